Source: an optimization exercise on an open RTL-to-GDS flow (aim: small area, a short achievable clock period and few clock cycles per item). Production flows keep margins and buffers that such runs may drop.
The RTL was checked by simulation tests, not by an equivalence proof against the original design.
Order is by start time. A run may have started before the one above it ended, and the first run may already hold edits.
The series may have gaps, and a smaller design here may also do less where the tests do not look.
Power and IR drop assume default switching activity.

==> flow/design.v <==
module SNN(
	clk,
	rst_n,
	in_valid,
	img,
	ker,
	weight,
	out_valid,
	out_data
);
input clk;
input rst_n;
input in_valid;
input [7:0] img;
input [7:0] ker;
input [7:0] weight;
output reg out_valid;
output reg [9:0] out_data;
genvar x, y;
reg [6:0] count_in;
wire [2:0] count_in_x;
wire [1:0] count_in_y;
wire [2:0] count_row;
reg [7:0] image[2:0][5:0];
reg [7:0] kernel[8:0];
reg [7:0] fc_weight[3:0];
reg conv_in_valid;
wire conv_out_valid;
reg [63:0] next_conv_in;
reg [71:0] conv_in;
wire [19:0] conv_out;
wire [7:0] conv_quantize_out;
wire conv_quantize_out_valid;
wire [7:0] max_pool_out;
wire max_pool_out_valid;
wire [16:0] fc_out_1;
wire [16:0] fc_out_2;
wire fc_out_valid;
wire [7:0] fc_quantization_out_1;
wire [7:0] fc_quantization_out_2;
wire fc_quantization_out_valid;
wire [9:0] l1_out;
wire l1_out_valid;
assign count_in_x = count_in % 'd6;
assign count_in_y = (count_in / 'd6) % 'd3;
assign count_row = (count_in / 'd6) % 'd6;
always@(posedge clk or negedge rst_n) begin
	if(!rst_n)
		count_in <= 0;
	else if(in_valid)
		count_in <= count_in + 1;
	else
		count_in <= 0;
end
generate
for(x=0;x<6;x=x+1) begin
	for(y=0;y<3;y=y+1) begin
		always@(posedge clk) begin
			if(x == count_in_x && count_in_y == y)
				image[y][x] <= img;
			else
				image[y][x] <= image[y][x];
		end
	end
end
for(x=0;x<9;x=x+1) begin
	always@(posedge clk) begin
		if(x == count_in)
			kernel[x] <= ker;
		else
			kernel[x] <= kernel[x];
	end
end
for(x=0;x<4;x=x+1) begin
	always@(posedge clk) begin
		if(in_valid && x == count_in)
			fc_weight[x] <= weight;
		else
			fc_weight[x] <= fc_weight[x];
	end
end
endgenerate
wire [23:0] row1;
wire [23:0] row2;
wire [23:0] row3;
assign row1 = {image[0][count_in_x],image[0][count_in_x-1],image[0][count_in_x-2]};
assign row2 = {image[1][count_in_x],image[1][count_in_x-1],image[1][count_in_x-2]};
assign row3 = {image[2][count_in_x],image[2][count_in_x-1],image[2][count_in_x-2]};
always@(*) begin
	case(count_in_y)
	'd2: next_conv_in = {row3[15:0],row2,row1};
	'd0: next_conv_in = {row1[15:0],row3,row2};
	'd1: next_conv_in = {row2[15:0],row1,row3};
	default: next_conv_in = 0;
	endcase
end
always@(*) begin
	if(count_row > 1 && count_in_x > 1)
		conv_in = {img,next_conv_in};
	else
		conv_in = 0;
end
always@(*) begin
	conv_in_valid = count_row > 1 && count_in_x > 1;
end
conv c1(
	.rst_n(rst_n),
	.clk(clk),
	.clk_valid(clk),
	.in_valid(conv_in_valid),
	.kernel({kernel[8],kernel[7],kernel[6],kernel[5],kernel[4],kernel[3],kernel[2],kernel[1],kernel[0]}),
	.image(conv_in),
	.out_valid(conv_out_valid),
	.out(conv_out)
);
quatization_1 q1(
	.rst_n(rst_n),
	.clk(clk),
	.in_valid(conv_out_valid),
	.in(conv_out),
	.out(conv_quantize_out),
	.out_valid(conv_quantize_out_valid)
);
max_pool m1(
	.rst_n(rst_n),
	.clk(clk),
	.in_valid(conv_quantize_out_valid),
	.in(conv_quantize_out),
	.out(max_pool_out),
	.out_valid(max_pool_out_valid)
);
fully_connect fc1(
	.rst_n(rst_n),
	.clk(clk),
	.in_valid(max_pool_out_valid),
	.in(max_pool_out),
	.weight({fc_weight[3],fc_weight[2],fc_weight[1],fc_weight[0]}),
	.out_1(fc_out_1),
	.out_2(fc_out_2),
	.out_valid(fc_out_valid)
);
quatization_2 q2(
	.rst_n(rst_n),
	.clk(clk),
	.in_valid(fc_out_valid),
	.in_1(fc_out_1),
	.in_2(fc_out_2),
	.out_1(fc_quantization_out_1),
	.out_2(fc_quantization_out_2),
	.out_valid(fc_quantization_out_valid)
);
L1_distance l1(
	.rst_n(rst_n),
	.clk(clk),
	.in_valid(fc_quantization_out_valid),
	.in_1(fc_quantization_out_1),
	.in_2(fc_quantization_out_2),
	.out(l1_out),
	.out_valid(l1_out_valid)
);
always@(posedge clk or negedge rst_n) begin
	if(!rst_n) begin
		out_data <= 0;
	end
	else if(l1_out_valid)
		out_data <= l1_out;
	else
		out_data <= 0;
end
always@(posedge clk or negedge rst_n) begin
	if(!rst_n) begin
		out_valid <= 0;
	end
	else
		out_valid <= l1_out_valid;
end
endmodule
module conv(
	input rst_n,
	input clk,
	input clk_valid,
	input in_valid,
	input [71:0] kernel,
	input [71:0] image,
	output reg out_valid,
	output reg [19:0] out
);
wire [15:0] mult_out[8:0];
genvar gen_conv;
generate
for(gen_conv=0;gen_conv<9;gen_conv=gen_conv+1)
	assign mult_out[gen_conv] = kernel[(gen_conv*8)+7:(gen_conv*8)] * image[(gen_conv*8)+7:(gen_conv*8)];
endgenerate
wire [19:0] next_out;
assign next_out = ( (mult_out[0] + mult_out[1]) + (mult_out[2] + mult_out[3]) ) + ( (mult_out[4] + mult_out[5]) + (mult_out[6] + mult_out[7]) + mult_out[8]);
always@(posedge clk) begin
	if(in_valid)
		out <= next_out;
	else
		out <= out;
end
always@(posedge clk_valid or negedge rst_n) begin
	if(!rst_n)
		out_valid <= 0;
	else
		out_valid <= in_valid;
end
endmodule
module quatization_1(
	input rst_n,
	input clk,
	input in_valid,
	input [19:0] in,
	output reg [7:0] out,
	output reg out_valid
);
wire [7:0] next_out;
assign next_out = in / 'd2295;
always@(*) begin
	out = next_out;
end
always@(*) begin
	out_valid = in_valid;
end
endmodule
module max_pool(
	input rst_n,
	input clk,
	input in_valid,
	input [7:0] in,
	output reg [7:0] out,
	output reg out_valid
);
reg [2:0] count_in;
reg [7:0] temp1;
reg [7:0] temp2;
wire [7:0] next_temp;
reg [7:0] cmp_in;
always@(posedge clk or negedge rst_n) begin
	if(!rst_n)
		count_in <= 0;
	else if(in_valid)
		count_in <= count_in + 1;
	else
		count_in <= count_in;
end
always@(posedge clk) begin
	if(in_valid && count_in == 0)
		temp1 <= in;
	else if(in_valid && (count_in == 'd1 || count_in == 'd4))
		temp1 <= next_temp;
	else
		temp1 <= temp1;
end
always@(posedge clk) begin
	if(in_valid && count_in == 'd2)
		temp2 <= in;
	else if(in_valid && (count_in == 'd3 || count_in == 'd6))
		temp2 <= next_temp;
	else
		temp2 <= temp2;
end
always@(*) begin
	case(count_in)
	'd1,'d4,'d5: cmp_in = temp1;
	'd3,'d6,'d7: cmp_in = temp2;
	default: cmp_in = temp1;
	endcase
end
assign next_temp = (cmp_in > in) ? cmp_in : in;
always@(posedge clk) begin
	if(count_in == 'd5 || count_in == 'd7)
		out <= next_temp;
	else
		out <= out;
end
always@(posedge clk or negedge rst_n) begin
	if(!rst_n)
		out_valid <= 0;
	else
		out_valid <= (count_in == 'd5 || count_in == 'd7) && in_valid;
end
endmodule
module fully_connect(
	input rst_n,
	input clk,
	input in_valid,
	input [7:0] in,
	input [31:0] weight,
	output reg [16:0] out_1,
	output reg [16:0] out_2,
	output reg out_valid
);
reg count_in;
wire [15:0] mul_out_1;
wire [15:0] mul_out_2;
reg [7:0] mul_in_1;
reg [7:0] mul_in_2;
reg [15:0] temp1;
reg [15:0] temp2;
always@(posedge clk or negedge rst_n) begin
	if(!rst_n)
		count_in <= 0;
	else if(in_valid)
		count_in <= ~count_in;
	else
		count_in <= count_in;
end
always@(*) begin
	case(count_in)
	'd0: mul_in_1 = weight[7:0];
	'd1: mul_in_1 = weight[23:16];
	endcase
end
always@(*) begin
	case(count_in)
	'd0: mul_in_2 = weight[15:8];
	'd1: mul_in_2 = weight[31:24];
	endcase
end
assign mul_out_1 = mul_in_1 * in;
assign mul_out_2 = mul_in_2 * in;
always@(posedge clk) begin
	if(in_valid)
		temp1 <= mul_out_1;
	else
		temp1 <= temp1;
end
always@(posedge clk) begin
	if(in_valid)
		temp2 <= mul_out_2;
	else
		temp2 <= temp2;
end
always@(*) begin
	if(in_valid && count_in)
		out_1 = mul_out_1 + temp1;
	else
		out_1 = 0;
end
always@(*) begin
	if(in_valid && count_in)
		out_2 = mul_out_2 + temp2;
	else
		out_2 = 0;
end
always@(*) begin
	out_valid = in_valid && count_in;
end
endmodule
module quatization_2(
	input rst_n,
	input clk,
	input in_valid,
	input [16:0] in_1,
	input [16:0] in_2,
	output reg [7:0] out_1,
	output reg [7:0] out_2,
	output reg out_valid
);
always@(*) begin
	out_1 = in_1 / 'd510;
end
always@(*) begin
	out_2 = in_2 / 'd510;
end
always@(*) begin
	out_valid = in_valid;
end
endmodule
module L1_distance(
	input rst_n,
	input clk,
	input in_valid,
	input [7:0] in_1,
	input [7:0] in_2,
	output reg [9:0] out,
	output reg out_valid
);
reg [1:0] count_in;
reg [7:0] temp [3:0];
wire [7:0] next_temp[3:0];
always@(posedge clk or negedge rst_n) begin
	if(!rst_n)
		count_in <= 0;
	else if(in_valid)
		count_in <= count_in + 1;
	else
		count_in <= count_in;
end
always@(posedge clk) begin
	if(in_valid && count_in == 0) begin
		temp[0] <= in_1;
		temp[1] <= in_2;
	end
	else if(in_valid && count_in == 'd1) begin
		temp[2] <= in_1;
		temp[3] <= in_2;
	end
	else begin
		temp[0] <= temp[0];
		temp[1] <= temp[1];
		temp[2] <= temp[2];
		temp[3] <= temp[3];
	end
end
reg [7:0] adder_in_1;
reg [7:0] adder_in_2;
reg [7:0] adder_in_3;
reg [7:0] adder_in_4;
always@(*) begin
	if(count_in == 'd2) begin
		adder_in_1 = (temp[0] > in_1) ? temp[0] - in_1 : in_1 - temp[0];
		adder_in_2 = (temp[1] > in_2) ? temp[1] - in_2 : in_2 - temp[1];
	end
	else begin
		adder_in_1 = 0;
		adder_in_2 = 0;
	end
end
always@(*) begin
	if(count_in == 'd3) begin
		adder_in_3 = (temp[2] > in_1) ? temp[2] - in_1 : in_1 - temp[2];
		adder_in_4 = (temp[3] > in_2) ? temp[3] - in_2 : in_2 - temp[3];
	end
	else begin
		adder_in_3 = 0;
		adder_in_4 = 0;
	end
end
wire [7:0] real_adder_in_1;
wire [7:0] real_adder_in_2;
assign real_adder_in_1 = (count_in == 'd3) ? adder_in_3 : adder_in_1;
assign real_adder_in_2 = (count_in == 'd3) ? adder_in_4 : adder_in_2;
wire [8:0] adder_out;
assign adder_out = real_adder_in_1 + real_adder_in_2;
reg [8:0] temp_out;
always@(posedge clk) begin
	if(count_in == 'd2)
		temp_out <= adder_out;
	else
		temp_out <= temp_out;
end
wire [9:0] sum;
wire [9:0] next_out;
assign sum = adder_out + temp_out;
assign next_out = (sum > 'd15) ? sum : 0;
always@(*) begin
	out = next_out;
end
always@(*) begin
	out_valid = count_in == 'd3 && in_valid;
end
endmodule
==> flow/run.sh <==
#!/bin/bash
# synth_recipe.tcl (not shown) runs the flow's synth.tcl, then flattens the netlist and writes it again
# the make line also repeats each setting of config.mk as NAME=value (left out here)
make -C /OpenROAD-flow-scripts/flow DESIGN_CONFIG=/design/flow/config.mk WORK_HOME=/design/flow/orfs CLKGATE_MAP_FILE= SYNTH_SCRIPT=/design/flow/synth_recipe.tcl finish
==> flow/config.mk <==
export PLATFORM = sky130hd
export DESIGN_NAME = SNN
export DESIGN_NICKNAME = SNN
export VERILOG_FILES = /design/flow/design.v
export SDC_FILE = /design/flow/constraint.sdc
export NUM_CORES = 4
export LEC_CHECK = 0
export CAP_MARGIN = 20
export CORE_MARGIN = 2
export CORE_UTILIZATION = 40
export SLEW_MARGIN = 20
==> flow/constraint.sdc <==
create_clock -name core_clock -period 17.0 [get_ports {clk}]
set_input_delay 3.4000 -clock core_clock [delete_from_list [all_inputs] [get_ports {clk}]]
set_output_delay 3.4000 -clock core_clock [all_outputs]
set_load 0.01 [all_outputs]
==> results.tsv, run 1 <==
stage	metric	value	unit
outcome	status	finished clean	
min_path	min-delay worst type	flop to flop	
layout	fillers	13900	
clock_network	Worst-path clk slew	0.06	ns
placed_design	Final GP Congestion	1.10	
worst_setup_path	WP data arrival	16.73	ns
worst_setup_path	CP Max Fanout	20	
worst_setup_path	reg2reg path depth	60	
worst_setup_path	kind of critical path	flop to flop	
sta	Hold Vio Cnt, Final	0	
clock_network	CTS tree	built	
synth	Post-synth EDFFs	365	
synth	top_reg_cell synth	edfxtp_1	
worst_setup_path	CP endpoint kind	flop	
clock_network	Longest Clk Path Bufs	3	
clock_network	CTS buffer count	51	
routing	initial DRC count	5763	
min_path	Worst Hold Endpoint	m1.count_in[0]	
layout	# nets final	7667	
worst_setup_path	flop-to-flop setup slack	0.73	ns
routing	Vias/cell	5.98	
placed_design	number of port buffers	37	
routing	Routed Antenna Nets	0	
sta	setup_tns	0	ns
clock_network	clk sinks	391	
floorplan	CORE AREA	0.143	mm^2
sta	Slew Limit Fails	0	
floorplan	row cnt	139	
global_routing	vias in the first global route	50600	
worst_setup_path	reg-to-reg critical path startpoint	count_in[6]	
placed_design	pre-CTS WS	-0.248	ns
sta	worst-margin pin slew	1.20	ns
clock_network	clock latency (worst-skew pair)	0.71	ns
sta	clk_skew	0.0816	ns
floorplan	Die Ht	384	um
sta	post-route setup slack	0.727	ns
floorplan	IO Count	38	
layout	fraction of layout cells with a size suffix above 1	9.76	%
worst_setup_path	CP most frequent cell	fa_1	
clock_network	cts hold-fix bufs	0	
floorplan	Initial Util	40.2	%
sta	period utilisation layout	95.7	%
placed_design	HPWL after detailed placement	158000	um
routing	First-pass DRT Iterations	13	
routing	drt total wl	203000	um
layout	commonest non-fill, non-tap cell in the layout	inv_1	
run	max-cap violations	0	
power_and_ir_drop	leakage	29.1	nW
clock_network	H-Tree Depth	2	
min_path	hold path depth	1	
worst_setup_path	WP data required	17.46	ns
routing	DR vias	50800	
worst_setup_path	reg-to-reg endpoint	c1.out[18]	
synth	sequential share of the synthesized area	20.1	%
synth	YS warnings	11	
sta	worst hold margin	0.562	ns
power_and_ir_drop	power per cell area	67.0	mW/mm^2
floorplan	Die X	384	um
worst_setup_path	CP max stage delay	0.91	ns
layout	area delta synth->final	11.6	%
synth	flops & latches, synth	391	
synth	Cell Area, Synth	0.0577	mm^2
global_routing	first-pass GRT wire length	308000	um
global_routing	global-route usage over all layers	27.1	%
global_routing	GR Overflow Total	0	
routing	WL/cell	23.9	um
layout	area of the multi-input gates	0.0427	mm^2
global_routing	initial antenna violation count	3	
layout	Register Area	0.0116	mm^2
layout	most frequent cells in the layout	inv_1 (882), nand2_1 (638), fa_1 (568)	
sta	Final Critical Period	16.27	ns
sta	Max Clock Freq	61.5	MHz
sta	# setup viols final	0	
worst_setup_path	Setup crit start kind	flop	
synth	post-synthesis cell type count	124	
synth	synthesized instance count	6395	
power_and_ir_drop	Worst VDD drop	0.0000804	V
clock_network	Clock Root Buffer	clkbuf_16	
floorplan	die area	0.147	mm^2
sta	slew margin rel.	20.0	%
synth	asr flop ratio synth	6.65	%
global_routing	pin count of the biggest net entering global routing	72	
routing	Residual DRC	0	
min_path	worst hold start	m1.count_in[0]	
worst_setup_path	slowest cell on the critical path	nor2_1	
synth	Syn Area/Cell	9.02	um^2
[worst max path at each step]
stage | start | endpoint | slack [ns] | cells past startpoint
5_1_grt | fc1.count_in | out_data[0] | -0.24 | 76
3_5_place_dp | fc1.count_in | out_data[3] | -0.25 | 72
2_1_floorplan | fc1.count_in | out_data[2] | 0.04 | 74
3_3_place_gp | fc1.count_in | out_data[3] | 0.15 | 76
4_1_cts | count_in[6] | c1.out[18] | 0.03 | 61
6_report | count_in[6] | c1.out[18] | 0.73 | 60
[cells by family after synthesis]
logic type	Yosys count	share of synthesized area, %
xor+xnor	215	3.31
simple gates	1951	17.1
flops	391	20.1
mux	109	1.96
compound gates	1511	18.8
buf+inv	1113	7.34
fa+ha+maj	1105	31.4
[sequential cells by signal, summed over array words and instances, names as in the netlist]
signal,flops
c1.out,20
count_in,7
image,144
out_valid,1
m1.out,8
l1.count_in,2
m1.temp2,8
m1.temp1,8
fc1.temp2,16
fc1.temp1,16
out_data,10
kernel,72
fc1.count_in,1
m1.out_valid,1
l1.temp,32
l1.temp_out,9
fc_weight,32
m1.count_in,3
c1.out_valid,1
[Yosys cell counts (19+ instances only)]
library cell / count / area share (%)
inv_1: 884 / 5.8
nand2_1: 640 / 4.2
fa_1: 570 / 20
ha_1: 527 / 11
edfxtp_1: 365 / 19
and2_1: 313 / 3.4
a21oi_1: 305 / 2.6
nor2_1: 285 / 1.9
o21ai_0: 196 / 1.7
a22oi_1: 193 / 2.5
clkbuf_1: 178 / 1.2
nor2b_1: 159 / 1.7
xnor2_1: 153 / 2.3
nand3_1: 105 / 0.91
and3_1: 103 / 1.1
nor3_1: 88 / 0.76
o21bai_1: 81 / 1.1
mux2i_1: 80 / 1.4
nand4_1: 72 / 0.78
a222oi_1: 70 / 1.2
a211oi_1: 69 / 0.90
a21o_1: 60 / 0.78
xor2_1: 60 / 0.91
a221oi_1: 58 / 0.88
a22o_1: 54 / 0.82
nand2b_1: 53 / 0.58
a31oi_1: 48 / 0.52
o211ai_1: 44 / 0.57
o21a_1: 31 / 0.40
or3_1: 29 / 0.31
mux2_2: 27 / 0.53
dfrtp_1: 26 / 1.1
buf_1: 25 / 0.16
a2111oi_0: 21 / 0.32
o22a_1: 21 / 0.32
nor4_1: 20 / 0.22
o31ai_1: 19 / 0.25
[what timing repair did]
action / in CTS / in global routing
gates resized for setup: 11 / 165
pin swaps: 3 / 64
endpoints found under the hold margin: 0 / 0
setup buffers: 1 / 45
setup endpoints to repair: 6 / 23
[critical path, delay by kind of cell (launching register included)]
kind                     cells  cell delay [ns]
flip-flops                   1             0.53
buffers and inverters        8             0.87
XOR/XNOR                     4             1.14
AND/OR/NAND/NOR             10             2.50
adder cells (fa/ha/maj)     16             6.88
AO/OA/AOI/OAI               22             4.10
[area by class of cell]
cell class	count	area share, %
antenna	3	0.0117
clock inverter	37	0.733
inverter	891	5.20
tap	1903	3.70
clock buffer	58	2.07
timing repair buffer	317	3.87
sequential	391	18.0
multi-input combinational	4891	66.4
[metal layers]
layer | up-vias | part of all wire (%) | global-route usage, %
li1 | 22800 | - | -
met1 | 25100 | 40 | 35.0
met2 | 2414 | 46 | 44.6
met3 | 529 | 8.3 | 4.93
met4 | 4 | 5.0 | 11.4
met5 | - | 0.015 | 0
[where the power goes]
part           internal, W  switching, W  leakage, nW
combinational     0.000712       0.00127         24.6
clock             0.000670      0.000508        0.864
sequential         0.00110     0.0000497         3.64
[stage by stage]
step | area, um^2 | std cells | total power [W] | utilization, %
after floorplan | 57700 | 6395 | 0.00240 | -
after global placement | 61300 | 8345 | 0.00299 | 42.8
after detailed placement | 61300 | 8345 | 0.00300 | 42.8
after CTS | 63200 | 8441 | 0.00420 | 44.1
after global routing | 64300 | 8488 | 0.00454 | 44.9
final | 64400 | 8491 | 0.00431 | 44.9
Testbench counts, summed over its fixed seeds: cycles 14,208, items 192.
==> run 2: too many edits to list; what changed since run 1 <==
flow/design.v: 454 -> 1869 lines; modules unchanged: 0
  SNN: edited, 177 -> 1850 lines, shown in part
  snn_fa: new, 10 lines
  snn_ha: new, 9 lines
  removed: conv, quatization_1, max_pool, fully_connect, quatization_2, L1_distance
==> module SNN, changes in run 2, first 75 of 1986 lines <==
@@ -16,162 +16,1835 @@
 input [7:0] weight;
 output reg out_valid;
 output reg [9:0] out_data;
-genvar x, y;
-reg [6:0] count_in;
-wire [2:0] count_in_x;
-wire [1:0] count_in_y;
-wire [2:0] count_row;
-reg [7:0] image[2:0][5:0];
-reg [7:0] kernel[8:0];
-reg [7:0] fc_weight[3:0];
-reg conv_in_valid;
-wire conv_out_valid;
-reg [63:0] next_conv_in;
-reg [71:0] conv_in;
-wire [19:0] conv_out;
-wire [7:0] conv_quantize_out;
-wire conv_quantize_out_valid;
-wire [7:0] max_pool_out;
-wire max_pool_out_valid;
-wire [16:0] fc_out_1;
-wire [16:0] fc_out_2;
-wire fc_out_valid;
-wire [7:0] fc_quantization_out_1;
-wire [7:0] fc_quantization_out_2;
-wire fc_quantization_out_valid;
-wire [9:0] l1_out;
-wire l1_out_valid;
-assign count_in_x = count_in % 'd6;
-assign count_in_y = (count_in / 'd6) % 'd3;
-assign count_row = (count_in / 'd6) % 'd6;
-always@(posedge clk or negedge rst_n) begin
-	if(!rst_n)
-		count_in <= 0;
-	else if(in_valid)
-		count_in <= count_in + 1;
-	else
-		count_in <= 0;
-end
-generate
-for(x=0;x<6;x=x+1) begin
-	for(y=0;y<3;y=y+1) begin
-		always@(posedge clk) begin
-			if(x == count_in_x && count_in_y == y)
-				image[y][x] <= img;
-			else
-				image[y][x] <= image[y][x];
-		end
-	end
+reg       cnt_img;
+reg [2:0] cnt_row;
+reg [2:0] cnt_col;
+always @(posedge clk or negedge rst_n) begin
+	if (!rst_n) begin
+		cnt_img <= 1'b0;
+		cnt_row <= 3'd0;
+		cnt_col <= 3'd0;
+	end else if (!in_valid) begin
+		cnt_img <= 1'b0;
+		cnt_row <= 3'd0;
+		cnt_col <= 3'd0;
+	end else if (cnt_col == 3'd5) begin
+		cnt_col <= 3'd0;
+		if (cnt_row == 3'd5) begin
+			cnt_row <= 3'd0;
+			cnt_img <= ~cnt_img;
+		end else
+			cnt_row <= cnt_row + 3'd1;
+	end else
+		cnt_col <= cnt_col + 3'd1;
 end
-for(x=0;x<9;x=x+1) begin
-	always@(posedge clk) begin
-		if(x == count_in)
==> module snn_fa as of run 2 <==
module snn_fa(
	input a,
	input b,
	input c,
	output s,
	output co
);
assign s = a ^ b ^ c;
assign co = (a & b) | (a & c) | (b & c);
endmodule
==> module snn_ha as of run 2 <==
module snn_ha(
	input a,
	input b,
	output s,
	output co
);
assign s = a ^ b;
assign co = a & b;
endmodule
--- a/flow/config.mk
+++ b/flow/config.mk
@@ -9,3 +9,4 @@
 export CORE_MARGIN = 2
 export CORE_UTILIZATION = 40
 export SLEW_MARGIN = 20
+export SYNTH_HIERARCHICAL = 1
==> run 2 against run 1 <==
Against the previous run:
- clock skew shrank 0.048 ns
- die area is 31% lower
- setup slack gained 11 ns
- worst hold slack lost 0.24 ns
- clock-buffer cell count is 8 higher
- sequential share of layout area grew 11 points
==> results.tsv, run 2 <==
stage	metric	value	unit
synth	most frequent cell after synthesis	fa_1	
global_routing	initial antenna violation count	7	
clock_network	clk sinks	534	
min_path	min-delay worst type	flop to flop	
global_routing	GR Overflow Total	0	
clock_network	Longest Clk Path Bufs	3	
synth	Cell Area, Synth	0.0394	mm^2
synth	synth top area cells	fa_1 (37%), dfxtp_1 (16%), edfxtp_1 (15%)	
layout	fraction of layout cells with a size suffix above 1	5.51	%
routing	initial DRC count	1012	
layout	area delta synth->final	10.4	%
synth	Post-synth EDFFs	193	
worst_setup_path	reg-to-reg critical path startpoint	fbot	
outcome	status	finished clean	
synth	flops & latches, synth	534	
clock_network	postcts setup bufs	0	
worst_setup_path	CP Max Fanout	20	
worst_setup_path	WP data arrival	6.09	ns
sta	Max Clock Freq	179	MHz
sta	setup_tns	0	ns
synth	top_reg_cell synth	dfxtp_1	
synth	asr flop ratio synth	4.49	%
routing	drt total wl	86000	um
routing	WL/cell	19.4	um
floorplan	Initial Util	40.2	%
placed_design	HPWL after detailed placement	67800	um
sta	worst-margin pin slew	0.957	ns
clock_network	post-cts resize count	0	
routing	First-pass DRT Iterations	7	
global_routing	vias in the first global route	24800	
clock_network	CTS tree	built	
synth	Post-synth top cells	fa_1 (722), and2_1 (615), dfxtp_1 (317)	
clock_network	Clock Root Buffer	clkbuf_16	
worst_setup_path	CP endpoint kind	flop	
layout	post-layout util	44.4	%
synth	sequential share of the synthesized area	32.3	%
layout	ANT cells	0	
floorplan	Die X	318	um
min_path	worst hold start	mbot	
floorplan	IO Count	38	
synth	Syn Area/Cell	13.2	um^2
layout	# nets final	4067	
sta	slew margin rel.	34.4	%
synth	post-synth top area cell	fa_1	
placed_design	number of port buffers	37	
run	max-cap violations	0	
floorplan	die area	0.101	mm^2
placed_design	Final GP Congestion	0.836	
sta	Hold Vio Cnt, Final	0	
synth	Synth top area share	36.7	%
clock_network	H-Tree Depth	2	
floorplan	Die Ht	318	um
clock_network	cts hold-fix bufs	0	
sta	RSZ-0062 raised after global routing	no	
clock_network	CTS buffer count	59	
global_routing	first-pass GRT wire length	140000	um
routing	Routed Antenna Nets	0	
sta	Slew Limit Fails	0	
routing	DR vias	22100	
synth	post-synthesis cell type count	69	
sta	# setup viols final	0	
floorplan	row cnt	115	
worst_setup_path	Setup crit start kind	flop	
global_routing	pin count of the biggest net entering global routing	51	
sta	worst hold margin	0.319	ns
clock_network	clock latency (worst-skew pair)	0.64	ns
worst_setup_path	WP data required	17.51	ns
floorplan	CORE AREA	0.0980	mm^2
sta	clk_skew	0.0340	ns
synth	YS warnings	7	
worst_setup_path	kind of critical path	flop to flop	
sta	Final Critical Period	5.58	ns
synth	synthesized instance count	2991	
routing	Vias/cell	5.00	
worst_setup_path	Crit. Startpoint	fbot	
global_routing	global-route usage over all layers	17.7	%
sta	period utilisation layout	32.8	%
layout	most frequent cells in the layout	fa_1 (722), and2_1 (615), dfxtp_1 (315)	
routing	Residual DRC	0	
layout	commonest non-fill, non-tap cell in the layout	fa_1	
clock_network	Worst-path clk slew	0.06	ns
run 2: changes by cell type after synthesis, sizes merged, moves of 172 or more:
cell    delta
a22oi    -194
edfxtp   -172
nor2     -218
nand2    -598
inv      -782
ha       -296
a21oi    -239
dfxtp    +317
and2     +300
run 2: layout make-up:
| class | instances | area (um^2) |
|---|---|---|
| clock inverter | 46 | 483 |
| tap | 1287 | 1610 |
| inverter | 108 | 405 |
| multi-input combinational | 2338 | 26300 |
| clock buffer | 66 | 1600 |
| fill | 8918 | 54400 |
| timing repair buffer | 46 | 438 |
| sequential | 534 | 12700 |
run 2: layer usage:
| layer | track usage [%] | routed length, um | vias to the layer above |
|---|---|---|---|
| met4 | 5.01 | 2280 | 6 |
| met1 | 23.8 | 37600 | 11500 |
| met2 | 30.0 | 42600 | 413 |
| li1 | - | - | 10100 |
| met5 | 0 | 33 | - |
| met3 | 2.50 | 3430 | 128 |
run 2: worst paths after layout:
check | endpoint | slack [ns] | cells past startpoint
setup / recovery | out_data[2] | 11.42 | 21
hold / removal | xbot | 0.32 | 0
setup reg to reg | out_data[2] | 11.42 | 21
hold reg to reg | xbot | 0.32 | 0
max in group asynchronous | qv | 13.58 | 2
min in group asynchronous | cnt_row[0] | 3.14 | 2
run 2: per-module statistics from Yosys, one instance, submodules excluded:
module | copies in the design | cell area, um^2 | cells inside | flip-flops and latches
snn_ha | 88 | 12.5 | 1 | 0
snn_fa | 713 | 20.0 | 1 | 0
SNN | 1 | 24100 | 2190 | 534
run 2: through the flow:
step / setup WS [ns] / instance area [um^2] / cells
floorplan: 11.12 / 39500 / 3012
global placement: 11.14 / 41500 / 4313
detailed placement: 10.99 / 41500 / 4313
CTS: 10.99 / 43600 / 4425
global route: 11.02 / 43600 / 4425
finish: 11.42 / 43600 / 4425
run 2: critical path: stages (launching register included):
cell and delay (ns):
dfxtp_2 0.72, mux2i_1 0.42, inv_1 0.15, fa_1 0.45, nand3_1 0.15, a21oi_1 0.11
o22ai_4 0.34, mux2_2 0.42, ha_1 0.30, a21o_1 0.16, a21oi_1 0.22, o21bai_1 0.09
a21oi_1 0.21, xnor2_1 0.20, ha_1 0.32, a21o_1 0.22, a31oi_1 0.20, a21o_1 0.16
a21oi_1 0.08, xnor2_1 0.14, and4_1 0.19, nor4_1 0.23
run 2: cell families after synthesis:
family	after synthesis	synth area share [%]
AO/OA/AOI/OAI	239	4.10
XOR/XNOR	81	1.80
adder cells (fa/ha/maj)	953	44.0
buffers and inverters	140	1.35
flip-flops	534	32.3
multiplexers	63	1.66
other	2	0.0190
AND/OR/NAND/NOR	979	14.8
Testbench counts for the RTL of run 2, summed over its fixed seeds: cycles 14,976, items 192.
Power of run 2 is not shown: default switching activity piles up to over one toggle a cycle in this logic, so the estimate is an artifact.
==> run 3: changes to the inputs <==
--- a/flow/design.v
+++ b/flow/design.v
@@ -59,6 +59,7 @@
 end
 reg       v1;
 reg [7:0] px;
+reg [7:0] pxl;    
 reg       img1;
 reg [2:0] row1;
 reg [2:0] col1;
@@ -70,6 +71,8 @@
 end
 always @(posedge clk) begin
 	px   <= img;
+	if (in_valid)
+		pxl <= img;
 	img1 <= cnt_img;
 	row1 <= cnt_row;
 	col1 <= cnt_col;
@@ -91,12 +94,11 @@
 reg  [19:0] a1_s, a1_c, a2_s, a2_c, a3_s, a3_c;
 reg  [19:0] conv;
 reg  [7:0]  m;
-wire        mright;
-wire [7:0]  wsel0 = mright ? w2 : w0;
-wire [7:0]  wsel1 = mright ? w3 : w1;
-reg  [15:0] p0, p1;
-wire [15:0] pin0 = mright ? p0 : 16'd0;
-wire [15:0] pin1 = mright ? p1 : 16'd0;
+reg         mright;
+reg         mv, mv_d;
+reg  [16:0] xs;
+reg  [15:0] pin;
+reg  [7:0]  wsel;
 wire s1_0, s1_1;
 snn_fa s1_0_u (.a((k0[0] & sr11[6])), .b((k0[1] & sr11[5])), .c((k0[2] & sr11[4])), .s(s1_0), .co(s1_1));
 wire s1_2, s1_3;
@@ -853,8 +855,6 @@
 snn_fa s2_412_u (.a(a1_s[17]), .b(a1_c[17]), .c(s2_377), .s(s2_412), .co(s2_413));
 wire s2_414, s2_415;
 snn_ha s2_414_u (.a(a1_s[18]), .b(a1_c[18]), .s(s2_414), .co(s2_415));
-wire s2_416, s2_417;
-snn_ha s2_416_u (.a(a1_s[19]), .b(a1_c[19]), .s(s2_416), .co(s2_417));
 wire s3_0, s3_1;
 snn_ha s3_0_u (.a(a2_s[5]), .b(a2_c[5]), .s(s3_0), .co(s3_1));
 wire s3_2, s3_3;
@@ -1133,8 +1133,6 @@
 snn_ha s3_274_u (.a(a2_s[17]), .b(a2_c[17]), .s(s3_274), .co(s3_275));
 wire s3_276, s3_277;
 snn_ha s3_276_u (.a(a2_s[18]), .b(a2_c[18]), .s(s3_276), .co(s3_277));
-wire s3_278, s3_279;
-snn_ha s3_278_u (.a(a2_s[19]), .b(a2_c[19]), .s(s3_278), .co(s3_279));
 wire s4_0, s4_1;
 snn_ha s4_0_u (.a(a3_s[7]), .b(a3_c[7]), .s(s4_0), .co(s4_1));
 wire s4_2, s4_3;
@@ -1142,55 +1140,55 @@
 wire s4_4, s4_5;
 snn_ha s4_4_u (.a(a3_s[4]), .b(a3_c[4]), .s(s4_4), .co(s4_5));
 wire s4_6, s4_7;
-snn_fa s4_6_u (.a(a3_s[5]), .b(a3_c[5]), .c((k8[0] & px[5])), .s(s4_6), .co(s4_7));
+snn_fa s4_6_u (.a(a3_s[5]), .b(a3_c[5]), .c((k8[0] & pxl[5])), .s(s4_6), .co(s4_7));
 wire s4_8, s4_9;
-snn_ha s4_8_u (.a((k8[1] & px[4])), .b((k8[2] & px[3])), .s(s4_8), .co(s4_9));
+snn_ha s4_8_u (.a((k8[1] & pxl[4])), .b((k8[2] & pxl[3])), .s(s4_8), .co(s4_9));
 wire s4_10, s4_11;
-snn_fa s4_10_u (.a(a3_s[6]), .b(a3_c[6]), .c((k8[0] & px[6])), .s(s4_10), .co(s4_11));
+snn_fa s4_10_u (.a(a3_s[6]), .b(a3_c[6]), .c((k8[0] & pxl[6])), .s(s4_10), .co(s4_11));
 wire s4_12, s4_13;
-snn_fa s4_12_u (.a((k8[1] & px[5])), .b((k8[2] & px[4])), .c((k8[3] & px[3])), .s(s4_12), .co(s4_13));
+snn_fa s4_12_u (.a((k8[1] & pxl[5])), .b((k8[2] & pxl[4])), .c((k8[3] & pxl[3])), .s(s4_12), .co(s4_13));
 wire s4_14, s4_15;
-snn_ha s4_14_u (.a((k8[4] & px[2])), .b((k8[5] & px[1])), .s(s4_14), .co(s4_15));
+snn_ha s4_14_u (.a((k8[4] & pxl[2])), .b((k8[5] & pxl[1])), .s(s4_14), .co(s4_15));
 wire s4_16, s4_17;
-snn_fa s4_16_u (.a(s4_0), .b((k8[0] & px[7])), .c((k8[1] & px[6])), .s(s4_16), .co(s4_17));
+snn_fa s4_16_u (.a(s4_0), .b((k8[0] & pxl[7])), .c((k8[1] & pxl[6])), .s(s4_16), .co(s4_17));
 wire s4_18, s4_19;
-snn_fa s4_18_u (.a((k8[2] & px[5])), .b((k8[3] & px[4])), .c((k8[4] & px[3])), .s(s4_18), .co(s4_19));
+snn_fa s4_18_u (.a((k8[2] & pxl[5])), .b((k8[3] & pxl[4])), .c((k8[4] & pxl[3])), .s(s4_18), .co(s4_19));
 wire s4_20, s4_21;
-snn_fa s4_20_u (.a((k8[5] & px[2])), .b((k8[6] & px[1])), .c((k8[7] & px[0])), .s(s4_20), .co(s4_21));
+snn_fa s4_20_u (.a((k8[5] & pxl[2])), .b((k8[6] & pxl[1])), .c((k8[7] & pxl[0])), .s(s4_20), .co(s4_21));
 wire s4_22, s4_23;
-snn_fa s4_22_u (.a(s4_1), .b(s4_2), .c((k8[1] & px[7])), .s(s4_22), .co(s4_23));
+snn_fa s4_22_u (.a(s4_1), .b(s4_2), .c((k8[1] & pxl[7])), .s(s4_22), .co(s4_23));
 wire s4_24, s4_25;
-snn_fa s4_24_u (.a((k8[2] & px[6])), .b((k8[3] & px[5])), .c((k8[4] & px[4])), .s(s4_24), .co(s4_25));
+snn_fa s4_24_u (.a((k8[2] & pxl[6])), .b((k8[3] & pxl[5])), .c((k8[4] & pxl[4])), .s(s4_24), .co(s4_25));
 wire s4_26, s4_27;
-snn_fa s4_26_u (.a((k8[5] & px[3])), .b((k8[6] & px[2])), .c((k8[7] & px[1])), .s(s4_26), .co(s4_27));
+snn_fa s4_26_u (.a((k8[5] & pxl[3])), .b((k8[6] & pxl[2])), .c((k8[7] & pxl[1])), .s(s4_26), .co(s4_27));
 wire s4_28, s4_29;
 snn_fa s4_28_u (.a(a3_s[9]), .b(a3_c[9]), .c(s4_3), .s(s4_28), .co(s4_29));
 wire s4_30, s4_31;
-snn_fa s4_30_u (.a((k8[2] & px[7])), .b((k8[3] & px[6])), .c((k8[4] & px[5])), .s(s4_30), .co(s4_31));
+snn_fa s4_30_u (.a((k8[2] & pxl[7])), .b((k8[3] & pxl[6])), .c((k8[4] & pxl[5])), .s(s4_30), .co(s4_31));
 wire s4_32, s4_33;
-snn_fa s4_32_u (.a((k8[5] & px[4])), .b((k8[6] & px[3])), .c((k8[7] & px[2])), .s(s4_32), .co(s4_33));
+snn_fa s4_32_u (.a((k8[5] & pxl[4])), .b((k8[6] & pxl[3])), .c((k8[7] & pxl[2])), .s(s4_32), .co(s4_33));
 wire s4_34, s4_35;
-snn_fa s4_34_u (.a(a3_s[10]), .b(a3_c[10]), .c((k8[3] & px[7])), .s(s4_34), .co(s4_35));
+snn_fa s4_34_u (.a(a3_s[10]), .b(a3_c[10]), .c((k8[3] & pxl[7])), .s(s4_34), .co(s4_35));
 wire s4_36, s4_37;
-snn_fa s4_36_u (.a((k8[4] & px[6])), .b((k8[5] & px[5])), .c((k8[6] & px[4])), .s(s4_36), .co(s4_37));
+snn_fa s4_36_u (.a((k8[4] & pxl[6])), .b((k8[5] & pxl[5])), .c((k8[6] & pxl[4])), .s(s4_36), .co(s4_37));
 wire s4_38, s4_39;
-snn_fa s4_38_u (.a(a3_s[11]), .b(a3_c[11]), .c((k8[4] & px[7])), .s(s4_38), .co(s4_39));
+snn_fa s4_38_u (.a(a3_s[11]), .b(a3_c[11]), .c((k8[4] & pxl[7])), .s(s4_38), .co(s4_39));
 wire s4_40, s4_41;
 snn_ha s4_40_u (.a(a3_s[2]), .b(a3_c[2]), .s(s4_40), .co(s4_41));
 wire s4_42, s4_43;
-snn_fa s4_42_u (.a(a3_s[3]), .b(a3_c[3]), .c((k8[0] & px[3])), .s(s4_42), .co(s4_43));
+snn_fa s4_42_u (.a(a3_s[3]), .b(a3_c[3]), .c((k8[0] & pxl[3])), .s(s4_42), .co(s4_43));
 wire s4_44, s4_45;
-snn_ha s4_44_u (.a((k8[1] & px[2])), .b((k8[2] & px[1])), .s(s4_44), .co(s4_45));
+snn_ha s4_44_u (.a((k8[1] & pxl[2])), .b((k8[2] & pxl[1])), .s(s4_44), .co(s4_45));
 wire s4_46, s4_47;
-snn_fa s4_46_u (.a(s4_4), .b((k8[0] & px[4])), .c((k8[1] & px[3])), .s(s4_46), .co(s4_47));
+snn_fa s4_46_u (.a(s4_4), .b((k8[0] & pxl[4])), .c((k8[1] & pxl[3])), .s(s4_46), .co(s4_47));
 wire s4_48, s4_49;
-snn_fa s4_48_u (.a((k8[2] & px[2])), .b((k8[3] & px[1])), .c((k8[4] & px[0])), .s(s4_48), .co(s4_49));
+snn_fa s4_48_u (.a((k8[2] & pxl[2])), .b((k8[3] & pxl[1])), .c((k8[4] & pxl[0])), .s(s4_48), .co(s4_49));
 wire s4_50, s4_51;
-snn_fa s4_50_u (.a(s4_5), .b((k8[3] & px[2])), .c((k8[4] & px[1])), .s(s4_50), .co(s4_51));
+snn_fa s4_50_u (.a(s4_5), .b((k8[3] & pxl[2])), .c((k8[4] & pxl[1])), .s(s4_50), .co(s4_51));
 wire s4_52, s4_53;
-snn_fa s4_52_u (.a((k8[5] & px[0])), .b(s4_8), .c(s4_6), .s(s4_52), .co(s4_53));
+snn_fa s4_52_u (.a((k8[5] & pxl[0])), .b(s4_8), .c(s4_6), .s(s4_52), .co(s4_53));
 wire s4_54, s4_55;
-snn_fa s4_54_u (.a((k8[6] & px[0])), .b(s4_9), .c(s4_14), .s(s4_54), .co(s4_55));
+snn_fa s4_54_u (.a((k8[6] & pxl[0])), .b(s4_9), .c(s4_14), .s(s4_54), .co(s4_55));
 wire s4_56, s4_57;
 snn_fa s4_56_u (.a(s4_7), .b(s4_10), .c(s4_12), .s(s4_56), .co(s4_57));
 wire s4_58, s4_59;
@@ -1206,25 +1204,25 @@
 wire s4_68, s4_69;
 snn_fa s4_68_u (.a(s4_27), .b(s4_30), .c(s4_32), .s(s4_68), .co(s4_69));
 wire s4_70, s4_71;
-snn_fa s4_70_u (.a((k8[7] & px[3])), .b(s4_29), .c(s4_31), .s(s4_70), .co(s4_71));
+snn_fa s4_70_u (.a((k8[7] & pxl[3])), .b(s4_29), .c(s4_31), .s(s4_70), .co(s4_71));
 wire s4_72, s4_73;
 snn_fa s4_72_u (.a(s4_33), .b(s4_34), .c(s4_36), .s(s4_72), .co(s4_73));
 wire s4_74, s4_75;
-snn_fa s4_74_u (.a((k8[5] & px[6])), .b((k8[6] & px[5])), .c((k8[7] & px[4])), .s(s4_74), .co(s4_75));
+snn_fa s4_74_u (.a((k8[5] & pxl[6])), .b((k8[6] & pxl[5])), .c((k8[7] & pxl[4])), .s(s4_74), .co(s4_75));
 wire s4_76, s4_77;
 snn_fa s4_76_u (.a(s4_35), .b(s4_37), .c(s4_38), .s(s4_76), .co(s4_77));
 wire s4_78, s4_79;
-snn_fa s4_78_u (.a(a3_s[12]), .b(a3_c[12]), .c((k8[5] & px[7])), .s(s4_78), .co(s4_79));
+snn_fa s4_78_u (.a(a3_s[12]), .b(a3_c[12]), .c((k8[5] & pxl[7])), .s(s4_78), .co(s4_79));
 wire s4_80, s4_81;
-snn_fa s4_80_u (.a((k8[6] & px[6])), .b((k8[7] & px[5])), .c(s4_39), .s(s4_80), .co(s4_81));
+snn_fa s4_80_u (.a((k8[6] & pxl[6])), .b((k8[7] & pxl[5])), .c(s4_39), .s(s4_80), .co(s4_81));
 wire s4_82, s4_83;
-snn_fa s4_82_u (.a(a3_s[13]), .b(a3_c[13]), .c((k8[6] & px[7])), .s(s4_82), .co(s4_83));
+snn_fa s4_82_u (.a(a3_s[13]), .b(a3_c[13]), .c((k8[6] & pxl[7])), .s(s4_82), .co(s4_83));
 wire s4_84, s4_85;
 snn_ha s4_84_u (.a(a3_s[1]), .b(a3_c[1]), .s(s4_84), .co(s4_85));
 wire s4_86, s4_87;
-snn_fa s4_86_u (.a(s4_40), .b((k8[0] & px[2])), .c((k8[1] & px[1])), .s(s4_86), .co(s4_87));
+snn_fa s4_86_u (.a(s4_40), .b((k8[0] & pxl[2])), .c((k8[1] & pxl[1])), .s(s4_86), .co(s4_87));
 wire s4_88, s4_89;
-snn_fa s4_88_u (.a(s4_41), .b((k8[3] & px[0])), .c(s4_44), .s(s4_88), .co(s4_89));
+snn_fa s4_88_u (.a(s4_41), .b((k8[3] & pxl[0])), .c(s4_44), .s(s4_88), .co(s4_89));
 wire s4_90, s4_91;
 snn_fa s4_90_u (.a(s4_45), .b(s4_43), .c(s4_46), .s(s4_90), .co(s4_91));
 wire s4_92, s4_93;
@@ -1244,15 +1242,15 @@
 wire s4_106, s4_107;
 snn_fa s4_106_u (.a(s4_75), .b(s4_78), .c(s4_77), .s(s4_106), .co(s4_107));
 wire s4_108, s4_109;
-snn_fa s4_108_u (.a((k8[7] & px[6])), .b(s4_79), .c(s4_82), .s(s4_108), .co(s4_109));
+snn_fa s4_108_u (.a((k8[7] & pxl[6])), .b(s4_79), .c(s4_82), .s(s4_108), .co(s4_109));
 wire s4_110, s4_111;
-snn_fa s4_110_u (.a(a3_s[14]), .b(a3_c[14]), .c((k8[7] & px[7])), .s(s4_110), .co(s4_111));
+snn_fa s4_110_u (.a(a3_s[14]), .b(a3_c[14]), .c((k8[7] & pxl[7])), .s(s4_110), .co(s4_111));
 wire s4_112, s4_113;
 snn_ha s4_112_u (.a(a3_s[0]), .b(a3_c[0]), .s(s4_112), .co(s4_113));
 wire s4_114, s4_115;
-snn_fa s4_114_u (.a(s4_84), .b((k8[0] & px[1])), .c((k8[1] & px[0])), .s(s4_114), .co(s4_115));
+snn_fa s4_114_u (.a(s4_84), .b((k8[0] & pxl[1])), .c((k8[1] & pxl[0])), .s(s4_114), .co(s4_115));
 wire s4_116, s4_117;
-snn_fa s4_116_u (.a(s4_85), .b((k8[2] & px[0])), .c(s4_86), .s(s4_116), .co(s4_117));
+snn_fa s4_116_u (.a(s4_85), .b((k8[2] & pxl[0])), .c(s4_86), .s(s4_116), .co(s4_117));
 wire s4_118, s4_119;
 snn_fa s4_118_u (.a(s4_87), .b(s4_42), .c(s4_88), .s(s4_118), .co(s4_119));
 wire s4_120, s4_121;
@@ -1289,11 +1287,11 @@
 snn_ha s4_150_u (.a(a3_s[19]), .b(a3_c[19]), .s(s4_150), .co(s4_151));
 wire [19:0] s1_s = {1'b0, 1'b0, 1'b0, s1_339, s1_337, s1_335, s1_333, s1_331, s1_329, s1_327, s1_325, s1_323, s1_321, s1_319, s1_317, s1_315, s1_313, s1_311, s1_309, s1_308};
 wire [19:0] s1_c = {1'b0, 1'b0, 1'b0, 1'b0, s1_338, s1_336, s1_334, s1_332, s1_330, s1_328, s1_326, s1_324, s1_322, s1_320, s1_318, s1_316, s1_314, s1_312, s1_310, (k2[0] & sr9[0])};
-wire [19:0] s2_s = {s2_415, s2_413, s2_411, s2_409, s2_407, s2_405, s2_403, s2_401, s2_399, s2_397, s2_395, s2_393, s2_391, s2_389, s2_387, s2_385, s2_383, s2_381, s2_379, s2_378};
-wire [19:0] s2_c = {s2_416, s2_414, s2_412, s2_410, s2_408, s2_406, s2_404, s2_402, s2_400, s2_398, s2_396, s2_394, s2_392, s2_390, s2_388, s2_386, s2_384, s2_382, s2_380, s2_344};
-wire [19:0] s3_s = {s3_277, s3_275, s3_273, s3_271, s3_269, s3_267, s3_265, s3_263, s3_261, s3_259, s3_257, s3_255, s3_253, s3_251, s3_249, s3_247, s3_245, s3_243, s3_241, s3_240};
-wire [19:0] s3_c = {s3_278, s3_276, s3_274, s3_272, s3_270, s3_268, s3_266, s3_264, s3_262, s3_260, s3_258, s3_256, s3_254, s3_252, s3_250, s3_248, s3_246, s3_244, s3_242, (k7[0] & px[0])};
-wire [19:0] conv_nx = {s4_149, s4_147, s4_145, s4_143, s4_141, s4_139, s4_137, s4_135, s4_133, s4_131, s4_129, s4_127, s4_125, s4_123, s4_121, s4_119, s4_117, s4_115, s4_113, s4_112} + {s4_150, s4_148, s4_146, s4_144, s4_142, s4_140, s4_138, s4_136, s4_134, s4_132, s4_130, s4_128, s4_126, s4_124, s4_122, s4_120, s4_118, s4_116, s4_114, (k8[0] & px[0])};
+wire [19:0] s2_s = {1'b0, s2_413, s2_411, s2_409, s2_407, s2_405, s2_403, s2_401, s2_399, s2_397, s2_395, s2_393, s2_391, s2_389, s2_387, s2_385, s2_383, s2_381, s2_379, s2_378};
+wire [19:0] s2_c = {1'b0, s2_414, s2_412, s2_410, s2_408, s2_406, s2_404, s2_402, s2_400, s2_398, s2_396, s2_394, s2_392, s2_390, s2_388, s2_386, s2_384, s2_382, s2_380, s2_344};
+wire [19:0] s3_s = {1'b0, s3_275, s3_273, s3_271, s3_269, s3_267, s3_265, s3_263, s3_261, s3_259, s3_257, s3_255, s3_253, s3_251, s3_249, s3_247, s3_245, s3_243, s3_241, s3_240};
+wire [19:0] s3_c = {1'b0, s3_276, s3_274, s3_272, s3_270, s3_268, s3_266, s3_264, s3_262, s3_260, s3_258, s3_256, s3_254, s3_252, s3_250, s3_248, s3_246, s3_244, s3_242, (k7[0] & px[0])};
+wire [19:0] conv_nx = {s4_149, s4_147, s4_145, s4_143, s4_141, s4_139, s4_137, s4_135, s4_133, s4_131, s4_129, s4_127, s4_125, s4_123, s4_121, s4_119, s4_117, s4_115, s4_113, s4_112} + {s4_150, s4_148, s4_146, s4_144, s4_142, s4_140, s4_138, s4_136, s4_134, s4_132, s4_130, s4_128, s4_126, s4_124, s4_122, s4_120, s4_118, s4_116, s4_114, (k8[0] & pxl[0])};
 wire dq_0, dq_1;
 snn_ha dq_0_u (.a(~conv[14]), .b(~conv[12]), .s(dq_0), .co(dq_1));
 wire dq_2, dq_3;
@@ -1484,232 +1482,119 @@
 snn_ha dq_186_u (.a(conv[18]), .b(1'b1), .s(dq_186), .co(dq_187));
 wire [22:0] qsum = {dq_185, dq_183, dq_181, dq_179, dq_177, dq_175, dq_173, dq_171, dq_169, dq_167, dq_165, dq_163, dq_161, dq_159, dq_157, dq_155, dq_153, dq_151, dq_149, dq_147, dq_145, dq_143, dq_142} + {dq_186, dq_184, dq_182, dq_180, dq_178, dq_176, dq_174, dq_172, dq_170, dq_168, dq_166, dq_164, dq_162, dq_160, dq_158, dq_156, dq_154, dq_152, dq_150, dq_148, dq_146, dq_144, dq_36};
 wire [7:0] q_nx = qsum[22:15];
-wire fc0_0, fc0_1;
-snn_ha fc0_0_u (.a(pin0[5]), .b((wsel0[0] & m[5])), .s(fc0_0), .co(fc0_1));
-wire fc0_2, fc0_3;
-snn_fa fc0_2_u (.a(pin0[6]), .b((wsel0[0] & m[6])), .c((wsel0[1] & m[5])), .s(fc0_2), .co(fc0_3));
-wire fc0_4, fc0_5;
-snn_ha fc0_4_u (.a((wsel0[2] & m[4])), .b((wsel0[3] & m[3])), .s(fc0_4), .co(fc0_5));
-wire fc0_6, fc0_7;
-snn_fa fc0_6_u (.a(pin0[7]), .b((wsel0[0] & m[7])), .c((wsel0[1] & m[6])), .s(fc0_6), .co(fc0_7));
-wire fc0_8, fc0_9;
-snn_fa fc0_8_u (.a((wsel0[2] & m[5])), .b((wsel0[3] & m[4])), .c((wsel0[4] & m[3])), .s(fc0_8), .co(fc0_9));
-wire fc0_10, fc0_11;
-snn_ha fc0_10_u (.a((wsel0[5] & m[2])), .b((wsel0[6] & m[1])), .s(fc0_10), .co(fc0_11));
-wire fc0_12, fc0_13;
-snn_fa fc0_12_u (.a(pin0[8]), .b((wsel0[1] & m[7])), .c((wsel0[2] & m[6])), .s(fc0_12), .co(fc0_13));
-wire fc0_14, fc0_15;
-snn_fa fc0_14_u (.a((wsel0[3] & m[5])), .b((wsel0[4] & m[4])), .c((wsel0[5] & m[3])), .s(fc0_14), .co(fc0_15));
-wire fc0_16, fc0_17;
-snn_ha fc0_16_u (.a((wsel0[6] & m[2])), .b((wsel0[7] & m[1])), .s(fc0_16), .co(fc0_17));
-wire fc0_18, fc0_19;
-snn_fa fc0_18_u (.a(pin0[9]), .b((wsel0[2] & m[7])), .c((wsel0[3] & m[6])), .s(fc0_18), .co(fc0_19));
-wire fc0_20, fc0_21;
-snn_fa fc0_20_u (.a((wsel0[4] & m[5])), .b((wsel0[5] & m[4])), .c((wsel0[6] & m[3])), .s(fc0_20), .co(fc0_21));
-wire fc0_22, fc0_23;
-snn_fa fc0_22_u (.a(pin0[10]), .b((wsel0[3] & m[7])), .c((wsel0[4] & m[6])), .s(fc0_22), .co(fc0_23));
-wire fc0_24, fc0_25;
-snn_ha fc0_24_u (.a(pin0[3]), .b((wsel0[0] & m[3])), .s(fc0_24), .co(fc0_25));
-wire fc0_26, fc0_27;
-snn_fa fc0_26_u (.a(pin0[4]), .b((wsel0[0] & m[4])), .c((wsel0[1] & m[3])), .s(fc0_26), .co(fc0_27));
-wire fc0_28, fc0_29;
-snn_ha fc0_28_u (.a((wsel0[2] & m[2])), .b((wsel0[3] & m[1])), .s(fc0_28), .co(fc0_29));
-wire fc0_30, fc0_31;
-snn_fa fc0_30_u (.a((wsel0[1] & m[4])), .b((wsel0[2] & m[3])), .c((wsel0[3] & m[2])), .s(fc0_30), .co(fc0_31));
-wire fc0_32, fc0_33;
-snn_fa fc0_32_u (.a((wsel0[4] & m[1])), .b((wsel0[5] & m[0])), .c(fc0_0), .s(fc0_32), .co(fc0_33));
-wire fc0_34, fc0_35;
-snn_fa fc0_34_u (.a((wsel0[4] & m[2])), .b((wsel0[5] & m[1])), .c((wsel0[6] & m[0])), .s(fc0_34), .co(fc0_35));
-wire fc0_36, fc0_37;
-snn_fa fc0_36_u (.a(fc0_1), .b(fc0_4), .c(fc0_2), .s(fc0_36), .co(fc0_37));
-wire fc0_38, fc0_39;
-snn_fa fc0_38_u (.a((wsel0[7] & m[0])), .b(fc0_5), .c(fc0_10), .s(fc0_38), .co(fc0_39));
-wire fc0_40, fc0_41;
-snn_fa fc0_40_u (.a(fc0_3), .b(fc0_6), .c(fc0_8), .s(fc0_40), .co(fc0_41));
-wire fc0_42, fc0_43;
-snn_fa fc0_42_u (.a(fc0_11), .b(fc0_16), .c(fc0_7), .s(fc0_42), .co(fc0_43));
-wire fc0_44, fc0_45;
-snn_fa fc0_44_u (.a(fc0_9), .b(fc0_12), .c(fc0_14), .s(fc0_44), .co(fc0_45));
-wire fc0_46, fc0_47;
-snn_fa fc0_46_u (.a((wsel0[7] & m[2])), .b(fc0_17), .c(fc0_13), .s(fc0_46), .co(fc0_47));
-wire fc0_48, fc0_49;
-snn_fa fc0_48_u (.a(fc0_15), .b(fc0_18), .c(fc0_20), .s(fc0_48), .co(fc0_49));
-wire fc0_50, fc0_51;
-snn_fa fc0_50_u (.a((wsel0[5] & m[5])), .b((wsel0[6] & m[4])), .c((wsel0[7] & m[3])), .s(fc0_50), .co(fc0_51));
-wire fc0_52, fc0_53;
-snn_fa fc0_52_u (.a(fc0_19), .b(fc0_21), .c(fc0_22), .s(fc0_52), .co(fc0_53));
-wire fc0_54, fc0_55;
-snn_fa fc0_54_u (.a(pin0[11]), .b((wsel0[4] & m[7])), .c((wsel0[5] & m[6])), .s(fc0_54), .co(fc0_55));
-wire fc0_56, fc0_57;
-snn_fa fc0_56_u (.a((wsel0[6] & m[5])), .b((wsel0[7] & m[4])), .c(fc0_23), .s(fc0_56), .co(fc0_57));
-wire fc0_58, fc0_59;
-snn_fa fc0_58_u (.a(pin0[12]), .b((wsel0[5] & m[7])), .c((wsel0[6] & m[6])), .s(fc0_58), .co(fc0_59));
-wire fc0_60, fc0_61;
-snn_ha fc0_60_u (.a(pin0[2]), .b((wsel0[0] & m[2])), .s(fc0_60), .co(fc0_61));
-wire fc0_62, fc0_63;
-snn_fa fc0_62_u (.a((wsel0[1] & m[2])), .b((wsel0[2] & m[1])), .c((wsel0[3] & m[0])), .s(fc0_62), .co(fc0_63));
-wire fc0_64, fc0_65;
-snn_fa fc0_64_u (.a((wsel0[4] & m[0])), .b(fc0_25), .c(fc0_28), .s(fc0_64), .co(fc0_65));
-wire fc0_66, fc0_67;
-snn_fa fc0_66_u (.a(fc0_29), .b(fc0_27), .c(fc0_30), .s(fc0_66), .co(fc0_67));
-wire fc0_68, fc0_69;
-snn_fa fc0_68_u (.a(fc0_31), .b(fc0_34), .c(fc0_33), .s(fc0_68), .co(fc0_69));
-wire fc0_70, fc0_71;
-snn_fa fc0_70_u (.a(fc0_35), .b(fc0_38), .c(fc0_37), .s(fc0_70), .co(fc0_71));
-wire fc0_72, fc0_73;
-snn_fa fc0_72_u (.a(fc0_39), .b(fc0_41), .c(fc0_42), .s(fc0_72), .co(fc0_73));
-wire fc0_74, fc0_75;
-snn_fa fc0_74_u (.a(fc0_43), .b(fc0_45), .c(fc0_46), .s(fc0_74), .co(fc0_75));
-wire fc0_76, fc0_77;
-snn_fa fc0_76_u (.a(fc0_50), .b(fc0_47), .c(fc0_49), .s(fc0_76), .co(fc0_77));
-wire fc0_78, fc0_79;
-snn_fa fc0_78_u (.a(fc0_51), .b(fc0_54), .c(fc0_53), .s(fc0_78), .co(fc0_79));
-wire fc0_80, fc0_81;
-snn_fa fc0_80_u (.a((wsel0[7] & m[5])), .b(fc0_55), .c(fc0_58), .s(fc0_80), .co(fc0_81));
-wire fc0_82, fc0_83;
-snn_fa fc0_82_u (.a(pin0[13]), .b((wsel0[6] & m[7])), .c((wsel0[7] & m[6])), .s(fc0_82), .co(fc0_83));
-wire fc0_84, fc0_85;
-snn_ha fc0_84_u (.a(pin0[1]), .b((wsel0[0] & m[1])), .s(fc0_84), .co(fc0_85));
-wire fc0_86, fc0_87;
-snn_fa fc0_86_u (.a((wsel0[1] & m[1])), .b((wsel0[2] & m[0])), .c(fc0_60), .s(fc0_86), .co(fc0_87));
-wire fc0_88, fc0_89;
-snn_fa fc0_88_u (.a(fc0_61), .b(fc0_24), .c(fc0_62), .s(fc0_88), .co(fc0_89));
-wire fc0_90, fc0_91;
-snn_fa fc0_90_u (.a(fc0_63), .b(fc0_26), .c(fc0_64), .s(fc0_90), .co(fc0_91));
-wire fc0_92, fc0_93;
-snn_fa fc0_92_u (.a(fc0_65), .b(fc0_32), .c(fc0_66), .s(fc0_92), .co(fc0_93));
-wire fc0_94, fc0_95;
-snn_fa fc0_94_u (.a(fc0_67), .b(fc0_36), .c(fc0_68), .s(fc0_94), .co(fc0_95));
-wire fc0_96, fc0_97;
-snn_fa fc0_96_u (.a(fc0_40), .b(fc0_69), .c(fc0_70), .s(fc0_96), .co(fc0_97));
-wire fc0_98, fc0_99;
-snn_fa fc0_98_u (.a(fc0_44), .b(fc0_71), .c(fc0_72), .s(fc0_98), .co(fc0_99));
-wire fc0_100, fc0_101;
-snn_fa fc0_100_u (.a(fc0_48), .b(fc0_73), .c(fc0_74), .s(fc0_100), .co(fc0_101));
-wire fc0_102, fc0_103;
-snn_fa fc0_102_u (.a(fc0_52), .b(fc0_75), .c(fc0_76), .s(fc0_102), .co(fc0_103));
-wire fc0_104, fc0_105;
-snn_fa fc0_104_u (.a(fc0_56), .b(fc0_77), .c(fc0_78), .s(fc0_104), .co(fc0_105));
-wire fc0_106, fc0_107;
-snn_fa fc0_106_u (.a(fc0_80), .b(fc0_57), .c(fc0_79), .s(fc0_106), .co(fc0_107));
-wire fc0_108, fc0_109;
-snn_fa fc0_108_u (.a(fc0_82), .b(fc0_59), .c(fc0_81), .s(fc0_108), .co(fc0_109));
-wire fc0_110, fc0_111;
-snn_fa fc0_110_u (.a(pin0[14]), .b((wsel0[7] & m[7])), .c(fc0_83), .s(fc0_110), .co(fc0_111));
-wire [16:0] x0_nx = {1'b0, fc0_111, fc0_109, fc0_107, fc0_105, fc0_103, fc0_101, fc0_99, fc0_97, fc0_95, fc0_93, fc0_91, fc0_89, fc0_87, fc0_85, fc0_84, pin0[0]} + {1'b0, pin0[15], fc0_110, fc0_108, fc0_106, fc0_104, fc0_102, fc0_100, fc0_98, fc0_96, fc0_94, fc0_92, fc0_90, fc0_88, fc0_86, (wsel0[1] & m[0]), (wsel0[0] & m[0])};
-wire fc1_0, fc1_1;
-snn_ha fc1_0_u (.a(pin1[5]), .b((wsel1[0] & m[5])), .s(fc1_0), .co(fc1_1));
-wire fc1_2, fc1_3;
-snn_fa fc1_2_u (.a(pin1[6]), .b((wsel1[0] & m[6])), .c((wsel1[1] & m[5])), .s(fc1_2), .co(fc1_3));
-wire fc1_4, fc1_5;
-snn_ha fc1_4_u (.a((wsel1[2] & m[4])), .b((wsel1[3] & m[3])), .s(fc1_4), .co(fc1_5));
-wire fc1_6, fc1_7;
-snn_fa fc1_6_u (.a(pin1[7]), .b((wsel1[0] & m[7])), .c((wsel1[1] & m[6])), .s(fc1_6), .co(fc1_7));
-wire fc1_8, fc1_9;
-snn_fa fc1_8_u (.a((wsel1[2] & m[5])), .b((wsel1[3] & m[4])), .c((wsel1[4] & m[3])), .s(fc1_8), .co(fc1_9));
-wire fc1_10, fc1_11;
-snn_ha fc1_10_u (.a((wsel1[5] & m[2])), .b((wsel1[6] & m[1])), .s(fc1_10), .co(fc1_11));
-wire fc1_12, fc1_13;
-snn_fa fc1_12_u (.a(pin1[8]), .b((wsel1[1] & m[7])), .c((wsel1[2] & m[6])), .s(fc1_12), .co(fc1_13));
-wire fc1_14, fc1_15;
-snn_fa fc1_14_u (.a((wsel1[3] & m[5])), .b((wsel1[4] & m[4])), .c((wsel1[5] & m[3])), .s(fc1_14), .co(fc1_15));
-wire fc1_16, fc1_17;
-snn_ha fc1_16_u (.a((wsel1[6] & m[2])), .b((wsel1[7] & m[1])), .s(fc1_16), .co(fc1_17));
-wire fc1_18, fc1_19;
-snn_fa fc1_18_u (.a(pin1[9]), .b((wsel1[2] & m[7])), .c((wsel1[3] & m[6])), .s(fc1_18), .co(fc1_19));
-wire fc1_20, fc1_21;
-snn_fa fc1_20_u (.a((wsel1[4] & m[5])), .b((wsel1[5] & m[4])), .c((wsel1[6] & m[3])), .s(fc1_20), .co(fc1_21));
-wire fc1_22, fc1_23;
-snn_fa fc1_22_u (.a(pin1[10]), .b((wsel1[3] & m[7])), .c((wsel1[4] & m[6])), .s(fc1_22), .co(fc1_23));
-wire fc1_24, fc1_25;
-snn_ha fc1_24_u (.a(pin1[3]), .b((wsel1[0] & m[3])), .s(fc1_24), .co(fc1_25));
-wire fc1_26, fc1_27;
-snn_fa fc1_26_u (.a(pin1[4]), .b((wsel1[0] & m[4])), .c((wsel1[1] & m[3])), .s(fc1_26), .co(fc1_27));
-wire fc1_28, fc1_29;
-snn_ha fc1_28_u (.a((wsel1[2] & m[2])), .b((wsel1[3] & m[1])), .s(fc1_28), .co(fc1_29));
-wire fc1_30, fc1_31;
-snn_fa fc1_30_u (.a((wsel1[1] & m[4])), .b((wsel1[2] & m[3])), .c((wsel1[3] & m[2])), .s(fc1_30), .co(fc1_31));
-wire fc1_32, fc1_33;
-snn_fa fc1_32_u (.a((wsel1[4] & m[1])), .b((wsel1[5] & m[0])), .c(fc1_0), .s(fc1_32), .co(fc1_33));
-wire fc1_34, fc1_35;
-snn_fa fc1_34_u (.a((wsel1[4] & m[2])), .b((wsel1[5] & m[1])), .c((wsel1[6] & m[0])), .s(fc1_34), .co(fc1_35));
-wire fc1_36, fc1_37;
-snn_fa fc1_36_u (.a(fc1_1), .b(fc1_4), .c(fc1_2), .s(fc1_36), .co(fc1_37));
-wire fc1_38, fc1_39;
-snn_fa fc1_38_u (.a((wsel1[7] & m[0])), .b(fc1_5), .c(fc1_10), .s(fc1_38), .co(fc1_39));
-wire fc1_40, fc1_41;
-snn_fa fc1_40_u (.a(fc1_3), .b(fc1_6), .c(fc1_8), .s(fc1_40), .co(fc1_41));
-wire fc1_42, fc1_43;
-snn_fa fc1_42_u (.a(fc1_11), .b(fc1_16), .c(fc1_7), .s(fc1_42), .co(fc1_43));
-wire fc1_44, fc1_45;
-snn_fa fc1_44_u (.a(fc1_9), .b(fc1_12), .c(fc1_14), .s(fc1_44), .co(fc1_45));
-wire fc1_46, fc1_47;
-snn_fa fc1_46_u (.a((wsel1[7] & m[2])), .b(fc1_17), .c(fc1_13), .s(fc1_46), .co(fc1_47));
-wire fc1_48, fc1_49;
-snn_fa fc1_48_u (.a(fc1_15), .b(fc1_18), .c(fc1_20), .s(fc1_48), .co(fc1_49));
-wire fc1_50, fc1_51;
-snn_fa fc1_50_u (.a((wsel1[5] & m[5])), .b((wsel1[6] & m[4])), .c((wsel1[7] & m[3])), .s(fc1_50), .co(fc1_51));
-wire fc1_52, fc1_53;
-snn_fa fc1_52_u (.a(fc1_19), .b(fc1_21), .c(fc1_22), .s(fc1_52), .co(fc1_53));
-wire fc1_54, fc1_55;
-snn_fa fc1_54_u (.a(pin1[11]), .b((wsel1[4] & m[7])), .c((wsel1[5] & m[6])), .s(fc1_54), .co(fc1_55));
-wire fc1_56, fc1_57;
-snn_fa fc1_56_u (.a((wsel1[6] & m[5])), .b((wsel1[7] & m[4])), .c(fc1_23), .s(fc1_56), .co(fc1_57));
-wire fc1_58, fc1_59;
-snn_fa fc1_58_u (.a(pin1[12]), .b((wsel1[5] & m[7])), .c((wsel1[6] & m[6])), .s(fc1_58), .co(fc1_59));
-wire fc1_60, fc1_61;
-snn_ha fc1_60_u (.a(pin1[2]), .b((wsel1[0] & m[2])), .s(fc1_60), .co(fc1_61));
-wire fc1_62, fc1_63;
-snn_fa fc1_62_u (.a((wsel1[1] & m[2])), .b((wsel1[2] & m[1])), .c((wsel1[3] & m[0])), .s(fc1_62), .co(fc1_63));
-wire fc1_64, fc1_65;
-snn_fa fc1_64_u (.a((wsel1[4] & m[0])), .b(fc1_25), .c(fc1_28), .s(fc1_64), .co(fc1_65));
-wire fc1_66, fc1_67;
-snn_fa fc1_66_u (.a(fc1_29), .b(fc1_27), .c(fc1_30), .s(fc1_66), .co(fc1_67));
-wire fc1_68, fc1_69;
-snn_fa fc1_68_u (.a(fc1_31), .b(fc1_34), .c(fc1_33), .s(fc1_68), .co(fc1_69));
-wire fc1_70, fc1_71;
-snn_fa fc1_70_u (.a(fc1_35), .b(fc1_38), .c(fc1_37), .s(fc1_70), .co(fc1_71));
-wire fc1_72, fc1_73;
-snn_fa fc1_72_u (.a(fc1_39), .b(fc1_41), .c(fc1_42), .s(fc1_72), .co(fc1_73));
-wire fc1_74, fc1_75;
-snn_fa fc1_74_u (.a(fc1_43), .b(fc1_45), .c(fc1_46), .s(fc1_74), .co(fc1_75));
-wire fc1_76, fc1_77;
-snn_fa fc1_76_u (.a(fc1_50), .b(fc1_47), .c(fc1_49), .s(fc1_76), .co(fc1_77));
-wire fc1_78, fc1_79;
-snn_fa fc1_78_u (.a(fc1_51), .b(fc1_54), .c(fc1_53), .s(fc1_78), .co(fc1_79));
-wire fc1_80, fc1_81;
-snn_fa fc1_80_u (.a((wsel1[7] & m[5])), .b(fc1_55), .c(fc1_58), .s(fc1_80), .co(fc1_81));
-wire fc1_82, fc1_83;
-snn_fa fc1_82_u (.a(pin1[13]), .b((wsel1[6] & m[7])), .c((wsel1[7] & m[6])), .s(fc1_82), .co(fc1_83));
-wire fc1_84, fc1_85;
-snn_ha fc1_84_u (.a(pin1[1]), .b((wsel1[0] & m[1])), .s(fc1_84), .co(fc1_85));
-wire fc1_86, fc1_87;
-snn_fa fc1_86_u (.a((wsel1[1] & m[1])), .b((wsel1[2] & m[0])), .c(fc1_60), .s(fc1_86), .co(fc1_87));
-wire fc1_88, fc1_89;
-snn_fa fc1_88_u (.a(fc1_61), .b(fc1_24), .c(fc1_62), .s(fc1_88), .co(fc1_89));
-wire fc1_90, fc1_91;
-snn_fa fc1_90_u (.a(fc1_63), .b(fc1_26), .c(fc1_64), .s(fc1_90), .co(fc1_91));
-wire fc1_92, fc1_93;
-snn_fa fc1_92_u (.a(fc1_65), .b(fc1_32), .c(fc1_66), .s(fc1_92), .co(fc1_93));
-wire fc1_94, fc1_95;
-snn_fa fc1_94_u (.a(fc1_67), .b(fc1_36), .c(fc1_68), .s(fc1_94), .co(fc1_95));
-wire fc1_96, fc1_97;
-snn_fa fc1_96_u (.a(fc1_40), .b(fc1_69), .c(fc1_70), .s(fc1_96), .co(fc1_97));
-wire fc1_98, fc1_99;
-snn_fa fc1_98_u (.a(fc1_44), .b(fc1_71), .c(fc1_72), .s(fc1_98), .co(fc1_99));
-wire fc1_100, fc1_101;
-snn_fa fc1_100_u (.a(fc1_48), .b(fc1_73), .c(fc1_74), .s(fc1_100), .co(fc1_101));
-wire fc1_102, fc1_103;
-snn_fa fc1_102_u (.a(fc1_52), .b(fc1_75), .c(fc1_76), .s(fc1_102), .co(fc1_103));
-wire fc1_104, fc1_105;
-snn_fa fc1_104_u (.a(fc1_56), .b(fc1_77), .c(fc1_78), .s(fc1_104), .co(fc1_105));
-wire fc1_106, fc1_107;
-snn_fa fc1_106_u (.a(fc1_80), .b(fc1_57), .c(fc1_79), .s(fc1_106), .co(fc1_107));
-wire fc1_108, fc1_109;
-snn_fa fc1_108_u (.a(fc1_82), .b(fc1_59), .c(fc1_81), .s(fc1_108), .co(fc1_109));
-wire fc1_110, fc1_111;
-snn_fa fc1_110_u (.a(pin1[14]), .b((wsel1[7] & m[7])), .c(fc1_83), .s(fc1_110), .co(fc1_111));
-wire [16:0] x1_nx = {1'b0, fc1_111, fc1_109, fc1_107, fc1_105, fc1_103, fc1_101, fc1_99, fc1_97, fc1_95, fc1_93, fc1_91, fc1_89, fc1_87, fc1_85, fc1_84, pin1[0]} + {1'b0, pin1[15], fc1_110, fc1_108, fc1_106, fc1_104, fc1_102, fc1_100, fc1_98, fc1_96, fc1_94, fc1_92, fc1_90, fc1_88, fc1_86, (wsel1[1] & m[0]), (wsel1[0] & m[0])};
+wire fc_0, fc_1;
+snn_ha fc_0_u (.a(pin[5]), .b((wsel[0] & m[5])), .s(fc_0), .co(fc_1));
+wire fc_2, fc_3;
+snn_fa fc_2_u (.a(pin[6]), .b((wsel[0] & m[6])), .c((wsel[1] & m[5])), .s(fc_2), .co(fc_3));
+wire fc_4, fc_5;
+snn_ha fc_4_u (.a((wsel[2] & m[4])), .b((wsel[3] & m[3])), .s(fc_4), .co(fc_5));
+wire fc_6, fc_7;
+snn_fa fc_6_u (.a(pin[7]), .b((wsel[0] & m[7])), .c((wsel[1] & m[6])), .s(fc_6), .co(fc_7));
+wire fc_8, fc_9;
+snn_fa fc_8_u (.a((wsel[2] & m[5])), .b((wsel[3] & m[4])), .c((wsel[4] & m[3])), .s(fc_8), .co(fc_9));
+wire fc_10, fc_11;
+snn_ha fc_10_u (.a((wsel[5] & m[2])), .b((wsel[6] & m[1])), .s(fc_10), .co(fc_11));
+wire fc_12, fc_13;
+snn_fa fc_12_u (.a(pin[8]), .b((wsel[1] & m[7])), .c((wsel[2] & m[6])), .s(fc_12), .co(fc_13));
+wire fc_14, fc_15;
+snn_fa fc_14_u (.a((wsel[3] & m[5])), .b((wsel[4] & m[4])), .c((wsel[5] & m[3])), .s(fc_14), .co(fc_15));
+wire fc_16, fc_17;
+snn_ha fc_16_u (.a((wsel[6] & m[2])), .b((wsel[7] & m[1])), .s(fc_16), .co(fc_17));
+wire fc_18, fc_19;
+snn_fa fc_18_u (.a(pin[9]), .b((wsel[2] & m[7])), .c((wsel[3] & m[6])), .s(fc_18), .co(fc_19));
+wire fc_20, fc_21;
+snn_fa fc_20_u (.a((wsel[4] & m[5])), .b((wsel[5] & m[4])), .c((wsel[6] & m[3])), .s(fc_20), .co(fc_21));
+wire fc_22, fc_23;
+snn_fa fc_22_u (.a(pin[10]), .b((wsel[3] & m[7])), .c((wsel[4] & m[6])), .s(fc_22), .co(fc_23));
+wire fc_24, fc_25;
+snn_ha fc_24_u (.a(pin[3]), .b((wsel[0] & m[3])), .s(fc_24), .co(fc_25));
+wire fc_26, fc_27;
+snn_fa fc_26_u (.a(pin[4]), .b((wsel[0] & m[4])), .c((wsel[1] & m[3])), .s(fc_26), .co(fc_27));
+wire fc_28, fc_29;
+snn_ha fc_28_u (.a((wsel[2] & m[2])), .b((wsel[3] & m[1])), .s(fc_28), .co(fc_29));
+wire fc_30, fc_31;
+snn_fa fc_30_u (.a((wsel[1] & m[4])), .b((wsel[2] & m[3])), .c((wsel[3] & m[2])), .s(fc_30), .co(fc_31));
+wire fc_32, fc_33;
+snn_fa fc_32_u (.a((wsel[4] & m[1])), .b((wsel[5] & m[0])), .c(fc_0), .s(fc_32), .co(fc_33));
+wire fc_34, fc_35;
+snn_fa fc_34_u (.a((wsel[4] & m[2])), .b((wsel[5] & m[1])), .c((wsel[6] & m[0])), .s(fc_34), .co(fc_35));
+wire fc_36, fc_37;
+snn_fa fc_36_u (.a(fc_1), .b(fc_4), .c(fc_2), .s(fc_36), .co(fc_37));
+wire fc_38, fc_39;
+snn_fa fc_38_u (.a((wsel[7] & m[0])), .b(fc_5), .c(fc_10), .s(fc_38), .co(fc_39));
+wire fc_40, fc_41;
+snn_fa fc_40_u (.a(fc_3), .b(fc_6), .c(fc_8), .s(fc_40), .co(fc_41));
+wire fc_42, fc_43;
+snn_fa fc_42_u (.a(fc_11), .b(fc_16), .c(fc_7), .s(fc_42), .co(fc_43));
+wire fc_44, fc_45;
+snn_fa fc_44_u (.a(fc_9), .b(fc_12), .c(fc_14), .s(fc_44), .co(fc_45));
+wire fc_46, fc_47;
+snn_fa fc_46_u (.a((wsel[7] & m[2])), .b(fc_17), .c(fc_13), .s(fc_46), .co(fc_47));
+wire fc_48, fc_49;
+snn_fa fc_48_u (.a(fc_15), .b(fc_18), .c(fc_20), .s(fc_48), .co(fc_49));
+wire fc_50, fc_51;
+snn_fa fc_50_u (.a((wsel[5] & m[5])), .b((wsel[6] & m[4])), .c((wsel[7] & m[3])), .s(fc_50), .co(fc_51));
+wire fc_52, fc_53;
+snn_fa fc_52_u (.a(fc_19), .b(fc_21), .c(fc_22), .s(fc_52), .co(fc_53));
+wire fc_54, fc_55;
+snn_fa fc_54_u (.a(pin[11]), .b((wsel[4] & m[7])), .c((wsel[5] & m[6])), .s(fc_54), .co(fc_55));
+wire fc_56, fc_57;
+snn_fa fc_56_u (.a((wsel[6] & m[5])), .b((wsel[7] & m[4])), .c(fc_23), .s(fc_56), .co(fc_57));
+wire fc_58, fc_59;
+snn_fa fc_58_u (.a(pin[12]), .b((wsel[5] & m[7])), .c((wsel[6] & m[6])), .s(fc_58), .co(fc_59));
+wire fc_60, fc_61;
+snn_ha fc_60_u (.a(pin[2]), .b((wsel[0] & m[2])), .s(fc_60), .co(fc_61));
+wire fc_62, fc_63;
+snn_fa fc_62_u (.a((wsel[1] & m[2])), .b((wsel[2] & m[1])), .c((wsel[3] & m[0])), .s(fc_62), .co(fc_63));
+wire fc_64, fc_65;
+snn_fa fc_64_u (.a((wsel[4] & m[0])), .b(fc_25), .c(fc_28), .s(fc_64), .co(fc_65));
+wire fc_66, fc_67;
+snn_fa fc_66_u (.a(fc_29), .b(fc_27), .c(fc_30), .s(fc_66), .co(fc_67));
+wire fc_68, fc_69;
+snn_fa fc_68_u (.a(fc_31), .b(fc_34), .c(fc_33), .s(fc_68), .co(fc_69));
+wire fc_70, fc_71;
+snn_fa fc_70_u (.a(fc_35), .b(fc_38), .c(fc_37), .s(fc_70), .co(fc_71));
+wire fc_72, fc_73;
+snn_fa fc_72_u (.a(fc_39), .b(fc_41), .c(fc_42), .s(fc_72), .co(fc_73));
+wire fc_74, fc_75;
+snn_fa fc_74_u (.a(fc_43), .b(fc_45), .c(fc_46), .s(fc_74), .co(fc_75));
+wire fc_76, fc_77;
+snn_fa fc_76_u (.a(fc_50), .b(fc_47), .c(fc_49), .s(fc_76), .co(fc_77));
+wire fc_78, fc_79;
+snn_fa fc_78_u (.a(fc_51), .b(fc_54), .c(fc_53), .s(fc_78), .co(fc_79));
+wire fc_80, fc_81;
+snn_fa fc_80_u (.a((wsel[7] & m[5])), .b(fc_55), .c(fc_58), .s(fc_80), .co(fc_81));
+wire fc_82, fc_83;
+snn_fa fc_82_u (.a(pin[13]), .b((wsel[6] & m[7])), .c((wsel[7] & m[6])), .s(fc_82), .co(fc_83));
+wire fc_84, fc_85;
+snn_ha fc_84_u (.a(pin[1]), .b((wsel[0] & m[1])), .s(fc_84), .co(fc_85));
+wire fc_86, fc_87;
+snn_fa fc_86_u (.a((wsel[1] & m[1])), .b((wsel[2] & m[0])), .c(fc_60), .s(fc_86), .co(fc_87));
+wire fc_88, fc_89;
+snn_fa fc_88_u (.a(fc_61), .b(fc_24), .c(fc_62), .s(fc_88), .co(fc_89));
+wire fc_90, fc_91;
+snn_fa fc_90_u (.a(fc_63), .b(fc_26), .c(fc_64), .s(fc_90), .co(fc_91));
+wire fc_92, fc_93;
+snn_fa fc_92_u (.a(fc_65), .b(fc_32), .c(fc_66), .s(fc_92), .co(fc_93));
+wire fc_94, fc_95;
+snn_fa fc_94_u (.a(fc_67), .b(fc_36), .c(fc_68), .s(fc_94), .co(fc_95));
+wire fc_96, fc_97;
+snn_fa fc_96_u (.a(fc_40), .b(fc_69), .c(fc_70), .s(fc_96), .co(fc_97));
+wire fc_98, fc_99;
+snn_fa fc_98_u (.a(fc_44), .b(fc_71), .c(fc_72), .s(fc_98), .co(fc_99));
+wire fc_100, fc_101;
+snn_fa fc_100_u (.a(fc_48), .b(fc_73), .c(fc_74), .s(fc_100), .co(fc_101));
+wire fc_102, fc_103;
+snn_fa fc_102_u (.a(fc_52), .b(fc_75), .c(fc_76), .s(fc_102), .co(fc_103));
+wire fc_104, fc_105;
+snn_fa fc_104_u (.a(fc_56), .b(fc_77), .c(fc_78), .s(fc_104), .co(fc_105));
+wire fc_106, fc_107;
+snn_fa fc_106_u (.a(fc_80), .b(fc_57), .c(fc_79), .s(fc_106), .co(fc_107));
+wire fc_108, fc_109;
+snn_fa fc_108_u (.a(fc_82), .b(fc_59), .c(fc_81), .s(fc_108), .co(fc_109));
+wire fc_110, fc_111;
+snn_fa fc_110_u (.a(pin[14]), .b((wsel[7] & m[7])), .c(fc_83), .s(fc_110), .co(fc_111));
+wire [16:0] x_nx = {1'b0, fc_111, fc_109, fc_107, fc_105, fc_103, fc_101, fc_99, fc_97, fc_95, fc_93, fc_91, fc_89, fc_87, fc_85, fc_84, pin[0]} + {1'b0, pin[15], fc_110, fc_108, fc_106, fc_104, fc_102, fc_100, fc_98, fc_96, fc_94, fc_92, fc_90, fc_88, fc_86, (wsel[1] & m[0]), (wsel[0] & m[0])};
 always @(posedge clk) begin
 	a1_s <= s1_s;
 	a1_c <= s1_c;
@@ -1754,38 +1639,38 @@
 reg  [7:0] mp_l, mp_r;
 wire [7:0] mcur = qc[1] ? mp_r : mp_l;
 wire [7:0] mnew = (qr[0] || qc[0]) ? ((mcur > q) ? mcur : q) : q;
-reg mv;
+wire       mdone = qv && qr[0] && qc[0];
 reg mimg;
-reg mright_r;
 reg mbot;
-assign mright = mright_r;
 always @(posedge clk) begin
 	if (qv && !qc[1])
 		mp_l <= mnew;
 	if (qv && qc[1])
 		mp_r <= mnew;
-	m        <= mnew;
-	mimg     <= qimg;
-	mright_r <= qc[1];
-	mbot     <= qr[1];
+	if (mdone) begin
+		m      <= mnew;
+		mimg   <= qimg;
+		mright <= qc[1];
+		mbot   <= qr[1];
+	end
 end
 always @(posedge clk or negedge rst_n) begin
-	if (!rst_n)
-		mv <= 1'b0;
-	else
-		mv <= qv && qr[0] && qc[0];
+	if (!rst_n) begin
+		mv   <= 1'b0;
+		mv_d <= 1'b0;
+	end else begin
+		mv   <= mdone;
+		mv_d <= mv;
+	end
 end
-reg  [16:0] x0s, x1s;
-reg         xv;
-reg         ximg;
-reg         xbot;
+reg xv;
+reg ximg;
+reg xbot;
+wire nxt_right = mdone ? qc[1] : mright;
 always @(posedge clk) begin
-	if (mv && !mright) begin
-		p0 <= x0_nx[15:0];
-		p1 <= x1_nx[15:0];
-	end
-	x0s  <= x0_nx;
-	x1s  <= x1_nx;
+	xs   <= x_nx;
+	pin  <= nxt_right ? xs[15:0] : 16'd0;
+	wsel <= mdone ? (qc[1] ? w2 : w0) : (mright ? w3 : w1);
 	ximg <= mimg;
 	xbot <= mbot;
 end
@@ -1793,53 +1678,40 @@
 	if (!rst_n)
 		xv <= 1'b0;
 	else
-		xv <= mv && mright;
+		xv <= (mv || mv_d) && mright;
 end
-wire [15:0] y0 = x0s[16:1];
-wire [15:0] y1 = x1s[16:1];
-wire [16:0] f0p = y0 + y0[15:8] + 17'd1;
-wire [16:0] f1p = y1 + y1[15:8] + 17'd1;
-reg  [7:0]  f0, f1;
-reg         fv;
-reg         fimg;
-reg         fbot;
+wire [15:0] y = xs[16:1];
+wire [7:0]  yh = y[15:8];
+wire [8:0]  fl = y[7:0] + yh + 9'd1;
+wire        fc = fl[8];
+wire [7:0]  f = yh + fc;
+reg  [7:0] fa0, fa1, fa2, fa3;
+reg  [9:0] acc;
+reg  [1:0] fcnt;
+wire [9:0] base = (fcnt == 2'd0) ? 10'd0 : acc;
+wire [9:0] sp = base + fa0 - yh - fc;
+wire [9:0] sn = base + yh + fc - fa0;
+wire [9:0] dtot = (fa0 > yh) ? sp : sn;
 always @(posedge clk) begin
-	f0   <= f0p[15:8];
-	f1   <= f1p[15:8];
-	fimg <= ximg;
-	fbot <= xbot;
+	if (xv) begin
+		fa0 <= fa1;
+		fa1 <= fa2;
+		fa2 <= fa3;
+		fa3 <= f;
+		acc <= dtot;
+	end
 end
 always @(posedge clk or negedge rst_n) begin
 	if (!rst_n)
-		fv <= 1'b0;
-	else
-		fv <= xv;
-end
-reg  [7:0] fa0, fa1, fa2, fa3;
-reg  [8:0] s01;
-wire [7:0] ra0 = fbot ? fa2 : fa0;
-wire [7:0] ra1 = fbot ? fa3 : fa1;
-wire [7:0] d0 = (ra0 > f0) ? ra0 - f0 : f0 - ra0;
-wire [7:0] d1 = (ra1 > f1) ? ra1 - f1 : f1 - ra1;
-wire [8:0] dsum = d0 + d1;
-wire [9:0] dtot = dsum + s01;
-always @(posedge clk) begin
-	if (fv && !fimg && !fbot) begin
-		fa0 <= f0;
-		fa1 <= f1;
-	end
-	if (fv && !fimg && fbot) begin
-		fa2 <= f0;
-		fa3 <= f1;
-	end
-	if (fv && fimg && !fbot)
-		s01 <= dsum;
+		fcnt <= 2'd0;
+	else if (xv)
+		fcnt <= fcnt + 2'd1;
 end
 always @(posedge clk or negedge rst_n) begin
 	if (!rst_n) begin
 		out_valid <= 1'b0;
 		out_data  <= 10'd0;
-	end else if (fv && fimg && fbot) begin
+	end else if (xv && ximg && fcnt == 2'd3) begin
 		out_valid <= 1'b1;
 		out_data  <= (dtot > 10'd15) ? dtot : 10'd0;
 	end else begin
==> run 3 against run 2 <==
Against the previous run:
- critical path depth is 16 lower
- register-to-register slack better by 0.78 ns
- design area fell by 9.8%
- critical path type is now input pin to flop
- largest cell class unchanged
- highest routed layer unchanged
==> results.tsv, run 3 <==
stage	metric	value	unit
sta	worst-margin pin slew	1.03	ns
placed_design	number of port buffers	37	
synth	top_reg_cell synth	dfxtp_1	
worst_setup_path	WP data required	17.27	ns
synth	post-synthesis cell type count	68	
placed_design	Final GP Congestion	0.879	
synth	post-synth top area cell	fa_1	
floorplan	die area	0.0909	mm^2
clock_network	clk sinks	496	
worst_setup_path	critical path cell sequence	clkdlybuf4s50_1, buf_4, nor4b_1, nand2b_1, nor2_2	
global_routing	first-pass GRT wire length	128000	um
floorplan	IO Count	38	
synth	Synth top area share	38.7	%
floorplan	CORE AREA	0.0881	mm^2
layout	commonest non-fill, non-tap cell in the layout	fa_1	
sta	Slew Limit Fails	0	
sta	# setup viols final	0	
sta	slew margin rel.	31.2	%
synth	Post-synth EDFFs	179	
worst_setup_path	CP top delay family	simple AND/OR/NAND/NOR gates	
placed_design	pre-CTS WS	10.99	ns
routing	drt total wl	78900	um
worst_setup_path	kind of critical path	input pin to flop	
synth	YS warnings	7	
layout	most frequent cells in the layout	fa_1 (685), and2_1 (650), dfxtp_1 (291)	
sta	Hold Vio Cnt, Final	0	
global_routing	pin count of the biggest net entering global routing	47	
clock_network	post-cts resize count	0	
floorplan	Die Ht	302	um
worst_setup_path	CP max stage delay	0.76	ns
floorplan	Initial Util	40.2	%
synth	Cell Area, Synth	0.0354	mm^2
worst_setup_path	slowest cell on the critical path	nor2_2	
clock_network	CTS tree	built	
routing	DR vias	19600	
worst_setup_path	CP endpoint kind	flop	
layout	max FFs per register	20	
floorplan	Die X	302	um
worst_setup_path	WP data arrival	5.60	ns
clock_network	H-Tree Depth	2	
layout	Reg with most FFs	conv	
global_routing	global-route usage over all layers	18.3	%
routing	Routed Antenna Nets	0	
placed_design	HPWL after detailed placement	63700	um
sta	Max Clock Freq	187	MHz
sta	RSZ-0062 raised after global routing	no	
sta	clk_skew	0.0232	ns
clock_network	Worst-path clk slew	0.06	ns
synth	Syn Area/Cell	13.6	um^2
global_routing	GR Overflow Total	0	
synth	Post-synth top cells	fa_1 (685), and2_1 (650), dfxtp_1 (291)	
routing	WL/cell	20.1	um
clock_network	cts hold-fix bufs	0	
synth	synth top area cells	fa_1 (39%), dfxtp_1 (16%), edfxtp_1 (15%)	
sta	setup_tns	0	ns
clock_network	postcts setup bufs	0	
global_routing	initial antenna violation count	4	
layout	# nets final	3614	
synth	most frequent cell after synthesis	fa_1	
layout	fraction of layout cells with a size suffix above 1	4.39	%
sta	Final Critical Period	5.34	ns
clock_network	CTS buffer count	54	
routing	Vias/cell	4.99	
routing	initial DRC count	1035	
worst_setup_path	Setup crit start kind	input pin	
routing	First-pass DRT Iterations	4	
outcome	status	finished clean	
worst_setup_path	CP Max Fanout	17	
layout	fillers	8012	
floorplan	row cnt	109	
synth	synthesized instance count	2604	
synth	flops & latches, synth	496	
run	max-cap violations	0	
worst_setup_path	WP buf/inv	2	
min_path	min-delay worst type	flop to flop	
sta	post-route setup slack	11.66	ns
synth	asr flop ratio synth	5.24	%
routing	Residual DRC	0	
clock_network	Longest Clk Path Bufs	3	
layout	area delta synth->final	10.9	%
clock_network	clock latency (worst-skew pair)	0.64	ns
sta	period utilisation layout	31.4	%
synth	sequential share of the synthesized area	33.5	%
clock_network	Clock Root Buffer	clkbuf_16	
global_routing	vias in the first global route	22800	
## run 3: cell families (layout without fill, tap and decap cells)
| logic type | Yosys count | in the layout | synth area share [%] |
|---|---|---|---|
| simple gates | 840 | 840 | 14.2 |
| mux | 23 | 23 | 0.689 |
| fa+ha+maj | 874 | 874 | 45.4 |
| buf+inv | 122 | 255 | 1.30 |
| flops | 496 | 496 | 33.5 |
| xor+xnor | 61 | 61 | 1.51 |
| compound gates | 186 | 186 | 3.43 |
| other cells | 2 | 25 | 0.0212 |
## run 3: per-module statistics from Yosys (local to each module, per instance)
module  cells inside  area, um^2  flops+latches
SNN             1861       21100            496
snn_ha             1        12.5              0
snn_fa             1        20.0              0
## run 3: path summary, 6_finish.rpt
check                           startpoint     endpoint  slack (ns)  cells past startpoint
worst min-delay path                sr8[0]       sr9[0]        0.31                      0
min in group asynchronous            rst_n  out_data[1]        3.14                      2
worst min register to register      sr8[0]       sr9[0]        0.31                      0
worst max-delay path              in_valid        k2[5]       11.66                      5
max in group asynchronous            rst_n           xv       13.56                      2
worst max register to register       k8[3]     conv[16]       12.20                     13
## run 3: worst register-to-register path: stages (launching register included)
cell and delay, ns:
edfxtp_1 0.57, and2_1 0.26, fa_1 0.48, fa_1 0.42
fa_1 0.55, fa_1 0.43, ha_1 0.36, a21o_1 0.20
a221o_1 0.39, or3_1 0.33, o21ba_1 0.25, a21o_1 0.21
a21oi_2 0.14, xnor2_1 0.13
## run 3: area by class of cell
type	count	area [um^2]	share of cell area, %
timing repair buffer	42	408	1.04
clock inverter	35	483	1.23
multi-input combinational	2007	23200	59.1
sequential	496	11900	30.2
tap	1165	1460	3.71
antenna	2	5.00	0.0127
clock buffer	66	1450	3.69
inverter	112	420	1.07
## run 3: per-layer routing
metal,up-vias,global-route usage [%],part of all wire (%)
met5,-,0,0.052
met4,6,5.07,2.4
met3,121,3.12,4.7
met2,391,31.3,50
met1,10400,23.9,43
li1,8675,-,-
## run 3: metrics by stage
step	cells	util (%)	area (um^2)	hold WS, ns
final	3925	44.6	39300	0.314
after global routing	3923	44.6	39300	0.307
after CTS	3923	44.6	39300	0.301
after detailed placement	3822	42.4	37400	0.312
after global placement	3822	42.4	37400	0.312
after floorplan	2625	-	35500	0.310
Testbench counts for the RTL of run 3, summed over its fixed seeds: cycles 14,976, items 192.
Power of run 3 is not shown: the default activity estimate is doubtful for this run.
==> run 4: changes to the inputs <==
--- a/flow/config.mk
+++ b/flow/config.mk
@@ -7,6 +7,7 @@
 export LEC_CHECK = 0
 export CAP_MARGIN = 20
 export CORE_MARGIN = 2
-export CORE_UTILIZATION = 40
+export CORE_UTILIZATION = 55
+export CTS_BUF_LIST = sky130_fd_sc_hd__clkbuf_8 sky130_fd_sc_hd__clkbuf_4
 export SLEW_MARGIN = 20
 export SYNTH_HIERARCHICAL = 1
==> run 4 against run 3 <==
Against the previous run:
- still clean on timing, DRC and antenna
- critical path depth stayed put
- via count rose by 1.3%
- flip-flop and latch count is the same
- wire length grew 0.32%
- global-route usage rose by 7.2 points
- design area fell by 0.91%
- sequential share of layout area up 0.28 points
- register-to-register slack worse by 0.02 ns
- non-clock buffer count rose by 4
- clock skew increased by 0.027 ns
- largest cell class unchanged
==> results.tsv, run 4 <==
stage	metric	value	unit
global_routing	GR Overflow Total	0	
sta	# setup viols final	0	
routing	Routed Antenna Nets	0	
min_path	min-delay worst type	flop to flop	
synth	most frequent cell after synthesis	fa_1	
clock_network	Worst-path clk slew	0.06	ns
sta	Hold Vio Cnt, Final	0	
global_routing	met3 Resource Use GR	6.22	%
run	max-cap violations	0	
global_routing	pin count of the biggest net entering global routing	47	
worst_setup_path	flop-to-flop setup slack	12.18	ns
floorplan	Die Ht	258	um
clock_network	cts hold-fix bufs	0	
global_routing	vias in the first global route	23100	
synth	Syn Area/Cell	13.6	um^2
worst_setup_path	CP Depth	5	
synth	synthesized instance count	2604	
worst_setup_path	WP data arrival	5.44	ns
clock_network	H-Tree Depth	3	
sta	period utilisation layout	30.4	%
sta	slew margin rel.	35.1	%
placed_design	Cells after DPL	3516	
clock_network	clock latency (worst-skew pair)	0.69	ns
layout	commonest non-fill, non-tap cell in the layout	fa_1	
global_routing	layer with the highest usage	met2	
worst_setup_path	Crit. Startpoint	in_valid	
worst_setup_path	slowest cell on the critical path	nor4_2	
clock_network	CTS tree	built	
worst_setup_path	CP endpoint kind	flop	
worst_setup_path	CP Max Fanout	17	
global_routing	GRT met2 Usage	43.0	%
placed_design	pre-CTS WS	11.18	ns
sta	post-route setup slack	11.84	ns
routing	Residual DRC	0	
floorplan	IO Count	38	
floorplan	CORE AREA	0.0641	mm^2
synth	Post-synth top cells	fa_1 (685), and2_1 (650), dfxtp_1 (291)	
floorplan	row cnt	93	
global_routing	initial antenna violation count	4	
placed_design	number of port buffers	37	
worst_setup_path	reg-to-reg critical path startpoint	conv[16]	
worst_setup_path	WP buf/inv	2	
synth	post-synth top area cell	fa_1	
placed_design	Final GP Congestion	0.882	
worst_setup_path	reg-to-reg endpoint	q[5]	
layout	final instance area	0.0389	mm^2
routing	DR vias	19800	
outcome	status	finished clean	
clock_network	clk sinks	496	
floorplan	die area	0.0664	mm^2
synth	sequential share of the synthesized area	33.5	%
routing	WL/cell	21.5	um
placed_design	HPWL after detailed placement	63000	um
synth	YS warnings	7	
worst_setup_path	kind of critical path	input pin to flop	
clock_network	post-cts resize count	0	
global_routing	met1 GRT Util	32.8	%
floorplan	Die X	258	um
routing	drt total wl	79100	um
worst_setup_path	WP data required	17.28	ns
synth	synth top area cells	fa_1 (39%), dfxtp_1 (16%), edfxtp_1 (15%)	
synth	Post-synth EDFFs	179	
synth	Cell Area, Synth	0.0354	mm^2
synth	post-synthesis cell type count	68	
global_routing	global-route usage over all layers	25.5	%
sta	Max Clock Freq	194	MHz
global_routing	first-pass GRT wire length	129000	um
worst_setup_path	CP top delay family	simple AND/OR/NAND/NOR gates	
clock_network	Clock Root Buffer	clkbuf_8	
layout	# nets final	3651	
layout	fraction of layout cells with a size suffix above 1	6.80	%
synth	asr flop ratio synth	5.24	%
synth	flops & latches, synth	496	
layout	most frequent cells in the layout	fa_1 (685), and2_1 (650), dfxtp_1 (290)	
synth	top_reg_cell synth	dfxtp_1	
routing	First-pass DRT Iterations	5	
sta	worst-margin pin slew	0.965	ns
worst_setup_path	Setup crit start kind	input pin	
worst_setup_path	CP max stage delay	0.71	ns
sta	clk_skew	0.0500	ns
floorplan	Initial Util	55.2	%
sta	Slew Limit Fails	0	
clock_network	postcts setup bufs	0	
layout	Reg with most FFs	conv	
worst_setup_path	crit path to	k4[2]	
routing	Vias/cell	5.39	
worst_setup_path	critical path cell sequence	clkdlybuf4s50_1, buf_4, nor4b_1, nand2b_1, nor4_2	
clock_network	Longest Clk Path Bufs	3	
layout	final std cells w/o fill	3679	
clock_network	CTS buffer count	87	
worst_setup_path	reg2reg path depth	14	
placed_design	DP Area	0.0370	mm^2
layout	max FFs per register	20	
sta	RSZ-0062 raised after global routing	no	
layout	area delta synth->final	9.91	%
synth	Synth top area share	38.7	%
routing	initial DRC count	1097	
sta	setup_tns	0	ns
layout	fillers	5114	
sta	Final Critical Period	5.16	ns
[run 4: through the flow]
| step | utilization [%] | hold WS, ns |
|---|---|---|
| final | 60.7 | 0.310 |
| after global routing | 60.7 | 0.305 |
| after CTS | 60.7 | 0.302 |
| after detailed placement | 57.7 | 0.312 |
| after global placement | 57.7 | 0.311 |
| after floorplan | - | 0.310 |
[run 4: metal layers]
layer  wire, um  share of wire (%)  vias up
met5         28              0.035        -
met4       2260                2.9        4
met3       4600                5.8      138
met2      40100                 51      457
met1      32100                 41    10400
li1           -                  -     8771
[run 4: per-module statistics from Yosys (local to each module, per instance)]
module | cells | times used | cell area [um^2]
snn_fa | 1 | 665 | 20.0
snn_ha | 1 | 78 | 12.5
SNN | 1861 | 1 | 21100
[run 4: cells by family after synthesis]
kind of cell	Yosys count	synth area share [%]
AOI/OAI and AO/OA	186	3.43
xor gates and xnor gates	61	1.51
adders and majority gates	874	45.4
buffers and inverters	122	1.30
DFF	496	33.5
muxes	23	0.689
other	2	0.0212
and+or+nand+nor	840	14.2
[run 4: layout make-up]
cell class	count	area (um^2)	area share [%]
multi-input cells	2007	23200	59.6
flip-flops and latches	496	11900	30.4
clock buffers	122	1550	3.99
well taps	855	1070	2.75
repair buffers	46	438	1.12
inverters	112	420	1.08
clock inverters	40	385	0.990
diodes	1	2.50	0.00643
[run 4: worst min-delay path by stage]
| stage | from | endpoint | slack (ns) | cells past startpoint |
|---|---|---|---|---|
| global placement | row1[0] | cr | 0.31 | 0 |
| floorplan | col1[0] | cc[0] | 0.31 | 0 |
| global route | sr7[1] | sr8[1] | 0.31 | 0 |
| finish | sr8[0] | sr9[0] | 0.31 | 0 |
| CTS | sr7[1] | sr8[1] | 0.30 | 0 |
| detailed placement | cc[1] | qc[1] | 0.31 | 0 |
Power of run 4 is not shown: the default activity estimate is doubtful for this run.
==> run 5: too many edits to list; what changed since run 4 <==
flow/design.v: 1741 -> 3029 lines; modules unchanged: 2
  SNN: edited, 1722 -> 3003 lines, shown in part
  snn_pp: new, 7 lines
==> module SNN, changes in run 5, first 57 of 3690 lines <==
@@ -38,28 +38,11 @@
 	end else
 		cnt_col <= cnt_col + 3'd1;
 end
-wire first_row = in_valid && !cnt_img && cnt_row == 3'd0;
-wire second_row = in_valid && !cnt_img && cnt_row == 3'd1;
-reg [7:0] k0, k1, k2, k3, k4, k5, k6, k7, k8;
+reg [7:0] k0_n, k1_n, k2_n, k3_n, k4_n, k5_n, k6_n, k7_n, k8_n;
 reg [7:0] w0, w1, w2, w3;
-always @(posedge clk) begin
-	if (first_row && cnt_col == 3'd0) k0 <= ker;
-	if (first_row && cnt_col == 3'd1) k1 <= ker;
-	if (first_row && cnt_col == 3'd2) k2 <= ker;
-	if (first_row && cnt_col == 3'd3) k3 <= ker;
-	if (first_row && cnt_col == 3'd4) k4 <= ker;
-	if (first_row && cnt_col == 3'd5) k5 <= ker;
-	if (second_row && cnt_col == 3'd0) k6 <= ker;
-	if (second_row && cnt_col == 3'd1) k7 <= ker;
-	if (second_row && cnt_col == 3'd2) k8 <= ker;
-	if (first_row && cnt_col == 3'd0) w0 <= weight;
-	if (first_row && cnt_col == 3'd1) w1 <= weight;
-	if (first_row && cnt_col == 3'd2) w2 <= weight;
-	if (first_row && cnt_col == 3'd3) w3 <= weight;
-end
 reg       v1;
-reg [7:0] px;
-reg [7:0] pxl;    
+reg [7:0] px_n;
+reg [7:0] pxl_n;    
 reg       img1;
 reg [2:0] row1;
 reg [2:0] col1;
@@ -70,1228 +53,2398 @@
 		v1 <= in_valid;
 end
 always @(posedge clk) begin
-	px   <= img;
+	px_n <= ~img;
 	if (in_valid)
-		pxl <= img;
+		pxl_n <= ~img;
 	img1 <= cnt_img;
 	row1 <= cnt_row;
 	col1 <= cnt_col;
 end
-reg [7:0] sr1, sr2, sr3, sr4, sr5, sr6, sr7, sr8, sr9, sr10, sr11;
+reg [7:0] ker1_n, wgt1;
+always @(posedge clk) begin
+	ker1_n <= ~ker;
+	wgt1 <= weight;
+end
+wire first_row1 = v1 && !img1 && row1 == 3'd0;
+wire second_row1 = v1 && !img1 && row1 == 3'd1;
+always @(posedge clk) begin
+	if (first_row1 && col1 == 3'd0) k0_n <= ker1_n;
+	if (first_row1 && col1 == 3'd1) k1_n <= ker1_n;
+	if (first_row1 && col1 == 3'd2) k2_n <= ker1_n;
==> module snn_pp as of run 5 <==
module snn_pp(
	input a,
	input b,
	output y
);
assign y = ~(a | b);
endmodule
==> run 5 against run 4 <==
Against the previous run:
- worst hold slack gained 0.0044 ns
- global-route usage rose by 0.34 points
- final cell count is 0.14% lower
- highest routed layer is now met4
==> results.tsv, run 5 <==
stage	metric	value	unit
routing	initial DRC count	1085	
worst_setup_path	Setup crit start kind	flop	
clock_network	postcts setup bufs	0	
placed_design	DP Area	0.0358	mm^2
sta	RSZ-0062 raised after global routing	no	
layout	area of the multi-input gates	0.0216	mm^2
sta	Max Clock Freq	202	MHz
worst_setup_path	flop-to-flop setup slack	12.33	ns
global_routing	vias in the first global route	22700	
placed_design	HPWL after detailed placement	61500	um
worst_setup_path	kind of critical path	flop to output pin	
run	max-cap violations	0	
synth	YS warnings	7	
placed_design	number of port buffers	37	
layout	max FFs per register	20	
worst_setup_path	reg-to-reg critical path startpoint	xs[10]	
outcome	status	finished clean	
routing	drt total wl	77600	um
clock_network	Longest Clk Path Bufs	3	
sta	period utilisation layout	29.1	%
layout	commonest non-fill, non-tap cell in the layout	fa_1	
routing	First-pass DRT Iterations	7	
sta	Slew Limit Fails	0	
synth	Post-synth EDFFs	179	
routing	Vias/cell	5.41	
clock_network	clk sinks	511	
min_path	min-delay worst type	flop to flop	
synth	sequential share of the synthesized area	35.5	%
synth	flops & latches, synth	511	
layout	fillers	4961	
worst_setup_path	WP data arrival	1.55	ns
global_routing	GR Overflow Total	0	
worst_setup_path	CP Max Fanout	1	
layout	Register Area	0.0122	mm^2
sta	clk_skew	0.0451	ns
clock_network	post-cts resize count	0	
layout	# nets final	3661	
synth	Post-synth top cells	fa_1 (685), nor2_1 (682), dfxtp_1 (306)	
floorplan	CORE AREA	0.0616	mm^2
worst_setup_path	reg-to-reg endpoint	out_data[3]	
clock_network	H-Tree Depth	3	
worst_setup_path	reg2reg path depth	23	
floorplan	IO Count	38	
global_routing	first-pass GRT wire length	125000	um
sta	setup_tns	0	ns
routing	Routed Antenna Nets	0	
sta	# setup viols final	0	
layout	most frequent cells in the layout	fa_1 (685), nor2_1 (682), dfxtp_1 (306)	
layout	fraction of layout cells with a size suffix above 1	7.37	%
min_path	worst hold start	sr2_n[0]	
worst_setup_path	WP data required	13.60	ns
min_path	hold path depth	0	
floorplan	Initial Util	55.5	%
synth	post-synth top area cell	fa_1	
layout	area delta synth->final	10.2	%
placed_design	Final GP Congestion	0.864	
synth	Synth top area share	40.1	%
worst_setup_path	CP max stage delay	0.53	ns
clock_network	cts hold-fix bufs	0	
layout	post-layout util	61.2	%
clock_network	clock latency (worst-skew pair)	0.68	ns
sta	slew margin rel.	36.7	%
synth	synth top area cells	fa_1 (40%), dfxtp_1 (18%), edfxtp_1 (16%)	
routing	DR vias	19900	
clock_network	CTS tree	built	
synth	Syn Area/Cell	13.1	um^2
global_routing	pin count of the biggest net entering global routing	47	
routing	Residual DRC	0	
worst_setup_path	slowest cell on the critical path	clkdlybuf4s50_1	
synth	synthesized instance count	2620	
min_path	Worst Hold Endpoint	sr3_n[0]	
floorplan	row cnt	91	
clock_network	CTS buffer count	84	
worst_setup_path	critical path cell sequence	clkdlybuf4s50_1	
sta	Hold Vio Cnt, Final	0	
worst_setup_path	WP buf/inv	1	
floorplan	Die X	253	um
synth	post-synthesis cell type count	64	
synth	most frequent cell after synthesis	fa_1	
floorplan	die area	0.0642	mm^2
sta	Final Critical Period	4.95	ns
clock_network	Clock Root Buffer	clkbuf_8	
synth	asr flop ratio synth	5.09	%
global_routing	initial antenna violation count	1	
sta	worst-margin pin slew	0.945	ns
floorplan	Die Ht	253	um
synth	top_reg_cell synth	dfxtp_1	
clock_network	Worst-path clk slew	0.06	ns
global_routing	global-route usage over all layers	25.8	%
synth	Cell Area, Synth	0.0342	mm^2
worst_setup_path	CP top delay family	buffers and inverters	
worst_setup_path	CP endpoint kind	output pin	
layout	Reg with most FFs	conv	
routing	WL/cell	21.1	um
layout	final instance area	0.0377	mm^2
worst_setup_path	Crit. Startpoint	out_data[9]	
run 5: changes by cell type in the layout (fill, tap and decap cells not counted), moves of 8 or more:
| cell | delta |
|---|---|
| nor2_1 | +621 |
| inv_1 | +23 |
| and2_1 | -639 |
| a21oi_1 | -10 |
| clkbuf_4 | +11 |
| mux2i_1 | +11 |
| o21ai_1 | -8 |
| a211oi_1 | -10 |
| nor2b_1 | -9 |
| nand2_1 | +16 |
| dfxtp_1 | +16 |
| a21o_1 | -10 |
run 5: worst max path at each step:
stage	end	slack (ns)	depth (start not counted)
finish	out_data[9]	12.05	1
floorplan	out_data[0]	12.75	23
global placement	pxl_n[0]	12.29	1
CTS	out_data[7]	11.97	1
global route	out_data[3]	11.93	23
detailed placement	pxl_n[0]	12.29	1
run 5: final cells by class:
type | count | share of cell area (%)
antenna | 3 | 0.0199
clock buffer | 131 | 4.27
clock inverter | 26 | 0.827
inverter | 134 | 1.33
multi-input combinational | 1984 | 57.3
sequential | 511 | 32.2
tap | 837 | 2.78
timing repair buffer | 48 | 1.20
run 5: kinds of logic (layout without fill, tap and decap cells):
logic type / Yosys count / in the layout / share of synthesized area, %
muxes: 42 / 42 / 1.31
other: 2 / 23 / 0.0220
adders and majority gates: 871 / 871 / 46.9
xor gates and xnor gates: 65 / 65 / 1.66
DFF: 511 / 511 / 35.5
AOI/OAI and AO/OA: 143 / 143 / 2.85
buffers and inverters: 143 / 339 / 1.59
and+or+nand+nor: 843 / 843 / 10.1
run 5: per-module statistics from Yosys, one instance, submodules excluded:
module  flops+latches  cell area (um^2)  times used  cells
snn_ha              0              12.5          76      1
snn_fa              0              20.0         665      1
snn_pp              0              3.75         640      1
SNN               511             17500           1   1239
run 5: through the flow:
step | setup slack, ns | hold slack, ns | instances
floorplan | 12.75 | 0.310 | 2638
global placement | 12.29 | 0.311 | 3514
detailed placement | 12.29 | 0.312 | 3514
CTS | 11.97 | 0.318 | 3671
global route | 11.93 | 0.315 | 3672
finish | 12.05 | 0.315 | 3674
run 5: metal layers:
metal / vias to the layer above / track usage (%) / wire [um]
met5: - / 0 / 0
met4: 0 / 8.83 / 2320
met3: 137 / 5.30 / 4340
met2: 518 / 43.1 / 39300
met1: 10500 / 33.8 / 31700
li1: 8746 / - / -
Testbench counts for the RTL of run 5, summed over its fixed seeds: cycles 14,976, items 192.
Power of run 5 is not shown: the default activity estimate is doubtful for this run.
==> run 6: changes to the inputs <==
==> flow/flow/run.sh (new file) <==
#!/bin/bash
# The standard layout, with the port buffers made of buf_4 cells instead of
# the cell buffer_ports picks by default (a slow delay buffer).
set -o pipefail
export BUFFER_PORTS_ARGS="-buffer_cell sky130_fd_sc_hd__buf_4"
bash standard.sh 2>&1 | tee standard.log
==> flow/standard.sh (new file) <==
#!/bin/bash
# synth_recipe.tcl (not shown) runs the flow's synth.tcl, then flattens the netlist and writes it again
# the make line also repeats each setting of config.mk as NAME=value (left out here)
make -C /OpenROAD-flow-scripts/flow DESIGN_CONFIG=/design/flow/config.mk WORK_HOME=/design/flow/orfs CLKGATE_MAP_FILE= SYNTH_SCRIPT=/design/flow/synth_recipe.tcl "${@:-finish}"
removed: flow/run.sh
==> run 6 against run 5 <==
Against the previous run:
- final cell count did not move
- flip-flop and latch count did not move
- register-to-register slack got worse by 0.04 ns
- die area did not move
- worst hold slack improved by 0.011 ns
- highest routed layer unchanged
==> results.tsv, run 6 <==
stage	metric	value	unit
routing	First-pass DRT Iterations	5	
min_path	min-delay worst type	flop to flop	
clock_network	CTS tree	built	
global_routing	layer with the highest usage	met2	
layout	most frequent cells in the layout	fa_1 (685), nor2_1 (682), dfxtp_1 (306)	
sta	clk_skew	0.0353	ns
clock_network	post-cts resize count	0	
placed_design	number of port buffers	37	
synth	YS warnings	7	
synth	Post-synth top cells	fa_1 (685), nor2_1 (682), dfxtp_1 (306)	
floorplan	CORE AREA	0.0616	mm^2
global_routing	global-route usage over all layers	26.4	%
global_routing	GRT met2 Usage	44.0	%
layout	area of the multi-input gates	0.0216	mm^2
routing	Vias/cell	5.44	
routing	initial DRC count	1215	
layout	area delta synth->final	10.3	%
sta	Slew Limit Fails	0	
worst_setup_path	WP data arrival	5.27	ns
layout	fillers	4858	
worst_setup_path	reg-to-reg critical path startpoint	xs[10]	
sta	slew margin rel.	35.7	%
synth	Cell Area, Synth	0.0342	mm^2
synth	synthesized instance count	2620	
clock_network	CTS buffer count	85	
layout	fraction of layout cells with a size suffix above 1	8.68	%
run	max-cap violations	0	
worst_setup_path	crit path to	out_data[2]	
sta	# setup viols final	0	
sta	Max Clock Freq	212	MHz
clock_network	postcts setup bufs	0	
placed_design	Final GP Congestion	0.904	
clock_network	H-Tree Depth	3	
synth	Synth top area share	40.1	%
floorplan	row cnt	91	
routing	drt total wl	78700	um
global_routing	vias in the first global route	23100	
clock_network	Clock Root Buffer	clkbuf_8	
floorplan	IO Count	38	
worst_setup_path	reg-to-reg endpoint	out_data[2]	
layout	Register Area	0.0122	mm^2
floorplan	die area	0.0642	mm^2
worst_setup_path	reg2reg path depth	23	
routing	WL/cell	21.4	um
clock_network	clock latency (worst-skew pair)	0.69	ns
sta	worst-margin pin slew	0.963	ns
floorplan	Initial Util	55.5	%
placed_design	HPWL after detailed placement	62300	um
layout	max FFs per register	20	
sta	Hold Vio Cnt, Final	0	
synth	post-synthesis cell type count	64	
global_routing	met3 Resource Use GR	5.03	%
routing	Residual DRC	0	
synth	synth top area cells	fa_1 (40%), dfxtp_1 (18%), edfxtp_1 (16%)	
worst_setup_path	Crit. Startpoint	xs[10]	
layout	Reg with most FFs	conv	
global_routing	GR Overflow Total	0	
synth	most frequent cell after synthesis	fa_1	
clock_network	clk sinks	511	
global_routing	met1 GRT Util	34.8	%
min_path	worst hold start	sr3_n[3]	
floorplan	Die Ht	253	um
sta	setup_tns	0	ns
worst_setup_path	flop-to-flop setup slack	12.29	ns
worst_setup_path	WP data required	17.56	ns
clock_network	Worst-path clk slew	0.06	ns
worst_setup_path	Setup crit start kind	flop	
routing	DR vias	20000	
sta	RSZ-0062 raised after global routing	no	
synth	post-synth top area cell	fa_1	
sta	period utilisation layout	27.7	%
synth	sequential share of the synthesized area	35.5	%
routing	Routed Antenna Nets	0	
global_routing	initial antenna violation count	2	
floorplan	Die X	253	um
sta	Final Critical Period	4.71	ns
worst_setup_path	kind of critical path	flop to flop	
clock_network	cts hold-fix bufs	0	
synth	Post-synth EDFFs	179	
synth	asr flop ratio synth	5.09	%
layout	# nets final	3661	
synth	top_reg_cell synth	dfxtp_1	
global_routing	pin count of the biggest net entering global routing	47	
worst_setup_path	CP Max Fanout	5	
synth	flops & latches, synth	511	
layout	commonest non-fill, non-tap cell in the layout	fa_1	
synth	Syn Area/Cell	13.1	um^2
outcome	status	finished clean	
global_routing	first-pass GRT wire length	128000	um
clock_network	Longest Clk Path Bufs	3	
worst_setup_path	CP endpoint kind	flop	
-- run 6: cell counts after synthesis --
Identical to the previous run, type by type.
-- run 6: Yosys stat by module (local to each module, per instance) --
module / cells inside / area (um^2) / copies in the design
SNN: 1239 / 17500 / 1
snn_pp: 1 / 3.75 / 640
snn_fa: 1 / 20.0 / 665
snn_ha: 1 / 12.5 / 76
-- run 6: routing by layer --
layer / vias to the layer above / routed length (um)
met5: - / 0
met4: 0 / 2430
met3: 141 / 4560
met2: 593 / 39900
met1: 10500 / 31700
li1: 8753 / -
-- run 6: cell families after synthesis --
family / Yosys count / synth area share (%)
AO/OA/AOI/OAI: 143 / 2.85
flip-flops: 511 / 35.5
XOR/XNOR: 65 / 1.66
buffers and inverters: 143 / 1.59
AND/OR/NAND/NOR: 843 / 10.1
adder cells (fa/ha/maj): 871 / 46.9
multiplexers: 42 / 1.31
other: 2 / 0.0220
-- run 6: layout make-up --
| type | instances | share of cell area (%) |
|---|---|---|
| inverters | 134 | 1.33 |
| clock buffers | 124 | 4.22 |
| repair buffers | 47 | 0.935 |
| flip-flops and latches | 511 | 32.2 |
| well taps | 837 | 2.78 |
| clock inverters | 35 | 1.28 |
| diodes | 2 | 0.0133 |
| multi-input cells | 1984 | 57.2 |
-- run 6: through the flow --
stage	worst slack, ns	util, %	cells	hold slack (ns)	area [um^2]
3_5_place_dp	12.26	57.9	3513	0.312	35700
6_report	12.29	61.3	3674	0.325	37700
3_3_place_gp	12.40	57.9	3513	0.311	35700
5_1_grt	11.95	61.3	3673	0.329	37700
4_1_cts	12.29	61.3	3672	0.326	37700
2_1_floorplan	12.75	-	2638	0.310	34300
-- run 6: worst min-delay path by stage --
stage          depth (start not counted)        to
2_1_floorplan                          0     qc[0]
3_3_place_gp                           0      qimg
3_5_place_dp                           0     qc[0]
4_1_cts                                0  sr4_n[3]
5_1_grt                                0      qimg
6_report                               0  sr4_n[3]
-- run 6: critical path, stage by stage (launching register included) --
cell and delay, ns:
dfxtp_1 0.41, ha_1 0.26, o21a_1 0.10, o21a_1 0.17
o21ai_0 0.18, nand2b_1 0.08, a21oi_1 0.14, nor2b_1 0.05
o21ai_0 0.14, a21oi_1 0.14, fa_1 0.49, fa_1 0.52
inv_1 0.04, ha_1 0.18, inv_1 0.07, fa_1 0.19
inv_1 0.05, a21o_1 0.21, a311oi_1 0.34, xnor2_1 0.10
mux2i_1 0.23, nand3_1 0.17, nor4_4 0.24, nor2_1 0.09
Power of run 6 is not shown: the default activity estimate is doubtful for this run.
==> run 7: changes to the inputs <==
--- a/flow/design.v
+++ b/flow/design.v
@@ -40,6 +40,24 @@
 end
 reg [7:0] k0_n, k1_n, k2_n, k3_n, k4_n, k5_n, k6_n, k7_n, k8_n;
 reg [7:0] w0, w1, w2, w3;
+wire cap_row0 = !cnt_img && cnt_row == 3'd0;
+wire cap_row1 = !cnt_img && cnt_row == 3'd1;
+wire [7:0] ker_n = ~ker;
+always @(posedge clk) begin
+	if (cap_row0 && cnt_col == 3'd0) k0_n <= ker_n;
+	if (cap_row0 && cnt_col == 3'd1) k1_n <= ker_n;
+	if (cap_row0 && cnt_col == 3'd2) k2_n <= ker_n;
+	if (cap_row0 && cnt_col == 3'd3) k3_n <= ker_n;
+	if (cap_row0 && cnt_col == 3'd4) k4_n <= ker_n;
+	if (cap_row0 && cnt_col == 3'd5) k5_n <= ker_n;
+	if (cap_row1 && cnt_col == 3'd0) k6_n <= ker_n;
+	if (cap_row1 && cnt_col == 3'd1) k7_n <= ker_n;
+	if (cap_row1 && cnt_col == 3'd2) k8_n <= ker_n;
+	if (in_valid && cap_row0 && cnt_col == 3'd0) w0 <= weight;
+	if (cap_row0 && cnt_col == 3'd1) w1 <= weight;
+	if (cap_row0 && cnt_col == 3'd2) w2 <= weight;
+	if (cap_row0 && cnt_col == 3'd3) w3 <= weight;
+end
 reg       v1;
 reg [7:0] px_n;
 reg [7:0] pxl_n;    
@@ -60,28 +78,6 @@
 	row1 <= cnt_row;
 	col1 <= cnt_col;
 end
-reg [7:0] ker1_n, wgt1;
-always @(posedge clk) begin
-	ker1_n <= ~ker;
-	wgt1 <= weight;
-end
-wire first_row1 = v1 && !img1 && row1 == 3'd0;
-wire second_row1 = v1 && !img1 && row1 == 3'd1;
-always @(posedge clk) begin
-	if (first_row1 && col1 == 3'd0) k0_n <= ker1_n;
-	if (first_row1 && col1 == 3'd1) k1_n <= ker1_n;
-	if (first_row1 && col1 == 3'd2) k2_n <= ker1_n;
-	if (first_row1 && col1 == 3'd3) k3_n <= ker1_n;
-	if (first_row1 && col1 == 3'd4) k4_n <= ker1_n;
-	if (first_row1 && col1 == 3'd5) k5_n <= ker1_n;
-	if (second_row1 && col1 == 3'd0) k6_n <= ker1_n;
-	if (second_row1 && col1 == 3'd1) k7_n <= ker1_n;
-	if (second_row1 && col1 == 3'd2) k8_n <= ker1_n;
-	if (first_row1 && col1 == 3'd0) w0 <= wgt1;
-	if (first_row1 && col1 == 3'd1) w1 <= wgt1;
-	if (first_row1 && col1 == 3'd2) w2 <= wgt1;
-	if (first_row1 && col1 == 3'd3) w3 <= wgt1;
-end
 reg [7:0] sr1_n, sr2_n, sr3_n, sr4_n, sr5_n, sr6_n, sr7_n, sr8_n, sr9_n, sr10_n, sr11_n;
 always @(posedge clk) begin
 	sr1_n  <= px_n;
@@ -2375,63 +2371,147 @@
 wire s4_148, s4_149;
 snn_ha s4_148_u (.a(a3_s[1]), .b(a3_c[1]), .s(s4_148), .co(s4_149));
 wire s4_150, s4_151;
-snn_fa s4_150_u (.a(s4_104), .b(s4_pp2_0), .c(s4_pp9_0), .s(s4_150), .co(s4_151));
+wire s4_150_x;
+snn_x2 s4_150_u0 (.a(s4_104), .b(s4_pp2_0), .y(s4_150_x));
+snn_x2 s4_150_u1 (.a(s4_150_x), .b(s4_pp9_0), .y(s4_150));
+snn_mj s4_150_u2 (.a(s4_104), .b(s4_pp2_0), .c(s4_pp9_0), .y(s4_151));
 wire s4_152, s4_153;
-snn_fa s4_152_u (.a(s4_105), .b(s4_pp24_0), .c(s4_108), .s(s4_152), .co(s4_153));
+wire s4_152_x;
+snn_x2 s4_152_u0 (.a(s4_105), .b(s4_pp24_0), .y(s4_152_x));
+snn_x2 s4_152_u1 (.a(s4_152_x), .b(s4_108), .y(s4_152));
+snn_mj s4_152_u2 (.a(s4_105), .b(s4_pp24_0), .c(s4_108), .y(s4_153));
 wire s4_154, s4_155;
-snn_fa s4_154_u (.a(s4_109), .b(s4_107), .c(s4_110), .s(s4_154), .co(s4_155));
+wire s4_154_x;
+snn_x2 s4_154_u0 (.a(s4_109), .b(s4_107), .y(s4_154_x));
+snn_x2 s4_154_u1 (.a(s4_154_x), .b(s4_110), .y(s4_154));
+snn_mj s4_154_u2 (.a(s4_109), .b(s4_107), .c(s4_110), .y(s4_155));
 wire s4_156, s4_157;
-snn_fa s4_156_u (.a(s4_111), .b(s4_113), .c(s4_114), .s(s4_156), .co(s4_157));
+wire s4_156_x;
+snn_x2 s4_156_u0 (.a(s4_111), .b(s4_113), .y(s4_156_x));
+snn_x2 s4_156_u1 (.a(s4_156_x), .b(s4_114), .y(s4_156));
+snn_mj s4_156_u2 (.a(s4_111), .b(s4_113), .c(s4_114), .y(s4_157));
 wire s4_158, s4_159;
-snn_fa s4_158_u (.a(s4_115), .b(s4_118), .c(s4_117), .s(s4_158), .co(s4_159));
+wire s4_158_x;
+snn_x2 s4_158_u0 (.a(s4_115), .b(s4_118), .y(s4_158_x));
+snn_x2 s4_158_u1 (.a(s4_158_x), .b(s4_117), .y(s4_158));
+snn_mj s4_158_u2 (.a(s4_115), .b(s4_118), .c(s4_117), .y(s4_159));
 wire s4_160, s4_161;
-snn_fa s4_160_u (.a(s4_119), .b(s4_121), .c(s4_122), .s(s4_160), .co(s4_161));
+wire s4_160_x;
+snn_x2 s4_160_u0 (.a(s4_119), .b(s4_121), .y(s4_160_x));
+snn_x2 s4_160_u1 (.a(s4_160_x), .b(s4_122), .y(s4_160));
+snn_mj s4_160_u2 (.a(s4_119), .b(s4_121), .c(s4_122), .y(s4_161));
 wire s4_162, s4_163;
-snn_fa s4_162_u (.a(s4_123), .b(s4_125), .c(s4_126), .s(s4_162), .co(s4_163));
+wire s4_162_x;
+snn_x2 s4_162_u0 (.a(s4_123), .b(s4_125), .y(s4_162_x));
+snn_x2 s4_162_u1 (.a(s4_162_x), .b(s4_126), .y(s4_162));
+snn_mj s4_162_u2 (.a(s4_123), .b(s4_125), .c(s4_126), .y(s4_163));
 wire s4_164, s4_165;
-snn_fa s4_164_u (.a(s4_127), .b(s4_129), .c(s4_130), .s(s4_164), .co(s4_165));
+wire s4_164_x;
+snn_x2 s4_164_u0 (.a(s4_127), .b(s4_129), .y(s4_164_x));
+snn_x2 s4_164_u1 (.a(s4_164_x), .b(s4_130), .y(s4_164));
+snn_mj s4_164_u2 (.a(s4_127), .b(s4_129), .c(s4_130), .y(s4_165));
 wire s4_166, s4_167;
-snn_fa s4_166_u (.a(s4_131), .b(s4_133), .c(s4_134), .s(s4_166), .co(s4_167));
+wire s4_166_x;
+snn_x2 s4_166_u0 (.a(s4_131), .b(s4_133), .y(s4_166_x));
+snn_x2 s4_166_u1 (.a(s4_166_x), .b(s4_134), .y(s4_166));
+snn_mj s4_166_u2 (.a(s4_131), .b(s4_133), .c(s4_134), .y(s4_167));
 wire s4_168, s4_169;
-snn_fa s4_168_u (.a(s4_138), .b(s4_135), .c(s4_137), .s(s4_168), .co(s4_169));
+wire s4_168_x;
+snn_x2 s4_168_u0 (.a(s4_138), .b(s4_135), .y(s4_168_x));
+snn_x2 s4_168_u1 (.a(s4_168_x), .b(s4_137), .y(s4_168));
+snn_mj s4_168_u2 (.a(s4_138), .b(s4_135), .c(s4_137), .y(s4_169));
 wire s4_170, s4_171;
-snn_fa s4_170_u (.a(s4_139), .b(s4_142), .c(s4_141), .s(s4_170), .co(s4_171));
+wire s4_170_x;
+snn_x2 s4_170_u0 (.a(s4_139), .b(s4_142), .y(s4_170_x));
+snn_x2 s4_170_u1 (.a(s4_170_x), .b(s4_141), .y(s4_170));
+snn_mj s4_170_u2 (.a(s4_139), .b(s4_142), .c(s4_141), .y(s4_171));
 wire s4_172, s4_173;
-snn_fa s4_172_u (.a(s4_pp62_0), .b(s4_143), .c(s4_146), .s(s4_172), .co(s4_173));
+wire s4_172_x;
+snn_x2 s4_172_u0 (.a(s4_pp62_0), .b(s4_143), .y(s4_172_x));
+snn_x2 s4_172_u1 (.a(s4_172_x), .b(s4_146), .y(s4_172));
+snn_mj s4_172_u2 (.a(s4_pp62_0), .b(s4_143), .c(s4_146), .y(s4_173));
 wire s4_174, s4_175;
-snn_fa s4_174_u (.a(a3_s[14]), .b(a3_c[14]), .c(s4_pp63_0), .s(s4_174), .co(s4_175));
+wire s4_174_x;
+snn_x2 s4_174_u0 (.a(a3_s[14]), .b(a3_c[14]), .y(s4_174_x));
+snn_x2 s4_174_u1 (.a(s4_174_x), .b(s4_pp63_0), .y(s4_174));
+snn_mj s4_174_u2 (.a(a3_s[14]), .b(a3_c[14]), .c(s4_pp63_0), .y(s4_175));
 wire s4_176, s4_177;
 snn_ha s4_176_u (.a(a3_s[0]), .b(a3_c[0]), .s(s4_176), .co(s4_177));
 wire s4_178, s4_179;
-snn_fa s4_178_u (.a(s4_148), .b(s4_pp1_0), .c(s4_pp8_0), .s(s4_178), .co(s4_179));
+wire s4_178_x;
+snn_x2 s4_178_u0 (.a(s4_148), .b(s4_pp1_0), .y(s4_178_x));
+snn_x2 s4_178_u1 (.a(s4_178_x), .b(s4_pp8_0), .y(s4_178));
+snn_mj s4_178_u2 (.a(s4_148), .b(s4_pp1_0), .c(s4_pp8_0), .y(s4_179));
 wire s4_180, s4_181;
-snn_fa s4_180_u (.a(s4_149), .b(s4_pp16_0), .c(s4_150), .s(s4_180), .co(s4_181));
+wire s4_180_x;
+snn_x2 s4_180_u0 (.a(s4_149), .b(s4_pp16_0), .y(s4_180_x));
+snn_x2 s4_180_u1 (.a(s4_180_x), .b(s4_150), .y(s4_180));
+snn_mj s4_180_u2 (.a(s4_149), .b(s4_pp16_0), .c(s4_150), .y(s4_181));
 wire s4_182, s4_183;
-snn_fa s4_182_u (.a(s4_151), .b(s4_106), .c(s4_152), .s(s4_182), .co(s4_183));
+wire s4_182_x;
+snn_x2 s4_182_u0 (.a(s4_151), .b(s4_106), .y(s4_182_x));
+snn_x2 s4_182_u1 (.a(s4_182_x), .b(s4_152), .y(s4_182));
+snn_mj s4_182_u2 (.a(s4_151), .b(s4_106), .c(s4_152), .y(s4_183));
 wire s4_184, s4_185;
-snn_fa s4_184_u (.a(s4_112), .b(s4_153), .c(s4_154), .s(s4_184), .co(s4_185));
+wire s4_184_x;
+snn_x2 s4_184_u0 (.a(s4_112), .b(s4_153), .y(s4_184_x));
+snn_x2 s4_184_u1 (.a(s4_184_x), .b(s4_154), .y(s4_184));
+snn_mj s4_184_u2 (.a(s4_112), .b(s4_153), .c(s4_154), .y(s4_185));
 wire s4_186, s4_187;
-snn_fa s4_186_u (.a(s4_155), .b(s4_156), .c(s4_116), .s(s4_186), .co(s4_187));
+wire s4_186_x;
+snn_x2 s4_186_u0 (.a(s4_155), .b(s4_156), .y(s4_186_x));
+snn_x2 s4_186_u1 (.a(s4_186_x), .b(s4_116), .y(s4_186));
+snn_mj s4_186_u2 (.a(s4_155), .b(s4_156), .c(s4_116), .y(s4_187));
 wire s4_188, s4_189;
-snn_fa s4_188_u (.a(s4_157), .b(s4_120), .c(s4_158), .s(s4_188), .co(s4_189));
+wire s4_188_x;
+snn_x2 s4_188_u0 (.a(s4_157), .b(s4_120), .y(s4_188_x));
+snn_x2 s4_188_u1 (.a(s4_188_x), .b(s4_158), .y(s4_188));
+snn_mj s4_188_u2 (.a(s4_157), .b(s4_120), .c(s4_158), .y(s4_189));
 wire s4_190, s4_191;
-snn_fa s4_190_u (.a(s4_124), .b(s4_159), .c(s4_160), .s(s4_190), .co(s4_191));
+wire s4_190_x;
+snn_x2 s4_190_u0 (.a(s4_124), .b(s4_159), .y(s4_190_x));
+snn_x2 s4_190_u1 (.a(s4_190_x), .b(s4_160), .y(s4_190));
+snn_mj s4_190_u2 (.a(s4_124), .b(s4_159), .c(s4_160), .y(s4_191));
 wire s4_192, s4_193;
-snn_fa s4_192_u (.a(s4_128), .b(s4_161), .c(s4_162), .s(s4_192), .co(s4_193));
+wire s4_192_x;
+snn_x2 s4_192_u0 (.a(s4_128), .b(s4_161), .y(s4_192_x));
+snn_x2 s4_192_u1 (.a(s4_192_x), .b(s4_162), .y(s4_192));
+snn_mj s4_192_u2 (.a(s4_128), .b(s4_161), .c(s4_162), .y(s4_193));
 wire s4_194, s4_195;
-snn_fa s4_194_u (.a(s4_132), .b(s4_163), .c(s4_164), .s(s4_194), .co(s4_195));
+wire s4_194_x;
+snn_x2 s4_194_u0 (.a(s4_132), .b(s4_163), .y(s4_194_x));
+snn_x2 s4_194_u1 (.a(s4_194_x), .b(s4_164), .y(s4_194));
+snn_mj s4_194_u2 (.a(s4_132), .b(s4_163), .c(s4_164), .y(s4_195));
 wire s4_196, s4_197;
-snn_fa s4_196_u (.a(s4_136), .b(s4_165), .c(s4_166), .s(s4_196), .co(s4_197));
+wire s4_196_x;
+snn_x2 s4_196_u0 (.a(s4_136), .b(s4_165), .y(s4_196_x));
+snn_x2 s4_196_u1 (.a(s4_196_x), .b(s4_166), .y(s4_196));
+snn_mj s4_196_u2 (.a(s4_136), .b(s4_165), .c(s4_166), .y(s4_197));
 wire s4_198, s4_199;
-snn_fa s4_198_u (.a(s4_140), .b(s4_167), .c(s4_168), .s(s4_198), .co(s4_199));
+wire s4_198_x;
+snn_x2 s4_198_u0 (.a(s4_140), .b(s4_167), .y(s4_198_x));
+snn_x2 s4_198_u1 (.a(s4_198_x), .b(s4_168), .y(s4_198));
+snn_mj s4_198_u2 (.a(s4_140), .b(s4_167), .c(s4_168), .y(s4_199));
 wire s4_200, s4_201;
-snn_fa s4_200_u (.a(s4_144), .b(s4_169), .c(s4_170), .s(s4_200), .co(s4_201));
+wire s4_200_x;
+snn_x2 s4_200_u0 (.a(s4_144), .b(s4_169), .y(s4_200_x));
+snn_x2 s4_200_u1 (.a(s4_200_x), .b(s4_170), .y(s4_200));
+snn_mj s4_200_u2 (.a(s4_144), .b(s4_169), .c(s4_170), .y(s4_201));
 wire s4_202, s4_203;
-snn_fa s4_202_u (.a(s4_172), .b(s4_145), .c(s4_171), .s(s4_202), .co(s4_203));
+wire s4_202_x;
+snn_x2 s4_202_u0 (.a(s4_172), .b(s4_145), .y(s4_202_x));
+snn_x2 s4_202_u1 (.a(s4_202_x), .b(s4_171), .y(s4_202));
+snn_mj s4_202_u2 (.a(s4_172), .b(s4_145), .c(s4_171), .y(s4_203));
 wire s4_204, s4_205;
-snn_fa s4_204_u (.a(s4_174), .b(s4_147), .c(s4_173), .s(s4_204), .co(s4_205));
+wire s4_204_x;
+snn_x2 s4_204_u0 (.a(s4_174), .b(s4_147), .y(s4_204_x));
+snn_x2 s4_204_u1 (.a(s4_204_x), .b(s4_173), .y(s4_204));
+snn_mj s4_204_u2 (.a(s4_174), .b(s4_147), .c(s4_173), .y(s4_205));
 wire s4_206, s4_207;
-snn_fa s4_206_u (.a(a3_s[15]), .b(a3_c[15]), .c(s4_175), .s(s4_206), .co(s4_207));
+wire s4_206_x;
+snn_x2 s4_206_u0 (.a(a3_s[15]), .b(a3_c[15]), .y(s4_206_x));
+snn_x2 s4_206_u1 (.a(s4_206_x), .b(s4_175), .y(s4_206));
+snn_mj s4_206_u2 (.a(a3_s[15]), .b(a3_c[15]), .c(s4_175), .y(s4_207));
 wire s4_208, s4_209;
 snn_ha s4_208_u (.a(a3_s[16]), .b(a3_c[16]), .s(s4_208), .co(s4_209));
 wire s4_210, s4_211;
@@ -2548,41 +2628,95 @@
 wire dq_100, dq_101;
 snn_ha dq_100_u (.a(conv[2]), .b(1'b1), .s(dq_100), .co(dq_101));
 wire dq_102, dq_103;
-snn_fa dq_102_u (.a(dq_37), .b(dq_38), .c(dq_2), .s(dq_102), .co(dq_103));
+wire dq_102_x;
+snn_x2 dq_102_u0 (.a(dq_37), .b(dq_38), .y(dq_102_x));
+snn_x2 dq_102_u1 (.a(dq_102_x), .b(dq_2), .y(dq_102));
+snn_mj dq_102_u2 (.a(dq_37), .b(dq_38), .c(dq_2), .y(dq_103));
 wire dq_104, dq_105;
-snn_fa dq_104_u (.a(dq_39), .b(dq_42), .c(dq_41), .s(dq_104), .co(dq_105));
+wire dq_104_x;
+snn_x2 dq_104_u0 (.a(dq_39), .b(dq_42), .y(dq_104_x));
+snn_x2 dq_104_u1 (.a(dq_104_x), .b(dq_41), .y(dq_104));
+snn_mj dq_104_u2 (.a(dq_39), .b(dq_42), .c(dq_41), .y(dq_105));
 wire dq_106, dq_107;
-snn_fa dq_106_u (.a(dq_43), .b(dq_46), .c(dq_45), .s(dq_106), .co(dq_107));
+wire dq_106_x;
+snn_x2 dq_106_u0 (.a(dq_43), .b(dq_46), .y(dq_106_x));
+snn_x2 dq_106_u1 (.a(dq_106_x), .b(dq_45), .y(dq_106));
+snn_mj dq_106_u2 (.a(dq_43), .b(dq_46), .c(dq_45), .y(dq_107));
 wire dq_108, dq_109;
-snn_fa dq_108_u (.a(dq_47), .b(dq_50), .c(dq_49), .s(dq_108), .co(dq_109));
+wire dq_108_x;
+snn_x2 dq_108_u0 (.a(dq_47), .b(dq_50), .y(dq_108_x));
+snn_x2 dq_108_u1 (.a(dq_108_x), .b(dq_49), .y(dq_108));
+snn_mj dq_108_u2 (.a(dq_47), .b(dq_50), .c(dq_49), .y(dq_109));
 wire dq_110, dq_111;
-snn_fa dq_110_u (.a(dq_51), .b(dq_53), .c(dq_54), .s(dq_110), .co(dq_111));
+wire dq_110_x;
+snn_x2 dq_110_u0 (.a(dq_51), .b(dq_53), .y(dq_110_x));
+snn_x2 dq_110_u1 (.a(dq_110_x), .b(dq_54), .y(dq_110));
+snn_mj dq_110_u2 (.a(dq_51), .b(dq_53), .c(dq_54), .y(dq_111));
 wire dq_112, dq_113;
-snn_fa dq_112_u (.a(dq_55), .b(dq_57), .c(dq_58), .s(dq_112), .co(dq_113));
+wire dq_112_x;
+snn_x2 dq_112_u0 (.a(dq_55), .b(dq_57), .y(dq_112_x));
+snn_x2 dq_112_u1 (.a(dq_112_x), .b(dq_58), .y(dq_112));
+snn_mj dq_112_u2 (.a(dq_55), .b(dq_57), .c(dq_58), .y(dq_113));
 wire dq_114, dq_115;
-snn_fa dq_114_u (.a(dq_59), .b(dq_61), .c(dq_62), .s(dq_114), .co(dq_115));
+wire dq_114_x;
+snn_x2 dq_114_u0 (.a(dq_59), .b(dq_61), .y(dq_114_x));
+snn_x2 dq_114_u1 (.a(dq_114_x), .b(dq_62), .y(dq_114));
+snn_mj dq_114_u2 (.a(dq_59), .b(dq_61), .c(dq_62), .y(dq_115));
 wire dq_116, dq_117;
-snn_fa dq_116_u (.a(dq_66), .b(dq_63), .c(dq_65), .s(dq_116), .co(dq_117));
+wire dq_116_x;
+snn_x2 dq_116_u0 (.a(dq_66), .b(dq_63), .y(dq_116_x));
+snn_x2 dq_116_u1 (.a(dq_116_x), .b(dq_65), .y(dq_116));
+snn_mj dq_116_u2 (.a(dq_66), .b(dq_63), .c(dq_65), .y(dq_117));
 wire dq_118, dq_119;
-snn_fa dq_118_u (.a(dq_67), .b(dq_70), .c(dq_69), .s(dq_118), .co(dq_119));
+wire dq_118_x;
+snn_x2 dq_118_u0 (.a(dq_67), .b(dq_70), .y(dq_118_x));
+snn_x2 dq_118_u1 (.a(dq_118_x), .b(dq_69), .y(dq_118));
+snn_mj dq_118_u2 (.a(dq_67), .b(dq_70), .c(dq_69), .y(dq_119));
 wire dq_120, dq_121;
-snn_fa dq_120_u (.a(dq_71), .b(dq_74), .c(dq_73), .s(dq_120), .co(dq_121));
+wire dq_120_x;
+snn_x2 dq_120_u0 (.a(dq_71), .b(dq_74), .y(dq_120_x));
+snn_x2 dq_120_u1 (.a(dq_120_x), .b(dq_73), .y(dq_120));
+snn_mj dq_120_u2 (.a(dq_71), .b(dq_74), .c(dq_73), .y(dq_121));
 wire dq_122, dq_123;
-snn_fa dq_122_u (.a(dq_75), .b(dq_78), .c(dq_80), .s(dq_122), .co(dq_123));
+wire dq_122_x;
+snn_x2 dq_122_u0 (.a(dq_75), .b(dq_78), .y(dq_122_x));
+snn_x2 dq_122_u1 (.a(dq_122_x), .b(dq_80), .y(dq_122));
+snn_mj dq_122_u2 (.a(dq_75), .b(dq_78), .c(dq_80), .y(dq_123));
 wire dq_124, dq_125;
-snn_fa dq_124_u (.a(dq_79), .b(dq_82), .c(dq_84), .s(dq_124), .co(dq_125));
+wire dq_124_x;
+snn_x2 dq_124_u0 (.a(dq_79), .b(dq_82), .y(dq_124_x));
+snn_x2 dq_124_u1 (.a(dq_124_x), .b(dq_84), .y(dq_124));
+snn_mj dq_124_u2 (.a(dq_79), .b(dq_82), .c(dq_84), .y(dq_125));
 wire dq_126, dq_127;
-snn_fa dq_126_u (.a(dq_88), .b(dq_83), .c(dq_86), .s(dq_126), .co(dq_127));
+wire dq_126_x;
+snn_x2 dq_126_u0 (.a(dq_88), .b(dq_83), .y(dq_126_x));
+snn_x2 dq_126_u1 (.a(dq_126_x), .b(dq_86), .y(dq_126));
+snn_mj dq_126_u2 (.a(dq_88), .b(dq_83), .c(dq_86), .y(dq_127));
 wire dq_128, dq_129;
-snn_fa dq_128_u (.a(dq_89), .b(dq_92), .c(dq_87), .s(dq_128), .co(dq_129));
+wire dq_128_x;
+snn_x2 dq_128_u0 (.a(dq_89), .b(dq_92), .y(dq_128_x));
+snn_x2 dq_128_u1 (.a(dq_128_x), .b(dq_87), .y(dq_128));
+snn_mj dq_128_u2 (.a(dq_89), .b(dq_92), .c(dq_87), .y(dq_129));
 wire dq_130, dq_131;
-snn_fa dq_130_u (.a(1'b1), .b(dq_93), .c(dq_91), .s(dq_130), .co(dq_131));
+wire dq_130_x;
+snn_x2 dq_130_u0 (.a(1'b1), .b(dq_93), .y(dq_130_x));
+snn_x2 dq_130_u1 (.a(dq_130_x), .b(dq_91), .y(dq_130));
+snn_mj dq_130_u2 (.a(1'b1), .b(dq_93), .c(dq_91), .y(dq_131));
 wire dq_132, dq_133;
-snn_fa dq_132_u (.a(conv[12]), .b(1'b1), .c(dq_96), .s(dq_132), .co(dq_133));
+wire dq_132_x;
+snn_x2 dq_132_u0 (.a(conv[12]), .b(1'b1), .y(dq_132_x));
+snn_x2 dq_132_u1 (.a(dq_132_x), .b(dq_96), .y(dq_132));
+snn_mj dq_132_u2 (.a(conv[12]), .b(1'b1), .c(dq_96), .y(dq_133));
 wire dq_134, dq_135;
-snn_fa dq_134_u (.a(conv[13]), .b(1'b1), .c(dq_97), .s(dq_134), .co(dq_135));
+wire dq_134_x;
+snn_x2 dq_134_u0 (.a(conv[13]), .b(1'b1), .y(dq_134_x));
+snn_x2 dq_134_u1 (.a(dq_134_x), .b(dq_97), .y(dq_134));
+snn_mj dq_134_u2 (.a(conv[13]), .b(1'b1), .c(dq_97), .y(dq_135));
 wire dq_136, dq_137;
-snn_fa dq_136_u (.a(~conv[17]), .b(conv[14]), .c(1'b1), .s(dq_136), .co(dq_137));
+wire dq_136_x;
+snn_x2 dq_136_u0 (.a(~conv[17]), .b(conv[14]), .y(dq_136_x));
+snn_x2 dq_136_u1 (.a(dq_136_x), .b(1'b1), .y(dq_136));
+snn_mj dq_136_u2 (.a(~conv[17]), .b(conv[14]), .c(1'b1), .y(dq_137));
 wire dq_138, dq_139;
 snn_ha dq_138_u (.a(~conv[18]), .b(conv[15]), .s(dq_138), .co(dq_139));
 wire dq_140, dq_141;
@@ -2590,45 +2724,105 @@
 wire dq_142, dq_143;
 snn_ha dq_142_u (.a(dq_100), .b(dq_0), .s(dq_142), .co(dq_143));
 wire dq_144, dq_145;
-snn_fa dq_144_u (.a(dq_101), .b(dq_40), .c(dq_102), .s(dq_144), .co(dq_145));
+wire dq_144_x;
+snn_x2 dq_144_u0 (.a(dq_101), .b(dq_40), .y(dq_144_x));
+snn_x2 dq_144_u1 (.a(dq_144_x), .b(dq_102), .y(dq_144));
+snn_mj dq_144_u2 (.a(dq_101), .b(dq_40), .c(dq_102), .y(dq_145));
 wire dq_146, dq_147;
-snn_fa dq_146_u (.a(dq_103), .b(dq_44), .c(dq_104), .s(dq_146), .co(dq_147));
+wire dq_146_x;
+snn_x2 dq_146_u0 (.a(dq_103), .b(dq_44), .y(dq_146_x));
+snn_x2 dq_146_u1 (.a(dq_146_x), .b(dq_104), .y(dq_146));
+snn_mj dq_146_u2 (.a(dq_103), .b(dq_44), .c(dq_104), .y(dq_147));
 wire dq_148, dq_149;
-snn_fa dq_148_u (.a(dq_48), .b(dq_105), .c(dq_106), .s(dq_148), .co(dq_149));
+wire dq_148_x;
+snn_x2 dq_148_u0 (.a(dq_48), .b(dq_105), .y(dq_148_x));
+snn_x2 dq_148_u1 (.a(dq_148_x), .b(dq_106), .y(dq_148));
+snn_mj dq_148_u2 (.a(dq_48), .b(dq_105), .c(dq_106), .y(dq_149));
 wire dq_150, dq_151;
-snn_fa dq_150_u (.a(dq_52), .b(dq_107), .c(dq_108), .s(dq_150), .co(dq_151));
+wire dq_150_x;
+snn_x2 dq_150_u0 (.a(dq_52), .b(dq_107), .y(dq_150_x));
+snn_x2 dq_150_u1 (.a(dq_150_x), .b(dq_108), .y(dq_150));
+snn_mj dq_150_u2 (.a(dq_52), .b(dq_107), .c(dq_108), .y(dq_151));
 wire dq_152, dq_153;
-snn_fa dq_152_u (.a(dq_56), .b(dq_109), .c(dq_110), .s(dq_152), .co(dq_153));
+wire dq_152_x;
+snn_x2 dq_152_u0 (.a(dq_56), .b(dq_109), .y(dq_152_x));
+snn_x2 dq_152_u1 (.a(dq_152_x), .b(dq_110), .y(dq_152));
+snn_mj dq_152_u2 (.a(dq_56), .b(dq_109), .c(dq_110), .y(dq_153));
 wire dq_154, dq_155;
-snn_fa dq_154_u (.a(dq_60), .b(dq_111), .c(dq_112), .s(dq_154), .co(dq_155));
+wire dq_154_x;
+snn_x2 dq_154_u0 (.a(dq_60), .b(dq_111), .y(dq_154_x));
+snn_x2 dq_154_u1 (.a(dq_154_x), .b(dq_112), .y(dq_154));
+snn_mj dq_154_u2 (.a(dq_60), .b(dq_111), .c(dq_112), .y(dq_155));
 wire dq_156, dq_157;
-snn_fa dq_156_u (.a(dq_64), .b(dq_113), .c(dq_114), .s(dq_156), .co(dq_157));
+wire dq_156_x;
+snn_x2 dq_156_u0 (.a(dq_64), .b(dq_113), .y(dq_156_x));
+snn_x2 dq_156_u1 (.a(dq_156_x), .b(dq_114), .y(dq_156));
+snn_mj dq_156_u2 (.a(dq_64), .b(dq_113), .c(dq_114), .y(dq_157));
 wire dq_158, dq_159;
-snn_fa dq_158_u (.a(dq_68), .b(dq_115), .c(dq_116), .s(dq_158), .co(dq_159));
+wire dq_158_x;
+snn_x2 dq_158_u0 (.a(dq_68), .b(dq_115), .y(dq_158_x));
+snn_x2 dq_158_u1 (.a(dq_158_x), .b(dq_116), .y(dq_158));
+snn_mj dq_158_u2 (.a(dq_68), .b(dq_115), .c(dq_116), .y(dq_159));
 wire dq_160, dq_161;
-snn_fa dq_160_u (.a(dq_72), .b(dq_117), .c(dq_118), .s(dq_160), .co(dq_161));
+wire dq_160_x;
+snn_x2 dq_160_u0 (.a(dq_72), .b(dq_117), .y(dq_160_x));
+snn_x2 dq_160_u1 (.a(dq_160_x), .b(dq_118), .y(dq_160));
+snn_mj dq_160_u2 (.a(dq_72), .b(dq_117), .c(dq_118), .y(dq_161));
 wire dq_162, dq_163;
-snn_fa dq_162_u (.a(dq_76), .b(dq_119), .c(dq_120), .s(dq_162), .co(dq_163));
+wire dq_162_x;
+snn_x2 dq_162_u0 (.a(dq_76), .b(dq_119), .y(dq_162_x));
+snn_x2 dq_162_u1 (.a(dq_162_x), .b(dq_120), .y(dq_162));
+snn_mj dq_162_u2 (.a(dq_76), .b(dq_119), .c(dq_120), .y(dq_163));
 wire dq_164, dq_165;
-snn_fa dq_164_u (.a(dq_77), .b(dq_122), .c(dq_121), .s(dq_164), .co(dq_165));
+wire dq_164_x;
+snn_x2 dq_164_u0 (.a(dq_77), .b(dq_122), .y(dq_164_x));
+snn_x2 dq_164_u1 (.a(dq_164_x), .b(dq_121), .y(dq_164));
+snn_mj dq_164_u2 (.a(dq_77), .b(dq_122), .c(dq_121), .y(dq_165));
 wire dq_166, dq_167;
-snn_fa dq_166_u (.a(dq_81), .b(dq_124), .c(dq_123), .s(dq_166), .co(dq_167));
+wire dq_166_x;
+snn_x2 dq_166_u0 (.a(dq_81), .b(dq_124), .y(dq_166_x));
+snn_x2 dq_166_u1 (.a(dq_166_x), .b(dq_123), .y(dq_166));
+snn_mj dq_166_u2 (.a(dq_81), .b(dq_124), .c(dq_123), .y(dq_167));
 wire dq_168, dq_169;
-snn_fa dq_168_u (.a(dq_85), .b(dq_126), .c(dq_125), .s(dq_168), .co(dq_169));
+wire dq_168_x;
+snn_x2 dq_168_u0 (.a(dq_85), .b(dq_126), .y(dq_168_x));
+snn_x2 dq_168_u1 (.a(dq_168_x), .b(dq_125), .y(dq_168));
+snn_mj dq_168_u2 (.a(dq_85), .b(dq_126), .c(dq_125), .y(dq_169));
 wire dq_170, dq_171;
-snn_fa dq_170_u (.a(dq_90), .b(dq_127), .c(dq_128), .s(dq_170), .co(dq_171));
+wire dq_170_x;
+snn_x2 dq_170_u0 (.a(dq_90), .b(dq_127), .y(dq_170_x));
+snn_x2 dq_170_u1 (.a(dq_170_x), .b(dq_128), .y(dq_170));
+snn_mj dq_170_u2 (.a(dq_90), .b(dq_127), .c(dq_128), .y(dq_171));
 wire dq_172, dq_173;
-snn_fa dq_172_u (.a(dq_94), .b(dq_129), .c(dq_130), .s(dq_172), .co(dq_173));
+wire dq_172_x;
+snn_x2 dq_172_u0 (.a(dq_94), .b(dq_129), .y(dq_172_x));
+snn_x2 dq_172_u1 (.a(dq_172_x), .b(dq_130), .y(dq_172));
+snn_mj dq_172_u2 (.a(dq_94), .b(dq_129), .c(dq_130), .y(dq_173));
 wire dq_174, dq_175;
-snn_fa dq_174_u (.a(dq_95), .b(dq_132), .c(dq_131), .s(dq_174), .co(dq_175));
+wire dq_174_x;
+snn_x2 dq_174_u0 (.a(dq_95), .b(dq_132), .y(dq_174_x));
+snn_x2 dq_174_u1 (.a(dq_174_x), .b(dq_131), .y(dq_174));
+snn_mj dq_174_u2 (.a(dq_95), .b(dq_132), .c(dq_131), .y(dq_175));
 wire dq_176, dq_177;
-snn_fa dq_176_u (.a(dq_98), .b(dq_133), .c(dq_134), .s(dq_176), .co(dq_177));
+wire dq_176_x;
+snn_x2 dq_176_u0 (.a(dq_98), .b(dq_133), .y(dq_176_x));
+snn_x2 dq_176_u1 (.a(dq_176_x), .b(dq_134), .y(dq_176));
+snn_mj dq_176_u2 (.a(dq_98), .b(dq_133), .c(dq_134), .y(dq_177));
 wire dq_178, dq_179;
-snn_fa dq_178_u (.a(dq_99), .b(dq_136), .c(dq_135), .s(dq_178), .co(dq_179));
+wire dq_178_x;
+snn_x2 dq_178_u0 (.a(dq_99), .b(dq_136), .y(dq_178_x));
+snn_x2 dq_178_u1 (.a(dq_178_x), .b(dq_135), .y(dq_178));
+snn_mj dq_178_u2 (.a(dq_99), .b(dq_136), .c(dq_135), .y(dq_179));
 wire dq_180, dq_181;
-snn_fa dq_180_u (.a(1'b1), .b(dq_138), .c(dq_137), .s(dq_180), .co(dq_181));
+wire dq_180_x;
+snn_x2 dq_180_u0 (.a(1'b1), .b(dq_138), .y(dq_180_x));
+snn_x2 dq_180_u1 (.a(dq_180_x), .b(dq_137), .y(dq_180));
+snn_mj dq_180_u2 (.a(1'b1), .b(dq_138), .c(dq_137), .y(dq_181));
 wire dq_182, dq_183;
-snn_fa dq_182_u (.a(1'b1), .b(dq_139), .c(dq_140), .s(dq_182), .co(dq_183));
+wire dq_182_x;
+snn_x2 dq_182_u0 (.a(1'b1), .b(dq_139), .y(dq_182_x));
+snn_x2 dq_182_u1 (.a(dq_182_x), .b(dq_140), .y(dq_182));
+snn_mj dq_182_u2 (.a(1'b1), .b(dq_139), .c(dq_140), .y(dq_183));
 wire dq_184, dq_185;
 snn_ha dq_184_u (.a(conv[17]), .b(dq_141), .s(dq_184), .co(dq_185));
 wire dq_186, dq_187;
@@ -2963,16 +3157,18 @@
 end
 wire [15:0] y = xs[16:1];
 wire [7:0]  yh = y[15:8];
-wire [8:0]  fl = y[7:0] + yh + 9'd1;
-wire        fc = fl[8];
+wire        fc = y[7:0] >= ~yh;
 wire [7:0]  f = yh + fc;
 reg  [7:0] fa0, fa1, fa2, fa3;
 reg  [9:0] acc;
 reg  [1:0] fcnt;
 wire [9:0] base = (fcnt == 2'd0) ? 10'd0 : acc;
-wire [9:0] sp = base + fa0 - yh - fc;
-wire [9:0] sn = base + yh + fc - fa0;
-wire [9:0] dtot = (fa0 > yh) ? sp : sn;
+wire [9:0] sp1 = base + fa0 + ~{2'b11, yh};            
+wire [9:0] sp0 = base + fa0 + ~{2'b11, yh} + 10'd1;    
+wire [9:0] sn0 = base + yh + ~{2'b11, fa0} + 10'd1;    
+wire [9:0] sn1 = base + yh + ~{2'b11, fa0} + 10'd2;    
+wire       gt = fa0 > yh;
+wire [9:0] dtot = gt ? (fc ? sp1 : sp0) : (fc ? sn1 : sn0);
 always @(posedge clk) begin
 	if (xv) begin
 		fa0 <= fa1;
@@ -3008,6 +3204,21 @@
 );
 assign y = ~(a | b);
 endmodule
+module snn_x2(
+	input a,
+	input b,
+	output y
+);
+assign y = a ^ b;
+endmodule
+module snn_mj(
+	input a,
+	input b,
+	input c,
+	output y
+);
+assign y = (a & b) | (a & c) | (b & c);
+endmodule
 module snn_fa(
 	input a,
 	input b,
==> run 7 against run 6 <==
Against the previous run:
- register-to-register slack improved by 0.22 ns
- area after synthesis rose by 1.4%
- clock-buffer cell count rose by 4
- design area rose by 0.79%
- critical endpoint is now out_data[3]
==> results.tsv, run 7 <==
stage	metric	value	unit
outcome	status	finished clean	
clock_network	CTS tree	built	
clock_network	Longest Clk Path Bufs	3	
synth	Synth top area share	35.6	%
sta	Final Critical Period	4.59	ns
sta	# setup viols final	0	
clock_network	CTS buffer count	83	
synth	Post-synth EDFFs	179	
routing	WL/cell	21.3	um
floorplan	CORE AREA	0.0627	mm^2
placed_design	number of port buffers	37	
synth	top_reg_cell synth	dfxtp_1	
synth	synth top area cells	fa_1 (36%), dfxtp_1 (17%), edfxtp_1 (15%)	
synth	Cell Area, Synth	0.0347	mm^2
routing	Vias/cell	5.51	
global_routing	pin count of the biggest net entering global routing	47	
sta	Slew Limit Fails	0	
sta	worst-margin pin slew	1.14	ns
clock_network	postcts setup bufs	0	
global_routing	global-route usage over all layers	26.8	%
global_routing	first-pass GRT wire length	130000	um
placed_design	Final GP Congestion	0.891	
worst_setup_path	WP data required	13.60	ns
layout	fillers	5073	
worst_setup_path	WP buf/inv	1	
global_routing	initial antenna violation count	6	
clock_network	Worst-path clk slew	0.06	ns
placed_design	DP Area	0.0361	mm^2
worst_setup_path	CP max stage delay	0.37	ns
layout	fraction of layout cells with a size suffix above 1	10.3	%
run	max-cap violations	0	
clock_network	clk sinks	495	
synth	Syn Area/Cell	12.5	um^2
synth	YS warnings	7	
layout	Reg with most FFs	conv	
routing	initial DRC count	1230	
layout	most frequent cells in the layout	nor2_1 (694), fa_1 (617), dfxtp_1 (290)	
synth	sequential share of the synthesized area	34.1	%
worst_setup_path	CP endpoint kind	output pin	
floorplan	row cnt	92	
sta	Max Clock Freq	218	MHz
routing	Residual DRC	0	
sta	clk_skew	0.0340	ns
floorplan	Die Ht	255	um
synth	asr flop ratio synth	5.25	%
layout	commonest non-fill, non-tap cell in the layout	nor2_1	
global_routing	GR Overflow Total	0	
sta	setup_tns	0	ns
layout	post-layout util	60.6	%
clock_network	clock latency (worst-skew pair)	0.69	ns
global_routing	vias in the first global route	23300	
sta	slew margin rel.	23.4	%
clock_network	post-cts resize count	0	
routing	drt total wl	81800	um
worst_setup_path	Setup crit start kind	flop	
floorplan	Die X	255	um
routing	DR vias	21200	
worst_setup_path	CP Max Fanout	1	
clock_network	H-Tree Depth	3	
routing	First-pass DRT Iterations	5	
layout	area delta synth->final	9.61	%
sta	Hold Vio Cnt, Final	0	
worst_setup_path	critical path cell sequence	buf_4	
floorplan	IO Count	38	
worst_setup_path	kind of critical path	flop to output pin	
synth	flops & latches, synth	495	
placed_design	HPWL after detailed placement	65000	um
worst_setup_path	WP data arrival	1.19	ns
layout	# nets final	3740	
worst_setup_path	CP top delay family	flip-flops	
min_path	min-delay worst type	flop to flop	
floorplan	Initial Util	55.3	%
placed_design	pre-CTS WS	12.50	ns
clock_network	cts hold-fix bufs	0	
sta	post-route setup slack	12.41	ns
synth	post-synth top area cell	fa_1	
layout	max FFs per register	20	
sta	period utilisation layout	27.0	%
synth	Post-synth top cells	nor2_1 (694), fa_1 (617), dfxtp_1 (290)	
sta	RSZ-0062 raised after global routing	no	
worst_setup_path	slowest cell on the critical path	dfrtp_1	
synth	post-synthesis cell type count	79	
synth	synthesized instance count	2776	
layout	final instance area	0.0380	mm^2
clock_network	Clock Root Buffer	clkbuf_8	
synth	most frequent cell after synthesis	nor2_1	
routing	Routed Antenna Nets	0	
floorplan	die area	0.0651	mm^2
## run 7: final timing paths
| kind | to | cells past startpoint | slack, ns | from |
|---|---|---|---|---|
| setup / recovery | out_data[3] | 1 | 12.41 | out_data[3] |
| hold / removal | cc[0] | 0 | 0.31 | col1[0] |
| setup reg to reg | conv[18] | 16 | 12.51 | k8_n[0] |
| hold reg to reg | cc[0] | 0 | 0.31 | col1[0] |
| max in group asynchronous | xv | 1 | 14.07 | rst_n |
| min in group asynchronous | out_data[5] | 1 | 2.63 | rst_n |
## run 7: cell type report
| type | instances | area, um^2 | area share [%] |
|---|---|---|---|
| antenna | 5 | 12.5 | 0.0329 |
| clock buffer | 128 | 1580 | 4.15 |
| clock inverter | 28 | 299 | 0.786 |
| inverter | 115 | 432 | 1.13 |
| multi-input combinational | 2179 | 22500 | 59.2 |
| sequential | 495 | 11800 | 31.1 |
| tap | 846 | 1060 | 2.78 |
| timing repair buffer | 43 | 323 | 0.849 |
## run 7: through the flow
step / std cells / hold WS (ns)
floorplan: 2800 / 0.310
finish: 3839 / 0.311
global route: 3838 / 0.311
CTS: 3834 / 0.304
detailed placement: 3678 / 0.313
global placement: 3678 / 0.310
## run 7: per-module statistics from Yosys (local to each module, per instance)
module	flops+latches	cells	times used	cell area, um^2
snn_pp	0	1	640	3.75
snn_mj	0	1	66	11.3
snn_fa	0	1	599	20.0
snn_x2	0	1	132	8.76
snn_ha	0	1	76	12.5
SNN	495	1263	1	17500
## run 7: cells by family after synthesis
group,after synthesis,synth area share (%)
and+or+nand+nor,870,10.4
adders and majority gates,862,44.2
DFF,495,34.1
xor gates and xnor gates,202,5.16
AOI/OAI and AO/OA,179,3.52
buffers and inverters,126,1.39
muxes,40,1.24
other,2,0.0216
## run 7: metal layers
layer  GRT usage, %  vias to the layer above  share of wire, %
li1               -                     9409                 -
met1           36.4                    10900                42
met2           43.3                      628                49
met3           4.42                      185               5.1
met4           10.6                        0               3.7
met5              0                        -                 0
## run 7: worst register-to-register path, delay by kind of cell (launching register included)
kind | cells | cell delay, ns
DFF | 1 | 0.54
and+or+nand+nor | 3 | 0.51
adders and majority gates | 4 | 1.60
AOI/OAI and AO/OA | 6 | 1.28
xor gates and xnor gates | 3 | 0.48
Testbench counts for the RTL of run 7, summed over its fixed seeds: cycles 14,976, items 192.
Power of run 7 is not shown: the default activity estimate is doubtful for this run.
==> run 8: changes to the inputs <==
--- a/flow/config.mk
+++ b/flow/config.mk
@@ -7,7 +7,9 @@
 export LEC_CHECK = 0
 export CAP_MARGIN = 20
 export CORE_MARGIN = 2
-export CORE_UTILIZATION = 55
-export CTS_BUF_LIST = sky130_fd_sc_hd__clkbuf_8 sky130_fd_sc_hd__clkbuf_4
+export CORE_UTILIZATION = 60
+export CTS_BUF_LIST = sky130_fd_sc_hd__clkbuf_16 sky130_fd_sc_hd__clkbuf_8
+export CTS_CLUSTER_DIAMETER = 60
+export CTS_CLUSTER_SIZE = 30
 export SLEW_MARGIN = 20
 export SYNTH_HIERARCHICAL = 1
==> run 8 against run 7 <==
Against the previous run:
- still clean on timing, DRC and antenna
- first-iteration DRC count is 6.6% higher
- clock skew up 0.012 ns
- area after synthesis unchanged
- non-clock buffer count grew 1
- clock-buffer cell count shrank 83
- synthesized cell count unchanged
- final cell count decreased by 4.2%
- design area is 0.29% lower
- critical path type is now flop to flop
==> results.tsv, run 8 <==
stage	metric	value	unit
outcome	status	finished clean	
global_routing	vias in the first global route	23500	
global_routing	met1 GRT Util	39.8	%
worst_setup_path	CP top delay family	compound AO/OA/AOI/OAI gates	
clock_network	clk sinks	495	
placed_design	Cells after DPL	3598	
sta	RSZ-0062 raised after global routing	no	
synth	Cell Area, Synth	0.0347	mm^2
global_routing	met3 Resource Use GR	4.19	%
synth	Post-synth EDFFs	179	
worst_setup_path	WP buf/inv	0	
worst_setup_path	critical path cell sequence	nor2_1, fa_1, fa_1, xor2_1, xor2_1, xor2_1, ha_1, a2111oi_0, a21oi_1, o211ai_1, a21oi_1, nor4_1, nor3_1, a211oi_1, a21oi_1, xor2_1	
synth	Post-synth top cells	nor2_1 (694), fa_1 (617), dfxtp_1 (290)	
floorplan	Die X	244	um
sta	setup_tns	0	ns
worst_setup_path	WP data arrival	5.05	ns
worst_setup_path	CP Max Fanout	8	
routing	Routed Antenna Nets	0	
global_routing	layer with the highest usage	met2	
routing	First-pass DRT Iterations	5	
sta	Final Critical Period	4.58	ns
synth	top_reg_cell synth	dfxtp_1	
worst_setup_path	Crit. Startpoint	pxl_n[4]	
worst_setup_path	slowest cell on the critical path	edfxtp_1	
clock_network	Clock Root Buffer	clkbuf_16	
layout	area delta synth->final	9.29	%
clock_network	post-cts resize count	0	
sta	clk_skew	0.0461	ns
worst_setup_path	WP data required	17.47	ns
routing	Residual DRC	0	
routing	drt total wl	80800	um
clock_network	clock latency (worst-skew pair)	0.62	ns
worst_setup_path	CP Depth	16	
worst_setup_path	reg-to-reg endpoint	conv[18]	
sta	Hold Vio Cnt, Final	0	
layout	commonest non-fill, non-tap cell in the layout	nor2_1	
routing	WL/cell	22.0	um
floorplan	IO Count	38	
worst_setup_path	reg-to-reg critical path startpoint	pxl_n[4]	
global_routing	first-pass GRT wire length	131000	um
placed_design	number of port buffers	37	
worst_setup_path	CP endpoint kind	flop	
worst_setup_path	reg2reg path depth	16	
synth	synthesized instance count	2776	
layout	Register Area	0.0118	mm^2
layout	Reg with most FFs	conv	
sta	period utilisation layout	26.9	%
layout	final std cells w/o fill	3678	
routing	Vias/cell	5.73	
sta	Max Clock Freq	218	MHz
clock_network	postcts setup bufs	0	
global_routing	pin count of the biggest net entering global routing	47	
placed_design	Final GP Congestion	0.921	
global_routing	initial antenna violation count	5	
layout	max FFs per register	20	
worst_setup_path	flop-to-flop setup slack	12.42	ns
floorplan	row cnt	88	
global_routing	GRT met2 Usage	46.8	%
synth	sequential share of the synthesized area	34.1	%
clock_network	H-Tree Depth	2	
floorplan	die area	0.0598	mm^2
synth	YS warnings	7	
sta	Slew Limit Fails	0	
sta	worst-margin pin slew	1.05	ns
run	max-cap violations	0	
synth	post-synth top area cell	fa_1	
layout	most frequent cells in the layout	nor2_1 (694), fa_1 (617), dfxtp_1 (290)	
layout	fraction of layout cells with a size suffix above 1	7.93	%
worst_setup_path	kind of critical path	flop to flop	
sta	slew margin rel.	30.0	%
worst_setup_path	Setup crit start kind	flop	
clock_network	CTS tree	built	
synth	post-synthesis cell type count	79	
routing	initial DRC count	1311	
worst_setup_path	CP most frequent cell	xor2_1	
synth	Synth top area share	35.6	%
floorplan	Die Ht	244	um
sta	# setup viols final	0	
synth	most frequent cell after synthesis	nor2_1	
worst_setup_path	crit path to	conv[18]	
floorplan	Initial Util	60.4	%
layout	fillers	4363	
global_routing	global-route usage over all layers	28.8	%
layout	area of the multi-input gates	0.0225	mm^2
clock_network	Longest Clk Path Bufs	3	
placed_design	HPWL after detailed placement	64000	um
layout	# nets final	3701	
synth	Syn Area/Cell	12.5	um^2
clock_network	cts hold-fix bufs	0	
synth	flops & latches, synth	495	
min_path	min-delay worst type	flop to flop	
synth	synth top area cells	fa_1 (36%), dfxtp_1 (17%), edfxtp_1 (15%)	
min_path	worst hold start	sr2_n[7]	
global_routing	GR Overflow Total	0	
worst_setup_path	CP max stage delay	0.55	ns
synth	asr flop ratio synth	5.25	%
floorplan	CORE AREA	0.0575	mm^2
clock_network	Worst-path clk slew	0.11	ns
clock_network	CTS buffer count	43	
routing	DR vias	21100	
## run 8: cell counts after synthesis
Identical to the previous run, type by type.
## run 8: cell families after synthesis
family | count (synthesis) | share of synthesized area (%)
mux | 40 | 1.24
fa+ha+maj | 862 | 44.2
other cells | 2 | 0.0216
simple gates | 870 | 10.4
xor+xnor | 202 | 5.16
buf+inv | 126 | 1.39
compound gates | 179 | 3.52
flops | 495 | 34.1
## run 8: worst min path at each step
stage,to,slack (ns),cells past startpoint
floorplan,cc[0],0.31,0
global placement,qc[1],0.31,0
detailed placement,sr4_n[2],0.31,0
CTS,sr3_n[5],0.32,0
global route,sr3_n[5],0.32,0
finish,sr3_n[7],0.32,0
## run 8: worst reg2reg max path: cells and delay by family (launching register included)
family                   cells  cell delay [ns]
AND/OR/NAND/NOR              3             0.55
flip-flops                   1             0.55
AO/OA/AOI/OAI                6             1.30
XOR/XNOR                     4             0.88
adder cells (fa/ha/maj)      3             1.19
## run 8: per-layer routing
metal / vias up / routed length [um] / share of wire [%]
met5: - / 8 / 0.0099
met4: 2 / 3310 / 4.1
met3: 192 / 4380 / 5.4
met2: 667 / 39300 / 49
met1: 10900 / 33700 / 42
li1: 9269 / - / -
## run 8: stage by stage
step | hold slack (ns) | setup WS [ns] | utilization [%] | cell area, um^2
after global placement | 0.311 | 12.53 | 62.7 | 36000
final | 0.321 | 12.42 | 66.0 | 37900
after detailed placement | 0.312 | 12.46 | 62.7 | 36000
after floorplan | 0.310 | 12.90 | - | 34800
after CTS | 0.322 | 12.45 | 66.0 | 37900
after global routing | 0.324 | 12.17 | 66.0 | 37900
## run 8: final cells by class
| class | instances | area share [%] |
|---|---|---|
| Tap cell | 765 | 2.52 |
| Clock inverter | 34 | 2.01 |
| Timing Repair Buffer | 44 | 0.871 |
| Antenna cell | 1 | 0.00660 |
| Inverter | 115 | 1.14 |
| Clock buffer | 45 | 2.97 |
| Multi-Input combinational cell | 2179 | 59.3 |
| Sequential cell | 495 | 31.2 |
## run 8: modules after synthesis (local to each module, per instance)
module  cell area (um^2)  flip-flops and latches  times used
snn_fa              20.0                       0         599
snn_ha              12.5                       0          76
snn_pp              3.75                       0         640
SNN                17500                     495           1
snn_mj              11.3                       0          66
snn_x2              8.76                       0         132
Power of run 8 is not shown: the default activity estimate is doubtful for this run.
==> run 9: changes to the inputs <==
--- a/flow/design.v
+++ b/flow/design.v
@@ -60,7 +60,6 @@
 end
 reg       v1;
 reg [7:0] px_n;
-reg [7:0] pxl_n;    
 reg       img1;
 reg [2:0] row1;
 reg [2:0] col1;
@@ -72,8 +71,6 @@
 end
 always @(posedge clk) begin
 	px_n <= ~img;
-	if (in_valid)
-		pxl_n <= ~img;
 	img1 <= cnt_img;
 	row1 <= cnt_row;
 	col1 <= cnt_col;
@@ -2157,133 +2154,133 @@
 wire s3_404, s3_405;
 snn_ha s3_404_u (.a(a2_s[18]), .b(a2_c[18]), .s(s3_404), .co(s3_405));
 wire s4_pp0_0;
-snn_pp s4_pp0_0_u (.a(k8_n[0]), .b(pxl_n[0]), .y(s4_pp0_0));
+snn_pp s4_pp0_0_u (.a(k8_n[0]), .b(px_n[0]), .y(s4_pp0_0));
 wire s4_pp1_0;
-snn_pp s4_pp1_0_u (.a(k8_n[0]), .b(pxl_n[1]), .y(s4_pp1_0));
+snn_pp s4_pp1_0_u (.a(k8_n[0]), .b(px_n[1]), .y(s4_pp1_0));
 wire s4_pp2_0;
-snn_pp s4_pp2_0_u (.a(k8_n[0]), .b(pxl_n[2]), .y(s4_pp2_0));
+snn_pp s4_pp2_0_u (.a(k8_n[0]), .b(px_n[2]), .y(s4_pp2_0));
 wire s4_pp3_0;
-snn_pp s4_pp3_0_u (.a(k8_n[0]), .b(pxl_n[3]), .y(s4_pp3_0));
+snn_pp s4_pp3_0_u (.a(k8_n[0]), .b(px_n[3]), .y(s4_pp3_0));
 wire s4_pp4_0;
-snn_pp s4_pp4_0_u (.a(k8_n[0]), .b(pxl_n[4]), .y(s4_pp4_0));
+snn_pp s4_pp4_0_u (.a(k8_n[0]), .b(px_n[4]), .y(s4_pp4_0));
 wire s4_pp5_0;
-snn_pp s4_pp5_0_u (.a(k8_n[0]), .b(pxl_n[5]), .y(s4_pp5_0));
+snn_pp s4_pp5_0_u (.a(k8_n[0]), .b(px_n[5]), .y(s4_pp5_0));
 wire s4_pp6_0;
-snn_pp s4_pp6_0_u (.a(k8_n[0]), .b(pxl_n[6]), .y(s4_pp6_0));
+snn_pp s4_pp6_0_u (.a(k8_n[0]), .b(px_n[6]), .y(s4_pp6_0));
 wire s4_pp7_0;
-snn_pp s4_pp7_0_u (.a(k8_n[0]), .b(pxl_n[7]), .y(s4_pp7_0));
+snn_pp s4_pp7_0_u (.a(k8_n[0]), .b(px_n[7]), .y(s4_pp7_0));
 wire s4_pp8_0;
-snn_pp s4_pp8_0_u (.a(k8_n[1]), .b(pxl_n[0]), .y(s4_pp8_0));
+snn_pp s4_pp8_0_u (.a(k8_n[1]), .b(px_n[0]), .y(s4_pp8_0));
 wire s4_pp9_0;
-snn_pp s4_pp9_0_u (.a(k8_n[1]), .b(pxl_n[1]), .y(s4_pp9_0));
+snn_pp s4_pp9_0_u (.a(k8_n[1]), .b(px_n[1]), .y(s4_pp9_0));
 wire s4_pp10_0;
-snn_pp s4_pp10_0_u (.a(k8_n[1]), .b(pxl_n[2]), .y(s4_pp10_0));
+snn_pp s4_pp10_0_u (.a(k8_n[1]), .b(px_n[2]), .y(s4_pp10_0));
 wire s4_pp11_0;
-snn_pp s4_pp11_0_u (.a(k8_n[1]), .b(pxl_n[3]), .y(s4_pp11_0));
+snn_pp s4_pp11_0_u (.a(k8_n[1]), .b(px_n[3]), .y(s4_pp11_0));
 wire s4_pp12_0;
-snn_pp s4_pp12_0_u (.a(k8_n[1]), .b(pxl_n[4]), .y(s4_pp12_0));
+snn_pp s4_pp12_0_u (.a(k8_n[1]), .b(px_n[4]), .y(s4_pp12_0));
 wire s4_pp13_0;
-snn_pp s4_pp13_0_u (.a(k8_n[1]), .b(pxl_n[5]), .y(s4_pp13_0));
+snn_pp s4_pp13_0_u (.a(k8_n[1]), .b(px_n[5]), .y(s4_pp13_0));
 wire s4_pp14_0;
-snn_pp s4_pp14_0_u (.a(k8_n[1]), .b(pxl_n[6]), .y(s4_pp14_0));
+snn_pp s4_pp14_0_u (.a(k8_n[1]), .b(px_n[6]), .y(s4_pp14_0));
 wire s4_pp15_0;
-snn_pp s4_pp15_0_u (.a(k8_n[1]), .b(pxl_n[7]), .y(s4_pp15_0));
+snn_pp s4_pp15_0_u (.a(k8_n[1]), .b(px_n[7]), .y(s4_pp15_0));
 wire s4_pp16_0;
-snn_pp s4_pp16_0_u (.a(k8_n[2]), .b(pxl_n[0]), .y(s4_pp16_0));
+snn_pp s4_pp16_0_u (.a(k8_n[2]), .b(px_n[0]), .y(s4_pp16_0));
 wire s4_pp17_0;
-snn_pp s4_pp17_0_u (.a(k8_n[2]), .b(pxl_n[1]), .y(s4_pp17_0));
+snn_pp s4_pp17_0_u (.a(k8_n[2]), .b(px_n[1]), .y(s4_pp17_0));
 wire s4_pp18_0;
-snn_pp s4_pp18_0_u (.a(k8_n[2]), .b(pxl_n[2]), .y(s4_pp18_0));
+snn_pp s4_pp18_0_u (.a(k8_n[2]), .b(px_n[2]), .y(s4_pp18_0));
 wire s4_pp19_0;
-snn_pp s4_pp19_0_u (.a(k8_n[2]), .b(pxl_n[3]), .y(s4_pp19_0));
+snn_pp s4_pp19_0_u (.a(k8_n[2]), .b(px_n[3]), .y(s4_pp19_0));
 wire s4_pp20_0;
-snn_pp s4_pp20_0_u (.a(k8_n[2]), .b(pxl_n[4]), .y(s4_pp20_0));
+snn_pp s4_pp20_0_u (.a(k8_n[2]), .b(px_n[4]), .y(s4_pp20_0));
 wire s4_pp21_0;
-snn_pp s4_pp21_0_u (.a(k8_n[2]), .b(pxl_n[5]), .y(s4_pp21_0));
+snn_pp s4_pp21_0_u (.a(k8_n[2]), .b(px_n[5]), .y(s4_pp21_0));
 wire s4_pp22_0;
-snn_pp s4_pp22_0_u (.a(k8_n[2]), .b(pxl_n[6]), .y(s4_pp22_0));
+snn_pp s4_pp22_0_u (.a(k8_n[2]), .b(px_n[6]), .y(s4_pp22_0));
 wire s4_pp23_0;
-snn_pp s4_pp23_0_u (.a(k8_n[2]), .b(pxl_n[7]), .y(s4_pp23_0));
+snn_pp s4_pp23_0_u (.a(k8_n[2]), .b(px_n[7]), .y(s4_pp23_0));
 wire s4_pp24_0;
-snn_pp s4_pp24_0_u (.a(k8_n[3]), .b(pxl_n[0]), .y(s4_pp24_0));
+snn_pp s4_pp24_0_u (.a(k8_n[3]), .b(px_n[0]), .y(s4_pp24_0));
 wire s4_pp25_0;
-snn_pp s4_pp25_0_u (.a(k8_n[3]), .b(pxl_n[1]), .y(s4_pp25_0));
+snn_pp s4_pp25_0_u (.a(k8_n[3]), .b(px_n[1]), .y(s4_pp25_0));
 wire s4_pp26_0;
-snn_pp s4_pp26_0_u (.a(k8_n[3]), .b(pxl_n[2]), .y(s4_pp26_0));
+snn_pp s4_pp26_0_u (.a(k8_n[3]), .b(px_n[2]), .y(s4_pp26_0));
 wire s4_pp27_0;
-snn_pp s4_pp27_0_u (.a(k8_n[3]), .b(pxl_n[3]), .y(s4_pp27_0));
+snn_pp s4_pp27_0_u (.a(k8_n[3]), .b(px_n[3]), .y(s4_pp27_0));
 wire s4_pp28_0;
-snn_pp s4_pp28_0_u (.a(k8_n[3]), .b(pxl_n[4]), .y(s4_pp28_0));
+snn_pp s4_pp28_0_u (.a(k8_n[3]), .b(px_n[4]), .y(s4_pp28_0));
 wire s4_pp29_0;
-snn_pp s4_pp29_0_u (.a(k8_n[3]), .b(pxl_n[5]), .y(s4_pp29_0));
+snn_pp s4_pp29_0_u (.a(k8_n[3]), .b(px_n[5]), .y(s4_pp29_0));
 wire s4_pp30_0;
-snn_pp s4_pp30_0_u (.a(k8_n[3]), .b(pxl_n[6]), .y(s4_pp30_0));
+snn_pp s4_pp30_0_u (.a(k8_n[3]), .b(px_n[6]), .y(s4_pp30_0));
 wire s4_pp31_0;
-snn_pp s4_pp31_0_u (.a(k8_n[3]), .b(pxl_n[7]), .y(s4_pp31_0));
+snn_pp s4_pp31_0_u (.a(k8_n[3]), .b(px_n[7]), .y(s4_pp31_0));
 wire s4_pp32_0;
-snn_pp s4_pp32_0_u (.a(k8_n[4]), .b(pxl_n[0]), .y(s4_pp32_0));
+snn_pp s4_pp32_0_u (.a(k8_n[4]), .b(px_n[0]), .y(s4_pp32_0));
 wire s4_pp33_0;
-snn_pp s4_pp33_0_u (.a(k8_n[4]), .b(pxl_n[1]), .y(s4_pp33_0));
+snn_pp s4_pp33_0_u (.a(k8_n[4]), .b(px_n[1]), .y(s4_pp33_0));
 wire s4_pp34_0;
-snn_pp s4_pp34_0_u (.a(k8_n[4]), .b(pxl_n[2]), .y(s4_pp34_0));
+snn_pp s4_pp34_0_u (.a(k8_n[4]), .b(px_n[2]), .y(s4_pp34_0));
 wire s4_pp35_0;
-snn_pp s4_pp35_0_u (.a(k8_n[4]), .b(pxl_n[3]), .y(s4_pp35_0));
+snn_pp s4_pp35_0_u (.a(k8_n[4]), .b(px_n[3]), .y(s4_pp35_0));
 wire s4_pp36_0;
-snn_pp s4_pp36_0_u (.a(k8_n[4]), .b(pxl_n[4]), .y(s4_pp36_0));
+snn_pp s4_pp36_0_u (.a(k8_n[4]), .b(px_n[4]), .y(s4_pp36_0));
 wire s4_pp37_0;
-snn_pp s4_pp37_0_u (.a(k8_n[4]), .b(pxl_n[5]), .y(s4_pp37_0));
+snn_pp s4_pp37_0_u (.a(k8_n[4]), .b(px_n[5]), .y(s4_pp37_0));
 wire s4_pp38_0;
-snn_pp s4_pp38_0_u (.a(k8_n[4]), .b(pxl_n[6]), .y(s4_pp38_0));
+snn_pp s4_pp38_0_u (.a(k8_n[4]), .b(px_n[6]), .y(s4_pp38_0));
 wire s4_pp39_0;
-snn_pp s4_pp39_0_u (.a(k8_n[4]), .b(pxl_n[7]), .y(s4_pp39_0));
+snn_pp s4_pp39_0_u (.a(k8_n[4]), .b(px_n[7]), .y(s4_pp39_0));
 wire s4_pp40_0;
-snn_pp s4_pp40_0_u (.a(k8_n[5]), .b(pxl_n[0]), .y(s4_pp40_0));
+snn_pp s4_pp40_0_u (.a(k8_n[5]), .b(px_n[0]), .y(s4_pp40_0));
 wire s4_pp41_0;
-snn_pp s4_pp41_0_u (.a(k8_n[5]), .b(pxl_n[1]), .y(s4_pp41_0));
+snn_pp s4_pp41_0_u (.a(k8_n[5]), .b(px_n[1]), .y(s4_pp41_0));
 wire s4_pp42_0;
-snn_pp s4_pp42_0_u (.a(k8_n[5]), .b(pxl_n[2]), .y(s4_pp42_0));
+snn_pp s4_pp42_0_u (.a(k8_n[5]), .b(px_n[2]), .y(s4_pp42_0));
 wire s4_pp43_0;
-snn_pp s4_pp43_0_u (.a(k8_n[5]), .b(pxl_n[3]), .y(s4_pp43_0));
+snn_pp s4_pp43_0_u (.a(k8_n[5]), .b(px_n[3]), .y(s4_pp43_0));
 wire s4_pp44_0;
-snn_pp s4_pp44_0_u (.a(k8_n[5]), .b(pxl_n[4]), .y(s4_pp44_0));
+snn_pp s4_pp44_0_u (.a(k8_n[5]), .b(px_n[4]), .y(s4_pp44_0));
 wire s4_pp45_0;
-snn_pp s4_pp45_0_u (.a(k8_n[5]), .b(pxl_n[5]), .y(s4_pp45_0));
+snn_pp s4_pp45_0_u (.a(k8_n[5]), .b(px_n[5]), .y(s4_pp45_0));
 wire s4_pp46_0;
-snn_pp s4_pp46_0_u (.a(k8_n[5]), .b(pxl_n[6]), .y(s4_pp46_0));
+snn_pp s4_pp46_0_u (.a(k8_n[5]), .b(px_n[6]), .y(s4_pp46_0));
 wire s4_pp47_0;
-snn_pp s4_pp47_0_u (.a(k8_n[5]), .b(pxl_n[7]), .y(s4_pp47_0));
+snn_pp s4_pp47_0_u (.a(k8_n[5]), .b(px_n[7]), .y(s4_pp47_0));
 wire s4_pp48_0;
-snn_pp s4_pp48_0_u (.a(k8_n[6]), .b(pxl_n[0]), .y(s4_pp48_0));
+snn_pp s4_pp48_0_u (.a(k8_n[6]), .b(px_n[0]), .y(s4_pp48_0));
 wire s4_pp49_0;
-snn_pp s4_pp49_0_u (.a(k8_n[6]), .b(pxl_n[1]), .y(s4_pp49_0));
+snn_pp s4_pp49_0_u (.a(k8_n[6]), .b(px_n[1]), .y(s4_pp49_0));
 wire s4_pp50_0;
-snn_pp s4_pp50_0_u (.a(k8_n[6]), .b(pxl_n[2]), .y(s4_pp50_0));
+snn_pp s4_pp50_0_u (.a(k8_n[6]), .b(px_n[2]), .y(s4_pp50_0));
 wire s4_pp51_0;
-snn_pp s4_pp51_0_u (.a(k8_n[6]), .b(pxl_n[3]), .y(s4_pp51_0));
+snn_pp s4_pp51_0_u (.a(k8_n[6]), .b(px_n[3]), .y(s4_pp51_0));
 wire s4_pp52_0;
-snn_pp s4_pp52_0_u (.a(k8_n[6]), .b(pxl_n[4]), .y(s4_pp52_0));
+snn_pp s4_pp52_0_u (.a(k8_n[6]), .b(px_n[4]), .y(s4_pp52_0));
 wire s4_pp53_0;
-snn_pp s4_pp53_0_u (.a(k8_n[6]), .b(pxl_n[5]), .y(s4_pp53_0));
+snn_pp s4_pp53_0_u (.a(k8_n[6]), .b(px_n[5]), .y(s4_pp53_0));
 wire s4_pp54_0;
-snn_pp s4_pp54_0_u (.a(k8_n[6]), .b(pxl_n[6]), .y(s4_pp54_0));
+snn_pp s4_pp54_0_u (.a(k8_n[6]), .b(px_n[6]), .y(s4_pp54_0));
 wire s4_pp55_0;
-snn_pp s4_pp55_0_u (.a(k8_n[6]), .b(pxl_n[7]), .y(s4_pp55_0));
+snn_pp s4_pp55_0_u (.a(k8_n[6]), .b(px_n[7]), .y(s4_pp55_0));
 wire s4_pp56_0;
-snn_pp s4_pp56_0_u (.a(k8_n[7]), .b(pxl_n[0]), .y(s4_pp56_0));
+snn_pp s4_pp56_0_u (.a(k8_n[7]), .b(px_n[0]), .y(s4_pp56_0));
 wire s4_pp57_0;
-snn_pp s4_pp57_0_u (.a(k8_n[7]), .b(pxl_n[1]), .y(s4_pp57_0));
+snn_pp s4_pp57_0_u (.a(k8_n[7]), .b(px_n[1]), .y(s4_pp57_0));
 wire s4_pp58_0;
-snn_pp s4_pp58_0_u (.a(k8_n[7]), .b(pxl_n[2]), .y(s4_pp58_0));
+snn_pp s4_pp58_0_u (.a(k8_n[7]), .b(px_n[2]), .y(s4_pp58_0));
 wire s4_pp59_0;
-snn_pp s4_pp59_0_u (.a(k8_n[7]), .b(pxl_n[3]), .y(s4_pp59_0));
+snn_pp s4_pp59_0_u (.a(k8_n[7]), .b(px_n[3]), .y(s4_pp59_0));
 wire s4_pp60_0;
-snn_pp s4_pp60_0_u (.a(k8_n[7]), .b(pxl_n[4]), .y(s4_pp60_0));
+snn_pp s4_pp60_0_u (.a(k8_n[7]), .b(px_n[4]), .y(s4_pp60_0));
 wire s4_pp61_0;
-snn_pp s4_pp61_0_u (.a(k8_n[7]), .b(pxl_n[5]), .y(s4_pp61_0));
+snn_pp s4_pp61_0_u (.a(k8_n[7]), .b(px_n[5]), .y(s4_pp61_0));
 wire s4_pp62_0;
-snn_pp s4_pp62_0_u (.a(k8_n[7]), .b(pxl_n[6]), .y(s4_pp62_0));
+snn_pp s4_pp62_0_u (.a(k8_n[7]), .b(px_n[6]), .y(s4_pp62_0));
 wire s4_pp63_0;
-snn_pp s4_pp63_0_u (.a(k8_n[7]), .b(pxl_n[7]), .y(s4_pp63_0));
+snn_pp s4_pp63_0_u (.a(k8_n[7]), .b(px_n[7]), .y(s4_pp63_0));
 wire s4_64, s4_65;
 snn_ha s4_64_u (.a(a3_s[7]), .b(a3_c[7]), .s(s4_64), .co(s4_65));
 wire s4_66, s4_67;
@@ -2291,83 +2288,188 @@
 wire s4_68, s4_69;
 snn_ha s4_68_u (.a(a3_s[4]), .b(a3_c[4]), .s(s4_68), .co(s4_69));
 wire s4_70, s4_71;
-snn_fa s4_70_u (.a(a3_s[5]), .b(a3_c[5]), .c(s4_pp5_0), .s(s4_70), .co(s4_71));
+wire s4_70_x;
+snn_x2 s4_70_u0 (.a(a3_s[5]), .b(a3_c[5]), .y(s4_70_x));
+snn_x2 s4_70_u1 (.a(s4_70_x), .b(s4_pp5_0), .y(s4_70));
+snn_mj s4_70_u2 (.a(a3_s[5]), .b(a3_c[5]), .c(s4_pp5_0), .y(s4_71));
 wire s4_72, s4_73;
 snn_ha s4_72_u (.a(s4_pp12_0), .b(s4_pp19_0), .s(s4_72), .co(s4_73));
 wire s4_74, s4_75;
-snn_fa s4_74_u (.a(a3_s[6]), .b(a3_c[6]), .c(s4_pp6_0), .s(s4_74), .co(s4_75));
+wire s4_74_x;
+snn_x2 s4_74_u0 (.a(a3_s[6]), .b(a3_c[6]), .y(s4_74_x));
+snn_x2 s4_74_u1 (.a(s4_74_x), .b(s4_pp6_0), .y(s4_74));
+snn_mj s4_74_u2 (.a(a3_s[6]), .b(a3_c[6]), .c(s4_pp6_0), .y(s4_75));
 wire s4_76, s4_77;
-snn_fa s4_76_u (.a(s4_pp13_0), .b(s4_pp20_0), .c(s4_pp27_0), .s(s4_76), .co(s4_77));
+wire s4_76_x;
+snn_x2 s4_76_u0 (.a(s4_pp13_0), .b(s4_pp20_0), .y(s4_76_x));
+snn_x2 s4_76_u1 (.a(s4_76_x), .b(s4_pp27_0), .y(s4_76));
+snn_mj s4_76_u2 (.a(s4_pp13_0), .b(s4_pp20_0), .c(s4_pp27_0), .y(s4_77));
 wire s4_78, s4_79;
 snn_ha s4_78_u (.a(s4_pp34_0), .b(s4_pp41_0), .s(s4_78), .co(s4_79));
 wire s4_80, s4_81;
-snn_fa s4_80_u (.a(s4_64), .b(s4_pp7_0), .c(s4_pp14_0), .s(s4_80), .co(s4_81));
+wire s4_80_x;
+snn_x2 s4_80_u0 (.a(s4_64), .b(s4_pp7_0), .y(s4_80_x));
+snn_x2 s4_80_u1 (.a(s4_80_x), .b(s4_pp14_0), .y(s4_80));
+snn_mj s4_80_u2 (.a(s4_64), .b(s4_pp7_0), .c(s4_pp14_0), .y(s4_81));
 wire s4_82, s4_83;
-snn_fa s4_82_u (.a(s4_pp21_0), .b(s4_pp28_0), .c(s4_pp35_0), .s(s4_82), .co(s4_83));
+wire s4_82_x;
+snn_x2 s4_82_u0 (.a(s4_pp21_0), .b(s4_pp28_0), .y(s4_82_x));
+snn_x2 s4_82_u1 (.a(s4_82_x), .b(s4_pp35_0), .y(s4_82));
+snn_mj s4_82_u2 (.a(s4_pp21_0), .b(s4_pp28_0), .c(s4_pp35_0), .y(s4_83));
 wire s4_84, s4_85;
-snn_fa s4_84_u (.a(s4_pp42_0), .b(s4_pp49_0), .c(s4_pp56_0), .s(s4_84), .co(s4_85));
+wire s4_84_x;
+snn_x2 s4_84_u0 (.a(s4_pp42_0), .b(s4_pp49_0), .y(s4_84_x));
+snn_x2 s4_84_u1 (.a(s4_84_x), .b(s4_pp56_0), .y(s4_84));
+snn_mj s4_84_u2 (.a(s4_pp42_0), .b(s4_pp49_0), .c(s4_pp56_0), .y(s4_85));
 wire s4_86, s4_87;
-snn_fa s4_86_u (.a(s4_65), .b(s4_66), .c(s4_pp15_0), .s(s4_86), .co(s4_87));
+wire s4_86_x;
+snn_x2 s4_86_u0 (.a(s4_65), .b(s4_66), .y(s4_86_x));
+snn_x2 s4_86_u1 (.a(s4_86_x), .b(s4_pp15_0), .y(s4_86));
+snn_mj s4_86_u2 (.a(s4_65), .b(s4_66), .c(s4_pp15_0), .y(s4_87));
 wire s4_88, s4_89;
-snn_fa s4_88_u (.a(s4_pp22_0), .b(s4_pp29_0), .c(s4_pp36_0), .s(s4_88), .co(s4_89));
+wire s4_88_x;
+snn_x2 s4_88_u0 (.a(s4_pp22_0), .b(s4_pp29_0), .y(s4_88_x));
+snn_x2 s4_88_u1 (.a(s4_88_x), .b(s4_pp36_0), .y(s4_88));
+snn_mj s4_88_u2 (.a(s4_pp22_0), .b(s4_pp29_0), .c(s4_pp36_0), .y(s4_89));
 wire s4_90, s4_91;
-snn_fa s4_90_u (.a(s4_pp43_0), .b(s4_pp50_0), .c(s4_pp57_0), .s(s4_90), .co(s4_91));
+wire s4_90_x;
+snn_x2 s4_90_u0 (.a(s4_pp43_0), .b(s4_pp50_0), .y(s4_90_x));
+snn_x2 s4_90_u1 (.a(s4_90_x), .b(s4_pp57_0), .y(s4_90));
+snn_mj s4_90_u2 (.a(s4_pp43_0), .b(s4_pp50_0), .c(s4_pp57_0), .y(s4_91));
 wire s4_92, s4_93;
-snn_fa s4_92_u (.a(a3_s[9]), .b(a3_c[9]), .c(s4_67), .s(s4_92), .co(s4_93));
+wire s4_92_x;
+snn_x2 s4_92_u0 (.a(a3_s[9]), .b(a3_c[9]), .y(s4_92_x));
+snn_x2 s4_92_u1 (.a(s4_92_x), .b(s4_67), .y(s4_92));
+snn_mj s4_92_u2 (.a(a3_s[9]), .b(a3_c[9]), .c(s4_67), .y(s4_93));
 wire s4_94, s4_95;
-snn_fa s4_94_u (.a(s4_pp23_0), .b(s4_pp30_0), .c(s4_pp37_0), .s(s4_94), .co(s4_95));
+wire s4_94_x;
+snn_x2 s4_94_u0 (.a(s4_pp23_0), .b(s4_pp30_0), .y(s4_94_x));
+snn_x2 s4_94_u1 (.a(s4_94_x), .b(s4_pp37_0), .y(s4_94));
+snn_mj s4_94_u2 (.a(s4_pp23_0), .b(s4_pp30_0), .c(s4_pp37_0), .y(s4_95));
 wire s4_96, s4_97;
-snn_fa s4_96_u (.a(s4_pp44_0), .b(s4_pp51_0), .c(s4_pp58_0), .s(s4_96), .co(s4_97));
+wire s4_96_x;
+snn_x2 s4_96_u0 (.a(s4_pp44_0), .b(s4_pp51_0), .y(s4_96_x));
+snn_x2 s4_96_u1 (.a(s4_96_x), .b(s4_pp58_0), .y(s4_96));
+snn_mj s4_96_u2 (.a(s4_pp44_0), .b(s4_pp51_0), .c(s4_pp58_0), .y(s4_97));
 wire s4_98, s4_99;
-snn_fa s4_98_u (.a(a3_s[10]), .b(a3_c[10]), .c(s4_pp31_0), .s(s4_98), .co(s4_99));
+wire s4_98_x;
+snn_x2 s4_98_u0 (.a(a3_s[10]), .b(a3_c[10]), .y(s4_98_x));
+snn_x2 s4_98_u1 (.a(s4_98_x), .b(s4_pp31_0), .y(s4_98));
+snn_mj s4_98_u2 (.a(a3_s[10]), .b(a3_c[10]), .c(s4_pp31_0), .y(s4_99));
 wire s4_100, s4_101;
-snn_fa s4_100_u (.a(s4_pp38_0), .b(s4_pp45_0), .c(s4_pp52_0), .s(s4_100), .co(s4_101));
+wire s4_100_x;
+snn_x2 s4_100_u0 (.a(s4_pp38_0), .b(s4_pp45_0), .y(s4_100_x));
+snn_x2 s4_100_u1 (.a(s4_100_x), .b(s4_pp52_0), .y(s4_100));
+snn_mj s4_100_u2 (.a(s4_pp38_0), .b(s4_pp45_0), .c(s4_pp52_0), .y(s4_101));
 wire s4_102, s4_103;
-snn_fa s4_102_u (.a(a3_s[11]), .b(a3_c[11]), .c(s4_pp39_0), .s(s4_102), .co(s4_103));
+wire s4_102_x;
+snn_x2 s4_102_u0 (.a(a3_s[11]), .b(a3_c[11]), .y(s4_102_x));
+snn_x2 s4_102_u1 (.a(s4_102_x), .b(s4_pp39_0), .y(s4_102));
+snn_mj s4_102_u2 (.a(a3_s[11]), .b(a3_c[11]), .c(s4_pp39_0), .y(s4_103));
 wire s4_104, s4_105;
 snn_ha s4_104_u (.a(a3_s[2]), .b(a3_c[2]), .s(s4_104), .co(s4_105));
 wire s4_106, s4_107;
-snn_fa s4_106_u (.a(a3_s[3]), .b(a3_c[3]), .c(s4_pp3_0), .s(s4_106), .co(s4_107));
+wire s4_106_x;
+snn_x2 s4_106_u0 (.a(a3_s[3]), .b(a3_c[3]), .y(s4_106_x));
+snn_x2 s4_106_u1 (.a(s4_106_x), .b(s4_pp3_0), .y(s4_106));
+snn_mj s4_106_u2 (.a(a3_s[3]), .b(a3_c[3]), .c(s4_pp3_0), .y(s4_107));
 wire s4_108, s4_109;
 snn_ha s4_108_u (.a(s4_pp10_0), .b(s4_pp17_0), .s(s4_108), .co(s4_109));
 wire s4_110, s4_111;
-snn_fa s4_110_u (.a(s4_68), .b(s4_pp4_0), .c(s4_pp11_0), .s(s4_110), .co(s4_111));
+wire s4_110_x;
+snn_x2 s4_110_u0 (.a(s4_68), .b(s4_pp4_0), .y(s4_110_x));
+snn_x2 s4_110_u1 (.a(s4_110_x), .b(s4_pp11_0), .y(s4_110));
+snn_mj s4_110_u2 (.a(s4_68), .b(s4_pp4_0), .c(s4_pp11_0), .y(s4_111));
 wire s4_112, s4_113;
-snn_fa s4_112_u (.a(s4_pp18_0), .b(s4_pp25_0), .c(s4_pp32_0), .s(s4_112), .co(s4_113));
+wire s4_112_x;
+snn_x2 s4_112_u0 (.a(s4_pp18_0), .b(s4_pp25_0), .y(s4_112_x));
+snn_x2 s4_112_u1 (.a(s4_112_x), .b(s4_pp32_0), .y(s4_112));
+snn_mj s4_112_u2 (.a(s4_pp18_0), .b(s4_pp25_0), .c(s4_pp32_0), .y(s4_113));
 wire s4_114, s4_115;
-snn_fa s4_114_u (.a(s4_69), .b(s4_pp26_0), .c(s4_pp33_0), .s(s4_114), .co(s4_115));
+wire s4_114_x;
+snn_x2 s4_114_u0 (.a(s4_69), .b(s4_pp26_0), .y(s4_114_x));
+snn_x2 s4_114_u1 (.a(s4_114_x), .b(s4_pp33_0), .y(s4_114));
+snn_mj s4_114_u2 (.a(s4_69), .b(s4_pp26_0), .c(s4_pp33_0), .y(s4_115));
 wire s4_116, s4_117;
-snn_fa s4_116_u (.a(s4_pp40_0), .b(s4_72), .c(s4_70), .s(s4_116), .co(s4_117));
+wire s4_116_x;
+snn_x2 s4_116_u0 (.a(s4_pp40_0), .b(s4_72), .y(s4_116_x));
+snn_x2 s4_116_u1 (.a(s4_116_x), .b(s4_70), .y(s4_116));
+snn_mj s4_116_u2 (.a(s4_pp40_0), .b(s4_72), .c(s4_70), .y(s4_117));
 wire s4_118, s4_119;
-snn_fa s4_118_u (.a(s4_pp48_0), .b(s4_73), .c(s4_78), .s(s4_118), .co(s4_119));
+wire s4_118_x;
+snn_x2 s4_118_u0 (.a(s4_pp48_0), .b(s4_73), .y(s4_118_x));
+snn_x2 s4_118_u1 (.a(s4_118_x), .b(s4_78), .y(s4_118));
+snn_mj s4_118_u2 (.a(s4_pp48_0), .b(s4_73), .c(s4_78), .y(s4_119));
 wire s4_120, s4_121;
-snn_fa s4_120_u (.a(s4_71), .b(s4_74), .c(s4_76), .s(s4_120), .co(s4_121));
+wire s4_120_x;
+snn_x2 s4_120_u0 (.a(s4_71), .b(s4_74), .y(s4_120_x));
+snn_x2 s4_120_u1 (.a(s4_120_x), .b(s4_76), .y(s4_120));
+snn_mj s4_120_u2 (.a(s4_71), .b(s4_74), .c(s4_76), .y(s4_121));
 wire s4_122, s4_123;
-snn_fa s4_122_u (.a(s4_79), .b(s4_75), .c(s4_77), .s(s4_122), .co(s4_123));
+wire s4_122_x;
+snn_x2 s4_122_u0 (.a(s4_79), .b(s4_75), .y(s4_122_x));
+snn_x2 s4_122_u1 (.a(s4_122_x), .b(s4_77), .y(s4_122));
+snn_mj s4_122_u2 (.a(s4_79), .b(s4_75), .c(s4_77), .y(s4_123));
 wire s4_124, s4_125;
-snn_fa s4_124_u (.a(s4_80), .b(s4_82), .c(s4_84), .s(s4_124), .co(s4_125));
+wire s4_124_x;
+snn_x2 s4_124_u0 (.a(s4_80), .b(s4_82), .y(s4_124_x));
+snn_x2 s4_124_u1 (.a(s4_124_x), .b(s4_84), .y(s4_124));
+snn_mj s4_124_u2 (.a(s4_80), .b(s4_82), .c(s4_84), .y(s4_125));
 wire s4_126, s4_127;
-snn_fa s4_126_u (.a(s4_81), .b(s4_83), .c(s4_85), .s(s4_126), .co(s4_127));
+wire s4_126_x;
+snn_x2 s4_126_u0 (.a(s4_81), .b(s4_83), .y(s4_126_x));
+snn_x2 s4_126_u1 (.a(s4_126_x), .b(s4_85), .y(s4_126));
+snn_mj s4_126_u2 (.a(s4_81), .b(s4_83), .c(s4_85), .y(s4_127));
 wire s4_128, s4_129;
-snn_fa s4_128_u (.a(s4_86), .b(s4_88), .c(s4_90), .s(s4_128), .co(s4_129));
+wire s4_128_x;
+snn_x2 s4_128_u0 (.a(s4_86), .b(s4_88), .y(s4_128_x));
+snn_x2 s4_128_u1 (.a(s4_128_x), .b(s4_90), .y(s4_128));
+snn_mj s4_128_u2 (.a(s4_86), .b(s4_88), .c(s4_90), .y(s4_129));
 wire s4_130, s4_131;
-snn_fa s4_130_u (.a(s4_92), .b(s4_87), .c(s4_89), .s(s4_130), .co(s4_131));
+wire s4_130_x;
+snn_x2 s4_130_u0 (.a(s4_92), .b(s4_87), .y(s4_130_x));
+snn_x2 s4_130_u1 (.a(s4_130_x), .b(s4_89), .y(s4_130));
+snn_mj s4_130_u2 (.a(s4_92), .b(s4_87), .c(s4_89), .y(s4_131));
 wire s4_132, s4_133;
-snn_fa s4_132_u (.a(s4_91), .b(s4_94), .c(s4_96), .s(s4_132), .co(s4_133));
+wire s4_132_x;
+snn_x2 s4_132_u0 (.a(s4_91), .b(s4_94), .y(s4_132_x));
+snn_x2 s4_132_u1 (.a(s4_132_x), .b(s4_96), .y(s4_132));
+snn_mj s4_132_u2 (.a(s4_91), .b(s4_94), .c(s4_96), .y(s4_133));
 wire s4_134, s4_135;
-snn_fa s4_134_u (.a(s4_pp59_0), .b(s4_93), .c(s4_95), .s(s4_134), .co(s4_135));
+wire s4_134_x;
+snn_x2 s4_134_u0 (.a(s4_pp59_0), .b(s4_93), .y(s4_134_x));
+snn_x2 s4_134_u1 (.a(s4_134_x), .b(s4_95), .y(s4_134));
+snn_mj s4_134_u2 (.a(s4_pp59_0), .b(s4_93), .c(s4_95), .y(s4_135));
 wire s4_136, s4_137;
-snn_fa s4_136_u (.a(s4_97), .b(s4_98), .c(s4_100), .s(s4_136), .co(s4_137));
+wire s4_136_x;
+snn_x2 s4_136_u0 (.a(s4_97), .b(s4_98), .y(s4_136_x));
+snn_x2 s4_136_u1 (.a(s4_136_x), .b(s4_100), .y(s4_136));
+snn_mj s4_136_u2 (.a(s4_97), .b(s4_98), .c(s4_100), .y(s4_137));
 wire s4_138, s4_139;
-snn_fa s4_138_u (.a(s4_pp46_0), .b(s4_pp53_0), .c(s4_pp60_0), .s(s4_138), .co(s4_139));
+wire s4_138_x;
+snn_x2 s4_138_u0 (.a(s4_pp46_0), .b(s4_pp53_0), .y(s4_138_x));
+snn_x2 s4_138_u1 (.a(s4_138_x), .b(s4_pp60_0), .y(s4_138));
+snn_mj s4_138_u2 (.a(s4_pp46_0), .b(s4_pp53_0), .c(s4_pp60_0), .y(s4_139));
 wire s4_140, s4_141;
-snn_fa s4_140_u (.a(s4_99), .b(s4_101), .c(s4_102), .s(s4_140), .co(s4_141));
+wire s4_140_x;
+snn_x2 s4_140_u0 (.a(s4_99), .b(s4_101), .y(s4_140_x));
+snn_x2 s4_140_u1 (.a(s4_140_x), .b(s4_102), .y(s4_140));
+snn_mj s4_140_u2 (.a(s4_99), .b(s4_101), .c(s4_102), .y(s4_141));
 wire s4_142, s4_143;
-snn_fa s4_142_u (.a(a3_s[12]), .b(a3_c[12]), .c(s4_pp47_0), .s(s4_142), .co(s4_143));
+wire s4_142_x;
+snn_x2 s4_142_u0 (.a(a3_s[12]), .b(a3_c[12]), .y(s4_142_x));
+snn_x2 s4_142_u1 (.a(s4_142_x), .b(s4_pp47_0), .y(s4_142));
+snn_mj s4_142_u2 (.a(a3_s[12]), .b(a3_c[12]), .c(s4_pp47_0), .y(s4_143));
 wire s4_144, s4_145;
-snn_fa s4_144_u (.a(s4_pp54_0), .b(s4_pp61_0), .c(s4_103), .s(s4_144), .co(s4_145));
+wire s4_144_x;
+snn_x2 s4_144_u0 (.a(s4_pp54_0), .b(s4_pp61_0), .y(s4_144_x));
+snn_x2 s4_144_u1 (.a(s4_144_x), .b(s4_103), .y(s4_144));
+snn_mj s4_144_u2 (.a(s4_pp54_0), .b(s4_pp61_0), .c(s4_103), .y(s4_145));
 wire s4_146, s4_147;
-snn_fa s4_146_u (.a(a3_s[13]), .b(a3_c[13]), .c(s4_pp55_0), .s(s4_146), .co(s4_147));
+wire s4_146_x;
+snn_x2 s4_146_u0 (.a(a3_s[13]), .b(a3_c[13]), .y(s4_146_x));
+snn_x2 s4_146_u1 (.a(s4_146_x), .b(s4_pp55_0), .y(s4_146));
+snn_mj s4_146_u2 (.a(a3_s[13]), .b(a3_c[13]), .c(s4_pp55_0), .y(s4_147));
 wire s4_148, s4_149;
 snn_ha s4_148_u (.a(a3_s[1]), .b(a3_c[1]), .s(s4_148), .co(s4_149));
 wire s4_150, s4_151;
@@ -2528,99 +2630,216 @@
 wire dq_0, dq_1;
 snn_ha dq_0_u (.a(~conv[14]), .b(~conv[12]), .s(dq_0), .co(dq_1));
 wire dq_2, dq_3;
-snn_fa dq_2_u (.a(~conv[15]), .b(~conv[13]), .c(conv[11]), .s(dq_2), .co(dq_3));
+wire dq_2_x;
+snn_x2 dq_2_u0 (.a(~conv[15]), .b(~conv[13]), .y(dq_2_x));
+snn_x2 dq_2_u1 (.a(dq_2_x), .b(conv[11]), .y(dq_2));
+snn_mj dq_2_u2 (.a(~conv[15]), .b(~conv[13]), .c(conv[11]), .y(dq_3));
 wire dq_4, dq_5;
-snn_fa dq_4_u (.a(~conv[16]), .b(~conv[14]), .c(conv[12]), .s(dq_4), .co(dq_5));
+wire dq_4_x;
+snn_x2 dq_4_u0 (.a(~conv[16]), .b(~conv[14]), .y(dq_4_x));
+snn_x2 dq_4_u1 (.a(dq_4_x), .b(conv[12]), .y(dq_4));
+snn_mj dq_4_u2 (.a(~conv[16]), .b(~conv[14]), .c(conv[12]), .y(dq_5));
 wire dq_6, dq_7;
 snn_ha dq_6_u (.a(~conv[10]), .b(conv[7]), .s(dq_6), .co(dq_7));
 wire dq_8, dq_9;
-snn_fa dq_8_u (.a(~conv[17]), .b(~conv[15]), .c(conv[13]), .s(dq_8), .co(dq_9));
+wire dq_8_x;
+snn_x2 dq_8_u0 (.a(~conv[17]), .b(~conv[15]), .y(dq_8_x));
+snn_x2 dq_8_u1 (.a(dq_8_x), .b(conv[13]), .y(dq_8));
+snn_mj dq_8_u2 (.a(~conv[17]), .b(~conv[15]), .c(conv[13]), .y(dq_9));
 wire dq_10, dq_11;
 snn_ha dq_10_u (.a(~conv[11]), .b(conv[8]), .s(dq_10), .co(dq_11));
 wire dq_12, dq_13;
-snn_fa dq_12_u (.a(~conv[18]), .b(~conv[16]), .c(conv[14]), .s(dq_12), .co(dq_13));
+wire dq_12_x;
+snn_x2 dq_12_u0 (.a(~conv[18]), .b(~conv[16]), .y(dq_12_x));
+snn_x2 dq_12_u1 (.a(dq_12_x), .b(conv[14]), .y(dq_12));
+snn_mj dq_12_u2 (.a(~conv[18]), .b(~conv[16]), .c(conv[14]), .y(dq_13));
 wire dq_14, dq_15;
-snn_fa dq_14_u (.a(~conv[12]), .b(conv[9]), .c(conv[6]), .s(dq_14), .co(dq_15));
+wire dq_14_x;
+snn_x2 dq_14_u0 (.a(~conv[12]), .b(conv[9]), .y(dq_14_x));
+snn_x2 dq_14_u1 (.a(dq_14_x), .b(conv[6]), .y(dq_14));
+snn_mj dq_14_u2 (.a(~conv[12]), .b(conv[9]), .c(conv[6]), .y(dq_15));
 wire dq_16, dq_17;
-snn_fa dq_16_u (.a(~conv[19]), .b(~conv[17]), .c(conv[15]), .s(dq_16), .co(dq_17));
+wire dq_16_x;
+snn_x2 dq_16_u0 (.a(~conv[19]), .b(~conv[17]), .y(dq_16_x));
+snn_x2 dq_16_u1 (.a(dq_16_x), .b(conv[15]), .y(dq_16));
+snn_mj dq_16_u2 (.a(~conv[19]), .b(~conv[17]), .c(conv[15]), .y(dq_17));
 wire dq_18, dq_19;
-snn_fa dq_18_u (.a(~conv[13]), .b(conv[10]), .c(conv[7]), .s(dq_18), .co(dq_19));
+wire dq_18_x;
+snn_x2 dq_18_u0 (.a(~conv[13]), .b(conv[10]), .y(dq_18_x));
+snn_x2 dq_18_u1 (.a(dq_18_x), .b(conv[7]), .y(dq_18));
+snn_mj dq_18_u2 (.a(~conv[13]), .b(conv[10]), .c(conv[7]), .y(dq_19));
 wire dq_20, dq_21;
-snn_fa dq_20_u (.a(~conv[18]), .b(conv[16]), .c(~conv[14]), .s(dq_20), .co(dq_21));
+wire dq_20_x;
+snn_x2 dq_20_u0 (.a(~conv[18]), .b(conv[16]), .y(dq_20_x));
+snn_x2 dq_20_u1 (.a(dq_20_x), .b(~conv[14]), .y(dq_20));
+snn_mj dq_20_u2 (.a(~conv[18]), .b(conv[16]), .c(~conv[14]), .y(dq_21));
 wire dq_22, dq_23;
-snn_fa dq_22_u (.a(conv[11]), .b(conv[8]), .c(~conv[5]), .s(dq_22), .co(dq_23));
+wire dq_22_x;
+snn_x2 dq_22_u0 (.a(conv[11]), .b(conv[8]), .y(dq_22_x));
+snn_x2 dq_22_u1 (.a(dq_22_x), .b(~conv[5]), .y(dq_22));
+snn_mj dq_22_u2 (.a(conv[11]), .b(conv[8]), .c(~conv[5]), .y(dq_23));
 wire dq_24, dq_25;
-snn_fa dq_24_u (.a(~conv[19]), .b(conv[17]), .c(~conv[15]), .s(dq_24), .co(dq_25));
+wire dq_24_x;
+snn_x2 dq_24_u0 (.a(~conv[19]), .b(conv[17]), .y(dq_24_x));
+snn_x2 dq_24_u1 (.a(dq_24_x), .b(~conv[15]), .y(dq_24));
+snn_mj dq_24_u2 (.a(~conv[19]), .b(conv[17]), .c(~conv[15]), .y(dq_25));
 wire dq_26, dq_27;
-snn_fa dq_26_u (.a(conv[12]), .b(conv[9]), .c(~conv[6]), .s(dq_26), .co(dq_27));
+wire dq_26_x;
+snn_x2 dq_26_u0 (.a(conv[12]), .b(conv[9]), .y(dq_26_x));
+snn_x2 dq_26_u1 (.a(dq_26_x), .b(~conv[6]), .y(dq_26));
+snn_mj dq_26_u2 (.a(conv[12]), .b(conv[9]), .c(~conv[6]), .y(dq_27));
 wire dq_28, dq_29;
-snn_fa dq_28_u (.a(conv[18]), .b(~conv[16]), .c(conv[13]), .s(dq_28), .co(dq_29));
+wire dq_28_x;
+snn_x2 dq_28_u0 (.a(conv[18]), .b(~conv[16]), .y(dq_28_x));
+snn_x2 dq_28_u1 (.a(dq_28_x), .b(conv[13]), .y(dq_28));
+snn_mj dq_28_u2 (.a(conv[18]), .b(~conv[16]), .c(conv[13]), .y(dq_29));
 wire dq_30, dq_31;
-snn_fa dq_30_u (.a(conv[19]), .b(~conv[17]), .c(conv[14]), .s(dq_30), .co(dq_31));
+wire dq_30_x;
+snn_x2 dq_30_u0 (.a(conv[19]), .b(~conv[17]), .y(dq_30_x));
+snn_x2 dq_30_u1 (.a(dq_30_x), .b(conv[14]), .y(dq_30));
+snn_mj dq_30_u2 (.a(conv[19]), .b(~conv[17]), .c(conv[14]), .y(dq_31));
 wire dq_32, dq_33;
 snn_ha dq_32_u (.a(~conv[18]), .b(conv[15]), .s(dq_32), .co(dq_33));
 wire dq_34, dq_35;
 snn_ha dq_34_u (.a(~conv[19]), .b(conv[16]), .s(dq_34), .co(dq_35));
 wire dq_36, dq_37;
-snn_fa dq_36_u (.a(conv[10]), .b(~conv[8]), .c(conv[5]), .s(dq_36), .co(dq_37));
+wire dq_36_x;
+snn_x2 dq_36_u0 (.a(conv[10]), .b(~conv[8]), .y(dq_36_x));
+snn_x2 dq_36_u1 (.a(dq_36_x), .b(conv[5]), .y(dq_36));
+snn_mj dq_36_u2 (.a(conv[10]), .b(~conv[8]), .c(conv[5]), .y(dq_37));
 wire dq_38, dq_39;
-snn_fa dq_38_u (.a(~conv[9]), .b(conv[6]), .c(conv[3]), .s(dq_38), .co(dq_39));
+wire dq_38_x;
+snn_x2 dq_38_u0 (.a(~conv[9]), .b(conv[6]), .y(dq_38_x));
+snn_x2 dq_38_u1 (.a(dq_38_x), .b(conv[3]), .y(dq_38));
+snn_mj dq_38_u2 (.a(~conv[9]), .b(conv[6]), .c(conv[3]), .y(dq_39));
 wire dq_40, dq_41;
 snn_ha dq_40_u (.a(~conv[0]), .b(dq_1), .s(dq_40), .co(dq_41));
 wire dq_42, dq_43;
-snn_fa dq_42_u (.a(conv[4]), .b(~conv[1]), .c(1'b1), .s(dq_42), .co(dq_43));
+wire dq_42_x;
+snn_x2 dq_42_u0 (.a(conv[4]), .b(~conv[1]), .y(dq_42_x));
+snn_x2 dq_42_u1 (.a(dq_42_x), .b(1'b1), .y(dq_42));
+snn_mj dq_42_u2 (.a(conv[4]), .b(~conv[1]), .c(1'b1), .y(dq_43));
 wire dq_44, dq_45;
-snn_fa dq_44_u (.a(dq_6), .b(dq_3), .c(dq_4), .s(dq_44), .co(dq_45));
+wire dq_44_x;
+snn_x2 dq_44_u0 (.a(dq_6), .b(dq_3), .y(dq_44_x));
+snn_x2 dq_44_u1 (.a(dq_44_x), .b(dq_4), .y(dq_44));
+snn_mj dq_44_u2 (.a(dq_6), .b(dq_3), .c(dq_4), .y(dq_45));
 wire dq_46, dq_47;
-snn_fa dq_46_u (.a(conv[5]), .b(~conv[2]), .c(dq_7), .s(dq_46), .co(dq_47));
+wire dq_46_x;
+snn_x2 dq_46_u0 (.a(conv[5]), .b(~conv[2]), .y(dq_46_x));
+snn_x2 dq_46_u1 (.a(dq_46_x), .b(dq_7), .y(dq_46));
+snn_mj dq_46_u2 (.a(conv[5]), .b(~conv[2]), .c(dq_7), .y(dq_47));
 wire dq_48, dq_49;
-snn_fa dq_48_u (.a(dq_10), .b(dq_5), .c(dq_8), .s(dq_48), .co(dq_49));
+wire dq_48_x;
+snn_x2 dq_48_u0 (.a(dq_10), .b(dq_5), .y(dq_48_x));
+snn_x2 dq_48_u1 (.a(dq_48_x), .b(dq_8), .y(dq_48));
+snn_mj dq_48_u2 (.a(dq_10), .b(dq_5), .c(dq_8), .y(dq_49));
 wire dq_50, dq_51;
-snn_fa dq_50_u (.a(~conv[3]), .b(conv[0]), .c(dq_11), .s(dq_50), .co(dq_51));
+wire dq_50_x;
+snn_x2 dq_50_u0 (.a(~conv[3]), .b(conv[0]), .y(dq_50_x));
+snn_x2 dq_50_u1 (.a(dq_50_x), .b(dq_11), .y(dq_50));
+snn_mj dq_50_u2 (.a(~conv[3]), .b(conv[0]), .c(dq_11), .y(dq_51));
 wire dq_52, dq_53;
-snn_fa dq_52_u (.a(dq_9), .b(dq_12), .c(dq_14), .s(dq_52), .co(dq_53));
+wire dq_52_x;
+snn_x2 dq_52_u0 (.a(dq_9), .b(dq_12), .y(dq_52_x));
+snn_x2 dq_52_u1 (.a(dq_52_x), .b(dq_14), .y(dq_52));
+snn_mj dq_52_u2 (.a(dq_9), .b(dq_12), .c(dq_14), .y(dq_53));
 wire dq_54, dq_55;
-snn_fa dq_54_u (.a(~conv[4]), .b(conv[1]), .c(dq_13), .s(dq_54), .co(dq_55));
+wire dq_54_x;
+snn_x2 dq_54_u0 (.a(~conv[4]), .b(conv[1]), .y(dq_54_x));
+snn_x2 dq_54_u1 (.a(dq_54_x), .b(dq_13), .y(dq_54));
+snn_mj dq_54_u2 (.a(~conv[4]), .b(conv[1]), .c(dq_13), .y(dq_55));
 wire dq_56, dq_57;
-snn_fa dq_56_u (.a(dq_15), .b(dq_16), .c(dq_18), .s(dq_56), .co(dq_57));
+wire dq_56_x;
+snn_x2 dq_56_u0 (.a(dq_15), .b(dq_16), .y(dq_56_x));
+snn_x2 dq_56_u1 (.a(dq_56_x), .b(dq_18), .y(dq_56));
+snn_mj dq_56_u2 (.a(dq_15), .b(dq_16), .c(dq_18), .y(dq_57));
 wire dq_58, dq_59;
-snn_fa dq_58_u (.a(conv[2]), .b(1'b1), .c(dq_17), .s(dq_58), .co(dq_59));
+wire dq_58_x;
+snn_x2 dq_58_u0 (.a(conv[2]), .b(1'b1), .y(dq_58_x));
+snn_x2 dq_58_u1 (.a(dq_58_x), .b(dq_17), .y(dq_58));
+snn_mj dq_58_u2 (.a(conv[2]), .b(1'b1), .c(dq_17), .y(dq_59));
 wire dq_60, dq_61;
-snn_fa dq_60_u (.a(dq_19), .b(dq_20), .c(dq_22), .s(dq_60), .co(dq_61));
+wire dq_60_x;
+snn_x2 dq_60_u0 (.a(dq_19), .b(dq_20), .y(dq_60_x));
+snn_x2 dq_60_u1 (.a(dq_60_x), .b(dq_22), .y(dq_60));
+snn_mj dq_60_u2 (.a(dq_19), .b(dq_20), .c(dq_22), .y(dq_61));
 wire dq_62, dq_63;
-snn_fa dq_62_u (.a(conv[3]), .b(1'b1), .c(dq_21), .s(dq_62), .co(dq_63));
+wire dq_62_x;
+snn_x2 dq_62_u0 (.a(conv[3]), .b(1'b1), .y(dq_62_x));
+snn_x2 dq_62_u1 (.a(dq_62_x), .b(dq_21), .y(dq_62));
+snn_mj dq_62_u2 (.a(conv[3]), .b(1'b1), .c(dq_21), .y(dq_63));
 wire dq_64, dq_65;
-snn_fa dq_64_u (.a(dq_23), .b(dq_24), .c(dq_26), .s(dq_64), .co(dq_65));
+wire dq_64_x;
+snn_x2 dq_64_u0 (.a(dq_23), .b(dq_24), .y(dq_64_x));
+snn_x2 dq_64_u1 (.a(dq_64_x), .b(dq_26), .y(dq_64));
+snn_mj dq_64_u2 (.a(dq_23), .b(dq_24), .c(dq_26), .y(dq_65));
 wire dq_66, dq_67;
-snn_fa dq_66_u (.a(conv[10]), .b(~conv[7]), .c(conv[4]), .s(dq_66), .co(dq_67));
+wire dq_66_x;
+snn_x2 dq_66_u0 (.a(conv[10]), .b(~conv[7]), .y(dq_66_x));
+snn_x2 dq_66_u1 (.a(dq_66_x), .b(conv[4]), .y(dq_66));
+snn_mj dq_66_u2 (.a(conv[10]), .b(~conv[7]), .c(conv[4]), .y(dq_67));
 wire dq_68, dq_69;
-snn_fa dq_68_u (.a(dq_25), .b(dq_27), .c(dq_28), .s(dq_68), .co(dq_69));
+wire dq_68_x;
+snn_x2 dq_68_u0 (.a(dq_25), .b(dq_27), .y(dq_68_x));
+snn_x2 dq_68_u1 (.a(dq_68_x), .b(dq_28), .y(dq_68));
+snn_mj dq_68_u2 (.a(dq_25), .b(dq_27), .c(dq_28), .y(dq_69));
 wire dq_70, dq_71;
-snn_fa dq_70_u (.a(conv[11]), .b(~conv[8]), .c(conv[5]), .s(dq_70), .co(dq_71));
+wire dq_70_x;
+snn_x2 dq_70_u0 (.a(conv[11]), .b(~conv[8]), .y(dq_70_x));
+snn_x2 dq_70_u1 (.a(dq_70_x), .b(conv[5]), .y(dq_70));
+snn_mj dq_70_u2 (.a(conv[11]), .b(~conv[8]), .c(conv[5]), .y(dq_71));
 wire dq_72, dq_73;
-snn_fa dq_72_u (.a(1'b1), .b(dq_29), .c(dq_30), .s(dq_72), .co(dq_73));
+wire dq_72_x;
+snn_x2 dq_72_u0 (.a(1'b1), .b(dq_29), .y(dq_72_x));
+snn_x2 dq_72_u1 (.a(dq_72_x), .b(dq_30), .y(dq_72));
+snn_mj dq_72_u2 (.a(1'b1), .b(dq_29), .c(dq_30), .y(dq_73));
 wire dq_74, dq_75;
-snn_fa dq_74_u (.a(conv[12]), .b(~conv[9]), .c(conv[6]), .s(dq_74), .co(dq_75));
+wire dq_74_x;
+snn_x2 dq_74_u0 (.a(conv[12]), .b(~conv[9]), .y(dq_74_x));
+snn_x2 dq_74_u1 (.a(dq_74_x), .b(conv[6]), .y(dq_74));
+snn_mj dq_74_u2 (.a(conv[12]), .b(~conv[9]), .c(conv[6]), .y(dq_75));
 wire dq_76, dq_77;
-snn_fa dq_76_u (.a(1'b1), .b(dq_32), .c(dq_31), .s(dq_76), .co(dq_77));
+wire dq_76_x;
+snn_x2 dq_76_u0 (.a(1'b1), .b(dq_32), .y(dq_76_x));
+snn_x2 dq_76_u1 (.a(dq_76_x), .b(dq_31), .y(dq_76));
+snn_mj dq_76_u2 (.a(1'b1), .b(dq_32), .c(dq_31), .y(dq_77));
 wire dq_78, dq_79;
-snn_fa dq_78_u (.a(conv[13]), .b(~conv[10]), .c(conv[7]), .s(dq_78), .co(dq_79));
+wire dq_78_x;
+snn_x2 dq_78_u0 (.a(conv[13]), .b(~conv[10]), .y(dq_78_x));
+snn_x2 dq_78_u1 (.a(dq_78_x), .b(conv[7]), .y(dq_78));
+snn_mj dq_78_u2 (.a(conv[13]), .b(~conv[10]), .c(conv[7]), .y(dq_79));
 wire dq_80, dq_81;
-snn_fa dq_80_u (.a(1'b1), .b(dq_33), .c(dq_34), .s(dq_80), .co(dq_81));
+wire dq_80_x;
+snn_x2 dq_80_u0 (.a(1'b1), .b(dq_33), .y(dq_80_x));
+snn_x2 dq_80_u1 (.a(dq_80_x), .b(dq_34), .y(dq_80));
+snn_mj dq_80_u2 (.a(1'b1), .b(dq_33), .c(dq_34), .y(dq_81));
 wire dq_82, dq_83;
-snn_fa dq_82_u (.a(conv[17]), .b(conv[14]), .c(~conv[11]), .s(dq_82), .co(dq_83));
+wire dq_82_x;
+snn_x2 dq_82_u0 (.a(conv[17]), .b(conv[14]), .y(dq_82_x));
+snn_x2 dq_82_u1 (.a(dq_82_x), .b(~conv[11]), .y(dq_82));
+snn_mj dq_82_u2 (.a(conv[17]), .b(conv[14]), .c(~conv[11]), .y(dq_83));
 wire dq_84, dq_85;
 snn_ha dq_84_u (.a(conv[8]), .b(dq_35), .s(dq_84), .co(dq_85));
 wire dq_86, dq_87;
-snn_fa dq_86_u (.a(conv[18]), .b(conv[15]), .c(~conv[12]), .s(dq_86), .co(dq_87));
+wire dq_86_x;
+snn_x2 dq_86_u0 (.a(conv[18]), .b(conv[15]), .y(dq_86_x));
+snn_x2 dq_86_u1 (.a(dq_86_x), .b(~conv[12]), .y(dq_86));
+snn_mj dq_86_u2 (.a(conv[18]), .b(conv[15]), .c(~conv[12]), .y(dq_87));
 wire dq_88, dq_89;
 snn_ha dq_88_u (.a(conv[9]), .b(1'b1), .s(dq_88), .co(dq_89));
 wire dq_90, dq_91;
-snn_fa dq_90_u (.a(conv[19]), .b(conv[16]), .c(~conv[13]), .s(dq_90), .co(dq_91));
+wire dq_90_x;
+snn_x2 dq_90_u0 (.a(conv[19]), .b(conv[16]), .y(dq_90_x));
+snn_x2 dq_90_u1 (.a(dq_90_x), .b(~conv[13]), .y(dq_90));
+snn_mj dq_90_u2 (.a(conv[19]), .b(conv[16]), .c(~conv[13]), .y(dq_91));
 wire dq_92, dq_93;
 snn_ha dq_92_u (.a(conv[10]), .b(1'b1), .s(dq_92), .co(dq_93));
 wire dq_94, dq_95;
-snn_fa dq_94_u (.a(conv[17]), .b(~conv[14]), .c(conv[11]), .s(dq_94), .co(dq_95));
+wire dq_94_x;
+snn_x2 dq_94_u0 (.a(conv[17]), .b(~conv[14]), .y(dq_94_x));
+snn_x2 dq_94_u1 (.a(dq_94_x), .b(conv[11]), .y(dq_94));
+snn_mj dq_94_u2 (.a(conv[17]), .b(~conv[14]), .c(conv[11]), .y(dq_95));
 wire dq_96, dq_97;
 snn_ha dq_96_u (.a(conv[18]), .b(~conv[15]), .s(dq_96), .co(dq_97));
 wire dq_98, dq_99;
@@ -2827,8 +3046,8 @@
 snn_ha dq_184_u (.a(conv[17]), .b(dq_141), .s(dq_184), .co(dq_185));
 wire dq_186, dq_187;
 snn_ha dq_186_u (.a(conv[18]), .b(1'b1), .s(dq_186), .co(dq_187));
-wire [22:0] qsum = {dq_185, dq_183, dq_181, dq_179, dq_177, dq_175, dq_173, dq_171, dq_169, dq_167, dq_165, dq_163, dq_161, dq_159, dq_157, dq_155, dq_153, dq_151, dq_149, dq_147, dq_145, dq_143, dq_142} + {dq_186, dq_184, dq_182, dq_180, dq_178, dq_176, dq_174, dq_172, dq_170, dq_168, dq_166, dq_164, dq_162, dq_160, dq_158, dq_156, dq_154, dq_152, dq_150, dq_148, dq_146, dq_144, dq_36};
-wire [7:0] q_nx = qsum[22:15];
+wire [7:0] q_nx;
+snn_qadd u_qadd (.a({dq_185, dq_183, dq_181, dq_179, dq_177, dq_175, dq_173, dq_171, dq_169, dq_167, dq_165, dq_163, dq_161, dq_159, dq_157, dq_155, dq_153, dq_151, dq_149, dq_147, dq_145, dq_143, dq_142}), .b({dq_186, dq_184, dq_182, dq_180, dq_178, dq_176, dq_174, dq_172, dq_170, dq_168, dq_166, dq_164, dq_162, dq_160, dq_158, dq_156, dq_154, dq_152, dq_150, dq_148, dq_146, dq_144, dq_36}), .y(q_nx));
 wire fc_pp0_0;
 snn_pp fc_pp0_0_u (.a(wsel_n[0]), .b(m_n[0]), .y(fc_pp0_0));
 wire fc_pp1_0;
@@ -3020,55 +3239,127 @@
 wire fc_124, fc_125;
 snn_ha fc_124_u (.a(pin[2]), .b(fc_pp2_0), .s(fc_124), .co(fc_125));
 wire fc_126, fc_127;
-snn_fa fc_126_u (.a(fc_pp10_0), .b(fc_pp17_0), .c(fc_pp24_0), .s(fc_126), .co(fc_127));
+wire fc_126_x;
+snn_x2 fc_126_u0 (.a(fc_pp10_0), .b(fc_pp17_0), .y(fc_126_x));
+snn_x2 fc_126_u1 (.a(fc_126_x), .b(fc_pp24_0), .y(fc_126));
+snn_mj fc_126_u2 (.a(fc_pp10_0), .b(fc_pp17_0), .c(fc_pp24_0), .y(fc_127));
 wire fc_128, fc_129;
-snn_fa fc_128_u (.a(fc_pp32_0), .b(fc_89), .c(fc_92), .s(fc_128), .co(fc_129));
+wire fc_128_x;
+snn_x2 fc_128_u0 (.a(fc_pp32_0), .b(fc_89), .y(fc_128_x));
+snn_x2 fc_128_u1 (.a(fc_128_x), .b(fc_92), .y(fc_128));
+snn_mj fc_128_u2 (.a(fc_pp32_0), .b(fc_89), .c(fc_92), .y(fc_129));
 wire fc_130, fc_131;
-snn_fa fc_130_u (.a(fc_93), .b(fc_91), .c(fc_94), .s(fc_130), .co(fc_131));
+wire fc_130_x;
+snn_x2 fc_130_u0 (.a(fc_93), .b(fc_91), .y(fc_130_x));
+snn_x2 fc_130_u1 (.a(fc_130_x), .b(fc_94), .y(fc_130));
+snn_mj fc_130_u2 (.a(fc_93), .b(fc_91), .c(fc_94), .y(fc_131));
 wire fc_132, fc_133;
-snn_fa fc_132_u (.a(fc_95), .b(fc_98), .c(fc_97), .s(fc_132), .co(fc_133));
+wire fc_132_x;
+snn_x2 fc_132_u0 (.a(fc_95), .b(fc_98), .y(fc_132_x));
+snn_x2 fc_132_u1 (.a(fc_132_x), .b(fc_97), .y(fc_132));
+snn_mj fc_132_u2 (.a(fc_95), .b(fc_98), .c(fc_97), .y(fc_133));
 wire fc_134, fc_135;
-snn_fa fc_134_u (.a(fc_99), .b(fc_102), .c(fc_101), .s(fc_134), .co(fc_135));
+wire fc_134_x;
+snn_x2 fc_134_u0 (.a(fc_99), .b(fc_102), .y(fc_134_x));
+snn_x2 fc_134_u1 (.a(fc_134_x), .b(fc_101), .y(fc_134));
+snn_mj fc_134_u2 (.a(fc_99), .b(fc_102), .c(fc_101), .y(fc_135));
 wire fc_136, fc_137;
-snn_fa fc_136_u (.a(fc_103), .b(fc_105), .c(fc_106), .s(fc_136), .co(fc_137));
+wire fc_136_x;
+snn_x2 fc_136_u0 (.a(fc_103), .b(fc_105), .y(fc_136_x));
+snn_x2 fc_136_u1 (.a(fc_136_x), .b(fc_106), .y(fc_136));
+snn_mj fc_136_u2 (.a(fc_103), .b(fc_105), .c(fc_106), .y(fc_137));
 wire fc_138, fc_139;
-snn_fa fc_138_u (.a(fc_107), .b(fc_109), .c(fc_110), .s(fc_138), .co(fc_139));
+wire fc_138_x;
+snn_x2 fc_138_u0 (.a(fc_107), .b(fc_109), .y(fc_138_x));
+snn_x2 fc_138_u1 (.a(fc_138_x), .b(fc_110), .y(fc_138));
+snn_mj fc_138_u2 (.a(fc_107), .b(fc_109), .c(fc_110), .y(fc_139));
 wire fc_140, fc_141;
-snn_fa fc_140_u (.a(fc_114), .b(fc_111), .c(fc_113), .s(fc_140), .co(fc_141));
+wire fc_140_x;
+snn_x2 fc_140_u0 (.a(fc_114), .b(fc_111), .y(fc_140_x));
+snn_x2 fc_140_u1 (.a(fc_140_x), .b(fc_113), .y(fc_140));
+snn_mj fc_140_u2 (.a(fc_114), .b(fc_111), .c(fc_113), .y(fc_141));
 wire fc_142, fc_143;
-snn_fa fc_142_u (.a(fc_115), .b(fc_118), .c(fc_117), .s(fc_142), .co(fc_143));
+wire fc_142_x;
+snn_x2 fc_142_u0 (.a(fc_115), .b(fc_118), .y(fc_142_x));
+snn_x2 fc_142_u1 (.a(fc_142_x), .b(fc_117), .y(fc_142));
+snn_mj fc_142_u2 (.a(fc_115), .b(fc_118), .c(fc_117), .y(fc_143));
 wire fc_144, fc_145;
-snn_fa fc_144_u (.a(fc_pp61_0), .b(fc_119), .c(fc_122), .s(fc_144), .co(fc_145));
+wire fc_144_x;
+snn_x2 fc_144_u0 (.a(fc_pp61_0), .b(fc_119), .y(fc_144_x));
+snn_x2 fc_144_u1 (.a(fc_144_x), .b(fc_122), .y(fc_144));
+snn_mj fc_144_u2 (.a(fc_pp61_0), .b(fc_119), .c(fc_122), .y(fc_145));
 wire fc_146, fc_147;
-snn_fa fc_146_u (.a(pin[13]), .b(fc_pp55_0), .c(fc_pp62_0), .s(fc_146), .co(fc_147));
+wire fc_146_x;
+snn_x2 fc_146_u0 (.a(pin[13]), .b(fc_pp55_0), .y(fc_146_x));
+snn_x2 fc_146_u1 (.a(fc_146_x), .b(fc_pp62_0), .y(fc_146));
+snn_mj fc_146_u2 (.a(pin[13]), .b(fc_pp55_0), .c(fc_pp62_0), .y(fc_147));
 wire fc_148, fc_149;
 snn_ha fc_148_u (.a(pin[1]), .b(fc_pp1_0), .s(fc_148), .co(fc_149));
 wire fc_150, fc_151;
-snn_fa fc_150_u (.a(fc_pp9_0), .b(fc_pp16_0), .c(fc_124), .s(fc_150), .co(fc_151));
+wire fc_150_x;
+snn_x2 fc_150_u0 (.a(fc_pp9_0), .b(fc_pp16_0), .y(fc_150_x));
+snn_x2 fc_150_u1 (.a(fc_150_x), .b(fc_124), .y(fc_150));
+snn_mj fc_150_u2 (.a(fc_pp9_0), .b(fc_pp16_0), .c(fc_124), .y(fc_151));
 wire fc_152, fc_153;
-snn_fa fc_152_u (.a(fc_125), .b(fc_88), .c(fc_126), .s(fc_152), .co(fc_153));
+wire fc_152_x;
+snn_x2 fc_152_u0 (.a(fc_125), .b(fc_88), .y(fc_152_x));
+snn_x2 fc_152_u1 (.a(fc_152_x), .b(fc_126), .y(fc_152));
+snn_mj fc_152_u2 (.a(fc_125), .b(fc_88), .c(fc_126), .y(fc_153));
 wire fc_154, fc_155;
-snn_fa fc_154_u (.a(fc_127), .b(fc_90), .c(fc_128), .s(fc_154), .co(fc_155));
+wire fc_154_x;
+snn_x2 fc_154_u0 (.a(fc_127), .b(fc_90), .y(fc_154_x));
+snn_x2 fc_154_u1 (.a(fc_154_x), .b(fc_128), .y(fc_154));
+snn_mj fc_154_u2 (.a(fc_127), .b(fc_90), .c(fc_128), .y(fc_155));
 wire fc_156, fc_157;
-snn_fa fc_156_u (.a(fc_129), .b(fc_96), .c(fc_130), .s(fc_156), .co(fc_157));
+wire fc_156_x;
+snn_x2 fc_156_u0 (.a(fc_129), .b(fc_96), .y(fc_156_x));
+snn_x2 fc_156_u1 (.a(fc_156_x), .b(fc_130), .y(fc_156));
+snn_mj fc_156_u2 (.a(fc_129), .b(fc_96), .c(fc_130), .y(fc_157));
 wire fc_158, fc_159;
-snn_fa fc_158_u (.a(fc_131), .b(fc_100), .c(fc_132), .s(fc_158), .co(fc_159));
+wire fc_158_x;
+snn_x2 fc_158_u0 (.a(fc_131), .b(fc_100), .y(fc_158_x));
+snn_x2 fc_158_u1 (.a(fc_158_x), .b(fc_132), .y(fc_158));
+snn_mj fc_158_u2 (.a(fc_131), .b(fc_100), .c(fc_132), .y(fc_159));
 wire fc_160, fc_161;
-snn_fa fc_160_u (.a(fc_104), .b(fc_133), .c(fc_134), .s(fc_160), .co(fc_161));
+wire fc_160_x;
+snn_x2 fc_160_u0 (.a(fc_104), .b(fc_133), .y(fc_160_x));
+snn_x2 fc_160_u1 (.a(fc_160_x), .b(fc_134), .y(fc_160));
+snn_mj fc_160_u2 (.a(fc_104), .b(fc_133), .c(fc_134), .y(fc_161));
 wire fc_162, fc_163;
-snn_fa fc_162_u (.a(fc_108), .b(fc_135), .c(fc_136), .s(fc_162), .co(fc_163));
+wire fc_162_x;
+snn_x2 fc_162_u0 (.a(fc_108), .b(fc_135), .y(fc_162_x));
+snn_x2 fc_162_u1 (.a(fc_162_x), .b(fc_136), .y(fc_162));
+snn_mj fc_162_u2 (.a(fc_108), .b(fc_135), .c(fc_136), .y(fc_163));
 wire fc_164, fc_165;
-snn_fa fc_164_u (.a(fc_112), .b(fc_137), .c(fc_138), .s(fc_164), .co(fc_165));
+wire fc_164_x;
+snn_x2 fc_164_u0 (.a(fc_112), .b(fc_137), .y(fc_164_x));
+snn_x2 fc_164_u1 (.a(fc_164_x), .b(fc_138), .y(fc_164));
+snn_mj fc_164_u2 (.a(fc_112), .b(fc_137), .c(fc_138), .y(fc_165));
 wire fc_166, fc_167;
-snn_fa fc_166_u (.a(fc_116), .b(fc_139), .c(fc_140), .s(fc_166), .co(fc_167));
+wire fc_166_x;
+snn_x2 fc_166_u0 (.a(fc_116), .b(fc_139), .y(fc_166_x));
+snn_x2 fc_166_u1 (.a(fc_166_x), .b(fc_140), .y(fc_166));
+snn_mj fc_166_u2 (.a(fc_116), .b(fc_139), .c(fc_140), .y(fc_167));
 wire fc_168, fc_169;
-snn_fa fc_168_u (.a(fc_120), .b(fc_141), .c(fc_142), .s(fc_168), .co(fc_169));
+wire fc_168_x;
+snn_x2 fc_168_u0 (.a(fc_120), .b(fc_141), .y(fc_168_x));
+snn_x2 fc_168_u1 (.a(fc_168_x), .b(fc_142), .y(fc_168));
+snn_mj fc_168_u2 (.a(fc_120), .b(fc_141), .c(fc_142), .y(fc_169));
 wire fc_170, fc_171;
-snn_fa fc_170_u (.a(fc_144), .b(fc_121), .c(fc_143), .s(fc_170), .co(fc_171));
+wire fc_170_x;
+snn_x2 fc_170_u0 (.a(fc_144), .b(fc_121), .y(fc_170_x));
+snn_x2 fc_170_u1 (.a(fc_170_x), .b(fc_143), .y(fc_170));
+snn_mj fc_170_u2 (.a(fc_144), .b(fc_121), .c(fc_143), .y(fc_171));
 wire fc_172, fc_173;
-snn_fa fc_172_u (.a(fc_146), .b(fc_123), .c(fc_145), .s(fc_172), .co(fc_173));
+wire fc_172_x;
+snn_x2 fc_172_u0 (.a(fc_146), .b(fc_123), .y(fc_172_x));
+snn_x2 fc_172_u1 (.a(fc_172_x), .b(fc_145), .y(fc_172));
+snn_mj fc_172_u2 (.a(fc_146), .b(fc_123), .c(fc_145), .y(fc_173));
 wire fc_174, fc_175;
-snn_fa fc_174_u (.a(pin[14]), .b(fc_pp63_0), .c(fc_147), .s(fc_174), .co(fc_175));
+wire fc_174_x;
+snn_x2 fc_174_u0 (.a(pin[14]), .b(fc_pp63_0), .y(fc_174_x));
+snn_x2 fc_174_u1 (.a(fc_174_x), .b(fc_147), .y(fc_174));
+snn_mj fc_174_u2 (.a(pin[14]), .b(fc_pp63_0), .c(fc_147), .y(fc_175));
 wire [16:0] x_nx = {1'b0, fc_175, fc_173, fc_171, fc_169, fc_167, fc_165, fc_163, fc_161, fc_159, fc_157, fc_155, fc_153, fc_151, fc_149, fc_148, pin[0]} + {1'b0, pin[15], fc_174, fc_172, fc_170, fc_168, fc_166, fc_164, fc_162, fc_160, fc_158, fc_156, fc_154, fc_152, fc_150, fc_pp8_0, fc_pp0_0};
 always @(posedge clk) begin
 	a1_s <= s1_s;
@@ -3238,3 +3529,247 @@
 assign s = a ^ b;
 assign co = a & b;
 endmodule
+module snn_qadd(
+	input [22:0] a,
+	input [22:0] b,
+	output [7:0] y
+);
+wire [22:0] p = a ^ b;
+wire [22:0] c0 = a & b;
+wire [22:0] c1, t1;
+assign c1[0] = c0[0];
+assign t1[0] = p[0];
+assign c1[1] = c0[1] | (p[1] & c0[0]);
+assign t1[1] = p[1] & p[0];
+assign c1[2] = c0[2];
+assign t1[2] = p[2];
+assign c1[3] = c0[3] | (p[3] & c0[2]);
+assign t1[3] = p[3] & p[2];
+assign c1[4] = c0[4];
+assign t1[4] = p[4];
+assign c1[5] = c0[5] | (p[5] & c0[4]);
+assign t1[5] = p[5] & p[4];
+assign c1[6] = c0[6];
+assign t1[6] = p[6];
+assign c1[7] = c0[7] | (p[7] & c0[6]);
+assign t1[7] = p[7] & p[6];
+assign c1[8] = c0[8];
+assign t1[8] = p[8];
+assign c1[9] = c0[9] | (p[9] & c0[8]);
+assign t1[9] = p[9] & p[8];
+assign c1[10] = c0[10];
+assign t1[10] = p[10];
+assign c1[11] = c0[11] | (p[11] & c0[10]);
+assign t1[11] = p[11] & p[10];
+assign c1[12] = c0[12];
+assign t1[12] = p[12];
+assign c1[13] = c0[13] | (p[13] & c0[12]);
+assign t1[13] = p[13] & p[12];
+assign c1[14] = c0[14];
+assign t1[14] = p[14];
+assign c1[15] = c0[15] | (p[15] & c0[14]);
+assign t1[15] = p[15] & p[14];
+assign c1[16] = c0[16];
+assign t1[16] = p[16];
+assign c1[17] = c0[17] | (p[17] & c0[16]);
+assign t1[17] = p[17] & p[16];
+assign c1[18] = c0[18];
+assign t1[18] = p[18];
+assign c1[19] = c0[19] | (p[19] & c0[18]);
+assign t1[19] = p[19] & p[18];
+assign c1[20] = c0[20];
+assign t1[20] = p[20];
+assign c1[21] = c0[21] | (p[21] & c0[20]);
+assign t1[21] = p[21] & p[20];
+assign c1[22] = c0[22];
+assign t1[22] = p[22];
+wire [22:0] c2, t2;
+assign c2[0] = c1[0];
+assign t2[0] = t1[0];
+assign c2[1] = c1[1];
+assign t2[1] = t1[1];
+assign c2[2] = c1[2] | (t1[2] & c1[1]);
+assign t2[2] = t1[2] & t1[1];
+assign c2[3] = c1[3] | (t1[3] & c1[1]);
+assign t2[3] = t1[3] & t1[1];
+assign c2[4] = c1[4];
+assign t2[4] = t1[4];
+assign c2[5] = c1[5];
+assign t2[5] = t1[5];
+assign c2[6] = c1[6] | (t1[6] & c1[5]);
+assign t2[6] = t1[6] & t1[5];
+assign c2[7] = c1[7] | (t1[7] & c1[5]);
+assign t2[7] = t1[7] & t1[5];
+assign c2[8] = c1[8];
+assign t2[8] = t1[8];
+assign c2[9] = c1[9];
+assign t2[9] = t1[9];
+assign c2[10] = c1[10] | (t1[10] & c1[9]);
+assign t2[10] = t1[10] & t1[9];
+assign c2[11] = c1[11] | (t1[11] & c1[9]);
+assign t2[11] = t1[11] & t1[9];
+assign c2[12] = c1[12];
+assign t2[12] = t1[12];
+assign c2[13] = c1[13];
+assign t2[13] = t1[13];
+assign c2[14] = c1[14] | (t1[14] & c1[13]);
+assign t2[14] = t1[14] & t1[13];
+assign c2[15] = c1[15] | (t1[15] & c1[13]);
+assign t2[15] = t1[15] & t1[13];
+assign c2[16] = c1[16];
+assign t2[16] = t1[16];
+assign c2[17] = c1[17];
+assign t2[17] = t1[17];
+assign c2[18] = c1[18] | (t1[18] & c1[17]);
+assign t2[18] = t1[18] & t1[17];
+assign c2[19] = c1[19] | (t1[19] & c1[17]);
+assign t2[19] = t1[19] & t1[17];
+assign c2[20] = c1[20];
+assign t2[20] = t1[20];
+assign c2[21] = c1[21];
+assign t2[21] = t1[21];
+assign c2[22] = c1[22] | (t1[22] & c1[21]);
+assign t2[22] = t1[22] & t1[21];
+wire [22:0] c3, t3;
+assign c3[0] = c2[0];
+assign t3[0] = t2[0];
+assign c3[1] = c2[1];
+assign t3[1] = t2[1];
+assign c3[2] = c2[2];
+assign t3[2] = t2[2];
+assign c3[3] = c2[3];
+assign t3[3] = t2[3];
+assign c3[4] = c2[4] | (t2[4] & c2[3]);
+assign t3[4] = t2[4] & t2[3];
+assign c3[5] = c2[5] | (t2[5] & c2[3]);
+assign t3[5] = t2[5] & t2[3];
+assign c3[6] = c2[6] | (t2[6] & c2[3]);
+assign t3[6] = t2[6] & t2[3];
+assign c3[7] = c2[7] | (t2[7] & c2[3]);
+assign t3[7] = t2[7] & t2[3];
+assign c3[8] = c2[8];
+assign t3[8] = t2[8];
+assign c3[9] = c2[9];
+assign t3[9] = t2[9];
+assign c3[10] = c2[10];
+assign t3[10] = t2[10];
+assign c3[11] = c2[11];
+assign t3[11] = t2[11];
+assign c3[12] = c2[12] | (t2[12] & c2[11]);
+assign t3[12] = t2[12] & t2[11];
+assign c3[13] = c2[13] | (t2[13] & c2[11]);
+assign t3[13] = t2[13] & t2[11];
+assign c3[14] = c2[14] | (t2[14] & c2[11]);
+assign t3[14] = t2[14] & t2[11];
+assign c3[15] = c2[15] | (t2[15] & c2[11]);
+assign t3[15] = t2[15] & t2[11];
+assign c3[16] = c2[16];
+assign t3[16] = t2[16];
+assign c3[17] = c2[17];
+assign t3[17] = t2[17];
+assign c3[18] = c2[18];
+assign t3[18] = t2[18];
+assign c3[19] = c2[19];
+assign t3[19] = t2[19];
+assign c3[20] = c2[20] | (t2[20] & c2[19]);
+assign t3[20] = t2[20] & t2[19];
+assign c3[21] = c2[21] | (t2[21] & c2[19]);
+assign t3[21] = t2[21] & t2[19];
+assign c3[22] = c2[22] | (t2[22] & c2[19]);
+assign t3[22] = t2[22] & t2[19];
+wire [22:0] c4, t4;
+assign c4[0] = c3[0];
+assign t4[0] = t3[0];
+assign c4[1] = c3[1];
+assign t4[1] = t3[1];
+assign c4[2] = c3[2];
+assign t4[2] = t3[2];
+assign c4[3] = c3[3];
+assign t4[3] = t3[3];
+assign c4[4] = c3[4];
+assign t4[4] = t3[4];
+assign c4[5] = c3[5];
+assign t4[5] = t3[5];
+assign c4[6] = c3[6];
+assign t4[6] = t3[6];
+assign c4[7] = c3[7];
+assign t4[7] = t3[7];
+assign c4[8] = c3[8] | (t3[8] & c3[7]);
+assign t4[8] = t3[8] & t3[7];
+assign c4[9] = c3[9] | (t3[9] & c3[7]);
+assign t4[9] = t3[9] & t3[7];
+assign c4[10] = c3[10] | (t3[10] & c3[7]);
+assign t4[10] = t3[10] & t3[7];
+assign c4[11] = c3[11] | (t3[11] & c3[7]);
+assign t4[11] = t3[11] & t3[7];
+assign c4[12] = c3[12] | (t3[12] & c3[7]);
+assign t4[12] = t3[12] & t3[7];
+assign c4[13] = c3[13] | (t3[13] & c3[7]);
+assign t4[13] = t3[13] & t3[7];
+assign c4[14] = c3[14] | (t3[14] & c3[7]);
+assign t4[14] = t3[14] & t3[7];
+assign c4[15] = c3[15] | (t3[15] & c3[7]);
+assign t4[15] = t3[15] & t3[7];
+assign c4[16] = c3[16];
+assign t4[16] = t3[16];
+assign c4[17] = c3[17];
+assign t4[17] = t3[17];
+assign c4[18] = c3[18];
+assign t4[18] = t3[18];
+assign c4[19] = c3[19];
+assign t4[19] = t3[19];
+assign c4[20] = c3[20];
+assign t4[20] = t3[20];
+assign c4[21] = c3[21];
+assign t4[21] = t3[21];
+assign c4[22] = c3[22];
+assign t4[22] = t3[22];
+wire [22:0] c5, t5;
+assign c5[0] = c4[0];
+assign t5[0] = t4[0];
+assign c5[1] = c4[1];
+assign t5[1] = t4[1];
+assign c5[2] = c4[2];
+assign t5[2] = t4[2];
+assign c5[3] = c4[3];
+assign t5[3] = t4[3];
+assign c5[4] = c4[4];
+assign t5[4] = t4[4];
+assign c5[5] = c4[5];
+assign t5[5] = t4[5];
+assign c5[6] = c4[6];
+assign t5[6] = t4[6];
+assign c5[7] = c4[7];
+assign t5[7] = t4[7];
+assign c5[8] = c4[8];
+assign t5[8] = t4[8];
+assign c5[9] = c4[9];
+assign t5[9] = t4[9];
+assign c5[10] = c4[10];
+assign t5[10] = t4[10];
+assign c5[11] = c4[11];
+assign t5[11] = t4[11];
+assign c5[12] = c4[12];
+assign t5[12] = t4[12];
+assign c5[13] = c4[13];
+assign t5[13] = t4[13];
+assign c5[14] = c4[14];
+assign t5[14] = t4[14];
+assign c5[15] = c4[15];
+assign t5[15] = t4[15];
+assign c5[16] = c4[16] | (t4[16] & c4[15]);
+assign t5[16] = t4[16] & t4[15];
+assign c5[17] = c4[17] | (t4[17] & c4[15]);
+assign t5[17] = t4[17] & t4[15];
+assign c5[18] = c4[18] | (t4[18] & c4[15]);
+assign t5[18] = t4[18] & t4[15];
+assign c5[19] = c4[19] | (t4[19] & c4[15]);
+assign t5[19] = t4[19] & t4[15];
+assign c5[20] = c4[20] | (t4[20] & c4[15]);
+assign t5[20] = t4[20] & t4[15];
+assign c5[21] = c4[21] | (t4[21] & c4[15]);
+assign t5[21] = t4[21] & t4[15];
+assign c5[22] = c4[22] | (t4[22] & c4[15]);
+assign t5[22] = t4[22] & t4[15];
+assign y = {p[22] ^ c5[21], p[21] ^ c5[20], p[20] ^ c5[19], p[19] ^ c5[18], p[18] ^ c5[17], p[17] ^ c5[16], p[16] ^ c5[15], p[15] ^ c5[14]};
+endmodule
==> flow/config.mk (replaced) <==
export PLATFORM = sky130hd
export DESIGN_NAME = SNN
export DESIGN_NICKNAME = SNN
export VERILOG_FILES = /design/flow/design.v
export SDC_FILE = /design/flow/constraint.sdc
export NUM_CORES = 4
export LEC_CHECK = 0
export CAP_MARGIN = 20
export CORE_MARGIN = 2
export CORE_UTILIZATION = 55
export CTS_BUF_LIST = sky130_fd_sc_hd__clkbuf_8 sky130_fd_sc_hd__clkbuf_4
export SLEW_MARGIN = 20
export SYNTH_HIERARCHICAL = 1
==> run 9 against run 8 <==
Against the previous run:
- fmax shrank 2.3%
- core utilization shrank 5.3 points
- register-to-register slack lost 0.11 ns
- still clean on timing, DRC and antenna
- synthesized cell count grew 7.4%
==> results.tsv, run 9 <==
stage	metric	value	unit
synth	largest family of logic cells by synthesized area	adder cells	
run	max-cap violations	0	
synth	Post-synth EDFFs	171	
worst_setup_path	WP data required	17.54	ns
floorplan	Die X	258	um
sta	Final Critical Period	4.69	ns
clock_network	clock latency (worst-skew pair)	0.69	ns
floorplan	CORE AREA	0.0641	mm^2
synth	Cell Area, Synth	0.0354	mm^2
floorplan	row cnt	93	
clock_network	CTS buffer count	85	
clock_network	clk sinks	487	
min_path	hold path depth	0	
synth	Post-synth top cells	nor2_1 (692), fa_1 (520), xor2_1 (348)	
min_path	worst hold start	sr2_n[1]	
sta	Max Clock Freq	213	MHz
routing	initial DRC count	1572	
sta	Slew Limit Fails	0	
clock_network	post-cts resize count	0	
layout	# nets final	3853	
routing	drt total wl	82300	um
clock_network	Clock Root Buffer	clkbuf_8	
synth	XOR/XNOR share of the synthesized area	10.0	%
clock_network	cts hold-fix bufs	0	
synth	flops & latches, synth	487	
layout	commonest non-fill, non-tap cell in the layout	nor2_1	
synth	top_reg_cell synth	dfxtp_1	
layout	most frequent cells in the layout	nor2_1 (692), fa_1 (520), xor2_1 (348)	
layout	Reg with most FFs	conv	
routing	First-pass DRT Iterations	6	
layout	max FFs per register	20	
worst_setup_path	CP max stage delay	0.59	ns
synth	Synth top area share	29.4	%
global_routing	vias in the first global route	24700	
synth	asr flop ratio synth	5.34	%
worst_setup_path	WP data arrival	5.23	ns
floorplan	Initial Util	55.3	%
routing	WL/cell	20.3	um
global_routing	global-route usage over all layers	26.2	%
worst_setup_path	flop-to-flop setup slack	12.31	ns
synth	Syn Area/Cell	11.9	um^2
floorplan	die area	0.0665	mm^2
clock_network	H-Tree Depth	3	
clock_network	Worst-path clk slew	0.07	ns
worst_setup_path	reg-to-reg endpoint	out_data[1]	
synth	Synth Area in Adders	41.0	%
sta	period utilisation layout	27.6	%
outcome	status	finished clean	
placed_design	Final GP Congestion	0.877	
sta	Hold Vio Cnt, Final	0	
min_path	min-delay worst type	flop to flop	
layout	area delta synth->final	9.76	%
worst_setup_path	kind of critical path	flop to flop	
synth	synth top area cells	fa_1 (29%), dfxtp_1 (16%), edfxtp_1 (14%)	
global_routing	pin count of the biggest net entering global routing	47	
global_routing	first-pass GRT wire length	135000	um
clock_network	Longest Clk Path Bufs	3	
global_routing	initial antenna violation count	1	
routing	Vias/cell	5.48	
min_path	Worst Hold Endpoint	sr3_n[1]	
routing	DR vias	22200	
worst_setup_path	reg2reg path depth	15	
clock_network	postcts setup bufs	0	
sta	RSZ-0062 raised after global routing	no	
floorplan	IO Count	38	
floorplan	Die Ht	258	um
global_routing	GR Overflow Total	0	
placed_design	number of port buffers	37	
layout	fraction of layout cells with a size suffix above 1	12.8	%
worst_setup_path	reg-to-reg critical path startpoint	fcnt[0]	
synth	YS warnings	7	
sta	clk_skew	0.0334	ns
synth	post-synth top area cell	fa_1	
sta	# setup viols final	0	
worst_setup_path	CP endpoint kind	flop	
synth	synthesized instance count	2982	
layout	ANT cells	0	
sta	setup_tns	0	ns
routing	Routed Antenna Nets	0	
synth	post-synthesis compound-gate area fraction	3.33	%
synth	Simple-Gate Fraction of Synth Area	10.3	%
synth	most frequent cell after synthesis	nor2_1	
synth	post-synthesis cell type count	79	
sta	worst-margin pin slew	1.06	ns
worst_setup_path	CP Max Fanout	10	
worst_setup_path	Setup crit start kind	flop	
synth	sequential share of the synthesized area	32.7	%
worst_setup_path	critical path cell sequence	inv_1, ha_1, nand2b_1, fa_1, xor2_1, ha_1, o21bai_1, o221a_1, o41ai_1, nand2b_1, xnor2_1, or4_1, o211ai_2, nor4_2, a21oi_1	
worst_setup_path	slowest cell on the critical path	fa_1	
routing	Residual DRC	0	
placed_design	HPWL after detailed placement	65500	um
synth	multiplexer share of the synthesized area	1.21	%
sta	slew margin rel.	29.0	%
clock_network	CTS tree	built	
[run 9: through the flow]
step / util [%] / hold WS, ns / cells / instance area [um^2] / worst slack [ns]
2_1_floorplan: - / 0.310 / 3012 / 35600 / 13.00
3_3_place_gp: 57.6 / 0.311 / 3897 / 36900 / 12.54
3_5_place_dp: 57.6 / 0.312 / 3897 / 36900 / 12.40
4_1_cts: 60.7 / 0.309 / 4055 / 38900 / 12.31
5_1_grt: 60.7 / 0.325 / 4055 / 38900 / 11.98
6_report: 60.7 / 0.319 / 4055 / 38900 / 12.31
[run 9: worst max path at each step]
stage / startpoint / endpoint / slack (ns) / cells past startpoint
global placement: fcnt[0] / acc[9] / 12.54 / 15
floorplan: m_n[6] / xs[15] / 13.00 / 14
global route: fcnt[0] / out_data[1] / 11.98 / 15
detailed placement: fcnt[0] / out_data[1] / 12.40 / 15
finish: fcnt[0] / out_data[1] / 12.31 / 15
CTS: out_data[5] / out_data[5] / 12.31 / 1
[run 9: critical path: cells and delay by family, from the launching register on]
| family | cells | cell delay [ns] |
|---|---|---|
| AOI/OAI and AO/OA | 5 | 1.10 |
| xor gates and xnor gates | 2 | 0.69 |
| adders and majority gates | 3 | 1.18 |
| buffers and inverters | 1 | 0.07 |
| DFF | 1 | 0.41 |
| and+or+nand+nor | 4 | 1.08 |
[run 9: layout make-up]
class / instances / area, um^2
clock inverter: 48 / 574
multi-input combinational: 2392 / 23500
clock buffer: 110 / 1410
inverter: 120 / 450
fill: 5170 / 25200
sequential: 487 / 11600
tap: 855 / 1070
timing repair buffer: 43 / 323
[run 9: Yosys stat by module (local to each module, per instance)]
module,copies in the design,cells inside,area [um^2]
snn_fa,501,1,20.0
snn_qadd,1,81,663
snn_mj,164,1,11.3
snn_ha,76,1,12.5
snn_x2,328,1,8.76
snn_pp,640,1,3.75
SNN,1,1192,16700
[run 9: kinds of logic (layout without fill, tap and decap cells)]
group | Yosys count | in the layout
other | 2 | 32
and+or+nand+nor | 876 | 876
muxes | 39 | 39
adders and majority gates | 866 | 866
DFF | 487 | 487
xor gates and xnor gates | 404 | 404
AOI/OAI and AO/OA | 175 | 175
buffers and inverters | 133 | 321
[run 9: metal layers]
layer  up-vias  track usage, %  share of wire [%]
met5         -               0              0.016
met2       663            42.4                 48
met3       146            4.20                5.6
met4         2            8.01                2.7
li1      10100               -                  -
met1     11300            36.5                 43
Testbench counts for the RTL of run 9, summed over its fixed seeds: cycles 14,976, items 192.
Power of run 9 is not shown: the default activity estimate is doubtful for this run.
==> run 10: changes to the inputs <==
--- a/flow/config.mk
+++ b/flow/config.mk
@@ -7,7 +7,7 @@
 export LEC_CHECK = 0
 export CAP_MARGIN = 20
 export CORE_MARGIN = 2
-export CORE_UTILIZATION = 55
+export CORE_UTILIZATION = 65
 export CTS_BUF_LIST = sky130_fd_sc_hd__clkbuf_8 sky130_fd_sc_hd__clkbuf_4
 export SLEW_MARGIN = 20
 export SYNTH_HIERARCHICAL = 1
==> run 10 against run 9 <==
Against the previous run:
- clock skew rose by 0.00051 ns
- setup slack improved by 0.098 ns
- via count rose by 2.1%
- design area decreased by 0.89%
- critical path type is now flop to output pin
- highest routed layer unchanged
==> results.tsv, run 10 <==
stage	metric	value	unit
outcome	status	finished clean	
worst_setup_path	CP top delay family	flip-flops	
sta	Max Clock Freq	218	MHz
synth	Post-synth EDFFs	171	
worst_setup_path	kind of critical path	flop to output pin	
floorplan	CORE AREA	0.0538	mm^2
layout	Reg with most FFs	conv	
min_path	min-delay worst type	flop to flop	
worst_setup_path	flop-to-flop setup slack	12.45	ns
layout	final std cells w/o fill	3894	
synth	sequential share of the synthesized area	32.7	%
synth	Post-synth top cells	nor2_1 (692), fa_1 (520), xor2_1 (348)	
synth	top_reg_cell synth	dfxtp_1	
clock_network	cts hold-fix bufs	0	
clock_network	CTS buffer count	81	
min_path	Worst Hold Endpoint	sr9_n[0]	
sta	RSZ-0062 raised after global routing	no	
clock_network	H-Tree Depth	3	
sta	setup_tns	0	ns
layout	most frequent cells in the layout	nor2_1 (692), fa_1 (520), xor2_1 (348)	
layout	fraction of layout cells with a size suffix above 1	12.6	%
sta	worst-margin pin slew	1.18	ns
floorplan	Initial Util	65.9	%
sta	period utilisation layout	27.0	%
placed_design	number of port buffers	37	
synth	YS warnings	7	
layout	commonest non-fill, non-tap cell in the layout	nor2_1	
synth	most frequent cell after synthesis	nor2_1	
worst_setup_path	reg-to-reg critical path startpoint	px_n[2]	
sta	Final Critical Period	4.59	ns
global_routing	GR Overflow Total	0	
global_routing	vias in the first global route	24900	
global_routing	global-route usage over all layers	30.2	%
routing	initial DRC count	1507	
synth	post-synth top area cell	fa_1	
run	max-cap violations	0	
layout	Register Area	0.0116	mm^2
placed_design	Cells after DPL	3739	
floorplan	Die X	238	um
sta	slew margin rel.	20.7	%
synth	asr flop ratio synth	5.34	%
sta	Hold Vio Cnt, Final	0	
routing	DR vias	22700	
layout	post-layout util	71.6	%
sta	# setup viols final	0	
routing	drt total wl	80500	um
routing	WL/cell	20.7	um
clock_network	Longest Clk Path Bufs	3	
routing	First-pass DRT Iterations	5	
layout	max FFs per register	20	
global_routing	first-pass GRT wire length	132000	um
placed_design	HPWL after detailed placement	63900	um
worst_setup_path	CP endpoint kind	output pin	
synth	Cell Area, Synth	0.0354	mm^2
clock_network	Worst-path clk slew	0.06	ns
worst_setup_path	CP max stage delay	0.38	ns
clock_network	postcts setup bufs	0	
sta	worst hold margin	0.303	ns
routing	Residual DRC	0	
layout	area of the multi-input gates	0.0235	mm^2
worst_setup_path	WP data arrival	1.19	ns
clock_network	Clock Root Buffer	clkbuf_8	
layout	area delta synth->final	8.78	%
worst_setup_path	WP data required	13.60	ns
worst_setup_path	critical path cell sequence	buf_4	
worst_setup_path	Setup crit start kind	flop	
floorplan	row cnt	85	
synth	Synth top area share	29.4	%
clock_network	CTS tree	built	
worst_setup_path	slowest cell on the critical path	dfrtp_1	
synth	synthesized instance count	2982	
floorplan	IO Count	38	
worst_setup_path	WP buf/inv	1	
placed_design	Final GP Congestion	0.907	
floorplan	die area	0.0564	mm^2
synth	post-synthesis cell type count	79	
global_routing	pin count of the biggest net entering global routing	47	
global_routing	initial antenna violation count	7	
layout	fillers	3837	
clock_network	clk sinks	487	
worst_setup_path	reg-to-reg endpoint	conv[19]	
routing	Routed Antenna Nets	0	
worst_setup_path	reg2reg path depth	15	
clock_network	clock latency (worst-skew pair)	0.67	ns
sta	clk_skew	0.0339	ns
synth	Syn Area/Cell	11.9	um^2
worst_setup_path	CP Max Fanout	1	
floorplan	Die Ht	238	um
synth	synth top area cells	fa_1 (29%), dfxtp_1 (16%), edfxtp_1 (14%)	
min_path	worst hold start	sr8_n[0]	
sta	Slew Limit Fails	0	
layout	# nets final	3851	
synth	flops & latches, synth	487	
min_path	hold path depth	0	
clock_network	post-cts resize count	0	
routing	Vias/cell	5.82	
run 10: cell types whose count changed in the layout (fill, tap and decap cells not counted), moves of 2 or more:
cell / previous run / this run
bufinv_16: 11 / 7
inv_8: 1 / 3
diode_2: 0 / 5
buf_4: 43 / 45
clkinv_2: 19 / 11
clkinv_1: 8 / 10
clkbuf_4: 16 / 20
run 10: cell families after synthesis:
| family | share of synthesized area, % |
|---|---|
| mux | 1.21 |
| xor+xnor | 10.0 |
| fa+ha+maj | 41.0 |
| flops | 32.7 |
| buf+inv | 1.44 |
| compound gates | 3.33 |
| other cells | 0.0212 |
| simple gates | 10.3 |
run 10: per-module statistics from Yosys (local to each module, per instance):
module / times used / flip-flops and latches / cells inside / cell area (um^2)
snn_qadd: 1 / 0 / 81 / 663
snn_pp: 640 / 0 / 1 / 3.75
SNN: 1 / 487 / 1192 / 16700
snn_x2: 328 / 0 / 1 / 8.76
snn_ha: 76 / 0 / 1 / 12.5
snn_mj: 164 / 0 / 1 / 11.3
snn_fa: 501 / 0 / 1 / 20.0
run 10: worst register-to-register path, cell delays in order (launching register included):
cell and delay, ns:
dfxtp_1 0.86, nor2_1 0.17, ha_1 0.38, maj3_2 0.34, xor2_1 0.17, xor2_1 0.15
ha_1 0.35, nand3_1 0.09, o211ai_1 0.23, nor4_1 0.11, o31a_1 0.34, nand3b_1 0.23
o221a_2 0.31, o211a_1 0.26, a21oi_1 0.19, xor2_1 0.26
run 10: worst max-delay path by stage:
stage / endpoint / cells past startpoint / slack [ns] / start
global route: acc[9] / 15 / 12.01 / fcnt[0]
detailed placement: out_data[3] / 15 / 12.48 / fcnt[0]
finish: out_data[5] / 1 / 12.41 / out_data[5]
CTS: out_data[5] / 1 / 12.36 / out_data[5]
floorplan: xs[15] / 14 / 13.00 / m_n[6]
global placement: acc[9] / 15 / 12.57 / fcnt[0]
run 10: final cells by class:
cell class / count / area share (%)
Multi-Input combinational cell: 2392 / 60.9
Sequential cell: 487 / 30.1
Inverter: 120 / 1.17
Clock buffer: 113 / 3.71
Antenna cell: 5 / 0.0325
Timing Repair Buffer: 45 / 0.876
Tap cell: 696 / 2.26
Clock inverter: 36 / 0.993
run 10: metrics by stage:
stage / cell area (um^2) / worst slack [ns]
CTS: 38500 / 12.36
detailed placement: 36700 / 12.48
floorplan: 35600 / 13.00
finish: 38600 / 12.41
global route: 38500 / 12.01
global placement: 36700 / 12.57
run 10: layer usage:
metal,routed length (um),up-vias,global-route usage (%)
li1,-,10100,-
met1,32900,11500,41.1
met2,39100,861,48.9
met3,5800,204,6.28
met4,2670,6,10.5
met5,40,-,0
Power of run 10 is not shown: the default activity estimate is doubtful for this run.
==> run 11: changes to the inputs <==
==> flow/flow/run.sh (replaced) <==
#!/bin/bash
# The standard layout, with two changes to how it is made:
#  - the port buffers are buf_4 cells instead of the cell buffer_ports picks
#    by default (a slow delay buffer);
#  - the timing repair steps aim for 12.6 ns of setup slack on the 17 ns
#    clock, so they size up the gates of the longest register-to-register
#    paths. The clock, its period and the constraints are unchanged.
set -o pipefail
export BUFFER_PORTS_ARGS="-buffer_cell sky130_fd_sc_hd__buf_4"
export SETUP_SLACK_MARGIN=12.6
bash standard.sh 2>&1 | tee standard.log
--- a/flow/config.mk
+++ b/flow/config.mk
@@ -7,7 +7,7 @@
 export LEC_CHECK = 0
 export CAP_MARGIN = 20
 export CORE_MARGIN = 2
-export CORE_UTILIZATION = 65
+export CORE_UTILIZATION = 55
 export CTS_BUF_LIST = sky130_fd_sc_hd__clkbuf_8 sky130_fd_sc_hd__clkbuf_4
 export SLEW_MARGIN = 20
 export SYNTH_HIERARCHICAL = 1
==> run 11 against run 10 <==
Against the previous run:
- critical path depth unchanged
- design area grew 1.7%
- register-to-register slack gained 0.32 ns
- non-clock buffer count grew 19
- wire length grew 2.5%
- still clean
- global-route usage decreased by 4.1 points
- critical path type unchanged
- die area up 18%
- sequential share of layout area shrank 0.43 points
==> results.tsv, run 11 <==
stage	metric	value	unit
worst_setup_path	kind of critical path	flop to output pin	
layout	fraction of layout cells with a size suffix above 1	14.5	%
global_routing	initial antenna violation count	1	
placed_design	HPWL after detailed placement	65500	um
worst_setup_path	slowest cell on the critical path	dfrtp_1	
clock_network	Worst-path clk slew	0.07	ns
sta	setup_tns	0	ns
worst_setup_path	CP max stage delay	0.40	ns
clock_network	CTS buffer count	85	
sta	worst-margin pin slew	1.03	ns
floorplan	row cnt	93	
worst_setup_path	WP buf/inv	1	
sta	# setup viols final	0	
floorplan	IO Count	38	
worst_setup_path	critical path cell sequence	buf_6	
floorplan	Die Ht	258	um
routing	Residual DRC	0	
placed_design	Final GP Congestion	0.877	
layout	area delta synth->final	10.7	%
sta	Hold Vio Cnt, Final	0	
routing	WL/cell	20.3	um
layout	post-layout util	61.2	%
synth	most frequent cell after synthesis	nor2_1	
layout	# nets final	3874	
routing	Routed Antenna Nets	0	
run	max-cap violations	0	
sta	worst hold margin	0.317	ns
synth	Cell Area, Synth	0.0354	mm^2
layout	max FFs per register	20	
worst_setup_path	CP top delay family	flip-flops	
floorplan	CORE AREA	0.0641	mm^2
global_routing	first-pass GRT wire length	135000	um
synth	top_reg_cell synth	dfxtp_1	
layout	commonest non-fill, non-tap cell in the layout	nor2_1	
layout	final instance area	0.0392	mm^2
synth	Post-synth EDFFs	171	
clock_network	H-Tree Depth	3	
synth	synth top area cells	fa_1 (29%), dfxtp_1 (16%), edfxtp_1 (14%)	
sta	period utilisation layout	27.1	%
routing	initial DRC count	1606	
global_routing	pin count of the biggest net entering global routing	47	
placed_design	DP Area	0.0369	mm^2
synth	synthesized instance count	2982	
routing	drt total wl	82600	um
clock_network	CTS tree	built	
sta	clk_skew	0.0334	ns
global_routing	vias in the first global route	24700	
synth	post-synth top area cell	fa_1	
synth	post-synthesis cell type count	79	
global_routing	GR Overflow Total	0	
routing	First-pass DRT Iterations	5	
routing	DR vias	22400	
routing	Vias/cell	5.48	
min_path	min-delay worst type	flop to flop	
sta	Final Critical Period	4.61	ns
sta	Max Clock Freq	217	MHz
synth	flops & latches, synth	487	
synth	Synth top area share	29.4	%
floorplan	Initial Util	55.3	%
synth	YS warnings	7	
floorplan	die area	0.0665	mm^2
clock_network	clock latency (worst-skew pair)	0.69	ns
layout	ANT cells	0	
layout	Reg with most FFs	conv	
worst_setup_path	CP Max Fanout	1	
placed_design	number of port buffers	37	
layout	most frequent cells in the layout	nor2_1 (689), fa_1 (519), xor2_1 (347)	
floorplan	Die X	258	um
worst_setup_path	WP data required	13.60	ns
synth	Post-synth top cells	nor2_1 (692), fa_1 (520), xor2_1 (348)	
clock_network	clk sinks	487	
global_routing	global-route usage over all layers	26.2	%
worst_setup_path	CP endpoint kind	output pin	
synth	Syn Area/Cell	11.9	um^2
clock_network	Clock Root Buffer	clkbuf_8	
synth	sequential share of the synthesized area	32.7	%
worst_setup_path	WP data arrival	1.21	ns
worst_setup_path	Setup crit start kind	flop	
outcome	status	finished clean	
synth	asr flop ratio synth	5.34	%
sta	Slew Limit Fails	0	
clock_network	Longest Clk Path Bufs	3	
clock_network	cts hold-fix bufs	0	
sta	RSZ-0062 raised after global routing	yes	
sta	slew margin rel.	30.6	%
## run 11: cell types whose count changed in the layout (fill, tap and decap cells not counted), sizes merged
cell | previous run | this run
diode | 5 | 0
clkbuf | 113 | 110
inv | 128 | 129
buf | 45 | 64
clkinv | 21 | 28
bufinv | 7 | 11
## run 11: logic make-up after synthesis
group	synth area share, %
xor+xnor	10.0
compound gates	3.33
mux	1.21
fa+ha+maj	41.0
buf+inv	1.44
simple gates	10.3
other cells	0.0212
flops	32.7
## run 11: through the flow
stage,std cells,setup WS (ns)
2_1_floorplan,3012,13.00
3_3_place_gp,3897,12.54
3_5_place_dp,3897,12.40
4_1_cts,4055,12.32
5_1_grt,4076,12.32
6_report,4076,12.39
## run 11: worst paths after layout
path / start / endpoint / slack (ns) / cells after the start
setup / recovery: out_data[5] / out_data[5] / 12.39 / 1
setup reg to reg: m_n[5] / xs[15] / 12.77 / 14
hold / removal: sr2_n[1] / sr3_n[1] / 0.32 / 0
min in group asynchronous: rst_n / out_data[7] / 2.62 / 1
max in group asynchronous: rst_n / qv / 14.05 / 1
hold reg to reg: sr2_n[1] / sr3_n[1] / 0.32 / 0
## run 11: modules after synthesis (local to each module, per instance)
| module | cells | cell area (um^2) |
|---|---|---|
| snn_ha | 1 | 12.5 |
| SNN | 1192 | 16700 |
| snn_mj | 1 | 11.3 |
| snn_pp | 1 | 3.75 |
| snn_fa | 1 | 20.0 |
| snn_x2 | 1 | 8.76 |
| snn_qadd | 81 | 663 |
## run 11: cell type report
cell class,instances,area (um^2)
clock buffers,110,1410
clock inverters,48,574
fillers,5161,24900
inverters,120,450
multi-input cells,2392,23600
flip-flops and latches,487,11600
well taps,855,1070
repair buffers,64,522
## run 11: layer usage
| layer | vias up | part of all wire (%) | wire length, um | track usage [%] |
|---|---|---|---|---|
| met3 | 158 | 5.2 | 4290 | 4.20 |
| met2 | 656 | 48 | 40000 | 42.5 |
| met5 | - | 0.016 | 13 | 0 |
| met1 | 11400 | 44 | 36000 | 36.5 |
| met4 | 2 | 2.8 | 2300 | 8.03 |
| li1 | 10200 | - | - | - |
## run 11: timing repair
| action | CTS | global route |
|---|---|---|
| pin swaps | 0 | 4 |
| resized for setup | 23 | 32 |
| endpoints found under the setup margin | 19 | 24 |
| setup buffers | 0 | 21 |
| endpoints found under the hold margin | 0 | 0 |
Power of run 11 is not shown: the default activity estimate is doubtful for this run.
==> run 12: changes to the inputs <==
==> flow/design.v: back to that of run 7 <==
==> flow/flow/run.sh (replaced) <==
#!/bin/bash
# The standard layout (standard.sh), with these changes to how it is made:
#  - the port buffers are buf_4 cells instead of the cell buffer_ports picks
#    by default (a slow delay buffer);
#  - the timing repair steps aim for 12.7 ns of setup slack on the 17 ns
#    clock and may change a cell's footprint, so they size up the gates of
#    the longest paths. The clock, its period and the constraints are
#    unchanged.
set -o pipefail
bash standard.sh \
  BUFFER_PORTS_ARGS="-buffer_cell sky130_fd_sc_hd__buf_4" \
  SETUP_SLACK_MARGIN=12.7 \
  MATCH_CELL_FOOTPRINT=0 \
  finish 2>&1 | tee standard.log
==> run 12 against run 11 <==
Against the previous run:
- synthesized cell count decreased by 6.9%
- clock-buffer cell count increased by 18
- wire length about the same
- die area decreased by 2.1%
- via count is 4.2% lower
- area after synthesis down 2.1%
- clock skew is essentially flat
- critical path depth stayed put
- largest cell class unchanged
==> results.tsv, run 12 <==
stage	metric	value	unit
worst_setup_path	CP top delay family	flip-flops	
synth	Cell Area, Synth	0.0347	mm^2
routing	DR vias	21400	
worst_setup_path	WP data arrival	1.19	ns
routing	Routed Antenna Nets	0	
synth	YS warnings	7	
routing	Top Layer Used	met4	
sta	worst hold margin	0.312	ns
placed_design	Final GP Congestion	0.891	
synth	flops & latches, synth	495	
sta	RSZ-0062 raised after global routing	yes	
placed_design	number of port buffers	37	
routing	WL/cell	21.2	um
synth	post-synthesis cell type count	79	
clock_network	Longest Clk Path Bufs	3	
synth	top_reg_cell synth	dfxtp_1	
routing	Vias/cell	5.50	
clock_network	clk sinks	495	
min_path	min-delay worst type	flop to flop	
synth	Post-synth top cells	nor2_1 (694), fa_1 (617), dfxtp_1 (290)	
floorplan	CORE AREA	0.0627	mm^2
worst_setup_path	slowest cell on the critical path	dfrtp_1	
routing	met2 WL	40400	um
sta	# setup viols final	0	
layout	commonest non-fill, non-tap cell in the layout	nor2_1	
synth	asr flop ratio synth	5.25	%
floorplan	Die X	255	um
sta	worst-margin pin slew	1.14	ns
layout	final std cells w/o fill	3894	
clock_network	Clock Root Buffer	clkbuf_8	
layout	Reg with most FFs	conv	
placed_design	HPWL after detailed placement	65000	um
synth	Synth top area share	35.6	%
clock_network	Worst-path clk slew	0.06	ns
sta	Hold Vio Cnt, Final	0	
clock_network	H-Tree Depth	3	
outcome	status	finished clean	
global_routing	vias in the first global route	23400	
run	max-cap violations	0	
worst_setup_path	CP Max Fanout	1	
worst_setup_path	critical path cell sequence	buf_6	
clock_network	cts hold-fix bufs	0	
worst_setup_path	Setup crit start kind	flop	
worst_setup_path	CP endpoint kind	output pin	
synth	post-synth top area cell	fa_1	
layout	fillers	5029	
global_routing	pin count of the biggest net entering global routing	47	
worst_setup_path	reg2reg path depth	15	
routing	met3 WL	4200	um
sta	slew margin rel.	23.2	%
clock_network	CTS tree	built	
routing	met1 WL	34900	um
sta	Final Critical Period	4.59	ns
min_path	hold path depth	0	
global_routing	initial antenna violation count	6	
layout	fraction of layout cells with a size suffix above 1	13.9	%
clock_network	CTS buffer count	83	
floorplan	row cnt	92	
placed_design	Cells after DPL	3678	
synth	sequential share of the synthesized area	34.1	%
synth	synth top area cells	fa_1 (36%), dfxtp_1 (17%), edfxtp_1 (15%)	
worst_setup_path	CP max stage delay	0.38	ns
sta	setup_tns	0	ns
synth	most frequent cell after synthesis	nor2_1	
routing	drt total wl	82500	um
layout	# nets final	3796	
layout	Register Area	0.0119	mm^2
clock_network	clock latency (worst-skew pair)	0.68	ns
global_routing	GR Overflow Total	0	
global_routing	first-pass GRT wire length	131000	um
global_routing	global-route usage over all layers	26.8	%
routing	First-pass DRT Iterations	5	
layout	area of the multi-input gates	0.0228	mm^2
floorplan	Die Ht	255	um
floorplan	Initial Util	55.3	%
worst_setup_path	WP data required	13.60	ns
sta	period utilisation layout	27.0	%
routing	initial DRC count	1276	
sta	clk_skew	0.0336	ns
sta	Slew Limit Fails	0	
layout	most frequent cells in the layout	nor2_1 (686), fa_1 (612), dfxtp_1 (280)	
layout	max FFs per register	20	
synth	Post-synth EDFFs	179	
worst_setup_path	WP buf/inv	1	
worst_setup_path	kind of critical path	flop to output pin	
synth	synthesized instance count	2776	
worst_setup_path	CP Depth	1	
sta	Max Clock Freq	218	MHz
routing	Residual DRC	0	
floorplan	IO Count	38	
floorplan	die area	0.0651	mm^2
synth	Syn Area/Cell	12.5	um^2
layout	area delta synth->final	11.9	%
==> run 12: timing repair <==
action | 4_1_cts | 5_1_grt
pin swaps | 1 | 28
gates resized for setup | 23 | 65
endpoints found under the setup margin | 22 | 32
setup buffers | 13 | 43
==> run 12: final timing paths <==
path	start	endpoint	slack [ns]
hold / removal	col1[0]	cc[0]	0.31
min in group asynchronous	rst_n	out_data[5]	2.63
setup reg to reg	k8_n[0]	conv[18]	12.71
max in group asynchronous	rst_n	xv	14.07
hold reg to reg	col1[0]	cc[0]	0.31
setup / recovery	out_data[3]	out_data[3]	12.41
==> run 12: logic make-up after synthesis <==
family / Yosys count / share of synthesized area [%]
DFF: 495 / 34.1
buffers and inverters: 126 / 1.39
muxes: 40 / 1.24
xor gates and xnor gates: 202 / 5.16
and+or+nand+nor: 870 / 10.4
other: 2 / 0.0216
AOI/OAI and AO/OA: 179 / 3.52
adders and majority gates: 862 / 44.2
==> run 12: per-module statistics from Yosys (local to each module, per instance) <==
module / flip-flops and latches / area, um^2
SNN: 495 / 17500
snn_x2: 0 / 8.76
snn_pp: 0 / 3.75
snn_mj: 0 / 11.3
snn_fa: 0 / 20.0
snn_ha: 0 / 12.5
==> run 12: final cells by class <==
class                   count  share of cell area [%]
flip-flops and latches    495                    30.5
clock buffers             128                    4.07
inverters                 115                    1.13
clock inverters            28                   0.770
repair buffers             99                    2.06
well taps                 846                    2.73
diodes                      4                  0.0258
multi-input cells        2179                    58.7
==> run 12: stage by stage <==
stage | setup WS (ns) | area [um^2] | util (%)
CTS | 12.35 | 38200 | 60.9
detailed placement | 12.50 | 36100 | 57.6
finish | 12.41 | 38800 | 61.9
global placement | 12.49 | 36100 | 57.6
floorplan | 12.90 | 34800 | -
global route | 12.36 | 38800 | 61.9
==> run 12: worst register-to-register path, delay by kind of cell (launching register included) <==
kind	cells	cell delay [ns]
xor gates and xnor gates	3	0.53
adders and majority gates	3	1.30
and+or+nand+nor	3	0.53
AOI/OAI and AO/OA	5	1.20
buffers and inverters	1	0.18
DFF	1	0.47
==> run 12: metal layers <==
metal / vias to the layer above / GRT usage, %
met5: - / 0
met4: 0 / 10.6
met3: 179 / 4.37
met2: 604 / 43.5
met1: 11100 / 36.5
li1: 9510 / -
Testbench counts for the RTL of run 12, summed over its fixed seeds: cycles 14,976, items 192.
Power of run 12 is not shown: the default activity estimate is doubtful for this run.
==> run 13: changes to the inputs <==
==> flow/design.v: back to that of run 9 <==
==> run 13 against run 12 <==
Against the previous run:
- still clean
- critical path depth stayed put
- global-route usage is 0.60 points lower
- setup slack worse by 0.024 ns
- design area is 2.0% higher
- core utilization is 0.15 points lower
- non-clock buffer count is 3 lower
- first-iteration DRC count is 10% higher
- clock-buffer cell count is 18 lower
- synthesized cell count is 7.4% higher
- die area is 2.1% higher
- fmax is 0.53% lower
==> results.tsv, run 13 <==
stage	metric	value	unit
worst_setup_path	WP data required	13.60	ns
sta	Hold Vio Cnt, Final	0	
layout	fraction of layout cells with a size suffix above 1	16.0	%
synth	top_reg_cell synth	dfxtp_1	
layout	commonest non-fill, non-tap cell in the layout	nor2_1	
layout	Register Area	0.0116	mm^2
sta	# setup viols final	0	
routing	Routed Antenna Nets	0	
worst_setup_path	Setup crit start kind	flop	
routing	drt total wl	82800	um
sta	Slew Limit Fails	0	
layout	ANT cells	0	
worst_setup_path	critical path cell sequence	buf_6	
clock_network	CTS buffer count	85	
layout	most frequent cells in the layout	nor2_1 (684), fa_1 (516), xor2_1 (347)	
sta	period utilisation layout	27.1	%
synth	synthesized instance count	2982	
clock_network	Clock Root Buffer	clkbuf_8	
clock_network	CTS tree	built	
layout	fillers	5134	
sta	setup_tns	0	ns
floorplan	row cnt	93	
floorplan	CORE AREA	0.0641	mm^2
floorplan	Die X	258	um
floorplan	Initial Util	55.3	%
routing	WL/cell	20.2	um
synth	Cell Area, Synth	0.0354	mm^2
placed_design	number of port buffers	37	
worst_setup_path	CP endpoint kind	output pin	
clock_network	H-Tree Depth	3	
clock_network	Longest Clk Path Bufs	3	
global_routing	first-pass GRT wire length	135000	um
synth	synth top area cells	fa_1 (29%), dfxtp_1 (16%), edfxtp_1 (14%)	
sta	Final Critical Period	4.61	ns
routing	First-pass DRT Iterations	5	
worst_setup_path	WP data arrival	1.21	ns
placed_design	Final GP Congestion	0.877	
synth	Post-synth EDFFs	171	
global_routing	initial antenna violation count	1	
worst_setup_path	WP buf/inv	1	
min_path	worst hold start	sr2_n[1]	
clock_network	Worst-path clk slew	0.07	ns
synth	Post-synth top cells	nor2_1 (692), fa_1 (520), xor2_1 (348)	
layout	area delta synth->final	11.7	%
synth	asr flop ratio synth	5.34	%
layout	# nets final	3906	
sta	Max Clock Freq	217	MHz
worst_setup_path	slowest cell on the critical path	dfrtp_1	
worst_setup_path	CP top delay family	flip-flops	
layout	area of the multi-input gates	0.0237	mm^2
worst_setup_path	CP max stage delay	0.39	ns
run	max-cap violations	0	
placed_design	HPWL after detailed placement	65500	um
routing	DR vias	22400	
synth	Synth top area share	29.4	%
layout	max FFs per register	20	
global_routing	global-route usage over all layers	26.2	%
synth	most frequent cell after synthesis	nor2_1	
sta	worst-margin pin slew	1.05	ns
global_routing	pin count of the biggest net entering global routing	47	
outcome	status	finished clean	
clock_network	clk sinks	487	
global_routing	vias in the first global route	24800	
floorplan	die area	0.0665	mm^2
routing	Vias/cell	5.46	
floorplan	IO Count	38	
worst_setup_path	Crit. Startpoint	out_data[5]	
sta	slew margin rel.	29.4	%
min_path	min-delay worst type	flop to flop	
sta	RSZ-0062 raised after global routing	yes	
synth	YS warnings	7	
worst_setup_path	kind of critical path	flop to output pin	
worst_setup_path	CP Max Fanout	1	
synth	post-synthesis cell type count	79	
synth	flops & latches, synth	487	
global_routing	GR Overflow Total	0	
floorplan	Die Ht	258	um
synth	post-synth top area cell	fa_1	
routing	Residual DRC	0	
synth	sequential share of the synthesized area	32.7	%
layout	Reg with most FFs	conv	
sta	clk_skew	0.0329	ns
routing	initial DRC count	1409	
synth	Syn Area/Cell	11.9	um^2
worst_setup_path	reg-to-reg critical path startpoint	sr6_n[2]	
clock_network	clock latency (worst-skew pair)	0.69	ns
==> run 13: final cells by class <==
class / count / area share (%)
Tap cell: 855 / 2.70
Clock inverter: 48 / 1.45
Inverter: 120 / 1.17
Timing Repair Buffer: 96 / 1.92
Multi-Input combinational cell: 2392 / 59.8
Sequential cell: 487 / 29.4
Clock buffer: 110 / 3.57
==> run 13: kinds of logic (layout without fill, tap and decap cells) <==
kind of cell	Yosys count	in the layout	share of synthesized area (%)
buf+inv	133	374	1.44
compound gates	175	175	3.33
mux	39	39	1.21
other cells	2	32	0.0212
xor+xnor	404	404	10.0
flops	487	487	32.7
simple gates	876	876	10.3
fa+ha+maj	866	866	41.0
==> run 13: repair_timing <==
action | CTS | global route
hold buffers | 0 | 0
pin swaps | 2 | 14
buffers inserted | 12 | 41
gates resized for setup | 34 | 53
setup endpoints to repair | 21 | 26
==> run 13: Yosys stat by module, one instance, submodules excluded <==
module / cell area (um^2) / copies in the design
SNN: 16700 / 1
snn_qadd: 663 / 1
snn_fa: 20.0 / 501
snn_ha: 12.5 / 76
snn_mj: 11.3 / 164
snn_x2: 8.76 / 328
snn_pp: 3.75 / 640
==> run 13: per-stage QoR <==
step | hold WS, ns | std cells | setup slack (ns) | cell area, um^2 | utilization, %
6_report | 0.316 | 4108 | 12.39 | 39600 | 61.7
4_1_cts | 0.309 | 4067 | 12.32 | 39100 | 61.0
3_3_place_gp | 0.311 | 3897 | 12.54 | 36900 | 57.6
5_1_grt | 0.325 | 4108 | 12.32 | 39600 | 61.7
3_5_place_dp | 0.312 | 3897 | 12.40 | 36900 | 57.6
2_1_floorplan | 0.310 | 3012 | 13.00 | 35600 | -
==> run 13: worst paths after layout <==
check	to	slack, ns	depth (start not counted)
max	out_data[5]	12.39	1
min	sr3_n[1]	0.32	0
max reg2reg	a2_c[11]	12.81	8
min reg2reg	sr3_n[1]	0.32	0
max in group asynchronous	qv	14.05	1
min in group asynchronous	out_data[2]	2.62	1
==> run 13: routing by layer <==
layer  vias up  share of wire, %  track usage (%)
met3       147               5.4             4.14
met4         2               2.7             8.08
li1      10200                 -                -
met5         -             0.016                0
met1     11400                43             36.5
met2       648                49             42.6
Testbench counts for the RTL of run 13, summed over its fixed seeds: cycles 14,976, items 192.
Power of run 13 is not shown: the default activity estimate is doubtful for this run.
==> run 14: changes to the inputs <==
==> flow/design.v: back to that of run 7 <==
--- a/flow/flow/run.sh
+++ b/flow/flow/run.sh
@@ -9,6 +9,6 @@
 set -o pipefail
 bash standard.sh \
   BUFFER_PORTS_ARGS="-buffer_cell sky130_fd_sc_hd__buf_4" \
-  SETUP_SLACK_MARGIN=12.7 \
+  SETUP_SLACK_MARGIN=12.45 \
   MATCH_CELL_FOOTPRINT=0 \
   finish 2>&1 | tee standard.log
--- a/flow/config.mk
+++ b/flow/config.mk
@@ -8,6 +8,6 @@
 export CAP_MARGIN = 20
 export CORE_MARGIN = 2
 export CORE_UTILIZATION = 55
-export CTS_BUF_LIST = sky130_fd_sc_hd__clkbuf_8 sky130_fd_sc_hd__clkbuf_4
+export CTS_BUF_LIST = sky130_fd_sc_hd__clkbuf_16 sky130_fd_sc_hd__clkbuf_8
 export SLEW_MARGIN = 20
 export SYNTH_HIERARCHICAL = 1
==> run 14 against run 13 <==
Against the previous run:
- critical path depth unchanged
- register-to-register slack got worse by 0.27 ns
- clock skew increased by 0.0098 ns
- still clean on timing, DRC and antenna
- setup slack improved by 0.098 ns
- core utilization decreased by 0.76 points
- sequential share of layout area increased by 1.5 points
- critical path type unchanged
- non-clock buffer count decreased by 38
==> results.tsv, run 14 <==
stage	metric	value	unit
clock_network	CTS buffer count	55	
clock_network	Worst-path clk slew	0.07	ns
placed_design	number of port buffers	37	
sta	Max Clock Freq	222	MHz
global_routing	GR Overflow Total	0	
layout	final std cells w/o fill	3800	
synth	Post-synth top cells	nor2_1 (694), fa_1 (617), dfxtp_1 (290)	
worst_setup_path	WP data required	13.60	ns
layout	fraction of layout cells with a size suffix above 1	9.42	%
routing	WL/cell	21.5	um
global_routing	vias in the first global route	23000	
clock_network	clock latency (worst-skew pair)	0.62	ns
layout	post-layout util	61.0	%
worst_setup_path	kind of critical path	flop to output pin	
floorplan	row cnt	92	
sta	clk_skew	0.0427	ns
routing	DR vias	20900	
global_routing	pin count of the biggest net entering global routing	47	
clock_network	CTS tree	built	
synth	synth top area cells	fa_1 (36%), dfxtp_1 (17%), edfxtp_1 (15%)	
layout	final instance area	0.0383	mm^2
worst_setup_path	reg-to-reg critical path startpoint	pxl_n[5]	
synth	asr flop ratio synth	5.25	%
synth	Synth top area share	35.6	%
global_routing	global-route usage over all layers	26.6	%
worst_setup_path	crit path to	out_data[2]	
synth	Cell Area, Synth	0.0347	mm^2
placed_design	Final GP Congestion	0.891	
sta	worst-margin pin slew	1.08	ns
sta	RSZ-0062 raised after global routing	yes	
routing	Vias/cell	5.50	
worst_setup_path	CP Max Fanout	1	
worst_setup_path	CP max stage delay	0.39	ns
layout	most frequent cells in the layout	nor2_1 (691), fa_1 (615), dfxtp_1 (288)	
worst_setup_path	CP endpoint kind	output pin	
layout	fillers	5071	
routing	Residual DRC	0	
sta	Final Critical Period	4.51	ns
global_routing	first-pass GRT wire length	130000	um
synth	Post-synth EDFFs	179	
worst_setup_path	critical path cell sequence	buf_6	
worst_setup_path	Setup crit start kind	flop	
layout	area delta synth->final	10.2	%
routing	initial DRC count	1285	
floorplan	Die X	255	um
synth	post-synthesis cell type count	79	
layout	# nets final	3727	
worst_setup_path	Crit. Startpoint	out_data[2]	
synth	top_reg_cell synth	dfxtp_1	
sta	# setup viols final	0	
sta	Slew Limit Fails	0	
routing	First-pass DRT Iterations	5	
run	max-cap violations	0	
synth	flops & latches, synth	495	
outcome	status	finished clean	
layout	commonest non-fill, non-tap cell in the layout	nor2_1	
worst_setup_path	reg2reg path depth	15	
placed_design	DP Area	0.0361	mm^2
synth	synthesized instance count	2776	
worst_setup_path	CP Depth	1	
floorplan	IO Count	38	
min_path	min-delay worst type	flop to flop	
synth	sequential share of the synthesized area	34.1	%
floorplan	Initial Util	55.3	%
floorplan	Die Ht	255	um
layout	Reg with most FFs	conv	
placed_design	HPWL after detailed placement	65000	um
worst_setup_path	reg-to-reg endpoint	conv[18]	
worst_setup_path	WP buf/inv	1	
worst_setup_path	slowest cell on the critical path	dfrtp_1	
floorplan	CORE AREA	0.0627	mm^2
routing	Routed Antenna Nets	0	
synth	post-synth top area cell	fa_1	
routing	drt total wl	81600	um
sta	slew margin rel.	27.5	%
clock_network	H-Tree Depth	2	
global_routing	initial antenna violation count	6	
floorplan	die area	0.0651	mm^2
synth	most frequent cell after synthesis	nor2_1	
placed_design	Cells after DPL	3678	
worst_setup_path	CP top delay family	flip-flops	
sta	period utilisation layout	26.5	%
sta	Hold Vio Cnt, Final	0	
clock_network	clk sinks	495	
clock_network	Longest Clk Path Bufs	3	
worst_setup_path	WP data arrival	1.11	ns
synth	Syn Area/Cell	12.5	um^2
clock_network	Clock Root Buffer	clkbuf_16	
sta	setup_tns	0	ns
layout	max FFs per register	20	
worst_setup_path	flop-to-flop setup slack	12.54	ns
synth	YS warnings	7	
-- run 14: metal layers --
metal / GRT usage, % / vias to the layer above / routed length [um]
li1: - / 9372 / -
met1: 36.4 / 10800 / 34800
met2: 43.3 / 562 / 39500
met3: 4.21 / 165 / 4150
met4: 9.59 / 0 / 3100
met5: 0 / - / 0
-- run 14: worst reg2reg max path: stages (launching register included) --
cell and delay [ns]:
edfxtp_1 0.53, nor2_2 0.17, fa_1 0.44, fa_2 0.38
maj3_2 0.34, xor2_1 0.18, xor2_1 0.18, ha_2 0.33
a2111o_1 0.43, o211ai_1 0.21, a21oi_1 0.15, nor4_2 0.31
nor3_2 0.10, a211oi_2 0.28, a21oi_1 0.12, xor2_1 0.15
-- run 14: logic make-up after synthesis --
group,count (synthesis),share of synthesized area (%)
AOI/OAI and AO/OA,179,3.52
xor gates and xnor gates,202,5.16
adders and majority gates,862,44.2
buffers and inverters,126,1.39
DFF,495,34.1
muxes,40,1.24
other,2,0.0216
and+or+nand+nor,870,10.4
-- run 14: per-module statistics from Yosys, one instance, submodules excluded --
module / flops+latches / cell area (um^2) / times used
snn_mj: 0 / 11.3 / 66
snn_fa: 0 / 20.0 / 599
SNN: 495 / 17500 / 1
snn_x2: 0 / 8.76 / 132
snn_ha: 0 / 12.5 / 76
snn_pp: 0 / 3.75 / 640
-- run 14: area by class of cell --
class | count | area (um^2) | area share (%)
Tap cell | 846 | 1060 | 2.77
Timing Repair Buffer | 58 | 450 | 1.18
Multi-Input combinational cell | 2179 | 22600 | 59.0
Clock inverter | 38 | 319 | 0.834
Inverter | 115 | 432 | 1.13
Sequential cell | 495 | 11800 | 30.9
Clock buffer | 65 | 1580 | 4.13
Antenna cell | 4 | 10.0 | 0.0262
-- run 14: worst min-delay path by stage --
| stage | cells after the start | slack, ns | start | to |
|---|---|---|---|---|
| 3_5_place_dp | 0 | 0.31 | sr2_n[0] | sr3_n[0] |
| 5_1_grt | 0 | 0.32 | sr3_n[1] | sr4_n[1] |
| 4_1_cts | 0 | 0.31 | sr8_n[0] | sr9_n[0] |
| 2_1_floorplan | 0 | 0.31 | col1[0] | cc[0] |
| 3_3_place_gp | 0 | 0.31 | cc[1] | qc[1] |
| 6_report | 0 | 0.32 | sr8_n[0] | sr9_n[0] |
-- run 14: stage by stage --
| stage | hold WS, ns | worst slack [ns] |
|---|---|---|
| after CTS | 0.312 | 12.45 |
| after global routing | 0.317 | 12.33 |
| after global placement | 0.310 | 12.49 |
| final | 0.320 | 12.49 |
| after floorplan | 0.310 | 12.90 |
| after detailed placement | 0.313 | 12.50 |
-- run 14: what timing repair did --
item                                    CTS  global route
hold buffers                              0             0
resized for setup                         4            19
pin swaps                                 0             5
endpoints found under the setup margin    4            16
setup buffers                             0            15
hold endpoints to repair                  0             0
Testbench counts for the RTL of run 14, summed over its fixed seeds: cycles 14,976, items 192.
Power of run 14 is not shown: the default activity estimate is doubtful for this run.
==> run 15: changes to the inputs <==
--- a/flow/config.mk
+++ b/flow/config.mk
@@ -8,6 +8,8 @@
 export CAP_MARGIN = 20
 export CORE_MARGIN = 2
 export CORE_UTILIZATION = 55
-export CTS_BUF_LIST = sky130_fd_sc_hd__clkbuf_16 sky130_fd_sc_hd__clkbuf_8
+export CTS_BUF_LIST = sky130_fd_sc_hd__clkbuf_16
+export CTS_CLUSTER_DIAMETER = 100
+export CTS_CLUSTER_SIZE = 20
 export SLEW_MARGIN = 20
 export SYNTH_HIERARCHICAL = 1
==> run 15 against run 14 <==
Against the previous run:
- core utilization decreased by 1.6 points
- fmax decreased by 0.57%
- synthesized cell count unchanged
- highest routed layer unchanged
- worst hold slack improved by 0.0062 ns
- critical path type unchanged
- design area decreased by 2.6%
- wire length decreased by 1.1%
- flip-flop and latch count unchanged
- first-iteration DRC count increased by 3.9%
- clock skew decreased by 0.017 ns
- die area unchanged
==> results.tsv, run 15 <==
stage	metric	value	unit
clock_network	H-Tree Depth	1	
placed_design	HPWL after detailed placement	65000	um
global_routing	initial antenna violation count	5	
global_routing	pin count of the biggest net entering global routing	47	
clock_network	CTS buffer count	31	
sta	Final Critical Period	4.54	ns
min_path	min-delay worst type	flop to flop	
routing	WL/cell	21.5	um
clock_network	CTS tree	built	
worst_setup_path	WP data required	13.60	ns
sta	slew margin rel.	26.2	%
outcome	status	finished clean	
floorplan	Die X	255	um
sta	Hold Vio Cnt, Final	0	
placed_design	number of port buffers	37	
routing	DR vias	20800	
floorplan	Die Ht	255	um
global_routing	GR Overflow Total	0	
sta	setup_tns	0	ns
floorplan	CORE AREA	0.0627	mm^2
layout	Reg with most FFs	conv	
global_routing	first-pass GRT wire length	129000	um
sta	period utilisation layout	26.7	%
layout	# nets final	3696	
sta	clk_skew	0.0256	ns
global_routing	global-route usage over all layers	26.2	%
sta	post-route setup slack	12.46	ns
sta	Max Clock Freq	220	MHz
global_routing	vias in the first global route	22700	
synth	sequential share of the synthesized area	34.1	%
floorplan	IO Count	38	
sta	RSZ-0062 raised after global routing	yes	
routing	drt total wl	80700	um
sta	Slew Limit Fails	0	
worst_setup_path	slowest cell on the critical path	dfrtp_1	
worst_setup_path	CP top delay family	flip-flops	
routing	Vias/cell	5.56	
synth	most frequent cell after synthesis	nor2_1	
clock_network	clk sinks	495	
worst_setup_path	CP Max Fanout	1	
routing	initial DRC count	1335	
min_path	hold path depth	0	
synth	synthesized instance count	2776	
layout	fraction of layout cells with a size suffix above 1	7.35	%
synth	post-synthesis cell type count	79	
layout	most frequent cells in the layout	nor2_1 (692), fa_1 (617), dfxtp_1 (288)	
clock_network	clock latency (worst-skew pair)	0.62	ns
worst_setup_path	reg2reg path depth	16	
layout	max FFs per register	20	
worst_setup_path	WP buf/inv	1	
synth	YS warnings	7	
clock_network	Longest Clk Path Bufs	3	
floorplan	row cnt	92	
layout	area delta synth->final	7.32	%
clock_network	Worst-path clk slew	0.09	ns
synth	flops & latches, synth	495	
sta	worst-margin pin slew	1.10	ns
synth	post-synth top area cell	fa_1	
placed_design	Final GP Congestion	0.891	
clock_network	Clock Root Buffer	clkbuf_16	
sta	# setup viols final	0	
floorplan	die area	0.0651	mm^2
synth	Cell Area, Synth	0.0347	mm^2
worst_setup_path	CP max stage delay	0.39	ns
synth	asr flop ratio synth	5.25	%
routing	First-pass DRT Iterations	5	
layout	commonest non-fill, non-tap cell in the layout	nor2_1	
run	max-cap violations	0	
worst_setup_path	kind of critical path	flop to output pin	
synth	synth top area cells	fa_1 (36%), dfxtp_1 (17%), edfxtp_1 (15%)	
clock_network	cts hold-fix bufs	0	
synth	Post-synth EDFFs	179	
worst_setup_path	WP data arrival	1.14	ns
worst_setup_path	CP endpoint kind	output pin	
routing	Routed Antenna Nets	0	
worst_setup_path	CP Depth	1	
floorplan	Initial Util	55.3	%
synth	Post-synth top cells	nor2_1 (694), fa_1 (617), dfxtp_1 (290)	
synth	top_reg_cell synth	dfxtp_1	
routing	Residual DRC	0	
synth	Synth top area share	35.6	%
placed_design	pre-CTS WS	12.50	ns
worst_setup_path	Setup crit start kind	flop	
worst_setup_path	critical path cell sequence	buf_6	
synth	Syn Area/Cell	12.5	um^2
run 15: cell families after synthesis:
family          synth area share [%]
other cells                   0.0216
simple gates                    10.4
compound gates                  3.52
buf+inv                         1.39
xor+xnor                        5.16
fa+ha+maj                       44.2
flops                           34.1
mux                             1.24
run 15: worst paths after layout:
check                             from  slack, ns          end
hold / removal                sr8_n[4]       0.33     sr9_n[4]
setup / recovery           out_data[3]      12.46  out_data[3]
max in group asynchronous        rst_n      14.02           xv
setup reg to reg              conv[16]      12.59         q[7]
hold reg to reg               sr8_n[4]       0.33     sr9_n[4]
min in group asynchronous        rst_n       2.68  out_data[0]
run 15: final cells by class:
cell class                      instances  area (um^2)
Fill cell                            5153        25500
Tap cell                              846         1060
Clock buffer                           32          801
Clock inverter                         26          149
Sequential cell                       495        11800
Antenna cell                            3         7.51
Multi-Input combinational cell       2179        22500
Timing Repair Buffer                   51          413
Inverter                              115          432
run 15: layer usage:
metal | track usage, % | up-vias | share of wire [%]
met1 | 36.6 | 10800 | 43
li1 | - | 9273 | -
met5 | 0 | - | 0
met3 | 3.14 | 135 | 4.8
met2 | 43.3 | 583 | 49
met4 | 8.27 | 0 | 3.1
run 15: timing repair:
item / in CTS / in global routing
setup endpoints to repair: 8 / 19
setup buffers: 0 / 8
pin swaps: 0 / 0
resized for setup: 8 / 13
run 15: Yosys stat by module (local to each module, per instance):
module  area (um^2)  cells inside  copies in the design  flip-flops and latches
SNN           17500          1263                     1                     495
snn_fa         20.0             1                   599                       0
snn_pp         3.75             1                   640                       0
snn_mj         11.3             1                    66                       0
snn_ha         12.5             1                    76                       0
snn_x2         8.76             1                   132                       0
run 15: through the flow:
stage	hold slack (ns)	cell area (um^2)	util [%]	instances
4_1_cts	0.326	37100	59.2	3736
2_1_floorplan	0.310	34800	-	2800
3_5_place_dp	0.313	36100	57.6	3678
5_1_grt	0.335	37200	59.4	3747
3_3_place_gp	0.310	36100	57.6	3678
6_report	0.326	37200	59.4	3747
Power of run 15 is not shown: the default activity estimate is doubtful for this run.
==> run 16: changes to the inputs <==
--- a/flow/flow/run.sh
+++ b/flow/flow/run.sh
@@ -2,7 +2,7 @@
 # The standard layout (standard.sh), with these changes to how it is made:
 #  - the port buffers are buf_4 cells instead of the cell buffer_ports picks
 #    by default (a slow delay buffer);
-#  - the timing repair steps aim for 12.7 ns of setup slack on the 17 ns
+#  - the timing repair steps aim for 12.45 ns of setup slack on the 17 ns
 #    clock and may change a cell's footprint, so they size up the gates of
 #    the longest paths. The clock, its period and the constraints are
 #    unchanged.
==> run 16 against run 15 <==
Against the previous run:
- die area stayed put
- non-clock buffer count stayed put
- sequential share of layout area stayed put
- fmax stayed put
- register-to-register slack hardly changed
- critical path depth stayed put
- synthesized cell count stayed put
- critical endpoint unchanged
- first-iteration DRC count stayed put
- still clean on timing, DRC and antenna
- via count stayed put
- setup slack stayed put
==> results.tsv, run 16 <==
stage	metric	value	unit
clock_network	clock latency (worst-skew pair)	0.62	ns
routing	WL/cell	21.5	um
clock_network	H-Tree Depth	1	
routing	DR vias	20800	
synth	Synth Area in Adders	44.2	%
synth	Post-synth top cells	nor2_1 (694), fa_1 (617), dfxtp_1 (290)	
routing	Vias/cell	5.56	
synth	flops & latches, synth	495	
clock_network	CTS buffer count	31	
layout	final instance area	0.0372	mm^2
clock_network	clk sinks	495	
global_routing	global-route usage over all layers	26.2	%
synth	Simple-Gate Fraction of Synth Area	10.4	%
worst_setup_path	WP data arrival	1.14	ns
clock_network	CTS tree	built	
global_routing	initial antenna violation count	5	
min_path	min-delay worst type	flop to flop	
worst_setup_path	slowest cell on the critical path	dfrtp_1	
synth	asr flop ratio synth	5.25	%
global_routing	vias in the first global route	22700	
sta	worst-margin pin slew	1.10	ns
routing	Residual DRC	0	
layout	area delta synth->final	7.32	%
synth	top_reg_cell synth	dfxtp_1	
worst_setup_path	critical path cell sequence	buf_6	
worst_setup_path	WP buf/inv	1	
worst_setup_path	CP Depth	1	
clock_network	Clock Root Buffer	clkbuf_16	
synth	YS warnings	7	
sta	setup_tns	0	ns
synth	sequential share of the synthesized area	34.1	%
floorplan	Die Ht	255	um
placed_design	number of port buffers	37	
global_routing	first-pass GRT wire length	129000	um
synth	synth top area cells	fa_1 (36%), dfxtp_1 (17%), edfxtp_1 (15%)	
sta	clk_skew	0.0256	ns
outcome	status	finished clean	
sta	Max Clock Freq	220	MHz
worst_setup_path	kind of critical path	flop to output pin	
synth	post-synthesis compound-gate area fraction	3.52	%
clock_network	Worst-path clk slew	0.09	ns
worst_setup_path	reg2reg path depth	16	
floorplan	IO Count	38	
synth	post-synth top area cell	fa_1	
sta	period utilisation layout	26.7	%
synth	synthesized instance count	2776	
layout	Reg with most FFs	conv	
global_routing	GR Overflow Total	0	
worst_setup_path	CP max stage delay	0.39	ns
routing	drt total wl	80700	um
worst_setup_path	WP data required	13.60	ns
floorplan	die area	0.0651	mm^2
sta	Slew Limit Fails	0	
worst_setup_path	crit path to	out_data[3]	
sta	Hold Vio Cnt, Final	0	
layout	most frequent cells in the layout	nor2_1 (692), fa_1 (617), dfxtp_1 (288)	
worst_setup_path	CP top delay family	flip-flops	
routing	First-pass DRT Iterations	5	
worst_setup_path	reg-to-reg endpoint	q[7]	
sta	slew margin rel.	26.2	%
sta	RSZ-0062 raised after global routing	yes	
worst_setup_path	Setup crit start kind	flop	
worst_setup_path	flop-to-flop setup slack	12.59	ns
layout	commonest non-fill, non-tap cell in the layout	nor2_1	
worst_setup_path	reg-to-reg critical path startpoint	conv[16]	
sta	post-route setup slack	12.46	ns
placed_design	Cells after DPL	3678	
run	max-cap violations	0	
placed_design	Final GP Congestion	0.891	
synth	Post-synth EDFFs	179	
floorplan	CORE AREA	0.0627	mm^2
synth	XOR/XNOR share of the synthesized area	5.16	%
clock_network	Longest Clk Path Bufs	3	
layout	fraction of layout cells with a size suffix above 1	7.35	%
layout	# nets final	3696	
layout	max FFs per register	20	
placed_design	HPWL after detailed placement	65000	um
sta	# setup viols final	0	
worst_setup_path	CP endpoint kind	output pin	
floorplan	row cnt	92	
worst_setup_path	Crit. Startpoint	out_data[3]	
synth	largest family of logic cells by synthesized area	adder cells	
synth	Synth top area share	35.6	%
routing	Routed Antenna Nets	0	
synth	post-synthesis cell type count	79	
worst_setup_path	CP Max Fanout	1	
layout	fillers	5153	
layout	final std cells w/o fill	3747	
synth	multiplexer share of the synthesized area	1.24	%
placed_design	pre-CTS WS	12.50	ns
floorplan	Initial Util	55.3	%
floorplan	Die X	255	um
clock_network	cts hold-fix bufs	0	
sta	Final Critical Period	4.54	ns
placed_design	DP Area	0.0361	mm^2
routing	initial DRC count	1335	
global_routing	pin count of the biggest net entering global routing	47	
synth	Syn Area/Cell	12.5	um^2
synth	Cell Area, Synth	0.0347	mm^2
synth	most frequent cell after synthesis	nor2_1	
## run 16: repair_timing
action | CTS | global route
pin swaps | 0 | 0
gates resized for setup | 8 | 13
setup buffers | 0 | 8
setup endpoints to repair | 8 | 19
## run 16: stage by stage
stage	hold WS [ns]	util [%]
6_report	0.326	59.4
5_1_grt	0.335	59.4
4_1_cts	0.326	59.2
3_5_place_dp	0.313	57.6
3_3_place_gp	0.310	57.6
2_1_floorplan	0.310	-
## run 16: cells by family (layout without fill, tap and decap cells)
kind of cell	after synthesis	after routing
mux	40	40
buf+inv	126	224
compound gates	179	179
simple gates	870	870
xor+xnor	202	202
flops	495	495
fa+ha+maj	862	862
other cells	2	29
## run 16: metal layers
| metal | GRT usage (%) | up-vias | routed length (um) |
|---|---|---|---|
| met5 | 0 | - | 0 |
| met4 | 8.27 | 0 | 2510 |
| met3 | 3.14 | 135 | 3890 |
| met2 | 43.3 | 583 | 39700 |
| met1 | 36.6 | 10800 | 34600 |
| li1 | - | 9273 | - |
## run 16: cell type report
class / instances / area (um^2) / share of cell area (%)
clock buffers: 32 / 801 / 2.15
diodes: 3 / 7.51 / 0.0202
flip-flops and latches: 495 / 11800 / 31.8
well taps: 846 / 1060 / 2.84
multi-input cells: 2179 / 22500 / 60.5
inverters: 115 / 432 / 1.16
repair buffers: 51 / 413 / 1.11
clock inverters: 26 / 149 / 0.400
## run 16: worst min-delay path by stage
stage	to	cells after the start	slack, ns	startpoint
2_1_floorplan	cc[0]	0	0.31	col1[0]
4_1_cts	sr9_n[6]	0	0.33	sr8_n[6]
3_3_place_gp	qc[1]	0	0.31	cc[1]
3_5_place_dp	sr3_n[0]	0	0.31	sr2_n[0]
5_1_grt	sr9_n[6]	0	0.34	sr8_n[6]
6_report	sr9_n[4]	0	0.33	sr8_n[4]
## run 16: modules after synthesis, one instance, submodules excluded
module  area (um^2)  cells inside
SNN           17500          1263
snn_fa         20.0             1
snn_ha         12.5             1
snn_mj         11.3             1
snn_pp         3.75             1
snn_x2         8.76             1
Power of run 16 is not shown: the default activity estimate is doubtful for this run.
==> run 17: changes to the inputs <==
--- a/flow/design.v
+++ b/flow/design.v
@@ -60,7 +60,6 @@
 end
 reg       v1;
 reg [7:0] px_n;
-reg [7:0] pxl_n;    
 reg       img1;
 reg [2:0] row1;
 reg [2:0] col1;
@@ -72,8 +71,6 @@
 end
 always @(posedge clk) begin
 	px_n <= ~img;
-	if (in_valid)
-		pxl_n <= ~img;
 	img1 <= cnt_img;
 	row1 <= cnt_row;
 	col1 <= cnt_col;
@@ -2157,133 +2154,133 @@
 wire s3_404, s3_405;
 snn_ha s3_404_u (.a(a2_s[18]), .b(a2_c[18]), .s(s3_404), .co(s3_405));
 wire s4_pp0_0;
-snn_pp s4_pp0_0_u (.a(k8_n[0]), .b(pxl_n[0]), .y(s4_pp0_0));
+snn_pp s4_pp0_0_u (.a(k8_n[0]), .b(px_n[0]), .y(s4_pp0_0));
 wire s4_pp1_0;
-snn_pp s4_pp1_0_u (.a(k8_n[0]), .b(pxl_n[1]), .y(s4_pp1_0));
+snn_pp s4_pp1_0_u (.a(k8_n[0]), .b(px_n[1]), .y(s4_pp1_0));
 wire s4_pp2_0;
-snn_pp s4_pp2_0_u (.a(k8_n[0]), .b(pxl_n[2]), .y(s4_pp2_0));
+snn_pp s4_pp2_0_u (.a(k8_n[0]), .b(px_n[2]), .y(s4_pp2_0));
 wire s4_pp3_0;
-snn_pp s4_pp3_0_u (.a(k8_n[0]), .b(pxl_n[3]), .y(s4_pp3_0));
+snn_pp s4_pp3_0_u (.a(k8_n[0]), .b(px_n[3]), .y(s4_pp3_0));
 wire s4_pp4_0;
-snn_pp s4_pp4_0_u (.a(k8_n[0]), .b(pxl_n[4]), .y(s4_pp4_0));
+snn_pp s4_pp4_0_u (.a(k8_n[0]), .b(px_n[4]), .y(s4_pp4_0));
 wire s4_pp5_0;
-snn_pp s4_pp5_0_u (.a(k8_n[0]), .b(pxl_n[5]), .y(s4_pp5_0));
+snn_pp s4_pp5_0_u (.a(k8_n[0]), .b(px_n[5]), .y(s4_pp5_0));
 wire s4_pp6_0;
-snn_pp s4_pp6_0_u (.a(k8_n[0]), .b(pxl_n[6]), .y(s4_pp6_0));
+snn_pp s4_pp6_0_u (.a(k8_n[0]), .b(px_n[6]), .y(s4_pp6_0));
 wire s4_pp7_0;
-snn_pp s4_pp7_0_u (.a(k8_n[0]), .b(pxl_n[7]), .y(s4_pp7_0));
+snn_pp s4_pp7_0_u (.a(k8_n[0]), .b(px_n[7]), .y(s4_pp7_0));
 wire s4_pp8_0;
-snn_pp s4_pp8_0_u (.a(k8_n[1]), .b(pxl_n[0]), .y(s4_pp8_0));
+snn_pp s4_pp8_0_u (.a(k8_n[1]), .b(px_n[0]), .y(s4_pp8_0));
 wire s4_pp9_0;
-snn_pp s4_pp9_0_u (.a(k8_n[1]), .b(pxl_n[1]), .y(s4_pp9_0));
+snn_pp s4_pp9_0_u (.a(k8_n[1]), .b(px_n[1]), .y(s4_pp9_0));
 wire s4_pp10_0;
-snn_pp s4_pp10_0_u (.a(k8_n[1]), .b(pxl_n[2]), .y(s4_pp10_0));
+snn_pp s4_pp10_0_u (.a(k8_n[1]), .b(px_n[2]), .y(s4_pp10_0));
 wire s4_pp11_0;
-snn_pp s4_pp11_0_u (.a(k8_n[1]), .b(pxl_n[3]), .y(s4_pp11_0));
+snn_pp s4_pp11_0_u (.a(k8_n[1]), .b(px_n[3]), .y(s4_pp11_0));
 wire s4_pp12_0;
-snn_pp s4_pp12_0_u (.a(k8_n[1]), .b(pxl_n[4]), .y(s4_pp12_0));
+snn_pp s4_pp12_0_u (.a(k8_n[1]), .b(px_n[4]), .y(s4_pp12_0));
 wire s4_pp13_0;
-snn_pp s4_pp13_0_u (.a(k8_n[1]), .b(pxl_n[5]), .y(s4_pp13_0));
+snn_pp s4_pp13_0_u (.a(k8_n[1]), .b(px_n[5]), .y(s4_pp13_0));
 wire s4_pp14_0;
-snn_pp s4_pp14_0_u (.a(k8_n[1]), .b(pxl_n[6]), .y(s4_pp14_0));
+snn_pp s4_pp14_0_u (.a(k8_n[1]), .b(px_n[6]), .y(s4_pp14_0));
 wire s4_pp15_0;
-snn_pp s4_pp15_0_u (.a(k8_n[1]), .b(pxl_n[7]), .y(s4_pp15_0));
+snn_pp s4_pp15_0_u (.a(k8_n[1]), .b(px_n[7]), .y(s4_pp15_0));
 wire s4_pp16_0;
-snn_pp s4_pp16_0_u (.a(k8_n[2]), .b(pxl_n[0]), .y(s4_pp16_0));
+snn_pp s4_pp16_0_u (.a(k8_n[2]), .b(px_n[0]), .y(s4_pp16_0));
 wire s4_pp17_0;
-snn_pp s4_pp17_0_u (.a(k8_n[2]), .b(pxl_n[1]), .y(s4_pp17_0));
+snn_pp s4_pp17_0_u (.a(k8_n[2]), .b(px_n[1]), .y(s4_pp17_0));
 wire s4_pp18_0;
-snn_pp s4_pp18_0_u (.a(k8_n[2]), .b(pxl_n[2]), .y(s4_pp18_0));
+snn_pp s4_pp18_0_u (.a(k8_n[2]), .b(px_n[2]), .y(s4_pp18_0));
 wire s4_pp19_0;
-snn_pp s4_pp19_0_u (.a(k8_n[2]), .b(pxl_n[3]), .y(s4_pp19_0));
+snn_pp s4_pp19_0_u (.a(k8_n[2]), .b(px_n[3]), .y(s4_pp19_0));
 wire s4_pp20_0;
-snn_pp s4_pp20_0_u (.a(k8_n[2]), .b(pxl_n[4]), .y(s4_pp20_0));
+snn_pp s4_pp20_0_u (.a(k8_n[2]), .b(px_n[4]), .y(s4_pp20_0));
 wire s4_pp21_0;
-snn_pp s4_pp21_0_u (.a(k8_n[2]), .b(pxl_n[5]), .y(s4_pp21_0));
+snn_pp s4_pp21_0_u (.a(k8_n[2]), .b(px_n[5]), .y(s4_pp21_0));
 wire s4_pp22_0;
-snn_pp s4_pp22_0_u (.a(k8_n[2]), .b(pxl_n[6]), .y(s4_pp22_0));
+snn_pp s4_pp22_0_u (.a(k8_n[2]), .b(px_n[6]), .y(s4_pp22_0));
 wire s4_pp23_0;
-snn_pp s4_pp23_0_u (.a(k8_n[2]), .b(pxl_n[7]), .y(s4_pp23_0));
+snn_pp s4_pp23_0_u (.a(k8_n[2]), .b(px_n[7]), .y(s4_pp23_0));
 wire s4_pp24_0;
-snn_pp s4_pp24_0_u (.a(k8_n[3]), .b(pxl_n[0]), .y(s4_pp24_0));
+snn_pp s4_pp24_0_u (.a(k8_n[3]), .b(px_n[0]), .y(s4_pp24_0));
 wire s4_pp25_0;
-snn_pp s4_pp25_0_u (.a(k8_n[3]), .b(pxl_n[1]), .y(s4_pp25_0));
+snn_pp s4_pp25_0_u (.a(k8_n[3]), .b(px_n[1]), .y(s4_pp25_0));
 wire s4_pp26_0;
-snn_pp s4_pp26_0_u (.a(k8_n[3]), .b(pxl_n[2]), .y(s4_pp26_0));
+snn_pp s4_pp26_0_u (.a(k8_n[3]), .b(px_n[2]), .y(s4_pp26_0));
 wire s4_pp27_0;
-snn_pp s4_pp27_0_u (.a(k8_n[3]), .b(pxl_n[3]), .y(s4_pp27_0));
+snn_pp s4_pp27_0_u (.a(k8_n[3]), .b(px_n[3]), .y(s4_pp27_0));
 wire s4_pp28_0;
-snn_pp s4_pp28_0_u (.a(k8_n[3]), .b(pxl_n[4]), .y(s4_pp28_0));
+snn_pp s4_pp28_0_u (.a(k8_n[3]), .b(px_n[4]), .y(s4_pp28_0));
 wire s4_pp29_0;
-snn_pp s4_pp29_0_u (.a(k8_n[3]), .b(pxl_n[5]), .y(s4_pp29_0));
+snn_pp s4_pp29_0_u (.a(k8_n[3]), .b(px_n[5]), .y(s4_pp29_0));
 wire s4_pp30_0;
-snn_pp s4_pp30_0_u (.a(k8_n[3]), .b(pxl_n[6]), .y(s4_pp30_0));
+snn_pp s4_pp30_0_u (.a(k8_n[3]), .b(px_n[6]), .y(s4_pp30_0));
 wire s4_pp31_0;
-snn_pp s4_pp31_0_u (.a(k8_n[3]), .b(pxl_n[7]), .y(s4_pp31_0));
+snn_pp s4_pp31_0_u (.a(k8_n[3]), .b(px_n[7]), .y(s4_pp31_0));
 wire s4_pp32_0;
-snn_pp s4_pp32_0_u (.a(k8_n[4]), .b(pxl_n[0]), .y(s4_pp32_0));
+snn_pp s4_pp32_0_u (.a(k8_n[4]), .b(px_n[0]), .y(s4_pp32_0));
 wire s4_pp33_0;
-snn_pp s4_pp33_0_u (.a(k8_n[4]), .b(pxl_n[1]), .y(s4_pp33_0));
+snn_pp s4_pp33_0_u (.a(k8_n[4]), .b(px_n[1]), .y(s4_pp33_0));
 wire s4_pp34_0;
-snn_pp s4_pp34_0_u (.a(k8_n[4]), .b(pxl_n[2]), .y(s4_pp34_0));
+snn_pp s4_pp34_0_u (.a(k8_n[4]), .b(px_n[2]), .y(s4_pp34_0));
 wire s4_pp35_0;
-snn_pp s4_pp35_0_u (.a(k8_n[4]), .b(pxl_n[3]), .y(s4_pp35_0));
+snn_pp s4_pp35_0_u (.a(k8_n[4]), .b(px_n[3]), .y(s4_pp35_0));
 wire s4_pp36_0;
-snn_pp s4_pp36_0_u (.a(k8_n[4]), .b(pxl_n[4]), .y(s4_pp36_0));
+snn_pp s4_pp36_0_u (.a(k8_n[4]), .b(px_n[4]), .y(s4_pp36_0));
 wire s4_pp37_0;
-snn_pp s4_pp37_0_u (.a(k8_n[4]), .b(pxl_n[5]), .y(s4_pp37_0));
+snn_pp s4_pp37_0_u (.a(k8_n[4]), .b(px_n[5]), .y(s4_pp37_0));
 wire s4_pp38_0;
-snn_pp s4_pp38_0_u (.a(k8_n[4]), .b(pxl_n[6]), .y(s4_pp38_0));
+snn_pp s4_pp38_0_u (.a(k8_n[4]), .b(px_n[6]), .y(s4_pp38_0));
 wire s4_pp39_0;
-snn_pp s4_pp39_0_u (.a(k8_n[4]), .b(pxl_n[7]), .y(s4_pp39_0));
+snn_pp s4_pp39_0_u (.a(k8_n[4]), .b(px_n[7]), .y(s4_pp39_0));
 wire s4_pp40_0;
-snn_pp s4_pp40_0_u (.a(k8_n[5]), .b(pxl_n[0]), .y(s4_pp40_0));
+snn_pp s4_pp40_0_u (.a(k8_n[5]), .b(px_n[0]), .y(s4_pp40_0));
 wire s4_pp41_0;
-snn_pp s4_pp41_0_u (.a(k8_n[5]), .b(pxl_n[1]), .y(s4_pp41_0));
+snn_pp s4_pp41_0_u (.a(k8_n[5]), .b(px_n[1]), .y(s4_pp41_0));
 wire s4_pp42_0;
-snn_pp s4_pp42_0_u (.a(k8_n[5]), .b(pxl_n[2]), .y(s4_pp42_0));
+snn_pp s4_pp42_0_u (.a(k8_n[5]), .b(px_n[2]), .y(s4_pp42_0));
 wire s4_pp43_0;
-snn_pp s4_pp43_0_u (.a(k8_n[5]), .b(pxl_n[3]), .y(s4_pp43_0));
+snn_pp s4_pp43_0_u (.a(k8_n[5]), .b(px_n[3]), .y(s4_pp43_0));
 wire s4_pp44_0;
-snn_pp s4_pp44_0_u (.a(k8_n[5]), .b(pxl_n[4]), .y(s4_pp44_0));
+snn_pp s4_pp44_0_u (.a(k8_n[5]), .b(px_n[4]), .y(s4_pp44_0));
 wire s4_pp45_0;
-snn_pp s4_pp45_0_u (.a(k8_n[5]), .b(pxl_n[5]), .y(s4_pp45_0));
+snn_pp s4_pp45_0_u (.a(k8_n[5]), .b(px_n[5]), .y(s4_pp45_0));
 wire s4_pp46_0;
-snn_pp s4_pp46_0_u (.a(k8_n[5]), .b(pxl_n[6]), .y(s4_pp46_0));
+snn_pp s4_pp46_0_u (.a(k8_n[5]), .b(px_n[6]), .y(s4_pp46_0));
 wire s4_pp47_0;
-snn_pp s4_pp47_0_u (.a(k8_n[5]), .b(pxl_n[7]), .y(s4_pp47_0));
+snn_pp s4_pp47_0_u (.a(k8_n[5]), .b(px_n[7]), .y(s4_pp47_0));
 wire s4_pp48_0;
-snn_pp s4_pp48_0_u (.a(k8_n[6]), .b(pxl_n[0]), .y(s4_pp48_0));
+snn_pp s4_pp48_0_u (.a(k8_n[6]), .b(px_n[0]), .y(s4_pp48_0));
 wire s4_pp49_0;
-snn_pp s4_pp49_0_u (.a(k8_n[6]), .b(pxl_n[1]), .y(s4_pp49_0));
+snn_pp s4_pp49_0_u (.a(k8_n[6]), .b(px_n[1]), .y(s4_pp49_0));
 wire s4_pp50_0;
-snn_pp s4_pp50_0_u (.a(k8_n[6]), .b(pxl_n[2]), .y(s4_pp50_0));
+snn_pp s4_pp50_0_u (.a(k8_n[6]), .b(px_n[2]), .y(s4_pp50_0));
 wire s4_pp51_0;
-snn_pp s4_pp51_0_u (.a(k8_n[6]), .b(pxl_n[3]), .y(s4_pp51_0));
+snn_pp s4_pp51_0_u (.a(k8_n[6]), .b(px_n[3]), .y(s4_pp51_0));
 wire s4_pp52_0;
-snn_pp s4_pp52_0_u (.a(k8_n[6]), .b(pxl_n[4]), .y(s4_pp52_0));
+snn_pp s4_pp52_0_u (.a(k8_n[6]), .b(px_n[4]), .y(s4_pp52_0));
 wire s4_pp53_0;
-snn_pp s4_pp53_0_u (.a(k8_n[6]), .b(pxl_n[5]), .y(s4_pp53_0));
+snn_pp s4_pp53_0_u (.a(k8_n[6]), .b(px_n[5]), .y(s4_pp53_0));
 wire s4_pp54_0;
-snn_pp s4_pp54_0_u (.a(k8_n[6]), .b(pxl_n[6]), .y(s4_pp54_0));
+snn_pp s4_pp54_0_u (.a(k8_n[6]), .b(px_n[6]), .y(s4_pp54_0));
 wire s4_pp55_0;
-snn_pp s4_pp55_0_u (.a(k8_n[6]), .b(pxl_n[7]), .y(s4_pp55_0));
+snn_pp s4_pp55_0_u (.a(k8_n[6]), .b(px_n[7]), .y(s4_pp55_0));
 wire s4_pp56_0;
-snn_pp s4_pp56_0_u (.a(k8_n[7]), .b(pxl_n[0]), .y(s4_pp56_0));
+snn_pp s4_pp56_0_u (.a(k8_n[7]), .b(px_n[0]), .y(s4_pp56_0));
 wire s4_pp57_0;
-snn_pp s4_pp57_0_u (.a(k8_n[7]), .b(pxl_n[1]), .y(s4_pp57_0));
+snn_pp s4_pp57_0_u (.a(k8_n[7]), .b(px_n[1]), .y(s4_pp57_0));
 wire s4_pp58_0;
-snn_pp s4_pp58_0_u (.a(k8_n[7]), .b(pxl_n[2]), .y(s4_pp58_0));
+snn_pp s4_pp58_0_u (.a(k8_n[7]), .b(px_n[2]), .y(s4_pp58_0));
 wire s4_pp59_0;
-snn_pp s4_pp59_0_u (.a(k8_n[7]), .b(pxl_n[3]), .y(s4_pp59_0));
+snn_pp s4_pp59_0_u (.a(k8_n[7]), .b(px_n[3]), .y(s4_pp59_0));
 wire s4_pp60_0;
-snn_pp s4_pp60_0_u (.a(k8_n[7]), .b(pxl_n[4]), .y(s4_pp60_0));
+snn_pp s4_pp60_0_u (.a(k8_n[7]), .b(px_n[4]), .y(s4_pp60_0));
 wire s4_pp61_0;
-snn_pp s4_pp61_0_u (.a(k8_n[7]), .b(pxl_n[5]), .y(s4_pp61_0));
+snn_pp s4_pp61_0_u (.a(k8_n[7]), .b(px_n[5]), .y(s4_pp61_0));
 wire s4_pp62_0;
-snn_pp s4_pp62_0_u (.a(k8_n[7]), .b(pxl_n[6]), .y(s4_pp62_0));
+snn_pp s4_pp62_0_u (.a(k8_n[7]), .b(px_n[6]), .y(s4_pp62_0));
 wire s4_pp63_0;
-snn_pp s4_pp63_0_u (.a(k8_n[7]), .b(pxl_n[7]), .y(s4_pp63_0));
+snn_pp s4_pp63_0_u (.a(k8_n[7]), .b(px_n[7]), .y(s4_pp63_0));
 wire s4_64, s4_65;
 snn_ha s4_64_u (.a(a3_s[7]), .b(a3_c[7]), .s(s4_64), .co(s4_65));
 wire s4_66, s4_67;
@@ -2371,147 +2368,63 @@
 wire s4_148, s4_149;
 snn_ha s4_148_u (.a(a3_s[1]), .b(a3_c[1]), .s(s4_148), .co(s4_149));
 wire s4_150, s4_151;
-wire s4_150_x;
-snn_x2 s4_150_u0 (.a(s4_104), .b(s4_pp2_0), .y(s4_150_x));
-snn_x2 s4_150_u1 (.a(s4_150_x), .b(s4_pp9_0), .y(s4_150));
-snn_mj s4_150_u2 (.a(s4_104), .b(s4_pp2_0), .c(s4_pp9_0), .y(s4_151));
+snn_fa s4_150_u (.a(s4_104), .b(s4_pp2_0), .c(s4_pp9_0), .s(s4_150), .co(s4_151));
 wire s4_152, s4_153;
-wire s4_152_x;
-snn_x2 s4_152_u0 (.a(s4_105), .b(s4_pp24_0), .y(s4_152_x));
-snn_x2 s4_152_u1 (.a(s4_152_x), .b(s4_108), .y(s4_152));
-snn_mj s4_152_u2 (.a(s4_105), .b(s4_pp24_0), .c(s4_108), .y(s4_153));
+snn_fa s4_152_u (.a(s4_105), .b(s4_pp24_0), .c(s4_108), .s(s4_152), .co(s4_153));
 wire s4_154, s4_155;
-wire s4_154_x;
-snn_x2 s4_154_u0 (.a(s4_109), .b(s4_107), .y(s4_154_x));
-snn_x2 s4_154_u1 (.a(s4_154_x), .b(s4_110), .y(s4_154));
-snn_mj s4_154_u2 (.a(s4_109), .b(s4_107), .c(s4_110), .y(s4_155));
+snn_fa s4_154_u (.a(s4_109), .b(s4_107), .c(s4_110), .s(s4_154), .co(s4_155));
 wire s4_156, s4_157;
-wire s4_156_x;
-snn_x2 s4_156_u0 (.a(s4_111), .b(s4_113), .y(s4_156_x));
-snn_x2 s4_156_u1 (.a(s4_156_x), .b(s4_114), .y(s4_156));
-snn_mj s4_156_u2 (.a(s4_111), .b(s4_113), .c(s4_114), .y(s4_157));
+snn_fa s4_156_u (.a(s4_111), .b(s4_113), .c(s4_114), .s(s4_156), .co(s4_157));
 wire s4_158, s4_159;
-wire s4_158_x;
-snn_x2 s4_158_u0 (.a(s4_115), .b(s4_118), .y(s4_158_x));
-snn_x2 s4_158_u1 (.a(s4_158_x), .b(s4_117), .y(s4_158));
-snn_mj s4_158_u2 (.a(s4_115), .b(s4_118), .c(s4_117), .y(s4_159));
+snn_fa s4_158_u (.a(s4_115), .b(s4_118), .c(s4_117), .s(s4_158), .co(s4_159));
 wire s4_160, s4_161;
-wire s4_160_x;
-snn_x2 s4_160_u0 (.a(s4_119), .b(s4_121), .y(s4_160_x));
-snn_x2 s4_160_u1 (.a(s4_160_x), .b(s4_122), .y(s4_160));
-snn_mj s4_160_u2 (.a(s4_119), .b(s4_121), .c(s4_122), .y(s4_161));
+snn_fa s4_160_u (.a(s4_119), .b(s4_121), .c(s4_122), .s(s4_160), .co(s4_161));
 wire s4_162, s4_163;
-wire s4_162_x;
-snn_x2 s4_162_u0 (.a(s4_123), .b(s4_125), .y(s4_162_x));
-snn_x2 s4_162_u1 (.a(s4_162_x), .b(s4_126), .y(s4_162));
-snn_mj s4_162_u2 (.a(s4_123), .b(s4_125), .c(s4_126), .y(s4_163));
+snn_fa s4_162_u (.a(s4_123), .b(s4_125), .c(s4_126), .s(s4_162), .co(s4_163));
 wire s4_164, s4_165;
-wire s4_164_x;
-snn_x2 s4_164_u0 (.a(s4_127), .b(s4_129), .y(s4_164_x));
-snn_x2 s4_164_u1 (.a(s4_164_x), .b(s4_130), .y(s4_164));
-snn_mj s4_164_u2 (.a(s4_127), .b(s4_129), .c(s4_130), .y(s4_165));
+snn_fa s4_164_u (.a(s4_127), .b(s4_129), .c(s4_130), .s(s4_164), .co(s4_165));
 wire s4_166, s4_167;
-wire s4_166_x;
-snn_x2 s4_166_u0 (.a(s4_131), .b(s4_133), .y(s4_166_x));
-snn_x2 s4_166_u1 (.a(s4_166_x), .b(s4_134), .y(s4_166));
-snn_mj s4_166_u2 (.a(s4_131), .b(s4_133), .c(s4_134), .y(s4_167));
+snn_fa s4_166_u (.a(s4_131), .b(s4_133), .c(s4_134), .s(s4_166), .co(s4_167));
 wire s4_168, s4_169;
-wire s4_168_x;
-snn_x2 s4_168_u0 (.a(s4_138), .b(s4_135), .y(s4_168_x));
-snn_x2 s4_168_u1 (.a(s4_168_x), .b(s4_137), .y(s4_168));
-snn_mj s4_168_u2 (.a(s4_138), .b(s4_135), .c(s4_137), .y(s4_169));
+snn_fa s4_168_u (.a(s4_138), .b(s4_135), .c(s4_137), .s(s4_168), .co(s4_169));
 wire s4_170, s4_171;
-wire s4_170_x;
-snn_x2 s4_170_u0 (.a(s4_139), .b(s4_142), .y(s4_170_x));
-snn_x2 s4_170_u1 (.a(s4_170_x), .b(s4_141), .y(s4_170));
-snn_mj s4_170_u2 (.a(s4_139), .b(s4_142), .c(s4_141), .y(s4_171));
+snn_fa s4_170_u (.a(s4_139), .b(s4_142), .c(s4_141), .s(s4_170), .co(s4_171));
 wire s4_172, s4_173;
-wire s4_172_x;
-snn_x2 s4_172_u0 (.a(s4_pp62_0), .b(s4_143), .y(s4_172_x));
-snn_x2 s4_172_u1 (.a(s4_172_x), .b(s4_146), .y(s4_172));
-snn_mj s4_172_u2 (.a(s4_pp62_0), .b(s4_143), .c(s4_146), .y(s4_173));
+snn_fa s4_172_u (.a(s4_pp62_0), .b(s4_143), .c(s4_146), .s(s4_172), .co(s4_173));
 wire s4_174, s4_175;
-wire s4_174_x;
-snn_x2 s4_174_u0 (.a(a3_s[14]), .b(a3_c[14]), .y(s4_174_x));
-snn_x2 s4_174_u1 (.a(s4_174_x), .b(s4_pp63_0), .y(s4_174));
-snn_mj s4_174_u2 (.a(a3_s[14]), .b(a3_c[14]), .c(s4_pp63_0), .y(s4_175));
+snn_fa s4_174_u (.a(a3_s[14]), .b(a3_c[14]), .c(s4_pp63_0), .s(s4_174), .co(s4_175));
 wire s4_176, s4_177;
 snn_ha s4_176_u (.a(a3_s[0]), .b(a3_c[0]), .s(s4_176), .co(s4_177));
 wire s4_178, s4_179;
-wire s4_178_x;
-snn_x2 s4_178_u0 (.a(s4_148), .b(s4_pp1_0), .y(s4_178_x));
-snn_x2 s4_178_u1 (.a(s4_178_x), .b(s4_pp8_0), .y(s4_178));
-snn_mj s4_178_u2 (.a(s4_148), .b(s4_pp1_0), .c(s4_pp8_0), .y(s4_179));
+snn_fa s4_178_u (.a(s4_148), .b(s4_pp1_0), .c(s4_pp8_0), .s(s4_178), .co(s4_179));
 wire s4_180, s4_181;
-wire s4_180_x;
-snn_x2 s4_180_u0 (.a(s4_149), .b(s4_pp16_0), .y(s4_180_x));
-snn_x2 s4_180_u1 (.a(s4_180_x), .b(s4_150), .y(s4_180));
-snn_mj s4_180_u2 (.a(s4_149), .b(s4_pp16_0), .c(s4_150), .y(s4_181));
+snn_fa s4_180_u (.a(s4_149), .b(s4_pp16_0), .c(s4_150), .s(s4_180), .co(s4_181));
 wire s4_182, s4_183;
-wire s4_182_x;
-snn_x2 s4_182_u0 (.a(s4_151), .b(s4_106), .y(s4_182_x));
-snn_x2 s4_182_u1 (.a(s4_182_x), .b(s4_152), .y(s4_182));
-snn_mj s4_182_u2 (.a(s4_151), .b(s4_106), .c(s4_152), .y(s4_183));
+snn_fa s4_182_u (.a(s4_151), .b(s4_106), .c(s4_152), .s(s4_182), .co(s4_183));
 wire s4_184, s4_185;
-wire s4_184_x;
-snn_x2 s4_184_u0 (.a(s4_112), .b(s4_153), .y(s4_184_x));
-snn_x2 s4_184_u1 (.a(s4_184_x), .b(s4_154), .y(s4_184));
-snn_mj s4_184_u2 (.a(s4_112), .b(s4_153), .c(s4_154), .y(s4_185));
+snn_fa s4_184_u (.a(s4_112), .b(s4_153), .c(s4_154), .s(s4_184), .co(s4_185));
 wire s4_186, s4_187;
-wire s4_186_x;
-snn_x2 s4_186_u0 (.a(s4_155), .b(s4_156), .y(s4_186_x));
-snn_x2 s4_186_u1 (.a(s4_186_x), .b(s4_116), .y(s4_186));
-snn_mj s4_186_u2 (.a(s4_155), .b(s4_156), .c(s4_116), .y(s4_187));
+snn_fa s4_186_u (.a(s4_155), .b(s4_156), .c(s4_116), .s(s4_186), .co(s4_187));
 wire s4_188, s4_189;
-wire s4_188_x;
-snn_x2 s4_188_u0 (.a(s4_157), .b(s4_120), .y(s4_188_x));
-snn_x2 s4_188_u1 (.a(s4_188_x), .b(s4_158), .y(s4_188));
-snn_mj s4_188_u2 (.a(s4_157), .b(s4_120), .c(s4_158), .y(s4_189));
+snn_fa s4_188_u (.a(s4_157), .b(s4_120), .c(s4_158), .s(s4_188), .co(s4_189));
 wire s4_190, s4_191;
-wire s4_190_x;
-snn_x2 s4_190_u0 (.a(s4_124), .b(s4_159), .y(s4_190_x));
-snn_x2 s4_190_u1 (.a(s4_190_x), .b(s4_160), .y(s4_190));
-snn_mj s4_190_u2 (.a(s4_124), .b(s4_159), .c(s4_160), .y(s4_191));
+snn_fa s4_190_u (.a(s4_124), .b(s4_159), .c(s4_160), .s(s4_190), .co(s4_191));
 wire s4_192, s4_193;
-wire s4_192_x;
-snn_x2 s4_192_u0 (.a(s4_128), .b(s4_161), .y(s4_192_x));
-snn_x2 s4_192_u1 (.a(s4_192_x), .b(s4_162), .y(s4_192));
-snn_mj s4_192_u2 (.a(s4_128), .b(s4_161), .c(s4_162), .y(s4_193));
+snn_fa s4_192_u (.a(s4_128), .b(s4_161), .c(s4_162), .s(s4_192), .co(s4_193));
 wire s4_194, s4_195;
-wire s4_194_x;
-snn_x2 s4_194_u0 (.a(s4_132), .b(s4_163), .y(s4_194_x));
-snn_x2 s4_194_u1 (.a(s4_194_x), .b(s4_164), .y(s4_194));
-snn_mj s4_194_u2 (.a(s4_132), .b(s4_163), .c(s4_164), .y(s4_195));
+snn_fa s4_194_u (.a(s4_132), .b(s4_163), .c(s4_164), .s(s4_194), .co(s4_195));
 wire s4_196, s4_197;
-wire s4_196_x;
-snn_x2 s4_196_u0 (.a(s4_136), .b(s4_165), .y(s4_196_x));
-snn_x2 s4_196_u1 (.a(s4_196_x), .b(s4_166), .y(s4_196));
-snn_mj s4_196_u2 (.a(s4_136), .b(s4_165), .c(s4_166), .y(s4_197));
+snn_fa s4_196_u (.a(s4_136), .b(s4_165), .c(s4_166), .s(s4_196), .co(s4_197));
 wire s4_198, s4_199;
-wire s4_198_x;
-snn_x2 s4_198_u0 (.a(s4_140), .b(s4_167), .y(s4_198_x));
-snn_x2 s4_198_u1 (.a(s4_198_x), .b(s4_168), .y(s4_198));
-snn_mj s4_198_u2 (.a(s4_140), .b(s4_167), .c(s4_168), .y(s4_199));
+snn_fa s4_198_u (.a(s4_140), .b(s4_167), .c(s4_168), .s(s4_198), .co(s4_199));
 wire s4_200, s4_201;
-wire s4_200_x;
-snn_x2 s4_200_u0 (.a(s4_144), .b(s4_169), .y(s4_200_x));
-snn_x2 s4_200_u1 (.a(s4_200_x), .b(s4_170), .y(s4_200));
-snn_mj s4_200_u2 (.a(s4_144), .b(s4_169), .c(s4_170), .y(s4_201));
+snn_fa s4_200_u (.a(s4_144), .b(s4_169), .c(s4_170), .s(s4_200), .co(s4_201));
 wire s4_202, s4_203;
-wire s4_202_x;
-snn_x2 s4_202_u0 (.a(s4_172), .b(s4_145), .y(s4_202_x));
-snn_x2 s4_202_u1 (.a(s4_202_x), .b(s4_171), .y(s4_202));
-snn_mj s4_202_u2 (.a(s4_172), .b(s4_145), .c(s4_171), .y(s4_203));
+snn_fa s4_202_u (.a(s4_172), .b(s4_145), .c(s4_171), .s(s4_202), .co(s4_203));
 wire s4_204, s4_205;
-wire s4_204_x;
-snn_x2 s4_204_u0 (.a(s4_174), .b(s4_147), .y(s4_204_x));
-snn_x2 s4_204_u1 (.a(s4_204_x), .b(s4_173), .y(s4_204));
-snn_mj s4_204_u2 (.a(s4_174), .b(s4_147), .c(s4_173), .y(s4_205));
+snn_fa s4_204_u (.a(s4_174), .b(s4_147), .c(s4_173), .s(s4_204), .co(s4_205));
 wire s4_206, s4_207;
-wire s4_206_x;
-snn_x2 s4_206_u0 (.a(a3_s[15]), .b(a3_c[15]), .y(s4_206_x));
-snn_x2 s4_206_u1 (.a(s4_206_x), .b(s4_175), .y(s4_206));
-snn_mj s4_206_u2 (.a(a3_s[15]), .b(a3_c[15]), .c(s4_175), .y(s4_207));
+snn_fa s4_206_u (.a(a3_s[15]), .b(a3_c[15]), .c(s4_175), .s(s4_206), .co(s4_207));
 wire s4_208, s4_209;
 snn_ha s4_208_u (.a(a3_s[16]), .b(a3_c[16]), .s(s4_208), .co(s4_209));
 wire s4_210, s4_211;
@@ -2628,95 +2541,41 @@
 wire dq_100, dq_101;
 snn_ha dq_100_u (.a(conv[2]), .b(1'b1), .s(dq_100), .co(dq_101));
 wire dq_102, dq_103;
-wire dq_102_x;
-snn_x2 dq_102_u0 (.a(dq_37), .b(dq_38), .y(dq_102_x));
-snn_x2 dq_102_u1 (.a(dq_102_x), .b(dq_2), .y(dq_102));
-snn_mj dq_102_u2 (.a(dq_37), .b(dq_38), .c(dq_2), .y(dq_103));
+snn_fa dq_102_u (.a(dq_37), .b(dq_38), .c(dq_2), .s(dq_102), .co(dq_103));
 wire dq_104, dq_105;
-wire dq_104_x;
-snn_x2 dq_104_u0 (.a(dq_39), .b(dq_42), .y(dq_104_x));
-snn_x2 dq_104_u1 (.a(dq_104_x), .b(dq_41), .y(dq_104));
-snn_mj dq_104_u2 (.a(dq_39), .b(dq_42), .c(dq_41), .y(dq_105));
+snn_fa dq_104_u (.a(dq_39), .b(dq_42), .c(dq_41), .s(dq_104), .co(dq_105));
 wire dq_106, dq_107;
-wire dq_106_x;
-snn_x2 dq_106_u0 (.a(dq_43), .b(dq_46), .y(dq_106_x));
-snn_x2 dq_106_u1 (.a(dq_106_x), .b(dq_45), .y(dq_106));
-snn_mj dq_106_u2 (.a(dq_43), .b(dq_46), .c(dq_45), .y(dq_107));
+snn_fa dq_106_u (.a(dq_43), .b(dq_46), .c(dq_45), .s(dq_106), .co(dq_107));
 wire dq_108, dq_109;
-wire dq_108_x;
-snn_x2 dq_108_u0 (.a(dq_47), .b(dq_50), .y(dq_108_x));
-snn_x2 dq_108_u1 (.a(dq_108_x), .b(dq_49), .y(dq_108));
-snn_mj dq_108_u2 (.a(dq_47), .b(dq_50), .c(dq_49), .y(dq_109));
+snn_fa dq_108_u (.a(dq_47), .b(dq_50), .c(dq_49), .s(dq_108), .co(dq_109));
 wire dq_110, dq_111;
-wire dq_110_x;
-snn_x2 dq_110_u0 (.a(dq_51), .b(dq_53), .y(dq_110_x));
-snn_x2 dq_110_u1 (.a(dq_110_x), .b(dq_54), .y(dq_110));
-snn_mj dq_110_u2 (.a(dq_51), .b(dq_53), .c(dq_54), .y(dq_111));
+snn_fa dq_110_u (.a(dq_51), .b(dq_53), .c(dq_54), .s(dq_110), .co(dq_111));
 wire dq_112, dq_113;
-wire dq_112_x;
-snn_x2 dq_112_u0 (.a(dq_55), .b(dq_57), .y(dq_112_x));
-snn_x2 dq_112_u1 (.a(dq_112_x), .b(dq_58), .y(dq_112));
-snn_mj dq_112_u2 (.a(dq_55), .b(dq_57), .c(dq_58), .y(dq_113));
+snn_fa dq_112_u (.a(dq_55), .b(dq_57), .c(dq_58), .s(dq_112), .co(dq_113));
 wire dq_114, dq_115;
-wire dq_114_x;
-snn_x2 dq_114_u0 (.a(dq_59), .b(dq_61), .y(dq_114_x));
-snn_x2 dq_114_u1 (.a(dq_114_x), .b(dq_62), .y(dq_114));
-snn_mj dq_114_u2 (.a(dq_59), .b(dq_61), .c(dq_62), .y(dq_115));
+snn_fa dq_114_u (.a(dq_59), .b(dq_61), .c(dq_62), .s(dq_114), .co(dq_115));
 wire dq_116, dq_117;
-wire dq_116_x;
-snn_x2 dq_116_u0 (.a(dq_66), .b(dq_63), .y(dq_116_x));
-snn_x2 dq_116_u1 (.a(dq_116_x), .b(dq_65), .y(dq_116));
-snn_mj dq_116_u2 (.a(dq_66), .b(dq_63), .c(dq_65), .y(dq_117));
+snn_fa dq_116_u (.a(dq_66), .b(dq_63), .c(dq_65), .s(dq_116), .co(dq_117));
 wire dq_118, dq_119;
-wire dq_118_x;
-snn_x2 dq_118_u0 (.a(dq_67), .b(dq_70), .y(dq_118_x));
-snn_x2 dq_118_u1 (.a(dq_118_x), .b(dq_69), .y(dq_118));
-snn_mj dq_118_u2 (.a(dq_67), .b(dq_70), .c(dq_69), .y(dq_119));
+snn_fa dq_118_u (.a(dq_67), .b(dq_70), .c(dq_69), .s(dq_118), .co(dq_119));
 wire dq_120, dq_121;
-wire dq_120_x;
-snn_x2 dq_120_u0 (.a(dq_71), .b(dq_74), .y(dq_120_x));
-snn_x2 dq_120_u1 (.a(dq_120_x), .b(dq_73), .y(dq_120));
-snn_mj dq_120_u2 (.a(dq_71), .b(dq_74), .c(dq_73), .y(dq_121));
+snn_fa dq_120_u (.a(dq_71), .b(dq_74), .c(dq_73), .s(dq_120), .co(dq_121));
 wire dq_122, dq_123;
-wire dq_122_x;
-snn_x2 dq_122_u0 (.a(dq_75), .b(dq_78), .y(dq_122_x));
-snn_x2 dq_122_u1 (.a(dq_122_x), .b(dq_80), .y(dq_122));
-snn_mj dq_122_u2 (.a(dq_75), .b(dq_78), .c(dq_80), .y(dq_123));
+snn_fa dq_122_u (.a(dq_75), .b(dq_78), .c(dq_80), .s(dq_122), .co(dq_123));
 wire dq_124, dq_125;
-wire dq_124_x;
-snn_x2 dq_124_u0 (.a(dq_79), .b(dq_82), .y(dq_124_x));
-snn_x2 dq_124_u1 (.a(dq_124_x), .b(dq_84), .y(dq_124));
-snn_mj dq_124_u2 (.a(dq_79), .b(dq_82), .c(dq_84), .y(dq_125));
+snn_fa dq_124_u (.a(dq_79), .b(dq_82), .c(dq_84), .s(dq_124), .co(dq_125));
 wire dq_126, dq_127;
-wire dq_126_x;
-snn_x2 dq_126_u0 (.a(dq_88), .b(dq_83), .y(dq_126_x));
-snn_x2 dq_126_u1 (.a(dq_126_x), .b(dq_86), .y(dq_126));
-snn_mj dq_126_u2 (.a(dq_88), .b(dq_83), .c(dq_86), .y(dq_127));
+snn_fa dq_126_u (.a(dq_88), .b(dq_83), .c(dq_86), .s(dq_126), .co(dq_127));
 wire dq_128, dq_129;
-wire dq_128_x;
-snn_x2 dq_128_u0 (.a(dq_89), .b(dq_92), .y(dq_128_x));
-snn_x2 dq_128_u1 (.a(dq_128_x), .b(dq_87), .y(dq_128));
-snn_mj dq_128_u2 (.a(dq_89), .b(dq_92), .c(dq_87), .y(dq_129));
+snn_fa dq_128_u (.a(dq_89), .b(dq_92), .c(dq_87), .s(dq_128), .co(dq_129));
 wire dq_130, dq_131;
-wire dq_130_x;
-snn_x2 dq_130_u0 (.a(1'b1), .b(dq_93), .y(dq_130_x));
-snn_x2 dq_130_u1 (.a(dq_130_x), .b(dq_91), .y(dq_130));
-snn_mj dq_130_u2 (.a(1'b1), .b(dq_93), .c(dq_91), .y(dq_131));
+snn_fa dq_130_u (.a(1'b1), .b(dq_93), .c(dq_91), .s(dq_130), .co(dq_131));
 wire dq_132, dq_133;
-wire dq_132_x;
-snn_x2 dq_132_u0 (.a(conv[12]), .b(1'b1), .y(dq_132_x));
-snn_x2 dq_132_u1 (.a(dq_132_x), .b(dq_96), .y(dq_132));
-snn_mj dq_132_u2 (.a(conv[12]), .b(1'b1), .c(dq_96), .y(dq_133));
+snn_fa dq_132_u (.a(conv[12]), .b(1'b1), .c(dq_96), .s(dq_132), .co(dq_133));
 wire dq_134, dq_135;
-wire dq_134_x;
-snn_x2 dq_134_u0 (.a(conv[13]), .b(1'b1), .y(dq_134_x));
-snn_x2 dq_134_u1 (.a(dq_134_x), .b(dq_97), .y(dq_134));
-snn_mj dq_134_u2 (.a(conv[13]), .b(1'b1), .c(dq_97), .y(dq_135));
+snn_fa dq_134_u (.a(conv[13]), .b(1'b1), .c(dq_97), .s(dq_134), .co(dq_135));
 wire dq_136, dq_137;
-wire dq_136_x;
-snn_x2 dq_136_u0 (.a(~conv[17]), .b(conv[14]), .y(dq_136_x));
-snn_x2 dq_136_u1 (.a(dq_136_x), .b(1'b1), .y(dq_136));
-snn_mj dq_136_u2 (.a(~conv[17]), .b(conv[14]), .c(1'b1), .y(dq_137));
+snn_fa dq_136_u (.a(~conv[17]), .b(conv[14]), .c(1'b1), .s(dq_136), .co(dq_137));
 wire dq_138, dq_139;
 snn_ha dq_138_u (.a(~conv[18]), .b(conv[15]), .s(dq_138), .co(dq_139));
 wire dq_140, dq_141;
@@ -2724,105 +2583,45 @@
 wire dq_142, dq_143;
 snn_ha dq_142_u (.a(dq_100), .b(dq_0), .s(dq_142), .co(dq_143));
 wire dq_144, dq_145;
-wire dq_144_x;
-snn_x2 dq_144_u0 (.a(dq_101), .b(dq_40), .y(dq_144_x));
-snn_x2 dq_144_u1 (.a(dq_144_x), .b(dq_102), .y(dq_144));
-snn_mj dq_144_u2 (.a(dq_101), .b(dq_40), .c(dq_102), .y(dq_145));
+snn_fa dq_144_u (.a(dq_101), .b(dq_40), .c(dq_102), .s(dq_144), .co(dq_145));
 wire dq_146, dq_147;
-wire dq_146_x;
-snn_x2 dq_146_u0 (.a(dq_103), .b(dq_44), .y(dq_146_x));
-snn_x2 dq_146_u1 (.a(dq_146_x), .b(dq_104), .y(dq_146));
-snn_mj dq_146_u2 (.a(dq_103), .b(dq_44), .c(dq_104), .y(dq_147));
+snn_fa dq_146_u (.a(dq_103), .b(dq_44), .c(dq_104), .s(dq_146), .co(dq_147));
 wire dq_148, dq_149;
-wire dq_148_x;
-snn_x2 dq_148_u0 (.a(dq_48), .b(dq_105), .y(dq_148_x));
-snn_x2 dq_148_u1 (.a(dq_148_x), .b(dq_106), .y(dq_148));
-snn_mj dq_148_u2 (.a(dq_48), .b(dq_105), .c(dq_106), .y(dq_149));
+snn_fa dq_148_u (.a(dq_48), .b(dq_105), .c(dq_106), .s(dq_148), .co(dq_149));
 wire dq_150, dq_151;
-wire dq_150_x;
-snn_x2 dq_150_u0 (.a(dq_52), .b(dq_107), .y(dq_150_x));
-snn_x2 dq_150_u1 (.a(dq_150_x), .b(dq_108), .y(dq_150));
-snn_mj dq_150_u2 (.a(dq_52), .b(dq_107), .c(dq_108), .y(dq_151));
+snn_fa dq_150_u (.a(dq_52), .b(dq_107), .c(dq_108), .s(dq_150), .co(dq_151));
 wire dq_152, dq_153;
-wire dq_152_x;
-snn_x2 dq_152_u0 (.a(dq_56), .b(dq_109), .y(dq_152_x));
-snn_x2 dq_152_u1 (.a(dq_152_x), .b(dq_110), .y(dq_152));
-snn_mj dq_152_u2 (.a(dq_56), .b(dq_109), .c(dq_110), .y(dq_153));
+snn_fa dq_152_u (.a(dq_56), .b(dq_109), .c(dq_110), .s(dq_152), .co(dq_153));
 wire dq_154, dq_155;
-wire dq_154_x;
-snn_x2 dq_154_u0 (.a(dq_60), .b(dq_111), .y(dq_154_x));
-snn_x2 dq_154_u1 (.a(dq_154_x), .b(dq_112), .y(dq_154));
-snn_mj dq_154_u2 (.a(dq_60), .b(dq_111), .c(dq_112), .y(dq_155));
+snn_fa dq_154_u (.a(dq_60), .b(dq_111), .c(dq_112), .s(dq_154), .co(dq_155));
 wire dq_156, dq_157;
-wire dq_156_x;
-snn_x2 dq_156_u0 (.a(dq_64), .b(dq_113), .y(dq_156_x));
-snn_x2 dq_156_u1 (.a(dq_156_x), .b(dq_114), .y(dq_156));
-snn_mj dq_156_u2 (.a(dq_64), .b(dq_113), .c(dq_114), .y(dq_157));
+snn_fa dq_156_u (.a(dq_64), .b(dq_113), .c(dq_114), .s(dq_156), .co(dq_157));
 wire dq_158, dq_159;
-wire dq_158_x;
-snn_x2 dq_158_u0 (.a(dq_68), .b(dq_115), .y(dq_158_x));
-snn_x2 dq_158_u1 (.a(dq_158_x), .b(dq_116), .y(dq_158));
-snn_mj dq_158_u2 (.a(dq_68), .b(dq_115), .c(dq_116), .y(dq_159));
+snn_fa dq_158_u (.a(dq_68), .b(dq_115), .c(dq_116), .s(dq_158), .co(dq_159));
 wire dq_160, dq_161;
-wire dq_160_x;
-snn_x2 dq_160_u0 (.a(dq_72), .b(dq_117), .y(dq_160_x));
-snn_x2 dq_160_u1 (.a(dq_160_x), .b(dq_118), .y(dq_160));
-snn_mj dq_160_u2 (.a(dq_72), .b(dq_117), .c(dq_118), .y(dq_161));
+snn_fa dq_160_u (.a(dq_72), .b(dq_117), .c(dq_118), .s(dq_160), .co(dq_161));
 wire dq_162, dq_163;
-wire dq_162_x;
-snn_x2 dq_162_u0 (.a(dq_76), .b(dq_119), .y(dq_162_x));
-snn_x2 dq_162_u1 (.a(dq_162_x), .b(dq_120), .y(dq_162));
-snn_mj dq_162_u2 (.a(dq_76), .b(dq_119), .c(dq_120), .y(dq_163));
+snn_fa dq_162_u (.a(dq_76), .b(dq_119), .c(dq_120), .s(dq_162), .co(dq_163));
 wire dq_164, dq_165;
-wire dq_164_x;
-snn_x2 dq_164_u0 (.a(dq_77), .b(dq_122), .y(dq_164_x));
-snn_x2 dq_164_u1 (.a(dq_164_x), .b(dq_121), .y(dq_164));
-snn_mj dq_164_u2 (.a(dq_77), .b(dq_122), .c(dq_121), .y(dq_165));
+snn_fa dq_164_u (.a(dq_77), .b(dq_122), .c(dq_121), .s(dq_164), .co(dq_165));
 wire dq_166, dq_167;
-wire dq_166_x;
-snn_x2 dq_166_u0 (.a(dq_81), .b(dq_124), .y(dq_166_x));
-snn_x2 dq_166_u1 (.a(dq_166_x), .b(dq_123), .y(dq_166));
-snn_mj dq_166_u2 (.a(dq_81), .b(dq_124), .c(dq_123), .y(dq_167));
+snn_fa dq_166_u (.a(dq_81), .b(dq_124), .c(dq_123), .s(dq_166), .co(dq_167));
 wire dq_168, dq_169;
-wire dq_168_x;
-snn_x2 dq_168_u0 (.a(dq_85), .b(dq_126), .y(dq_168_x));
-snn_x2 dq_168_u1 (.a(dq_168_x), .b(dq_125), .y(dq_168));
-snn_mj dq_168_u2 (.a(dq_85), .b(dq_126), .c(dq_125), .y(dq_169));
+snn_fa dq_168_u (.a(dq_85), .b(dq_126), .c(dq_125), .s(dq_168), .co(dq_169));
 wire dq_170, dq_171;
-wire dq_170_x;
-snn_x2 dq_170_u0 (.a(dq_90), .b(dq_127), .y(dq_170_x));
-snn_x2 dq_170_u1 (.a(dq_170_x), .b(dq_128), .y(dq_170));
-snn_mj dq_170_u2 (.a(dq_90), .b(dq_127), .c(dq_128), .y(dq_171));
+snn_fa dq_170_u (.a(dq_90), .b(dq_127), .c(dq_128), .s(dq_170), .co(dq_171));
 wire dq_172, dq_173;
-wire dq_172_x;
-snn_x2 dq_172_u0 (.a(dq_94), .b(dq_129), .y(dq_172_x));
-snn_x2 dq_172_u1 (.a(dq_172_x), .b(dq_130), .y(dq_172));
-snn_mj dq_172_u2 (.a(dq_94), .b(dq_129), .c(dq_130), .y(dq_173));
+snn_fa dq_172_u (.a(dq_94), .b(dq_129), .c(dq_130), .s(dq_172), .co(dq_173));
 wire dq_174, dq_175;
-wire dq_174_x;
-snn_x2 dq_174_u0 (.a(dq_95), .b(dq_132), .y(dq_174_x));
-snn_x2 dq_174_u1 (.a(dq_174_x), .b(dq_131), .y(dq_174));
-snn_mj dq_174_u2 (.a(dq_95), .b(dq_132), .c(dq_131), .y(dq_175));
+snn_fa dq_174_u (.a(dq_95), .b(dq_132), .c(dq_131), .s(dq_174), .co(dq_175));
 wire dq_176, dq_177;
-wire dq_176_x;
-snn_x2 dq_176_u0 (.a(dq_98), .b(dq_133), .y(dq_176_x));
-snn_x2 dq_176_u1 (.a(dq_176_x), .b(dq_134), .y(dq_176));
-snn_mj dq_176_u2 (.a(dq_98), .b(dq_133), .c(dq_134), .y(dq_177));
+snn_fa dq_176_u (.a(dq_98), .b(dq_133), .c(dq_134), .s(dq_176), .co(dq_177));
 wire dq_178, dq_179;
-wire dq_178_x;
-snn_x2 dq_178_u0 (.a(dq_99), .b(dq_136), .y(dq_178_x));
-snn_x2 dq_178_u1 (.a(dq_178_x), .b(dq_135), .y(dq_178));
-snn_mj dq_178_u2 (.a(dq_99), .b(dq_136), .c(dq_135), .y(dq_179));
+snn_fa dq_178_u (.a(dq_99), .b(dq_136), .c(dq_135), .s(dq_178), .co(dq_179));
 wire dq_180, dq_181;
-wire dq_180_x;
-snn_x2 dq_180_u0 (.a(1'b1), .b(dq_138), .y(dq_180_x));
-snn_x2 dq_180_u1 (.a(dq_180_x), .b(dq_137), .y(dq_180));
-snn_mj dq_180_u2 (.a(1'b1), .b(dq_138), .c(dq_137), .y(dq_181));
+snn_fa dq_180_u (.a(1'b1), .b(dq_138), .c(dq_137), .s(dq_180), .co(dq_181));
 wire dq_182, dq_183;
-wire dq_182_x;
-snn_x2 dq_182_u0 (.a(1'b1), .b(dq_139), .y(dq_182_x));
-snn_x2 dq_182_u1 (.a(dq_182_x), .b(dq_140), .y(dq_182));
-snn_mj dq_182_u2 (.a(1'b1), .b(dq_139), .c(dq_140), .y(dq_183));
+snn_fa dq_182_u (.a(1'b1), .b(dq_139), .c(dq_140), .s(dq_182), .co(dq_183));
 wire dq_184, dq_185;
 snn_ha dq_184_u (.a(conv[17]), .b(dq_141), .s(dq_184), .co(dq_185));
 wire dq_186, dq_187;
==> run 17 against run 16 <==
Against the previous run:
- critical endpoint is now out_data[6]
- final cell count decreased by 4.3%
- fmax increased by 0.40%
- wire length decreased by 3.3%
- first-iteration DRC count increased by 0.45%
- setup slack improved by 0.018 ns
==> results.tsv, run 17 <==
stage	metric	value	unit
outcome	status	finished clean	
min_path	hold path depth	0	
sta	period utilisation layout	26.6	%
worst_setup_path	CP Max Fanout	1	
routing	DR vias	20300	
synth	Simple-Gate Fraction of Synth Area	11.0	%
worst_setup_path	Setup crit start kind	flop	
synth	post-synthesis compound-gate area fraction	3.70	%
global_routing	global-route usage over all layers	26.0	%
floorplan	die area	0.0639	mm^2
run	max-cap violations	0	
sta	setup_tns	0	ns
min_path	min-delay worst type	flop to flop	
worst_setup_path	WP data required	13.60	ns
clock_network	Longest Clk Path Bufs	3	
sta	clk_skew	0.0373	ns
routing	First-pass DRT Iterations	5	
clock_network	H-Tree Depth	1	
global_routing	GR Overflow Total	0	
layout	area delta synth->final	8.15	%
worst_setup_path	WP buf/inv	1	
synth	Post-synth EDFFs	171	
worst_setup_path	CP endpoint kind	output pin	
worst_setup_path	CP top delay family	flip-flops	
synth	flops & latches, synth	487	
global_routing	pin count of the biggest net entering global routing	47	
synth	post-synthesis cell type count	81	
layout	max FFs per register	20	
placed_design	DP Area	0.0354	mm^2
sta	worst-margin pin slew	1.06	ns
floorplan	row cnt	91	
routing	WL/cell	21.8	um
clock_network	clock latency (worst-skew pair)	0.63	ns
routing	initial DRC count	1341	
synth	Post-synth top cells	nor2_1 (699), fa_1 (683), dfxtp_1 (290)	
synth	synthesized instance count	2656	
synth	Synth Area in Adders	46.7	%
synth	multiplexer share of the synthesized area	1.21	%
layout	commonest non-fill, non-tap cell in the layout	nor2_1	
routing	Residual DRC	0	
synth	top_reg_cell synth	dfxtp_1	
worst_setup_path	flop-to-flop setup slack	12.60	ns
floorplan	Die X	253	um
sta	Slew Limit Fails	0	
synth	YS warnings	7	
clock_network	cts hold-fix bufs	0	
placed_design	number of port buffers	37	
synth	asr flop ratio synth	5.34	%
routing	Routed Antenna Nets	0	
synth	Synth top area share	40.2	%
min_path	Worst Hold Endpoint	sr9_n[0]	
synth	Syn Area/Cell	12.8	um^2
worst_setup_path	reg-to-reg endpoint	out_data[2]	
synth	synth top area cells	fa_1 (40%), dfxtp_1 (17%), edfxtp_1 (15%)	
floorplan	Die Ht	253	um
sta	RSZ-0062 raised after global routing	yes	
worst_setup_path	slowest cell on the critical path	dfrtp_1	
synth	sequential share of the synthesized area	34.0	%
placed_design	HPWL after detailed placement	62100	um
synth	XOR/XNOR share of the synthesized area	1.80	%
sta	Hold Vio Cnt, Final	0	
worst_setup_path	reg2reg path depth	15	
layout	# nets final	3659	
sta	slew margin rel.	29.4	%
clock_network	Worst-path clk slew	0.09	ns
sta	worst hold margin	0.325	ns
clock_network	CTS tree	built	
clock_network	CTS buffer count	31	
sta	Final Critical Period	4.52	ns
global_routing	first-pass GRT wire length	127000	um
sta	# setup viols final	0	
clock_network	Clock Root Buffer	clkbuf_16	
layout	most frequent cells in the layout	nor2_1 (697), fa_1 (681), dfxtp_1 (274)	
synth	post-synth top area cell	fa_1	
worst_setup_path	kind of critical path	flop to output pin	
floorplan	IO Count	38	
clock_network	clk sinks	487	
routing	drt total wl	78000	um
worst_setup_path	WP data arrival	1.12	ns
global_routing	vias in the first global route	23100	
worst_setup_path	reg-to-reg critical path startpoint	fcnt[0]	
synth	most frequent cell after synthesis	nor2_1	
sta	Max Clock Freq	221	MHz
worst_setup_path	critical path cell sequence	buf_6	
worst_setup_path	CP max stage delay	0.39	ns
placed_design	Final GP Congestion	0.878	
global_routing	initial antenna violation count	2	
synth	largest family of logic cells by synthesized area	adder cells	
layout	Reg with most FFs	conv	
synth	Cell Area, Synth	0.0340	mm^2
worst_setup_path	CP Depth	1	
floorplan	CORE AREA	0.0615	mm^2
layout	final instance area	0.0368	mm^2
floorplan	Initial Util	55.4	%
worst_setup_path	Crit. Startpoint	out_data[6]	
min_path	worst hold start	sr8_n[0]	
layout	fraction of layout cells with a size suffix above 1	7.55	%
routing	Vias/cell	5.67	
-- run 17: worst max-delay path by stage --
stage	to	slack (ns)
global route	conv[18]	12.41
CTS	conv[18]	12.44
global placement	conv[18]	12.00
floorplan	conv[18]	12.50
detailed placement	conv[18]	11.82
finish	out_data[6]	12.48
-- run 17: Yosys stat by module (local to each module, per instance) --
| module | cells inside | copies in the design |
|---|---|---|
| snn_ha | 1 | 76 |
| snn_fa | 1 | 665 |
| SNN | 1275 | 1 |
| snn_pp | 1 | 640 |
-- run 17: metal layers --
metal  track usage, %  vias up  part of all wire (%)
li1                 -     8879                     -
met1             36.2    10700                    42
met2             43.4      560                    50
met3             3.69      135                   5.4
met4             7.12        4                   3.0
met5                0        -                 0.029
-- run 17: kinds of logic (layout without fill, tap and decap cells) --
kind of cell	count (synthesis)	count (layout)
simple gates	895	895
fa+ha+maj	862	862
flops	487	487
compound gates	171	171
buf+inv	130	251
xor+xnor	70	70
mux	39	39
other cells	2	21
-- run 17: what timing repair did --
item                                    in CTS  in global routing
pin swaps                                   11                 16
endpoints found under the setup margin      23                 25
setup buffers                               14                 21
resized for setup                           43                 28
endpoints found under the hold margin        0                  0
cloned                                       0                  0
-- run 17: cell type report --
type	count	area (um^2)
fill	4982	24700
multi-input combinational	2057	22200
sequential	487	11600
tap	790	988
clock buffer	31	776
timing repair buffer	79	634
inverter	114	432
clock inverter	27	168
antenna	1	2.50
-- run 17: stage by stage --
step / worst slack (ns) / util [%] / cells
floorplan: 12.50 / - / 2674
global placement: 12.00 / 57.5 / 3492
detailed placement: 11.82 / 57.5 / 3492
CTS: 12.44 / 59.4 / 3564
global route: 12.41 / 59.9 / 3585
finish: 12.48 / 59.9 / 3586
Testbench counts for the RTL of run 17, summed over its fixed seeds: cycles 14,976, items 192.
Power of run 17 is not shown: the default activity estimate is doubtful for this run.
==> run 18: changes to the inputs <==
--- a/flow/config.mk
+++ b/flow/config.mk
@@ -7,7 +7,7 @@
 export LEC_CHECK = 0
 export CAP_MARGIN = 20
 export CORE_MARGIN = 2
-export CORE_UTILIZATION = 55
+export CORE_UTILIZATION = 65
 export CTS_BUF_LIST = sky130_fd_sc_hd__clkbuf_16
 export CTS_CLUSTER_DIAMETER = 100
 export CTS_CLUSTER_SIZE = 20
==> run 18 against run 17 <==
Against the previous run:
- wire length shrank 1.9%
- sequential share of layout area grew 0.20 points
- via count grew 1.0%
- critical path depth grew 13
- non-clock buffer count is the same
- worst hold slack lost 0.0013 ns
- global-route usage grew 4.2 points
- first-iteration DRC count grew 4.5%
- final cell count shrank 3.2%
- die area shrank 15%
- register-to-register slack lost 0.19 ns
- clock-buffer cell count is the same
- critical endpoint is now conv[18]
- largest cell class unchanged
==> results.tsv, run 18 <==
stage	metric	value	unit
synth	Syn Area/Cell	12.8	um^2
worst_setup_path	reg-to-reg critical path startpoint	k8_n[0]	
worst_setup_path	flop-to-flop setup slack	12.41	ns
worst_setup_path	CP Max Fanout	6	
min_path	Worst Hold Endpoint	sr3_n[5]	
layout	area of the multi-input gates	0.0222	mm^2
layout	final std cells w/o fill	3473	
min_path	min-delay worst type	flop to flop	
min_path	hold path depth	0	
sta	period utilisation layout	27.0	%
floorplan	CORE AREA	0.0515	mm^2
clock_network	CTS tree	built	
placed_design	Cells after DPL	3383	
min_path	worst hold start	sr2_n[5]	
worst_setup_path	kind of critical path	flop to flop	
layout	ANT cells	0	
sta	Final Critical Period	4.59	ns
worst_setup_path	reg-to-reg endpoint	conv[18]	
global_routing	GR Overflow Total	0	
sta	worst hold margin	0.324	ns
floorplan	row cnt	83	
routing	Vias/cell	5.91	
layout	most frequent cells in the layout	nor2_1 (697), fa_1 (681), dfxtp_1 (272)	
floorplan	Die Ht	233	um
routing	drt total wl	76600	um
placed_design	HPWL after detailed placement	60700	um
worst_setup_path	CP endpoint kind	flop	
synth	flops & latches, synth	487	
worst_setup_path	Setup crit start kind	flop	
synth	post-synthesis cell type count	81	
clock_network	clock latency (worst-skew pair)	0.62	ns
layout	area delta synth->final	7.50	%
global_routing	vias in the first global route	23000	
clock_network	Clock Root Buffer	clkbuf_16	
layout	Reg with most FFs	conv	
global_routing	first-pass GRT wire length	124000	um
sta	Max Clock Freq	218	MHz
worst_setup_path	WP data arrival	5.07	ns
worst_setup_path	reg2reg path depth	14	
sta	setup_tns	0	ns
sta	Slew Limit Fails	0	
routing	WL/cell	22.0	um
routing	Residual DRC	0	
sta	Hold Vio Cnt, Final	0	
routing	Routed Antenna Nets	0	
global_routing	initial antenna violation count	0	
synth	most frequent cell after synthesis	nor2_1	
placed_design	number of port buffers	37	
layout	commonest non-fill, non-tap cell in the layout	nor2_1	
routing	met3 WL	5230	um
synth	top_reg_cell synth	dfxtp_1	
clock_network	Longest Clk Path Bufs	3	
synth	synthesized instance count	2656	
sta	# setup viols final	0	
routing	First-pass DRT Iterations	5	
synth	YS warnings	7	
synth	sequential share of the synthesized area	34.0	%
floorplan	IO Count	38	
floorplan	Die X	233	um
clock_network	clk sinks	487	
synth	Synth top area share	40.2	%
routing	met1 WL	31000	um
worst_setup_path	WP data required	17.47	ns
routing	Top Layer Used	met5	
synth	asr flop ratio synth	5.34	%
floorplan	Initial Util	66.1	%
sta	clk_skew	0.0388	ns
routing	initial DRC count	1402	
global_routing	global-route usage over all layers	30.2	%
synth	synth top area cells	fa_1 (40%), dfxtp_1 (17%), edfxtp_1 (15%)	
layout	max FFs per register	20	
sta	worst-margin pin slew	1.05	ns
sta	slew margin rel.	30.0	%
layout	# nets final	3658	
layout	fraction of layout cells with a size suffix above 1	7.38	%
outcome	status	finished clean	
layout	fillers	3677	
synth	Post-synth top cells	nor2_1 (699), fa_1 (683), dfxtp_1 (290)	
global_routing	pin count of the biggest net entering global routing	47	
floorplan	die area	0.0542	mm^2
clock_network	H-Tree Depth	1	
sta	RSZ-0062 raised after global routing	yes	
layout	Register Area	0.0116	mm^2
clock_network	CTS buffer count	30	
routing	met2 WL	37800	um
synth	Post-synth EDFFs	171	
run	max-cap violations	0	
clock_network	cts hold-fix bufs	0	
synth	post-synth top area cell	fa_1	
placed_design	Final GP Congestion	0.899	
clock_network	Worst-path clk slew	0.09	ns
synth	Cell Area, Synth	0.0340	mm^2
routing	DR vias	20500	
[run 18: cell counts after synthesis]
Identical to the previous run, type by type.
[run 18: how the worst max path moves through the flow]
stage | start | to | slack [ns] | cells after the start
2_1_floorplan | px_n[5] | conv[18] | 12.50 | 14
3_3_place_gp | px_n[5] | conv[18] | 12.01 | 15
3_5_place_dp | px_n[5] | conv[18] | 11.86 | 15
4_1_cts | px_n[5] | conv[18] | 12.42 | 14
5_1_grt | k8_n[0] | conv[18] | 12.16 | 14
6_report | k8_n[0] | conv[18] | 12.41 | 14
[run 18: Yosys stat by module (local to each module, per instance)]
module,copies in the design,flops+latches
snn_fa,665,0
snn_pp,640,0
SNN,1,487
snn_ha,76,0
[run 18: logic make-up (layout without fill, tap and decap cells)]
group / after synthesis / count (layout) / share of synthesized area [%]
adders and majority gates: 862 / 862 / 46.7
other: 2 / 20 / 0.0221
buffers and inverters: 130 / 249 / 1.49
AOI/OAI and AO/OA: 171 / 171 / 3.70
and+or+nand+nor: 895 / 895 / 11.0
muxes: 39 / 39 / 1.21
DFF: 487 / 487 / 34.0
xor gates and xnor gates: 70 / 70 / 1.80
[run 18: metal layers]
layer | vias to the layer above | global-route usage, %
met5 | - | 1.29
met4 | 2 | 9.22
met3 | 164 | 5.87
met2 | 752 | 49.2
met1 | 10700 | 41.5
li1 | 8873 | -
[run 18: metrics by stage]
| stage | util [%] | cell area [um^2] | setup slack (ns) |
|---|---|---|---|
| after floorplan | - | 34100 | 12.50 |
| after global placement | 68.4 | 35200 | 12.01 |
| after detailed placement | 68.4 | 35200 | 11.86 |
| after CTS | 70.5 | 36300 | 12.42 |
| after global routing | 71.0 | 36600 | 12.16 |
| final | 71.0 | 36600 | 12.41 |
[run 18: critical path, stage by stage (launching register included)]
cell and delay (ns):
edfxtp_1 0.50, nor2_2 0.17, fa_1 0.45, fa_2 0.37, fa_1 0.46, fa_1 0.54, ha_4 0.24, a2111o_1 0.38
o211ai_1 0.28, a21oi_2 0.12, nor4_2 0.30, nor3_2 0.10, a211oi_2 0.28, a21oi_1 0.12, xor2_1 0.15
[run 18: what timing repair did]
| action | CTS | global route |
|---|---|---|
| buffers inserted | 9 | 24 |
| setup endpoints to repair | 17 | 20 |
| pin swaps | 2 | 23 |
| resized for setup | 35 | 26 |
[run 18: area by class of cell]
| cell class | count | area share, % |
|---|---|---|
| clock inverters | 25 | 0.352 |
| multi-input cells | 2057 | 60.6 |
| well taps | 680 | 2.32 |
| inverters | 114 | 1.18 |
| clock buffers | 31 | 2.12 |
| repair buffers | 79 | 1.67 |
| flip-flops and latches | 487 | 31.8 |
Power of run 18 is not shown: the default activity estimate is doubtful for this run.
==> run 19: changes to the inputs <==
--- a/flow/config.mk
+++ b/flow/config.mk
@@ -7,9 +7,9 @@
 export LEC_CHECK = 0
 export CAP_MARGIN = 20
 export CORE_MARGIN = 2
-export CORE_UTILIZATION = 65
+export CORE_UTILIZATION = 70
 export CTS_BUF_LIST = sky130_fd_sc_hd__clkbuf_16
 export CTS_CLUSTER_DIAMETER = 100
-export CTS_CLUSTER_SIZE = 20
+export CTS_CLUSTER_SIZE = 24
 export SLEW_MARGIN = 20
 export SYNTH_HIERARCHICAL = 1
==> run 19 against run 18 <==
Against the previous run:
- design area up 0.10%
- clock skew shrank 0.011 ns
- still clean
- setup slack got worse by 0.053 ns
- critical endpoint unchanged
- synthesized cell count did not move
==> results.tsv, run 19 <==
stage	metric	value	unit
layout	commonest non-fill, non-tap cell in the layout	nor2_1	
worst_setup_path	WP data required	17.47	ns
synth	sequential share of the synthesized area	34.0	%
synth	Post-synth top cells	nor2_1 (699), fa_1 (683), dfxtp_1 (290)	
floorplan	CORE AREA	0.0478	mm^2
sta	Slew Limit Fails	0	
global_routing	GR Overflow Total	0	
placed_design	HPWL after detailed placement	61600	um
synth	post-synthesis compound-gate area fraction	3.70	%
placed_design	pre-CTS WS	11.92	ns
global_routing	initial antenna violation count	2	
layout	max FFs per register	20	
floorplan	Die Ht	225	um
min_path	min-delay worst type	flop to flop	
min_path	worst hold start	cr	
routing	initial DRC count	1776	
worst_setup_path	reg-to-reg critical path startpoint	k8_n[0]	
clock_network	Clock Root Buffer	clkbuf_16	
layout	Reg with most FFs	conv	
global_routing	met1 GRT Util	44.9	%
floorplan	Initial Util	71.2	%
synth	YS warnings	7	
clock_network	clock latency (worst-skew pair)	0.60	ns
synth	multiplexer share of the synthesized area	1.21	%
global_routing	global-route usage over all layers	33.1	%
worst_setup_path	WP data arrival	5.11	ns
clock_network	clk sinks	487	
sta	Final Critical Period	4.65	ns
synth	synthesized instance count	2656	
layout	area delta synth->final	7.61	%
floorplan	Die X	225	um
synth	Post-synth EDFFs	171	
routing	WL/cell	22.9	um
sta	worst hold margin	0.333	ns
floorplan	IO Count	38	
synth	asr flop ratio synth	5.34	%
run	max-cap violations	0	
synth	Synth Area in Adders	46.7	%
sta	# setup viols final	0	
clock_network	CTS tree	built	
worst_setup_path	CP endpoint kind	flop	
layout	most frequent cells in the layout	nor2_1 (696), fa_1 (681), dfxtp_1 (274)	
clock_network	Worst-path clk slew	0.10	ns
routing	DR vias	20900	
clock_network	CTS buffer count	26	
synth	XOR/XNOR share of the synthesized area	1.80	%
worst_setup_path	kind of critical path	flop to flop	
synth	post-synth top area cell	fa_1	
sta	Hold Vio Cnt, Final	0	
global_routing	met3 Resource Use GR	5.89	%
placed_design	number of port buffers	37	
placed_design	Final GP Congestion	0.929	
routing	First-pass DRT Iterations	5	
global_routing	pin count of the biggest net entering global routing	47	
worst_setup_path	CP Max Fanout	4	
layout	final std cells w/o fill	3417	
sta	Max Clock Freq	215	MHz
routing	Residual DRC	0	
routing	Routed Antenna Nets	0	
synth	Syn Area/Cell	12.8	um^2
global_routing	vias in the first global route	23500	
synth	Synth top area share	40.2	%
sta	post-route setup slack	12.35	ns
worst_setup_path	Setup crit start kind	flop	
floorplan	die area	0.0504	mm^2
clock_network	Longest Clk Path Bufs	3	
sta	clk_skew	0.0279	ns
routing	drt total wl	78400	um
synth	Simple-Gate Fraction of Synth Area	11.0	%
placed_design	Cells after DPL	3317	
global_routing	GRT met2 Usage	54.6	%
routing	Vias/cell	6.12	
layout	fraction of layout cells with a size suffix above 1	8.21	%
clock_network	H-Tree Depth	1	
sta	RSZ-0062 raised after global routing	yes	
global_routing	layer with the highest usage	met2	
layout	# nets final	3669	
synth	top_reg_cell synth	dfxtp_1	
floorplan	row cnt	80	
sta	worst-margin pin slew	1.10	ns
sta	period utilisation layout	27.3	%
sta	setup_tns	0	ns
worst_setup_path	Crit. Startpoint	k8_n[0]	
synth	most frequent cell after synthesis	nor2_1	
global_routing	first-pass GRT wire length	126000	um
synth	flops & latches, synth	487	
synth	Cell Area, Synth	0.0340	mm^2
synth	synth top area cells	fa_1 (40%), dfxtp_1 (17%), edfxtp_1 (15%)	
outcome	status	finished clean	
synth	post-synthesis cell type count	81	
sta	slew margin rel.	26.4	%
synth	largest family of logic cells by synthesized area	adder cells	
run 19: cell types whose count changed in the layout (fill, tap and decap cells not counted), moves of 4 or more:
cell / change
inv_6: -4
buf_4: +20
inv_1: -7
dfxtp_2: -8
dfxtp_4: +6
buf_6: -5
clkbuf_16: -4
run 19: Yosys stat by module (local to each module, per instance):
module | copies in the design | cells inside
SNN | 1 | 1275
snn_fa | 665 | 1
snn_ha | 76 | 1
snn_pp | 640 | 1
run 19: cell families (layout without fill, tap and decap cells):
family,after synthesis,count (layout)
AND/OR/NAND/NOR,895,895
AO/OA/AOI/OAI,171,171
buffers and inverters,130,256
other,2,22
multiplexers,39,39
flip-flops,487,487
XOR/XNOR,70,70
adder cells (fa/ha/maj),862,862
run 19: layout make-up:
type / count / area [um^2]
clock buffers: 27 / 676
repair buffers: 94 / 703
multi-input cells: 2057 / 22300
well taps: 615 / 769
clock inverters: 21 / 129
fillers: 3085 / 11200
diodes: 2 / 5.00
inverters: 114 / 443
flip-flops and latches: 487 / 11600
run 19: through the flow:
stage | area [um^2] | utilization, %
after floorplan | 34100 | -
after global placement | 35200 | 73.5
after detailed placement | 35200 | 73.5
after CTS | 36100 | 75.4
after global routing | 36600 | 76.6
final | 36600 | 76.6
run 19: routing by layer:
| layer | wire, um | share of wire, % |
|---|---|---|
| met5 | 0 | 0 |
| met1 | 30500 | 39 |
| met3 | 5360 | 6.8 |
| met2 | 39400 | 50 |
| met4 | 3100 | 4.0 |
run 19: critical path: stages (launching register included):
cell      delay (ns)
edfxtp_1        0.48
nor2_2          0.17
fa_1            0.44
fa_2            0.36
fa_1            0.47
fa_1            0.56
ha_4            0.23
a2111o_1        0.39
o211ai_1        0.32
a21oi_2         0.13
nor4_2          0.36
nor3_2          0.10
a211oi_2        0.29
a21oi_2         0.09
xor2_1          0.14
run 19: final timing paths:
kind                         endpoint  slack, ns  cells past startpoint
hold / removal                     qr       0.33                      0
setup reg to reg             conv[18]      12.35                     14
min in group asynchronous  cnt_row[0]       2.73                      1
hold reg to reg                    qr       0.33                      0
setup / recovery             conv[18]      12.35                     14
max in group asynchronous          xv      13.92                      1
run 19: repair_timing:
item                                    4_1_cts  5_1_grt
pin swaps                                     2       27
setup buffers                                 8       42
gates resized for setup                      31       49
endpoints found under the setup margin       16       15
hold buffers                                  0        0
Power of run 19 is not shown: the default activity estimate is doubtful for this run.
==> run 20: changes to the inputs <==
==> flow/flow/run.sh (replaced) <==
#!/bin/bash
# The standard layout (standard.sh), with these changes to how it is made:
#  - the port buffers are buf_4 cells instead of the cell buffer_ports picks
#    by default (a slow delay buffer);
#  - after placement's resizing, the output registers are given the
#    strongest drive of their own cell type (flow/upsize_out.tcl);
#  - the timing repair steps aim for 12.45 ns of setup slack on the 17 ns
#    clock and may change a cell's footprint, so they size up the gates of
#    the longest paths. The clock, its period and the constraints are
#    unchanged.
set -o pipefail
bash standard.sh \
  BUFFER_PORTS_ARGS="-buffer_cell sky130_fd_sc_hd__buf_4" \
  POST_RESIZE_TCL="$PWD/flow/upsize_out.tcl" \
  SETUP_SLACK_MARGIN=12.45 \
  MATCH_CELL_FOOTPRINT=0 \
  finish 2>&1 | tee standard.log
==> flow/flow/upsize_out.tcl (new file) <==
# Output registers: a stronger flip-flop of the same type, so the output
# ports are driven sooner after the clock edge.
foreach inst [get_cells -quiet {out_data* out_valid*}] {
  puts "upsize_out: [get_full_name $inst] -> sky130_fd_sc_hd__dfrtp_4"
  replace_cell $inst sky130_fd_sc_hd__dfrtp_4
}
--- a/flow/config.mk
+++ b/flow/config.mk
@@ -7,9 +7,9 @@
 export LEC_CHECK = 0
 export CAP_MARGIN = 20
 export CORE_MARGIN = 2
-export CORE_UTILIZATION = 70
+export CORE_UTILIZATION = 55
 export CTS_BUF_LIST = sky130_fd_sc_hd__clkbuf_16
 export CTS_CLUSTER_DIAMETER = 100
-export CTS_CLUSTER_SIZE = 24
+export CTS_CLUSTER_SIZE = 20
 export SLEW_MARGIN = 20
 export SYNTH_HIERARCHICAL = 1
==> run 20 against run 19 <==
Against the previous run:
- wire length is 0.76% lower
- clock skew is 0.012 ns higher
- critical path depth is 13 lower
- via count is 2.9% lower
- core utilization is 16 points lower
- clock-buffer cell count is 5 higher
- non-clock buffer count is 8 lower
- critical endpoint is now out_data[7]
==> results.tsv, run 20 <==
stage	metric	value	unit
layout	fraction of layout cells with a size suffix above 1	8.24	%
layout	# nets final	3666	
worst_setup_path	CP Max Fanout	1	
clock_network	Worst-path clk slew	0.09	ns
placed_design	DP Area	0.0354	mm^2
sta	worst-margin pin slew	1.01	ns
sta	Slew Limit Fails	0	
synth	top_reg_cell synth	dfxtp_1	
worst_setup_path	flop-to-flop setup slack	12.42	ns
sta	period utilisation layout	27.2	%
synth	Cell Area, Synth	0.0340	mm^2
layout	max FFs per register	20	
layout	fillers	4961	
sta	# setup viols final	0	
floorplan	CORE AREA	0.0615	mm^2
synth	Synth top area share	40.2	%
worst_setup_path	Setup crit start kind	flop	
routing	initial DRC count	1313	
global_routing	global-route usage over all layers	25.8	%
routing	WL/cell	21.6	um
run	max-cap violations	0	
min_path	Worst Hold Endpoint	sr9_n[5]	
worst_setup_path	reg-to-reg critical path startpoint	px_n[4]	
routing	Routed Antenna Nets	0	
clock_network	Clock Root Buffer	clkbuf_16	
synth	Synth Area in Adders	46.7	%
floorplan	Initial Util	55.4	%
synth	most frequent cell after synthesis	nor2_1	
sta	slew margin rel.	32.6	%
worst_setup_path	WP buf/inv	1	
min_path	min-delay worst type	flop to flop	
synth	Simple-Gate Fraction of Synth Area	11.0	%
worst_setup_path	WP data required	13.60	ns
worst_setup_path	CP Depth	1	
clock_network	cts hold-fix bufs	0	
routing	DR vias	20300	
sta	post-route setup slack	12.38	ns
layout	area delta synth->final	8.52	%
global_routing	GR Overflow Total	0	
clock_network	CTS tree	built	
floorplan	IO Count	38	
synth	multiplexer share of the synthesized area	1.21	%
placed_design	Final GP Congestion	0.878	
outcome	status	finished clean	
synth	Post-synth EDFFs	171	
layout	area of the multi-input gates	0.0222	mm^2
global_routing	initial antenna violation count	3	
floorplan	row cnt	91	
worst_setup_path	slowest cell on the critical path	dfrtp_4	
floorplan	Die X	253	um
synth	post-synthesis compound-gate area fraction	3.70	%
global_routing	pin count of the biggest net entering global routing	47	
layout	Reg with most FFs	conv	
synth	sequential share of the synthesized area	34.0	%
worst_setup_path	CP endpoint kind	output pin	
synth	synthesized instance count	2656	
clock_network	CTS buffer count	31	
synth	asr flop ratio synth	5.34	%
sta	Final Critical Period	4.62	ns
worst_setup_path	CP max stage delay	0.48	ns
routing	Vias/cell	5.65	
placed_design	pre-CTS WS	11.84	ns
synth	post-synthesis cell type count	81	
synth	flops & latches, synth	487	
min_path	hold path depth	0	
synth	largest family of logic cells by synthesized area	adder cells	
sta	Max Clock Freq	217	MHz
routing	drt total wl	77800	um
sta	clk_skew	0.0397	ns
worst_setup_path	critical path cell sequence	buf_6	
global_routing	vias in the first global route	22900	
floorplan	Die Ht	253	um
clock_network	H-Tree Depth	1	
synth	YS warnings	7	
floorplan	die area	0.0639	mm^2
placed_design	number of port buffers	37	
layout	Register Area	0.0117	mm^2
clock_network	clock latency (worst-skew pair)	0.63	ns
sta	RSZ-0062 raised after global routing	yes	
synth	XOR/XNOR share of the synthesized area	1.80	%
worst_setup_path	CP top delay family	flip-flops	
layout	most frequent cells in the layout	nor2_1 (697), fa_1 (680), dfxtp_1 (271)	
routing	First-pass DRT Iterations	5	
layout	commonest non-fill, non-tap cell in the layout	nor2_1	
clock_network	Longest Clk Path Bufs	3	
worst_setup_path	reg2reg path depth	14	
routing	Residual DRC	0	
synth	Post-synth top cells	nor2_1 (699), fa_1 (683), dfxtp_1 (290)	
sta	Hold Vio Cnt, Final	0	
synth	Syn Area/Cell	12.8	um^2
min_path	worst hold start	sr8_n[5]	
clock_network	clk sinks	487	
sta	setup_tns	0	ns
worst_setup_path	Crit. Startpoint	out_data[7]	
layout	final instance area	0.0369	mm^2
worst_setup_path	WP data arrival	1.22	ns
placed_design	HPWL after detailed placement	62200	um
synth	synth top area cells	fa_1 (40%), dfxtp_1 (17%), edfxtp_1 (15%)	
synth	post-synth top area cell	fa_1	
global_routing	first-pass GRT wire length	126000	um
worst_setup_path	kind of critical path	flop to output pin	
worst_setup_path	reg-to-reg endpoint	conv[18]	
## run 20: cell counts after synthesis
No cell type changed its count.
## run 20: per-stage QoR
step | utilization [%] | hold slack (ns) | std cells
final | 60.1 | 0.322 | 3594
after global placement | 57.5 | 0.310 | 3492
after detailed placement | 57.6 | 0.312 | 3492
after CTS | 59.4 | 0.323 | 3555
after floorplan | - | 0.310 | 2674
after global routing | 60.1 | 0.332 | 3592
## run 20: cell families after synthesis
family / Yosys count
XOR/XNOR: 70
other: 2
AO/OA/AOI/OAI: 171
buffers and inverters: 130
adder cells (fa/ha/maj): 862
flip-flops: 487
multiplexers: 39
AND/OR/NAND/NOR: 895
## run 20: cell type report
type	count	share of cell area (%)
Antenna cell	2	0.0135
Clock buffer	32	2.17
Clock inverter	26	0.437
Inverter	114	1.17
Multi-Input combinational cell	2057	60.1
Sequential cell	487	31.6
Tap cell	790	2.68
Timing Repair Buffer	86	1.85
## run 20: repair_timing
action	in CTS	in global routing
buffers inserted	5	37
resized for setup	37	37
pin swaps	0	23
setup endpoints to repair	25	26
## run 20: worst max path at each step
stage	endpoint
after floorplan	conv[18]
after global placement	conv[18]
after detailed placement	conv[18]
after CTS	out_data[6]
after global routing	conv[18]
final	out_data[7]
## run 20: routing by layer
metal,part of all wire (%),GRT usage [%],up-vias
met1,42,36.0,10700
met4,3.1,7.39,4
met3,5.5,3.48,131
li1,-,-,8891
met5,0.026,0,-
met2,50,42.9,580
## run 20: Yosys stat by module, one instance, submodules excluded
module  cells  times used
SNN      1275           1
snn_fa      1         665
snn_pp      1         640
snn_ha      1          76
Power of run 20 is not shown: the default activity estimate is doubtful for this run.
==> run 21: changes to the inputs <==
==> flow/flow/run.sh (replaced) <==
#!/bin/bash
# The standard layout (standard.sh), with these changes to how it is made:
#  - the port buffers are buf_4 cells instead of the cell buffer_ports picks
#    by default (a slow delay buffer);
#  - the timing repair steps aim for 12.45 ns of setup slack on the 17 ns
#    clock and may change a cell's footprint, so they size up the gates of
#    the longest paths. The clock, its period and the constraints are
#    unchanged.
set -o pipefail
bash standard.sh \
  BUFFER_PORTS_ARGS="-buffer_cell sky130_fd_sc_hd__buf_4" \
  SETUP_SLACK_MARGIN=12.45 \
  MATCH_CELL_FOOTPRINT=0 \
  finish 2>&1 | tee standard.log
--- a/flow/config.mk
+++ b/flow/config.mk
@@ -9,7 +9,7 @@
 export CORE_MARGIN = 2
 export CORE_UTILIZATION = 55
 export CTS_BUF_LIST = sky130_fd_sc_hd__clkbuf_16
-export CTS_CLUSTER_DIAMETER = 100
-export CTS_CLUSTER_SIZE = 20
+export CTS_CLUSTER_DIAMETER = 110
+export CTS_CLUSTER_SIZE = 24
 export SLEW_MARGIN = 20
 export SYNTH_HIERARCHICAL = 1
removed: flow/flow/upsize_out.tcl
==> run 21 against run 20 <==
Against the previous run:
- critical path type unchanged
- flip-flop and latch count stayed put
- sequential share of layout area is 0.085 points higher
- worst hold slack better by 0.0082 ns
- non-clock buffer count is 7 lower
- highest routed layer unchanged
- area after synthesis stayed put
- wire length hardly changed
- register-to-register slack better by 0.15 ns
- die area stayed put
==> results.tsv, run 21 <==
stage	metric	value	unit
floorplan	row cnt	91	
sta	Final Critical Period	4.50	ns
clock_network	CTS tree	built	
outcome	status	finished clean	
sta	RSZ-0062 raised after global routing	yes	
sta	clk_skew	0.0318	ns
worst_setup_path	WP buf/inv	1	
routing	Residual DRC	0	
worst_setup_path	CP endpoint kind	output pin	
synth	most frequent cell after synthesis	nor2_1	
worst_setup_path	slowest cell on the critical path	dfrtp_1	
clock_network	CTS buffer count	26	
synth	multiplexer share of the synthesized area	1.21	%
floorplan	Die X	253	um
synth	Synth top area share	40.2	%
synth	Cell Area, Synth	0.0340	mm^2
synth	top_reg_cell synth	dfxtp_1	
synth	synthesized instance count	2656	
placed_design	Cells after DPL	3492	
layout	ANT cells	0	
routing	WL/cell	21.7	um
floorplan	Die Ht	253	um
clock_network	Longest Clk Path Bufs	3	
routing	Vias/cell	5.66	
sta	Slew Limit Fails	0	
worst_setup_path	CP top delay family	flip-flops	
global_routing	pin count of the biggest net entering global routing	47	
synth	sequential share of the synthesized area	34.0	%
sta	Hold Vio Cnt, Final	0	
clock_network	clock latency (worst-skew pair)	0.60	ns
floorplan	IO Count	38	
routing	initial DRC count	1265	
layout	most frequent cells in the layout	nor2_1 (697), fa_1 (680), dfxtp_1 (273)	
placed_design	number of port buffers	37	
placed_design	Final GP Congestion	0.878	
layout	fillers	4995	
sta	# setup viols final	0	
synth	YS warnings	7	
synth	post-synthesis cell type count	81	
synth	Synth Area in Adders	46.7	%
global_routing	GR Overflow Total	0	
min_path	min-delay worst type	flop to flop	
routing	drt total wl	77700	um
global_routing	vias in the first global route	23100	
worst_setup_path	CP Max Fanout	1	
layout	final std cells w/o fill	3575	
global_routing	first-pass GRT wire length	127000	um
synth	post-synthesis compound-gate area fraction	3.70	%
worst_setup_path	WP data arrival	1.10	ns
layout	commonest non-fill, non-tap cell in the layout	nor2_1	
synth	largest family of logic cells by synthesized area	adder cells	
synth	XOR/XNOR share of the synthesized area	1.80	%
sta	setup_tns	0	ns
layout	# nets final	3654	
sta	worst hold margin	0.330	ns
synth	post-synth top area cell	fa_1	
clock_network	Clock Root Buffer	clkbuf_16	
clock_network	Worst-path clk slew	0.09	ns
floorplan	CORE AREA	0.0615	mm^2
layout	fraction of layout cells with a size suffix above 1	7.29	%
clock_network	clk sinks	487	
synth	Syn Area/Cell	12.8	um^2
worst_setup_path	Setup crit start kind	flop	
sta	Max Clock Freq	222	MHz
routing	met1 WL	32800	um
synth	Post-synth top cells	nor2_1 (699), fa_1 (683), dfxtp_1 (290)	
floorplan	Initial Util	55.4	%
routing	Routed Antenna Nets	0	
worst_setup_path	flop-to-flop setup slack	12.57	ns
routing	met3 WL	3960	um
synth	Simple-Gate Fraction of Synth Area	11.0	%
synth	synth top area cells	fa_1 (40%), dfxtp_1 (17%), edfxtp_1 (15%)	
routing	First-pass DRT Iterations	6	
global_routing	global-route usage over all layers	25.9	%
routing	Top Layer Used	met5	
layout	Reg with most FFs	conv	
sta	period utilisation layout	26.5	%
sta	slew margin rel.	30.6	%
layout	max FFs per register	20	
layout	area delta synth->final	7.82	%
worst_setup_path	WP data required	13.60	ns
synth	Post-synth EDFFs	171	
sta	worst-margin pin slew	1.04	ns
placed_design	HPWL after detailed placement	62100	um
routing	DR vias	20200	
worst_setup_path	kind of critical path	flop to output pin	
synth	flops & latches, synth	487	
synth	asr flop ratio synth	5.34	%
clock_network	H-Tree Depth	1	
worst_setup_path	critical path cell sequence	buf_6	
routing	met2 WL	38700	um
worst_setup_path	CP max stage delay	0.39	ns
floorplan	die area	0.0639	mm^2
run	max-cap violations	0	
global_routing	initial antenna violation count	2	
-- run 21: layout make-up --
cell class	count	area [um^2]	area share, %
tap	790	988	2.69
clock inverter	21	159	0.433
sequential	487	11600	31.7
clock buffer	27	676	1.84
inverter	114	432	1.18
multi-input combinational	2057	22200	60.4
timing repair buffer	79	623	1.70
-- run 21: routing by layer --
layer	vias up	GRT usage, %
met2	545	43.1
met3	133	3.31
li1	8853	-
met5	-	0
met4	4	6.98
met1	10700	36.4
-- run 21: metrics by stage --
| step | setup slack (ns) | instance area, um^2 | util [%] |
|---|---|---|---|
| after floorplan | 12.50 | 34100 | - |
| after global placement | 12.00 | 35400 | 57.5 |
| after detailed placement | 11.82 | 35400 | 57.5 |
| after CTS | 12.43 | 36400 | 59.2 |
| after global routing | 12.44 | 36700 | 59.7 |
| final | 12.50 | 36700 | 59.7 |
-- run 21: worst paths after layout --
| path | start | end | cells after the start |
|---|---|---|---|
| max reg2reg | fcnt[0] | out_data[2] | 15 |
| min in group asynchronous | rst_n | out_data[4] | 1 |
| max | out_data[0] | out_data[0] | 1 |
| min reg2reg | sr3_n[3] | sr4_n[3] | 0 |
| max in group asynchronous | rst_n | xv | 1 |
| min | sr3_n[3] | sr4_n[3] | 0 |
-- run 21: Yosys stat by module (local to each module, per instance) --
| module | times used | cells inside | flops+latches | area (um^2) |
|---|---|---|---|---|
| snn_ha | 76 | 1 | 0 | 12.5 |
| SNN | 1 | 1275 | 487 | 17400 |
| snn_fa | 665 | 1 | 0 | 20.0 |
| snn_pp | 640 | 1 | 0 | 3.75 |
-- run 21: timing repair --
item,in CTS,in global routing
buffers inserted,13,22
endpoints found under the hold margin,0,0
pin swaps,11,17
endpoints found under the setup margin,16,22
gates cloned,0,0
hold buffers,0,0
gates resized for setup,36,33
-- run 21: logic make-up (layout without fill, tap and decap cells) --
logic type,Yosys count,in the layout
AO/OA/AOI/OAI,171,171
AND/OR/NAND/NOR,895,895
XOR/XNOR,70,70
buffers and inverters,130,241
flip-flops,487,487
adder cells (fa/ha/maj),862,862
multiplexers,39,39
other,2,20
Power of run 21 is not shown: the default activity estimate is doubtful for this run.
==> run 22: changes to the inputs <==
==> flow/config.mk (replaced) <==
export PLATFORM = sky130hd
export DESIGN_NAME = SNN
export DESIGN_NICKNAME = SNN
export VERILOG_FILES = /design/flow/design.v
export SDC_FILE = /design/flow/constraint.sdc
export NUM_CORES = 4
export LEC_CHECK = 0
export ABC_AREA = 1
export CAP_MARGIN = 20
export CORE_MARGIN = 2
export CORE_UTILIZATION = 55
export CTS_BUF_LIST = sky130_fd_sc_hd__clkbuf_16
export CTS_CLUSTER_DIAMETER = 100
export CTS_CLUSTER_SIZE = 20
export SLEW_MARGIN = 20
export SYNTH_HIERARCHICAL = 1
==> run 22 against run 21 <==
Against the previous run:
- first-iteration DRC count rose by 8.7%
- design area is 0.17% higher
- critical path depth did not move
- fmax is 0.61% lower
- via count up 5.5%
- final cell count grew 8.3%
- flip-flop and latch count is the same
- global-route usage increased by 0.23 points
==> results.tsv, run 22 <==
stage	metric	value	unit
sta	Slew Limit Fails	0	
run	max-cap violations	0	
sta	Max Clock Freq	221	MHz
synth	post-synth top area cell	fa_1	
sta	RSZ-0062 raised after global routing	yes	
layout	commonest non-fill, non-tap cell in the layout	nor2_1	
synth	synth top area cells	fa_1 (40%), dfxtp_1 (17%), edfxtp_1 (15%)	
synth	YS warnings	7	
placed_design	DP Area	0.0358	mm^2
worst_setup_path	slowest cell on the critical path	dfrtp_1	
floorplan	row cnt	91	
global_routing	first-pass GRT wire length	129000	um
layout	fillers	5097	
layout	max FFs per register	20	
worst_setup_path	WP buf/inv	1	
placed_design	Final GP Congestion	0.896	
global_routing	vias in the first global route	23700	
worst_setup_path	WP data arrival	1.13	ns
sta	period utilisation layout	26.6	%
clock_network	CTS buffer count	31	
floorplan	Die Ht	254	um
synth	Post-synth top cells	nor2_1 (732), fa_1 (683), dfxtp_1 (290)	
synth	flops & latches, synth	487	
clock_network	Worst-path clk slew	0.09	ns
worst_setup_path	WP data required	13.60	ns
floorplan	Initial Util	55.7	%
layout	most frequent cells in the layout	nor2_1 (730), fa_1 (683), dfxtp_1 (280)	
routing	drt total wl	79100	um
synth	synthesized instance count	2925	
routing	Routed Antenna Nets	0	
routing	initial DRC count	1375	
sta	Final Critical Period	4.53	ns
synth	sequential share of the synthesized area	33.7	%
synth	Post-synth EDFFs	171	
floorplan	IO Count	38	
worst_setup_path	critical path cell sequence	buf_6	
floorplan	die area	0.0645	mm^2
placed_design	number of port buffers	37	
clock_network	Clock Root Buffer	clkbuf_16	
clock_network	Longest Clk Path Bufs	3	
sta	Hold Vio Cnt, Final	0	
global_routing	initial antenna violation count	1	
worst_setup_path	CP endpoint kind	output pin	
sta	setup_tns	0	ns
routing	Residual DRC	0	
layout	fraction of layout cells with a size suffix above 1	4.22	%
floorplan	Die X	254	um
clock_network	CTS tree	built	
routing	DR vias	21300	
clock_network	postcts setup bufs	0	
sta	# setup viols final	0	
synth	asr flop ratio synth	5.34	%
layout	area delta synth->final	7.03	%
synth	Cell Area, Synth	0.0343	mm^2
worst_setup_path	CP top delay family	flip-flops	
outcome	status	finished clean	
synth	Synth top area share	39.8	%
global_routing	pin count of the biggest net entering global routing	47	
worst_setup_path	CP max stage delay	0.39	ns
min_path	min-delay worst type	flop to flop	
synth	Syn Area/Cell	11.7	um^2
sta	clk_skew	0.0195	ns
layout	# nets final	3900	
routing	Vias/cell	5.51	
worst_setup_path	CP Max Fanout	1	
clock_network	clock latency (worst-skew pair)	0.61	ns
layout	Reg with most FFs	conv	
sta	worst-margin pin slew	1.05	ns
worst_setup_path	Setup crit start kind	flop	
synth	top_reg_cell synth	dfxtp_1	
synth	post-synthesis cell type count	44	
layout	final instance area	0.0368	mm^2
clock_network	clk sinks	487	
floorplan	CORE AREA	0.0617	mm^2
routing	WL/cell	20.4	um
global_routing	GR Overflow Total	0	
clock_network	H-Tree Depth	1	
synth	most frequent cell after synthesis	nor2_1	
routing	First-pass DRT Iterations	5	
placed_design	HPWL after detailed placement	64100	um
sta	slew margin rel.	29.4	%
worst_setup_path	kind of critical path	flop to output pin	
global_routing	global-route usage over all layers	26.2	%
run 22: cell count changes after synthesis, moves of 15 or more:
| cell | before | now |
|---|---|---|
| nand2_1 | 47 | 238 |
| inv_1 | 113 | 205 |
| nand3_1 | 21 | 79 |
| a21oi_1 | 40 | 84 |
| xnor2_1 | 51 | 12 |
| nor2_1 | 699 | 732 |
| o21ai_0 | 31 | 58 |
| nor2b_1 | 23 | 0 |
| xor2_1 | 19 | 37 |
| nand2b_1 | 16 | 0 |
| mux2i_1 | 22 | 7 |
run 22: stage by stage:
stage	hold WS (ns)	std cells	setup WS (ns)	utilization, %
2_1_floorplan	0.310	2943	12.54	-
3_3_place_gp	0.312	3814	12.23	58.0
3_5_place_dp	0.312	3814	12.10	58.0
4_1_cts	0.327	3871	12.42	59.5
5_1_grt	0.327	3873	12.43	59.6
6_report	0.324	3873	12.47	59.6
run 22: final cells by class:
type / instances / area [um^2] / area share [%]
Multi-Input combinational cell: 2241 / 22000 / 60.0
Sequential cell: 487 / 11600 / 31.6
Tap cell: 837 / 1050 / 2.85
Inverter: 208 / 781 / 2.12
Clock buffer: 31 / 776 / 2.11
Timing Repair Buffer: 42 / 349 / 0.949
Clock inverter: 26 / 160 / 0.436
Antenna cell: 1 / 2.50 / 0.00681
run 22: repair_timing:
action / CTS / global route
endpoints found under the setup margin: 9 / 19
resized for setup: 9 / 11
hold buffers: 0 / 0
run 22: routing by layer:
layer,track usage (%),share of wire [%],wire (um),vias up
met5,0,0,0,-
met4,6.92,3.0,2380,0
met3,3.72,5.3,4230,141
met2,43.5,49,39000,613
met1,36.4,42,33500,11100
li1,-,-,-,9500
run 22: worst paths after layout:
kind | start | end | slack [ns] | cells past startpoint
setup / recovery | out_data[9] | out_data[9] | 12.47 | 1
min in group asynchronous | rst_n | out_data[7] | 2.69 | 1
setup reg to reg | k8_n[4] | conv[16] | 12.64 | 11
max in group asynchronous | rst_n | xv | 13.99 | 1
hold / removal | sr2_n[3] | sr3_n[3] | 0.32 | 0
hold reg to reg | sr2_n[3] | sr3_n[3] | 0.32 | 0
run 22: worst reg2reg max path: cells and delay by family (launching register included):
family / cells / cell delay, ns
adder cells (fa/ha/maj): 5 / 2.19
AO/OA/AOI/OAI: 4 / 1.04
XOR/XNOR: 1 / 0.17
flip-flops: 1 / 0.67
AND/OR/NAND/NOR: 1 / 0.14
run 22: kinds of logic (layout without fill, tap and decap cells):
| group | Yosys count | count (layout) | share of synthesized area (%) |
|---|---|---|---|
| xor gates and xnor gates | 49 | 49 | 1.25 |
| adders and majority gates | 862 | 862 | 46.3 |
| and+or+nand+nor | 1107 | 1107 | 12.8 |
| buffers and inverters | 215 | 307 | 2.36 |
| AOI/OAI and AO/OA | 188 | 188 | 3.04 |
| other | 2 | 21 | 0.0219 |
| muxes | 15 | 15 | 0.466 |
| DFF | 487 | 487 | 33.7 |
run 22: modules after synthesis, one instance, submodules excluded:
module	copies in the design	cells inside	flops+latches
SNN	1	1544	487
snn_fa	665	1	0
snn_ha	76	1	0
snn_pp	640	1	0
Power of run 22 is left out: the tool's default activity adds up to more than one toggle a clock period on the data nets, which glitch-free logic cannot reach.
==> run 23: changes to the inputs <==
==> flow/flow/run.sh (replaced) <==
#!/bin/bash
# The standard layout (standard.sh), with these changes to how it is made:
#  - the port buffers are buf_4 cells instead of the cell buffer_ports picks
#    by default (a slow delay buffer);
#  - the timing repair steps aim for 12.5 ns of setup slack on the 17 ns
#    clock and may change a cell's footprint, so they size up the gates of
#    the longest paths. The clock, its period and the constraints are
#    unchanged.
set -o pipefail
bash standard.sh \
  BUFFER_PORTS_ARGS="-buffer_cell sky130_fd_sc_hd__buf_4" \
  SETUP_SLACK_MARGIN=12.5 \
  MATCH_CELL_FOOTPRINT=0 \
  finish 2>&1 | tee standard.log
==> flow/config.mk (replaced) <==
export PLATFORM = sky130hd
export DESIGN_NAME = SNN
export DESIGN_NICKNAME = SNN
export VERILOG_FILES = /design/flow/design.v
export SDC_FILE = /design/flow/constraint.sdc
export NUM_CORES = 4
export LEC_CHECK = 0
export CAP_MARGIN = 20
export CORE_MARGIN = 2
export CORE_UTILIZATION = 55
export CTS_BUF_LIST = sky130_fd_sc_hd__clkbuf_16
export CTS_CLUSTER_DIAMETER = 115
export CTS_CLUSTER_SIZE = 26
export SLEW_MARGIN = 20
export SYNTH_HIERARCHICAL = 1
==> run 23 against run 22 <==
Against the previous run:
- clock skew up 0.0017 ns
- wire length fell by 2.5%
- worst hold slack about the same
- core utilization up 0.38 points
- largest cell class unchanged
- sequential share of layout area barely moved
- register-to-register slack got worse by 0.02 ns
- final cell count decreased by 7.4%
- setup slack better by 0.021 ns
- global-route usage shrank 0.47 points
==> results.tsv, run 23 <==
stage	metric	value	unit
outcome	status	finished clean	
sta	# setup viols final	0	
routing	Residual DRC	0	
synth	Cell Area, Synth	0.0340	mm^2
routing	initial DRC count	1109	
clock_network	Clock Root Buffer	clkbuf_16	
layout	commonest non-fill, non-tap cell in the layout	nor2_1	
min_path	min-delay worst type	flop to flop	
sta	Hold Vio Cnt, Final	0	
worst_setup_path	CP top delay family	flip-flops	
worst_setup_path	critical path cell sequence	buf_6	
synth	post-synthesis cell type count	81	
clock_network	clk sinks	487	
global_routing	vias in the first global route	22900	
synth	Syn Area/Cell	12.8	um^2
synth	asr flop ratio synth	5.34	%
synth	post-synth top area cell	fa_1	
worst_setup_path	CP max stage delay	0.41	ns
sta	RSZ-0062 raised after global routing	yes	
sta	Max Clock Freq	222	MHz
placed_design	DP Area	0.0354	mm^2
sta	period utilisation layout	26.5	%
sta	Slew Limit Fails	0	
synth	YS warnings	7	
sta	Final Critical Period	4.51	ns
worst_setup_path	WP data arrival	1.11	ns
worst_setup_path	WP data required	13.60	ns
floorplan	die area	0.0639	mm^2
clock_network	CTS buffer count	24	
sta	setup_tns	0	ns
clock_network	CTS tree	built	
worst_setup_path	flop-to-flop setup slack	12.62	ns
min_path	hold path depth	0	
floorplan	Initial Util	55.4	%
synth	sequential share of the synthesized area	34.0	%
floorplan	Die X	253	um
global_routing	global-route usage over all layers	25.7	%
clock_network	H-Tree Depth	1	
synth	top_reg_cell synth	dfxtp_1	
worst_setup_path	WP buf/inv	1	
placed_design	HPWL after detailed placement	61900	um
routing	drt total wl	77200	um
layout	area delta synth->final	8.29	%
layout	max FFs per register	20	
worst_setup_path	reg-to-reg critical path startpoint	k8_n[0]	
floorplan	Die Ht	253	um
global_routing	pin count of the biggest net entering global routing	47	
synth	Post-synth EDFFs	171	
worst_setup_path	reg2reg path depth	14	
layout	most frequent cells in the layout	nor2_1 (696), fa_1 (675), dfxtp_1 (270)	
placed_design	number of port buffers	37	
sta	slew margin rel.	29.9	%
synth	Post-synth top cells	nor2_1 (699), fa_1 (683), dfxtp_1 (290)	
routing	Routed Antenna Nets	0	
clock_network	Longest Clk Path Bufs	3	
worst_setup_path	CP endpoint kind	output pin	
synth	flops & latches, synth	487	
synth	synthesized instance count	2656	
run	max-cap violations	0	
routing	Vias/cell	5.62	
placed_design	Final GP Congestion	0.880	
floorplan	row cnt	91	
min_path	worst hold start	sr3_n[1]	
global_routing	GR Overflow Total	0	
routing	DR vias	20200	
floorplan	IO Count	38	
layout	area of the multi-input gates	0.0223	mm^2
worst_setup_path	CP Max Fanout	1	
synth	most frequent cell after synthesis	nor2_1	
floorplan	CORE AREA	0.0615	mm^2
worst_setup_path	Setup crit start kind	flop	
routing	First-pass DRT Iterations	8	
layout	Reg with most FFs	conv	
layout	# nets final	3669	
layout	final instance area	0.0369	mm^2
synth	Synth top area share	40.2	%
global_routing	first-pass GRT wire length	126000	um
layout	fillers	4973	
worst_setup_path	slowest cell on the critical path	dfrtp_1	
layout	Register Area	0.0116	mm^2
layout	fraction of layout cells with a size suffix above 1	8.61	%
min_path	Worst Hold Endpoint	sr4_n[1]	
global_routing	initial antenna violation count	1	
clock_network	Worst-path clk slew	0.10	ns
worst_setup_path	kind of critical path	flop to output pin	
routing	WL/cell	21.5	um
synth	synth top area cells	fa_1 (40%), dfxtp_1 (17%), edfxtp_1 (15%)	
sta	worst-margin pin slew	1.05	ns
clock_network	clock latency (worst-skew pair)	0.59	ns
layout	ANT cells	0	
sta	clk_skew	0.0211	ns
worst_setup_path	reg-to-reg endpoint	conv[18]	
## run 23: routing by layer
| metal | routed length, um | vias up | track usage (%) |
|---|---|---|---|
| met4 | 2220 | 2 | 6.63 |
| met1 | 32500 | 10600 | 35.9 |
| met5 | 14 | - | 0 |
| met3 | 4180 | 134 | 4.26 |
| met2 | 38200 | 505 | 42.4 |
| li1 | - | 8884 | - |
## run 23: per-stage QoR
stage / setup WS (ns) / util [%] / instances / hold WS [ns]
3_5_place_dp: 11.90 / 57.5 / 3493 / 0.312
4_1_cts: 12.45 / 59.2 / 3554 / 0.327
5_1_grt: 12.43 / 60.0 / 3588 / 0.334
2_1_floorplan: 12.52 / - / 2674 / 0.310
6_report: 12.49 / 60.0 / 3588 / 0.325
3_3_place_gp: 12.02 / 57.5 / 3493 / 0.311
## run 23: per-module statistics from Yosys, one instance, submodules excluded
| module | cells | cell area [um^2] | flip-flops and latches | times used |
|---|---|---|---|---|
| SNN | 1275 | 17400 | 487 | 1 |
| snn_ha | 1 | 12.5 | 0 | 76 |
| snn_fa | 1 | 20.0 | 0 | 665 |
| snn_pp | 1 | 3.75 | 0 | 640 |
## run 23: layout make-up
cell class	count	area share (%)
Multi-Input combinational cell	2057	60.4
Sequential cell	487	31.6
Tap cell	790	2.68
Timing Repair Buffer	96	2.10
Clock buffer	25	1.70
Inverter	114	1.19
Clock inverter	19	0.336
## run 23: timing repair
action	4_1_cts	5_1_grt
resized for setup	50	47
endpoints found under the setup margin	28	31
pin swaps	14	29
setup buffers	17	34
hold buffers	0	0
## run 23: logic make-up (layout without fill, tap and decap cells)
logic type / Yosys count / in the layout / synth area share [%]
buffers and inverters: 130 / 254 / 1.49
multiplexers: 39 / 39 / 1.21
AND/OR/NAND/NOR: 895 / 895 / 11.0
flip-flops: 487 / 487 / 34.0
other: 2 / 20 / 0.0221
XOR/XNOR: 70 / 70 / 1.80
adder cells (fa/ha/maj): 862 / 862 / 46.7
AO/OA/AOI/OAI: 171 / 171 / 3.70
## run 23: worst max path at each step
stage / cells after the start / from / slack [ns] / end
final: 1 / out_data[3] / 12.49 / out_data[3]
after global routing: 1 / out_data[3] / 12.43 / out_data[3]
after CTS: 1 / out_data[3] / 12.45 / out_data[3]
after detailed placement: 15 / px_n[4] / 11.90 / conv[18]
after global placement: 15 / px_n[6] / 12.02 / conv[18]
after floorplan: 14 / px_n[6] / 12.52 / conv[18]
Power of run 23 is not shown: the default activity estimate is doubtful for this run.
==> run 24: changes to the inputs <==
--- a/flow/config.mk
+++ b/flow/config.mk
@@ -7,9 +7,9 @@
 export LEC_CHECK = 0
 export CAP_MARGIN = 20
 export CORE_MARGIN = 2
-export CORE_UTILIZATION = 55
+export CORE_UTILIZATION = 50
 export CTS_BUF_LIST = sky130_fd_sc_hd__clkbuf_16
-export CTS_CLUSTER_DIAMETER = 115
-export CTS_CLUSTER_SIZE = 26
+export CTS_CLUSTER_DIAMETER = 110
+export CTS_CLUSTER_SIZE = 24
 export SLEW_MARGIN = 20
 export SYNTH_HIERARCHICAL = 1
==> run 24 against run 23 <==
Against the previous run:
- register-to-register slack worse by 0.07 ns
- flip-flop and latch count stayed put
- clock-buffer cell count stayed put
- area after synthesis stayed put
- synthesized cell count stayed put
- via count hardly changed
- critical endpoint is now out_data[9]
- largest cell class unchanged
==> results.tsv, run 24 <==
stage	metric	value	unit
sta	RSZ-0062 raised after global routing	yes	
global_routing	first-pass GRT wire length	126000	um
routing	First-pass DRT Iterations	7	
routing	Residual DRC	0	
worst_setup_path	reg-to-reg critical path startpoint	k8_n[3]	
global_routing	pin count of the biggest net entering global routing	47	
synth	asr flop ratio synth	5.34	%
clock_network	CTS buffer count	25	
layout	Reg with most FFs	conv	
global_routing	vias in the first global route	22800	
worst_setup_path	reg-to-reg endpoint	conv[18]	
synth	Synth top area share	40.2	%
worst_setup_path	Setup crit start kind	flop	
synth	post-synth top area cell	fa_1	
worst_setup_path	reg2reg path depth	14	
worst_setup_path	crit path to	out_data[9]	
layout	commonest non-fill, non-tap cell in the layout	nor2_1	
run	max-cap violations	0	
worst_setup_path	slowest cell on the critical path	dfrtp_1	
synth	synth top area cells	fa_1 (40%), dfxtp_1 (17%), edfxtp_1 (15%)	
floorplan	Initial Util	50.6	%
worst_setup_path	WP data arrival	1.10	ns
synth	Syn Area/Cell	12.8	um^2
worst_setup_path	kind of critical path	flop to output pin	
floorplan	Die Ht	265	um
synth	post-synthesis cell type count	81	
clock_network	H-Tree Depth	1	
worst_setup_path	WP data required	13.60	ns
synth	most frequent cell after synthesis	nor2_1	
sta	setup_tns	0	ns
floorplan	die area	0.0702	mm^2
worst_setup_path	CP top delay family	flip-flops	
worst_setup_path	CP endpoint kind	output pin	
clock_network	Longest Clk Path Bufs	3	
floorplan	row cnt	95	
layout	fraction of layout cells with a size suffix above 1	8.31	%
synth	sequential share of the synthesized area	34.0	%
sta	worst-margin pin slew	1.10	ns
routing	Vias/cell	5.50	
routing	DR vias	20200	
worst_setup_path	CP max stage delay	0.40	ns
sta	clk_skew	0.0290	ns
routing	WL/cell	21.2	um
sta	# setup viols final	0	
clock_network	clock latency (worst-skew pair)	0.60	ns
synth	synthesized instance count	2656	
sta	Max Clock Freq	222	MHz
placed_design	Final GP Congestion	0.889	
placed_design	number of port buffers	37	
synth	Post-synth top cells	nor2_1 (699), fa_1 (683), dfxtp_1 (290)	
routing	initial DRC count	1358	
synth	flops & latches, synth	487	
global_routing	initial antenna violation count	1	
placed_design	HPWL after detailed placement	62000	um
sta	Final Critical Period	4.50	ns
synth	Cell Area, Synth	0.0340	mm^2
layout	post-layout util	54.8	%
outcome	status	finished clean	
synth	top_reg_cell synth	dfxtp_1	
routing	Routed Antenna Nets	0	
worst_setup_path	flop-to-flop setup slack	12.55	ns
worst_setup_path	WP buf/inv	1	
synth	YS warnings	7	
worst_setup_path	CP Max Fanout	1	
layout	ANT cells	0	
synth	Post-synth EDFFs	171	
global_routing	GR Overflow Total	0	
floorplan	Die X	265	um
sta	slew margin rel.	26.5	%
worst_setup_path	CP Depth	1	
clock_network	Worst-path clk slew	0.10	ns
layout	most frequent cells in the layout	nor2_1 (692), fa_1 (674), dfxtp_1 (271)	
sta	Hold Vio Cnt, Final	0	
min_path	min-delay worst type	flop to flop	
floorplan	IO Count	38	
worst_setup_path	critical path cell sequence	buf_6	
floorplan	CORE AREA	0.0673	mm^2
layout	max FFs per register	20	
worst_setup_path	Crit. Startpoint	out_data[9]	
sta	Slew Limit Fails	0	
layout	# nets final	3663	
layout	area delta synth->final	8.33	%
global_routing	global-route usage over all layers	23.3	%
sta	period utilisation layout	26.5	%
clock_network	Clock Root Buffer	clkbuf_16	
routing	drt total wl	77600	um
clock_network	CTS tree	built	
clock_network	clk sinks	487	
[run 24: changes by cell type in the layout (fill, tap and decap cells not counted), sizes merged]
cell and delta:
clkinvlp -1, inv +6, buf -7, clkinv -3
[run 24: logic make-up (layout without fill, tap and decap cells)]
logic type / after synthesis / after routing / share of synthesized area [%]
DFF: 487 / 487 / 34.0
adders and majority gates: 862 / 862 / 46.7
other: 2 / 20 / 0.0221
buffers and inverters: 130 / 249 / 1.49
AOI/OAI and AO/OA: 171 / 171 / 3.70
xor gates and xnor gates: 70 / 70 / 1.80
and+or+nand+nor: 895 / 895 / 11.0
muxes: 39 / 39 / 1.21
[run 24: how the worst min path moves through the flow]
| stage | from | end | slack (ns) | depth (start not counted) |
|---|---|---|---|---|
| final | sr3_n[2] | sr4_n[2] | 0.33 | 0 |
| after global routing | sr3_n[2] | sr4_n[2] | 0.33 | 0 |
| after CTS | sr3_n[2] | sr4_n[2] | 0.33 | 0 |
| after detailed placement | sr2_n[5] | sr3_n[5] | 0.31 | 0 |
| after global placement | cc[0] | qc[0] | 0.31 | 0 |
| after floorplan | col1[0] | cc[0] | 0.31 | 0 |
[run 24: what timing repair did]
action | in CTS | in global routing
buffers inserted | 16 | 29
hold buffers | 0 | 0
setup endpoints to repair | 28 | 28
gates resized for setup | 45 | 50
pin swaps | 13 | 22
[run 24: layout make-up]
type,instances,area (um^2)
clock buffer,25,626
clock inverter,21,115
fill,5702,30400
inverter,114,432
multi-input combinational,2057,22300
sequential,487,11600
tap,873,1090
timing repair buffer,89,713
[run 24: stage by stage]
step | hold WS [ns] | cell area, um^2 | setup WS (ns) | cells
6_report | 0.331 | 36900 | 12.50 | 3666
5_1_grt | 0.326 | 36900 | 12.42 | 3666
4_1_cts | 0.332 | 36500 | 12.41 | 3637
3_5_place_dp | 0.312 | 35500 | 11.81 | 3575
3_3_place_gp | 0.310 | 35500 | 11.93 | 3575
2_1_floorplan | 0.310 | 34100 | 12.52 | 2674
[run 24: per-module statistics from Yosys, one instance, submodules excluded]
module | cells | copies in the design
SNN | 1275 | 1
snn_pp | 1 | 640
snn_ha | 1 | 76
snn_fa | 1 | 665
[run 24: metal layers]
layer | up-vias | wire [um] | global-route usage [%]
li1 | 8868 | - | -
met1 | 10600 | 32500 | 32.2
met2 | 565 | 38600 | 38.9
met3 | 101 | 4730 | 4.17
met4 | 0 | 1810 | 4.99
met5 | - | 0 | 0
Power of run 24 is not shown: the default activity estimate is doubtful for this run.

static timing again, ports no longer ideal:
No port has a modelled driver above. Below, the same layouts with a new extraction and two added sets of constraints.
Step 1: set_driving_cell puts a clkbuf_16 on clk and a buf_2 on each other input, an assumption about the parent block.
Step 2 moves the port delays by t, midway between the first and last clock arrival at a register: inputs arrive t later, outputs are due t later. That takes back most of the time a late clock gives input paths.
Three values: ideal, step 1, step 2; two values: the first two.
| run | shift t [ns] | slack for setup (ns) | worst setup path at the end | cell pins on the clock port's net |
|---|---|---|---|---|
| run 1 | 0.744 | 0.727 / 0.727 / 0.727 | register to register | 1 |
| run 2 | 0.690 | 11.419 / 11.419 / 11.010 | input to register | 1 |
| run 3 | 0.688 | 11.662 / 11.690 / 11.003 | input to register | 1 |
| run 4 | 0.730 | 11.839 / 11.878 / 11.148 | input to register | 1 |
| run 5 | 0.720 | 12.048 / 11.989 / 12.291 | input to register | 1 |
| run 6 | 0.732 | 12.292 / 12.292 / 12.292 | register to register | 1 |
| run 7 | 0.734 | 12.409 / 12.345 / 12.507 | register to register | 1 |
| run 8 | 0.653 | 12.419 / 12.419 / 12.419 | register to register | 1 |
| run 9 | 0.734 | 12.313 / 12.313 / 12.313 | register to register | 1 |
| run 10 | 0.712 | 12.411 / 12.350 / 12.447 | register to register | 1 |
| run 11 | 0.734 | 12.386 / 12.327 / 12.621 | input to register | 1 |
| run 12 | 0.734 | 12.415 / 12.350 / 12.543 | input to register | 1 |
| run 13 | 0.734 | 12.390 / 12.331 / 12.623 | input to register | 1 |
| run 14 | 0.666 | 12.488 / 12.424 / 12.539 | register to register | 1 |
| run 15 | 0.672 | 12.462 / 12.396 / 12.552 | input to register | 1 |
| run 16 | 0.672 | 12.462 / 12.396 / 12.552 | input to register | 1 |
| run 17 | 0.681 | 12.480 / 12.413 / 12.584 | input to register | 1 |
| run 18 | 0.657 | 12.406 / 12.406 / 12.406 | register to register | 1 |
| run 19 | 0.641 | 12.353 / 12.353 / 12.353 | register to register | 1 |
| run 20 | 0.685 | 12.382 / 12.314 / 12.423 | register to register | 1 |
| run 21 | 0.649 | 12.498 / 12.433 / 12.575 | register to register | 1 |
| run 22 | 0.659 | 12.471 / 12.412 / 12.406 | input to register | 1 |
| run 23 | 0.641 | 12.491 / 12.426 / 12.616 | input to register | 1 |
| run 24 | 0.647 | 12.498 / 12.434 / 12.552 | register to register | 1 |
After both steps setup and hold are still met in every run listed. For run 4, which loses most, drivers alone change the setup slack by +0.039 ns; drivers and shift together by -0.691 ns.
